From an optimization exercise on the open Yosys and OpenROAD flow, aimed at small area, a short achievable clock period and few clock cycles; shortcuts taken in it are not production practice.
Where RTL was checked, it was by simulation tests only, not by an equivalence proof against the original.
Runs are listed by start time; runs that overlapped did not see each other's results, and the first one shown may already differ from the original design.
Some runs may be left out. An edit can pass the tests and still lose a function that they never use.
For runs 3 to 10, 13 to 16 and 30, only the layout was checked, not whether the RTL still works.

$ cat design.v
module MyDesign (
  input   wire dut_run                    , 
  output  reg dut_busy                   ,
  input   wire reset_b                    ,  
  input   wire clk                        ,
  output wire        input_sram_write_enable    ,
  output wire [11:0] input_sram_write_addresss  ,
  output wire [15:0] input_sram_write_data      ,
  output reg [11:0] input_sram_read_address    ,
  input wire [15:0] input_sram_read_data       ,
  output reg        output_sram_write_enable    ,
  output reg [11:0] output_sram_write_addresss  ,
  output reg [15:0] output_sram_write_data      ,
  output wire [11:0] output_sram_read_address    ,
  input wire [15:0] output_sram_read_data       ,
  output wire        scratchpad_sram_write_enable    ,
  output wire [11:0] scratchpad_sram_write_addresss  ,
  output wire [15:0] scratchpad_sram_write_data      ,
  output wire [11:0] scratchpad_sram_read_address    ,
  input wire [15:0] scratchpad_sram_read_data       ,
  output wire        weights_sram_write_enable    ,
  output wire [11:0] weights_sram_write_addresss  ,
  output wire [15:0] weights_sram_write_data      ,
  output reg [11:0] weights_sram_read_address    ,
  input wire [15:0] weights_sram_read_data       
);
  reg enable_reading_N, kernel_matrix_read, alternate_reg_storage, enable_reading_input_matrix, enable_accumulating, enable_relu, max_pooling_output_flag, enable_maxpooling, write_to_sram_flag, accumulate_to_write_to_sram, write_to_higher_bits_flag, new_matrix_flag, append_zero_flag, output_sram_write_enable_flag, increment_address_flag, reset_flag_set;
  reg signed [7:0] kernel_matrix_0, kernel_matrix_1, kernel_matrix_2, kernel_matrix_3, kernel_matrix_4, kernel_matrix_5, kernel_matrix_6, kernel_matrix_7, kernel_matrix_8;
  reg signed [7:0] input_temp_reg_1, input_temp_reg_2, input_temp_reg_3, input_temp_reg_4, input_temp_reg_5, input_temp_reg_6;
  reg [5:0] current_state, next_state;
  reg [6:0] N_value, row_number, col_number_tracker;
  reg [1:0] traversal_row_number, row_number_tracker;
  reg signed [7:0] kernel_reg_1, kernel_reg_2, kernel_reg_3;
  reg signed [8:0] relu_output_2, relu_output_1, max_pooling_reg_1, max_pooling_reg_2;
  reg signed [19:0] relu_input_1, relu_input_2;
  reg signed [19:0] accum1, accum2;
  reg [15:0] max_pooling_output, address_reference_for_right_shifting;
  reg [1:0] current_state_1, next_state_1;
  reg [19:0] write_to_higher_bits_counter;
  reg last_pass;
  assign input_sram_write_enable = 0;
  assign input_sram_write_addresss = 0;
  assign input_sram_write_data = 0;
  assign output_sram_read_address = 0;
  assign scratchpad_sram_write_enable = 0;
  assign scratchpad_sram_write_addresss = 0;
  assign scratchpad_sram_write_data = 0;
  assign scratchpad_sram_read_address = 0;
  assign weights_sram_write_enable = 0;
  assign weights_sram_write_addresss = 0;
  assign weights_sram_write_data = 0;
  parameter [3:0]
    Idle = 4'b0000,
    read_N_state = 4'b0001,
    delay_state = 4'b0010,
    read_inputs_1 = 4'b0011,
    read_inputs_2 = 4'b0100,
    delay_state_1 = 4'b0101,
    delay_state_2 = 4'b0110,
    delay_state_3 = 4'b0111,
    delay_state_4 = 4'b1000,
    delay_state_5 = 4'b1001;
  parameter [1:0]
    start_relu = 2'b00,
    stop_relu = 2'b01,
    generate_output = 2'b10,
    write_to_sram = 2'b11;
  always @(*) begin
    alternate_reg_storage = 1;
    enable_accumulating = 0;  
    write_to_sram_flag = 0;
    enable_reading_N = 0;
    enable_reading_input_matrix = 0;
    dut_busy = 1;
    casex(current_state) 
      Idle: begin  
              dut_busy = 0;
              if(dut_run)
              begin     
                next_state = read_N_state;
              end
              else
                next_state = Idle;
            end
      read_N_state: begin  
                      enable_reading_N = 1;
                      if(new_matrix_flag) 
                        next_state = read_inputs_1;
                      else
                        next_state = delay_state;
                    end
      delay_state:  begin  
                      enable_reading_N = 1;
                      next_state = read_inputs_1;
                    end
      read_inputs_1:  begin  
                        if(N_value == 7'h7f)
                          begin
                            next_state = delay_state_1;
                          end
                        else
                          begin
                            enable_reading_input_matrix = 1;
                            enable_accumulating = 1;
                            next_state = read_inputs_2;
                          end
                      end
      read_inputs_2:  begin  
                        alternate_reg_storage = 0;
                        if(new_matrix_flag)
                          next_state = last_pass ? delay_state_1 : read_N_state;
                        else
                          next_state = read_inputs_1;
                          enable_reading_input_matrix = 1;
                      end
      delay_state_1: begin  
                        next_state = delay_state_2;
                      end
      delay_state_2: begin
                        next_state = delay_state_3;
                      end
      delay_state_3: begin
                        next_state = delay_state_4;
                      end
      delay_state_4: begin
                      next_state = delay_state_5;
                    end
      delay_state_5: begin
                      next_state = Idle;
                    end
      default:  begin
                  next_state = Idle;
                end
    endcase
  end
  always @(posedge clk or negedge reset_b) begin
    if (!reset_b)
      current_state <= Idle;
    else
      current_state <= next_state;
  end
  always @(*) begin
    enable_relu = 0;    
    enable_maxpooling = 0; 
    casex(current_state_1) 
      start_relu:   
        begin
          if(traversal_row_number == 3 || reset_flag_set)
            begin
              next_state_1 = stop_relu;
              enable_relu = 1;
            end
          else if(traversal_row_number == 1)   
          begin
            next_state_1 = start_relu;
          end
          else 
            begin
              next_state_1 = start_relu;
            end
        end
      stop_relu: begin  
        enable_maxpooling = 1;
        next_state_1 = generate_output;
      end
      generate_output: begin  
        next_state_1 = write_to_sram;
        write_to_sram_flag = 1;
      end
      write_to_sram: begin  
        next_state_1 = start_relu;
      end
    endcase
  end
  always @(posedge clk) begin
    if (!reset_b || current_state == Idle)
      current_state_1 <= start_relu;
    else
      current_state_1 <= next_state_1;
  end
  always @(posedge clk) begin
    if(current_state == Idle || current_state == delay_state_5)
      reset_flag_set <= 0;
    if(current_state == Idle)
      last_pass <= 0;
    if(current_state == 0)
      begin
        input_sram_read_address <= 0;
        col_number_tracker <= 1;
        traversal_row_number <= 1;
        row_number_tracker <= 1;
        new_matrix_flag <= 0; 
        address_reference_for_right_shifting <= 1;
        row_number <= 1;
      end
    else if(enable_reading_N)
      begin
        input_sram_read_address <= input_sram_read_address + 1;
        if(input_sram_read_data[15:0] == 16'hffff)
          begin
            N_value <= 4;
            last_pass <= 1;
          end
        else
          begin
            N_value <= input_sram_read_data[7:0];
            last_pass <= 0;
          end
        if(input_sram_read_data[7:0] != 7'h7f)
          new_matrix_flag <= 0;
      end
    else if(enable_reading_input_matrix)
      begin
        if (alternate_reg_storage) begin
          input_temp_reg_1 <= input_sram_read_data[15:8];
          input_temp_reg_2 <= input_sram_read_data[7:0];
          input_temp_reg_4 <= input_sram_read_data[7:0];
          traversal_row_number <= traversal_row_number + 1;
          if(traversal_row_number != 3)
            input_sram_read_address <= input_sram_read_address + (N_value/2 - 1);
          else 
            begin
              traversal_row_number <= 1;
               if(col_number_tracker == (N_value/2 - 1) && row_number_tracker % 2 == 0)  
                begin
                  if(row_number + 1 == N_value/2)  
                    begin
                      input_sram_read_address <= input_sram_read_address + 1;
                      new_matrix_flag <= 1;
                      col_number_tracker <= 1;
                      address_reference_for_right_shifting <= input_sram_read_address + 2;
                      row_number <= 1;
                      row_number_tracker <= 1;
                    end
                  else  
                    begin
                      address_reference_for_right_shifting <= input_sram_read_address - (N_value - 1);
                      col_number_tracker <= 1;
                      row_number <= row_number + 1;
                      input_sram_read_address <= input_sram_read_address - (N_value - 1);
                      row_number_tracker <= 1;
                    end
                end
              else if(row_number_tracker % 2 == 0)  
                begin
                  col_number_tracker <= col_number_tracker + 1;
                  address_reference_for_right_shifting <= address_reference_for_right_shifting + 1;
                  input_sram_read_address <= address_reference_for_right_shifting + 1;
                  row_number_tracker <= 1;
                end
              else  
                begin
                  row_number_tracker <= row_number_tracker + 1;
                  input_sram_read_address <= input_sram_read_address - (N_value/2 + 1); 
                end
            end
        end
        else begin
          input_temp_reg_3 <= input_sram_read_data[15:8];
          input_temp_reg_5 <= input_sram_read_data[15:8];
          input_temp_reg_6 <= input_sram_read_data[7:0];
          input_sram_read_address <= input_sram_read_address + 1;
        end
      end
  end
  always @(posedge clk) begin
    if(current_state == Idle)
      begin
        accum1 <= 0;
        accum2 <= 0;
      end
    else if(enable_accumulating)
      begin
        accum1 <= accum1 + (input_temp_reg_1 * kernel_reg_1) + (input_temp_reg_2 * kernel_reg_2) + (input_temp_reg_3 * kernel_reg_3);  
        accum2 <= accum2 + (input_temp_reg_4 * kernel_reg_1) + (input_temp_reg_5 * kernel_reg_2) + (input_temp_reg_6 * kernel_reg_3);  
      end
    else
      begin
        if(traversal_row_number == 2)
          begin
            accum1 <= 0;
            accum2 <= 0;
            relu_input_1 <= accum1;
            relu_input_2 <= accum2;
            kernel_reg_1 <= kernel_matrix_0;
            kernel_reg_2 <= kernel_matrix_1;
            kernel_reg_3 <= kernel_matrix_2;
          end
        else if(traversal_row_number == 3)
          begin
            kernel_reg_1 <= kernel_matrix_3;
            kernel_reg_2 <= kernel_matrix_4;
            kernel_reg_3 <= kernel_matrix_5;
          end
        else
          begin
            kernel_reg_1 <= kernel_matrix_6;
            kernel_reg_2 <= kernel_matrix_7;
            kernel_reg_3 <= kernel_matrix_8;
          end
      end
  end
  always @(posedge clk) begin
    begin
      if(enable_relu)  
        begin
          if(relu_input_1 < 0)
            relu_output_1 <= 0;
          else if(relu_input_1 > 127)
            relu_output_1 <= 127;
          else
            relu_output_1 <= relu_input_1;
        end
      else
        relu_output_1 <= relu_output_1;
    end
  end
  always @(posedge clk)
    begin
      if(enable_relu)
        begin
          if(relu_input_2 < 0)
            relu_output_2 <= 0;
          else if(relu_input_2 > 127)
            relu_output_2 <= 127;
          else
            relu_output_2 <= relu_input_2;
        end
      else  
        relu_output_2 <= relu_output_2;
    end
  always @(posedge clk) 
    begin
      if(current_state == Idle)
        begin
          max_pooling_output_flag <= 0;
          write_to_higher_bits_flag <= 1;
          max_pooling_output <= 0;
          accumulate_to_write_to_sram <= 0;
          append_zero_flag <= 0;
          max_pooling_reg_1 <= 0;
          max_pooling_reg_2 <= 0;
          write_to_higher_bits_counter <= 0;
        end
      else if(enable_maxpooling)
        begin
        if(max_pooling_output_flag)
          begin
            max_pooling_reg_1 <= (relu_output_1 > relu_output_2)? relu_output_1: relu_output_2;  
            if(row_number == (N_value/2-1) && col_number_tracker == (N_value/2-1))
            begin
              append_zero_flag <= 1;
              if(reset_flag_set)
                begin
                  max_pooling_reg_2 <= 0;
                  accumulate_to_write_to_sram <= 1;
                  max_pooling_output_flag <= 1;
                end
            end
          end
        else
          begin
            max_pooling_reg_2 <= (relu_output_1 > relu_output_2)? relu_output_1: relu_output_2;
            accumulate_to_write_to_sram <= 1;
          end
      end
      if(current_state_1 == generate_output)
        max_pooling_output_flag <= ~max_pooling_output_flag;
      if(accumulate_to_write_to_sram)
        begin
          accumulate_to_write_to_sram <= 0;
          if(write_to_higher_bits_flag)
            begin
              max_pooling_output[7:0] <= (max_pooling_reg_1 > max_pooling_reg_2)? max_pooling_reg_1: max_pooling_reg_2;  
              write_to_higher_bits_flag <= 0;
              if(write_to_higher_bits_counter > 1)
                output_sram_write_enable_flag <= 1;
            end
          else 
            begin
              write_to_higher_bits_flag <= 1;
              max_pooling_output[15:8] <= (max_pooling_reg_1 > max_pooling_reg_2)? max_pooling_reg_1: max_pooling_reg_2;  
              if(append_zero_flag)
                begin
                  max_pooling_output[7:0] <= 0;
                  append_zero_flag <= 0;
                  output_sram_write_enable_flag <= 1;
                  write_to_higher_bits_flag <= 0;
                end
            end
        end
      if(current_state_1 == write_to_sram)
        write_to_higher_bits_counter <= write_to_higher_bits_counter + 1; 
      if(current_state_1 == start_relu)
        output_sram_write_enable_flag <= 0;
  end
  always @(posedge clk)
    begin
      if(current_state_1 == start_relu && traversal_row_number == 1)
        output_sram_write_enable <= 0;
      if(output_sram_write_enable_flag)  
        begin
          output_sram_write_enable <= 1;
          output_sram_write_data <= max_pooling_output;
          increment_address_flag <= 1;
        end
      if(current_state == Idle && dut_run)
        output_sram_write_addresss <= 0;
      else if(increment_address_flag)
        begin
          increment_address_flag <= 0;
          output_sram_write_addresss <= output_sram_write_addresss + 1;
        end
    end
  always @(posedge clk) begin
    if(current_state == Idle)
      begin
        kernel_matrix_read <= 0;
        weights_sram_read_address <= 0;
      end
    else if(reset_b && kernel_matrix_read)  
      begin
        if(weights_sram_read_address == 1)
          begin
            kernel_matrix_0 <= weights_sram_read_data[15:8];
            kernel_matrix_1 <= weights_sram_read_data[7:0];
          end
        else if(weights_sram_read_address == 2)
          begin
            kernel_matrix_2 <= weights_sram_read_data[15:8];
            kernel_matrix_3 <= weights_sram_read_data[7:0];
          end
        else if(weights_sram_read_address == 3)
          begin
            kernel_matrix_4 <= weights_sram_read_data[15:8];
            kernel_matrix_5 <= weights_sram_read_data[7:0];
          end
        else if(weights_sram_read_address == 4)
          begin
            kernel_matrix_6 <= weights_sram_read_data[15:8];
            kernel_matrix_7 <= weights_sram_read_data[7:0];
          end
        else if(weights_sram_read_address == 5)
          begin
            kernel_matrix_8 <= weights_sram_read_data[15:8];
            kernel_matrix_read <= 0;
          end
        weights_sram_read_address <= weights_sram_read_address + 1;
      end  
    if(!new_matrix_flag || current_state == Idle)
      kernel_matrix_read <= 1;
    else
      kernel_matrix_read <= 0;
  end
endmodule
$ cat run.sh
#!/bin/bash
# synth_recipe.tcl (not shown) runs the flow's synth.tcl, then flattens the netlist and writes it again
# the make line also repeats each setting of config.mk as NAME=value (left out here)
make -C /OpenROAD-flow-scripts/flow DESIGN_CONFIG=/design/flow/config.mk WORK_HOME=/design/flow/orfs CLKGATE_MAP_FILE= SYNTH_SCRIPT=/design/flow/synth_recipe.tcl finish
$ cat constraint.sdc
create_clock -name core_clock -period 8.5 [get_ports {clk}]
set_input_delay 1.7000 -clock core_clock [delete_from_list [all_inputs] [get_ports {clk}]]
set_output_delay 1.7000 -clock core_clock [all_outputs]
set_load 0.01 [all_outputs]
$ cat config.mk
export PLATFORM = sky130hd
export DESIGN_NAME = MyDesign
export DESIGN_NICKNAME = MyDesign
export VERILOG_FILES = /design/flow/design.v
export SDC_FILE = /design/flow/constraint.sdc
export NUM_CORES = 4
export LEC_CHECK = 0
export CAP_MARGIN = 20
export CORE_MARGIN = 2
export CORE_UTILIZATION = 40
export PLACE_DENSITY = 0.6
export SLEW_MARGIN = 20
==> flow_summary.yaml, run 1 <==
global_routing:
  grt-ovfl-total: 0
  grtUsageTotal_pct: 18.7
  grt_pass1_wl_microns: 143000
  first_global_vias: 25600
  grt_max_degree: 63
  antenna_found_initial: 0
placed_design:
  port_buffers: 88
  dpl.hpwl_microns: 67900
  place_congestion: 0.827
  place_inst: 5022
floorplanning:
  core_area_sq_um: 93300
  die_x_microns: 311
  initial_core_util_pct: 40.3
  num_rows: 112
  ios: 232
  die-area_sq_um: 96600
  die_h_microns: 311
timing:
  final-hold-violation-count: 0
  skew_ps: 53.5
  tns_ps: 0
  finalSetupViolCount: 0
  min_period_ps: 7750
  max_freq_ghz: 0.129
  worst_pin_slew_ps: 1000
  slew_viol_final: 0
  maxSlewHeadroom_pct: 33.3
  rsz0062_at_grt: "false"
  post-route-period-util_pct: 91.2
hold_path:
  min_path_cells: 0
  hold_path.startpoint: "max_pooling_output[10]$_DFF_P_"
  min_path_type: "register to register"
routing:
  routed_wl_microns: 88800
  via_per_inst: 4.97
  routedWlPerCell_microns: 17.4
  first_pass_iters: 5
  drt_iter0_drc: 1553
  detail-route-antenna-nets: 0
  drc: 0
  num_vias: 25400
synthesis:
  yosysSeqAreaShare_pct: 26.6
  synth_area_per_cell_sq_um: 9.96
  synth-main-ff-cell: "edfxtp_1"
  synth.largest_area_cell: "fa_1"
  yosysWarnings: 1
  ys_top_cells_by_area: "fa_1 (28%), edfxtp_1 (18%), ha_1 (8.7%), dfxtp_1 (7.9%), inv_1 (7.0%)"
  yosysTopAreaCellShare_pct: 27.8
  ys_ff_latch: 384
  synth_area_sq_um: 37700
  synth_edf_count: 231
  synthTopCellsByCount: "inv_1 (706), fa_1 (522), nand2_1 (306)"
  synthArstFlopShare_pct: 1.04
  postSynthCellCount: 3781
  yosysMostFrequentCell: "inv_1"
  synth_cell_type_count: 82
status:
  status: "no timing/DRC/antenna violations"
cts:
  cts-root-buf: "clkbuf_16"
  htree_levels: 2
  numCtsBuffers: 44
  post_cts_resized: 0
  holdBufCountCts: 0
  cts_sinks: 384
  clock_latency_ps: 610
  cts_setup_buffers: 0
  cts.clk_slew.worst_paths_ps: 60
  cts_tree: "built"
  clk_path_buf_depth: 3
setup_path:
  crit_type: "register to register"
  slowest_stage: "edfxtp_1"
  slowest_delay_ps: 900
  path_cells: "nand2_1 > fa_1 > inv_1 > fa_1 > inv_1 > fa_1 > fa_1 > inv_1 > fa_1 > fa_1 > inv_1 > fa_1 > inv_1 > ha_1 > a21o_1 > o41ai_1 > o21ai_0 > a311oi_1 > nor2_1 > and3_1 > nor4_1"
  endpoint_kind: "register"
  worstSetupPathDepth: 21
  r2r-end: "accum2[16]$_SDFFE_PP0P_"
  cp.required_ps: 9020
  crit_path_end: "accum2[16]$_SDFFE_PP0P_"
  cpMostUsedCell: "fa_1"
  cp_max_fo: 16
  crit_buf_inv: 5
  cp-start-kind: "register"
  reg2regPathDepth: 21
  crit_family: "adder cells"
  worstPathArrival_ps: 8270
  crit_start: "kernel_reg_2[0]$_DFFE_PP_"
  ff2ff_setup_slack_ps: 750
  r2r_start: "kernel_reg_2[0]$_DFFE_PP_"
final_layout:
  nets: 4666
  final_util_pct: 44.0
  area_delta_synth_final_pct: 9.05
  stdcell_count: 5105
  drive_gt1_share_pct: 3.69
job:
  max_cap_viol_count: 0
## flip-flops by register name, summed over array words and instances, names as in the netlist, 16 cells and up
name and flops:
relu_input_1 20, relu_input_2 20, accum1 20, output_sram_write_data 16
accum2 20, write_to_higher_bits_counter 20, max_pooling_output 16
## worst min-delay path by stage
stage,end,slack [ps]
5_1_grt,output_sram_write_data[9]$_DFFE_PP_,440
2_1_floorplan,kernel_matrix_read$_DFF_P_,390
6_report,output_sram_write_data[10]$_DFFE_PP_,430
3_3_place_gp,output_sram_write_data[11]$_DFFE_PP_,420
4_1_cts,output_sram_write_data[10]$_DFFE_PP_,440
3_5_place_dp,output_sram_write_data[15]$_DFFE_PP_,420
## layer usage
metal / track usage (%) / up-vias / wire, microns
met5: 0 / - / 0
met4: 5.37 / 0 / 2610
met3: 2.81 / 112 / 5230
met2: 30.0 / 662 / 41200
met1: 26.1 / 12700 / 39700
li1: - / 11900 / -
## cell families after synthesis
family	after synthesis	synth area share, %
buf+inv	952	10.7
compound gates	424	6.96
xor+xnor	168	3.96
mux	72	1.93
other cells	1	0.00996
simple gates	995	13.4
flops	384	26.6
fa+ha+maj	785	36.5
## layout by cell type (no fill, tap or decap), types with 16 or more instances in the layout
master | synthesis | layout
o21a_1 | 19 | 19
nor4_1 | 19 | 16
nor2b_1 | 16 | 16
dfxtp_1 | 149 | 149
a21oi_1 | 129 | 129
edfxtp_1 | 231 | 231
nand2b_1 | 35 | 35
or3_1 | 16 | 16
a21o_1 | 17 | 17
and3_1 | 24 | 24
xor2_1 | 58 | 58
and2_1 | 207 | 207
a211oi_1 | 29 | 29
inv_1 | 706 | 706
buf_4 | 112 | 27
ha_1 | 263 | 261
mux2i_1 | 69 | 69
nand4_1 | 20 | 20
nor3_1 | 54 | 51
clkdlybuf4s50_1 | 0 | 88
clkbuf_16 | 0 | 45
nor2_1 | 154 | 153
nand3_1 | 85 | 85
xnor2_1 | 108 | 108
o21ai_0 | 125 | 124
fa_1 | 522 | 522
nand2_1 | 306 | 306
conb_1 | 1 | 115
## worst register-to-register path: stages, from the launching register on
cell and delay, ps:
edfxtp_1 900, nand2_1 510, fa_1 630, inv_1 50, fa_1 490, inv_1 50
fa_1 490, fa_1 510, inv_1 50, fa_1 470, fa_1 540, inv_1 50
fa_1 550, inv_1 50, ha_1 340, a21o_1 210, o41ai_1 420, o21ai_0 310
a311oi_1 560, nor2_1 100, and3_1 200, nor4_1 230
## cell type report
cell class | instances | area, sq um
Antenna cell | 1 | 2.50
Clock buffer | 49 | 1140
Clock inverter | 33 | 472
Fill cell | 9095 | 52300
Inverter | 710 | 2670
Multi-Input combinational cell | 2559 | 24100
Sequential cell | 384 | 10000
Tap cell | 1254 | 1570
Timing Repair Buffer | 115 | 1080
## stage by stage
step | instance area (sq um) | hold slack [ps] | worst slack (ps)
after floorplan | 38100 | 393 | 2020
after global placement | 39400 | 417 | 895
after detailed placement | 39400 | 421 | 856
after CTS | 41100 | 437 | 887
after global routing | 41100 | 444 | 505
final | 41100 | 433 | 747
Testbench counts, summed over its fixed seeds: cycles 283,585.
Power of run 1 is not shown: default switching activity piles up to over one toggle a cycle in this logic, so the estimate is an artifact.
## Run 2: large edit since run 1, in outline
design.v: 455 -> 2088 lines; modules unchanged: 0
  MyDesign: edited, 455 -> 2088 lines, shown in part
==> module MyDesign, changes in run 2, first 38 of 2517 lines <==
@@ -1,455 +1,2088 @@
 module MyDesign (
-  input   wire dut_run                    , 
-  output  reg dut_busy                   ,
-  input   wire reset_b                    ,  
-  input   wire clk                        ,
-  output wire        input_sram_write_enable    ,
-  output wire [11:0] input_sram_write_addresss  ,
-  output wire [15:0] input_sram_write_data      ,
-  output reg [11:0] input_sram_read_address    ,
-  input wire [15:0] input_sram_read_data       ,
-  output reg        output_sram_write_enable    ,
-  output reg [11:0] output_sram_write_addresss  ,
-  output reg [15:0] output_sram_write_data      ,
-  output wire [11:0] output_sram_read_address    ,
-  input wire [15:0] output_sram_read_data       ,
-  output wire        scratchpad_sram_write_enable    ,
-  output wire [11:0] scratchpad_sram_write_addresss  ,
-  output wire [15:0] scratchpad_sram_write_data      ,
-  output wire [11:0] scratchpad_sram_read_address    ,
-  input wire [15:0] scratchpad_sram_read_data       ,
-  output wire        weights_sram_write_enable    ,
-  output wire [11:0] weights_sram_write_addresss  ,
-  output wire [15:0] weights_sram_write_data      ,
-  output reg [11:0] weights_sram_read_address    ,
-  input wire [15:0] weights_sram_read_data       
+  input  wire        dut_run,
+  output reg         dut_busy,
+  input  wire        reset_b,
+  input  wire        clk,
+  output wire        input_sram_write_enable,
+  output wire [11:0] input_sram_write_addresss,
+  output wire [15:0] input_sram_write_data,
+  output reg  [11:0] input_sram_read_address,
+  input  wire [15:0] input_sram_read_data,
+  output reg         output_sram_write_enable,
+  output reg  [11:0] output_sram_write_addresss,
+  output reg  [15:0] output_sram_write_data,
==> run 2 against run 1 <==
Count of clock-buffer cells in the layout increased by 18. Critical endpoint is now cs1_0[8]$_DFF_P_. Synthesized cell count decreased by 16%. Global-route usage increased by 1.5 points. Hold slack got worse by 110 ps.
==> flow_summary.yaml, run 2 <==
status:
  status: "no timing/DRC/antenna violations"
synthesis:
  yosysTopAreaCellShare_pct: 32.8
  synth_cell_type_count: 69
  synth_edf_count: 254
  synthArstFlopShare_pct: 6.07
  synth-main-ff-cell: "edfxtp_1"
  synth.largest_area_cell: "fa_1"
  postSynthCellCount: 3166
  yosysWarnings: 1
  synthTopCellsByCount: "inv_1 (638), fa_1 (551), nand2_1 (388)"
  synth_area_sq_um: 33700
  ys_ff_latch: 412
  synth_area_per_cell_sq_um: 10.6
  yosysMostFrequentCell: "inv_1"
  ys_top_cells_by_area: "fa_1 (33%), edfxtp_1 (23%), dfxtp_1 (7.9%), inv_1 (7.1%), and2_1 (6.6%)"
  yosysSeqAreaShare_pct: 32.4
timing:
  finalSetupViolCount: 0
  final-hold-violation-count: 0
  min_period_ps: 6290
  post-route-period-util_pct: 74.0
  maxSlewHeadroom_pct: 24.8
  layout_setup_ws_ps: 2210
  skew_ps: 72.3
  max_freq_ghz: 0.159
  rsz0062_at_grt: "false"
  tns_ps: 0
  worst_pin_slew_ps: 1130
  slew_viol_final: 0
routing:
  first_pass_iters: 5
  num_vias: 21700
  routedWlPerCell_microns: 19.4
  routed_wl_microns: 84900
  via_per_inst: 4.97
  drt_iter0_drc: 1741
  detail-route-antenna-nets: 0
  drc: 0
global_routing:
  first_global_vias: 22700
  grt_max_degree: 46
  grt_pass1_wl_microns: 134000
  grt-ovfl-total: 0
  grtUsageTotal_pct: 20.2
  antenna_found_initial: 3
placed_design:
  pre_cts_ws_ps: 2250
  port_buffers: 77
  place_congestion: 0.880
  place_inst: 4279
  dpl.hpwl_microns: 68400
floorplanning:
  num_rows: 106
  die_h_microns: 294
  die-area_sq_um: 86500
  initial_core_util_pct: 40.4
  die_x_microns: 294
  ios: 232
  core_area_sq_um: 83400
final_layout:
  largest_reg_flops: 19
  final_util_pct: 44.3
  nets: 3923
  top_register: "cs2_0"
  multiInputGateArea_sq_um: 19700
  reg_top3: "cs2_0 x19, cs1_0 x18, cs0_0 x17"
  area_delta_synth_final_pct: 9.82
  final_cell_mix: "inv_1 (638), fa_1 (551), nand2_1 (388), and2_1 (356), edfxtp_1 (254)"
  drive_gt1_share_pct: 3.62
  final_common_cell: "inv_1"
  nFillCells: 7905
  stdcell_count: 4369
  seq_area_sq_um: 10900
setup_path:
  worstPathArrival_ps: 6730
  crit_start: "p1$_DFF_PN0_"
  cp_max_fo: 33
  crit_type: "register to register"
  path_cells: "buf_4 > a22oi_1 > nand3_1 > and2_1 > fa_1 > inv_1 > fa_1 > inv_1 > fa_1 > fa_1 > fa_1 > fa_1 > inv_1 > fa_1 > inv_1 > fa_1 > fa_1"
  endpoint_kind: "register"
  r2r_start: "p1$_DFF_PN0_"
  cp-start-kind: "register"
  slowest_stage: "dfrtp_1"
  cp.required_ps: 8940
  slowest_delay_ps: 580
  cpMostUsedCell: "fa_1"
cts:
  cts.clk_slew.worst_paths_ps: 60
  cts-root-buf: "clkbuf_16"
  clock_latency_ps: 630
  cts_sinks: 412
  clk_path_buf_depth: 3
  cts_setup_buffers: 0
  cts_tree: "built"
  numCtsBuffers: 47
  post_cts_resized: 0
  htree_levels: 2
  holdBufCountCts: 0
hold_path:
  hold_path.startpoint: "l0$_DFF_P_"
  min_path_type: "register to register"
job:
  max_cap_viol_count: 0
-- run 2: cell types whose count changed after synthesis, moves of 57 or more --
cell	change
xnor2_1	-79
nor2_1	-81
o21ai_0	-67
mux2i_1	-63
ha_1	-206
a21oi_1	-96
clkbuf_1	-57
a22oi_1	+96
nand2_1	+82
and2_1	+149
inv_1	-68
-- run 2: cell families after synthesis --
kind of cell    count (synthesis)  synth area share [%]
simple gates                  994                  15.0
buf+inv                       820                  10.5
fa+ha+maj                     608                  34.9
flops                         412                  32.4
compound gates                279                  5.75
xor+xnor                       45                  1.17
mux                             7                 0.212
other cells                     1                0.0111
-- run 2: final timing paths --
check	endpoint	slack, ps	depth (start not counted)
max reg2reg	cs1_0[8]$_DFF_P_	2210	17
max	cs1_0[8]$_DFF_P_	2210	17
min reg2reg	l1$_DFF_P_	320	0
min in group asynchronous	sl[0]$_DFFE_PN0P_	1440	2
min	l1$_DFF_P_	320	0
max in group asynchronous	p3$_DFF_PN0_	6720	2
-- run 2: worst max-delay path, delay by kind of cell, from the launching register on --
family / cells / cell delay [ps]
adder cells (fa/ha/maj): 9 / 4010
AND/OR/NAND/NOR: 2 / 660
buffers and inverters: 5 / 630
flip-flops: 1 / 580
AO/OA/AOI/OAI: 1 / 200
-- run 2: final cells by class --
class	instances	share of cell area, %
well taps	1080	3.66
multi-input cells	2055	53.2
clock buffers	67	3.77
flip-flops and latches	412	29.5
clock inverters	21	0.880
diodes	2	0.0135
repair buffers	93	2.41
inverters	639	6.49
-- run 2: per-layer routing --
layer	vias up	wire length, microns	global-route usage [%]	share of wire [%]
li1	9773	-	-	-
met1	11200	37800	28.4	45
met2	671	40600	33.3	48
met3	85	5080	2.54	6.0
met4	0	1360	4.55	1.6
met5	-	0	0	0
-- run 2: metrics by stage --
step                      hold slack, ps  area, sq um
after floorplan                      310        34100
after global placement               311        35200
after global routing                 333        37000
after detailed placement             312        35200
final                                323        37000
after CTS                            326        37000
Testbench counts for the RTL of run 2, summed over its fixed seeds: cycles 100,565.
Power of run 2 is not shown: the default activity estimate is doubtful for this run.
## Run 3: large edit since run 2, in outline
design.v: 2088 -> 2663 lines; modules unchanged: 0
  MyDesign: edited, 2088 -> 2663 lines, shown in part
==> module MyDesign, changes in run 3, first 47 of 3000 lines <==
@@ -37,7 +37,7 @@
   assign weights_sram_write_data = 16'd0;
   localparam [3:0] S_IDLE = 4'd0, S_R0S = 4'd1, S_BUB = 4'd2, S_MS = 4'd3,
                    S_P0 = 4'd4, S_P1 = 4'd5, S_P2 = 4'd6, S_P3 = 4'd7,
-                   S_R0M = 4'd8, S_END = 4'd9;
+                   S_END = 4'd9;
   reg [3:0]  sl;           
   reg [11:0] colptr;       
   reg [11:0] sb;           
@@ -46,8 +46,8 @@
   reg [6:0]  w3m1;         
   reg [4:0]  wd;           
   reg [4:0]  prd;          
-  reg i_r0, i_r1, i_r2, i_r3, i_n, i_c, i_l;
-  reg a_r0, a_r1, a_r2, a_r3, a_n;
+  reg i_n, i_c, i_l;
+  reg a_n;
   reg p0, p1, p2, p3, p4, p5, p6;
   reg l0, l1, l2, l3, l4, l5, l6;
   reg [2:0]  wcnt;
@@ -76,7 +76,7 @@
   always @(*) begin
     xsel = 2'd0; ysel = 2'd0; cin = 1'b0;
     case (sl)
-      S_BUB, S_R0M: begin xsel = 2'd1; ysel = 2'd1; end            
+      S_BUB: begin xsel = 2'd1; ysel = 2'd1; end            
       S_MS, S_P3:   begin xsel = 2'd0; ysel = 2'd2; end            
       S_P0: begin
         if (!lastcol)        begin xsel = 2'd0; ysel = 2'd0; cin = 1'b1; end   
@@ -96,39 +96,36 @@
     if (!reset_b) begin
       sl <= S_IDLE;
       dut_busy <= 1'b0;
-      i_r0 <= 1'b0; i_r1 <= 1'b0; i_r2 <= 1'b0; i_r3 <= 1'b0; i_n <= 1'b0; i_c <= 1'b0; i_l <= 1'b0;
-      a_r0 <= 1'b0; a_r1 <= 1'b0; a_r2 <= 1'b0; a_r3 <= 1'b0; a_n <= 1'b0;
+      i_n <= 1'b0; i_c <= 1'b0; i_l <= 1'b0;
+      a_n <= 1'b0;
       p0 <= 1'b0;
     end else begin
-      a_r0 <= i_r0; a_r1 <= i_r1; a_r2 <= i_r2; a_r3 <= i_r3; a_n <= i_n;
+      a_n <= i_n;
       p0 <= i_c;
-      i_r0 <= 1'b0; i_r1 <= 1'b0; i_r2 <= 1'b0; i_r3 <= 1'b0; i_n <= 1'b0; i_c <= 1'b0; i_l <= 1'b0;
+      i_n <= 1'b0; i_c <= 1'b0; i_l <= 1'b0;
       case (sl)
         S_IDLE: begin
           if (dut_run) begin
==> run 3 against run 2 <==
Still clean. Global-route usage increased by 0.16 points. Wire length decreased by 6.0%. Setup slack got worse by 210 ps. Clock skew decreased by 38 ps. First-iteration DRC count decreased by 28%. Core utilization increased by 0.32 points. Critical endpoint unchanged. Largest cell class unchanged.
==> flow_summary.yaml, run 3 <==
synthesis:
  ys_ff_latch: 400
  ys_top_cells_by_area: "fa_1 (35%), dfxtp_1 (16%), edfxtp_1 (12%), inv_1 (5.3%), nor2b_1 (5.2%)"
  synth_edf_count: 126
  postSynthCellCount: 2750
  yosysTopAreaCellShare_pct: 35.3
  synth-main-ff-cell: "dfxtp_1"
  synth_area_per_cell_sq_um: 11.4
  synthTopCellsByCount: "fa_1 (551), inv_1 (440), nor2b_1 (260)"
  synthArstFlopShare_pct: 4.25
  yosysMostFrequentCell: "fa_1"
  synth_area_sq_um: 31200
  yosysSeqAreaShare_pct: 29.9
  synth_cell_type_count: 79
  synth.largest_area_cell: "fa_1"
  yosysWarnings: 1
setup_path:
  path_cells: "buf_4 > mux4_2 > and2_1 > fa_1 > inv_1 > fa_1 > fa_1 > fa_1 > fa_1 > inv_1 > fa_1 > fa_1 > fa_1"
  crit_type: "register to register"
  crit_family: "adder cells"
  cp-start-kind: "register"
  cp_max_fo: 14
  slowest_delay_ps: 830
  cp.required_ps: 8940
  worstPathArrival_ps: 6940
  cpMostUsedCell: "fa_1"
  crit_buf_inv: 3
  endpoint_kind: "register"
  slowest_stage: "dfxtp_1"
floorplanning:
  ios: 232
  core_area_sq_um: 77300
  die_h_microns: 283
  num_rows: 102
  initial_core_util_pct: 40.4
  die_x_microns: 283
  die-area_sq_um: 80300
global_routing:
  first_global_vias: 21800
  grt-ovfl-total: 0
  grtUsageTotal_pct: 20.3
  grt_pass1_wl_microns: 126000
  antenna_found_initial: 7
  grt_max_degree: 25
final_layout:
  largest_reg_flops: 19
  nFillCells: 7228
  top_register: "cs2_0"
  nets: 3541
  final_cell_mix: "fa_1 (551), inv_1 (440), nor2b_1 (260), dfxtp_1 (257), nand2_1 (199)"
  area_delta_synth_final_pct: 10.5
  reg_top3: "cs2_0 x19, cs1_0 x18, cs0_0 x17"
  final_common_cell: "fa_1"
  drive_gt1_share_pct: 6.03
timing:
  tns_ps: 0
  maxSlewHeadroom_pct: 23.1
  worst_pin_slew_ps: 1120
  final-hold-violation-count: 0
  skew_ps: 34.3
  post-route-period-util_pct: 76.5
  rsz0062_at_grt: "false"
  finalSetupViolCount: 0
  slew_viol_final: 0
  max_freq_ghz: 0.154
  min_period_ps: 6500
routing:
  first_pass_iters: 5
  num_vias: 19600
  drt_iter0_drc: 1246
  drc: 0
  detail-route-antenna-nets: 0
  routedWlPerCell_microns: 20.2
  routed_wl_microns: 79800
  via_per_inst: 4.96
placed_design:
  dpl.hpwl_microns: 64400
  port_buffers: 77
  place_congestion: 0.899
cts:
  htree_levels: 2
  post_cts_resized: 0
  cts_sinks: 400
  clk_path_buf_depth: 3
  holdBufCountCts: 0
  cts-root-buf: "clkbuf_16"
  numCtsBuffers: 45
  clock_latency_ps: 590
  cts_setup_buffers: 0
  cts.clk_slew.worst_paths_ps: 70
  cts_tree: "built"
job:
  max_cap_viol_count: 0
hold_path:
  min_path_type: "register to register"
status:
  status: "no timing/DRC/antenna violations"
-- run 3: layout make-up --
cell class	instances	area, sq um	area share [%]
Antenna cell	3	7.51	0.0217
Clock buffer	61	1370	3.98
Clock inverter	22	206	0.598
Inverter	441	1660	4.80
Multi-Input combinational cell	1873	19600	56.9
Sequential cell	400	9350	27.1
Tap cell	1040	1300	3.77
Timing Repair Buffer	105	981	2.84
-- run 3: metal layers --
layer	global-route usage, %	part of all wire [%]
met1	26.5	41
met2	34.2	50
met3	3.25	5.5
met4	7.49	3.5
met5	0	0
-- run 3: final timing paths --
check                                 from           endpoint  slack, ps  cells past startpoint
min                        sr4[13]$_DFF_P_    sr5[13]$_DFF_P_        320                      0
max                         s1i[0]$_DFF_P_   cs1_0[8]$_DFF_P_       2000                     13
max reg2reg                 s1i[0]$_DFF_P_   cs1_0[8]$_DFF_P_       2000                     13
min reg2reg                sr4[13]$_DFF_P_    sr5[13]$_DFF_P_        320                      0
max in group asynchronous          reset_b       p6$_DFF_PN0_       6340                      1
min in group asynchronous          reset_b  sl[1]$_DFFE_PN0P_       1610                      1
-- run 3: kinds of logic (layout without fill, tap and decap cells) --
group / count (synthesis) / in the layout / share of synthesized area, %
and+or+nand+nor: 848 / 848 / 15.1
adders and majority gates: 608 / 608 / 37.6
buffers and inverters: 598 / 629 / 8.70
DFF: 400 / 400 / 29.9
AOI/OAI and AO/OA: 172 / 172 / 3.87
muxes: 79 / 79 / 3.54
xor gates and xnor gates: 44 / 44 / 1.23
other: 1 / 125 / 0.0120
-- run 3: per-stage QoR --
stage | util, % | worst slack (ps) | instance area, sq um | instances | hold slack (ps)
floorplan | - | 2210 | 31700 | 2871 | 310
global placement | 42.6 | 1980 | 32900 | 3859 | 310
detailed placement | 42.6 | 1970 | 32900 | 3859 | 312
CTS | 44.6 | 1930 | 34500 | 3942 | 325
global route | 44.6 | 1710 | 34500 | 3942 | 331
finish | 44.6 | 2000 | 34500 | 3945 | 323
Power of run 3 is not shown: the default activity estimate is doubtful for this run.
--- run 4: outline of the changes from run 3 ---
design.v: 2663 -> 2718 lines; modules unchanged: 0
  MyDesign: edited, 2663 -> 2718 lines, shown in part
==> module MyDesign as of run 4, first 41 of 2718 lines <==
module MyDesign (
  input  wire        dut_run,
  output reg         dut_busy,
  input  wire        reset_b,
  input  wire        clk,
  output wire        input_sram_write_enable,
  output wire [11:0] input_sram_write_addresss,
  output wire [15:0] input_sram_write_data,
  output reg  [11:0] input_sram_read_address,
  input  wire [15:0] input_sram_read_data,
  output reg         output_sram_write_enable,
  output reg  [11:0] output_sram_write_addresss,
  output reg  [15:0] output_sram_write_data,
  output wire [11:0] output_sram_read_address,
  input  wire [15:0] output_sram_read_data,
  output wire        scratchpad_sram_write_enable,
  output wire [11:0] scratchpad_sram_write_addresss,
  output wire [15:0] scratchpad_sram_write_data,
  output wire [11:0] scratchpad_sram_read_address,
  input  wire [15:0] scratchpad_sram_read_data,
  output wire        weights_sram_write_enable,
  output wire [11:0] weights_sram_write_addresss,
  output wire [15:0] weights_sram_write_data,
  output wire [11:0] weights_sram_read_address,
  input  wire [15:0] weights_sram_read_data
);
  assign input_sram_write_enable = 1'b0;
  assign input_sram_write_addresss = 12'd0;
  assign input_sram_write_data = 16'd0;
  assign output_sram_read_address = 12'd0;
  assign scratchpad_sram_write_enable = 1'b0;
  assign scratchpad_sram_write_addresss = 12'd0;
  assign scratchpad_sram_write_data = 16'd0;
  assign scratchpad_sram_read_address = 12'd0;
  assign weights_sram_write_enable = 1'b0;
  assign weights_sram_write_addresss = 12'd0;
  assign weights_sram_write_data = 16'd0;
  localparam [3:0] S_IDLE = 4'd0, S_R0S = 4'd1, S_BUB = 4'd2, S_MS = 4'd3,
                   S_P0 = 4'd4, S_P1 = 4'd5, S_P2 = 4'd6, S_P3 = 4'd7,
                   S_END = 4'd9;
  reg [3:0]  sl;           
==> run 4 against run 3 <==
Area after synthesis up 4.2%. Wire length down 3.4%. Cell area up 3.9%. Register-to-register slack better by 580 ps. Synthesized cell count up 5.6%. Global-route usage down 1.3 points. Non-clock buffer count down 4. Clock skew down 4.3 ps. Critical path type unchanged. Critical path depth down 2. Core utilization down 0.089 points. Sequential share of layout area up 0.48 points.
==> flow_summary.yaml, run 4 <==
placed_design:
  place_congestion: 0.874
  place_inst: 4024
  port_buffers: 77
  pre_cts_ws_ps: 2580
  dpl.hpwl_microns: 63100
setup_path:
  reg2regPathDepth: 11
  crit_family: "adder cells"
  worstSetupPathDepth: 11
  crit_buf_inv: 2
  cp.required_ps: 8990
  slowest_stage: "dfxtp_1"
  ff2ff_setup_slack_ps: 2580
  slowest_delay_ps: 880
  cp-start-kind: "register"
  path_cells: "buf_4 > mux4_2 > and2_1 > fa_1 > fa_1 > fa_1 > fa_1 > fa_1 > fa_1 > fa_1 > inv_1"
  endpoint_kind: "register"
  r2r_start: "s1i[1]$_DFF_P_"
  crit_type: "register to register"
  crit_start: "s1i[1]$_DFF_P_"
  r2r-end: "cs1_1[11]$_DFF_P_"
  cpMostUsedCell: "fa_1"
  crit_path_end: "cs1_1[11]$_DFF_P_"
  cp_max_fo: 13
  worstPathArrival_ps: 6410
floorplanning:
  die_x_microns: 289
  die-area_sq_um: 83700
  ios: 232
  initial_core_util_pct: 40.4
  core_area_sq_um: 80500
  die_h_microns: 289
  num_rows: 104
cts:
  cts_tree: "built"
  cts_sinks: 427
  post_cts_resized: 0
  cts-root-buf: "clkbuf_16"
  cts.clk_slew.worst_paths_ps: 60
  clock_latency_ps: 610
  holdBufCountCts: 0
  cts_setup_buffers: 0
  clk_path_buf_depth: 3
  htree_levels: 2
  numCtsBuffers: 47
routing:
  first_pass_iters: 7
  routedWlPerCell_microns: 18.7
  num_vias: 19900
  routed_wl_microns: 77100
  detail-route-antenna-nets: 0
  drt_iter0_drc: 1095
  drc: 0
  via_per_inst: 4.84
timing:
  tns_ps: 0
  slew_viol_final: 0
  final-hold-violation-count: 0
  max_freq_ghz: 0.169
  skew_ps: 30.1
  worst_pin_slew_ps: 1120
  maxSlewHeadroom_pct: 23.4
  min_period_ps: 5920
  finalSetupViolCount: 0
  layout_setup_ws_ps: 2580
  post-route-period-util_pct: 69.7
  rsz0062_at_grt: "false"
synthesis:
  synthTopCellsByCount: "fa_1 (544), inv_1 (469), dfxtp_1 (284)"
  yosysSeqAreaShare_pct: 30.4
  ys_top_cells_by_area: "fa_1 (33%), dfxtp_1 (17%), edfxtp_1 (12%), inv_1 (5.4%), and2_1 (4.3%)"
  yosysTopAreaCellShare_pct: 33.4
  synth_area_per_cell_sq_um: 11.2
  synth.largest_area_cell: "fa_1"
  synthArstFlopShare_pct: 3.98
  synth_cell_type_count: 73
  synth_edf_count: 126
  yosysMostFrequentCell: "fa_1"
  postSynthCellCount: 2904
  synth_area_sq_um: 32600
  ys_ff_latch: 427
  synth-main-ff-cell: "dfxtp_1"
  yosysWarnings: 1
global_routing:
  use_met3_pct: 2.83
  grt_pass1_wl_microns: 121000
  grt-ovfl-total: 0
  grtUsageTotal_pct: 19.0
  use_met2_pct: 31.4
  grt_max_degree: 26
  use_met1_pct: 26.0
  gr-max-usage-layer: "met2"
  first_global_vias: 20900
  antenna_found_initial: 0
hold_path:
  min_path_type: "register to register"
final_layout:
  nets: 3728
  reg_top3: "cs2_0 x19, cs2_1 x19"
  stdcell_count: 4112
  area_delta_synth_final_pct: 10.2
  num_antenna_cells: 0
  drive_gt1_share_pct: 6.09
  final_common_cell: "fa_1"
  nFillCells: 7513
  final_cell_mix: "fa_1 (544), inv_1 (469), dfxtp_1 (284), nand2_1 (227), and2_1 (226)"
status:
  status: "no timing/DRC/antenna violations"
job:
  max_cap_viol_count: 0
[run 4: worst min path at each step]
stage	depth (start not counted)	start	slack (ps)	end
6_report	0	sr4[15]$_DFF_P_	310	sr5[15]$_DFF_P_
5_1_grt	0	sr4[1]$_DFF_P_	320	sr5[1]$_DFF_P_
4_1_cts	0	sr4[1]$_DFF_P_	310	sr5[1]$_DFF_P_
3_5_place_dp	0	sr1[6]$_DFF_P_	310	sr2[6]$_DFF_P_
3_3_place_gp	0	sr4[12]$_DFF_P_	310	sr5[12]$_DFF_P_
2_1_floorplan	0	l0$_DFF_P_	310	l1$_DFF_P_
[run 4: cells by family after synthesis]
group	after synthesis	share of synthesized area (%)
buffers and inverters	631	8.73
other	1	0.0115
xor gates and xnor gates	43	1.16
and+or+nand+nor	870	14.6
adders and majority gates	648	37.4
muxes	89	3.77
AOI/OAI and AO/OA	195	3.97
DFF	427	30.4
[run 4: metrics by stage]
step / instance area (sq um) / hold WS [ps] / util [%]
after floorplan: 33000 / 310 / -
after global placement: 34200 / 310 / 42.5
after detailed placement: 34200 / 312 / 42.5
after CTS: 35900 / 313 / 44.5
after global routing: 35900 / 322 / 44.5
final: 35900 / 315 / 44.5
[run 4: per-layer routing]
layer  up-vias  wire length (microns)
li1       9008                      -
met1     10300                  33100
met2       470                  37700
met3       122                   3820
met4         0                   2440
met5         -                      0
[run 4: final cells by class]
cell class,instances,area (sq um),share of cell area (%)
Clock buffer,63,1400,3.91
Clock inverter,25,258,0.718
Inverter,469,1760,4.91
Multi-Input combinational cell,1967,20300,56.5
Sequential cell,427,9890,27.6
Tap cell,1060,1330,3.70
Timing Repair Buffer,101,951,2.65
Power of run 4 is not shown: the default activity estimate is doubtful for this run.
==> run 5: changes to the inputs <==
--- a/design.v
+++ b/design.v
@@ -192,31 +192,32 @@
       endcase
     end
   end
-  reg [15:0] sr0, sr1, sr2, sr3, sr4, sr5, sr6, sr7;
+  reg [15:0] sr0, sr1, sr2, sr3, sr4, sr5;
+  reg [7:0]  sr6;
   always @(posedge clk) begin
     sr0 <= din; sr1 <= sr0; sr2 <= sr1; sr3 <= sr2;
-    sr4 <= sr3; sr5 <= sr4; sr6 <= sr5; sr7 <= sr6;
+    sr4 <= sr3; sr5 <= sr4; sr6 <= sr5[7:0];
   end
   reg s0o, s2o;
   reg [1:0] s1i;
   always @(posedge clk) begin
-    s0o <= p0 | p2;
-    s2o <= p2 | p4;
-    s1i <= {p2 | p3, p1 | p3};
+    s0o <= i_c | p1;
+    s2o <= p1 | p3;
+    s1i <= {p1 | p2, p0 | p2};
   end
-  wire [23:0] opA = {sr6[15:8], sr6[7:0], sr2[15:8]};   
-  wire [23:0] opB = {sr7[7:0],  sr3[15:8], sr3[7:0]};   
-  wire [23:0] opC = {sr5[15:8], sr5[7:0], sr1[15:8]};   
-  wire [23:0] opD = {sr6[7:0],  sr2[15:8], sr2[7:0]};   
-  wire [23:0] xs0 = s0o ? opB : opA;
-  wire [23:0] xs2 = s2o ? opD : opC;
-  reg  [23:0] xs1;
-  always @(*) begin
+  wire [23:0] opA = {sr5[15:8], sr5[7:0], sr1[15:8]};   
+  wire [23:0] opB = {sr6[7:0],  sr2[15:8], sr2[7:0]};   
+  wire [23:0] opC = {sr4[15:8], sr4[7:0], sr0[15:8]};   
+  wire [23:0] opD = {sr5[7:0],  sr1[15:8], sr1[7:0]};   
+  reg  [23:0] xs0, xs1, xs2;
+  always @(posedge clk) begin
+    xs0 <= s0o ? opB : opA;
+    xs2 <= s2o ? opD : opC;
     case (s1i)
-      2'd0: xs1 = opC;
-      2'd1: xs1 = opD;
-      2'd2: xs1 = opA;
-      default: xs1 = opB;
+      2'd0: xs1 <= opC;
+      2'd1: xs1 <= opD;
+      2'd2: xs1 <= opA;
+      default: xs1 <= opB;
     endcase
   end
   always @(posedge clk or negedge reset_b) begin
==> run 5 against run 4 <==
Sequential share of layout area up 2.2 points. Clock skew about the same. Die area increased by 3.3%. Highest routed layer unchanged.
==> flow_summary.yaml, run 5 <==
timing:
  rsz0062_at_grt: "false"
  final-hold-violation-count: 0
  skew_ps: 29.6
  maxSlewHeadroom_pct: 35.1
  max_freq_ghz: 0.186
  worst_pin_slew_ps: 966
  layout_setup_ws_ps: 3120
  post-route-period-util_pct: 63.3
  finalSetupViolCount: 0
  min_period_ps: 5380
  slew_viol_final: 0
  tns_ps: 0
setup_path:
  path_cells: "ha_1 > fa_1 > a211oi_1 > o211ai_1 > nand2b_1 > o22ai_1 > nor4_4 > nand4_4 > nor3_2 > nor2_1 > ha_1 > nor2b_1 > o21ai_0 > a21oi_1 > nor3_1 > nor2_2 > nor2_1 > or2_2 > o21ai_0"
  crit_family: "simple AND/OR/NAND/NOR gates"
  endpoint_kind: "register"
  cp_max_fo: 21
  crit_buf_inv: 0
  cp-start-kind: "register"
  slowest_stage: "nor2_2"
  cp.required_ps: 8960
  crit_type: "register to register"
  worstPathArrival_ps: 5830
  slowest_delay_ps: 610
synthesis:
  synth-main-ff-cell: "dfxtp_1"
  synth_area_sq_um: 33700
  yosysTopAreaCellShare_pct: 32.3
  synth.largest_area_cell: "fa_1"
  synthTopCellsByCount: "fa_1 (544), inv_1 (489), and2_1 (426)"
  synthArstFlopShare_pct: 3.52
  yosysWarnings: 1
  yosysMostFrequentCell: "fa_1"
  synth_cell_type_count: 83
  postSynthCellCount: 2963
  ys_top_cells_by_area: "fa_1 (32%), dfxtp_1 (20%), edfxtp_1 (11%), and2_1 (7.9%), inv_1 (5.5%)"
  yosysSeqAreaShare_pct: 32.7
  synth_area_per_cell_sq_um: 11.4
  ys_ff_latch: 483
  synth_edf_count: 126
routing:
  detail-route-antenna-nets: 0
  drc: 0
  num_vias: 20300
  via_per_inst: 4.84
  routedWlPerCell_microns: 18.8
  first_pass_iters: 5
  routed_wl_microns: 79000
  drt_iter0_drc: 1302
floorplanning:
  die_x_microns: 294
  initial_core_util_pct: 40.3
  die_h_microns: 294
  num_rows: 106
  ios: 232
  core_area_sq_um: 83600
  die-area_sq_um: 86500
final_layout:
  final_util_pct: 44.3
  drive_gt1_share_pct: 6.69
  nFillCells: 7893
  final_cell_mix: "fa_1 (544), inv_1 (489), and2_1 (425), dfxtp_1 (339), nand2_1 (234)"
  area_delta_synth_final_pct: 9.83
  final_common_cell: "fa_1"
  nets: 3781
  reg_top3: "xs0 x24, xs1 x24, xs2 x24"
cts:
  holdBufCountCts: 0
  cts_setup_buffers: 0
  cts.clk_slew.worst_paths_ps: 60
  clk_path_buf_depth: 3
  htree_levels: 2
  cts_tree: "built"
  clock_latency_ps: 620
  cts_sinks: 483
  numCtsBuffers: 53
  cts-root-buf: "clkbuf_16"
  post_cts_resized: 0
global_routing:
  grt_max_degree: 25
  first_global_vias: 21200
  grt_pass1_wl_microns: 124000
  antenna_found_initial: 1
  grtUsageTotal_pct: 18.8
  grt-ovfl-total: 0
placed_design:
  place_congestion: 0.877
  dpl.hpwl_microns: 64400
  pre_cts_ws_ps: 2890
  port_buffers: 77
status:
  status: "no timing/DRC/antenna violations"
job:
  max_cap_viol_count: 0
hold_path:
  min_path_type: "register to register"
## run 5: changes by cell type in the layout (fill, tap and decap cells not counted), sizes merged, moves of 20 or more
cell / previous run / this run
nand2b: 43 / 7
mux2i: 37 / 6
inv: 475 / 495
and2: 227 / 426
nor2b: 193 / 7
dfxtp: 284 / 340
mux2: 28 / 51
## run 5: cell type report
type / count / area (sq um) / area share, %
well taps: 1080 / 1350 / 3.65
clock buffers: 80 / 1570 / 4.25
flip-flops and latches: 483 / 11000 / 29.8
inverters: 490 / 1840 / 4.97
clock inverters: 20 / 156 / 0.423
repair buffers: 87 / 846 / 2.29
multi-input cells: 1951 / 20200 / 54.6
diodes: 1 / 2.50 / 0.00677
## run 5: logic make-up (layout without fill, tap and decap cells)
kind of cell | Yosys count | after routing | synth area share, %
AOI/OAI and AO/OA | 202 | 202 | 3.95
xor gates and xnor gates | 45 | 45 | 1.17
adders and majority gates | 648 | 648 | 36.2
buffers and inverters | 650 | 677 | 8.70
DFF | 483 | 483 | 32.7
muxes | 81 | 81 | 3.49
other | 1 | 123 | 0.0111
and+or+nand+nor | 853 | 853 | 13.7
## run 5: worst paths after layout
path	start	endpoint	slack [ps]	cells after the start
max in group asynchronous	reset_b	p0$_DFF_PN0_	6300	1
hold / removal	sr3[12]$_DFF_P_	sr4[12]$_DFF_P_	320	0
setup reg to reg	cs2_0[0]$_DFF_P_	mx[5]$_DFFE_PP_	3120	19
min in group asynchronous	reset_b	dut_busy$_DFFE_PN0P_	1620	1
hold reg to reg	sr3[12]$_DFF_P_	sr4[12]$_DFF_P_	320	0
setup / recovery	cs2_0[0]$_DFF_P_	mx[5]$_DFFE_PP_	3120	19
## run 5: per-stage QoR
| step | area [sq um] | instances | hold slack (ps) |
|---|---|---|---|
| after floorplan | 34100 | 3084 | 310 |
| after global placement | 35200 | 4090 | 310 |
| after detailed placement | 35200 | 4090 | 312 |
| after CTS | 37000 | 4190 | 308 |
| after global routing | 37000 | 4192 | 326 |
| final | 37000 | 4192 | 316 |
## run 5: routing by layer
metal,track usage (%),wire length [microns],vias up
li1,-,-,9189
met1,25.5,34000,10500
met2,31.2,38700,495
met3,2.52,3820,120
met4,5.90,2430,0
met5,0,0,-
Power of run 5 is not shown: the default activity estimate is doubtful for this run.
==> run 6: changes to the inputs <==
--- a/config.mk
+++ b/config.mk
@@ -9,4 +9,5 @@
 export CORE_MARGIN = 2
 export CORE_UTILIZATION = 40
 export PLACE_DENSITY = 0.6
+export SETUP_SLACK_MARGIN = 4.5
 export SLEW_MARGIN = 20
==> run 6 against run 5 <==
Core utilization rose by 2.5 points. Clock skew rose by 39 ps. Wire length rose by 5.5%. Sequential share of layout area fell by 1.5 points. Highest routed layer unchanged. Register-to-register slack improved by 1100 ps. Count of clock-buffer cells in the layout fell by 21. Cell count rose by 2.8%.
==> flow_summary.yaml, run 6 <==
status:
  status: "no timing/DRC/antenna violations"
timing:
  max_freq_ghz: 0.234
  slew_viol_final: 0
  skew_ps: 68.7
  layout_setup_ws_ps: 4230
  final-hold-violation-count: 0
  finalSetupViolCount: 0
  post-route-period-util_pct: 50.2
  worst_pin_slew_ps: 1060
  hold-worst-slack_ps: 287
  tns_ps: 0
  min_period_ps: 4270
  rsz0062_at_grt: "true"
  maxSlewHeadroom_pct: 29.4
setup_path:
  crit_type: "register to register"
  cp.required_ps: 9030
  cp_max_fo: 3
  slowest_stage: "fa_2"
  crit_family: "adder cells"
  worstPathArrival_ps: 4800
  cpMostUsedCell: "fa_2"
  path_cells: "and2_4 > fa_1 > inv_2 > fa_1 > inv_1 > fa_2 > fa_1 > fa_2 > fa_2 > fa_2 > inv_1"
  r2r_start: "k6[7]$_DFFE_PP_"
  crit_start: "k6[7]$_DFFE_PP_"
  endpoint_kind: "register"
  cp-start-kind: "register"
  slowest_delay_ps: 550
  crit_buf_inv: 3
routing:
  first_pass_iters: 6
  drc: 0
  routed-wl-met2_microns: 40700
  dr_wl_met3_microns: 4600
  routed_wl_microns: 83300
  num_vias: 21000
  drt_iter0_drc: 1360
  routedWlPerCell_microns: 19.3
  via_per_inst: 4.86
  detail-route-antenna-nets: 0
  met1_length_microns: 34900
  maxUsedRoutingLayer: "met4"
synthesis:
  synth_edf_count: 126
  yosysSeqAreaShare_pct: 32.7
  ys_ff_latch: 483
  synth_cell_type_count: 83
  synth-main-ff-cell: "dfxtp_1"
  yosysWarnings: 1
  postSynthCellCount: 2963
  synth.largest_area_cell: "fa_1"
  synthArstFlopShare_pct: 3.52
  synthTopCellsByCount: "fa_1 (544), inv_1 (489), and2_1 (426)"
  synth_area_sq_um: 33700
  ys_top_cells_by_area: "fa_1 (32%), dfxtp_1 (20%), edfxtp_1 (11%), and2_1 (7.9%), inv_1 (5.5%)"
  yosysMostFrequentCell: "fa_1"
  synth_area_per_cell_sq_um: 11.4
  yosysTopAreaCellShare_pct: 32.3
cts:
  holdBufCountCts: 0
  htree_levels: 2
  clk_path_buf_depth: 3
  cts.clk_slew.worst_paths_ps: 60
  cts_sinks: 483
  clock_latency_ps: 660
  cts-root-buf: "clkbuf_16"
  cts_tree: "built"
  numCtsBuffers: 52
global_routing:
  antenna_found_initial: 2
  grt-ovfl-total: 0
  first_global_vias: 21900
  grt_pass1_wl_microns: 128000
  grtUsageTotal_pct: 19.5
  grt_max_degree: 25
floorplanning:
  die-area_sq_um: 86500
  ios: 232
  num_rows: 106
  initial_core_util_pct: 40.3
  die_x_microns: 294
  core_area_sq_um: 83600
  die_h_microns: 294
final_layout:
  num_antenna_cells: 0
  seq_area_sq_um: 11000
  area_delta_synth_final_pct: 15.9
  drive_gt1_share_pct: 17.6
  final_common_cell: "inv_1"
  final_cell_mix: "inv_1 (471), fa_1 (447), and2_1 (399), dfxtp_1 (323), nand2_1 (232)"
  final_util_pct: 46.7
  nets: 3900
  nFillCells: 7594
  reg_top3: "xs0 x24, xs1 x24, xs2 x24"
  multiInputGateArea_sq_um: 21100
job:
  max_cap_viol_count: 0
placed_design:
  port_buffers: 77
  place_congestion: 0.868
  dpl.hpwl_microns: 64800
  pre_cts_ws_ps: 3350
hold_path:
  hold_path.startpoint: "sr3[10]$_DFF_P_"
  min_path_type: "register to register"
run 6: final cells by class:
| type | instances | share of cell area (%) |
|---|---|---|
| clock buffer | 59 | 3.51 |
| clock inverter | 39 | 1.26 |
| inverter | 490 | 4.72 |
| multi-input combinational | 1951 | 54.0 |
| sequential | 483 | 28.3 |
| tap | 1080 | 3.46 |
| timing repair buffer | 207 | 4.72 |
run 6: cells by family after synthesis:
kind of cell             synth area share, %
AND/OR/NAND/NOR                         13.7
buffers and inverters                   8.70
adder cells (fa/ha/maj)                 36.2
flip-flops                              32.7
AO/OA/AOI/OAI                           3.95
multiplexers                            3.49
XOR/XNOR                                1.17
other                                 0.0111
run 6: timing repair:
item                       in CTS  in global routing
pin swaps                      93                 96
setup endpoints to repair      81                 72
setup buffers                  60                 59
gates cloned                    2                  0
gates resized for setup       158                131
run 6: final timing paths:
kind,cells after the start,slack [ps],end
max,11,4230,cs2_1[8]$_DFF_P_
min in group asynchronous,1,1530,sl[3]$_DFFE_PN0P_
max in group asynchronous,1,6390,sl[2]$_DFFE_PN0P_
min reg2reg,0,290,sr4[10]$_DFF_P_
max reg2reg,11,4230,cs2_1[8]$_DFF_P_
min,0,290,sr4[10]$_DFF_P_
run 6: layer usage:
layer / up-vias / GRT usage [%]
met2: 569 / 32.1
li1: 9441 / -
met5: - / 0
met1: 10800 / 26.3
met3: 136 / 3.01
met4: 0 / 6.94
run 6: through the flow:
stage          area (sq um)  instances
4_1_cts               38200       4250
3_3_place_gp          35300       4090
5_1_grt               39000       4309
2_1_floorplan         34200       3084
3_5_place_dp          35300       4090
6_report              39000       4309
Power of run 6 is not shown: the default activity estimate is doubtful for this run.
==> run 7: changes to the inputs <==
--- a/config.mk
+++ b/config.mk
@@ -5,9 +5,10 @@
 export SDC_FILE = /design/flow/constraint.sdc
 export NUM_CORES = 4
 export LEC_CHECK = 0
+export ABC_CLOCK_PERIOD_IN_PS = 3500
 export CAP_MARGIN = 20
 export CORE_MARGIN = 2
 export CORE_UTILIZATION = 40
 export PLACE_DENSITY = 0.6
-export SETUP_SLACK_MARGIN = 4.5
+export SETUP_SLACK_MARGIN = 5.0
 export SLEW_MARGIN = 20
==> run 7 against run 6 <==
Register-to-register slack improved by 40 ps. Die area did not move. Core utilization rose by 0.89 points. Hold slack improved by 33 ps. Via count rose by 1.7%. Sequential share of layout area fell by 0.47 points. Critical endpoint is now cs1_1[8]$_DFF_P_. Highest routed layer unchanged.
==> flow_summary.yaml, run 7 <==
status:
  status: "no timing/DRC/antenna violations"
setup_path:
  slowest_stage: "fa_1"
  crit_path_end: "cs1_1[8]$_DFF_P_"
  ff2ff_setup_slack_ps: 4270
  worstSetupPathDepth: 11
  cp.required_ps: 9010
  path_cells: "buf_6 > and2_4 > fa_2 > fa_1 > inv_2 > fa_2 > fa_1 > fa_2 > fa_2 > fa_2 > inv_1"
  crit_start: "k3[4]$_DFFE_PP_"
  crit_buf_inv: 3
  worstPathArrival_ps: 4740
  r2r-end: "cs1_1[8]$_DFF_P_"
  r2r_start: "k3[4]$_DFFE_PP_"
  cp-start-kind: "register"
  cpMostUsedCell: "fa_2"
  crit_family: "adder cells"
  slowest_delay_ps: 550
  cp_max_fo: 4
  reg2regPathDepth: 11
  endpoint_kind: "register"
  crit_type: "register to register"
global_routing:
  grt_pass1_wl_microns: 134000
  grt_max_degree: 25
  antenna_found_initial: 5
  first_global_vias: 22600
  grt-ovfl-total: 0
  grtUsageTotal_pct: 20.5
routing:
  num_vias: 21300
  drt_iter0_drc: 1310
  routedWlPerCell_microns: 20.0
  routed_wl_microns: 87000
  via_per_inst: 4.90
  first_pass_iters: 5
  drc: 0
  detail-route-antenna-nets: 0
timing:
  rsz0062_at_grt: "true"
  max_freq_ghz: 0.236
  worst_pin_slew_ps: 1070
  skew_ps: 40.2
  slew_viol_final: 0
  min_period_ps: 4230
  tns_ps: 0
  maxSlewHeadroom_pct: 28.1
  final-hold-violation-count: 0
  post-route-period-util_pct: 49.8
  finalSetupViolCount: 0
synthesis:
  yosysWarnings: 1
  synth-adder-area-share_pct: 36.2
  synth_mux_area_share_pct: 3.49
  synth_area_sq_um: 33700
  synth_xor_area_share_pct: 1.17
  synth.largest_area_cell: "fa_1"
  synth-main-ff-cell: "dfxtp_1"
  synth_top_family_by_area: "adder cells"
  postSynthCellCount: 2963
  synth_area_per_cell_sq_um: 11.4
  synth_cell_type_count: 83
  yosysTopAreaCellShare_pct: 32.3
  synth_compound_area_share_pct: 3.95
  yosysSeqAreaShare_pct: 32.7
  yosysMostFrequentCell: "fa_1"
  synthArstFlopShare_pct: 3.52
  synth_edf_count: 126
  synth-simple-area-share_pct: 13.7
  ys_top_cells_by_area: "fa_1 (32%), dfxtp_1 (20%), edfxtp_1 (11%), and2_1 (7.9%), inv_1 (5.5%)"
  synthTopCellsByCount: "fa_1 (544), inv_1 (489), and2_1 (426)"
  ys_ff_latch: 483
placed_design:
  port_buffers: 77
  place_congestion: 0.851
  dpl.hpwl_microns: 66300
cts:
  clk_path_buf_depth: 3
  numCtsBuffers: 53
  cts-root-buf: "clkbuf_16"
  cts_tree: "built"
  holdBufCountCts: 0
  htree_levels: 2
  clock_latency_ps: 630
  cts_sinks: 483
  cts.clk_slew.worst_paths_ps: 70
floorplanning:
  die-area_sq_um: 86500
  core_area_sq_um: 83600
  die_h_microns: 294
  initial_core_util_pct: 40.3
  num_rows: 106
  die_x_microns: 294
  ios: 232
final_layout:
  reg_top3: "xs0 x24, xs1 x24, xs2 x24"
  drive_gt1_share_pct: 23.9
  final_cell_mix: "inv_1 (448), fa_1 (380), and2_1 (353), dfxtp_1 (307), nand2_1 (230)"
  final_common_cell: "inv_1"
  nets: 3944
  area_delta_synth_final_pct: 18.1
job:
  max_cap_viol_count: 0
hold_path:
  min_path_type: "register to register"
## run 7: per-layer routing
| metal | track usage [%] | share of wire [%] | vias to the layer above |
|---|---|---|---|
| met1 | 27.3 | 42 | 11100 |
| met3 | 3.04 | 5.3 | 142 |
| li1 | - | - | 9526 |
| met2 | 34.9 | 50 | 549 |
| met5 | 0 | 0 | - |
| met4 | 5.56 | 2.9 | 0 |
## run 7: worst register-to-register path: stages (launching register included)
cell and delay, ps:
edfxtp_1 520, buf_6 180, and2_4 130, fa_2 370, fa_1 550, inv_2 40, fa_2 530, fa_1 440
fa_2 360, fa_2 430, fa_2 540, inv_1 40
## run 7: cell families after synthesis
| family | after synthesis |
|---|---|
| other cells | 1 |
| compound gates | 202 |
| fa+ha+maj | 648 |
| xor+xnor | 45 |
| mux | 81 |
| simple gates | 853 |
| flops | 483 |
| buf+inv | 650 |
## run 7: how the worst min path moves through the flow
stage / startpoint / endpoint / cells after the start
6_report: sr0[1]$_DFF_P_ / sr1[1]$_DFF_P_ / 0
5_1_grt: sr3[2]$_DFF_P_ / sr4[2]$_DFF_P_ / 0
4_1_cts: sr3[2]$_DFF_P_ / sr4[2]$_DFF_P_ / 0
3_5_place_dp: sr3[13]$_DFF_P_ / sr4[13]$_DFF_P_ / 0
3_3_place_gp: sr3[10]$_DFF_P_ / sr4[10]$_DFF_P_ / 0
2_1_floorplan: l0$_DFF_P_ / l1$_DFF_P_ / 0
## run 7: final cells by class
cell class                 instances  area [sq um]
inverter                         490          1840
timing repair buffer             250          2250
tap                             1080          1350
sequential                       483         11100
clock buffer                      73          1550
antenna                            1          2.50
fill                            7695         43800
clock inverter                    27           277
multi-input combinational       1951         21400
## run 7: repair_timing
item / 4_1_cts / 5_1_grt
gates resized for setup: 174 / 147
setup buffers: 107 / 57
cloned: 1 / 1
pin swaps: 103 / 71
endpoints found under the setup margin: 106 / 101
## run 7: metrics by stage
| step | setup slack, ps | area, sq um | hold slack (ps) | utilization [%] | cells |
|---|---|---|---|---|---|
| 2_1_floorplan | 4550 | 34700 | 310 | - | 3084 |
| 3_3_place_gp | 3900 | 35700 | 310 | 42.8 | 4088 |
| 3_5_place_dp | 3840 | 35700 | 312 | 42.8 | 4088 |
| 4_1_cts | 4290 | 38900 | 316 | 46.6 | 4296 |
| 5_1_grt | 4130 | 39800 | 319 | 47.6 | 4354 |
| 6_report | 4270 | 39800 | 319 | 47.6 | 4355 |
Power of run 7 is not shown: the default activity estimate is doubtful for this run.
==> run 8: changes to the inputs <==
--- a/design.v
+++ b/design.v
@@ -48,13 +48,13 @@
   reg [4:0]  prd;          
   reg i_n, i_c, i_l;
   reg a_n;
-  reg p0, p1, p2, p3, p4, p5, p6;
-  reg l0, l1, l2, l3, l4, l5, l6;
+  reg p0, p1, p2, p3, p4, p5, p6, p7;
+  reg l0, l1, l2, l3, l4, l5, l6, l7;
   reg [2:0]  wcnt;
   reg        half, wlast;
   wire [5:0] wv = nreg[6:1];
-  wire lastcol = (wd == 5'd0);
-  wire laststrip = (prd == 5'd0);
+  reg  lastcol;            
+  reg  laststrip;          
   wire [15:0] din = input_sram_read_data;
   reg  [1:0] xsel, ysel;
   reg        cin;
@@ -153,7 +153,10 @@
       default: input_sram_read_address <= anext;
     endcase
     case (sl)
-      S_BUB: begin colptr <= sb; wd <= wv - 6'd1; prd <= wv - 6'd2; end
+      S_BUB: begin
+        colptr <= sb; wd <= wv - 6'd1; prd <= wv - 6'd2;
+        lastcol <= 1'b0; laststrip <= (wv == 6'd2);
+      end
       S_P0: begin
         colptr <= colptr + 12'd1;
         if (lastcol && !laststrip) sb <= anext;
@@ -164,8 +167,13 @@
         if (lastcol && laststrip) sb <= anext;
       end
       S_P3: begin
-        if (lastcol) begin wd <= wv - 6'd1; prd <= prd - 5'd1; end
-        else begin wd <= wd - 5'd1; end
+        if (lastcol) begin
+          wd <= wv - 6'd1; prd <= prd - 5'd1;
+          lastcol <= 1'b0; laststrip <= (prd == 5'd1);
+        end else begin
+          wd <= wd - 5'd1;
+          lastcol <= (wd == 5'd1);
+        end
       end
       default: ;
     endcase
@@ -222,13 +230,13 @@
   end
   always @(posedge clk or negedge reset_b) begin
     if (!reset_b) begin
-      p1 <= 1'b0; p2 <= 1'b0; p3 <= 1'b0; p4 <= 1'b0; p5 <= 1'b0; p6 <= 1'b0;
+      p1 <= 1'b0; p2 <= 1'b0; p3 <= 1'b0; p4 <= 1'b0; p5 <= 1'b0; p6 <= 1'b0; p7 <= 1'b0;
     end else begin
-      p1 <= p0; p2 <= p1; p3 <= p2; p4 <= p3; p5 <= p4; p6 <= p5;
+      p1 <= p0; p2 <= p1; p3 <= p2; p4 <= p3; p5 <= p4; p6 <= p5; p7 <= p6;
     end
   end
   always @(posedge clk) begin
-    l1 <= l0; l2 <= l1; l3 <= l2; l4 <= l3; l5 <= l4; l6 <= l5;
+    l1 <= l0; l2 <= l1; l3 <= l2; l4 <= l3; l5 <= l4; l6 <= l5; l7 <= l6;
   end
   reg [18:0] cs0_0, cs0_1;
   reg [18:0] cs1_0, cs1_1;
@@ -2686,27 +2694,29 @@
   assign cs2_1_d[18] = t2_423;
   always @(posedge clk) begin cs2_0 <= cs2_0_d; cs2_1 <= cs2_1_d; end
   wire [18:0] csum = cs2_0 + cs2_1;
-  wire [6:0] v = csum[18] ? 7'd0 : ((|csum[17:7]) ? 7'd127 : csum[6:0]);
+  reg  [6:0] vr;    
+  always @(posedge clk)
+    vr <= csum[18] ? 7'd0 : ((|csum[17:7]) ? 7'd127 : csum[6:0]);
   reg  [6:0] mx;
-  wire [6:0] mxv = (v > mx) ? v : mx;
+  wire [6:0] mxv = (vr > mx) ? vr : mx;
   always @(posedge clk) begin
-    if (p3) mx <= v;
-    else if (p4 || p5) mx <= mxv;
+    if (p4) mx <= vr;
+    else if (p5 || p6) mx <= mxv;
   end
   always @(posedge clk or negedge reset_b) begin
     if (!reset_b) output_sram_write_enable <= 1'b0;
-    else output_sram_write_enable <= p6 && (half || l6);
+    else output_sram_write_enable <= p7 && (half || l7);
   end
   always @(posedge clk) begin
     if (!dut_busy) begin
       half <= 1'b0;
       wlast <= 1'b0;
-    end else if (p6) begin
+    end else if (p7) begin
       if (!half) begin
         output_sram_write_data[15:8] <= {1'b0, mxv};
-        if (l6) output_sram_write_data[7:0] <= 8'd0;
+        if (l7) output_sram_write_data[7:0] <= 8'd0;
         else half <= 1'b1;
-        wlast <= l6;
+        wlast <= l7;
       end else begin
         output_sram_write_data[7:0] <= {1'b0, mxv};
         half <= 1'b0;
--- a/config.mk
+++ b/config.mk
@@ -5,10 +5,9 @@
 export SDC_FILE = /design/flow/constraint.sdc
 export NUM_CORES = 4
 export LEC_CHECK = 0
-export ABC_CLOCK_PERIOD_IN_PS = 3500
 export CAP_MARGIN = 20
 export CORE_MARGIN = 2
 export CORE_UTILIZATION = 40
 export PLACE_DENSITY = 0.6
-export SETUP_SLACK_MARGIN = 5.0
+export SETUP_SLACK_MARGIN = 4.5
 export SLEW_MARGIN = 20
==> run 8 against run 7 <==
Area after synthesis increased by 0.84%. Fmax about the same. Sequential share of layout area increased by 1.5 points. Global-route usage decreased by 1.1 points. Critical path type unchanged. Highest routed layer unchanged.
==> flow_summary.yaml, run 8 <==
final_layout:
  nFillCells: 7848
  stdcell_count: 4324
  nets: 3860
  area_delta_synth_final_pct: 13.5
  seq_area_sq_um: 11300
  final_util_pct: 46.0
  drive_gt1_share_pct: 14.5
  multiInputGateArea_sq_um: 20600
  reg_top3: "xs0 x24, xs1 x24, xs2 x24"
  num_antenna_cells: 0
  final_common_cell: "inv_1"
  final_cell_mix: "inv_1 (478), fa_1 (442), and2_1 (406), dfxtp_1 (334), nand2_1 (213)"
routing:
  num_vias: 20700
  routedWlPerCell_microns: 18.8
  detail-route-antenna-nets: 0
  routed_wl_microns: 81500
  drc: 0
  via_per_inst: 4.79
  first_pass_iters: 5
  drt_iter0_drc: 1137
timing:
  skew_ps: 36.3
  min_period_ps: 4240
  tns_ps: 0
  layout_setup_ws_ps: 4260
  max_freq_ghz: 0.236
  slew_viol_final: 0
  rsz0062_at_grt: "true"
  maxSlewHeadroom_pct: 28.7
  post-route-period-util_pct: 49.8
  worst_pin_slew_ps: 1070
  finalSetupViolCount: 0
  final-hold-violation-count: 0
cts:
  cts_sinks: 494
  clock_latency_ps: 630
  htree_levels: 2
  holdBufCountCts: 0
  clk_path_buf_depth: 3
  cts-root-buf: "clkbuf_16"
  cts.clk_slew.worst_paths_ps: 70
  numCtsBuffers: 54
  cts_tree: "built"
placed_design:
  place_congestion: 0.865
  dpl.hpwl_microns: 64800
  port_buffers: 77
  place_inst: 4141
  pre_cts_ws_ps: 4080
synthesis:
  yosysMostFrequentCell: "fa_1"
  synth-main-ff-cell: "dfxtp_1"
  ys_top_cells_by_area: "fa_1 (32%), dfxtp_1 (21%), edfxtp_1 (11%), and2_1 (8.0%), inv_1 (5.4%)"
  synthArstFlopShare_pct: 3.64
  synth_cell_type_count: 77
  synthTopCellsByCount: "fa_1 (544), inv_1 (492), and2_1 (434)"
  postSynthCellCount: 2961
  synth_edf_count: 128
  yosysWarnings: 1
  yosysSeqAreaShare_pct: 33.2
  synth.largest_area_cell: "fa_1"
  synth_area_per_cell_sq_um: 11.5
  yosysTopAreaCellShare_pct: 32.1
  ys_ff_latch: 494
  synth_area_sq_um: 34000
setup_path:
  ff2ff_setup_slack_ps: 4260
  slowest_stage: "edfxtp_1"
  cp_max_fo: 8
  worstPathArrival_ps: 4740
  cp.required_ps: 9010
  crit_buf_inv: 2
  slowest_delay_ps: 550
  endpoint_kind: "register"
  path_cells: "buf_4 > and2_4 > fa_1 > fa_2 > fa_2 > fa_2 > fa_2 > fa_2 > fa_2 > inv_1"
  cpMostUsedCell: "fa_2"
  reg2regPathDepth: 10
  crit_family: "adder cells"
  cp-start-kind: "register"
  r2r-end: "cs1_1[11]$_DFF_P_"
  r2r_start: "k3[2]$_DFFE_PP_"
  crit_type: "register to register"
hold_path:
  min_path_type: "register to register"
  min_to: "sr1[3]$_DFF_P_"
  min_path_cells: 0
  hold_path.startpoint: "sr0[3]$_DFF_P_"
global_routing:
  antenna_found_initial: 0
  first_global_vias: 22100
  grt-ovfl-total: 0
  grt_max_degree: 26
  grt_pass1_wl_microns: 128000
  grtUsageTotal_pct: 19.4
floorplanning:
  ios: 232
  die-area_sq_um: 87200
  num_rows: 106
  die_h_microns: 295
  die_x_microns: 295
  initial_core_util_pct: 40.5
  core_area_sq_um: 83800
status:
  status: "no timing/DRC/antenna violations"
job:
  max_cap_viol_count: 0
[run 8: how the worst max path moves through the flow]
| stage | startpoint | cells past startpoint | end | slack [ps] |
|---|---|---|---|---|
| after global routing | k3[7]$_DFFE_PP_ | 11 | cs1_1[8]$_DFF_P_ | 4200 |
| final | k3[2]$_DFFE_PP_ | 10 | cs1_1[11]$_DFF_P_ | 4260 |
| after CTS | k3[7]$_DFFE_PP_ | 11 | cs1_1[8]$_DFF_P_ | 4310 |
| after floorplan | k4[6]$_DFFE_PP_ | 10 | cs1_1[10]$_DFF_P_ | 4470 |
| after global placement | sl[2]$_DFFE_PN0P_ | 15 | input_sram_read_address[10]$_DFFE_PN_ | 4060 |
| after detailed placement | sl[2]$_DFFE_PN0P_ | 15 | input_sram_read_address[10]$_DFFE_PN_ | 4080 |
[run 8: layout make-up]
| class | instances | area share [%] |
|---|---|---|
| clock buffer | 69 | 4.01 |
| tap | 1134 | 3.68 |
| multi-input combinational | 1935 | 53.4 |
| clock inverter | 33 | 0.958 |
| sequential | 494 | 29.3 |
| inverter | 494 | 4.82 |
| timing repair buffer | 165 | 3.88 |
[run 8: logic make-up (layout without fill, tap and decap cells)]
| logic type | Yosys count | in the layout | synth area share [%] |
|---|---|---|---|
| simple gates | 841 | 841 | 13.4 |
| buf+inv | 653 | 761 | 8.64 |
| fa+ha+maj | 649 | 649 | 35.9 |
| flops | 494 | 494 | 33.2 |
| compound gates | 185 | 185 | 3.79 |
| mux | 93 | 93 | 3.86 |
| xor+xnor | 45 | 45 | 1.16 |
| other cells | 1 | 122 | 0.0110 |
[run 8: per-layer routing]
metal  track usage [%]  part of all wire (%)  vias up  wire length, microns
met5                 0                     0        -                     0
met4              6.22                   3.0        0                  2420
met3              2.68                   5.2      116                  4250
met2              31.8                    49      533                 39900
met1              26.5                    43    10700                 34900
li1                  -                     -     9354                     -
[run 8: what timing repair did]
action                     4_1_cts  5_1_grt
buffers inserted                54       27
gates resized for setup         87       90
setup endpoints to repair       49       41
pin swaps                       65       62
cloned                           0        0
[run 8: metrics by stage]
step | area (sq um) | hold WS, ps
2_1_floorplan | 34400 | 310
3_3_place_gp | 35600 | 310
3_5_place_dp | 35600 | 312
4_1_cts | 38100 | 318
5_1_grt | 38500 | 318
6_report | 38500 | 322
Power of run 8 is not shown: default switching activity piles up to over one toggle a cycle in this logic, so the estimate is an artifact.
==> run 9: too many edits to list; what changed since run 8 <==
design.v: 2729 -> 1947 lines; modules unchanged: 0
  MyDesign: edited, 2729 -> 1947 lines, shown in part
==> module MyDesign, changes in run 9, first 37 of 4133 lines <==
@@ -183,7 +183,23 @@
     end
     w3m1 <= {1'b0, nreg[6:1]} + nreg - 7'd1;
   end
-  reg signed [7:0] k0, k1, k2, k3, k4, k5, k6, k7, k8;
+  reg [11:0] k0, k1, k2, k3, k4, k5, k6, k7, k8;
+  wire [7:0] wh = weights_sram_read_data[15:8];
+  wire [7:0] wl = weights_sram_read_data[7:0];
+  wire [11:0] rh, rl;
+  genvar gi;
+  generate
+    for (gi = 0; gi < 4; gi = gi + 1) begin : g_rec
+      wire h0 = (gi == 0) ? 1'b0 : wh[(gi == 0) ? 0 : 2 * gi - 1];
+      wire l0 = (gi == 0) ? 1'b0 : wl[(gi == 0) ? 0 : 2 * gi - 1];
+      assign rh[3 * gi]     = wh[2 * gi] ^ h0;
+      assign rh[3 * gi + 1] = (wh[2 * gi + 1] & ~wh[2 * gi] & ~h0) | (~wh[2 * gi + 1] & wh[2 * gi] & h0);
+      assign rh[3 * gi + 2] = wh[2 * gi + 1];
+      assign rl[3 * gi]     = wl[2 * gi] ^ l0;
+      assign rl[3 * gi + 1] = (wl[2 * gi + 1] & ~wl[2 * gi] & ~l0) | (~wl[2 * gi + 1] & wl[2 * gi] & l0);
+      assign rl[3 * gi + 2] = wl[2 * gi + 1];
+    end
+  endgenerate
   assign weights_sram_read_address = {9'd0, wcnt};
   always @(posedge clk) begin
     if (sl == S_IDLE) wcnt <= dut_run ? 3'd1 : 3'd0;
@@ -191,11 +207,11 @@
     else if (wcnt != 3'd7) wcnt <= wcnt + 3'd1;
     if (sl != S_IDLE) begin
       case (wcnt)
-        3'd1: begin k0 <= weights_sram_read_data[15:8]; k1 <= weights_sram_read_data[7:0]; end
-        3'd2: begin k2 <= weights_sram_read_data[15:8]; k3 <= weights_sram_read_data[7:0]; end
-        3'd3: begin k4 <= weights_sram_read_data[15:8]; k5 <= weights_sram_read_data[7:0]; end
-        3'd4: begin k6 <= weights_sram_read_data[15:8]; k7 <= weights_sram_read_data[7:0]; end
-        3'd5: begin k8 <= weights_sram_read_data[15:8]; end
+        3'd1: begin k0 <= rh; k1 <= rl; end
+        3'd2: begin k2 <= rh; k3 <= rl; end
+        3'd3: begin k4 <= rh; k5 <= rl; end
==> run 9 against run 8 <==
Still clean on timing, DRC and antenna. Flip-flop and latch count rose by 36. Cell area fell by 4.9%. Sequential share of layout area rose by 4.4 points. Die area fell by 1.7%. Largest cell class unchanged.
==> flow_summary.yaml, run 9 <==
synthesis:
  yosysSeqAreaShare_pct: 37.0
  yosysMostFrequentCell: "inv_1"
  yosysWarnings: 1
  synthTopCellsByCount: "inv_1 (367), fa_1 (362), dfxtp_1 (348)"
  synth_compound_area_share_pct: 10.0
  synth_mux_area_share_pct: 3.96
  synth-simple-area-share_pct: 4.77
  synth.largest_area_cell: "fa_1"
  yosysTopAreaCellShare_pct: 21.7
  synth_xor_area_share_pct: 9.87
  ys_ff_latch: 530
  synth-adder-area-share_pct: 25.1
  ys_top_cells_by_area: "fa_1 (22%), dfxtp_1 (21%), edfxtp_1 (15%), xor2_1 (6.3%), a22oi_1 (5.9%)"
  synth_area_per_cell_sq_um: 11.4
  synth_cell_type_count: 79
  postSynthCellCount: 2930
  synth_area_sq_um: 33400
  synthArstFlopShare_pct: 3.40
  synth_edf_count: 164
  synth_top_family_by_area: "adder cells"
  synth-main-ff-cell: "dfxtp_1"
hold_path:
  hold_path.startpoint: "sr3[14]$_DFF_P_"
  min_to: "sr4[14]$_DFF_P_"
  min_path_cells: 0
  min_path_type: "register to register"
setup_path:
  slowest_delay_ps: 640
  crit_type: "register to register"
  reg2regPathDepth: 10
  ff2ff_setup_slack_ps: 4460
  cp.required_ps: 8990
  r2r_start: "k3[1]$_DFFE_PP_"
  r2r-end: "cs1_1[8]$_DFF_P_"
  cp_max_fo: 3
  path_cells: "buf_4 > a22oi_2 > xor2_1 > fa_1 > fa_2 > fa_1 > fa_2 > fa_2 > fa_1 > inv_1"
  slowest_stage: "fa_2"
  worstPathArrival_ps: 4530
  endpoint_kind: "register"
  cp-start-kind: "register"
routing:
  routed_wl_microns: 81700
  via_per_inst: 5.01
  detail-route-antenna-nets: 0
  routedWlPerCell_microns: 20.3
  num_vias: 20200
  first_pass_iters: 6
  drc: 0
  drt_iter0_drc: 1405
floorplanning:
  core_area_sq_um: 82400
  die_x_microns: 293
  num_rows: 105
  initial_core_util_pct: 40.5
  die-area_sq_um: 85700
  die_h_microns: 293
  ios: 232
global_routing:
  grt-ovfl-total: 0
  gr-max-usage-layer: "met2"
  grt_max_degree: 26
  grt_pass1_wl_microns: 125000
  antenna_found_initial: 3
  use_met2_pct: 32.1
  grtUsageTotal_pct: 19.1
  use_met1_pct: 26.0
  first_global_vias: 20600
  use_met3_pct: 2.72
timing:
  min_period_ps: 4040
  skew_ps: 59.0
  finalSetupViolCount: 0
  final-hold-violation-count: 0
  max_freq_ghz: 0.248
  slew_viol_final: 0
  worst_pin_slew_ps: 1240
  maxSlewHeadroom_pct: 16.4
  rsz0062_at_grt: "true"
  tns_ps: 0
  post-route-period-util_pct: 47.5
status:
  status: "no timing/DRC/antenna violations"
placed_design:
  port_buffers: 77
  place_congestion: 0.889
  dpl.hpwl_microns: 64200
cts:
  clk_path_buf_depth: 3
  cts_tree: "built"
  holdBufCountCts: 0
  cts-root-buf: "clkbuf_16"
  cts.clk_slew.worst_paths_ps: 70
  numCtsBuffers: 52
  htree_levels: 2
  clock_latency_ps: 650
  cts_sinks: 530
final_layout:
  final_common_cell: "inv_1"
  area_delta_synth_final_pct: 9.93
  final_cell_mix: "inv_1 (364), fa_1 (349), dfxtp_1 (344), a22oi_1 (258), xor2_1 (235)"
  final_util_pct: 44.5
  nets: 3433
  reg_top3: "xs0 x24, xs1 x24, xs2 x24"
  drive_gt1_share_pct: 10.2
job:
  max_cap_viol_count: 0
run 9: changes by cell type after synthesis, moves of 16 or more:
| cell | previous run | this run |
|---|---|---|
| nand2_1 | 215 | 90 |
| clkbuf_1 | 27 | 203 |
| and2_1 | 434 | 25 |
| xnor2_1 | 31 | 138 |
| edfxtp_1 | 128 | 164 |
| fa_1 | 544 | 362 |
| inv_1 | 492 | 367 |
| ha_1 | 105 | 89 |
| a22oi_1 | 7 | 260 |
| o21ai_0 | 47 | 84 |
| xor2_1 | 14 | 238 |
run 9: final cells by class:
cell class | count | area [sq um]
Multi-Input combinational cell | 1821 | 18500
Clock inverter | 29 | 297
Inverter | 367 | 1380
Timing Repair Buffer | 143 | 1270
Tap cell | 1070 | 1340
Sequential cell | 530 | 12400
Fill cell | 7648 | 45700
Antenna cell | 1 | 2.50
Clock buffer | 69 | 1530
run 9: stage by stage:
step                      cells  instance area [sq um]  setup WS (ps)  hold slack [ps]
after detailed placement   3879                  34300           3830              312
final                      4030                  36700           4460              303
after global placement     3879                  34300           3790              310
after CTS                  3992                  36300           4480              304
after global routing       4029                  36700           4380              308
after floorplan            3051                  33800           4530              310
run 9: worst max-delay path by stage:
| stage | cells past startpoint | from | to | slack, ps |
|---|---|---|---|---|
| 4_1_cts | 15 | sl[2]$_DFFE_PN0P_ | input_sram_read_address[10]$_DFFE_PN_ | 4480 |
| 6_report | 10 | k3[1]$_DFFE_PP_ | cs1_1[8]$_DFF_P_ | 4460 |
| 2_1_floorplan | 11 | k3[2]$_DFFE_PP_ | cs1_1[9]$_DFF_P_ | 4530 |
| 3_5_place_dp | 15 | sl[2]$_DFFE_PN0P_ | input_sram_read_address[10]$_DFFE_PN_ | 3830 |
| 5_1_grt | 10 | k3[1]$_DFFE_PP_ | cs1_1[8]$_DFF_P_ | 4380 |
| 3_3_place_gp | 15 | sl[2]$_DFFE_PN0P_ | input_sram_read_address[10]$_DFFE_PN_ | 3790 |
run 9: repair_timing:
action | in CTS | in global routing
setup buffers | 15 | 37
gates resized for setup | 9 | 33
pin swaps | 14 | 21
setup endpoints to repair | 23 | 22
gates cloned | 0 | 0
endpoints found under the hold margin | 0 | 0
run 9: cells by family after synthesis:
family | after synthesis
AO/OA/AOI/OAI | 464
XOR/XNOR | 376
adder cells (fa/ha/maj) | 451
buffers and inverters | 700
flip-flops | 530
multiplexers | 94
other | 1
AND/OR/NAND/NOR | 314
run 9: metal layers:
metal / part of all wire, % / up-vias
li1: - / 9353
met1: 44 / 10100
met2: 48 / 581
met3: 5.7 / 124
met4: 2.6 / 0
met5: 0 / -
run 9: worst max-delay path: cells and delay by family, from the launching register on:
| kind | cells | cell delay, ps |
|---|---|---|
| DFF | 1 | 450 |
| xor gates and xnor gates | 1 | 230 |
| buffers and inverters | 2 | 210 |
| adders and majority gates | 6 | 2900 |
| AOI/OAI and AO/OA | 1 | 150 |
Power of run 9 is left out for the same reason.
==> run 10: changes to the inputs <==
--- a/config.mk
+++ b/config.mk
@@ -9,5 +9,5 @@
 export CORE_MARGIN = 2
 export CORE_UTILIZATION = 40
 export PLACE_DENSITY = 0.6
-export SETUP_SLACK_MARGIN = 4.5
+export SETUP_SLACK_MARGIN = 5.0
 export SLEW_MARGIN = 20
==> run 10 against run 9 <==
Still clean. Wire length up 10%. Sequential share of layout area down 1.9 points. Count of clock-buffer cells in the layout up 3. Setup slack better by 150 ps. Clock skew down 16 ps. Register-to-register slack better by 150 ps. Critical path type unchanged. Highest routed layer unchanged.
==> flow_summary.yaml, run 10 <==
floorplanning:
  die-area_sq_um: 85700
  num_rows: 105
  core_area_sq_um: 82400
  initial_core_util_pct: 40.5
  die_h_microns: 293
  die_x_microns: 293
  ios: 232
routing:
  first_pass_iters: 5
  num_vias: 21700
  drc: 0
  detail-route-antenna-nets: 0
  via_per_inst: 5.15
  drt_iter0_drc: 1526
  routed_wl_microns: 89900
  routedWlPerCell_microns: 21.3
final_layout:
  area_delta_synth_final_pct: 16.9
  nFillCells: 7289
  final_area_sq_um: 39000
  drive_gt1_share_pct: 22.5
  final_cell_mix: "inv_1 (347), dfxtp_1 (310), fa_1 (262), a22oi_1 (223), buf_4 (220)"
  nets: 3615
  reg_top3: "xs0 x24, xs1 x24, xs2 x24"
  final_common_cell: "inv_1"
global_routing:
  use_met3_pct: 2.83
  grtUsageTotal_pct: 20.7
  use_met2_pct: 35.5
  antenna_found_initial: 3
  grt-ovfl-total: 0
  use_met1_pct: 27.0
  grt_pass1_wl_microns: 136000
  gr-max-usage-layer: "met2"
  first_global_vias: 22700
  grt_max_degree: 26
synthesis:
  synth-main-ff-cell: "dfxtp_1"
  yosysSeqAreaShare_pct: 37.0
  synth_cell_type_count: 79
  synth_area_per_cell_sq_um: 11.4
  yosysMostFrequentCell: "inv_1"
  yosysWarnings: 1
  yosysTopAreaCellShare_pct: 21.7
  synth_edf_count: 164
  synth_area_sq_um: 33400
  synthArstFlopShare_pct: 3.40
  postSynthCellCount: 2930
  ys_top_cells_by_area: "fa_1 (22%), dfxtp_1 (21%), edfxtp_1 (15%), xor2_1 (6.3%), a22oi_1 (5.9%)"
  synth.largest_area_cell: "fa_1"
  synthTopCellsByCount: "inv_1 (367), fa_1 (362), dfxtp_1 (348)"
  ys_ff_latch: 530
cts:
  clock_latency_ps: 640
  cts_sinks: 530
  clk_path_buf_depth: 3
  holdBufCountCts: 0
  htree_levels: 2
  cts.clk_slew.worst_paths_ps: 60
  cts_tree: "built"
  numCtsBuffers: 54
  cts-root-buf: "clkbuf_16"
setup_path:
  cp-start-kind: "register"
  cp.required_ps: 9050
  crit_start: "k3[0]$_DFFE_PP_"
  crit_type: "register to register"
  cp_max_fo: 4
  worstPathArrival_ps: 4440
  endpoint_kind: "register"
  r2r_start: "k3[0]$_DFFE_PP_"
placed_design:
  dpl_cell_area_sq_um: 34400
  place_congestion: 0.942
  dpl.hpwl_microns: 67100
  port_buffers: 77
  pre_cts_ws_ps: 3780
hold_path:
  min_path_type: "register to register"
  hold_path.startpoint: "sr3[14]$_DFF_P_"
timing:
  min_period_ps: 3890
  final-hold-violation-count: 0
  layout_setup_ws_ps: 4610
  tns_ps: 0
  post-route-period-util_pct: 45.8
  hold-worst-slack_ps: 314
  finalSetupViolCount: 0
  rsz0062_at_grt: "true"
  maxSlewHeadroom_pct: 18.9
  max_freq_ghz: 0.257
  skew_ps: 43.3
  slew_viol_final: 0
  worst_pin_slew_ps: 1200
job:
  max_cap_viol_count: 0
status:
  status: "no timing/DRC/antenna violations"
run 10: layout make-up:
type	instances	area, sq um	area share, %
multi-input combinational	1821	19200	49.3
sequential	530	12400	31.8
timing repair buffer	323	2750	7.04
clock buffer	72	1590	4.06
inverter	367	1380	3.53
tap	1070	1340	3.43
clock inverter	30	310	0.796
antenna	1	2.50	0.00642
run 10: metrics by stage:
step                      cells  util, %
after CTS                  4145     46.2
after global placement     3878     41.8
after floorplan            3051        -
final                      4214     47.3
after detailed placement   3878     41.8
after global routing       4213     47.3
run 10: what timing repair did:
item / CTS / global route
endpoints found under the setup margin: 82 / 67
setup buffers: 165 / 66
pin swaps: 107 / 101
resized for setup: 163 / 123
run 10: worst max-delay path: stages, from the launching register on:
cell      delay [ps]
edfxtp_1         510
o21ai_4          240
xor2_4           200
fa_2             460
inv_2             70
fa_1             410
inv_1             80
fa_2             480
fa_2             360
fa_2             540
fa_1             410
inv_1             60
run 10: cells by family after synthesis:
family          synth area share [%]
compound gates                  10.0
simple gates                    4.77
mux                             3.96
xor+xnor                        9.87
fa+ha+maj                       25.1
other cells                   0.0112
flops                           37.0
buf+inv                         9.30
run 10: final timing paths:
check / slack (ps) / cells after the start / end
min reg2reg: 310 / 0 / sr4[14]$_DFF_P_
min in group asynchronous: 1310 / 1 / sl[2]$_DFFE_PN0P_
max reg2reg: 4610 / 11 / cs1_1[9]$_DFF_P_
max: 4610 / 11 / cs1_1[9]$_DFF_P_
min: 310 / 0 / sr4[14]$_DFF_P_
max in group asynchronous: 6770 / 2 / a_n$_DFF_PN0_
run 10: metal layers:
layer,share of wire (%),up-vias
met4,3.3,0
li1,-,9718
met1,42,11000
met5,0,-
met3,5.4,175
met2,50,813
Power of run 10 is left out for the same reason.
==> run 11: changes to the inputs <==
--- a/design.v
+++ b/design.v
@@ -699,44 +699,44 @@
   wire t0_215 = t0_215_x ^ t0_182;
   wire t0_216 = (t0_183 & t0_152) | (t0_215_x & t0_182);
   wire [18:0] cs0_0_d, cs0_1_d;
-  assign cs0_0_d[0] = t0_185;
-  assign cs0_1_d[0] = t0_153;
-  assign cs0_0_d[1] = t0_186;
-  assign cs0_1_d[1] = t0_187;
-  assign cs0_0_d[2] = t0_188;
-  assign cs0_1_d[2] = t0_189;
-  assign cs0_0_d[3] = t0_190;
-  assign cs0_1_d[3] = t0_191;
-  assign cs0_0_d[4] = t0_192;
-  assign cs0_1_d[4] = t0_193;
-  assign cs0_0_d[5] = t0_194;
-  assign cs0_1_d[5] = t0_195;
-  assign cs0_0_d[6] = t0_196;
-  assign cs0_1_d[6] = t0_197;
-  assign cs0_0_d[7] = t0_198;
-  assign cs0_1_d[7] = t0_199;
-  assign cs0_0_d[8] = t0_200;
-  assign cs0_1_d[8] = t0_201;
-  assign cs0_0_d[9] = t0_202;
-  assign cs0_1_d[9] = t0_203;
-  assign cs0_0_d[10] = t0_204;
-  assign cs0_1_d[10] = t0_205;
-  assign cs0_0_d[11] = t0_206;
-  assign cs0_1_d[11] = t0_207;
-  assign cs0_0_d[12] = t0_208;
-  assign cs0_1_d[12] = t0_209;
-  assign cs0_0_d[13] = t0_210;
-  assign cs0_1_d[13] = t0_211;
-  assign cs0_0_d[14] = t0_212;
-  assign cs0_1_d[14] = t0_213;
-  assign cs0_0_d[15] = t0_214;
-  assign cs0_1_d[15] = t0_215;
-  assign cs0_0_d[16] = t0_216;
-  assign cs0_1_d[16] = t0_184;
-  assign cs0_0_d[17] = 1'b1;
-  assign cs0_0_d[18] = 1'b1;
-  assign cs0_1_d[17] = 1'b0;
-  assign cs0_1_d[18] = 1'b0;
+  assign cs0_0_d[0] = ~t0_185;
+  assign cs0_1_d[0] = ~t0_153;
+  assign cs0_0_d[1] = ~t0_186;
+  assign cs0_1_d[1] = ~t0_187;
+  assign cs0_0_d[2] = ~t0_188;
+  assign cs0_1_d[2] = ~t0_189;
+  assign cs0_0_d[3] = ~t0_190;
+  assign cs0_1_d[3] = ~t0_191;
+  assign cs0_0_d[4] = ~t0_192;
+  assign cs0_1_d[4] = ~t0_193;
+  assign cs0_0_d[5] = ~t0_194;
+  assign cs0_1_d[5] = ~t0_195;
+  assign cs0_0_d[6] = ~t0_196;
+  assign cs0_1_d[6] = ~t0_197;
+  assign cs0_0_d[7] = ~t0_198;
+  assign cs0_1_d[7] = ~t0_199;
+  assign cs0_0_d[8] = ~t0_200;
+  assign cs0_1_d[8] = ~t0_201;
+  assign cs0_0_d[9] = ~t0_202;
+  assign cs0_1_d[9] = ~t0_203;
+  assign cs0_0_d[10] = ~t0_204;
+  assign cs0_1_d[10] = ~t0_205;
+  assign cs0_0_d[11] = ~t0_206;
+  assign cs0_1_d[11] = ~t0_207;
+  assign cs0_0_d[12] = ~t0_208;
+  assign cs0_1_d[12] = ~t0_209;
+  assign cs0_0_d[13] = ~t0_210;
+  assign cs0_1_d[13] = ~t0_211;
+  assign cs0_0_d[14] = ~t0_212;
+  assign cs0_1_d[14] = ~t0_213;
+  assign cs0_0_d[15] = ~t0_214;
+  assign cs0_1_d[15] = ~t0_215;
+  assign cs0_0_d[16] = ~t0_216;
+  assign cs0_1_d[16] = ~t0_184;
+  assign cs0_0_d[17] = ~1'b1;
+  assign cs0_0_d[18] = ~1'b1;
+  assign cs0_1_d[17] = 1'b1;
+  assign cs0_1_d[18] = 1'b1;
   always @(posedge clk) begin cs0_0 <= cs0_0_d; cs0_1 <= cs0_1_d; end
   wire [7:0] x1_0 = xs1[23:16];
   wire [11:0] kr1_0 = k3;
@@ -869,37 +869,37 @@
   wire t1_3_x = kr1_0[11] ^ kr1_1[11];
   wire t1_3 = t1_3_x ^ kr1_2[11];
   wire t1_4 = (kr1_0[11] & kr1_1[11]) | (t1_3_x & kr1_2[11]);
-  wire t1_5_x = cs0_0[6] ^ cs0_1[6];
+  wire t1_5_x = ~cs0_0[6] ^ ~cs0_1[6];
   wire t1_5 = t1_5_x ^ pp1_0_0_6;
-  wire t1_6 = (cs0_0[6] & cs0_1[6]) | (t1_5_x & pp1_0_0_6);
-  wire t1_7_x = cs0_0[7] ^ cs0_1[7];
+  wire t1_6 = (~cs0_0[6] & ~cs0_1[6]) | (t1_5_x & pp1_0_0_6);
+  wire t1_7_x = ~cs0_0[7] ^ ~cs0_1[7];
   wire t1_7 = t1_7_x ^ pp1_0_0_7;
-  wire t1_8 = (cs0_0[7] & cs0_1[7]) | (t1_7_x & pp1_0_0_7);
+  wire t1_8 = (~cs0_0[7] & ~cs0_1[7]) | (t1_7_x & pp1_0_0_7);
   wire t1_9 = pp1_0_1_5 ^ pp1_0_2_3;
   wire t1_10 = pp1_0_1_5 & pp1_0_2_3;
-  wire t1_11_x = cs0_0[8] ^ cs0_1[8];
+  wire t1_11_x = ~cs0_0[8] ^ ~cs0_1[8];
   wire t1_11 = t1_11_x ^ pp1_0_0_8;
-  wire t1_12 = (cs0_0[8] & cs0_1[8]) | (t1_11_x & pp1_0_0_8);
+  wire t1_12 = (~cs0_0[8] & ~cs0_1[8]) | (t1_11_x & pp1_0_0_8);
   wire t1_13 = pp1_0_1_6 ^ pp1_0_2_4;
   wire t1_14 = pp1_0_1_6 & pp1_0_2_4;
-  wire t1_15_x = 1'b1 ^ cs0_0[9];
-  wire t1_15 = t1_15_x ^ cs0_1[9];
-  wire t1_16 = (1'b1 & cs0_0[9]) | (t1_15_x & cs0_1[9]);
+  wire t1_15_x = 1'b1 ^ ~cs0_0[9];
+  wire t1_15 = t1_15_x ^ ~cs0_1[9];
+  wire t1_16 = (1'b1 & ~cs0_0[9]) | (t1_15_x & ~cs0_1[9]);
   wire t1_17_x = pp1_0_0_9 ^ pp1_0_1_7;
   wire t1_17 = t1_17_x ^ pp1_0_2_5;
   wire t1_18 = (pp1_0_0_9 & pp1_0_1_7) | (t1_17_x & pp1_0_2_5);
   wire t1_19_x = kr1_0[5] ^ kr1_1[5];
   wire t1_19 = t1_19_x ^ kr1_2[5];
   wire t1_20 = (kr1_0[5] & kr1_1[5]) | (t1_19_x & kr1_2[5]);
-  wire t1_21_x = kr1_2[8] ^ cs0_0[4];
-  wire t1_21 = t1_21_x ^ cs0_1[4];
-  wire t1_22 = (kr1_2[8] & cs0_0[4]) | (t1_21_x & cs0_1[4]);
+  wire t1_21_x = kr1_2[8] ^ ~cs0_0[4];
+  wire t1_21 = t1_21_x ^ ~cs0_1[4];
+  wire t1_22 = (kr1_2[8] & ~cs0_0[4]) | (t1_21_x & ~cs0_1[4]);
   wire t1_23_x = t1_1 ^ pp1_0_0_4;
   wire t1_23 = t1_23_x ^ pp1_0_1_2;
   wire t1_24 = (t1_1 & pp1_0_0_4) | (t1_23_x & pp1_0_1_2);
-  wire t1_25_x = cs0_0[5] ^ cs0_1[5];
+  wire t1_25_x = ~cs0_0[5] ^ ~cs0_1[5];
   wire t1_25 = t1_25_x ^ t1_2;
-  wire t1_26 = (cs0_0[5] & cs0_1[5]) | (t1_25_x & t1_2);
+  wire t1_26 = (~cs0_0[5] & ~cs0_1[5]) | (t1_25_x & t1_2);
   wire t1_27_x = pp1_0_0_5 ^ pp1_0_1_3;
   wire t1_27 = t1_27_x ^ pp1_0_2_1;
   wire t1_28 = (pp1_0_0_5 & pp1_0_1_3) | (t1_27_x & pp1_0_2_1);
@@ -952,9 +952,9 @@
   wire t1_61_x = pp1_2_3_3 ^ t1_12;
   wire t1_61 = t1_61_x ^ t1_14;
   wire t1_62 = (pp1_2_3_3 & t1_12) | (t1_61_x & t1_14);
-  wire t1_63_x = cs0_0[10] ^ cs0_1[10];
+  wire t1_63_x = ~cs0_0[10] ^ ~cs0_1[10];
   wire t1_63 = t1_63_x ^ t1_16;
-  wire t1_64 = (cs0_0[10] & cs0_1[10]) | (t1_63_x & t1_16);
+  wire t1_64 = (~cs0_0[10] & ~cs0_1[10]) | (t1_63_x & t1_16);
   wire t1_65_x = pp1_0_1_8 ^ pp1_0_2_6;
   wire t1_65 = t1_65_x ^ pp1_0_3_4;
   wire t1_66 = (pp1_0_1_8 & pp1_0_2_6) | (t1_65_x & pp1_0_3_4);
@@ -964,29 +964,29 @@
   wire t1_69_x = pp1_2_1_8 ^ pp1_2_2_6;
   wire t1_69 = t1_69_x ^ pp1_2_3_4;
   wire t1_70 = (pp1_2_1_8 & pp1_2_2_6) | (t1_69_x & pp1_2_3_4);
-  wire t1_71_x = cs0_0[11] ^ cs0_1[11];
+  wire t1_71_x = ~cs0_0[11] ^ ~cs0_1[11];
   wire t1_71 = t1_71_x ^ pp1_0_1_9;
-  wire t1_72 = (cs0_0[11] & cs0_1[11]) | (t1_71_x & pp1_0_1_9);
+  wire t1_72 = (~cs0_0[11] & ~cs0_1[11]) | (t1_71_x & pp1_0_1_9);
   wire t1_73_x = pp1_0_2_7 ^ pp1_0_3_5;
   wire t1_73 = t1_73_x ^ pp1_1_1_9;
   wire t1_74 = (pp1_0_2_7 & pp1_0_3_5) | (t1_73_x & pp1_1_1_9);
   wire t1_75_x = pp1_1_2_7 ^ pp1_1_3_5;
   wire t1_75 = t1_75_x ^ pp1_2_1_9;
   wire t1_76 = (pp1_1_2_7 & pp1_1_3_5) | (t1_75_x & pp1_2_1_9);
-  wire t1_77_x = cs0_0[12] ^ cs0_1[12];
+  wire t1_77_x = ~cs0_0[12] ^ ~cs0_1[12];
   wire t1_77 = t1_77_x ^ pp1_0_2_8;
-  wire t1_78 = (cs0_0[12] & cs0_1[12]) | (t1_77_x & pp1_0_2_8);
+  wire t1_78 = (~cs0_0[12] & ~cs0_1[12]) | (t1_77_x & pp1_0_2_8);
   wire t1_79_x = kr1_0[2] ^ kr1_1[2];
   wire t1_79 = t1_79_x ^ kr1_2[2];
   wire t1_80 = (kr1_0[2] & kr1_1[2]) | (t1_79_x & kr1_2[2]);
-  wire t1_81_x = cs0_0[2] ^ cs0_1[2];
+  wire t1_81_x = ~cs0_0[2] ^ ~cs0_1[2];
   wire t1_81 = t1_81_x ^ t1_19;
-  wire t1_82 = (cs0_0[2] & cs0_1[2]) | (t1_81_x & t1_19);
+  wire t1_82 = (~cs0_0[2] & ~cs0_1[2]) | (t1_81_x & t1_19);
   wire t1_83 = pp1_0_0_2 ^ pp1_0_1_0;
   wire t1_84 = pp1_0_0_2 & pp1_0_1_0;
-  wire t1_85_x = cs0_0[3] ^ cs0_1[3];
+  wire t1_85_x = ~cs0_0[3] ^ ~cs0_1[3];
   wire t1_85 = t1_85_x ^ t1_20;
-  wire t1_86 = (cs0_0[3] & cs0_1[3]) | (t1_85_x & t1_20);
+  wire t1_86 = (~cs0_0[3] & ~cs0_1[3]) | (t1_85_x & t1_20);
   wire t1_87_x = pp1_0_0_3 ^ pp1_0_1_1;
   wire t1_87 = t1_87_x ^ pp1_1_0_3;
   wire t1_88 = (pp1_0_0_3 & pp1_0_1_1) | (t1_87_x & pp1_1_0_3);
@@ -1073,24 +1073,24 @@
   wire t1_143_x = t1_74 ^ t1_76;
   wire t1_143 = t1_143_x ^ t1_77;
   wire t1_144 = (t1_74 & t1_76) | (t1_143_x & t1_77);
-  wire t1_145_x = cs0_0[13] ^ cs0_1[13];
+  wire t1_145_x = ~cs0_0[13] ^ ~cs0_1[13];
   wire t1_145 = t1_145_x ^ pp1_0_2_9;
-  wire t1_146 = (cs0_0[13] & cs0_1[13]) | (t1_145_x & pp1_0_2_9);
+  wire t1_146 = (~cs0_0[13] & ~cs0_1[13]) | (t1_145_x & pp1_0_2_9);
   wire t1_147_x = pp1_0_3_7 ^ pp1_1_2_9;
   wire t1_147 = t1_147_x ^ pp1_1_3_7;
   wire t1_148 = (pp1_0_3_7 & pp1_1_2_9) | (t1_147_x & pp1_1_3_7);
   wire t1_149_x = pp1_2_2_9 ^ pp1_2_3_7;
   wire t1_149 = t1_149_x ^ t1_78;
   wire t1_150 = (pp1_2_2_9 & pp1_2_3_7) | (t1_149_x & t1_78);
-  wire t1_151_x = cs0_0[14] ^ cs0_1[14];
+  wire t1_151_x = ~cs0_0[14] ^ ~cs0_1[14];
   wire t1_151 = t1_151_x ^ pp1_0_3_8;
-  wire t1_152 = (cs0_0[14] & cs0_1[14]) | (t1_151_x & pp1_0_3_8);
-  wire t1_153_x = cs0_0[0] ^ cs0_1[0];
+  wire t1_152 = (~cs0_0[14] & ~cs0_1[14]) | (t1_151_x & pp1_0_3_8);
+  wire t1_153_x = ~cs0_0[0] ^ ~cs0_1[0];
   wire t1_153 = t1_153_x ^ t1_79;
-  wire t1_154 = (cs0_0[0] & cs0_1[0]) | (t1_153_x & t1_79);
-  wire t1_155_x = cs0_0[1] ^ cs0_1[1];
+  wire t1_154 = (~cs0_0[0] & ~cs0_1[0]) | (t1_153_x & t1_79);
+  wire t1_155_x = ~cs0_0[1] ^ ~cs0_1[1];
   wire t1_155 = t1_155_x ^ t1_80;
-  wire t1_156 = (cs0_0[1] & cs0_1[1]) | (t1_155_x & t1_80);
+  wire t1_156 = (~cs0_0[1] & ~cs0_1[1]) | (t1_155_x & t1_80);
   wire t1_157 = pp1_0_0_1 ^ pp1_1_0_1;
   wire t1_158 = pp1_0_0_1 & pp1_1_0_1;
   wire t1_159_x = t1_81 ^ pp1_1_0_2;
@@ -1171,9 +1171,9 @@
   wire t1_209_x = t1_148 ^ t1_151;
   wire t1_209 = t1_209_x ^ t1_150;
   wire t1_210 = (t1_148 & t1_151) | (t1_209_x & t1_150);
-  wire t1_211_x = cs0_0[15] ^ cs0_1[15];
+  wire t1_211_x = ~cs0_0[15] ^ ~cs0_1[15];
   wire t1_211 = t1_211_x ^ pp1_0_3_9;
-  wire t1_212 = (cs0_0[15] & cs0_1[15]) | (t1_211_x & pp1_0_3_9);
+  wire t1_212 = (~cs0_0[15] & ~cs0_1[15]) | (t1_211_x & pp1_0_3_9);
   wire t1_213_x = pp1_1_3_9 ^ pp1_2_3_9;
   wire t1_213 = t1_213_x ^ t1_152;
   wire t1_214 = (pp1_1_3_9 & pp1_2_3_9) | (t1_213_x & t1_152);
@@ -1224,9 +1224,9 @@
   wire t1_245_x = t1_211 ^ t1_208;
   wire t1_245 = t1_245_x ^ t1_213;
   wire t1_246 = (t1_211 & t1_208) | (t1_245_x & t1_213);
-  wire t1_247_x = cs0_0[16] ^ cs0_1[16];
+  wire t1_247_x = ~cs0_0[16] ^ ~cs0_1[16];
   wire t1_247 = t1_247_x ^ t1_212;
-  wire t1_248 = (cs0_0[16] & cs0_1[16]) | (t1_247_x & t1_212);
+  wire t1_248 = (~cs0_0[16] & ~cs0_1[16]) | (t1_247_x & t1_212);
   wire t1_249 = pp1_1_0_0 ^ pp1_2_0_0;
   wire t1_250 = pp1_1_0_0 & pp1_2_0_0;
   wire t1_251_x = t1_216 ^ t1_217;
@@ -1277,50 +1277,50 @@
   wire t1_281_x = t1_247 ^ t1_214;
   wire t1_281 = t1_281_x ^ t1_246;
   wire t1_282 = (t1_247 & t1_214) | (t1_281_x & t1_246);
-  wire t1_283_x = 1'b1 ^ cs0_0[17];
+  wire t1_283_x = 1'b1 ^ ~cs0_0[17];
   wire t1_283 = t1_283_x ^ t1_248;
-  wire t1_284 = (1'b1 & cs0_0[17]) | (t1_283_x & t1_248);
-  wire t1_285 = 1'b1 ^ cs0_0[18];
-  wire t1_286 = 1'b1 & cs0_0[18];
+  wire t1_284 = (1'b1 & ~cs0_0[17]) | (t1_283_x & t1_248);
+  wire t1_285 = 1'b1 ^ ~cs0_0[18];
+  wire t1_286 = 1'b1 & ~cs0_0[18];
   wire [18:0] cs1_0_d, cs1_1_d;
-  assign cs1_0_d[0] = t1_249;
-  assign cs1_1_d[0] = t1_215;
-  assign cs1_0_d[1] = t1_250;
-  assign cs1_1_d[1] = t1_251;
-  assign cs1_0_d[2] = t1_252;
-  assign cs1_1_d[2] = t1_253;
-  assign cs1_0_d[3] = t1_254;
-  assign cs1_1_d[3] = t1_255;
-  assign cs1_0_d[4] = t1_256;
-  assign cs1_1_d[4] = t1_257;
-  assign cs1_0_d[5] = t1_258;
-  assign cs1_1_d[5] = t1_259;
-  assign cs1_0_d[6] = t1_260;
-  assign cs1_1_d[6] = t1_261;
-  assign cs1_0_d[7] = t1_262;
-  assign cs1_1_d[7] = t1_263;
-  assign cs1_0_d[8] = t1_264;
-  assign cs1_1_d[8] = t1_265;
-  assign cs1_0_d[9] = t1_266;
-  assign cs1_1_d[9] = t1_267;
-  assign cs1_0_d[10] = t1_268;
-  assign cs1_1_d[10] = t1_269;
-  assign cs1_0_d[11] = t1_270;
-  assign cs1_1_d[11] = t1_271;
-  assign cs1_0_d[12] = t1_272;
-  assign cs1_1_d[12] = t1_273;
-  assign cs1_0_d[13] = t1_274;
-  assign cs1_1_d[13] = t1_275;
-  assign cs1_0_d[14] = t1_276;
-  assign cs1_1_d[14] = t1_277;
-  assign cs1_0_d[15] = t1_278;
-  assign cs1_1_d[15] = t1_279;
-  assign cs1_0_d[16] = t1_280;
-  assign cs1_1_d[16] = t1_281;
-  assign cs1_0_d[17] = t1_282;
-  assign cs1_1_d[17] = t1_283;
-  assign cs1_0_d[18] = t1_284;
-  assign cs1_1_d[18] = t1_285;
+  assign cs1_0_d[0] = ~t1_249;
+  assign cs1_1_d[0] = ~t1_215;
+  assign cs1_0_d[1] = ~t1_250;
+  assign cs1_1_d[1] = ~t1_251;
+  assign cs1_0_d[2] = ~t1_252;
+  assign cs1_1_d[2] = ~t1_253;
+  assign cs1_0_d[3] = ~t1_254;
+  assign cs1_1_d[3] = ~t1_255;
+  assign cs1_0_d[4] = ~t1_256;
+  assign cs1_1_d[4] = ~t1_257;
+  assign cs1_0_d[5] = ~t1_258;
+  assign cs1_1_d[5] = ~t1_259;
+  assign cs1_0_d[6] = ~t1_260;
+  assign cs1_1_d[6] = ~t1_261;
+  assign cs1_0_d[7] = ~t1_262;
+  assign cs1_1_d[7] = ~t1_263;
+  assign cs1_0_d[8] = ~t1_264;
+  assign cs1_1_d[8] = ~t1_265;
+  assign cs1_0_d[9] = ~t1_266;
+  assign cs1_1_d[9] = ~t1_267;
+  assign cs1_0_d[10] = ~t1_268;
+  assign cs1_1_d[10] = ~t1_269;
+  assign cs1_0_d[11] = ~t1_270;
+  assign cs1_1_d[11] = ~t1_271;
+  assign cs1_0_d[12] = ~t1_272;
+  assign cs1_1_d[12] = ~t1_273;
+  assign cs1_0_d[13] = ~t1_274;
+  assign cs1_1_d[13] = ~t1_275;
+  assign cs1_0_d[14] = ~t1_276;
+  assign cs1_1_d[14] = ~t1_277;
+  assign cs1_0_d[15] = ~t1_278;
+  assign cs1_1_d[15] = ~t1_279;
+  assign cs1_0_d[16] = ~t1_280;
+  assign cs1_1_d[16] = ~t1_281;
+  assign cs1_0_d[17] = ~t1_282;
+  assign cs1_1_d[17] = ~t1_283;
+  assign cs1_0_d[18] = ~t1_284;
+  assign cs1_1_d[18] = ~t1_285;
   always @(posedge clk) begin cs1_0 <= cs1_0_d; cs1_1 <= cs1_1_d; end
   wire [7:0] x2_0 = xs2[23:16];
   wire [11:0] kr2_0 = k6;
@@ -1453,37 +1453,37 @@
   wire t2_3_x = kr2_0[11] ^ kr2_1[11];
   wire t2_3 = t2_3_x ^ kr2_2[11];
   wire t2_4 = (kr2_0[11] & kr2_1[11]) | (t2_3_x & kr2_2[11]);
-  wire t2_5_x = cs1_0[6] ^ cs1_1[6];
+  wire t2_5_x = ~cs1_0[6] ^ ~cs1_1[6];
   wire t2_5 = t2_5_x ^ pp2_0_0_6;
-  wire t2_6 = (cs1_0[6] & cs1_1[6]) | (t2_5_x & pp2_0_0_6);
-  wire t2_7_x = cs1_0[7] ^ cs1_1[7];
+  wire t2_6 = (~cs1_0[6] & ~cs1_1[6]) | (t2_5_x & pp2_0_0_6);
+  wire t2_7_x = ~cs1_0[7] ^ ~cs1_1[7];
   wire t2_7 = t2_7_x ^ pp2_0_0_7;
-  wire t2_8 = (cs1_0[7] & cs1_1[7]) | (t2_7_x & pp2_0_0_7);
+  wire t2_8 = (~cs1_0[7] & ~cs1_1[7]) | (t2_7_x & pp2_0_0_7);
   wire t2_9 = pp2_0_1_5 ^ pp2_0_2_3;
   wire t2_10 = pp2_0_1_5 & pp2_0_2_3;
-  wire t2_11_x = cs1_0[8] ^ cs1_1[8];
+  wire t2_11_x = ~cs1_0[8] ^ ~cs1_1[8];
   wire t2_11 = t2_11_x ^ pp2_0_0_8;
-  wire t2_12 = (cs1_0[8] & cs1_1[8]) | (t2_11_x & pp2_0_0_8);
+  wire t2_12 = (~cs1_0[8] & ~cs1_1[8]) | (t2_11_x & pp2_0_0_8);
   wire t2_13 = pp2_0_1_6 ^ pp2_0_2_4;
   wire t2_14 = pp2_0_1_6 & pp2_0_2_4;
-  wire t2_15_x = 1'b1 ^ cs1_0[9];
-  wire t2_15 = t2_15_x ^ cs1_1[9];
-  wire t2_16 = (1'b1 & cs1_0[9]) | (t2_15_x & cs1_1[9]);
+  wire t2_15_x = 1'b1 ^ ~cs1_0[9];
+  wire t2_15 = t2_15_x ^ ~cs1_1[9];
+  wire t2_16 = (1'b1 & ~cs1_0[9]) | (t2_15_x & ~cs1_1[9]);
   wire t2_17_x = pp2_0_0_9 ^ pp2_0_1_7;
   wire t2_17 = t2_17_x ^ pp2_0_2_5;
   wire t2_18 = (pp2_0_0_9 & pp2_0_1_7) | (t2_17_x & pp2_0_2_5);
   wire t2_19_x = kr2_0[5] ^ kr2_1[5];
   wire t2_19 = t2_19_x ^ kr2_2[5];
   wire t2_20 = (kr2_0[5] & kr2_1[5]) | (t2_19_x & kr2_2[5]);
-  wire t2_21_x = kr2_2[8] ^ cs1_0[4];
-  wire t2_21 = t2_21_x ^ cs1_1[4];
-  wire t2_22 = (kr2_2[8] & cs1_0[4]) | (t2_21_x & cs1_1[4]);
+  wire t2_21_x = kr2_2[8] ^ ~cs1_0[4];
+  wire t2_21 = t2_21_x ^ ~cs1_1[4];
+  wire t2_22 = (kr2_2[8] & ~cs1_0[4]) | (t2_21_x & ~cs1_1[4]);
   wire t2_23_x = t2_1 ^ pp2_0_0_4;
   wire t2_23 = t2_23_x ^ pp2_0_1_2;
   wire t2_24 = (t2_1 & pp2_0_0_4) | (t2_23_x & pp2_0_1_2);
-  wire t2_25_x = cs1_0[5] ^ cs1_1[5];
+  wire t2_25_x = ~cs1_0[5] ^ ~cs1_1[5];
   wire t2_25 = t2_25_x ^ t2_2;
-  wire t2_26 = (cs1_0[5] & cs1_1[5]) | (t2_25_x & t2_2);
+  wire t2_26 = (~cs1_0[5] & ~cs1_1[5]) | (t2_25_x & t2_2);
   wire t2_27_x = pp2_0_0_5 ^ pp2_0_1_3;
   wire t2_27 = t2_27_x ^ pp2_0_2_1;
   wire t2_28 = (pp2_0_0_5 & pp2_0_1_3) | (t2_27_x & pp2_0_2_1);
@@ -1536,9 +1536,9 @@
   wire t2_61_x = pp2_2_3_3 ^ t2_12;
   wire t2_61 = t2_61_x ^ t2_14;
   wire t2_62 = (pp2_2_3_3 & t2_12) | (t2_61_x & t2_14);
-  wire t2_63_x = cs1_0[10] ^ cs1_1[10];
+  wire t2_63_x = ~cs1_0[10] ^ ~cs1_1[10];
   wire t2_63 = t2_63_x ^ t2_16;
-  wire t2_64 = (cs1_0[10] & cs1_1[10]) | (t2_63_x & t2_16);
+  wire t2_64 = (~cs1_0[10] & ~cs1_1[10]) | (t2_63_x & t2_16);
   wire t2_65_x = pp2_0_1_8 ^ pp2_0_2_6;
   wire t2_65 = t2_65_x ^ pp2_0_3_4;
   wire t2_66 = (pp2_0_1_8 & pp2_0_2_6) | (t2_65_x & pp2_0_3_4);
@@ -1548,29 +1548,29 @@
   wire t2_69_x = pp2_2_1_8 ^ pp2_2_2_6;
   wire t2_69 = t2_69_x ^ pp2_2_3_4;
   wire t2_70 = (pp2_2_1_8 & pp2_2_2_6) | (t2_69_x & pp2_2_3_4);
-  wire t2_71_x = cs1_0[11] ^ cs1_1[11];
+  wire t2_71_x = ~cs1_0[11] ^ ~cs1_1[11];
   wire t2_71 = t2_71_x ^ pp2_0_1_9;
-  wire t2_72 = (cs1_0[11] & cs1_1[11]) | (t2_71_x & pp2_0_1_9);
+  wire t2_72 = (~cs1_0[11] & ~cs1_1[11]) | (t2_71_x & pp2_0_1_9);
   wire t2_73_x = pp2_0_2_7 ^ pp2_0_3_5;
   wire t2_73 = t2_73_x ^ pp2_1_1_9;
   wire t2_74 = (pp2_0_2_7 & pp2_0_3_5) | (t2_73_x & pp2_1_1_9);
   wire t2_75_x = pp2_1_2_7 ^ pp2_1_3_5;
   wire t2_75 = t2_75_x ^ pp2_2_1_9;
   wire t2_76 = (pp2_1_2_7 & pp2_1_3_5) | (t2_75_x & pp2_2_1_9);
-  wire t2_77_x = cs1_0[12] ^ cs1_1[12];
+  wire t2_77_x = ~cs1_0[12] ^ ~cs1_1[12];
   wire t2_77 = t2_77_x ^ pp2_0_2_8;
-  wire t2_78 = (cs1_0[12] & cs1_1[12]) | (t2_77_x & pp2_0_2_8);
+  wire t2_78 = (~cs1_0[12] & ~cs1_1[12]) | (t2_77_x & pp2_0_2_8);
   wire t2_79_x = kr2_0[2] ^ kr2_1[2];
   wire t2_79 = t2_79_x ^ kr2_2[2];
   wire t2_80 = (kr2_0[2] & kr2_1[2]) | (t2_79_x & kr2_2[2]);
-  wire t2_81_x = cs1_0[2] ^ cs1_1[2];
+  wire t2_81_x = ~cs1_0[2] ^ ~cs1_1[2];
   wire t2_81 = t2_81_x ^ t2_19;
-  wire t2_82 = (cs1_0[2] & cs1_1[2]) | (t2_81_x & t2_19);
+  wire t2_82 = (~cs1_0[2] & ~cs1_1[2]) | (t2_81_x & t2_19);
   wire t2_83 = pp2_0_0_2 ^ pp2_0_1_0;
   wire t2_84 = pp2_0_0_2 & pp2_0_1_0;
-  wire t2_85_x = cs1_0[3] ^ cs1_1[3];
+  wire t2_85_x = ~cs1_0[3] ^ ~cs1_1[3];
   wire t2_85 = t2_85_x ^ t2_20;
-  wire t2_86 = (cs1_0[3] & cs1_1[3]) | (t2_85_x & t2_20);
+  wire t2_86 = (~cs1_0[3] & ~cs1_1[3]) | (t2_85_x & t2_20);
   wire t2_87_x = pp2_0_0_3 ^ pp2_0_1_1;
   wire t2_87 = t2_87_x ^ pp2_1_0_3;
   wire t2_88 = (pp2_0_0_3 & pp2_0_1_1) | (t2_87_x & pp2_1_0_3);
@@ -1657,24 +1657,24 @@
   wire t2_143_x = t2_74 ^ t2_76;
   wire t2_143 = t2_143_x ^ t2_77;
   wire t2_144 = (t2_74 & t2_76) | (t2_143_x & t2_77);
-  wire t2_145_x = cs1_0[13] ^ cs1_1[13];
+  wire t2_145_x = ~cs1_0[13] ^ ~cs1_1[13];
   wire t2_145 = t2_145_x ^ pp2_0_2_9;
-  wire t2_146 = (cs1_0[13] & cs1_1[13]) | (t2_145_x & pp2_0_2_9);
+  wire t2_146 = (~cs1_0[13] & ~cs1_1[13]) | (t2_145_x & pp2_0_2_9);
   wire t2_147_x = pp2_0_3_7 ^ pp2_1_2_9;
   wire t2_147 = t2_147_x ^ pp2_1_3_7;
   wire t2_148 = (pp2_0_3_7 & pp2_1_2_9) | (t2_147_x & pp2_1_3_7);
   wire t2_149_x = pp2_2_2_9 ^ pp2_2_3_7;
   wire t2_149 = t2_149_x ^ t2_78;
   wire t2_150 = (pp2_2_2_9 & pp2_2_3_7) | (t2_149_x & t2_78);
-  wire t2_151_x = cs1_0[14] ^ cs1_1[14];
+  wire t2_151_x = ~cs1_0[14] ^ ~cs1_1[14];
   wire t2_151 = t2_151_x ^ pp2_0_3_8;
-  wire t2_152 = (cs1_0[14] & cs1_1[14]) | (t2_151_x & pp2_0_3_8);
-  wire t2_153_x = cs1_0[0] ^ cs1_1[0];
+  wire t2_152 = (~cs1_0[14] & ~cs1_1[14]) | (t2_151_x & pp2_0_3_8);
+  wire t2_153_x = ~cs1_0[0] ^ ~cs1_1[0];
   wire t2_153 = t2_153_x ^ t2_79;
-  wire t2_154 = (cs1_0[0] & cs1_1[0]) | (t2_153_x & t2_79);
-  wire t2_155_x = cs1_0[1] ^ cs1_1[1];
+  wire t2_154 = (~cs1_0[0] & ~cs1_1[0]) | (t2_153_x & t2_79);
+  wire t2_155_x = ~cs1_0[1] ^ ~cs1_1[1];
   wire t2_155 = t2_155_x ^ t2_80;
-  wire t2_156 = (cs1_0[1] & cs1_1[1]) | (t2_155_x & t2_80);
+  wire t2_156 = (~cs1_0[1] & ~cs1_1[1]) | (t2_155_x & t2_80);
   wire t2_157 = pp2_0_0_1 ^ pp2_1_0_1;
   wire t2_158 = pp2_0_0_1 & pp2_1_0_1;
   wire t2_159_x = t2_81 ^ pp2_1_0_2;
@@ -1755,9 +1755,9 @@
   wire t2_209_x = t2_148 ^ t2_151;
   wire t2_209 = t2_209_x ^ t2_150;
   wire t2_210 = (t2_148 & t2_151) | (t2_209_x & t2_150);
-  wire t2_211_x = cs1_0[15] ^ cs1_1[15];
+  wire t2_211_x = ~cs1_0[15] ^ ~cs1_1[15];
   wire t2_211 = t2_211_x ^ pp2_0_3_9;
-  wire t2_212 = (cs1_0[15] & cs1_1[15]) | (t2_211_x & pp2_0_3_9);
+  wire t2_212 = (~cs1_0[15] & ~cs1_1[15]) | (t2_211_x & pp2_0_3_9);
   wire t2_213_x = pp2_1_3_9 ^ pp2_2_3_9;
   wire t2_213 = t2_213_x ^ t2_152;
   wire t2_214 = (pp2_1_3_9 & pp2_2_3_9) | (t2_213_x & t2_152);
@@ -1808,13 +1808,13 @@
   wire t2_245_x = t2_211 ^ t2_208;
   wire t2_245 = t2_245_x ^ t2_213;
   wire t2_246 = (t2_211 & t2_208) | (t2_245_x & t2_213);
-  wire t2_247_x = cs1_0[16] ^ cs1_1[16];
+  wire t2_247_x = ~cs1_0[16] ^ ~cs1_1[16];
   wire t2_247 = t2_247_x ^ t2_212;
-  wire t2_248 = (cs1_0[16] & cs1_1[16]) | (t2_247_x & t2_212);
-  wire t2_249 = 1'b1 ^ cs1_0[17];
-  wire t2_250 = 1'b1 & cs1_0[17];
-  wire t2_251 = 1'b1 ^ cs1_0[18];
-  wire t2_252 = 1'b1 & cs1_0[18];
+  wire t2_248 = (~cs1_0[16] & ~cs1_1[16]) | (t2_247_x & t2_212);
+  wire t2_249 = 1'b1 ^ ~cs1_0[17];
+  wire t2_250 = 1'b1 & ~cs1_0[17];
+  wire t2_251 = 1'b1 ^ ~cs1_0[18];
+  wire t2_252 = 1'b1 & ~cs1_0[18];
   wire t2_253 = pp2_1_0_0 ^ pp2_2_0_0;
   wire t2_254 = pp2_1_0_0 & pp2_2_0_0;
   wire t2_255_x = t2_216 ^ t2_217;
@@ -1865,53 +1865,53 @@
   wire t2_285_x = t2_247 ^ t2_214;
   wire t2_285 = t2_285_x ^ t2_246;
   wire t2_286 = (t2_247 & t2_214) | (t2_285_x & t2_246);
-  wire t2_287_x = cs1_1[17] ^ t2_249;
+  wire t2_287_x = ~cs1_1[17] ^ t2_249;
   wire t2_287 = t2_287_x ^ t2_248;
-  wire t2_288 = (cs1_1[17] & t2_249) | (t2_287_x & t2_248);
-  wire t2_289_x = cs1_1[18] ^ t2_250;
+  wire t2_288 = (~cs1_1[17] & t2_249) | (t2_287_x & t2_248);
+  wire t2_289_x = ~cs1_1[18] ^ t2_250;
   wire t2_289 = t2_289_x ^ t2_251;
-  wire t2_290 = (cs1_1[18] & t2_250) | (t2_289_x & t2_251);
+  wire t2_290 = (~cs1_1[18] & t2_250) | (t2_289_x & t2_251);
   wire [18:0] cs2_0_d, cs2_1_d;
-  assign cs2_0_d[0] = t2_253;
-  assign cs2_1_d[0] = t2_215;
-  assign cs2_0_d[1] = t2_254;
-  assign cs2_1_d[1] = t2_255;
-  assign cs2_0_d[2] = t2_256;
-  assign cs2_1_d[2] = t2_257;
-  assign cs2_0_d[3] = t2_258;
-  assign cs2_1_d[3] = t2_259;
-  assign cs2_0_d[4] = t2_260;
-  assign cs2_1_d[4] = t2_261;
-  assign cs2_0_d[5] = t2_262;
-  assign cs2_1_d[5] = t2_263;
-  assign cs2_0_d[6] = t2_264;
-  assign cs2_1_d[6] = t2_265;
-  assign cs2_0_d[7] = t2_266;
-  assign cs2_1_d[7] = t2_267;
-  assign cs2_0_d[8] = t2_268;
-  assign cs2_1_d[8] = t2_269;
-  assign cs2_0_d[9] = t2_270;
-  assign cs2_1_d[9] = t2_271;
-  assign cs2_0_d[10] = t2_272;
-  assign cs2_1_d[10] = t2_273;
-  assign cs2_0_d[11] = t2_274;
-  assign cs2_1_d[11] = t2_275;
-  assign cs2_0_d[12] = t2_276;
-  assign cs2_1_d[12] = t2_277;
-  assign cs2_0_d[13] = t2_278;
-  assign cs2_1_d[13] = t2_279;
-  assign cs2_0_d[14] = t2_280;
-  assign cs2_1_d[14] = t2_281;
-  assign cs2_0_d[15] = t2_282;
-  assign cs2_1_d[15] = t2_283;
-  assign cs2_0_d[16] = t2_284;
-  assign cs2_1_d[16] = t2_285;
-  assign cs2_0_d[17] = t2_286;
-  assign cs2_1_d[17] = t2_287;
-  assign cs2_0_d[18] = t2_288;
-  assign cs2_1_d[18] = t2_289;
+  assign cs2_0_d[0] = ~t2_253;
+  assign cs2_1_d[0] = ~t2_215;
+  assign cs2_0_d[1] = ~t2_254;
+  assign cs2_1_d[1] = ~t2_255;
+  assign cs2_0_d[2] = ~t2_256;
+  assign cs2_1_d[2] = ~t2_257;
+  assign cs2_0_d[3] = ~t2_258;
+  assign cs2_1_d[3] = ~t2_259;
+  assign cs2_0_d[4] = ~t2_260;
+  assign cs2_1_d[4] = ~t2_261;
+  assign cs2_0_d[5] = ~t2_262;
+  assign cs2_1_d[5] = ~t2_263;
+  assign cs2_0_d[6] = ~t2_264;
+  assign cs2_1_d[6] = ~t2_265;
+  assign cs2_0_d[7] = ~t2_266;
+  assign cs2_1_d[7] = ~t2_267;
+  assign cs2_0_d[8] = ~t2_268;
+  assign cs2_1_d[8] = ~t2_269;
+  assign cs2_0_d[9] = ~t2_270;
+  assign cs2_1_d[9] = ~t2_271;
+  assign cs2_0_d[10] = ~t2_272;
+  assign cs2_1_d[10] = ~t2_273;
+  assign cs2_0_d[11] = ~t2_274;
+  assign cs2_1_d[11] = ~t2_275;
+  assign cs2_0_d[12] = ~t2_276;
+  assign cs2_1_d[12] = ~t2_277;
+  assign cs2_0_d[13] = ~t2_278;
+  assign cs2_1_d[13] = ~t2_279;
+  assign cs2_0_d[14] = ~t2_280;
+  assign cs2_1_d[14] = ~t2_281;
+  assign cs2_0_d[15] = ~t2_282;
+  assign cs2_1_d[15] = ~t2_283;
+  assign cs2_0_d[16] = ~t2_284;
+  assign cs2_1_d[16] = ~t2_285;
+  assign cs2_0_d[17] = ~t2_286;
+  assign cs2_1_d[17] = ~t2_287;
+  assign cs2_0_d[18] = ~t2_288;
+  assign cs2_1_d[18] = ~t2_289;
   always @(posedge clk) begin cs2_0 <= cs2_0_d; cs2_1 <= cs2_1_d; end
-  wire [18:0] csum = cs2_0 + cs2_1;
+  wire [18:0] csum = ~cs2_0 + ~cs2_1;
   reg  [6:0] vr;    
   always @(posedge clk)
     vr <= csum[18] ? 7'd0 : ((|csum[17:7]) ? 7'd127 : csum[6:0]);
--- a/config.mk
+++ b/config.mk
@@ -9,5 +9,5 @@
 export CORE_MARGIN = 2
 export CORE_UTILIZATION = 40
 export PLACE_DENSITY = 0.6
-export SETUP_SLACK_MARGIN = 5.0
+export SETUP_SLACK_MARGIN = 4.5
 export SLEW_MARGIN = 20
==> run 11 against run 10 <==
Cell count fell by 6.2%. Critical path depth fell by 3. Cell area fell by 7.1%. Register-to-register slack got worse by 60 ps. First-iteration DRC count fell by 0.33%. Fmax fell by 1.5%. Setup slack got worse by 60 ps.
==> flow_summary.yaml, run 11 <==
setup_path:
  endpoint_kind: "register"
  crit_start: "xs1[22]$_DFF_P_"
  crit_path_end: "cs1_1[8]$_DFF_P_"
  reg2regPathDepth: 8
  r2r_start: "xs1[22]$_DFF_P_"
  cp_max_fo: 8
  r2r-end: "cs1_1[8]$_DFF_P_"
  crit_type: "register to register"
  cp-start-kind: "register"
  worstPathArrival_ps: 4410
  ff2ff_setup_slack_ps: 4550
  cp.required_ps: 8960
final_layout:
  nFillCells: 7570
  final_area_sq_um: 36200
  final_common_cell: "fa_1"
  drive_gt1_share_pct: 9.16
  area_delta_synth_final_pct: 9.43
  nets: 3355
  reg_top3: "xs0 x24, xs1 x24, xs2 x24"
  final_cell_mix: "fa_1 (355), dfxtp_1 (346), inv_1 (292), a22oi_1 (253), xor2_1 (240)"
  final_util_pct: 44.2
routing:
  num_vias: 20500
  routed_wl_microns: 84100
  routedWlPerCell_microns: 21.3
  drc: 0
  first_pass_iters: 6
  detail-route-antenna-nets: 0
  drt_iter0_drc: 1521
  via_per_inst: 5.19
synthesis:
  synth_area_sq_um: 33100
  synth_cell_type_count: 77
  yosysWarnings: 1
  yosysSeqAreaShare_pct: 37.3
  ys_ff_latch: 530
  ys_top_cells_by_area: "fa_1 (22%), dfxtp_1 (21%), edfxtp_1 (15%), xor2_1 (6.4%), a22oi_1 (5.8%)"
  synth_area_per_cell_sq_um: 11.5
  synth_edf_count: 164
  synthArstFlopShare_pct: 3.40
  yosysTopAreaCellShare_pct: 21.9
  postSynthCellCount: 2875
  yosysMostFrequentCell: "fa_1"
  synth-main-ff-cell: "dfxtp_1"
  synthTopCellsByCount: "fa_1 (362), dfxtp_1 (348), inv_1 (293)"
  synth.largest_area_cell: "fa_1"
timing:
  post-route-period-util_pct: 46.5
  tns_ps: 0
  finalSetupViolCount: 0
  worst_pin_slew_ps: 1130
  max_freq_ghz: 0.253
  layout_setup_ws_ps: 4550
  min_period_ps: 3950
  final-hold-violation-count: 0
  slew_viol_final: 0
  skew_ps: 53.6
  rsz0062_at_grt: "true"
  maxSlewHeadroom_pct: 23.6
floorplanning:
  num_rows: 105
  die_x_microns: 292
  core_area_sq_um: 82000
  initial_core_util_pct: 40.4
  die_h_microns: 292
  ios: 232
  die-area_sq_um: 85100
global_routing:
  grt_max_degree: 25
  grt-ovfl-total: 0
  grt_pass1_wl_microns: 129000
  use_met2_pct: 33.6
  gr-max-usage-layer: "met2"
  antenna_found_initial: 4
  use_met3_pct: 2.18
  grtUsageTotal_pct: 19.6
  first_global_vias: 21500
  use_met1_pct: 26.1
cts:
  cts_sinks: 530
  numCtsBuffers: 54
  htree_levels: 2
  cts_tree: "built"
  cts-root-buf: "clkbuf_16"
  cts.clk_slew.worst_paths_ps: 70
  clock_latency_ps: 630
  clk_path_buf_depth: 3
hold_path:
  min_path_cells: 0
  min_path_type: "register to register"
placed_design:
  dpl_cell_area_sq_um: 34100
  dpl.hpwl_microns: 67000
  place_congestion: 0.909
  port_buffers: 77
  pre_cts_ws_ps: 4090
status:
  status: "no timing/DRC/antenna violations"
job:
  max_cap_viol_count: 0
run 11: changes by cell type after synthesis, moves of 4 or more:
cell / previous run / this run
inv_1: 367 / 293
a21oi_1: 28 / 38
o21ai_0: 84 / 93
xnor2_1: 138 / 131
a22oi_1: 260 / 254
nand4_1: 15 / 9
nand3_1: 26 / 31
nor4_1: 2 / 7
and2_1: 25 / 21
o21a_1: 5 / 9
or3_1: 1 / 5
run 11: final cells by class:
type                       count  area [sq um]  area share [%]
sequential                   530         12400            34.1
multi-input combinational   1840         18500            51.0
inverter                     295          1110            3.06
clock inverter                34           392            1.08
clock buffer                  67          1490            4.12
tap                         1070          1340            3.70
timing repair buffer         116          1060            2.94
antenna                        1          2.50         0.00691
run 11: critical path, stage by stage (launching register included):
cell and delay (ps):
dfxtp_1 530, a22oi_2 140, xor2_1 230, fa_1 490, fa_1 600, fa_2 480, fa_2 370, fa_1 540
fa_1 410
run 11: kinds of logic after synthesis:
group	share of synthesized area, %
mux	3.92
simple gates	4.94
buf+inv	8.52
fa+ha+maj	25.3
compound gates	10.2
xor+xnor	9.84
other cells	0.0113
flops	37.3
run 11: metrics by stage:
step	hold slack, ps	instances
after floorplan	310	2996
after global placement	311	3827
after detailed placement	312	3827
after CTS	324	3940
after global routing	324	3952
final	322	3953
run 11: how the worst min path moves through the flow:
stage	end	slack, ps	startpoint
floorplan	l1$_DFF_P_	310	l0$_DFF_P_
global placement	sr4[3]$_DFF_P_	310	sr3[3]$_DFF_P_
detailed placement	sr4[0]$_DFF_P_	310	sr3[0]$_DFF_P_
CTS	l5$_DFF_P_	320	l4$_DFF_P_
global route	sr4[10]$_DFF_P_	320	sr3[10]$_DFF_P_
finish	l5$_DFF_P_	320	l4$_DFF_P_
run 11: per-layer routing:
layer | routed length [microns] | vias to the layer above
li1 | - | 9258
met1 | 36400 | 10400
met2 | 41500 | 664
met3 | 3780 | 157
met4 | 2450 | 0
met5 | 0 | -
run 11: what timing repair did:
action                     in CTS  in global routing
hold buffers                    0                  0
pin swaps                       8                 14
gates resized for setup        17                 10
setup buffers                  12                 11
setup endpoints to repair      23                 19
Testbench counts for the RTL of run 11, summed over its fixed seeds: cycles 100,730.
Power of run 11 is left out for the same reason.
==> run 12: changes to the inputs <==
--- a/config.mk
+++ b/config.mk
@@ -7,7 +7,7 @@
 export LEC_CHECK = 0
 export CAP_MARGIN = 20
 export CORE_MARGIN = 2
-export CORE_UTILIZATION = 40
-export PLACE_DENSITY = 0.6
+export CORE_UTILIZATION = 55
+export PLACE_DENSITY = 0.75
 export SETUP_SLACK_MARGIN = 4.5
 export SLEW_MARGIN = 20
==> run 12 against run 11 <==
Area after synthesis did not move. First-iteration DRC count rose by 37%. Fmax rose by 0.50%. Sequential share of layout area rose by 0.19 points. Register-to-register slack improved by 20 ps. Wire length fell by 1.3%. Hold slack got worse by 2.8 ps. Clock skew fell by 3.3 ps. Global-route usage rose by 7.1 points. Cell count fell by 7.1%. Non-clock buffer count rose by 17. Synthesized cell count did not move.
==> flow_summary.yaml, run 12 <==
synthesis:
  synth.largest_area_cell: "fa_1"
  ys_ff_latch: 530
  yosysSeqAreaShare_pct: 37.3
  yosysMostFrequentCell: "fa_1"
  synthTopCellsByCount: "fa_1 (362), dfxtp_1 (348), inv_1 (293)"
  synth_area_per_cell_sq_um: 11.5
  synth-main-ff-cell: "dfxtp_1"
  ys_top_cells_by_area: "fa_1 (22%), dfxtp_1 (21%), edfxtp_1 (15%), xor2_1 (6.4%), a22oi_1 (5.8%)"
  synth_cell_type_count: 77
  postSynthCellCount: 2875
  yosysWarnings: 1
  yosysTopAreaCellShare_pct: 21.9
  synth_edf_count: 164
  synthArstFlopShare_pct: 3.40
  synth_area_sq_um: 33100
cts:
  holdBufCountCts: 0
  cts_tree: "built"
  numCtsBuffers: 54
  cts_sinks: 530
  cts-root-buf: "clkbuf_16"
  clk_path_buf_depth: 3
  clock_latency_ps: 640
  htree_levels: 2
  cts.clk_slew.worst_paths_ps: 70
final_layout:
  area_delta_synth_final_pct: 8.82
  nets: 3372
  reg_top3: "xs0 x24, xs1 x24, xs2 x24"
  num_antenna_cells: 0
  final_cell_mix: "fa_1 (351), dfxtp_1 (345), inv_1 (293), a22oi_1 (251), xor2_1 (238)"
  final_common_cell: "fa_1"
  drive_gt1_share_pct: 10.1
timing:
  finalSetupViolCount: 0
  min_period_ps: 3930
  rsz0062_at_grt: "true"
  final-hold-violation-count: 0
  slew_viol_final: 0
  worst_pin_slew_ps: 1030
  maxSlewHeadroom_pct: 30.9
  skew_ps: 50.4
  tns_ps: 0
  max_freq_ghz: 0.254
  post-route-period-util_pct: 46.3
floorplanning:
  die-area_sq_um: 62200
  num_rows: 89
  ios: 232
  die_h_microns: 249
  die_x_microns: 249
  initial_core_util_pct: 55.9
  core_area_sq_um: 59200
setup_path:
  ff2ff_setup_slack_ps: 4570
  cp.required_ps: 9000
  endpoint_kind: "register"
  cp-start-kind: "register"
  worstPathArrival_ps: 4430
  crit_type: "register to register"
  cp_max_fo: 7
global_routing:
  antenna_found_initial: 4
  grt_pass1_wl_microns: 128000
  grt-ovfl-total: 0
  first_global_vias: 21800
  grt_max_degree: 25
  grtUsageTotal_pct: 26.6
routing:
  routed_wl_microns: 83000
  drc: 0
  via_per_inst: 5.68
  num_vias: 20900
  drt_iter0_drc: 2091
  routedWlPerCell_microns: 22.6
  detail-route-antenna-nets: 0
  first_pass_iters: 7
job:
  max_cap_viol_count: 0
placed_design:
  dpl.hpwl_microns: 64500
  place_congestion: 0.990
  port_buffers: 77
status:
  status: "no timing/DRC/antenna violations"
hold_path:
  min_path_type: "register to register"
==> run 12: cell counts after synthesis <==
No cell type changed its count.
==> run 12: final cells by class <==
| cell class | instances | area (sq um) |
|---|---|---|
| fill | 4689 | 23200 |
| multi-input combinational | 1840 | 18500 |
| sequential | 530 | 12400 |
| clock buffer | 71 | 1530 |
| timing repair buffer | 133 | 1200 |
| inverter | 295 | 1110 |
| tap | 773 | 967 |
| clock inverter | 31 | 349 |
==> run 12: critical path: stages, from the launching register on <==
cell and delay, ps:
edfxtp_1 530, a22oi_2 250, xor2_1 210, fa_1 490
fa_1 540, fa_2 480, fa_2 370, fa_2 540
fa_1 400
==> run 12: worst paths after layout <==
path | start | endpoint | cells after the start
worst min-delay path | sr3[15]$_DFF_P_ | sr4[15]$_DFF_P_ | 0
worst max-delay path | k6[1]$_DFFE_PP_ | cs2_1[8]$_DFF_P_ | 8
worst max register to register | k6[1]$_DFFE_PP_ | cs2_1[8]$_DFF_P_ | 8
worst min register to register | sr3[15]$_DFF_P_ | sr4[15]$_DFF_P_ | 0
max in group asynchronous | reset_b | sl[1]$_DFFE_PN0P_ | 1
min in group asynchronous | reset_b | dut_busy$_DFFE_PN0P_ | 1
==> run 12: stage by stage <==
step                      worst slack, ps  instances  hold WS [ps]  util [%]  instance area (sq um)
after floorplan                      4500       2996           310         -                  33600
after global placement               4240       3526           310      56.8                  33700
after detailed placement             4150       3527           312      56.9                  33700
after CTS                            4510       3640           321      60.2                  35700
after global routing                 4460       3673           324      60.8                  36000
final                                4570       3673           319      60.8                  36000
==> run 12: cell families (layout without fill, tap and decap cells) <==
group | Yosys count | count (layout) | share of synthesized area, %
buffers and inverters | 626 | 530 | 8.52
DFF | 530 | 530 | 37.3
AOI/OAI and AO/OA | 484 | 484 | 10.2
adders and majority gates | 451 | 451 | 25.3
xor gates and xnor gates | 372 | 372 | 9.84
and+or+nand+nor | 319 | 319 | 4.94
muxes | 92 | 92 | 3.92
other | 1 | 122 | 0.0113
==> run 12: per-layer routing <==
metal,global-route usage [%],routed length (microns),up-vias
li1,-,-,9294
met1,35.5,34500,10500
met2,44.3,39900,930
met3,4.43,5820,193
met4,9.23,2770,0
met5,0,0,-
==> run 12: what timing repair did <==
action                                 CTS  global route
endpoints found under the hold margin    0             0
setup buffers                           11            32
pin swaps                               10            16
resized for setup                       12            25
setup endpoints to repair               25            28
Power of run 12 is left out for the same reason.
==> run 13: too many edits to list; what changed since run 12 <==
design.v: 1947 -> 1930 lines; modules unchanged: 0
  MyDesign: edited, 1947 -> 1930 lines, shown in part
==> module MyDesign, changes in run 13, first 42 of 1772 lines <==
@@ -389,8 +389,9 @@
   wire t0_3_x = kr0_0[8] ^ kr0_1[8];
   wire t0_3 = t0_3_x ^ kr0_2[8];
   wire t0_4 = (kr0_0[8] & kr0_1[8]) | (t0_3_x & kr0_2[8]);
-  wire t0_5 = pp0_0_0_4 ^ pp0_0_1_2;
-  wire t0_6 = pp0_0_0_4 & pp0_0_1_2;
+  wire t0_5_x = pp0_0_0_4 ^ pp0_0_1_2;
+  wire t0_5 = t0_5_x ^ pp0_0_2_0;
+  wire t0_6 = (pp0_0_0_4 & pp0_0_1_2) | (t0_5_x & pp0_0_2_0);
   wire t0_7_x = pp0_0_0_5 ^ pp0_0_1_3;
   wire t0_7 = t0_7_x ^ pp0_0_2_1;
   wire t0_8 = (pp0_0_0_5 & pp0_0_1_3) | (t0_7_x & pp0_0_2_1);
@@ -400,8 +401,9 @@
   wire t0_11_x = pp0_0_2_2 ^ pp0_0_3_0;
   wire t0_11 = t0_11_x ^ pp0_1_0_6;
   wire t0_12 = (pp0_0_2_2 & pp0_0_3_0) | (t0_11_x & pp0_1_0_6);
-  wire t0_13 = pp0_1_1_4 ^ pp0_1_2_2;
-  wire t0_14 = pp0_1_1_4 & pp0_1_2_2;
+  wire t0_13_x = pp0_1_1_4 ^ pp0_1_2_2;
+  wire t0_13 = t0_13_x ^ pp0_1_3_0;
+  wire t0_14 = (pp0_1_1_4 & pp0_1_2_2) | (t0_13_x & pp0_1_3_0);
   wire t0_15_x = t0_2 ^ pp0_0_0_7;
   wire t0_15 = t0_15_x ^ pp0_0_1_5;
   wire t0_16 = (t0_2 & pp0_0_0_7) | (t0_15_x & pp0_0_1_5);
@@ -411,8 +413,9 @@
   wire t0_19_x = pp0_1_1_5 ^ pp0_1_2_3;
   wire t0_19 = t0_19_x ^ pp0_1_3_1;
   wire t0_20 = (pp0_1_1_5 & pp0_1_2_3) | (t0_19_x & pp0_1_3_1);
-  wire t0_21 = pp0_2_0_7 ^ pp0_2_1_5;
-  wire t0_22 = pp0_2_0_7 & pp0_2_1_5;
+  wire t0_21_x = pp0_2_0_7 ^ pp0_2_1_5;
+  wire t0_21 = t0_21_x ^ pp0_2_2_3;
+  wire t0_22 = (pp0_2_0_7 & pp0_2_1_5) | (t0_21_x & pp0_2_2_3);
   wire t0_23_x = pp0_0_0_8 ^ pp0_0_1_6;
   wire t0_23 = t0_23_x ^ pp0_0_2_4;
   wire t0_24 = (pp0_0_0_8 & pp0_0_1_6) | (t0_23_x & pp0_0_2_4);
@@ -422,8 +425,9 @@
   wire t0_27_x = pp0_1_2_4 ^ pp0_1_3_2;
   wire t0_27 = t0_27_x ^ pp0_2_0_8;
   wire t0_28 = (pp0_1_2_4 & pp0_1_3_2) | (t0_27_x & pp0_2_0_8);
-  wire t0_29 = pp0_2_1_6 ^ pp0_2_2_4;
-  wire t0_30 = pp0_2_1_6 & pp0_2_2_4;
--- a/config.mk
+++ b/config.mk
@@ -7,7 +7,8 @@
 export LEC_CHECK = 0
 export CAP_MARGIN = 20
 export CORE_MARGIN = 2
-export CORE_UTILIZATION = 55
-export PLACE_DENSITY = 0.75
+export CORE_UTILIZATION = 40
+export CTS_BUF_LIST = sky130_fd_sc_hd__clkbuf_4
+export PLACE_DENSITY = 0.6
 export SETUP_SLACK_MARGIN = 4.5
 export SLEW_MARGIN = 20
==> run 13 against run 12 <==
Count of clock-buffer cells in the layout up 123. Largest cell class unchanged. Highest routed layer unchanged. Die area up 35%. Area after synthesis down 1.1%.
==> flow_summary.yaml, run 13 <==
final_layout:
  area_delta_synth_final_pct: 10.9
  reg_top3: "xs0 x24, xs1 x24, xs2 x24"
  seq_area_sq_um: 12300
  nets: 3443
  multiInputGateArea_sq_um: 18300
  nFillCells: 7463
  final_area_sq_um: 36300
  final_common_cell: "fa_1"
  final_cell_mix: "fa_1 (352), dfxtp_1 (339), xor2_1 (297), inv_1 (293), a22oi_1 (248)"
  drive_gt1_share_pct: 15.1
global_routing:
  grtUsageTotal_pct: 20.1
  grt_max_degree: 25
  grt_pass1_wl_microns: 130000
  grt-ovfl-total: 0
  antenna_found_initial: 5
  first_global_vias: 22200
timing:
  min_period_ps: 3960
  rsz0062_at_grt: "true"
  finalSetupViolCount: 0
  maxSlewHeadroom_pct: 27.7
  skew_ps: 80.0
  worst_pin_slew_ps: 1080
  layout_setup_ws_ps: 4540
  final-hold-violation-count: 0
  post-route-period-util_pct: 46.5
  slew_viol_final: 0
  max_freq_ghz: 0.253
  tns_ps: 0
synthesis:
  synth_edf_count: 164
  postSynthCellCount: 2837
  yosysSeqAreaShare_pct: 37.5
  synth-main-ff-cell: "dfxtp_1"
  synth_area_sq_um: 32700
  synth_cell_type_count: 66
  yosysWarnings: 1
  synth.largest_area_cell: "fa_1"
  synthArstFlopShare_pct: 3.42
  ys_top_cells_by_area: "fa_1 (22%), dfxtp_1 (21%), edfxtp_1 (15%), xor2_1 (8.1%), a22oi_1 (5.9%)"
  synth_area_per_cell_sq_um: 11.5
  ys_ff_latch: 527
  synthTopCellsByCount: "fa_1 (361), dfxtp_1 (345), xor2_1 (302)"
  yosysTopAreaCellShare_pct: 22.1
  yosysMostFrequentCell: "fa_1"
cts:
  cts-root-buf: "clkbuf_4"
  htree_levels: 4
  clk_path_buf_depth: 3
  clock_latency_ps: 1000
  cts_tree: "built"
  numCtsBuffers: 138
  cts_sinks: 527
  cts.clk_slew.worst_paths_ps: 80
placed_design:
  pre_cts_ws_ps: 3960
  place_congestion: 0.939
  dpl_cell_area_sq_um: 33700
  port_buffers: 77
  dpl.hpwl_microns: 65500
setup_path:
  endpoint_kind: "register"
  cp_max_fo: 2
  worstPathArrival_ps: 4750
  cp-start-kind: "register"
  cp.required_ps: 9290
  crit_type: "register to register"
routing:
  routed_wl_microns: 85000
  detail-route-antenna-nets: 0
  first_pass_iters: 6
  drt_iter0_drc: 1627
  routedWlPerCell_microns: 20.7
  drc: 0
  via_per_inst: 5.09
  num_vias: 20900
floorplanning:
  initial_core_util_pct: 40.5
  die-area_sq_um: 84200
  num_rows: 104
  die_h_microns: 290
  ios: 232
  core_area_sq_um: 80800
  die_x_microns: 290
hold_path:
  min_path_type: "register to register"
job:
  max_cap_viol_count: 0
status:
  status: "no timing/DRC/antenna violations"
[run 13: path summary, 6_finish.rpt]
check / start / to / slack, ps / cells after the start
setup / recovery: k3[9]$_DFFE_PP_ / cs1_1[10]$_DFF_P_ / 4540 / 10
setup reg to reg: k3[9]$_DFFE_PP_ / cs1_1[10]$_DFF_P_ / 4540 / 10
min in group asynchronous: reset_b / i_n$_DFF_PN0_ / 1200 / 1
max in group asynchronous: reset_b / sl[1]$_DFFE_PN0P_ / 6650 / 1
hold reg to reg: sr3[9]$_DFF_P_ / sr4[9]$_DFF_P_ / 320 / 0
hold / removal: sr3[9]$_DFF_P_ / sr4[9]$_DFF_P_ / 320 / 0
[run 13: kinds of logic (layout without fill, tap and decap cells)]
kind of cell | count (synthesis) | after routing | synth area share (%)
flops | 527 | 527 | 37.5
fa+ha+maj | 442 | 442 | 25.2
buf+inv | 628 | 717 | 8.61
compound gates | 472 | 472 | 10.0
mux | 92 | 92 | 3.97
xor+xnor | 377 | 377 | 10.1
simple gates | 298 | 298 | 4.65
other cells | 1 | 125 | 0.0115
[run 13: critical path: stages (launching register included)]
cell	delay (ps)
edfxtp_1	450
a22oi_2	230
xor2_1	260
fa_2	490
fa_2	390
fa_1	610
inv_2	50
fa_2	330
inv_2	60
fa_1	440
fa_1	480
[run 13: metrics by stage]
step | utilization (%) | hold WS, ps | cells
floorplan | - | 310 | 2958
global placement | 41.7 | 311 | 3777
detailed placement | 41.7 | 312 | 3778
CTS | 44.3 | 319 | 4057
global route | 44.9 | 329 | 4108
finish | 44.9 | 318 | 4110
[run 13: repair_timing]
| action | in CTS | in global routing |
|---|---|---|
| buffers inserted | 26 | 50 |
| endpoints found under the setup margin | 21 | 22 |
| gates resized for setup | 21 | 36 |
| hold buffers | 0 | 0 |
| pin swaps | 12 | 21 |
[run 13: cell type report]
type / count / share of cell area, %
Antenna cell: 3 / 0.0207
Clock buffer: 194 / 4.01
Clock inverter: 59 / 1.04
Inverter: 297 / 3.07
Multi-Input combinational cell: 1803 / 50.4
Sequential cell: 527 / 33.9
Tap cell: 1060 / 3.65
Timing Repair Buffer: 167 / 3.99
[run 13: layer usage]
layer  vias to the layer above  GRT usage (%)  wire, microns
met5                         -              0              0
met4                         0           7.57           2630
met3                       183           4.07           4920
met2                       758           34.0          41800
met1                     10500           25.3          35600
li1                       9470              -              -
Power of run 13 is left out for the same reason.
==> run 14: changes to the inputs <==
--- a/config.mk
+++ b/config.mk
@@ -8,7 +8,7 @@
 export CAP_MARGIN = 20
 export CORE_MARGIN = 2
 export CORE_UTILIZATION = 40
-export CTS_BUF_LIST = sky130_fd_sc_hd__clkbuf_4
+export CTS_BUF_LIST = sky130_fd_sc_hd__clkbuf_8
 export PLACE_DENSITY = 0.6
 export SETUP_SLACK_MARGIN = 4.5
 export SLEW_MARGIN = 20
==> run 14 against run 13 <==
First-iteration DRC count decreased by 8.4%. Highest routed layer unchanged. Area after synthesis unchanged. Largest cell class unchanged. Wire length decreased by 0.87%. Critical path type unchanged. Still clean on timing, DRC and antenna.
==> flow_summary.yaml, run 14 <==
routing:
  num_vias: 20600
  drt_iter0_drc: 1490
  drc: 0
  detail-route-antenna-nets: 0
  first_pass_iters: 5
  via_per_inst: 5.12
  routedWlPerCell_microns: 20.9
  routed_wl_microns: 84200
global_routing:
  grt_max_degree: 25
  grt_pass1_wl_microns: 129000
  first_global_vias: 21700
  grtUsageTotal_pct: 19.8
  antenna_found_initial: 4
  grt-ovfl-total: 0
setup_path:
  r2r_start: "k6[0]$_DFFE_PP_"
  crit_type: "register to register"
  ff2ff_setup_slack_ps: 4550
  cp.required_ps: 9050
  worstPathArrival_ps: 4500
  endpoint_kind: "register"
  reg2regPathDepth: 9
  cp-start-kind: "register"
  r2r-end: "cs2_1[9]$_DFF_P_"
  cp_max_fo: 3
placed_design:
  dpl.hpwl_microns: 65500
  place_congestion: 0.939
  port_buffers: 77
floorplanning:
  ios: 232
  die-area_sq_um: 84200
  initial_core_util_pct: 40.5
  num_rows: 104
  die_x_microns: 290
  core_area_sq_um: 80800
  die_h_microns: 290
timing:
  finalSetupViolCount: 0
  max_freq_ghz: 0.253
  min_period_ps: 3950
  rsz0062_at_grt: "false"
  post-route-period-util_pct: 46.5
  skew_ps: 62.0
  slew_viol_final: 0
  maxSlewHeadroom_pct: 26.8
  final-hold-violation-count: 0
  tns_ps: 0
  worst_pin_slew_ps: 1090
final_layout:
  nets: 3398
  multiInputGateArea_sq_um: 18300
  drive_gt1_share_pct: 12.8
  reg_top3: "xs0 x24, xs1 x24, xs2 x24"
  area_delta_synth_final_pct: 11.2
  final_cell_mix: "fa_1 (352), dfxtp_1 (338), inv_1 (316), xor2_1 (299), a22oi_1 (251)"
  seq_area_sq_um: 12300
  nFillCells: 7420
  final_common_cell: "fa_1"
cts:
  holdBufCountCts: 0
  numCtsBuffers: 85
  cts.clk_slew.worst_paths_ps: 60
  clock_latency_ps: 700
  cts-root-buf: "clkbuf_8"
  cts_tree: "built"
  clk_path_buf_depth: 3
  cts_sinks: 527
  htree_levels: 3
synthesis:
  synth.largest_area_cell: "fa_1"
  ys_top_cells_by_area: "fa_1 (22%), dfxtp_1 (21%), edfxtp_1 (15%), xor2_1 (8.1%), a22oi_1 (5.9%)"
  yosysTopAreaCellShare_pct: 22.1
  postSynthCellCount: 2837
  synth-main-ff-cell: "dfxtp_1"
  yosysMostFrequentCell: "fa_1"
  synthArstFlopShare_pct: 3.42
  synth_area_sq_um: 32700
  synth_area_per_cell_sq_um: 11.5
  yosysSeqAreaShare_pct: 37.5
  ys_ff_latch: 527
  yosysWarnings: 1
  synthTopCellsByCount: "fa_1 (361), dfxtp_1 (345), xor2_1 (302)"
  synth_cell_type_count: 66
  synth_edf_count: 164
hold_path:
  min_path_cells: 0
  min_to: "sr1[6]$_DFF_P_"
  min_path_type: "register to register"
  hold_path.startpoint: "sr0[6]$_DFF_P_"
job:
  max_cap_viol_count: 0
status:
  status: "no timing/DRC/antenna violations"
[run 14: worst max-delay path by stage]
stage,startpoint,end,cells after the start
after detailed placement,sl[2]$_DFFE_PN0P_,input_sram_read_address[10]$_DFFE_PN_,14
after floorplan,sl[1]$_DFFE_PN0P_,input_sram_read_address[10]$_DFFE_PN_,15
after global routing,k6[0]$_DFFE_PP_,cs2_1[10]$_DFF_P_,12
final,k6[0]$_DFFE_PP_,cs2_1[9]$_DFF_P_,9
after global placement,sl[2]$_DFFE_PN0P_,input_sram_read_address[10]$_DFFE_PN_,14
after CTS,sl[3]$_DFFE_PN0P_,input_sram_read_address[10]$_DFFE_PN_,14
[run 14: cells by family after synthesis]
family,after synthesis,share of synthesized area (%)
DFF,527,37.5
adders and majority gates,442,25.2
other,1,0.0115
buffers and inverters,628,8.61
muxes,92,3.97
and+or+nand+nor,298,4.65
AOI/OAI and AO/OA,472,10.0
xor gates and xnor gates,377,10.1
[run 14: per-layer routing]
metal | GRT usage, % | wire (microns) | up-vias
met2 | 33.7 | 41500 | 704
met4 | 7.71 | 2720 | 0
met3 | 2.83 | 4610 | 166
li1 | - | - | 9291
met1 | 25.4 | 35400 | 10400
met5 | 0 | 0 | -
[run 14: cell type report]
| type | count | area share (%) |
|---|---|---|
| clock buffers | 102 | 3.86 |
| well taps | 1060 | 3.64 |
| clock inverters | 57 | 1.34 |
| multi-input cells | 1803 | 50.2 |
| inverters | 297 | 3.06 |
| repair buffers | 175 | 4.15 |
| flip-flops and latches | 527 | 33.8 |
| diodes | 3 | 0.0206 |
[run 14: what timing repair did]
item / CTS / global route
setup endpoints to repair: 19 / 21
setup buffers: 28 / 56
resized for setup: 25 / 28
pin swaps: 9 / 24
cloned: 0 / 0
[run 14: stage by stage]
step | util, % | cells | worst slack, ps | area, sq um | hold WS (ps)
after global routing | 45.1 | 4023 | 4480 | 36400 | 324
after detailed placement | 41.7 | 3778 | 3960 | 33700 | 312
after floorplan | - | 2958 | 4540 | 33200 | 310
final | 45.1 | 4024 | 4550 | 36400 | 303
after global placement | 41.7 | 3777 | 4070 | 33700 | 311
after CTS | 44.4 | 3965 | 4480 | 35900 | 309
[run 14: critical path: stages (launching register included)]
cell and delay [ps]:
edfxtp_1 440, buf_4 170, a22oi_1 200, xor2_1 250, fa_1 480, fa_1 470
fa_1 480, fa_1 420, fa_1 520, fa_1 410
Power of run 14 is left out for the same reason.
==> run 15: too many edits to list; what changed since run 14 <==
design.v: 1930 -> 1922 lines; modules unchanged: 0
  MyDesign: edited, 1930 -> 1922 lines, shown in part
==> module MyDesign, changes in run 15, first 51 of 3358 lines <==
@@ -56,7 +56,7 @@
   reg  lastcol;            
   reg  laststrip;          
   wire [15:0] din = input_sram_read_data;
-  reg  [1:0] xsel, ysel;
+  reg  [1:0] xsel, ysel;    
   reg        cin;
   reg [11:0] xop, yop;
   always @(*) begin
@@ -73,25 +73,8 @@
     endcase
   end
   wire [11:0] anext = xop + yop + {11'd0, cin};
-  always @(*) begin
-    xsel = 2'd0; ysel = 2'd0; cin = 1'b0;
-    case (sl)
-      S_BUB: begin xsel = 2'd1; ysel = 2'd1; end            
-      S_MS, S_P3:   begin xsel = 2'd0; ysel = 2'd2; end            
-      S_P0: begin
-        if (!lastcol)        begin xsel = 2'd0; ysel = 2'd0; cin = 1'b1; end   
-        else if (!laststrip) begin xsel = 2'd1; ysel = 2'd2; end               
-        else                 begin xsel = 2'd2; ysel = 2'd1; cin = 1'b1; end   
-      end
-      S_P1: begin xsel = 2'd0; ysel = 2'd3; end                    
-      S_P2: begin
-        if (!lastcol)        begin xsel = 2'd0; ysel = 2'd1; end               
-        else if (!laststrip) begin xsel = 2'd1; ysel = 2'd1; end               
-        else                 begin xsel = 2'd1; ysel = 2'd0; cin = 1'b1; end   
-      end
-      default: ;
-    endcase
-  end
+  wire lc_p3 = lastcol ? 1'b0 : (wd == 5'd1);
+  wire ls_p3 = lastcol ? (prd == 5'd1) : laststrip;
   always @(posedge clk or negedge reset_b) begin
     if (!reset_b) begin
       sl <= S_IDLE;
@@ -111,24 +94,41 @@
             dut_busy <= 1'b1;
           end
         end
-        S_R0S: sl <= S_BUB;
+        S_R0S: begin
+          sl <= S_BUB;
+          xsel <= 2'd1; ysel <= 2'd1; cin <= 1'b0;              
+        end
         S_BUB: begin
           if (endflag) sl <= S_END;
           else sl <= S_MS;
+          xsel <= 2'd0; ysel <= 2'd2; cin <= 1'b0;              
+        end
--- a/config.mk
+++ b/config.mk
@@ -8,7 +8,6 @@
 export CAP_MARGIN = 20
 export CORE_MARGIN = 2
 export CORE_UTILIZATION = 40
-export CTS_BUF_LIST = sky130_fd_sc_hd__clkbuf_8
 export PLACE_DENSITY = 0.6
 export SETUP_SLACK_MARGIN = 4.5
 export SLEW_MARGIN = 20
==> run 15 against run 14 <==
Fmax fell by 0.65%. Global-route usage fell by 0.43 points. Hold slack improved by 18 ps. Register-to-register slack got worse by 30 ps. Wire length fell by 1.2%. Core utilization fell by 0.63 points. Area after synthesis rose by 2.7%. Cell area rose by 1.8%. Non-clock buffer count fell by 68.
==> flow_summary.yaml, run 15 <==
cts:
  cts.clk_slew.worst_paths_ps: 70
  cts_tree: "built"
  numCtsBuffers: 56
  clk_path_buf_depth: 3
  holdBufCountCts: 0
  cts-root-buf: "clkbuf_16"
  clock_latency_ps: 640
  htree_levels: 2
  cts_sinks: 562
timing:
  worst_pin_slew_ps: 1090
  post-route-period-util_pct: 46.8
  maxSlewHeadroom_pct: 27.3
  min_period_ps: 3970
  max_freq_ghz: 0.252
  tns_ps: 0
  slew_viol_final: 0
  finalSetupViolCount: 0
  skew_ps: 54.3
  rsz0062_at_grt: "true"
  final-hold-violation-count: 0
floorplanning:
  die-area_sq_um: 86400
  core_area_sq_um: 83400
  initial_core_util_pct: 40.3
  die_h_microns: 294
  num_rows: 106
  ios: 232
  die_x_microns: 294
synthesis:
  synth.largest_area_cell: "dfxtp_1"
  yosysTopAreaCellShare_pct: 22.3
  synth_area_sq_um: 33600
  synthTopCellsByCount: "dfxtp_1 (375), fa_1 (342), inv_1 (301)"
  yosysMostFrequentCell: "dfxtp_1"
  yosysWarnings: 1
  yosysSeqAreaShare_pct: 38.8
  postSynthCellCount: 2917
  ys_ff_latch: 562
  synth_cell_type_count: 72
  ys_top_cells_by_area: "dfxtp_1 (22%), fa_1 (20%), edfxtp_1 (15%), xor2_1 (7.7%), a22oi_1 (5.8%)"
  synth_area_per_cell_sq_um: 11.5
  synth-main-ff-cell: "dfxtp_1"
  synthArstFlopShare_pct: 3.20
  synth_edf_count: 169
setup_path:
  endpoint_kind: "register"
  cp_max_fo: 8
  slowest_delay_ps: 530
  worstPathArrival_ps: 4460
  slowest_stage: "fa_1"
  cpMostUsedCell: "inv_1"
  crit_family: "adder cells"
  crit_buf_inv: 4
  path_cells: "buf_4 > o21ai_2 > xor2_2 > inv_1 > fa_1 > inv_1 > fa_1 > inv_1 > ha_4 > a211oi_4 > o211ai_1 > a41oi_1 > o31ai_1 > xnor2_1 > and4_4 > a41oi_2"
  cp-start-kind: "register"
  crit_type: "register to register"
  cp.required_ps: 8990
global_routing:
  grtUsageTotal_pct: 19.3
  first_global_vias: 21800
  antenna_found_initial: 2
  grt-ovfl-total: 0
  grt_pass1_wl_microns: 129000
  grt_max_degree: 25
final_layout:
  num_antenna_cells: 0
  reg_top3: "xs0 x24, xs1 x24, xs2 x24"
  final_common_cell: "dfxtp_1"
  final_cell_mix: "dfxtp_1 (374), fa_1 (341), inv_1 (301), xor2_1 (288), a22oi_1 (255)"
  area_delta_synth_final_pct: 10.2
  nets: 3381
  drive_gt1_share_pct: 9.59
status:
  status: "no timing/DRC/antenna violations"
routing:
  via_per_inst: 5.16
  routed_wl_microns: 83200
  num_vias: 20700
  routedWlPerCell_microns: 20.8
  drc: 0
  detail-route-antenna-nets: 0
  first_pass_iters: 5
  drt_iter0_drc: 1351
placed_design:
  port_buffers: 77
  dpl.hpwl_microns: 66000
  place_congestion: 0.905
job:
  max_cap_viol_count: 0
hold_path:
  min_path_type: "register to register"
==> run 15: changes by cell type after synthesis, moves of 9 or more <==
cell,change
ha_1,+9
clkbuf_1,-11
dfxtp_1,+30
nand2_1,+9
o21ai_0,+20
fa_1,-19
xnor2_1,+24
mux2i_1,+17
o21ai_1,-22
nand3_1,+9
==> run 15: layout make-up <==
type / count / area (sq um)
fillers: 7550 / 46400
multi-input cells: 1854 / 18600
flip-flops and latches: 562 / 13000
clock buffers: 79 / 1710
well taps: 1080 / 1350
inverters: 301 / 1130
repair buffers: 107 / 1010
clock inverters: 27 / 263
==> run 15: repair_timing <==
| action | in CTS | in global routing |
|---|---|---|
| resized for setup | 33 | 30 |
| setup endpoints to repair | 10 | 9 |
| pin swaps | 12 | 22 |
| buffers inserted | 8 | 6 |
==> run 15: path summary, 6_finish.rpt <==
check / from / end / slack [ps] / depth (start not counted)
worst min-delay path: sr0[7]$_DFF_P_ / sr1[7]$_DFF_P_ / 320 / 0
worst max-delay path: k8[7]$_DFFE_PP_ / vr[1]$_SDFF_PP0_ / 4530 / 16
max in group asynchronous: reset_b / p4$_DFF_PN0_ / 7100 / 1
min in group asynchronous: reset_b / sl[2]$_DFFE_PN0P_ / 1030 / 1
worst max register to register: k8[7]$_DFFE_PP_ / vr[1]$_SDFF_PP0_ / 4530 / 16
worst min register to register: sr0[7]$_DFF_P_ / sr1[7]$_DFF_P_ / 320 / 0
==> run 15: per-layer routing <==
| metal | wire length (microns) | vias to the layer above | share of wire (%) | GRT usage, % |
|---|---|---|---|---|
| met2 | 41700 | 603 | 50 | 33.7 |
| met4 | 2720 | 0 | 3.3 | 6.58 |
| met5 | 0 | - | 0 | 0 |
| met1 | 34900 | 10600 | 42 | 24.6 |
| li1 | - | 9368 | - | - |
| met3 | 3900 | 161 | 4.7 | 2.62 |
==> run 15: cell families (layout without fill, tap and decap cells) <==
kind of cell	after synthesis	count (layout)	share of synthesized area (%)
buffers and inverters	622	514	8.36
flip-flops	562	562	38.8
AO/OA/AOI/OAI	469	469	9.66
adder cells (fa/ha/maj)	432	432	23.7
XOR/XNOR	393	393	10.2
AND/OR/NAND/NOR	329	329	4.89
multiplexers	109	109	4.37
other	1	122	0.0112
==> run 15: per-stage QoR <==
stage | area (sq um) | hold WS [ps] | cells | utilization, % | setup WS, ps
final | 37100 | 321 | 4010 | 44.4 | 4530
after global routing | 37100 | 327 | 4010 | 44.4 | 4380
after CTS | 36900 | 326 | 4004 | 44.2 | 4500
after detailed placement | 34700 | 312 | 3890 | 41.6 | 3680
after global placement | 34700 | 310 | 3890 | 41.6 | 3770
after floorplan | 34100 | 310 | 3038 | - | 4550
Power of run 15 is left out for the same reason.
==> run 16: changes to the inputs <==
--- a/config.mk
+++ b/config.mk
@@ -9,5 +9,5 @@
 export CORE_MARGIN = 2
 export CORE_UTILIZATION = 40
 export PLACE_DENSITY = 0.6
-export SETUP_SLACK_MARGIN = 4.5
+export SETUP_SLACK_MARGIN = 5.0
 export SLEW_MARGIN = 20
==> run 16 against run 15 <==
Still clean on timing, DRC and antenna. Via count grew 3.7%. Hold slack barely moved. Die area unchanged. Cell count increased by 4.2%. Area after synthesis is the same. Core utilization is 2.8 points higher. Critical endpoint is now vr[6]$_SDFF_PP0_. Largest cell class unchanged.
==> flow_summary.yaml, run 16 <==
status:
  status: "no timing/DRC/antenna violations"
placed_design:
  place_congestion: 0.909
  pre_cts_ws_ps: 3740
  port_buffers: 77
  dpl.hpwl_microns: 66000
synthesis:
  synth_area_per_cell_sq_um: 11.5
  synthTopCellsByCount: "dfxtp_1 (375), fa_1 (342), inv_1 (301)"
  yosysWarnings: 1
  synth.largest_area_cell: "dfxtp_1"
  ys_top_cells_by_area: "dfxtp_1 (22%), fa_1 (20%), edfxtp_1 (15%), xor2_1 (7.7%), a22oi_1 (5.8%)"
  yosysSeqAreaShare_pct: 38.8
  yosysTopAreaCellShare_pct: 22.3
  synth_area_sq_um: 33600
  synth_edf_count: 169
  synthArstFlopShare_pct: 3.20
  postSynthCellCount: 2917
  synth-main-ff-cell: "dfxtp_1"
  yosysMostFrequentCell: "dfxtp_1"
  ys_ff_latch: 562
  synth_cell_type_count: 72
final_layout:
  nFillCells: 7417
  reg_top3: "xs0 x24, xs1 x24, xs2 x24"
  final_cell_mix: "dfxtp_1 (329), inv_1 (291), xor2_1 (271), fa_1 (256), a22oi_1 (200)"
  drive_gt1_share_pct: 22.3
  num_antenna_cells: 0
  multiInputGateArea_sq_um: 19300
  final_common_cell: "dfxtp_1"
  area_delta_synth_final_pct: 17.1
  seq_area_sq_um: 13100
  nets: 3553
timing:
  layout_setup_ws_ps: 4570
  rsz0062_at_grt: "true"
  tns_ps: 0
  post-route-period-util_pct: 46.2
  final-hold-violation-count: 0
  hold-worst-slack_ps: 321
  max_freq_ghz: 0.255
  min_period_ps: 3930
  skew_ps: 18.6
  slew_viol_final: 0
  finalSetupViolCount: 0
  maxSlewHeadroom_pct: 32.0
  worst_pin_slew_ps: 1020
setup_path:
  crit_family: "adder cells"
  crit_type: "register to register"
  endpoint_kind: "register"
  slowest_stage: "fa_1"
  ff2ff_setup_slack_ps: 4570
  worstPathArrival_ps: 4410
  cp-start-kind: "register"
  slowest_delay_ps: 530
  path_cells: "buf_6 > a22oi_2 > xor2_1 > fa_1 > fa_1 > inv_2 > ha_4 > a21o_4 > a31oi_4 > nand2_2 > o41a_2 > nand4_1 > and4_4 > a41oi_2"
  crit_buf_inv: 2
  cp_max_fo: 7
  cpMostUsedCell: "fa_1"
  cp.required_ps: 8980
cts:
  numCtsBuffers: 55
  holdBufCountCts: 0
  htree_levels: 2
  cts_tree: "built"
  clock_latency_ps: 630
  cts_sinks: 562
  clk_path_buf_depth: 3
  cts.clk_slew.worst_paths_ps: 70
  cts-root-buf: "clkbuf_16"
global_routing:
  antenna_found_initial: 3
  first_global_vias: 22400
  grt-ovfl-total: 0
  grtUsageTotal_pct: 19.7
  grt_pass1_wl_microns: 131000
  grt_max_degree: 25
floorplanning:
  num_rows: 106
  core_area_sq_um: 83400
  die_x_microns: 294
  die_h_microns: 294
  initial_core_util_pct: 40.3
  die-area_sq_um: 86400
  ios: 232
routing:
  detail-route-antenna-nets: 0
  drc: 0
  first_pass_iters: 5
  routed_wl_microns: 86300
  drt_iter0_drc: 1408
  num_vias: 21500
  via_per_inst: 5.13
  routedWlPerCell_microns: 20.7
job:
  max_cap_viol_count: 0
hold_path:
  min_path_type: "register to register"
run 16: cell families (layout without fill, tap and decap cells):
family          after synthesis  after routing  share of synthesized area (%)
compound gates              469            469                           9.66
xor+xnor                    393            393                           10.2
fa+ha+maj                   432            432                           23.7
buf+inv                     622            684                           8.36
flops                       562            562                           38.8
mux                         109            109                           4.37
other cells                   1            122                         0.0112
simple gates                329            329                           4.89
run 16: path summary, 6_finish.rpt:
path,to,from,cells after the start
min in group asynchronous,sl[0]$_DFFE_PN0P_,reset_b,1
worst min register to register,l4$_DFF_P_,l3$_DFF_P_,0
max in group asynchronous,output_sram_write_enable$_DFF_PN0_,reset_b,2
worst max register to register,vr[6]$_SDFF_PP0_,k8[7]$_DFFE_PP_,14
worst max-delay path,vr[6]$_SDFF_PP0_,k8[7]$_DFFE_PP_,14
worst min-delay path,l4$_DFF_P_,l3$_DFF_P_,0
run 16: timing repair:
item / 4_1_cts / 5_1_grt
buffers inserted: 127 / 58
pin swaps: 54 / 119
cloned: 0 / 0
setup endpoints to repair: 64 / 59
gates resized for setup: 141 / 200
run 16: routing by layer:
metal,wire length [microns],GRT usage [%],vias to the layer above
met5,0,0,-
met4,2930,6.55,0
met3,4170,2.45,196
met2,43900,35.0,691
met1,35300,24.7,10900
li1,-,-,9707
run 16: cell type report:
class	instances	share of cell area (%)
clock inverter	26	0.973
timing repair buffer	280	6.05
tap	1080	3.43
multi-input combinational	1854	49.0
inverter	301	2.87
sequential	562	33.3
clock buffer	77	4.39
run 16: stage by stage:
stage	area [sq um]	instances	util, %
floorplan	34200	3038	-
global placement	34700	3891	41.7
detailed placement	34700	3891	41.7
CTS	38200	4121	45.8
global route	39400	4180	47.2
finish	39400	4180	47.2
Power of run 16 is left out for the same reason.
==> run 17: changes to the inputs <==
--- a/design.v
+++ b/design.v
@@ -184,6 +184,8 @@
   end
   reg [11:0] k0, k1, k2, k3, k4, k5, k6, k7, k8;
   reg [11:0] negc;
+  reg [3:0]  nsh, nsl;
+  reg        nsv;
   wire [7:0] wh = weights_sram_read_data[15:8];
   wire [7:0] wl = weights_sram_read_data[7:0];
   wire [11:0] rh, rl;
@@ -215,10 +217,13 @@
         default: ;
       endcase
     end
+    nsh <= {wh[7], wh[5], wh[3], wh[1]};
+    nsl <= (wcnt == 3'd5) ? 4'd0 : {wl[7], wl[5], wl[3], wl[1]};
+    nsv <= (sl != S_IDLE) && (wcnt >= 3'd1) && (wcnt <= 3'd5);
     if (sl == S_IDLE) negc <= 12'd1536;
-    else if (wcnt >= 3'd1 && wcnt <= 3'd5)
-      negc <= negc + {5'd0, wh[7], 1'b0, wh[5], 1'b0, wh[3], 1'b0, wh[1]}
-                   + ((wcnt == 3'd5) ? 12'd0 : {5'd0, wl[7], 1'b0, wl[5], 1'b0, wl[3], 1'b0, wl[1]});
+    else if (nsv)
+      negc <= negc + {5'd0, nsh[3], 1'b0, nsh[2], 1'b0, nsh[1], 1'b0, nsh[0]}
+                   + {5'd0, nsl[3], 1'b0, nsl[2], 1'b0, nsl[1], 1'b0, nsl[0]};
   end
   reg [15:0] sr0, sr1, sr2, sr3, sr4, sr5;
   reg [7:0]  sr6;
@@ -261,8 +266,72 @@
   reg [18:0] cs0_0, cs0_1;
   reg [18:0] cs1_0, cs1_1;
   reg [18:0] cs2_0, cs2_1;
-  reg [7:0] xd1, xd2;    
-  always @(posedge clk) begin xd1 <= xs1[7:0]; xd2 <= xs2[7:0]; end
+  reg [7:0] xd1;    
+  always @(posedge clk) xd1 <= xs1[7:0];
+  wire [7:0] op3_0 = xs2[7:0];
+  wire pp3_0_2_0 = (k8[6] & op3_0[0]) ^ k8[8];
+  wire pp3_0_2_1 = ((k8[6] & op3_0[1]) | (k8[7] & op3_0[0])) ^ k8[8];
+  wire pp3_0_2_2 = ((k8[6] & op3_0[2]) | (k8[7] & op3_0[1])) ^ k8[8];
+  wire pp3_0_2_3 = ((k8[6] & op3_0[3]) | (k8[7] & op3_0[2])) ^ k8[8];
+  wire pp3_0_2_4 = ((k8[6] & op3_0[4]) | (k8[7] & op3_0[3])) ^ k8[8];
+  wire pp3_0_2_5 = ((k8[6] & op3_0[5]) | (k8[7] & op3_0[4])) ^ k8[8];
+  wire pp3_0_2_6 = ((k8[6] & op3_0[6]) | (k8[7] & op3_0[5])) ^ k8[8];
+  wire pp3_0_2_7 = ((k8[6] & op3_0[7]) | (k8[7] & op3_0[6])) ^ k8[8];
+  wire pp3_0_2_8 = ((k8[6] & op3_0[7]) | (k8[7] & op3_0[7])) ^ k8[8];
+  wire pp3_0_2_9 = ~(((k8[6] & op3_0[7]) | (k8[7] & op3_0[7])) ^ k8[8]);
+  wire [7:0] op3_1 = xs2[7:0];
+  wire pp3_1_3_0 = (k8[9] & op3_1[0]) ^ k8[11];
+  wire pp3_1_3_1 = ((k8[9] & op3_1[1]) | (k8[10] & op3_1[0])) ^ k8[11];
+  wire pp3_1_3_2 = ((k8[9] & op3_1[2]) | (k8[10] & op3_1[1])) ^ k8[11];
+  wire pp3_1_3_3 = ((k8[9] & op3_1[3]) | (k8[10] & op3_1[2])) ^ k8[11];
+  wire pp3_1_3_4 = ((k8[9] & op3_1[4]) | (k8[10] & op3_1[3])) ^ k8[11];
+  wire pp3_1_3_5 = ((k8[9] & op3_1[5]) | (k8[10] & op3_1[4])) ^ k8[11];
+  wire pp3_1_3_6 = ((k8[9] & op3_1[6]) | (k8[10] & op3_1[5])) ^ k8[11];
+  wire pp3_1_3_7 = ((k8[9] & op3_1[7]) | (k8[10] & op3_1[6])) ^ k8[11];
+  wire pp3_1_3_8 = ((k8[9] & op3_1[7]) | (k8[10] & op3_1[7])) ^ k8[11];
+  wire pp3_1_3_9 = ~(((k8[9] & op3_1[7]) | (k8[10] & op3_1[7])) ^ k8[11]);
+  reg r_pp3_0_2_0;
+  reg r_pp3_0_2_1;
+  reg r_pp3_0_2_2;
+  reg r_pp3_0_2_3;
+  reg r_pp3_0_2_4;
+  reg r_pp3_0_2_5;
+  reg r_pp3_0_2_6;
+  reg r_pp3_0_2_7;
+  reg r_pp3_0_2_8;
+  reg r_pp3_0_2_9;
+  reg r_pp3_1_3_0;
+  reg r_pp3_1_3_1;
+  reg r_pp3_1_3_2;
+  reg r_pp3_1_3_3;
+  reg r_pp3_1_3_4;
+  reg r_pp3_1_3_5;
+  reg r_pp3_1_3_6;
+  reg r_pp3_1_3_7;
+  reg r_pp3_1_3_8;
+  reg r_pp3_1_3_9;
+  always @(posedge clk) begin
+    r_pp3_0_2_0 <= pp3_0_2_0;
+    r_pp3_0_2_1 <= pp3_0_2_1;
+    r_pp3_0_2_2 <= pp3_0_2_2;
+    r_pp3_0_2_3 <= pp3_0_2_3;
+    r_pp3_0_2_4 <= pp3_0_2_4;
+    r_pp3_0_2_5 <= pp3_0_2_5;
+    r_pp3_0_2_6 <= pp3_0_2_6;
+    r_pp3_0_2_7 <= pp3_0_2_7;
+    r_pp3_0_2_8 <= pp3_0_2_8;
+    r_pp3_0_2_9 <= pp3_0_2_9;
+    r_pp3_1_3_0 <= pp3_1_3_0;
+    r_pp3_1_3_1 <= pp3_1_3_1;
+    r_pp3_1_3_2 <= pp3_1_3_2;
+    r_pp3_1_3_3 <= pp3_1_3_3;
+    r_pp3_1_3_4 <= pp3_1_3_4;
+    r_pp3_1_3_5 <= pp3_1_3_5;
+    r_pp3_1_3_6 <= pp3_1_3_6;
+    r_pp3_1_3_7 <= pp3_1_3_7;
+    r_pp3_1_3_8 <= pp3_1_3_8;
+    r_pp3_1_3_9 <= pp3_1_3_9;
+  end
   wire [7:0] op0_0 = xs0[23:16];
   wire pp0_0_0_0 = (k0[0] & op0_0[0]) ^ k0[2];
   wire pp0_0_0_1 = ((k0[0] & op0_0[1]) | (k0[1] & op0_0[0])) ^ k0[2];
@@ -1755,87 +1824,65 @@
   assign cs2_1_d[18] = ~(~cs1_0[18]);
   assign cs2_1_d[3] = 1'b1;
   always @(posedge clk) begin cs2_0 <= cs2_0_d; cs2_1 <= cs2_1_d; end
-  wire [7:0] op3_0 = xd2;
-  wire pp3_0_2_0 = (k8[6] & op3_0[0]) ^ k8[8];
-  wire pp3_0_2_1 = ((k8[6] & op3_0[1]) | (k8[7] & op3_0[0])) ^ k8[8];
-  wire pp3_0_2_2 = ((k8[6] & op3_0[2]) | (k8[7] & op3_0[1])) ^ k8[8];
-  wire pp3_0_2_3 = ((k8[6] & op3_0[3]) | (k8[7] & op3_0[2])) ^ k8[8];
-  wire pp3_0_2_4 = ((k8[6] & op3_0[4]) | (k8[7] & op3_0[3])) ^ k8[8];
-  wire pp3_0_2_5 = ((k8[6] & op3_0[5]) | (k8[7] & op3_0[4])) ^ k8[8];
-  wire pp3_0_2_6 = ((k8[6] & op3_0[6]) | (k8[7] & op3_0[5])) ^ k8[8];
-  wire pp3_0_2_7 = ((k8[6] & op3_0[7]) | (k8[7] & op3_0[6])) ^ k8[8];
-  wire pp3_0_2_8 = ((k8[6] & op3_0[7]) | (k8[7] & op3_0[7])) ^ k8[8];
-  wire pp3_0_2_9 = ~(((k8[6] & op3_0[7]) | (k8[7] & op3_0[7])) ^ k8[8]);
-  wire [7:0] op3_1 = xd2;
-  wire pp3_1_3_0 = (k8[9] & op3_1[0]) ^ k8[11];
-  wire pp3_1_3_1 = ((k8[9] & op3_1[1]) | (k8[10] & op3_1[0])) ^ k8[11];
-  wire pp3_1_3_2 = ((k8[9] & op3_1[2]) | (k8[10] & op3_1[1])) ^ k8[11];
-  wire pp3_1_3_3 = ((k8[9] & op3_1[3]) | (k8[10] & op3_1[2])) ^ k8[11];
-  wire pp3_1_3_4 = ((k8[9] & op3_1[4]) | (k8[10] & op3_1[3])) ^ k8[11];
-  wire pp3_1_3_5 = ((k8[9] & op3_1[5]) | (k8[10] & op3_1[4])) ^ k8[11];
-  wire pp3_1_3_6 = ((k8[9] & op3_1[6]) | (k8[10] & op3_1[5])) ^ k8[11];
-  wire pp3_1_3_7 = ((k8[9] & op3_1[7]) | (k8[10] & op3_1[6])) ^ k8[11];
-  wire pp3_1_3_8 = ((k8[9] & op3_1[7]) | (k8[10] & op3_1[7])) ^ k8[11];
-  wire pp3_1_3_9 = ~(((k8[9] & op3_1[7]) | (k8[10] & op3_1[7])) ^ k8[11]);
-  wire t3_1_x = ~cs2_0[6] ^ ~cs2_1[6];
-  wire t3_1 = t3_1_x ^ pp3_0_2_2;
-  wire t3_2 = (~cs2_0[6] & ~cs2_1[6]) | (t3_1_x & pp3_0_2_2);
-  wire t3_3_x = ~cs2_0[7] ^ ~cs2_1[7];
-  wire t3_3 = t3_3_x ^ pp3_0_2_3;
-  wire t3_4 = (~cs2_0[7] & ~cs2_1[7]) | (t3_3_x & pp3_0_2_3);
-  wire t3_5_x = ~cs2_0[8] ^ ~cs2_1[8];
-  wire t3_5 = t3_5_x ^ pp3_0_2_4;
-  wire t3_6 = (~cs2_0[8] & ~cs2_1[8]) | (t3_5_x & pp3_0_2_4);
-  wire t3_7_x = ~cs2_0[9] ^ ~cs2_1[9];
-  wire t3_7 = t3_7_x ^ pp3_0_2_5;
-  wire t3_8 = (~cs2_0[9] & ~cs2_1[9]) | (t3_7_x & pp3_0_2_5);
-  wire t3_9_x = ~cs2_0[10] ^ ~cs2_1[10];
-  wire t3_9 = t3_9_x ^ pp3_0_2_6;
-  wire t3_10 = (~cs2_0[10] & ~cs2_1[10]) | (t3_9_x & pp3_0_2_6);
-  wire t3_11_x = ~cs2_0[11] ^ ~cs2_1[11];
-  wire t3_11 = t3_11_x ^ pp3_0_2_7;
-  wire t3_12 = (~cs2_0[11] & ~cs2_1[11]) | (t3_11_x & pp3_0_2_7);
-  wire t3_13_x = ~cs2_0[12] ^ ~cs2_1[12];
-  wire t3_13 = t3_13_x ^ pp3_0_2_8;
-  wire t3_14 = (~cs2_0[12] & ~cs2_1[12]) | (t3_13_x & pp3_0_2_8);
-  wire t3_15_x = ~cs2_0[13] ^ ~cs2_1[13];
-  wire t3_15 = t3_15_x ^ pp3_0_2_9;
-  wire t3_16 = (~cs2_0[13] & ~cs2_1[13]) | (t3_15_x & pp3_0_2_9);
-  wire t3_17_x = ~cs2_0[14] ^ ~cs2_1[14];
-  wire t3_17 = t3_17_x ^ pp3_1_3_8;
-  wire t3_18 = (~cs2_0[14] & ~cs2_1[14]) | (t3_17_x & pp3_1_3_8);
-  wire t3_19_x = ~cs2_0[15] ^ ~cs2_1[15];
-  wire t3_19 = t3_19_x ^ pp3_1_3_9;
-  wire t3_20 = (~cs2_0[15] & ~cs2_1[15]) | (t3_19_x & pp3_1_3_9);
-  wire t3_21_x = ~cs2_0[4] ^ ~cs2_1[4];
-  wire t3_21 = t3_21_x ^ pp3_0_2_0;
-  wire t3_22 = (~cs2_0[4] & ~cs2_1[4]) | (t3_21_x & pp3_0_2_0);
-  wire t3_23_x = ~cs2_0[5] ^ ~cs2_1[5];
-  wire t3_23 = t3_23_x ^ pp3_0_2_1;
-  wire t3_24 = (~cs2_0[5] & ~cs2_1[5]) | (t3_23_x & pp3_0_2_1);
-  wire t3_25 = pp3_1_3_0 ^ t3_1;
-  wire t3_26 = pp3_1_3_0 & t3_1;
-  wire t3_27_x = pp3_1_3_1 ^ t3_2;
+  wire t3_1_x = r_pp3_0_2_2 ^ r_pp3_1_3_0;
+  wire t3_1 = t3_1_x ^ ~cs2_0[6];
+  wire t3_2 = (r_pp3_0_2_2 & r_pp3_1_3_0) | (t3_1_x & ~cs2_0[6]);
+  wire t3_3_x = r_pp3_0_2_3 ^ r_pp3_1_3_1;
+  wire t3_3 = t3_3_x ^ ~cs2_0[7];
+  wire t3_4 = (r_pp3_0_2_3 & r_pp3_1_3_1) | (t3_3_x & ~cs2_0[7]);
+  wire t3_5_x = r_pp3_0_2_4 ^ r_pp3_1_3_2;
+  wire t3_5 = t3_5_x ^ ~cs2_0[8];
+  wire t3_6 = (r_pp3_0_2_4 & r_pp3_1_3_2) | (t3_5_x & ~cs2_0[8]);
+  wire t3_7_x = r_pp3_0_2_5 ^ r_pp3_1_3_3;
+  wire t3_7 = t3_7_x ^ ~cs2_0[9];
+  wire t3_8 = (r_pp3_0_2_5 & r_pp3_1_3_3) | (t3_7_x & ~cs2_0[9]);
+  wire t3_9_x = r_pp3_0_2_6 ^ r_pp3_1_3_4;
+  wire t3_9 = t3_9_x ^ ~cs2_0[10];
+  wire t3_10 = (r_pp3_0_2_6 & r_pp3_1_3_4) | (t3_9_x & ~cs2_0[10]);
+  wire t3_11_x = r_pp3_0_2_7 ^ r_pp3_1_3_5;
+  wire t3_11 = t3_11_x ^ ~cs2_0[11];
+  wire t3_12 = (r_pp3_0_2_7 & r_pp3_1_3_5) | (t3_11_x & ~cs2_0[11]);
+  wire t3_13_x = r_pp3_0_2_8 ^ r_pp3_1_3_6;
+  wire t3_13 = t3_13_x ^ ~cs2_0[12];
+  wire t3_14 = (r_pp3_0_2_8 & r_pp3_1_3_6) | (t3_13_x & ~cs2_0[12]);
+  wire t3_15_x = r_pp3_0_2_9 ^ r_pp3_1_3_7;
+  wire t3_15 = t3_15_x ^ ~cs2_0[13];
+  wire t3_16 = (r_pp3_0_2_9 & r_pp3_1_3_7) | (t3_15_x & ~cs2_0[13]);
+  wire t3_17_x = r_pp3_1_3_8 ^ ~cs2_0[14];
+  wire t3_17 = t3_17_x ^ ~cs2_1[14];
+  wire t3_18 = (r_pp3_1_3_8 & ~cs2_0[14]) | (t3_17_x & ~cs2_1[14]);
+  wire t3_19_x = r_pp3_1_3_9 ^ ~cs2_0[15];
+  wire t3_19 = t3_19_x ^ ~cs2_1[15];
+  wire t3_20 = (r_pp3_1_3_9 & ~cs2_0[15]) | (t3_19_x & ~cs2_1[15]);
+  wire t3_21_x = r_pp3_0_2_0 ^ ~cs2_0[4];
+  wire t3_21 = t3_21_x ^ ~cs2_1[4];
+  wire t3_22 = (r_pp3_0_2_0 & ~cs2_0[4]) | (t3_21_x & ~cs2_1[4]);
+  wire t3_23_x = r_pp3_0_2_1 ^ ~cs2_0[5];
+  wire t3_23 = t3_23_x ^ ~cs2_1[5];
+  wire t3_24 = (r_pp3_0_2_1 & ~cs2_0[5]) | (t3_23_x & ~cs2_1[5]);
+  wire t3_25 = ~cs2_1[6] ^ t3_1;
+  wire t3_26 = ~cs2_1[6] & t3_1;
+  wire t3_27_x = ~cs2_1[7] ^ t3_2;
   wire t3_27 = t3_27_x ^ t3_3;
-  wire t3_28 = (pp3_1_3_1 & t3_2) | (t3_27_x & t3_3);
-  wire t3_29_x = pp3_1_3_2 ^ t3_4;
+  wire t3_28 = (~cs2_1[7] & t3_2) | (t3_27_x & t3_3);
+  wire t3_29_x = ~cs2_1[8] ^ t3_4;
   wire t3_29 = t3_29_x ^ t3_5;
-  wire t3_30 = (pp3_1_3_2 & t3_4) | (t3_29_x & t3_5);
-  wire t3_31_x = pp3_1_3_3 ^ t3_6;
+  wire t3_30 = (~cs2_1[8] & t3_4) | (t3_29_x & t3_5);
+  wire t3_31_x = ~cs2_1[9] ^ t3_6;
   wire t3_31 = t3_31_x ^ t3_7;
-  wire t3_32 = (pp3_1_3_3 & t3_6) | (t3_31_x & t3_7);
-  wire t3_33_x = pp3_1_3_4 ^ t3_8;
+  wire t3_32 = (~cs2_1[9] & t3_6) | (t3_31_x & t3_7);
+  wire t3_33_x = ~cs2_1[10] ^ t3_8;
   wire t3_33 = t3_33_x ^ t3_9;
-  wire t3_34 = (pp3_1_3_4 & t3_8) | (t3_33_x & t3_9);
-  wire t3_35_x = pp3_1_3_5 ^ t3_10;
+  wire t3_34 = (~cs2_1[10] & t3_8) | (t3_33_x & t3_9);
+  wire t3_35_x = ~cs2_1[11] ^ t3_10;
   wire t3_35 = t3_35_x ^ t3_11;
-  wire t3_36 = (pp3_1_3_5 & t3_10) | (t3_35_x & t3_11);
-  wire t3_37_x = pp3_1_3_6 ^ t3_12;
+  wire t3_36 = (~cs2_1[11] & t3_10) | (t3_35_x & t3_11);
+  wire t3_37_x = ~cs2_1[12] ^ t3_12;
   wire t3_37 = t3_37_x ^ t3_13;
-  wire t3_38 = (pp3_1_3_6 & t3_12) | (t3_37_x & t3_13);
-  wire t3_39_x = pp3_1_3_7 ^ t3_14;
+  wire t3_38 = (~cs2_1[12] & t3_12) | (t3_37_x & t3_13);
+  wire t3_39_x = ~cs2_1[13] ^ t3_14;
   wire t3_39 = t3_39_x ^ t3_15;
-  wire t3_40 = (pp3_1_3_7 & t3_14) | (t3_39_x & t3_15);
+  wire t3_40 = (~cs2_1[13] & t3_14) | (t3_39_x & t3_15);
   wire t3_41 = t3_16 ^ t3_17;
   wire t3_42 = t3_16 & t3_17;
   wire t3_43 = t3_18 ^ t3_19;
==> run 17 against run 16 <==
Still clean. Non-clock buffer count grew 1. Count of clock-buffer cells in the layout increased by 3. Core utilization fell by 0.19 points. Setup slack better by 340 ps. Via count about the same. Critical path depth fell by 6. Clock skew rose by 48 ps. Register-to-register slack gained 340 ps. Area after synthesis grew 1.6%. First-iteration DRC count grew 11%. Synthesized cell count grew 2.1%.
==> flow_summary.yaml, run 17 <==
cts:
  holdBufCountCts: 0
  htree_levels: 2
  cts.clk_slew.worst_paths_ps: 60
  clk_path_buf_depth: 3
  cts-root-buf: "clkbuf_16"
  cts_sinks: 583
  cts_tree: "built"
  numCtsBuffers: 60
  clock_latency_ps: 680
final_layout:
  nets: 3608
  final_cell_mix: "dfxtp_1 (339), inv_1 (307), fa_1 (280), xor2_1 (257), a22oi_1 (197)"
  reg_top3: "xs0 x24, xs1 x24, xs2 x24"
  area_delta_synth_final_pct: 16.7
  num_antenna_cells: 0
  final_common_cell: "dfxtp_1"
  drive_gt1_share_pct: 21.1
floorplanning:
  die_h_microns: 296
  die-area_sq_um: 87800
  initial_core_util_pct: 40.3
  ios: 232
  die_x_microns: 296
  num_rows: 107
  core_area_sq_um: 84900
placed_design:
  dpl.hpwl_microns: 63300
  place_congestion: 0.893
  port_buffers: 77
global_routing:
  first_global_vias: 21500
  grt-ovfl-total: 0
  grt_max_degree: 25
  antenna_found_initial: 5
  grtUsageTotal_pct: 19.1
  grt_pass1_wl_microns: 127000
synthesis:
  yosysSeqAreaShare_pct: 39.4
  ys_ff_latch: 583
  synthTopCellsByCount: "dfxtp_1 (396), fa_1 (342), inv_1 (317)"
  synthArstFlopShare_pct: 3.09
  postSynthCellCount: 2978
  ys_top_cells_by_area: "dfxtp_1 (23%), fa_1 (20%), edfxtp_1 (15%), xor2_1 (7.0%), a22oi_1 (5.7%)"
  yosysWarnings: 1
  synth_area_per_cell_sq_um: 11.5
  yosysTopAreaCellShare_pct: 23.2
  synth_edf_count: 169
  yosysMostFrequentCell: "dfxtp_1"
  synth_area_sq_um: 34200
  synth-main-ff-cell: "dfxtp_1"
  synth.largest_area_cell: "dfxtp_1"
  synth_cell_type_count: 61
setup_path:
  cp-start-kind: "register"
  path_cells: "buf_4 > a22oi_2 > xor2_1 > fa_1 > fa_2 > fa_2 > fa_2 > fa_2"
  cp.required_ps: 9000
  crit_family: "adder cells"
  reg2regPathDepth: 8
  cp_max_fo: 6
  worstSetupPathDepth: 8
  cpMostUsedCell: "fa_2"
  worstPathArrival_ps: 4080
  crit_buf_inv: 1
  crit_type: "register to register"
  slowest_delay_ps: 590
  slowest_stage: "fa_2"
  endpoint_kind: "register"
routing:
  first_pass_iters: 7
  drt_iter0_drc: 1560
  detail-route-antenna-nets: 0
  via_per_inst: 4.98
  num_vias: 21400
  routedWlPerCell_microns: 19.7
  drc: 0
  routed_wl_microns: 84800
timing:
  min_period_ps: 3590
  finalSetupViolCount: 0
  tns_ps: 0
  worst_pin_slew_ps: 1020
  final-hold-violation-count: 0
  rsz0062_at_grt: "true"
  skew_ps: 66.3
  maxSlewHeadroom_pct: 31.7
  post-route-period-util_pct: 42.2
  max_freq_ghz: 0.279
  slew_viol_final: 0
hold_path:
  min_path_type: "register to register"
  min_path_cells: 0
job:
  max_cap_viol_count: 0
status:
  status: "no timing/DRC/antenna violations"
[run 17: cell count changes in the layout (fill, tap and decap cells not counted), sizes merged, moves of 12 or more]
| cell | before | now |
|---|---|---|
| inv | 307 | 324 |
| a21oi | 35 | 48 |
| dfxtp | 375 | 396 |
| xnor2 | 99 | 117 |
| xor2 | 294 | 275 |
| o21ai | 99 | 111 |
[run 17: cell families (layout without fill, tap and decap cells)]
logic type               after synthesis  after routing  synth area share [%]
AO/OA/AOI/OAI                        478            478                  9.50
flip-flops                           583            583                  39.4
AND/OR/NAND/NOR                      334            334                  4.95
multiplexers                         108            108                  4.27
buffers and inverters                650            712                  8.52
other                                  1            122                0.0110
adder cells (fa/ha/maj)              432            432                  23.3
XOR/XNOR                             392            392                  10.0
[run 17: area by class of cell]
type                            count  area (sq um)
Fill cell                        7649         45000
Multi-Input combinational cell   1866         19200
Sequential cell                   583         13500
Timing Repair Buffer              281          2370
Clock buffer                       80          1710
Tap cell                         1144          1430
Inverter                          317          1190
Clock inverter                     34           472
[run 17: path summary, 6_finish.rpt]
kind	start	end	slack [ps]
worst min register to register	l3$_DFF_P_	l4$_DFF_P_	330
max in group asynchronous	reset_b	output_sram_write_enable$_DFF_PN0_	6250
worst max-delay path	k3[3]$_DFFE_PP_	cs1_1[10]$_DFF_P_	4910
min in group asynchronous	reset_b	sl[3]$_DFFE_PN0P_	1560
worst max register to register	k3[3]$_DFFE_PP_	cs1_1[10]$_DFF_P_	4910
worst min-delay path	l3$_DFF_P_	l4$_DFF_P_	330
[run 17: metrics by stage]
stage	area (sq um)	instances	hold slack [ps]	utilization (%)	setup WS (ps)
final	39900	4305	325	47.0	4910
after global routing	39900	4305	331	47.0	4830
after CTS	38700	4230	323	45.6	4920
after detailed placement	35200	4004	312	41.5	4450
after global placement	35200	4004	310	41.5	4450
after floorplan	34600	3099	310	-	5000
[run 17: metal layers]
layer	GRT usage (%)	part of all wire (%)	up-vias
met5	0	0	-
met4	6.10	3.2	0
met3	2.13	5.2	157
met2	31.9	48	656
met1	26.0	43	10800
li1	-	-	9838
[run 17: repair_timing]
action | CTS | global route
setup buffers | 112 | 75
resized for setup | 135 | 172
endpoints found under the setup margin | 53 | 58
pin swaps | 37 | 97
Testbench counts for the RTL of run 17, summed over its fixed seeds: cycles 100,730.
Power of run 17 is left out for the same reason.
==> run 18: changes to the inputs <==
--- a/config.mk
+++ b/config.mk
@@ -9,5 +9,5 @@
 export CORE_MARGIN = 2
 export CORE_UTILIZATION = 40
 export PLACE_DENSITY = 0.6
-export SETUP_SLACK_MARGIN = 5.0
+export SETUP_SLACK_MARGIN = 4.75
 export SLEW_MARGIN = 20
==> run 18 against run 17 <==
Non-clock buffer count decreased by 137. Via count down 4.7%. Critical path type unchanged. Die area unchanged. Flip-flop and latch count unchanged. Synthesized cell count stayed put. Setup slack got worse by 85 ps. Sequential share of layout area increased by 1.6 points. Wire length is 5.0% lower. Global-route usage decreased by 0.58 points. First-iteration DRC count up 0.45%.
==> flow_summary.yaml, run 18 <==
routing:
  routed_wl_microns: 80500
  via_per_inst: 4.90
  detail-route-antenna-nets: 0
  drt_iter0_drc: 1567
  num_vias: 20400
  first_pass_iters: 5
  routedWlPerCell_microns: 19.3
  drc: 0
synthesis:
  synth_cell_type_count: 61
  synth_area_sq_um: 34200
  synthTopCellsByCount: "dfxtp_1 (396), fa_1 (342), inv_1 (317)"
  synth_area_per_cell_sq_um: 11.5
  ys_ff_latch: 583
  synth-main-ff-cell: "dfxtp_1"
  yosysWarnings: 1
  synthArstFlopShare_pct: 3.09
  yosysMostFrequentCell: "dfxtp_1"
  synth.largest_area_cell: "dfxtp_1"
  yosysSeqAreaShare_pct: 39.4
  ys_top_cells_by_area: "dfxtp_1 (23%), fa_1 (20%), edfxtp_1 (15%), xor2_1 (7.0%), a22oi_1 (5.7%)"
  yosysTopAreaCellShare_pct: 23.2
  postSynthCellCount: 2978
  synth_edf_count: 169
floorplanning:
  die_h_microns: 296
  core_area_sq_um: 84900
  die_x_microns: 296
  initial_core_util_pct: 40.3
  die-area_sq_um: 87800
  ios: 232
  num_rows: 107
setup_path:
  cpMostUsedCell: "fa_1"
  cp-start-kind: "register"
  slowest_delay_ps: 550
  cp_max_fo: 7
  worstPathArrival_ps: 4150
  cp.required_ps: 8980
  slowest_stage: "fa_1"
  crit_type: "register to register"
  endpoint_kind: "register"
  path_cells: "buf_4 > a22oi_1 > xor2_1 > fa_1 > fa_1 > fa_1 > fa_1 > fa_1"
timing:
  maxSlewHeadroom_pct: 27.3
  max_freq_ghz: 0.272
  min_period_ps: 3670
  final-hold-violation-count: 0
  finalSetupViolCount: 0
  worst_pin_slew_ps: 1090
  slew_viol_final: 0
  rsz0062_at_grt: "false"
  skew_ps: 65.0
  tns_ps: 0
  post-route-period-util_pct: 43.2
final_layout:
  nFillCells: 7848
  final_util_pct: 44.6
  reg_top3: "xs0 x24, xs1 x24, xs2 x24"
  nets: 3472
  area_delta_synth_final_pct: 10.8
  final_cell_mix: "dfxtp_1 (384), fa_1 (341), inv_1 (317), xor2_1 (272), a22oi_1 (261)"
  drive_gt1_share_pct: 10.1
  final_common_cell: "dfxtp_1"
hold_path:
  min_path_type: "register to register"
status:
  status: "no timing/DRC/antenna violations"
cts:
  numCtsBuffers: 61
  clock_latency_ps: 670
  holdBufCountCts: 0
  clk_path_buf_depth: 3
  cts_tree: "built"
  cts_sinks: 583
  cts.clk_slew.worst_paths_ps: 60
  cts-root-buf: "clkbuf_16"
  htree_levels: 2
global_routing:
  antenna_found_initial: 6
  first_global_vias: 20700
  grt_max_degree: 25
  grtUsageTotal_pct: 18.5
  grt_pass1_wl_microns: 123000
  grt-ovfl-total: 0
job:
  max_cap_viol_count: 0
placed_design:
  dpl.hpwl_microns: 63100
  place_congestion: 0.881
  port_buffers: 77
run 18: cell counts after synthesis:
Identical to the previous run, type by type.
run 18: path summary, 6_finish.rpt:
kind / from / to / slack, ps / cells past startpoint
setup / recovery: k3[1]$_DFFE_PP_ / cs1_0[8]$_DFF_P_ / 4830 / 8
hold / removal: sr0[4]$_DFF_P_ / sr1[4]$_DFF_P_ / 320 / 0
setup reg to reg: k3[1]$_DFFE_PP_ / cs1_0[8]$_DFF_P_ / 4830 / 8
hold reg to reg: sr0[4]$_DFF_P_ / sr1[4]$_DFF_P_ / 320 / 0
max in group asynchronous: reset_b / dut_busy$_DFFE_PN0P_ / 6310 / 1
min in group asynchronous: reset_b / sl[1]$_DFFE_PN0P_ / 1560 / 1
run 18: layout make-up:
type                       count  area (sq um)  share of cell area [%]
antenna                        2          5.00                  0.0132
clock buffer                  84          1750                    4.62
clock inverter                32           345                   0.912
inverter                     317          1190                    3.14
multi-input combinational   1866         18400                    48.6
sequential                   583         13500                    35.6
tap                         1144          1430                    3.78
timing repair buffer         144          1280                    3.39
run 18: critical path, delay by kind of cell (launching register included):
kind	cells	cell delay (ps)
flops	1	500
xor+xnor	1	190
compound gates	1	190
buf+inv	1	190
fa+ha+maj	5	2430
run 18: logic make-up (layout without fill, tap and decap cells):
kind of cell               Yosys count  in the layout  synth area share (%)
and+or+nand+nor                    334            334                  4.95
other                                1            124                0.0110
DFF                                583            583                  39.4
AOI/OAI and AO/OA                  478            478                  9.50
buffers and inverters              650            577                  8.52
muxes                              108            108                  4.27
xor gates and xnor gates           392            392                  10.0
adders and majority gates          432            432                  23.3
run 18: repair_timing:
action | 4_1_cts | 5_1_grt
buffers inserted | 5 | 42
pin swaps | 0 | 1
resized for setup | 10 | 34
endpoints found under the setup margin | 19 | 38
run 18: through the flow:
stage / setup slack [ps] / hold WS [ps] / instance area, sq um / std cells
6_report: 4830 / 323 / 37800 / 4172
5_1_grt: 4720 / 330 / 37800 / 4170
4_1_cts: 4770 / 325 / 37400 / 4128
3_5_place_dp: 4430 / 312 / 35300 / 4007
3_3_place_gp: 4420 / 310 / 35200 / 4004
2_1_floorplan: 4970 / 310 / 34600 / 3099
run 18: per-layer routing:
metal / GRT usage, % / wire length [microns] / up-vias
met4: 6.32 / 2510 / 0
met2: 30.2 / 38200 / 596
met3: 2.17 / 4010 / 125
met5: 0 / 0 / -
li1: - / - / 9581
met1: 25.6 / 35800 / 10100
Power of run 18 is left out for the same reason.
==> run 19: changes to the inputs <==
--- a/config.mk
+++ b/config.mk
@@ -8,6 +8,8 @@
 export CAP_MARGIN = 20
 export CORE_MARGIN = 2
 export CORE_UTILIZATION = 40
+export CTS_CLUSTER_DIAMETER = 60
+export CTS_CLUSTER_SIZE = 30
 export PLACE_DENSITY = 0.6
 export SETUP_SLACK_MARGIN = 4.75
 export SLEW_MARGIN = 20
==> run 19 against run 18 <==
Via count is 0.57% lower. Still clean. Clock skew increased by 0.75 ps. Register-to-register slack about the same. Core utilization fell by 0.75 points. Global-route usage fell by 0.063 points. Sequential share of layout area is 0.61 points higher. Synthesized cell count did not move. Non-clock buffer count shrank 7. Wire length decreased by 0.44%. Cell count shrank 1.1%. Cell area shrank 1.7%. Flip-flop and latch count stayed put.
==> flow_summary.yaml, run 19 <==
setup_path:
  r2r-end: "cs1_0[8]$_DFF_P_"
  cp_max_fo: 8
  cp-start-kind: "register"
  crit_buf_inv: 1
  r2r_start: "k3[1]$_DFFE_PP_"
  crit_family: "adder cells"
  crit_path_end: "cs1_0[8]$_DFF_P_"
  worstSetupPathDepth: 8
  crit_start: "k3[1]$_DFFE_PP_"
  path_cells: "buf_4 > a22oi_1 > xor2_1 > fa_1 > fa_1 > fa_1 > fa_1 > fa_1"
  slowest_delay_ps: 520
  cp.required_ps: 8960
  slowest_stage: "edfxtp_1"
  reg2regPathDepth: 8
  worstPathArrival_ps: 4140
  endpoint_kind: "register"
  crit_type: "register to register"
  cpMostUsedCell: "fa_1"
  ff2ff_setup_slack_ps: 4820
timing:
  finalSetupViolCount: 0
  skew_ps: 65.8
  worst_pin_slew_ps: 1040
  final-hold-violation-count: 0
  slew_viol_final: 0
  min_period_ps: 3680
  rsz0062_at_grt: "true"
  tns_ps: 0
  post-route-period-util_pct: 43.3
  maxSlewHeadroom_pct: 30.6
  max_freq_ghz: 0.272
synthesis:
  synth_edf_count: 169
  yosysWarnings: 1
  synth_xor_area_share_pct: 10.0
  ys_ff_latch: 583
  synthTopCellsByCount: "dfxtp_1 (396), fa_1 (342), inv_1 (317)"
  synth-main-ff-cell: "dfxtp_1"
  synth_mux_area_share_pct: 4.27
  synth_cell_type_count: 61
  yosysMostFrequentCell: "dfxtp_1"
  postSynthCellCount: 2978
  ys_top_cells_by_area: "dfxtp_1 (23%), fa_1 (20%), edfxtp_1 (15%), xor2_1 (7.0%), a22oi_1 (5.7%)"
  synth_area_per_cell_sq_um: 11.5
  yosysSeqAreaShare_pct: 39.4
  synth_compound_area_share_pct: 9.50
  synth-adder-area-share_pct: 23.3
  synth.largest_area_cell: "dfxtp_1"
  synth-simple-area-share_pct: 4.95
  synth_top_family_by_area: "adder cells"
  synth_area_sq_um: 34200
  synthArstFlopShare_pct: 3.09
  yosysTopAreaCellShare_pct: 23.2
global_routing:
  first_global_vias: 20500
  antenna_found_initial: 5
  grt_max_degree: 32
  grt_pass1_wl_microns: 123000
  grtUsageTotal_pct: 18.5
  grt-ovfl-total: 0
cts:
  numCtsBuffers: 42
  cts_sinks: 583
  cts_tree: "built"
  clock_latency_ps: 650
  clk_path_buf_depth: 3
  holdBufCountCts: 0
  htree_levels: 2
  cts-root-buf: "clkbuf_16"
  cts.clk_slew.worst_paths_ps: 100
routing:
  detail-route-antenna-nets: 0
  maxUsedRoutingLayer: "met4"
  routed-wl-met2_microns: 38900
  dr_wl_met3_microns: 3560
  routed_wl_microns: 80200
  routedWlPerCell_microns: 19.4
  met1_length_microns: 35900
  via_per_inst: 4.92
  first_pass_iters: 5
  drt_iter0_drc: 1367
  num_vias: 20300
  drc: 0
floorplanning:
  die_x_microns: 296
  ios: 232
  initial_core_util_pct: 40.3
  core_area_sq_um: 84900
  die-area_sq_um: 87800
  die_h_microns: 296
  num_rows: 107
status:
  status: "no timing/DRC/antenna violations"
final_layout:
  final_common_cell: "dfxtp_1"
  reg_top3: "xs0 x24, xs1 x24, xs2 x24"
  final_cell_mix: "dfxtp_1 (384), fa_1 (342), inv_1 (317), xor2_1 (272), a22oi_1 (261)"
  area_delta_synth_final_pct: 8.91
  nets: 3446
  drive_gt1_share_pct: 9.06
hold_path:
  min_path_type: "register to register"
placed_design:
  place_congestion: 0.881
  dpl.hpwl_microns: 63100
  port_buffers: 77
job:
  max_cap_viol_count: 0
run 19: cell counts after synthesis:
Identical to the previous run, type by type.
run 19: per-layer routing:
metal	vias up	global-route usage [%]
met5	-	0
met4	0	4.41
met3	95	2.02
met2	531	31.0
met1	10200	25.6
li1	9516	-
run 19: cell type report:
cell class	count	area, sq um
clock buffers	50	1100
multi-input cells	1866	18400
flip-flops and latches	583	13500
diodes	1	2.50
fillers	7892	47700
inverters	317	1190
repair buffers	137	1230
clock inverters	28	402
well taps	1144	1430
run 19: cells by family (layout without fill, tap and decap cells):
logic type,Yosys count,after routing
buffers and inverters,650,532
flip-flops,583,583
AO/OA/AOI/OAI,478,478
adder cells (fa/ha/maj),432,432
XOR/XNOR,392,392
AND/OR/NAND/NOR,334,334
multiplexers,108,108
other,1,123
run 19: through the flow:
stage	hold WS, ps	utilization, %	instances	area (sq um)	setup WS, ps
2_1_floorplan	310	-	3099	34600	4970
3_3_place_gp	310	41.5	4004	35200	4420
3_5_place_dp	312	41.6	4007	35300	4430
4_1_cts	335	43.4	4090	36800	4770
5_1_grt	339	43.8	4125	37200	4710
6_report	330	43.8	4126	37200	4820
run 19: how the worst min path moves through the flow:
stage / startpoint / to / slack, ps / depth (start not counted)
floorplan: cs1_0[18]$_DFF_P_ / cs2_1[18]$_DFF_P_ / 310 / 0
global placement: l6$_DFF_P_ / l7$_DFF_P_ / 310 / 0
detailed placement: l0$_DFF_P_ / l1$_DFF_P_ / 310 / 0
CTS: l6$_DFF_P_ / l7$_DFF_P_ / 330 / 0
global route: cs1_0[18]$_DFF_P_ / cs2_1[18]$_DFF_P_ / 340 / 0
finish: cs1_0[18]$_DFF_P_ / cs2_1[18]$_DFF_P_ / 330 / 0
run 19: timing repair:
action | CTS | global route
pin swaps | 0 | 3
endpoints found under the setup margin | 21 | 40
buffers inserted | 5 | 35
resized for setup | 10 | 37
Power of run 19 is left out for the same reason.
==> run 20: changes to the inputs <==
--- a/config.mk
+++ b/config.mk
@@ -8,8 +8,8 @@
 export CAP_MARGIN = 20
 export CORE_MARGIN = 2
 export CORE_UTILIZATION = 40
-export CTS_CLUSTER_DIAMETER = 60
-export CTS_CLUSTER_SIZE = 30
+export CTS_CLUSTER_DIAMETER = 50
+export CTS_CLUSTER_SIZE = 40
 export PLACE_DENSITY = 0.6
 export SETUP_SLACK_MARGIN = 4.75
 export SLEW_MARGIN = 20
==> run 20 against run 19 <==
Area after synthesis is the same. Register-to-register slack gained 30 ps. Wire length grew 0.26%. Fmax grew 0.81%. Sequential share of layout area shrank 0.91 points. Hold slack lost 5.8 ps. Core utilization grew 1.1 points. Clock skew grew 22 ps. Cell area grew 2.6%. Synthesized cell count is the same. Critical path depth shrank 1. Global-route usage is essentially flat. Highest routed layer unchanged.
==> flow_summary.yaml, run 20 <==
cts:
  cts_tree: "built"
  cts.clk_slew.worst_paths_ps: 90
  htree_levels: 2
  clk_path_buf_depth: 3
  clock_latency_ps: 680
  cts-root-buf: "clkbuf_16"
  holdBufCountCts: 0
  cts_sinks: 583
  numCtsBuffers: 57
placed_design:
  dpl.hpwl_microns: 63100
  port_buffers: 77
  place_inst: 4007
  place_congestion: 0.881
  dpl_cell_area_sq_um: 35300
global_routing:
  grt_pass1_wl_microns: 123000
  antenna_found_initial: 7
  grtUsageTotal_pct: 18.5
  first_global_vias: 20600
  grt_max_degree: 26
  grt-ovfl-total: 0
routing:
  met1_length_microns: 35300
  drt_iter0_drc: 1426
  num_vias: 20500
  dr_wl_met3_microns: 4370
  detail-route-antenna-nets: 0
  routed_wl_microns: 80400
  via_per_inst: 4.91
  routed-wl-met2_microns: 38400
  maxUsedRoutingLayer: "met4"
  first_pass_iters: 5
  drc: 0
  routedWlPerCell_microns: 19.2
timing:
  min_period_ps: 3650
  post-route-period-util_pct: 43.0
  finalSetupViolCount: 0
  slew_viol_final: 0
  max_freq_ghz: 0.274
  skew_ps: 87.6
  final-hold-violation-count: 0
  tns_ps: 0
  rsz0062_at_grt: "true"
  maxSlewHeadroom_pct: 32.2
  worst_pin_slew_ps: 1010
final_layout:
  final_area_sq_um: 38200
  nets: 3488
  final_common_cell: "dfxtp_1"
  final_cell_mix: "dfxtp_1 (383), fa_1 (337), inv_1 (317), xor2_1 (271), a22oi_1 (257)"
  reg_top3: "xs0 x24, xs1 x24, xs2 x24"
  drive_gt1_share_pct: 11.4
  num_antenna_cells: 0
  area_delta_synth_final_pct: 11.7
  stdcell_count: 4182
  final_util_pct: 45.0
  nFillCells: 7820
floorplanning:
  die-area_sq_um: 87800
  die_x_microns: 296
  num_rows: 107
  ios: 232
  die_h_microns: 296
  initial_core_util_pct: 40.3
  core_area_sq_um: 84900
synthesis:
  synth_area_per_cell_sq_um: 11.5
  ys_ff_latch: 583
  yosysWarnings: 1
  yosysSeqAreaShare_pct: 39.4
  yosysMostFrequentCell: "dfxtp_1"
  synth_area_sq_um: 34200
  postSynthCellCount: 2978
  synthTopCellsByCount: "dfxtp_1 (396), fa_1 (342), inv_1 (317)"
  synth-main-ff-cell: "dfxtp_1"
  synth_edf_count: 169
  synthArstFlopShare_pct: 3.09
  ys_top_cells_by_area: "dfxtp_1 (23%), fa_1 (20%), edfxtp_1 (15%), xor2_1 (7.0%), a22oi_1 (5.7%)"
  synth_cell_type_count: 61
  yosysTopAreaCellShare_pct: 23.2
  synth.largest_area_cell: "dfxtp_1"
setup_path:
  slowest_delay_ps: 620
  path_cells: "a22oi_1 > xor2_1 > fa_1 > fa_2 > fa_1 > fa_1 > fa_1"
  worstPathArrival_ps: 4130
  cp_max_fo: 8
  crit_buf_inv: 0
  endpoint_kind: "register"
  slowest_stage: "fa_1"
  reg2regPathDepth: 7
  r2r_start: "xs1[18]$_DFF_P_"
  cpMostUsedCell: "fa_1"
  cp-start-kind: "register"
  crit_family: "adder cells"
  ff2ff_setup_slack_ps: 4850
  r2r-end: "cs1_1[9]$_DFF_P_"
  cp.required_ps: 8980
  crit_type: "register to register"
job:
  max_cap_viol_count: 0
hold_path:
  hold_path.startpoint: "l5$_DFF_P_"
  min_path_cells: 0
  min_path_type: "register to register"
  min_to: "l6$_DFF_P_"
status:
  status: "no timing/DRC/antenna violations"
-- run 20: what timing repair did --
action                                  4_1_cts  5_1_grt
pin swaps                                     0        8
buffers inserted                              5       62
gates resized for setup                      13       48
endpoints found under the setup margin       20       39
-- run 20: how the worst max path moves through the flow --
| stage | end | slack (ps) | cells past startpoint | start |
|---|---|---|---|---|
| floorplan | cs1_1[9]$_DFF_P_ | 4970 | 8 | k5[0]$_DFFE_PP_ |
| global placement | k0[7]$_DFFE_PP_ | 4420 | 4 | weights_sram_read_data[13] |
| detailed placement | k0[7]$_DFFE_PP_ | 4430 | 4 | weights_sram_read_data[13] |
| CTS | cs1_1[10]$_DFF_P_ | 4750 | 9 | k3[0]$_DFFE_PP_ |
| global route | vr[4]$_SDFF_PP0_ | 4740 | 13 | r_pp3_0_2_8$_DFF_P_ |
| finish | cs1_1[9]$_DFF_P_ | 4850 | 7 | xs1[18]$_DFF_P_ |
-- run 20: logic make-up (layout without fill, tap and decap cells) --
| logic type | count (synthesis) | count (layout) | synth area share [%] |
|---|---|---|---|
| buf+inv | 650 | 589 | 8.52 |
| flops | 583 | 583 | 39.4 |
| compound gates | 478 | 478 | 9.50 |
| fa+ha+maj | 432 | 432 | 23.3 |
| xor+xnor | 392 | 392 | 10.0 |
| simple gates | 334 | 334 | 4.95 |
| mux | 108 | 108 | 4.27 |
| other cells | 1 | 122 | 0.0110 |
-- run 20: cell type report --
| type | instances | area, sq um | share of cell area [%] |
|---|---|---|---|
| Multi-Input combinational cell | 1866 | 18400 | 48.3 |
| Sequential cell | 583 | 13500 | 35.3 |
| Timing Repair Buffer | 164 | 1450 | 3.79 |
| Tap cell | 1144 | 1430 | 3.75 |
| Clock buffer | 57 | 1430 | 3.74 |
| Inverter | 317 | 1190 | 3.12 |
| Clock inverter | 51 | 790 | 2.07 |
-- run 20: per-stage QoR --
stage | setup slack [ps] | hold WS (ps)
after floorplan | 4970 | 310
after global placement | 4420 | 310
after detailed placement | 4430 | 312
after CTS | 4750 | 326
after global routing | 4740 | 333
final | 4850 | 324
-- run 20: worst register-to-register path: cells and delay by family, from the launching register on --
family	cells	cell delay, ps
flip-flops	1	580
adder cells (fa/ha/maj)	5	2510
XOR/XNOR	1	190
AO/OA/AOI/OAI	1	180
-- run 20: routing by layer --
layer  vias up  GRT usage (%)
li1       9617              -
met3       136           2.45
met4         0           5.49
met5         -              0
met2       604           30.5
met1     10200           25.3
Power of run 20 is left out for the same reason.
==> run 21: changes to the inputs <==
--- a/config.mk
+++ b/config.mk
@@ -8,8 +8,8 @@
 export CAP_MARGIN = 20
 export CORE_MARGIN = 2
 export CORE_UTILIZATION = 40
-export CTS_CLUSTER_DIAMETER = 50
-export CTS_CLUSTER_SIZE = 40
+export CTS_CLUSTER_DIAMETER = 45
+export CTS_CLUSTER_SIZE = 50
 export PLACE_DENSITY = 0.6
 export SETUP_SLACK_MARGIN = 4.75
 export SLEW_MARGIN = 20
==> run 21 against run 20 <==
Core utilization up 0.20 points. Hold slack worse by 3.7 ps. Critical path depth up 1. Die area unchanged. Area after synthesis unchanged. Wire length up 0.44%. Via count up 0.34%. Highest routed layer unchanged.
==> flow_summary.yaml, run 21 <==
hold_path:
  min_path_type: "register to register"
  min_path_cells: 0
setup_path:
  endpoint_kind: "register"
  cp_max_fo: 7
  worstPathArrival_ps: 4160
  cp-start-kind: "register"
  cp.required_ps: 8980
  crit_type: "register to register"
  reg2regPathDepth: 8
routing:
  drt_iter0_drc: 1390
  routed_wl_microns: 80700
  num_vias: 20600
  detail-route-antenna-nets: 0
  via_per_inst: 4.92
  drc: 0
  routedWlPerCell_microns: 19.3
  first_pass_iters: 6
placed_design:
  port_buffers: 77
  dpl.hpwl_microns: 63100
  place_inst: 4007
  place_congestion: 0.881
global_routing:
  first_global_vias: 20800
  antenna_found_initial: 8
  grt_max_degree: 25
  grt_pass1_wl_microns: 124000
  grtUsageTotal_pct: 18.6
  grt-ovfl-total: 0
timing:
  maxSlewHeadroom_pct: 29.3
  skew_ps: 41.0
  post-route-period-util_pct: 43.3
  rsz0062_at_grt: "true"
  slew_viol_final: 0
  tns_ps: 0
  min_period_ps: 3680
  worst_pin_slew_ps: 1060
  final-hold-violation-count: 0
  finalSetupViolCount: 0
  max_freq_ghz: 0.272
synthesis:
  yosysTopAreaCellShare_pct: 23.2
  synth_edf_count: 169
  yosysMostFrequentCell: "dfxtp_1"
  ys_ff_latch: 583
  synth-main-ff-cell: "dfxtp_1"
  yosysSeqAreaShare_pct: 39.4
  synthArstFlopShare_pct: 3.09
  yosysWarnings: 1
  synth_area_sq_um: 34200
  postSynthCellCount: 2978
  synth_area_per_cell_sq_um: 11.5
  synth.largest_area_cell: "dfxtp_1"
  synth_cell_type_count: 61
  ys_top_cells_by_area: "dfxtp_1 (23%), fa_1 (20%), edfxtp_1 (15%), xor2_1 (7.0%), a22oi_1 (5.7%)"
  synthTopCellsByCount: "dfxtp_1 (396), fa_1 (342), inv_1 (317)"
final_layout:
  stdcell_count: 4191
  reg_top3: "xs0 x24, xs1 x24, xs2 x24"
  nets: 3485
  final_cell_mix: "dfxtp_1 (386), fa_1 (342), inv_1 (317), xor2_1 (272), a22oi_1 (261)"
  area_delta_synth_final_pct: 12.2
  final_common_cell: "dfxtp_1"
  num_antenna_cells: 0
  drive_gt1_share_pct: 11.1
cts:
  cts_sinks: 583
  cts.clk_slew.worst_paths_ps: 70
  clk_path_buf_depth: 3
  cts_tree: "built"
  numCtsBuffers: 73
  cts-root-buf: "clkbuf_16"
  clock_latency_ps: 640
  htree_levels: 3
floorplanning:
  die_h_microns: 296
  die_x_microns: 296
  die-area_sq_um: 87800
  initial_core_util_pct: 40.3
  ios: 232
  num_rows: 107
  core_area_sq_um: 84900
job:
  max_cap_viol_count: 0
status:
  status: "no timing/DRC/antenna violations"
[run 21: cell counts after synthesis]
No cell type changed its count.
[run 21: critical path, cell delays in order, from the launching register on]
cell and delay, ps:
edfxtp_1 510, buf_4 190, a22oi_1 190, xor2_1 200, fa_1 470, fa_1 470, fa_1 500, fa_1 520
fa_1 480
[run 21: path summary, 6_finish.rpt]
check | start | endpoint | slack (ps)
worst min-delay path | sr3[15]$_DFF_P_ | sr4[15]$_DFF_P_ | 320
worst min register to register | sr3[15]$_DFF_P_ | sr4[15]$_DFF_P_ | 320
worst max register to register | k3[1]$_DFFE_PP_ | cs1_1[8]$_DFF_P_ | 4820
worst max-delay path | k3[1]$_DFFE_PP_ | cs1_1[8]$_DFF_P_ | 4820
max in group asynchronous | reset_b | dut_busy$_DFFE_PN0P_ | 6240
min in group asynchronous | reset_b | i_n$_DFF_PN0_ | 1610
[run 21: metrics by stage]
stage	area [sq um]	setup slack [ps]	util (%)	hold slack [ps]
final	38300	4820	45.2	320
after global routing	38300	4690	45.2	324
after CTS	37900	4770	44.7	322
after detailed placement	35300	4430	41.6	312
after global placement	35200	4420	41.5	310
after floorplan	34600	4970	-	310
[run 21: cell type report]
| type | count | area [sq um] |
|---|---|---|
| Tap cell | 1144 | 1430 |
| Multi-Input combinational cell | 1866 | 18400 |
| Fill cell | 7799 | 46500 |
| Inverter | 317 | 1190 |
| Timing Repair Buffer | 145 | 1290 |
| Sequential cell | 583 | 13500 |
| Clock inverter | 55 | 617 |
| Clock buffer | 81 | 1970 |
[run 21: cell families (layout without fill, tap and decap cells)]
| group | Yosys count | after routing | share of synthesized area (%) |
|---|---|---|---|
| simple gates | 334 | 334 | 4.95 |
| buf+inv | 650 | 598 | 8.52 |
| other cells | 1 | 122 | 0.0110 |
| mux | 108 | 108 | 4.27 |
| flops | 583 | 583 | 39.4 |
| compound gates | 478 | 478 | 9.50 |
| fa+ha+maj | 432 | 432 | 23.3 |
| xor+xnor | 392 | 392 | 10.0 |
[run 21: repair_timing]
action,4_1_cts,5_1_grt
pin swaps,0,2
hold buffers,0,0
setup buffers,5,43
endpoints found under the setup margin,17,37
gates resized for setup,9,36
[run 21: routing by layer]
metal / vias to the layer above / GRT usage (%) / wire length, microns
met3: 142 / 2.62 / 4670
met4: 0 / 6.59 / 2480
met2: 627 / 30.3 / 38300
li1: 9629 / - / -
met1: 10200 / 25.4 / 35300
met5: - / 0 / 0
Power of run 21 is left out for the same reason.
==> run 22: changes to the inputs <==
--- a/config.mk
+++ b/config.mk
@@ -8,8 +8,8 @@
 export CAP_MARGIN = 20
 export CORE_MARGIN = 2
 export CORE_UTILIZATION = 40
-export CTS_CLUSTER_DIAMETER = 45
-export CTS_CLUSTER_SIZE = 50
+export CTS_CLUSTER_DIAMETER = 80
+export CTS_CLUSTER_SIZE = 30
 export PLACE_DENSITY = 0.6
 export SETUP_SLACK_MARGIN = 4.75
 export SLEW_MARGIN = 20
==> run 22 against run 21 <==
Still clean on timing, DRC and antenna. Cell count down 1.4%. Clock skew up 13 ps. First-iteration DRC count up 5.6%. Cell area down 3.3%. Fmax down 0.21%. Via count down 1.6%. Wire length down 1.2%. Register-to-register slack about the same. Critical path depth unchanged. Flip-flop and latch count unchanged. Area after synthesis unchanged. Critical endpoint unchanged.
==> flow_summary.yaml, run 22 <==
final_layout:
  area_delta_synth_final_pct: 8.57
  seq_area_sq_um: 13500
  reg_top3: "xs0 x24, xs1 x24, xs2 x24"
  nets: 3460
  nFillCells: 7936
  final_cell_mix: "dfxtp_1 (385), fa_1 (342), inv_1 (317), xor2_1 (272), a22oi_1 (261)"
  multiInputGateArea_sq_um: 18400
  drive_gt1_share_pct: 9.14
  final_common_cell: "dfxtp_1"
routing:
  routedWlPerCell_microns: 19.3
  first_pass_iters: 6
  routed_wl_microns: 79800
  drc: 0
  detail-route-antenna-nets: 0
  via_per_inst: 4.91
  num_vias: 20300
  drt_iter0_drc: 1468
setup_path:
  cp.required_ps: 8950
  endpoint_kind: "register"
  worstPathArrival_ps: 4140
  cp-start-kind: "register"
  cp_max_fo: 7
  crit_type: "register to register"
synthesis:
  postSynthCellCount: 2978
  synth_top_family_by_area: "adder cells"
  yosysTopAreaCellShare_pct: 23.2
  synth_edf_count: 169
  ys_ff_latch: 583
  synth_compound_area_share_pct: 9.50
  synth-adder-area-share_pct: 23.3
  yosysMostFrequentCell: "dfxtp_1"
  synth_mux_area_share_pct: 4.27
  synth-simple-area-share_pct: 4.95
  synth_area_sq_um: 34200
  synth-main-ff-cell: "dfxtp_1"
  synth_cell_type_count: 61
  yosysSeqAreaShare_pct: 39.4
  synth_area_per_cell_sq_um: 11.5
  synth.largest_area_cell: "dfxtp_1"
  ys_top_cells_by_area: "dfxtp_1 (23%), fa_1 (20%), edfxtp_1 (15%), xor2_1 (7.0%), a22oi_1 (5.7%)"
  synthArstFlopShare_pct: 3.09
  yosysWarnings: 1
  synthTopCellsByCount: "dfxtp_1 (396), fa_1 (342), inv_1 (317)"
  synth_xor_area_share_pct: 10.0
cts:
  clk_path_buf_depth: 3
  cts_sinks: 583
  clock_latency_ps: 610
  holdBufCountCts: 0
  cts_tree: "built"
  htree_levels: 2
  cts-root-buf: "clkbuf_16"
  numCtsBuffers: 34
  cts.clk_slew.worst_paths_ps: 100
timing:
  rsz0062_at_grt: "true"
  max_freq_ghz: 0.271
  worst_pin_slew_ps: 1070
  tns_ps: 0
  final-hold-violation-count: 0
  finalSetupViolCount: 0
  layout_setup_ws_ps: 4810
  min_period_ps: 3690
  skew_ps: 54.3
  post-route-period-util_pct: 43.4
  maxSlewHeadroom_pct: 28.9
  slew_viol_final: 0
floorplanning:
  die_x_microns: 296
  core_area_sq_um: 84900
  die_h_microns: 296
  initial_core_util_pct: 40.3
  num_rows: 107
  die-area_sq_um: 87800
  ios: 232
global_routing:
  grt-ovfl-total: 0
  first_global_vias: 20300
  grtUsageTotal_pct: 18.3
  grt_max_degree: 32
  antenna_found_initial: 6
  grt_pass1_wl_microns: 122000
placed_design:
  port_buffers: 77
  dpl.hpwl_microns: 63100
  pre_cts_ws_ps: 4430
  place_congestion: 0.881
hold_path:
  min_path_type: "register to register"
job:
  max_cap_viol_count: 0
status:
  status: "no timing/DRC/antenna violations"
## run 22: cell types whose count changed in the layout (fill, tap and decap cells not counted), moves of 2 or more
cell,before,now
buf_4,65,79
clkbuf_1,1,6
clkbuf_16,77,34
clkbuf_8,3,1
clkinv_1,3,0
clkinv_2,4,1
clkinv_4,5,0
clkinv_8,8,4
clkinvlp_4,4,2
inv_12,1,4
inv_16,0,3
inv_4,3,1
inv_6,13,2
inv_8,10,0
## run 22: final timing paths
check                                  startpoint                    to  slack, ps  cells past startpoint
worst max-delay path              k3[1]$_DFFE_PP_      cs1_1[8]$_DFF_P_       4810                      8
worst min-delay path            cs1_0[18]$_DFF_P_     cs2_1[18]$_DFF_P_        330                      0
worst max register to register    k3[1]$_DFFE_PP_      cs1_1[8]$_DFF_P_       4810                      8
worst min register to register  cs1_0[18]$_DFF_P_     cs2_1[18]$_DFF_P_        330                      0
max in group asynchronous                 reset_b  dut_busy$_DFFE_PN0P_       6230                      1
min in group asynchronous                 reset_b     sl[3]$_DFFE_PN0P_       1610                      1
## run 22: repair_timing
action                     4_1_cts  5_1_grt
setup endpoints to repair       19       39
resized for setup                8       35
setup buffers                    5       57
pin swaps                        0        3
## run 22: final cells by class
cell class,instances,area share (%)
multi-input combinational,1866,49.5
sequential,583,36.3
tap,1144,3.86
timing repair buffer,159,3.76
inverter,317,3.21
clock buffer,41,2.39
clock inverter,21,0.955
antenna,1,0.00675
## run 22: kinds of logic after synthesis
logic type / after synthesis
simple gates: 334
mux: 108
flops: 583
xor+xnor: 392
other cells: 1
fa+ha+maj: 432
compound gates: 478
buf+inv: 650
## run 22: worst max-delay path: stages, from the launching register on
cell,delay (ps)
edfxtp_1,510
buf_4,190
a22oi_1,190
xor2_1,190
fa_1,470
fa_1,470
fa_1,500
fa_1,520
fa_1,490
## run 22: through the flow
step	util, %	hold WS [ps]	instances	instance area [sq um]
3_3_place_gp	41.5	310	4004	35200
4_1_cts	43.1	335	4074	36600
6_report	43.7	329	4132	37100
3_5_place_dp	41.6	312	4007	35300
5_1_grt	43.7	342	4131	37100
2_1_floorplan	-	310	3099	34600
## run 22: metal layers
layer	global-route usage [%]	up-vias	part of all wire, %	wire length [microns]
li1	-	9530	-	-
met1	25.6	10100	45	35500
met2	30.6	564	48	38600
met3	1.97	97	4.9	3890
met4	4.40	0	2.2	1750
met5	0	-	0	0
Power of run 22 is left out for the same reason.
==> run 23: changes to the inputs <==
--- a/config.mk
+++ b/config.mk
@@ -8,8 +8,8 @@
 export CAP_MARGIN = 20
 export CORE_MARGIN = 2
 export CORE_UTILIZATION = 40
-export CTS_CLUSTER_DIAMETER = 80
-export CTS_CLUSTER_SIZE = 30
+export CTS_CLUSTER_DIAMETER = 70
+export CTS_CLUSTER_SIZE = 35
 export PLACE_DENSITY = 0.6
 export SETUP_SLACK_MARGIN = 4.75
 export SLEW_MARGIN = 20
==> run 23 against run 22 <==
Still clean on timing, DRC and antenna. Critical path depth unchanged. Cell count is 0.19% higher. Hold slack worse by 1.9 ps. Fmax grew 0.47%. Clock skew up 15 ps. Register-to-register slack improved by 20 ps. Synthesized cell count did not move. Flip-flop and latch count did not move. Setup slack better by 17 ps. Via count is 0.37% higher. Die area unchanged. Highest routed layer unchanged.
==> flow_summary.yaml, run 23 <==
status:
  status: "no timing/DRC/antenna violations"
global_routing:
  grt_max_degree: 37
  grtUsageTotal_pct: 18.3
  grt-ovfl-total: 0
  antenna_found_initial: 6
  grt_pass1_wl_microns: 122000
  first_global_vias: 20300
timing:
  skew_ps: 69.0
  tns_ps: 0
  final-hold-violation-count: 0
  finalSetupViolCount: 0
  worst_pin_slew_ps: 1040
  maxSlewHeadroom_pct: 30.7
  post-route-period-util_pct: 43.2
  min_period_ps: 3670
  slew_viol_final: 0
  max_freq_ghz: 0.272
  rsz0062_at_grt: "true"
synthesis:
  synth.largest_area_cell: "dfxtp_1"
  synth_xor_area_share_pct: 10.0
  ys_ff_latch: 583
  synth-adder-area-share_pct: 23.3
  synth-main-ff-cell: "dfxtp_1"
  synth-simple-area-share_pct: 4.95
  synth_compound_area_share_pct: 9.50
  synthArstFlopShare_pct: 3.09
  postSynthCellCount: 2978
  synthTopCellsByCount: "dfxtp_1 (396), fa_1 (342), inv_1 (317)"
  synth_area_sq_um: 34200
  synth_edf_count: 169
  yosysSeqAreaShare_pct: 39.4
  synth_mux_area_share_pct: 4.27
  ys_top_cells_by_area: "dfxtp_1 (23%), fa_1 (20%), edfxtp_1 (15%), xor2_1 (7.0%), a22oi_1 (5.7%)"
  synth_cell_type_count: 61
  yosysMostFrequentCell: "dfxtp_1"
  synth_top_family_by_area: "adder cells"
  yosysWarnings: 1
  synth_area_per_cell_sq_um: 11.5
  yosysTopAreaCellShare_pct: 23.2
setup_path:
  cp.required_ps: 8950
  cp_max_fo: 5
  crit_type: "register to register"
  r2r-end: "cs1_1[8]$_DFF_P_"
  endpoint_kind: "register"
  cp-start-kind: "register"
  worstPathArrival_ps: 4120
  reg2regPathDepth: 8
  r2r_start: "k3[0]$_DFFE_PP_"
  ff2ff_setup_slack_ps: 4830
  crit_start: "k3[0]$_DFFE_PP_"
final_layout:
  area_delta_synth_final_pct: 9.56
  final_cell_mix: "dfxtp_1 (383), fa_1 (340), inv_1 (317), xor2_1 (272), a22oi_1 (260)"
  final_common_cell: "dfxtp_1"
  drive_gt1_share_pct: 9.75
  reg_top3: "xs0 x24, xs1 x24, xs2 x24"
  nets: 3464
routing:
  routed_wl_microns: 79900
  first_pass_iters: 5
  via_per_inst: 4.91
  routedWlPerCell_microns: 19.3
  detail-route-antenna-nets: 0
  drc: 0
  num_vias: 20300
  drt_iter0_drc: 1399
floorplanning:
  die_h_microns: 296
  num_rows: 107
  ios: 232
  die_x_microns: 296
  die-area_sq_um: 87800
  core_area_sq_um: 84900
  initial_core_util_pct: 40.3
hold_path:
  min_path_type: "register to register"
  min_path_cells: 0
  min_to: "l1$_DFF_P_"
  hold_path.startpoint: "l0$_DFF_P_"
job:
  max_cap_viol_count: 0
cts:
  cts_sinks: 583
  cts-root-buf: "clkbuf_16"
  clk_path_buf_depth: 3
  cts_tree: "built"
  clock_latency_ps: 630
  holdBufCountCts: 0
  cts.clk_slew.worst_paths_ps: 120
  htree_levels: 2
  numCtsBuffers: 38
placed_design:
  place_congestion: 0.881
  dpl.hpwl_microns: 63100
  port_buffers: 77
## run 23: cell types whose count changed in the layout (fill, tap and decap cells not counted), moves of 2 or more
cell        delta
clkbuf_1       -4
clkbuf_16      +4
clkinv_16      +7
clkinv_4       +2
clkinv_8       -3
clkinvlp_4     -2
dfxtp_1        -2
dfxtp_2        +2
fa_1           -2
fa_2           +2
inv_6          +2
inv_8          +4
o21ai_0        -2
o21ai_2        +2
## run 23: metrics by stage
step           util [%]  hold WS [ps]  cell area (sq um)  cells  setup slack [ps]
3_3_place_gp       41.5           310              35200   4004              4420
3_5_place_dp       41.6           312              35300   4007              4430
2_1_floorplan         -           310              34600   3099              4970
4_1_cts            43.5           327              36900   4084              4760
5_1_grt            44.1           328              37400   4139              4700
6_report           44.1           327              37400   4140              4830
## run 23: worst max-delay path by stage
stage                             end  slack [ps]
floorplan            cs1_1[9]$_DFF_P_        4970
global placement      k0[7]$_DFFE_PP_        4420
detailed placement    k0[7]$_DFFE_PP_        4430
CTS                 cs0_1[10]$_DFF_P_        4760
global route        cs1_1[10]$_DFF_P_        4700
finish               cs1_1[8]$_DFF_P_        4830
## run 23: area by class of cell
| type | instances | area (sq um) |
|---|---|---|
| fillers | 7876 | 47400 |
| multi-input cells | 1866 | 18400 |
| flip-flops and latches | 583 | 13500 |
| well taps | 1144 | 1430 |
| repair buffers | 159 | 1410 |
| inverters | 317 | 1190 |
| clock buffers | 41 | 972 |
| clock inverters | 29 | 573 |
| diodes | 1 | 2.50 |
## run 23: worst max-delay path, cell delays in order, from the launching register on
cell	delay, ps
edfxtp_1	470
buf_4	190
a22oi_1	180
xor2_1	200
fa_1	470
fa_1	470
fa_1	500
fa_1	520
fa_1	480
## run 23: timing repair
item	CTS	global route
setup endpoints to repair	20	40
gates resized for setup	9	43
pin swaps	0	6
setup buffers	7	55
hold endpoints to repair	0	0
## run 23: layer usage
layer,part of all wire (%),track usage (%),vias to the layer above
met5,0,0,-
met4,2.6,4.74,0
met3,4.9,2.39,113
met2,48,30.4,569
met1,45,25.4,10100
li1,-,-,9536
## run 23: cells by family (layout without fill, tap and decap cells)
kind of cell / after synthesis / in the layout
xor+xnor: 392 / 392
compound gates: 478 / 478
mux: 108 / 108
buf+inv: 650 / 546
flops: 583 / 583
simple gates: 334 / 334
other cells: 1 / 123
fa+ha+maj: 432 / 432
Power of run 23 is left out for the same reason.
==> run 24: changes to the inputs <==
--- a/config.mk
+++ b/config.mk
@@ -8,8 +8,8 @@
 export CAP_MARGIN = 20
 export CORE_MARGIN = 2
 export CORE_UTILIZATION = 40
-export CTS_CLUSTER_DIAMETER = 70
-export CTS_CLUSTER_SIZE = 35
+export CTS_CLUSTER_DIAMETER = 60
+export CTS_CLUSTER_SIZE = 30
 export PLACE_DENSITY = 0.6
-export SETUP_SLACK_MARGIN = 4.75
+export SETUP_SLACK_MARGIN = 4.6
 export SLEW_MARGIN = 20
==> run 24 against run 23 <==
Critical path depth up 1. Via count down 1.1%. Count of clock-buffer cells in the layout up 9. Hold slack better by 2.6 ps. Non-clock buffer count down 57. Clock skew down 1.8 ps. Sequential share of layout area up 0.49 points. Core utilization down 0.65 points. Critical path type unchanged. Critical endpoint is now cs0_1[10]$_DFF_P_. Setup slack worse by 89 ps.
==> flow_summary.yaml, run 24 <==
timing:
  max_freq_ghz: 0.266
  tns_ps: 0
  skew_ps: 67.2
  worst_pin_slew_ps: 1030
  post-route-period-util_pct: 44.2
  slew_viol_final: 0
  final-hold-violation-count: 0
  min_period_ps: 3760
  finalSetupViolCount: 0
  maxSlewHeadroom_pct: 31.1
  rsz0062_at_grt: "true"
cts:
  htree_levels: 2
  clock_latency_ps: 650
  holdBufCountCts: 0
  cts_tree: "built"
  numCtsBuffers: 42
  cts_sinks: 583
  cts-root-buf: "clkbuf_16"
  cts.clk_slew.worst_paths_ps: 100
  clk_path_buf_depth: 3
hold_path:
  min_path_cells: 0
  min_path_type: "register to register"
  min_to: "cs2_1[18]$_DFF_P_"
  hold_path.startpoint: "cs1_0[18]$_DFF_P_"
global_routing:
  grt-ovfl-total: 0
  grt_max_degree: 32
  grt_pass1_wl_microns: 123000
  antenna_found_initial: 5
  grtUsageTotal_pct: 18.5
  first_global_vias: 20500
synthesis:
  synth_area_per_cell_sq_um: 11.5
  synth_area_sq_um: 34200
  ys_ff_latch: 583
  yosysMostFrequentCell: "dfxtp_1"
  synth_edf_count: 169
  yosysTopAreaCellShare_pct: 23.2
  synth-main-ff-cell: "dfxtp_1"
  ys_top_cells_by_area: "dfxtp_1 (23%), fa_1 (20%), edfxtp_1 (15%), xor2_1 (7.0%), a22oi_1 (5.7%)"
  yosysSeqAreaShare_pct: 39.4
  synthTopCellsByCount: "dfxtp_1 (396), fa_1 (342), inv_1 (317)"
  postSynthCellCount: 2978
  synth_cell_type_count: 61
  yosysWarnings: 1
  synthArstFlopShare_pct: 3.09
  synth.largest_area_cell: "dfxtp_1"
routing:
  drc: 0
  routedWlPerCell_microns: 19.5
  first_pass_iters: 5
  routed_wl_microns: 79900
  detail-route-antenna-nets: 0
  num_vias: 20100
  drt_iter0_drc: 1486
  via_per_inst: 4.92
floorplanning:
  core_area_sq_um: 84900
  die_x_microns: 296
  initial_core_util_pct: 40.3
  die_h_microns: 296
  die-area_sq_um: 87800
  num_rows: 107
  ios: 232
final_layout:
  reg_top3: "xs0 x24, xs1 x24, xs2 x24"
  final_common_cell: "dfxtp_1"
  area_delta_synth_final_pct: 7.95
  nets: 3411
  final_area_sq_um: 36900
  final_cell_mix: "dfxtp_1 (394), fa_1 (342), inv_1 (317), xor2_1 (271), a22oi_1 (261)"
  drive_gt1_share_pct: 7.23
setup_path:
  r2r_start: "k1[1]$_DFFE_PP_"
  crit_type: "register to register"
  cp_max_fo: 8
  ff2ff_setup_slack_ps: 4740
  endpoint_kind: "register"
  r2r-end: "cs0_1[10]$_DFF_P_"
  reg2regPathDepth: 9
  cp.required_ps: 8990
  cp-start-kind: "register"
  worstPathArrival_ps: 4250
placed_design:
  dpl.hpwl_microns: 63100
  port_buffers: 77
  dpl_cell_area_sq_um: 35300
  place_congestion: 0.881
status:
  status: "no timing/DRC/antenna violations"
job:
  max_cap_viol_count: 0
-- run 24: how the worst max path moves through the flow --
| stage | from | to |
|---|---|---|
| 6_report | k1[1]$_DFFE_PP_ | cs0_1[10]$_DFF_P_ |
| 5_1_grt | k1[1]$_DFFE_PP_ | cs0_1[10]$_DFF_P_ |
| 4_1_cts | r_pp3_0_2_5$_DFF_P_ | vr[0]$_SDFF_PP0_ |
| 3_5_place_dp | weights_sram_read_data[13] | k0[7]$_DFFE_PP_ |
| 3_3_place_gp | weights_sram_read_data[13] | k0[7]$_DFFE_PP_ |
| 2_1_floorplan | k5[0]$_DFFE_PP_ | cs1_1[9]$_DFF_P_ |
-- run 24: area by class of cell --
| cell class | count | area (sq um) |
|---|---|---|
| Multi-Input combinational cell | 1866 | 18300 |
| Inverter | 317 | 1190 |
| Clock inverter | 28 | 402 |
| Antenna cell | 1 | 2.50 |
| Sequential cell | 583 | 13500 |
| Tap cell | 1144 | 1430 |
| Fill cell | 7940 | 48000 |
| Clock buffer | 50 | 1100 |
| Timing Repair Buffer | 102 | 970 |
-- run 24: logic make-up (layout without fill, tap and decap cells) --
kind of cell / after synthesis / in the layout / share of synthesized area, %
AOI/OAI and AO/OA: 478 / 478 / 9.50
xor gates and xnor gates: 392 / 392 / 10.0
adders and majority gates: 432 / 432 / 23.3
buffers and inverters: 650 / 497 / 8.52
DFF: 583 / 583 / 39.4
muxes: 108 / 108 / 4.27
other: 1 / 123 / 0.0110
and+or+nand+nor: 334 / 334 / 4.95
-- run 24: repair_timing --
action / in CTS / in global routing
buffers inserted: 0 / 5
resized for setup: 1 / 14
setup endpoints to repair: 5 / 21
-- run 24: routing by layer --
layer / vias up / wire length, microns / GRT usage (%)
li1: 9444 / - / -
met1: 10100 / 35800 / 25.6
met2: 515 / 38700 / 31.0
met3: 91 / 3670 / 2.02
met4: 0 / 1730 / 4.29
met5: - / 0 / 0
-- run 24: through the flow --
step	utilization, %	setup WS, ps	instances	hold WS (ps)
3_3_place_gp	41.5	4420	4004	310
2_1_floorplan	-	4970	3099	310
5_1_grt	43.5	4580	4090	339
6_report	43.5	4740	4091	330
3_5_place_dp	41.6	4430	4007	312
4_1_cts	43.3	4630	4085	335
-- run 24: critical path, cell delays in order (launching register included) --
cell and delay [ps]:
edfxtp_1 520, o21ai_0 310, xor2_1 120, buf_4 180, fa_1 530, inv_1 60
fa_1 490, fa_1 410, fa_1 560, fa_1 420
Power of run 24 is left out for the same reason.
==> run 25: changes to the inputs <==
--- a/config.mk
+++ b/config.mk
@@ -11,5 +11,5 @@
 export CTS_CLUSTER_DIAMETER = 60
 export CTS_CLUSTER_SIZE = 30
 export PLACE_DENSITY = 0.6
-export SETUP_SLACK_MARGIN = 4.6
+export SETUP_SLACK_MARGIN = 4.9
 export SLEW_MARGIN = 20
==> run 25 against run 24 <==
Global-route usage grew 0.25 points. First-iteration DRC count decreased by 6.1%. Critical endpoint is now cs1_1[9]$_DFF_P_. Setup slack better by 200 ps. Area after synthesis unchanged. Wire length rose by 3.1%. Non-clock buffer count up 127. Highest routed layer unchanged. Sequential share of layout area shrank 1.3 points.
==> flow_summary.yaml, run 25 <==
global_routing:
  grtUsageTotal_pct: 18.7
  grt_pass1_wl_microns: 125000
  grt-ovfl-total: 0
  first_global_vias: 20700
  antenna_found_initial: 5
  grt_max_degree: 32
timing:
  max_freq_ghz: 0.281
  skew_ps: 66.1
  finalSetupViolCount: 0
  worst_pin_slew_ps: 1060
  min_period_ps: 3560
  maxSlewHeadroom_pct: 28.6
  slew_viol_final: 0
  post-route-period-util_pct: 41.9
  final-hold-violation-count: 0
  rsz0062_at_grt: "true"
  tns_ps: 0
floorplanning:
  die_x_microns: 296
  initial_core_util_pct: 40.3
  ios: 232
  die-area_sq_um: 87800
  num_rows: 107
  die_h_microns: 296
  core_area_sq_um: 84900
final_layout:
  final_cell_mix: "dfxtp_1 (351), inv_1 (317), fa_1 (313), xor2_1 (267), a22oi_1 (232)"
  area_delta_synth_final_pct: 12.3
  nFillCells: 7790
  num_antenna_cells: 0
  nets: 3538
  drive_gt1_share_pct: 15.4
  reg_top3: "xs0 x24, xs1 x24, xs2 x24"
  final_common_cell: "dfxtp_1"
synthesis:
  yosysTopAreaCellShare_pct: 23.2
  synth-main-ff-cell: "dfxtp_1"
  ys_ff_latch: 583
  synth_area_sq_um: 34200
  synth.largest_area_cell: "dfxtp_1"
  yosysWarnings: 1
  synthArstFlopShare_pct: 3.09
  synthTopCellsByCount: "dfxtp_1 (396), fa_1 (342), inv_1 (317)"
  synth_cell_type_count: 61
  yosysSeqAreaShare_pct: 39.4
  ys_top_cells_by_area: "dfxtp_1 (23%), fa_1 (20%), edfxtp_1 (15%), xor2_1 (7.0%), a22oi_1 (5.7%)"
  postSynthCellCount: 2978
  yosysMostFrequentCell: "dfxtp_1"
  synth_area_per_cell_sq_um: 11.5
  synth_edf_count: 169
setup_path:
  worstPathArrival_ps: 4040
  r2r-end: "cs1_1[9]$_DFF_P_"
  crit_path_end: "cs1_1[9]$_DFF_P_"
  cp-start-kind: "register"
  crit_type: "register to register"
  slowest_delay_ps: 520
  ff2ff_setup_slack_ps: 4940
  worstSetupPathDepth: 8
  cp_max_fo: 7
  crit_start: "k4[1]$_DFFE_PP_"
  slowest_stage: "edfxtp_1"
  cp.required_ps: 8970
  endpoint_kind: "register"
  crit_family: "adder cells"
  r2r_start: "k4[1]$_DFFE_PP_"
  cpMostUsedCell: "fa_1"
  reg2regPathDepth: 8
  crit_buf_inv: 1
  path_cells: "o21ai_2 > xor2_1 > buf_4 > fa_1 > fa_2 > fa_1 > fa_1 > fa_1"
cts:
  cts_tree: "built"
  cts-root-buf: "clkbuf_16"
  cts_sinks: 583
  cts.clk_slew.worst_paths_ps: 70
  holdBufCountCts: 0
  htree_levels: 2
  numCtsBuffers: 42
  clock_latency_ps: 650
  clk_path_buf_depth: 3
placed_design:
  port_buffers: 77
  place_congestion: 0.881
  dpl.hpwl_microns: 63100
job:
  max_cap_viol_count: 0
routing:
  num_vias: 20900
  drt_iter0_drc: 1396
  routed_wl_microns: 82300
  routedWlPerCell_microns: 19.5
  detail-route-antenna-nets: 0
  via_per_inst: 4.95
  drc: 0
  first_pass_iters: 5
status:
  status: "no timing/DRC/antenna violations"
hold_path:
  min_path_type: "register to register"
## run 25: changes by cell type in the layout (fill, tap and decap cells not counted), sizes merged
| cell | previous run | this run |
|---|---|---|
| diode | 1 | 0 |
| clkbuf | 50 | 51 |
| buf | 25 | 151 |
## run 25: through the flow
step	instances	instance area [sq um]	hold WS [ps]	setup WS, ps	utilization, %
6_report	4217	38400	330	4940	45.2
3_5_place_dp	4007	35300	312	4430	41.6
4_1_cts	4135	37200	335	4900	43.9
5_1_grt	4217	38400	339	4800	45.2
3_3_place_gp	4004	35200	310	4420	41.5
2_1_floorplan	3099	34600	310	4970	-
## run 25: timing repair
action                                  CTS  global route
pin swaps                                 2            53
resized for setup                        39           145
endpoints found under the setup margin   42            55
setup buffers                            50            82
## run 25: per-layer routing
metal  up-vias  GRT usage, %  share of wire, %
met1     10500          25.8                44
met4         0          4.57               2.5
met5         -             0                 0
met3       117          2.14               4.8
met2       592          31.5                49
li1       9692             -                 -
## run 25: worst min-delay path by stage
| stage | startpoint | slack (ps) | end | depth (start not counted) |
|---|---|---|---|---|
| 6_report | cs1_0[18]$_DFF_P_ | 330 | cs2_1[18]$_DFF_P_ | 0 |
| 5_1_grt | cs1_0[18]$_DFF_P_ | 340 | cs2_1[18]$_DFF_P_ | 0 |
| 4_1_cts | l6$_DFF_P_ | 330 | l7$_DFF_P_ | 0 |
| 3_5_place_dp | l0$_DFF_P_ | 310 | l1$_DFF_P_ | 0 |
| 3_3_place_gp | l6$_DFF_P_ | 310 | l7$_DFF_P_ | 0 |
| 2_1_floorplan | cs1_0[18]$_DFF_P_ | 310 | cs2_1[18]$_DFF_P_ | 0 |
## run 25: cell families (layout without fill, tap and decap cells)
family / count (synthesis) / in the layout / synth area share [%]
muxes: 108 / 108 / 4.27
other: 1 / 122 / 0.0110
DFF: 583 / 583 / 39.4
AOI/OAI and AO/OA: 478 / 478 / 9.50
buffers and inverters: 650 / 624 / 8.52
and+or+nand+nor: 334 / 334 / 4.95
adders and majority gates: 432 / 432 / 23.3
xor gates and xnor gates: 392 / 392 / 10.0
## run 25: layout make-up
cell class	instances	area, sq um	share of cell area, %
well taps	1144	1430	3.73
inverters	317	1190	3.10
multi-input cells	1866	18800	49.0
clock inverters	28	402	1.05
clock buffers	50	1100	2.87
repair buffers	229	1940	5.05
flip-flops and latches	583	13500	35.2
Power of run 25 is left out for the same reason.
==> run 26: changes to the inputs <==
--- a/config.mk
+++ b/config.mk
@@ -5,6 +5,7 @@
 export SDC_FILE = /design/flow/constraint.sdc
 export NUM_CORES = 4
 export LEC_CHECK = 0
+export ABC_AREA = 1
 export CAP_MARGIN = 20
 export CORE_MARGIN = 2
 export CORE_UTILIZATION = 40
==> run 26 against run 25 <==
Die area decreased by 0.30%. Non-clock buffer count decreased by 90. Core utilization about the same. Wire length increased by 6.8%. Area after synthesis decreased by 0.31%. Fmax decreased by 0.58%. Count of clock-buffer cells in the layout decreased by 5.
==> flow_summary.yaml, run 26 <==
status:
  status: "no timing/DRC/antenna violations"
routing:
  routedWlPerCell_microns: 18.8
  drt_iter0_drc: 1716
  detail-route-antenna-nets: 0
  drc: 0
  routed_wl_microns: 87900
  first_pass_iters: 6
  via_per_inst: 4.85
  num_vias: 22700
final_layout:
  final_common_cell: "inv_1"
  reg_top3: "xs0 x24, xs1 x24, xs2 x24"
  area_delta_synth_final_pct: 12.5
  nets: 4006
  drive_gt1_share_pct: 10.3
  final_cell_mix: "inv_1 (591), dfxtp_1 (372), xor2_1 (323), fa_1 (321), nand2_1 (305)"
  num_antenna_cells: 0
  nFillCells: 7982
setup_path:
  worstSetupPathDepth: 8
  slowest_stage: "fa_1"
  cp.required_ps: 8980
  path_cells: "clkinvlp_4 > o22ai_2 > xor2_1 > fa_1 > fa_2 > fa_1 > fa_1 > fa_1"
  crit_type: "register to register"
  worstPathArrival_ps: 4070
  slowest_delay_ps: 530
  crit_start: "xs1[20]$_DFF_P_"
  ff2ff_setup_slack_ps: 4920
  cp_max_fo: 8
  cpMostUsedCell: "fa_1"
  cp-start-kind: "register"
  reg2regPathDepth: 8
  crit_path_end: "cs1_1[7]$_DFF_P_"
  r2r_start: "xs1[20]$_DFF_P_"
  crit_buf_inv: 1
  r2r-end: "cs1_1[7]$_DFF_P_"
  endpoint_kind: "register"
  crit_family: "adder cells"
cts:
  cts.clk_slew.worst_paths_ps: 100
  clk_path_buf_depth: 3
  cts_tree: "built"
  cts_sinks: 583
  cts-root-buf: "clkbuf_16"
  clock_latency_ps: 650
  numCtsBuffers: 41
  holdBufCountCts: 0
  htree_levels: 2
placed_design:
  dpl.hpwl_microns: 69700
  place_congestion: 0.915
  port_buffers: 77
timing:
  slew_viol_final: 0
  maxSlewHeadroom_pct: 36.4
  skew_ps: 58.4
  tns_ps: 0
  post-route-period-util_pct: 42.2
  worst_pin_slew_ps: 951
  min_period_ps: 3580
  final-hold-violation-count: 0
  rsz0062_at_grt: "true"
  finalSetupViolCount: 0
  max_freq_ghz: 0.279
synthesis:
  synth_area_sq_um: 34100
  postSynthCellCount: 3367
  yosysMostFrequentCell: "inv_1"
  ys_ff_latch: 583
  synthTopCellsByCount: "inv_1 (641), dfxtp_1 (396), fa_1 (342)"
  synth_cell_type_count: 57
  ys_top_cells_by_area: "dfxtp_1 (23%), fa_1 (20%), edfxtp_1 (15%), xor2_1 (8.8%), inv_1 (7.1%)"
  synth_area_per_cell_sq_um: 10.1
  synth-main-ff-cell: "dfxtp_1"
  yosysWarnings: 1
  synthArstFlopShare_pct: 3.09
  synth_edf_count: 169
  yosysTopAreaCellShare_pct: 23.3
  synth.largest_area_cell: "dfxtp_1"
  yosysSeqAreaShare_pct: 39.5
floorplanning:
  die_h_microns: 296
  die-area_sq_um: 87500
  ios: 232
  core_area_sq_um: 84700
  num_rows: 107
  initial_core_util_pct: 40.2
  die_x_microns: 296
global_routing:
  grt_max_degree: 49
  antenna_found_initial: 5
  grtUsageTotal_pct: 20.0
  grt-ovfl-total: 0
  grt_pass1_wl_microns: 132000
  first_global_vias: 22000
job:
  max_cap_viol_count: 0
hold_path:
  min_path_type: "register to register"
run 26: changes by cell type in the layout (fill, tap and decap cells not counted), moves of 87 or more:
cell,before,now
nor2_1,63,150
nand2_1,98,305
xnor2_1,113,10
inv_1,317,591
a22oi_1,232,2
o22ai_1,3,255
run 26: stage by stage:
| step | hold WS (ps) | setup WS, ps | instance area [sq um] | utilization [%] | instances |
|---|---|---|---|---|---|
| floorplan | 310 | 4940 | 34500 | - | 3488 |
| global placement | 311 | 4600 | 35800 | 42.2 | 4562 |
| detailed placement | 312 | 4630 | 35800 | 42.2 | 4562 |
| CTS | 326 | 4870 | 37500 | 44.3 | 4642 |
| global route | 328 | 4810 | 38300 | 45.2 | 4684 |
| finish | 320 | 4920 | 38300 | 45.2 | 4684 |
run 26: layout make-up:
| cell class | count | area [sq um] | area share, % |
|---|---|---|---|
| clock buffer | 45 | 1080 | 2.82 |
| inverter | 681 | 2640 | 6.88 |
| sequential | 583 | 13500 | 35.2 |
| timing repair buffer | 139 | 1250 | 3.26 |
| clock inverter | 31 | 554 | 1.45 |
| tap | 1144 | 1430 | 3.73 |
| multi-input combinational | 2061 | 17900 | 46.6 |
run 26: logic make-up after synthesis:
| family | Yosys count | share of synthesized area (%) |
|---|---|---|
| AO/OA/AOI/OAI | 569 | 9.97 |
| AND/OR/NAND/NOR | 578 | 7.09 |
| flip-flops | 583 | 39.5 |
| XOR/XNOR | 353 | 9.13 |
| buffers and inverters | 844 | 10.7 |
| multiplexers | 7 | 0.231 |
| other | 1 | 0.0110 |
| adder cells (fa/ha/maj) | 432 | 23.4 |
run 26: worst min-delay path by stage:
stage                                 start                end  slack [ps]  depth (start not counted)
after global placement       sr3[1]$_DFF_P_     sr4[1]$_DFF_P_         310                          0
final                        sr0[4]$_DFF_P_     sr1[4]$_DFF_P_         320                          0
after floorplan           cs1_0[18]$_DFF_P_  cs2_1[18]$_DFF_P_         310                          0
after detailed placement     sr3[0]$_DFF_P_     sr4[0]$_DFF_P_         310                          0
after global routing         sr0[4]$_DFF_P_     sr1[4]$_DFF_P_         330                          0
after CTS                    sr0[4]$_DFF_P_     sr1[4]$_DFF_P_         330                          0
run 26: timing repair:
| item | 4_1_cts | 5_1_grt |
|---|---|---|
| buffers inserted | 4 | 42 |
| resized for setup | 49 | 149 |
| pin swaps | 6 | 55 |
| setup endpoints to repair | 30 | 50 |
run 26: layer usage:
layer	vias up	part of all wire, %	GRT usage [%]
met5	-	0	0
met4	0	3.6	6.61
met3	147	6.3	3.04
met2	749	47	32.8
met1	11000	43	27.0
li1	10800	-	-
run 26: worst reg2reg max path, cell delays in order (launching register included):
cell	delay, ps
dfxtp_2	380
clkinvlp_4	230
o22ai_2	260
xor2_1	210
fa_1	480
fa_2	440
fa_1	490
fa_1	530
fa_1	400
Power of run 26 is left out for the same reason.
==> run 27: changes to the inputs <==
--- a/design.v
+++ b/design.v
@@ -43,6 +43,7 @@
   reg [11:0] sb;           
   reg [6:0]  nreg;         
   reg        endflag;      
+  reg        fm;           
   reg [6:0]  w3m1;         
   reg [4:0]  wd;           
   reg [4:0]  prd;          
@@ -56,6 +57,7 @@
   reg  lastcol;            
   reg  laststrip;          
   wire [15:0] din = input_sram_read_data;
+  wire empty = (sl == S_BUB) && endflag && fm;    
   reg  [1:0] xsel, ysel;    
   reg        cin;
   reg [11:0] xop, yop;
@@ -99,7 +101,8 @@
           xsel <= 2'd1; ysel <= 2'd1; cin <= 1'b0;              
         end
         S_BUB: begin
-          if (endflag) sl <= S_END;
+          if (empty) begin sl <= S_IDLE; dut_busy <= 1'b0; end   
+          else if (endflag) sl <= S_END;
           else sl <= S_MS;
           xsel <= 2'd0; ysel <= 2'd2; cin <= 1'b0;              
         end
@@ -147,8 +150,13 @@
         input_sram_read_address <= dut_run ? 12'd1 : 12'd0;
         colptr <= 12'd1;
         sb <= 12'd1;
+        fm <= 1'b1;
       end
       S_R0S: ;
+      S_BUB: begin
+        input_sram_read_address <= empty ? 12'd0 : anext;
+        fm <= 1'b0;
+      end
       S_END: input_sram_read_address <= 12'd0;
       default: input_sram_read_address <= anext;
     endcase
@@ -205,7 +213,7 @@
   assign weights_sram_read_address = {9'd0, wcnt};
   always @(posedge clk) begin
     if (sl == S_IDLE) wcnt <= dut_run ? 3'd1 : 3'd0;
-    else if (sl == S_END) wcnt <= 3'd0;
+    else if (sl == S_END || empty) wcnt <= 3'd0;
     else if (wcnt != 3'd7) wcnt <= wcnt + 3'd1;
     if (sl != S_IDLE) begin
       case (wcnt)
--- a/config.mk
+++ b/config.mk
@@ -5,12 +5,11 @@
 export SDC_FILE = /design/flow/constraint.sdc
 export NUM_CORES = 4
 export LEC_CHECK = 0
-export ABC_AREA = 1
 export CAP_MARGIN = 20
 export CORE_MARGIN = 2
 export CORE_UTILIZATION = 40
 export CTS_CLUSTER_DIAMETER = 60
 export CTS_CLUSTER_SIZE = 30
 export PLACE_DENSITY = 0.6
-export SETUP_SLACK_MARGIN = 4.9
+export SETUP_SLACK_MARGIN = 5.0
 export SLEW_MARGIN = 20
==> run 27 against run 26 <==
Still clean on timing, DRC and antenna. Fmax grew 0.23%. Core utilization is essentially flat. Count of clock-buffer cells in the layout up 1. Critical endpoint is now cs1_1[11]$_DFF_P_.
==> flow_summary.yaml, run 27 <==
timing:
  worst_pin_slew_ps: 1090
  max_freq_ghz: 0.280
  tns_ps: 0
  min_period_ps: 3580
  skew_ps: 57.3
  rsz0062_at_grt: "true"
  post-route-period-util_pct: 42.1
  final-hold-violation-count: 0
  finalSetupViolCount: 0
  maxSlewHeadroom_pct: 27.0
  slew_viol_final: 0
global_routing:
  grt_max_degree: 32
  grtUsageTotal_pct: 18.9
  grt-ovfl-total: 0
  antenna_found_initial: 3
  first_global_vias: 21300
  grt_pass1_wl_microns: 126000
cts:
  cts-root-buf: "clkbuf_16"
  cts_tree: "built"
  numCtsBuffers: 41
  htree_levels: 2
  cts_sinks: 584
  clk_path_buf_depth: 3
  clock_latency_ps: 640
  cts.clk_slew.worst_paths_ps: 110
routing:
  drt_iter0_drc: 1450
  detail-route-antenna-nets: 0
  routedWlPerCell_microns: 19.8
  via_per_inst: 4.95
  num_vias: 20600
  first_pass_iters: 5
  routed_wl_microns: 82600
  drc: 0
final_layout:
  nFillCells: 7861
  final_common_cell: "dfxtp_1"
  nets: 3490
  reg_top3: "xs0 x24, xs1 x24, xs2 x24"
  drive_gt1_share_pct: 16.4
  final_cell_mix: "dfxtp_1 (357), inv_1 (311), fa_1 (280), xor2_1 (257), a22oi_1 (234)"
  area_delta_synth_final_pct: 12.4
synthesis:
  synth_compound_area_share_pct: 9.72
  yosysTopAreaCellShare_pct: 23.2
  synth_top_family_by_area: "adder cells"
  synth-main-ff-cell: "dfxtp_1"
  synthArstFlopShare_pct: 3.08
  ys_ff_latch: 584
  synth_cell_type_count: 68
  ys_top_cells_by_area: "dfxtp_1 (23%), fa_1 (20%), edfxtp_1 (15%), xor2_1 (7.0%), a22oi_1 (5.8%)"
  yosysWarnings: 1
  synth.largest_area_cell: "dfxtp_1"
  synth_xor_area_share_pct: 9.97
  synth_area_per_cell_sq_um: 11.6
  synth_edf_count: 170
  synth-adder-area-share_pct: 23.3
  postSynthCellCount: 2956
  yosysMostFrequentCell: "dfxtp_1"
  synth_mux_area_share_pct: 4.43
  synthTopCellsByCount: "dfxtp_1 (396), fa_1 (342), inv_1 (318)"
  synth-simple-area-share_pct: 4.62
  synth_area_sq_um: 34200
  yosysSeqAreaShare_pct: 39.5
status:
  status: "no timing/DRC/antenna violations"
floorplanning:
  die_x_microns: 296
  die_h_microns: 296
  ios: 232
  initial_core_util_pct: 40.2
  core_area_sq_um: 84900
  die-area_sq_um: 87800
  num_rows: 107
placed_design:
  place_congestion: 0.881
  port_buffers: 77
  dpl.hpwl_microns: 63700
setup_path:
  cp.required_ps: 8970
  crit_type: "register to register"
  worstPathArrival_ps: 4050
  endpoint_kind: "register"
  cp-start-kind: "register"
  cp_max_fo: 4
job:
  max_cap_viol_count: 0
hold_path:
  min_path_type: "register to register"
[run 27: worst max-delay path: stages, from the launching register on]
cell,delay [ps]
edfxtp_1,530
buf_6,170
o21ai_2,110
xor2_1,70
buf_4,170
fa_2,560
fa_2,460
fa_2,360
fa_1,550
fa_1,410
[run 27: final cells by class]
type,count,area (sq um),area share [%]
Multi-Input combinational cell,1849,19000,49.5
Sequential cell,584,13500,35.2
Timing Repair Buffer,197,1720,4.47
Tap cell,1144,1430,3.73
Inverter,318,1190,3.11
Clock buffer,46,1040,2.72
Clock inverter,30,485,1.26
Antenna cell,1,2.50,0.00652
[run 27: through the flow]
step / setup slack (ps) / cell area, sq um / utilization (%) / std cells / hold slack, ps
6_report: 4920 / 38400 / 45.2 / 4169 / 322
5_1_grt: 4840 / 38400 / 45.2 / 4168 / 328
4_1_cts: 4940 / 37600 / 44.3 / 4132 / 326
3_5_place_dp: 4540 / 35300 / 41.5 / 3986 / 312
3_3_place_gp: 4570 / 35300 / 41.5 / 3986 / 310
2_1_floorplan: 5000 / 34600 / - / 3077 / 310
[run 27: final timing paths]
kind	start	slack, ps	endpoint	cells after the start
worst max-delay path	k3[3]$_DFFE_PP_	4920	cs1_1[11]$_DFF_P_	9
worst min-delay path	sr0[2]$_DFF_P_	320	sr1[2]$_DFF_P_	0
worst max register to register	k3[3]$_DFFE_PP_	4920	cs1_1[11]$_DFF_P_	9
worst min register to register	sr0[2]$_DFF_P_	320	sr1[2]$_DFF_P_	0
max in group asynchronous	reset_b	7110	p1$_DFF_PN0_	1
min in group asynchronous	reset_b	1020	i_l$_DFF_PN0_	1
[run 27: per-layer routing]
| layer | GRT usage (%) | vias to the layer above | share of wire, % |
|---|---|---|---|
| met5 | 0 | - | 0 |
| met1 | 25.0 | 10300 | 43 |
| met2 | 32.1 | 579 | 49 |
| met3 | 2.86 | 154 | 5.4 |
| li1 | - | 9587 | - |
| met4 | 5.67 | 0 | 3.1 |
[run 27: kinds of logic after synthesis]
family,Yosys count
AOI/OAI and AO/OA,474
DFF,584
other,1
muxes,113
buffers and inverters,644
adders and majority gates,432
xor gates and xnor gates,389
and+or+nand+nor,319
[run 27: repair_timing]
item | 4_1_cts | 5_1_grt
gates resized for setup | 99 | 130
setup buffers | 70 | 36
pin swaps | 55 | 74
hold buffers | 0 | 0
endpoints found under the setup margin | 55 | 59
Testbench counts for the RTL of run 27, summed over its fixed seeds: cycles 100,730.
Power of run 27 is left out for the same reason.
==> run 28: changes to the inputs <==
--- a/config.mk
+++ b/config.mk
@@ -7,9 +7,9 @@
 export LEC_CHECK = 0
 export CAP_MARGIN = 20
 export CORE_MARGIN = 2
-export CORE_UTILIZATION = 40
+export CORE_UTILIZATION = 50
 export CTS_CLUSTER_DIAMETER = 60
 export CTS_CLUSTER_SIZE = 30
-export PLACE_DENSITY = 0.6
-export SETUP_SLACK_MARGIN = 5.0
+export PLACE_DENSITY = 0.7
+export SETUP_SLACK_MARGIN = 4.9
 export SLEW_MARGIN = 20
==> run 28 against run 27 <==
Non-clock buffer count up 34. Largest cell class unchanged. First-iteration DRC count up 20%. Synthesized cell count unchanged. Sequential share of layout area up 0.32 points. Via count up 3.8%. Critical path depth down 1. Die area down 20%. Core utilization up 11 points. Fmax down 2.9%. Cell count down 5.8%.
==> flow_summary.yaml, run 28 <==
synthesis:
  synth_area_per_cell_sq_um: 11.6
  ys_top_cells_by_area: "dfxtp_1 (23%), fa_1 (20%), edfxtp_1 (15%), xor2_1 (7.0%), a22oi_1 (5.8%)"
  yosysSeqAreaShare_pct: 39.5
  ys_ff_latch: 584
  synth_edf_count: 170
  yosysWarnings: 1
  postSynthCellCount: 2956
  synth_area_sq_um: 34200
  yosysMostFrequentCell: "dfxtp_1"
  synthTopCellsByCount: "dfxtp_1 (396), fa_1 (342), inv_1 (318)"
  synth-main-ff-cell: "dfxtp_1"
  synth.largest_area_cell: "dfxtp_1"
  synthArstFlopShare_pct: 3.08
  synth_cell_type_count: 68
  yosysTopAreaCellShare_pct: 23.2
setup_path:
  slowest_stage: "fa_2"
  worstPathArrival_ps: 4210
  crit_buf_inv: 1
  cpMostUsedCell: "fa_2"
  cp_max_fo: 5
  cp-start-kind: "register"
  path_cells: "buf_6 > a22oi_1 > xor2_1 > fa_2 > fa_2 > fa_2 > fa_2 > fa_1"
  slowest_delay_ps: 560
  crit_family: "adder cells"
  endpoint_kind: "register"
  cp.required_ps: 9030
  crit_type: "register to register"
final_layout:
  drive_gt1_share_pct: 15.8
  nets: 3522
  final_cell_mix: "dfxtp_1 (357), inv_1 (314), fa_1 (302), xor2_1 (266), a22oi_1 (233)"
  num_antenna_cells: 0
  reg_top3: "xs0 x24, xs1 x24, xs2 x24"
  final_common_cell: "dfxtp_1"
  final_area_sq_um: 38100
  area_delta_synth_final_pct: 11.4
routing:
  routedWlPerCell_microns: 21.2
  routed-wl-met2_microns: 41800
  via_per_inst: 5.46
  first_pass_iters: 5
  num_vias: 21400
  drc: 0
  drt_iter0_drc: 1741
  met1_length_microns: 34400
  maxUsedRoutingLayer: "met4"
  detail-route-antenna-nets: 0
  routed_wl_microns: 83400
  dr_wl_met3_microns: 4390
cts:
  numCtsBuffers: 39
  cts_tree: "built"
  cts.clk_slew.worst_paths_ps: 110
  cts-root-buf: "clkbuf_16"
  clock_latency_ps: 630
  holdBufCountCts: 0
  cts_sinks: 584
  clk_path_buf_depth: 3
  htree_levels: 2
timing:
  slew_viol_final: 0
  skew_ps: 63.5
  post-route-period-util_pct: 43.3
  worst_pin_slew_ps: 1040
  maxSlewHeadroom_pct: 30.7
  finalSetupViolCount: 0
  min_period_ps: 3680
  rsz0062_at_grt: "true"
  max_freq_ghz: 0.271
  final-hold-violation-count: 0
  tns_ps: 0
global_routing:
  grt-ovfl-total: 0
  antenna_found_initial: 1
  grtUsageTotal_pct: 23.4
  grt_max_degree: 32
  first_global_vias: 22200
  grt_pass1_wl_microns: 127000
floorplanning:
  initial_core_util_pct: 50.7
  die_h_microns: 265
  die_x_microns: 265
  num_rows: 95
  core_area_sq_um: 67400
  ios: 232
  die-area_sq_um: 70400
placed_design:
  dpl_cell_area_sq_um: 34900
  dpl.hpwl_microns: 64200
  place_congestion: 0.916
  port_buffers: 77
job:
  max_cap_viol_count: 0
status:
  status: "no timing/DRC/antenna violations"
hold_path:
  min_path_type: "register to register"
## run 28: cell families after synthesis
kind of cell             synth area share, %
other                                 0.0110
buffers and inverters                   8.45
adder cells (fa/ha/maj)                 23.3
AND/OR/NAND/NOR                         4.62
multiplexers                            4.43
AO/OA/AOI/OAI                           9.72
flip-flops                              39.5
XOR/XNOR                                9.97
## run 28: per-stage QoR
stage / util (%) / hold WS (ps) / setup WS [ps] / cells
after global routing: 56.5 / 332 / 4750 / 3927
final: 56.5 / 330 / 4820 / 3927
after global placement: 51.8 / 311 / 4690 / 3714
after CTS: 55.0 / 330 / 4880 / 3858
after floorplan: - / 310 / 4970 / 3077
after detailed placement: 51.8 / 312 / 4630 / 3714
## run 28: routing by layer
| metal | global-route usage [%] | up-vias |
|---|---|---|
| met5 | 0 | - |
| met2 | 41.1 | 802 |
| met3 | 2.61 | 179 |
| met4 | 8.28 | 0 |
| li1 | - | 9654 |
| met1 | 30.1 | 10800 |
## run 28: worst register-to-register path: cells and delay by family, from the launching register on
kind                       cells  cell delay, ps
buffers and inverters          1             180
DFF                            1             520
adders and majority gates      5            2410
AOI/OAI and AO/OA              1             250
xor gates and xnor gates       1             230
## run 28: repair_timing
item | CTS | global route
pin swaps | 15 | 61
resized for setup | 51 | 133
gates cloned | 0 | 0
setup endpoints to repair | 47 | 55
setup buffers | 72 | 69
hold endpoints to repair | 0 | 0
## run 28: final cells by class
class | count | area, sq um
clock inverter | 30 | 493
timing repair buffer | 231 | 1970
clock buffer | 42 | 1010
fill | 5439 | 29300
inverter | 318 | 1190
sequential | 584 | 13500
tap | 873 | 1090
multi-input combinational | 1849 | 18800
## run 28: path summary, 6_finish.rpt
| check | slack, ps | end | from | depth (start not counted) |
|---|---|---|---|---|
| worst max-delay path | 4820 | cs1_1[8]$_DFF_P_ | k3[4]$_DFFE_PP_ | 8 |
| worst min-delay path | 330 | sr4[6]$_DFF_P_ | sr3[6]$_DFF_P_ | 0 |
| worst max register to register | 4820 | cs1_1[8]$_DFF_P_ | k3[4]$_DFFE_PP_ | 8 |
| worst min register to register | 330 | sr4[6]$_DFF_P_ | sr3[6]$_DFF_P_ | 0 |
| max in group asynchronous | 7100 | output_sram_write_enable$_DFF_PN0_ | reset_b | 1 |
| min in group asynchronous | 1020 | sl[0]$_DFFE_PN0P_ | reset_b | 1 |
Power of run 28 is left out for the same reason.
==> run 29: changes to the inputs <==
--- a/config.mk
+++ b/config.mk
@@ -7,9 +7,9 @@
 export LEC_CHECK = 0
 export CAP_MARGIN = 20
 export CORE_MARGIN = 2
-export CORE_UTILIZATION = 50
+export CORE_UTILIZATION = 40
 export CTS_CLUSTER_DIAMETER = 60
 export CTS_CLUSTER_SIZE = 30
-export PLACE_DENSITY = 0.7
+export PLACE_DENSITY = 0.6
 export SETUP_SLACK_MARGIN = 4.9
 export SLEW_MARGIN = 20
==> run 29 against run 28 <==
Still clean. Fmax rose by 1.9%. Flip-flop and latch count did not move. First-iteration DRC count fell by 15%. Register-to-register slack improved by 70 ps. Wire length fell by 1.2%. Cell area rose by 0.49%. Global-route usage fell by 4.7 points. Sequential share of layout area fell by 0.18 points. Core utilization fell by 11 points. Setup slack improved by 68 ps. Count of clock-buffer cells in the layout rose by 3. Hold slack got worse by 2.9 ps. Critical path type unchanged. Highest routed layer unchanged.
==> flow_summary.yaml, run 29 <==
setup_path:
  crit_buf_inv: 0
  crit_family: "adder cells"
  cp-start-kind: "register"
  slowest_delay_ps: 580
  path_cells: "o21ai_2 > xor2_2 > fa_1 > fa_1 > fa_1 > fa_1 > fa_2"
  reg2regPathDepth: 7
  worstSetupPathDepth: 7
  cp.required_ps: 9020
  worstPathArrival_ps: 4130
  cpMostUsedCell: "fa_1"
  slowest_stage: "fa_2"
  crit_type: "register to register"
  endpoint_kind: "register"
  cp_max_fo: 3
timing:
  max_freq_ghz: 0.277
  skew_ps: 57.5
  slew_viol_final: 0
  maxSlewHeadroom_pct: 30.9
  min_period_ps: 3620
  final-hold-violation-count: 0
  rsz0062_at_grt: "true"
  worst_pin_slew_ps: 1030
  finalSetupViolCount: 0
  post-route-period-util_pct: 42.5
  tns_ps: 0
floorplanning:
  initial_core_util_pct: 40.2
  ios: 232
  die-area_sq_um: 87800
  num_rows: 107
  die_x_microns: 296
  die_h_microns: 296
  core_area_sq_um: 84900
synthesis:
  yosysWarnings: 1
  synth-main-ff-cell: "dfxtp_1"
  ys_ff_latch: 584
  synthTopCellsByCount: "dfxtp_1 (396), fa_1 (342), inv_1 (318)"
  synthArstFlopShare_pct: 3.08
  yosysTopAreaCellShare_pct: 23.2
  postSynthCellCount: 2956
  synth.largest_area_cell: "dfxtp_1"
  synth_area_sq_um: 34200
  synth_area_per_cell_sq_um: 11.6
  yosysSeqAreaShare_pct: 39.5
  yosysMostFrequentCell: "dfxtp_1"
  synth_edf_count: 170
  ys_top_cells_by_area: "dfxtp_1 (23%), fa_1 (20%), edfxtp_1 (15%), xor2_1 (7.0%), a22oi_1 (5.8%)"
  synth_cell_type_count: 68
final_layout:
  final_cell_mix: "dfxtp_1 (356), inv_1 (314), fa_1 (306), xor2_1 (263), a22oi_1 (236)"
  nets: 3503
  reg_top3: "xs0 x24, xs1 x24, xs2 x24"
  area_delta_synth_final_pct: 12.0
  num_antenna_cells: 0
  nFillCells: 7897
  final_common_cell: "dfxtp_1"
  drive_gt1_share_pct: 15.1
placed_design:
  dpl.hpwl_microns: 63400
  place_congestion: 0.858
  port_buffers: 77
routing:
  via_per_inst: 4.97
  drt_iter0_drc: 1486
  drc: 0
  routed_wl_microns: 82400
  dr_wl_met3_microns: 3960
  routedWlPerCell_microns: 19.7
  maxUsedRoutingLayer: "met4"
  routed-wl-met2_microns: 40300
  detail-route-antenna-nets: 0
  num_vias: 20800
  met1_length_microns: 35900
  first_pass_iters: 5
cts:
  clock_latency_ps: 630
  clk_path_buf_depth: 3
  cts_sinks: 584
  cts-root-buf: "clkbuf_16"
  cts_tree: "built"
  cts.clk_slew.worst_paths_ps: 110
  numCtsBuffers: 42
  htree_levels: 2
hold_path:
  min_path_type: "register to register"
  min_path_cells: 0
global_routing:
  grtUsageTotal_pct: 18.8
  grt_pass1_wl_microns: 125000
  antenna_found_initial: 2
  grt-ovfl-total: 0
  first_global_vias: 21100
  grt_max_degree: 32
job:
  max_cap_viol_count: 0
status:
  status: "no timing/DRC/antenna violations"
## run 29: final cells by class
cell class,count,area [sq um],area share (%)
Multi-Input combinational cell,1849,18700,48.9
Tap cell,1144,1430,3.74
Clock buffer,45,1060,2.78
Sequential cell,584,13500,35.4
Timing Repair Buffer,209,1810,4.74
Clock inverter,33,494,1.29
Inverter,318,1190,3.12
## run 29: final timing paths
kind,to,startpoint,slack [ps]
hold reg to reg,sr4[10]$_DFF_P_,sr3[10]$_DFF_P_,330
setup reg to reg,cs1_1[9]$_DFF_P_,k3[1]$_DFFE_PP_,4880
setup / recovery,cs1_1[9]$_DFF_P_,k3[1]$_DFFE_PP_,4880
max in group asynchronous,p3$_DFF_PN0_,reset_b,6830
min in group asynchronous,sl[2]$_DFFE_PN0P_,reset_b,1410
hold / removal,sr4[10]$_DFF_P_,sr3[10]$_DFF_P_,330
## run 29: stage by stage
stage,hold WS [ps],utilization [%],cell area (sq um),setup WS (ps),std cells
finish,327,45.1,38300,4880,4182
floorplan,310,-,34600,4970,3077
global placement,310,41.5,35300,4580,3987
detailed placement,312,41.5,35300,4550,3987
global route,340,45.1,38300,4810,4182
CTS,327,43.9,37300,4850,4112
## run 29: routing by layer
layer / track usage [%] / vias to the layer above
li1: - / 9617
met1: 25.3 / 10500
met2: 32.0 / 577
met3: 2.00 / 127
met4: 5.22 / 0
met5: 0 / -
## run 29: what timing repair did
| action | CTS | global route |
|---|---|---|
| resized for setup | 37 | 133 |
| endpoints found under the setup margin | 43 | 56 |
| hold buffers | 0 | 0 |
| hold endpoints to repair | 0 | 0 |
| setup buffers | 47 | 70 |
| pin swaps | 14 | 69 |
## run 29: kinds of logic after synthesis
family	synth area share, %
buffers and inverters	8.45
flip-flops	39.5
other	0.0110
multiplexers	4.43
adder cells (fa/ha/maj)	23.3
AO/OA/AOI/OAI	9.72
XOR/XNOR	9.97
AND/OR/NAND/NOR	4.62
Power of run 29 is left out for the same reason.
==> run 30: changes to the inputs <==
--- a/design.v
+++ b/design.v
@@ -204,10 +204,10 @@
       wire l0 = (gi == 0) ? 1'b0 : wl[(gi == 0) ? 0 : 2 * gi - 1];
       assign rh[3 * gi]     = wh[2 * gi] ^ h0;
       assign rh[3 * gi + 1] = (wh[2 * gi + 1] & ~wh[2 * gi] & ~h0) | (~wh[2 * gi + 1] & wh[2 * gi] & h0);
-      assign rh[3 * gi + 2] = wh[2 * gi + 1];
+      assign rh[3 * gi + 2] = wh[2 * gi + 1] & ~(wh[2 * gi] & h0);
       assign rl[3 * gi]     = wl[2 * gi] ^ l0;
       assign rl[3 * gi + 1] = (wl[2 * gi + 1] & ~wl[2 * gi] & ~l0) | (~wl[2 * gi + 1] & wl[2 * gi] & l0);
-      assign rl[3 * gi + 2] = wl[2 * gi + 1];
+      assign rl[3 * gi + 2] = wl[2 * gi + 1] & ~(wl[2 * gi] & l0);
     end
   endgenerate
   assign weights_sram_read_address = {9'd0, wcnt};
@@ -225,8 +225,8 @@
         default: ;
       endcase
     end
-    nsh <= {wh[7], wh[5], wh[3], wh[1]};
-    nsl <= (wcnt == 3'd5) ? 4'd0 : {wl[7], wl[5], wl[3], wl[1]};
+    nsh <= {rh[11], rh[8], rh[5], rh[2]};
+    nsl <= (wcnt == 3'd5) ? 4'd0 : {rl[11], rl[8], rl[5], rl[2]};
     nsv <= (sl != S_IDLE) && (wcnt >= 3'd1) && (wcnt <= 3'd5);
     if (sl == S_IDLE) negc <= 12'd1536;
     else if (nsv)
@@ -277,27 +277,29 @@
   reg [7:0] xd1;    
   always @(posedge clk) xd1 <= xs1[7:0];
   wire [7:0] op3_0 = xs2[7:0];
-  wire pp3_0_2_0 = (k8[6] & op3_0[0]) ^ k8[8];
-  wire pp3_0_2_1 = ((k8[6] & op3_0[1]) | (k8[7] & op3_0[0])) ^ k8[8];
-  wire pp3_0_2_2 = ((k8[6] & op3_0[2]) | (k8[7] & op3_0[1])) ^ k8[8];
-  wire pp3_0_2_3 = ((k8[6] & op3_0[3]) | (k8[7] & op3_0[2])) ^ k8[8];
-  wire pp3_0_2_4 = ((k8[6] & op3_0[4]) | (k8[7] & op3_0[3])) ^ k8[8];
-  wire pp3_0_2_5 = ((k8[6] & op3_0[5]) | (k8[7] & op3_0[4])) ^ k8[8];
-  wire pp3_0_2_6 = ((k8[6] & op3_0[6]) | (k8[7] & op3_0[5])) ^ k8[8];
-  wire pp3_0_2_7 = ((k8[6] & op3_0[7]) | (k8[7] & op3_0[6])) ^ k8[8];
-  wire pp3_0_2_8 = ((k8[6] & op3_0[7]) | (k8[7] & op3_0[7])) ^ k8[8];
-  wire pp3_0_2_9 = ~(((k8[6] & op3_0[7]) | (k8[7] & op3_0[7])) ^ k8[8]);
+  wire [7:0] tx3_0_2 = op3_0 ^ {8{k8[8]}};
+  wire pp3_0_2_0 = (k8[6] & tx3_0_2[0]) | (k8[7] & k8[8]);
+  wire pp3_0_2_1 = (k8[6] & tx3_0_2[1]) | (k8[7] & tx3_0_2[0]);
+  wire pp3_0_2_2 = (k8[6] & tx3_0_2[2]) | (k8[7] & tx3_0_2[1]);
+  wire pp3_0_2_3 = (k8[6] & tx3_0_2[3]) | (k8[7] & tx3_0_2[2]);
+  wire pp3_0_2_4 = (k8[6] & tx3_0_2[4]) | (k8[7] & tx3_0_2[3]);
+  wire pp3_0_2_5 = (k8[6] & tx3_0_2[5]) | (k8[7] & tx3_0_2[4]);
+  wire pp3_0_2_6 = (k8[6] & tx3_0_2[6]) | (k8[7] & tx3_0_2[5]);
+  wire pp3_0_2_7 = (k8[6] & tx3_0_2[7]) | (k8[7] & tx3_0_2[6]);
+  wire pp3_0_2_8 = (k8[6] & tx3_0_2[7]) | (k8[7] & tx3_0_2[7]);
+  wire pp3_0_2_9 = ~((k8[6] & tx3_0_2[7]) | (k8[7] & tx3_0_2[7]));
   wire [7:0] op3_1 = xs2[7:0];
-  wire pp3_1_3_0 = (k8[9] & op3_1[0]) ^ k8[11];
-  wire pp3_1_3_1 = ((k8[9] & op3_1[1]) | (k8[10] & op3_1[0])) ^ k8[11];
-  wire pp3_1_3_2 = ((k8[9] & op3_1[2]) | (k8[10] & op3_1[1])) ^ k8[11];
-  wire pp3_1_3_3 = ((k8[9] & op3_1[3]) | (k8[10] & op3_1[2])) ^ k8[11];
-  wire pp3_1_3_4 = ((k8[9] & op3_1[4]) | (k8[10] & op3_1[3])) ^ k8[11];
-  wire pp3_1_3_5 = ((k8[9] & op3_1[5]) | (k8[10] & op3_1[4])) ^ k8[11];
-  wire pp3_1_3_6 = ((k8[9] & op3_1[6]) | (k8[10] & op3_1[5])) ^ k8[11];
-  wire pp3_1_3_7 = ((k8[9] & op3_1[7]) | (k8[10] & op3_1[6])) ^ k8[11];
-  wire pp3_1_3_8 = ((k8[9] & op3_1[7]) | (k8[10] & op3_1[7])) ^ k8[11];
-  wire pp3_1_3_9 = ~(((k8[9] & op3_1[7]) | (k8[10] & op3_1[7])) ^ k8[11]);
+  wire [7:0] tx3_1_3 = op3_1 ^ {8{k8[11]}};
+  wire pp3_1_3_0 = (k8[9] & tx3_1_3[0]) | (k8[10] & k8[11]);
+  wire pp3_1_3_1 = (k8[9] & tx3_1_3[1]) | (k8[10] & tx3_1_3[0]);
+  wire pp3_1_3_2 = (k8[9] & tx3_1_3[2]) | (k8[10] & tx3_1_3[1]);
+  wire pp3_1_3_3 = (k8[9] & tx3_1_3[3]) | (k8[10] & tx3_1_3[2]);
+  wire pp3_1_3_4 = (k8[9] & tx3_1_3[4]) | (k8[10] & tx3_1_3[3]);
+  wire pp3_1_3_5 = (k8[9] & tx3_1_3[5]) | (k8[10] & tx3_1_3[4]);
+  wire pp3_1_3_6 = (k8[9] & tx3_1_3[6]) | (k8[10] & tx3_1_3[5]);
+  wire pp3_1_3_7 = (k8[9] & tx3_1_3[7]) | (k8[10] & tx3_1_3[6]);
+  wire pp3_1_3_8 = (k8[9] & tx3_1_3[7]) | (k8[10] & tx3_1_3[7]);
+  wire pp3_1_3_9 = ~((k8[9] & tx3_1_3[7]) | (k8[10] & tx3_1_3[7]));
   reg r_pp3_0_2_0;
   reg r_pp3_0_2_1;
   reg r_pp3_0_2_2;
@@ -341,137 +343,149 @@
     r_pp3_1_3_9 <= pp3_1_3_9;
   end
   wire [7:0] op0_0 = xs0[23:16];
-  wire pp0_0_0_0 = (k0[0] & op0_0[0]) ^ k0[2];
-  wire pp0_0_0_1 = ((k0[0] & op0_0[1]) | (k0[1] & op0_0[0])) ^ k0[2];
-  wire pp0_0_0_2 = ((k0[0] & op0_0[2]) | (k0[1] & op0_0[1])) ^ k0[2];
-  wire pp0_0_0_3 = ((k0[0] & op0_0[3]) | (k0[1] & op0_0[2])) ^ k0[2];
-  wire pp0_0_0_4 = ((k0[0] & op0_0[4]) | (k0[1] & op0_0[3])) ^ k0[2];
-  wire pp0_0_0_5 = ((k0[0] & op0_0[5]) | (k0[1] & op0_0[4])) ^ k0[2];
-  wire pp0_0_0_6 = ((k0[0] & op0_0[6]) | (k0[1] & op0_0[5])) ^ k0[2];
-  wire pp0_0_0_7 = ((k0[0] & op0_0[7]) | (k0[1] & op0_0[6])) ^ k0[2];
-  wire pp0_0_0_8 = ((k0[0] & op0_0[7]) | (k0[1] & op0_0[7])) ^ k0[2];
-  wire pp0_0_0_9 = ~(((k0[0] & op0_0[7]) | (k0[1] & op0_0[7])) ^ k0[2]);
+  wire [7:0] tx0_0_0 = op0_0 ^ {8{k0[2]}};
+  wire pp0_0_0_0 = (k0[0] & tx0_0_0[0]) | (k0[1] & k0[2]);
+  wire pp0_0_0_1 = (k0[0] & tx0_0_0[1]) | (k0[1] & tx0_0_0[0]);
+  wire pp0_0_0_2 = (k0[0] & tx0_0_0[2]) | (k0[1] & tx0_0_0[1]);
+  wire pp0_0_0_3 = (k0[0] & tx0_0_0[3]) | (k0[1] & tx0_0_0[2]);
+  wire pp0_0_0_4 = (k0[0] & tx0_0_0[4]) | (k0[1] & tx0_0_0[3]);
+  wire pp0_0_0_5 = (k0[0] & tx0_0_0[5]) | (k0[1] & tx0_0_0[4]);
+  wire pp0_0_0_6 = (k0[0] & tx0_0_0[6]) | (k0[1] & tx0_0_0[5]);
+  wire pp0_0_0_7 = (k0[0] & tx0_0_0[7]) | (k0[1] & tx0_0_0[6]);
+  wire pp0_0_0_8 = (k0[0] & tx0_0_0[7]) | (k0[1] & tx0_0_0[7]);
+  wire pp0_0_0_9 = ~((k0[0] & tx0_0_0[7]) | (k0[1] & tx0_0_0[7]));
   wire [7:0] op0_1 = xs0[23:16];
-  wire pp0_1_1_0 = (k0[3] & op0_1[0]) ^ k0[5];
-  wire pp0_1_1_1 = ((k0[3] & op0_1[1]) | (k0[4] & op0_1[0])) ^ k0[5];
-  wire pp0_1_1_2 = ((k0[3] & op0_1[2]) | (k0[4] & op0_1[1])) ^ k0[5];
-  wire pp0_1_1_3 = ((k0[3] & op0_1[3]) | (k0[4] & op0_1[2])) ^ k0[5];
-  wire pp0_1_1_4 = ((k0[3] & op0_1[4]) | (k0[4] & op0_1[3])) ^ k0[5];
-  wire pp0_1_1_5 = ((k0[3] & op0_1[5]) | (k0[4] & op0_1[4])) ^ k0[5];
-  wire pp0_1_1_6 = ((k0[3] & op0_1[6]) | (k0[4] & op0_1[5])) ^ k0[5];
-  wire pp0_1_1_7 = ((k0[3] & op0_1[7]) | (k0[4] & op0_1[6])) ^ k0[5];
-  wire pp0_1_1_8 = ((k0[3] & op0_1[7]) | (k0[4] & op0_1[7])) ^ k0[5];
-  wire pp0_1_1_9 = ~(((k0[3] & op0_1[7]) | (k0[4] & op0_1[7])) ^ k0[5]);
+  wire [7:0] tx0_1_1 = op0_1 ^ {8{k0[5]}};
+  wire pp0_1_1_0 = (k0[3] & tx0_1_1[0]) | (k0[4] & k0[5]);
+  wire pp0_1_1_1 = (k0[3] & tx0_1_1[1]) | (k0[4] & tx0_1_1[0]);
+  wire pp0_1_1_2 = (k0[3] & tx0_1_1[2]) | (k0[4] & tx0_1_1[1]);
+  wire pp0_1_1_3 = (k0[3] & tx0_1_1[3]) | (k0[4] & tx0_1_1[2]);
+  wire pp0_1_1_4 = (k0[3] & tx0_1_1[4]) | (k0[4] & tx0_1_1[3]);
+  wire pp0_1_1_5 = (k0[3] & tx0_1_1[5]) | (k0[4] & tx0_1_1[4]);
+  wire pp0_1_1_6 = (k0[3] & tx0_1_1[6]) | (k0[4] & tx0_1_1[5]);
+  wire pp0_1_1_7 = (k0[3] & tx0_1_1[7]) | (k0[4] & tx0_1_1[6]);
+  wire pp0_1_1_8 = (k0[3] & tx0_1_1[7]) | (k0[4] & tx0_1_1[7]);
+  wire pp0_1_1_9 = ~((k0[3] & tx0_1_1[7]) | (k0[4] & tx0_1_1[7]));
   wire [7:0] op0_2 = xs0[23:16];
-  wire pp0_2_2_0 = (k0[6] & op0_2[0]) ^ k0[8];
-  wire pp0_2_2_1 = ((k0[6] & op0_2[1]) | (k0[7] & op0_2[0])) ^ k0[8];
-  wire pp0_2_2_2 = ((k0[6] & op0_2[2]) | (k0[7] & op0_2[1])) ^ k0[8];
-  wire pp0_2_2_3 = ((k0[6] & op0_2[3]) | (k0[7] & op0_2[2])) ^ k0[8];
-  wire pp0_2_2_4 = ((k0[6] & op0_2[4]) | (k0[7] & op0_2[3])) ^ k0[8];
-  wire pp0_2_2_5 = ((k0[6] & op0_2[5]) | (k0[7] & op0_2[4])) ^ k0[8];
-  wire pp0_2_2_6 = ((k0[6] & op0_2[6]) | (k0[7] & op0_2[5])) ^ k0[8];
-  wire pp0_2_2_7 = ((k0[6] & op0_2[7]) | (k0[7] & op0_2[6])) ^ k0[8];
-  wire pp0_2_2_8 = ((k0[6] & op0_2[7]) | (k0[7] & op0_2[7])) ^ k0[8];
-  wire pp0_2_2_9 = ~(((k0[6] & op0_2[7]) | (k0[7] & op0_2[7])) ^ k0[8]);
+  wire [7:0] tx0_2_2 = op0_2 ^ {8{k0[8]}};
+  wire pp0_2_2_0 = (k0[6] & tx0_2_2[0]) | (k0[7] & k0[8]);
+  wire pp0_2_2_1 = (k0[6] & tx0_2_2[1]) | (k0[7] & tx0_2_2[0]);
+  wire pp0_2_2_2 = (k0[6] & tx0_2_2[2]) | (k0[7] & tx0_2_2[1]);
+  wire pp0_2_2_3 = (k0[6] & tx0_2_2[3]) | (k0[7] & tx0_2_2[2]);
+  wire pp0_2_2_4 = (k0[6] & tx0_2_2[4]) | (k0[7] & tx0_2_2[3]);
+  wire pp0_2_2_5 = (k0[6] & tx0_2_2[5]) | (k0[7] & tx0_2_2[4]);
+  wire pp0_2_2_6 = (k0[6] & tx0_2_2[6]) | (k0[7] & tx0_2_2[5]);
+  wire pp0_2_2_7 = (k0[6] & tx0_2_2[7]) | (k0[7] & tx0_2_2[6]);
+  wire pp0_2_2_8 = (k0[6] & tx0_2_2[7]) | (k0[7] & tx0_2_2[7]);
+  wire pp0_2_2_9 = ~((k0[6] & tx0_2_2[7]) | (k0[7] & tx0_2_2[7]));
   wire [7:0] op0_3 = xs0[23:16];
-  wire pp0_3_3_0 = (k0[9] & op0_3[0]) ^ k0[11];
-  wire pp0_3_3_1 = ((k0[9] & op0_3[1]) | (k0[10] & op0_3[0])) ^ k0[11];
-  wire pp0_3_3_2 = ((k0[9] & op0_3[2]) | (k0[10] & op0_3[1])) ^ k0[11];
-  wire pp0_3_3_3 = ((k0[9] & op0_3[3]) | (k0[10] & op0_3[2])) ^ k0[11];
-  wire pp0_3_3_4 = ((k0[9] & op0_3[4]) | (k0[10] & op0_3[3])) ^ k0[11];
-  wire pp0_3_3_5 = ((k0[9] & op0_3[5]) | (k0[10] & op0_3[4])) ^ k0[11];
-  wire pp0_3_3_6 = ((k0[9] & op0_3[6]) | (k0[10] & op0_3[5])) ^ k0[11];
-  wire pp0_3_3_7 = ((k0[9] & op0_3[7]) | (k0[10] & op0_3[6])) ^ k0[11];
-  wire pp0_3_3_8 = ((k0[9] & op0_3[7]) | (k0[10] & op0_3[7])) ^ k0[11];
-  wire pp0_3_3_9 = ~(((k0[9] & op0_3[7]) | (k0[10] & op0_3[7])) ^ k0[11]);
+  wire [7:0] tx0_3_3 = op0_3 ^ {8{k0[11]}};
+  wire pp0_3_3_0 = (k0[9] & tx0_3_3[0]) | (k0[10] & k0[11]);
+  wire pp0_3_3_1 = (k0[9] & tx0_3_3[1]) | (k0[10] & tx0_3_3[0]);
+  wire pp0_3_3_2 = (k0[9] & tx0_3_3[2]) | (k0[10] & tx0_3_3[1]);
+  wire pp0_3_3_3 = (k0[9] & tx0_3_3[3]) | (k0[10] & tx0_3_3[2]);
+  wire pp0_3_3_4 = (k0[9] & tx0_3_3[4]) | (k0[10] & tx0_3_3[3]);
+  wire pp0_3_3_5 = (k0[9] & tx0_3_3[5]) | (k0[10] & tx0_3_3[4]);
+  wire pp0_3_3_6 = (k0[9] & tx0_3_3[6]) | (k0[10] & tx0_3_3[5]);
+  wire pp0_3_3_7 = (k0[9] & tx0_3_3[7]) | (k0[10] & tx0_3_3[6]);
+  wire pp0_3_3_8 = (k0[9] & tx0_3_3[7]) | (k0[10] & tx0_3_3[7]);
+  wire pp0_3_3_9 = ~((k0[9] & tx0_3_3[7]) | (k0[10] & tx0_3_3[7]));
   wire [7:0] op0_4 = xs0[15:8];
-  wire pp0_4_0_0 = (k1[0] & op0_4[0]) ^ k1[2];
-  wire pp0_4_0_1 = ((k1[0] & op0_4[1]) | (k1[1] & op0_4[0])) ^ k1[2];
-  wire pp0_4_0_2 = ((k1[0] & op0_4[2]) | (k1[1] & op0_4[1])) ^ k1[2];
-  wire pp0_4_0_3 = ((k1[0] & op0_4[3]) | (k1[1] & op0_4[2])) ^ k1[2];
-  wire pp0_4_0_4 = ((k1[0] & op0_4[4]) | (k1[1] & op0_4[3])) ^ k1[2];
-  wire pp0_4_0_5 = ((k1[0] & op0_4[5]) | (k1[1] & op0_4[4])) ^ k1[2];
-  wire pp0_4_0_6 = ((k1[0] & op0_4[6]) | (k1[1] & op0_4[5])) ^ k1[2];
-  wire pp0_4_0_7 = ((k1[0] & op0_4[7]) | (k1[1] & op0_4[6])) ^ k1[2];
-  wire pp0_4_0_8 = ((k1[0] & op0_4[7]) | (k1[1] & op0_4[7])) ^ k1[2];
-  wire pp0_4_0_9 = ~(((k1[0] & op0_4[7]) | (k1[1] & op0_4[7])) ^ k1[2]);
+  wire [7:0] tx0_4_0 = op0_4 ^ {8{k1[2]}};
+  wire pp0_4_0_0 = (k1[0] & tx0_4_0[0]) | (k1[1] & k1[2]);
+  wire pp0_4_0_1 = (k1[0] & tx0_4_0[1]) | (k1[1] & tx0_4_0[0]);
+  wire pp0_4_0_2 = (k1[0] & tx0_4_0[2]) | (k1[1] & tx0_4_0[1]);
+  wire pp0_4_0_3 = (k1[0] & tx0_4_0[3]) | (k1[1] & tx0_4_0[2]);
+  wire pp0_4_0_4 = (k1[0] & tx0_4_0[4]) | (k1[1] & tx0_4_0[3]);
+  wire pp0_4_0_5 = (k1[0] & tx0_4_0[5]) | (k1[1] & tx0_4_0[4]);
+  wire pp0_4_0_6 = (k1[0] & tx0_4_0[6]) | (k1[1] & tx0_4_0[5]);
+  wire pp0_4_0_7 = (k1[0] & tx0_4_0[7]) | (k1[1] & tx0_4_0[6]);
+  wire pp0_4_0_8 = (k1[0] & tx0_4_0[7]) | (k1[1] & tx0_4_0[7]);
+  wire pp0_4_0_9 = ~((k1[0] & tx0_4_0[7]) | (k1[1] & tx0_4_0[7]));
   wire [7:0] op0_5 = xs0[15:8];
-  wire pp0_5_1_0 = (k1[3] & op0_5[0]) ^ k1[5];
-  wire pp0_5_1_1 = ((k1[3] & op0_5[1]) | (k1[4] & op0_5[0])) ^ k1[5];
-  wire pp0_5_1_2 = ((k1[3] & op0_5[2]) | (k1[4] & op0_5[1])) ^ k1[5];
-  wire pp0_5_1_3 = ((k1[3] & op0_5[3]) | (k1[4] & op0_5[2])) ^ k1[5];
-  wire pp0_5_1_4 = ((k1[3] & op0_5[4]) | (k1[4] & op0_5[3])) ^ k1[5];
-  wire pp0_5_1_5 = ((k1[3] & op0_5[5]) | (k1[4] & op0_5[4])) ^ k1[5];
-  wire pp0_5_1_6 = ((k1[3] & op0_5[6]) | (k1[4] & op0_5[5])) ^ k1[5];
-  wire pp0_5_1_7 = ((k1[3] & op0_5[7]) | (k1[4] & op0_5[6])) ^ k1[5];
-  wire pp0_5_1_8 = ((k1[3] & op0_5[7]) | (k1[4] & op0_5[7])) ^ k1[5];
-  wire pp0_5_1_9 = ~(((k1[3] & op0_5[7]) | (k1[4] & op0_5[7])) ^ k1[5]);
+  wire [7:0] tx0_5_1 = op0_5 ^ {8{k1[5]}};
+  wire pp0_5_1_0 = (k1[3] & tx0_5_1[0]) | (k1[4] & k1[5]);
+  wire pp0_5_1_1 = (k1[3] & tx0_5_1[1]) | (k1[4] & tx0_5_1[0]);
+  wire pp0_5_1_2 = (k1[3] & tx0_5_1[2]) | (k1[4] & tx0_5_1[1]);
+  wire pp0_5_1_3 = (k1[3] & tx0_5_1[3]) | (k1[4] & tx0_5_1[2]);
+  wire pp0_5_1_4 = (k1[3] & tx0_5_1[4]) | (k1[4] & tx0_5_1[3]);
+  wire pp0_5_1_5 = (k1[3] & tx0_5_1[5]) | (k1[4] & tx0_5_1[4]);
+  wire pp0_5_1_6 = (k1[3] & tx0_5_1[6]) | (k1[4] & tx0_5_1[5]);
+  wire pp0_5_1_7 = (k1[3] & tx0_5_1[7]) | (k1[4] & tx0_5_1[6]);
+  wire pp0_5_1_8 = (k1[3] & tx0_5_1[7]) | (k1[4] & tx0_5_1[7]);
+  wire pp0_5_1_9 = ~((k1[3] & tx0_5_1[7]) | (k1[4] & tx0_5_1[7]));
   wire [7:0] op0_6 = xs0[15:8];
-  wire pp0_6_2_0 = (k1[6] & op0_6[0]) ^ k1[8];
-  wire pp0_6_2_1 = ((k1[6] & op0_6[1]) | (k1[7] & op0_6[0])) ^ k1[8];
-  wire pp0_6_2_2 = ((k1[6] & op0_6[2]) | (k1[7] & op0_6[1])) ^ k1[8];
-  wire pp0_6_2_3 = ((k1[6] & op0_6[3]) | (k1[7] & op0_6[2])) ^ k1[8];
-  wire pp0_6_2_4 = ((k1[6] & op0_6[4]) | (k1[7] & op0_6[3])) ^ k1[8];
-  wire pp0_6_2_5 = ((k1[6] & op0_6[5]) | (k1[7] & op0_6[4])) ^ k1[8];
-  wire pp0_6_2_6 = ((k1[6] & op0_6[6]) | (k1[7] & op0_6[5])) ^ k1[8];
-  wire pp0_6_2_7 = ((k1[6] & op0_6[7]) | (k1[7] & op0_6[6])) ^ k1[8];
-  wire pp0_6_2_8 = ((k1[6] & op0_6[7]) | (k1[7] & op0_6[7])) ^ k1[8];
-  wire pp0_6_2_9 = ~(((k1[6] & op0_6[7]) | (k1[7] & op0_6[7])) ^ k1[8]);
+  wire [7:0] tx0_6_2 = op0_6 ^ {8{k1[8]}};
+  wire pp0_6_2_0 = (k1[6] & tx0_6_2[0]) | (k1[7] & k1[8]);
+  wire pp0_6_2_1 = (k1[6] & tx0_6_2[1]) | (k1[7] & tx0_6_2[0]);
+  wire pp0_6_2_2 = (k1[6] & tx0_6_2[2]) | (k1[7] & tx0_6_2[1]);
+  wire pp0_6_2_3 = (k1[6] & tx0_6_2[3]) | (k1[7] & tx0_6_2[2]);
+  wire pp0_6_2_4 = (k1[6] & tx0_6_2[4]) | (k1[7] & tx0_6_2[3]);
+  wire pp0_6_2_5 = (k1[6] & tx0_6_2[5]) | (k1[7] & tx0_6_2[4]);
+  wire pp0_6_2_6 = (k1[6] & tx0_6_2[6]) | (k1[7] & tx0_6_2[5]);
+  wire pp0_6_2_7 = (k1[6] & tx0_6_2[7]) | (k1[7] & tx0_6_2[6]);
+  wire pp0_6_2_8 = (k1[6] & tx0_6_2[7]) | (k1[7] & tx0_6_2[7]);
+  wire pp0_6_2_9 = ~((k1[6] & tx0_6_2[7]) | (k1[7] & tx0_6_2[7]));
   wire [7:0] op0_7 = xs0[15:8];
-  wire pp0_7_3_0 = (k1[9] & op0_7[0]) ^ k1[11];
-  wire pp0_7_3_1 = ((k1[9] & op0_7[1]) | (k1[10] & op0_7[0])) ^ k1[11];
-  wire pp0_7_3_2 = ((k1[9] & op0_7[2]) | (k1[10] & op0_7[1])) ^ k1[11];
-  wire pp0_7_3_3 = ((k1[9] & op0_7[3]) | (k1[10] & op0_7[2])) ^ k1[11];
-  wire pp0_7_3_4 = ((k1[9] & op0_7[4]) | (k1[10] & op0_7[3])) ^ k1[11];
-  wire pp0_7_3_5 = ((k1[9] & op0_7[5]) | (k1[10] & op0_7[4])) ^ k1[11];
-  wire pp0_7_3_6 = ((k1[9] & op0_7[6]) | (k1[10] & op0_7[5])) ^ k1[11];
-  wire pp0_7_3_7 = ((k1[9] & op0_7[7]) | (k1[10] & op0_7[6])) ^ k1[11];
-  wire pp0_7_3_8 = ((k1[9] & op0_7[7]) | (k1[10] & op0_7[7])) ^ k1[11];
-  wire pp0_7_3_9 = ~(((k1[9] & op0_7[7]) | (k1[10] & op0_7[7])) ^ k1[11]);
+  wire [7:0] tx0_7_3 = op0_7 ^ {8{k1[11]}};
+  wire pp0_7_3_0 = (k1[9] & tx0_7_3[0]) | (k1[10] & k1[11]);
+  wire pp0_7_3_1 = (k1[9] & tx0_7_3[1]) | (k1[10] & tx0_7_3[0]);
+  wire pp0_7_3_2 = (k1[9] & tx0_7_3[2]) | (k1[10] & tx0_7_3[1]);
+  wire pp0_7_3_3 = (k1[9] & tx0_7_3[3]) | (k1[10] & tx0_7_3[2]);
+  wire pp0_7_3_4 = (k1[9] & tx0_7_3[4]) | (k1[10] & tx0_7_3[3]);
+  wire pp0_7_3_5 = (k1[9] & tx0_7_3[5]) | (k1[10] & tx0_7_3[4]);
+  wire pp0_7_3_6 = (k1[9] & tx0_7_3[6]) | (k1[10] & tx0_7_3[5]);
+  wire pp0_7_3_7 = (k1[9] & tx0_7_3[7]) | (k1[10] & tx0_7_3[6]);
+  wire pp0_7_3_8 = (k1[9] & tx0_7_3[7]) | (k1[10] & tx0_7_3[7]);
+  wire pp0_7_3_9 = ~((k1[9] & tx0_7_3[7]) | (k1[10] & tx0_7_3[7]));
   wire [7:0] op0_8 = xs0[7:0];
-  wire pp0_8_0_0 = (k2[0] & op0_8[0]) ^ k2[2];
-  wire pp0_8_0_1 = ((k2[0] & op0_8[1]) | (k2[1] & op0_8[0])) ^ k2[2];
-  wire pp0_8_0_2 = ((k2[0] & op0_8[2]) | (k2[1] & op0_8[1])) ^ k2[2];
-  wire pp0_8_0_3 = ((k2[0] & op0_8[3]) | (k2[1] & op0_8[2])) ^ k2[2];
-  wire pp0_8_0_4 = ((k2[0] & op0_8[4]) | (k2[1] & op0_8[3])) ^ k2[2];
-  wire pp0_8_0_5 = ((k2[0] & op0_8[5]) | (k2[1] & op0_8[4])) ^ k2[2];
-  wire pp0_8_0_6 = ((k2[0] & op0_8[6]) | (k2[1] & op0_8[5])) ^ k2[2];
-  wire pp0_8_0_7 = ((k2[0] & op0_8[7]) | (k2[1] & op0_8[6])) ^ k2[2];
-  wire pp0_8_0_8 = ((k2[0] & op0_8[7]) | (k2[1] & op0_8[7])) ^ k2[2];
-  wire pp0_8_0_9 = ~(((k2[0] & op0_8[7]) | (k2[1] & op0_8[7])) ^ k2[2]);
+  wire [7:0] tx0_8_0 = op0_8 ^ {8{k2[2]}};
+  wire pp0_8_0_0 = (k2[0] & tx0_8_0[0]) | (k2[1] & k2[2]);
+  wire pp0_8_0_1 = (k2[0] & tx0_8_0[1]) | (k2[1] & tx0_8_0[0]);
+  wire pp0_8_0_2 = (k2[0] & tx0_8_0[2]) | (k2[1] & tx0_8_0[1]);
+  wire pp0_8_0_3 = (k2[0] & tx0_8_0[3]) | (k2[1] & tx0_8_0[2]);
+  wire pp0_8_0_4 = (k2[0] & tx0_8_0[4]) | (k2[1] & tx0_8_0[3]);
+  wire pp0_8_0_5 = (k2[0] & tx0_8_0[5]) | (k2[1] & tx0_8_0[4]);
+  wire pp0_8_0_6 = (k2[0] & tx0_8_0[6]) | (k2[1] & tx0_8_0[5]);
+  wire pp0_8_0_7 = (k2[0] & tx0_8_0[7]) | (k2[1] & tx0_8_0[6]);
+  wire pp0_8_0_8 = (k2[0] & tx0_8_0[7]) | (k2[1] & tx0_8_0[7]);
+  wire pp0_8_0_9 = ~((k2[0] & tx0_8_0[7]) | (k2[1] & tx0_8_0[7]));
   wire [7:0] op0_9 = xs0[7:0];
-  wire pp0_9_1_0 = (k2[3] & op0_9[0]) ^ k2[5];
-  wire pp0_9_1_1 = ((k2[3] & op0_9[1]) | (k2[4] & op0_9[0])) ^ k2[5];
-  wire pp0_9_1_2 = ((k2[3] & op0_9[2]) | (k2[4] & op0_9[1])) ^ k2[5];
-  wire pp0_9_1_3 = ((k2[3] & op0_9[3]) | (k2[4] & op0_9[2])) ^ k2[5];
-  wire pp0_9_1_4 = ((k2[3] & op0_9[4]) | (k2[4] & op0_9[3])) ^ k2[5];
-  wire pp0_9_1_5 = ((k2[3] & op0_9[5]) | (k2[4] & op0_9[4])) ^ k2[5];
-  wire pp0_9_1_6 = ((k2[3] & op0_9[6]) | (k2[4] & op0_9[5])) ^ k2[5];
-  wire pp0_9_1_7 = ((k2[3] & op0_9[7]) | (k2[4] & op0_9[6])) ^ k2[5];
-  wire pp0_9_1_8 = ((k2[3] & op0_9[7]) | (k2[4] & op0_9[7])) ^ k2[5];
-  wire pp0_9_1_9 = ~(((k2[3] & op0_9[7]) | (k2[4] & op0_9[7])) ^ k2[5]);
+  wire [7:0] tx0_9_1 = op0_9 ^ {8{k2[5]}};
+  wire pp0_9_1_0 = (k2[3] & tx0_9_1[0]) | (k2[4] & k2[5]);
+  wire pp0_9_1_1 = (k2[3] & tx0_9_1[1]) | (k2[4] & tx0_9_1[0]);
+  wire pp0_9_1_2 = (k2[3] & tx0_9_1[2]) | (k2[4] & tx0_9_1[1]);
+  wire pp0_9_1_3 = (k2[3] & tx0_9_1[3]) | (k2[4] & tx0_9_1[2]);
+  wire pp0_9_1_4 = (k2[3] & tx0_9_1[4]) | (k2[4] & tx0_9_1[3]);
+  wire pp0_9_1_5 = (k2[3] & tx0_9_1[5]) | (k2[4] & tx0_9_1[4]);
+  wire pp0_9_1_6 = (k2[3] & tx0_9_1[6]) | (k2[4] & tx0_9_1[5]);
+  wire pp0_9_1_7 = (k2[3] & tx0_9_1[7]) | (k2[4] & tx0_9_1[6]);
+  wire pp0_9_1_8 = (k2[3] & tx0_9_1[7]) | (k2[4] & tx0_9_1[7]);
+  wire pp0_9_1_9 = ~((k2[3] & tx0_9_1[7]) | (k2[4] & tx0_9_1[7]));
   wire [7:0] op0_10 = xs0[7:0];
-  wire pp0_10_2_0 = (k2[6] & op0_10[0]) ^ k2[8];
-  wire pp0_10_2_1 = ((k2[6] & op0_10[1]) | (k2[7] & op0_10[0])) ^ k2[8];
-  wire pp0_10_2_2 = ((k2[6] & op0_10[2]) | (k2[7] & op0_10[1])) ^ k2[8];
-  wire pp0_10_2_3 = ((k2[6] & op0_10[3]) | (k2[7] & op0_10[2])) ^ k2[8];
-  wire pp0_10_2_4 = ((k2[6] & op0_10[4]) | (k2[7] & op0_10[3])) ^ k2[8];
-  wire pp0_10_2_5 = ((k2[6] & op0_10[5]) | (k2[7] & op0_10[4])) ^ k2[8];
-  wire pp0_10_2_6 = ((k2[6] & op0_10[6]) | (k2[7] & op0_10[5])) ^ k2[8];
-  wire pp0_10_2_7 = ((k2[6] & op0_10[7]) | (k2[7] & op0_10[6])) ^ k2[8];
-  wire pp0_10_2_8 = ((k2[6] & op0_10[7]) | (k2[7] & op0_10[7])) ^ k2[8];
-  wire pp0_10_2_9 = ~(((k2[6] & op0_10[7]) | (k2[7] & op0_10[7])) ^ k2[8]);
+  wire [7:0] tx0_10_2 = op0_10 ^ {8{k2[8]}};
+  wire pp0_10_2_0 = (k2[6] & tx0_10_2[0]) | (k2[7] & k2[8]);
+  wire pp0_10_2_1 = (k2[6] & tx0_10_2[1]) | (k2[7] & tx0_10_2[0]);
+  wire pp0_10_2_2 = (k2[6] & tx0_10_2[2]) | (k2[7] & tx0_10_2[1]);
+  wire pp0_10_2_3 = (k2[6] & tx0_10_2[3]) | (k2[7] & tx0_10_2[2]);
+  wire pp0_10_2_4 = (k2[6] & tx0_10_2[4]) | (k2[7] & tx0_10_2[3]);
+  wire pp0_10_2_5 = (k2[6] & tx0_10_2[5]) | (k2[7] & tx0_10_2[4]);
+  wire pp0_10_2_6 = (k2[6] & tx0_10_2[6]) | (k2[7] & tx0_10_2[5]);
+  wire pp0_10_2_7 = (k2[6] & tx0_10_2[7]) | (k2[7] & tx0_10_2[6]);
+  wire pp0_10_2_8 = (k2[6] & tx0_10_2[7]) | (k2[7] & tx0_10_2[7]);
+  wire pp0_10_2_9 = ~((k2[6] & tx0_10_2[7]) | (k2[7] & tx0_10_2[7]));
   wire [7:0] op0_11 = xs0[7:0];
-  wire pp0_11_3_0 = (k2[9] & op0_11[0]) ^ k2[11];
-  wire pp0_11_3_1 = ((k2[9] & op0_11[1]) | (k2[10] & op0_11[0])) ^ k2[11];
-  wire pp0_11_3_2 = ((k2[9] & op0_11[2]) | (k2[10] & op0_11[1])) ^ k2[11];
-  wire pp0_11_3_3 = ((k2[9] & op0_11[3]) | (k2[10] & op0_11[2])) ^ k2[11];
-  wire pp0_11_3_4 = ((k2[9] & op0_11[4]) | (k2[10] & op0_11[3])) ^ k2[11];
-  wire pp0_11_3_5 = ((k2[9] & op0_11[5]) | (k2[10] & op0_11[4])) ^ k2[11];
-  wire pp0_11_3_6 = ((k2[9] & op0_11[6]) | (k2[10] & op0_11[5])) ^ k2[11];
-  wire pp0_11_3_7 = ((k2[9] & op0_11[7]) | (k2[10] & op0_11[6])) ^ k2[11];
-  wire pp0_11_3_8 = ((k2[9] & op0_11[7]) | (k2[10] & op0_11[7])) ^ k2[11];
-  wire pp0_11_3_9 = ~(((k2[9] & op0_11[7]) | (k2[10] & op0_11[7])) ^ k2[11]);
+  wire [7:0] tx0_11_3 = op0_11 ^ {8{k2[11]}};
+  wire pp0_11_3_0 = (k2[9] & tx0_11_3[0]) | (k2[10] & k2[11]);
+  wire pp0_11_3_1 = (k2[9] & tx0_11_3[1]) | (k2[10] & tx0_11_3[0]);
+  wire pp0_11_3_2 = (k2[9] & tx0_11_3[2]) | (k2[10] & tx0_11_3[1]);
+  wire pp0_11_3_3 = (k2[9] & tx0_11_3[3]) | (k2[10] & tx0_11_3[2]);
+  wire pp0_11_3_4 = (k2[9] & tx0_11_3[4]) | (k2[10] & tx0_11_3[3]);
+  wire pp0_11_3_5 = (k2[9] & tx0_11_3[5]) | (k2[10] & tx0_11_3[4]);
+  wire pp0_11_3_6 = (k2[9] & tx0_11_3[6]) | (k2[10] & tx0_11_3[5]);
+  wire pp0_11_3_7 = (k2[9] & tx0_11_3[7]) | (k2[10] & tx0_11_3[6]);
+  wire pp0_11_3_8 = (k2[9] & tx0_11_3[7]) | (k2[10] & tx0_11_3[7]);
+  wire pp0_11_3_9 = ~((k2[9] & tx0_11_3[7]) | (k2[10] & tx0_11_3[7]));
   wire t0_1_x = negc[4] ^ pp0_0_0_4;
   wire t0_1 = t0_1_x ^ pp0_1_1_2;
   wire t0_2 = (negc[4] & pp0_0_0_4) | (t0_1_x & pp0_1_1_2);
@@ -831,126 +845,137 @@
   assign cs0_1_d[18] = 1'b1;
   always @(posedge clk) begin cs0_0 <= cs0_0_d; cs0_1 <= cs0_1_d; end
   wire [7:0] op1_0 = xs1[23:16];
-  wire pp1_0_0_0 = (k3[0] & op1_0[0]) ^ k3[2];
-  wire pp1_0_0_1 = ((k3[0] & op1_0[1]) | (k3[1] & op1_0[0])) ^ k3[2];
-  wire pp1_0_0_2 = ((k3[0] & op1_0[2]) | (k3[1] & op1_0[1])) ^ k3[2];
-  wire pp1_0_0_3 = ((k3[0] & op1_0[3]) | (k3[1] & op1_0[2])) ^ k3[2];
-  wire pp1_0_0_4 = ((k3[0] & op1_0[4]) | (k3[1] & op1_0[3])) ^ k3[2];
-  wire pp1_0_0_5 = ((k3[0] & op1_0[5]) | (k3[1] & op1_0[4])) ^ k3[2];
-  wire pp1_0_0_6 = ((k3[0] & op1_0[6]) | (k3[1] & op1_0[5])) ^ k3[2];
-  wire pp1_0_0_7 = ((k3[0] & op1_0[7]) | (k3[1] & op1_0[6])) ^ k3[2];
-  wire pp1_0_0_8 = ((k3[0] & op1_0[7]) | (k3[1] & op1_0[7])) ^ k3[2];
-  wire pp1_0_0_9 = ~(((k3[0] & op1_0[7]) | (k3[1] & op1_0[7])) ^ k3[2]);
+  wire [7:0] tx1_0_0 = op1_0 ^ {8{k3[2]}};
+  wire pp1_0_0_0 = (k3[0] & tx1_0_0[0]) | (k3[1] & k3[2]);
+  wire pp1_0_0_1 = (k3[0] & tx1_0_0[1]) | (k3[1] & tx1_0_0[0]);
+  wire pp1_0_0_2 = (k3[0] & tx1_0_0[2]) | (k3[1] & tx1_0_0[1]);
+  wire pp1_0_0_3 = (k3[0] & tx1_0_0[3]) | (k3[1] & tx1_0_0[2]);
+  wire pp1_0_0_4 = (k3[0] & tx1_0_0[4]) | (k3[1] & tx1_0_0[3]);
+  wire pp1_0_0_5 = (k3[0] & tx1_0_0[5]) | (k3[1] & tx1_0_0[4]);
+  wire pp1_0_0_6 = (k3[0] & tx1_0_0[6]) | (k3[1] & tx1_0_0[5]);
+  wire pp1_0_0_7 = (k3[0] & tx1_0_0[7]) | (k3[1] & tx1_0_0[6]);
+  wire pp1_0_0_8 = (k3[0] & tx1_0_0[7]) | (k3[1] & tx1_0_0[7]);
+  wire pp1_0_0_9 = ~((k3[0] & tx1_0_0[7]) | (k3[1] & tx1_0_0[7]));
   wire [7:0] op1_1 = xs1[23:16];
-  wire pp1_1_1_0 = (k3[3] & op1_1[0]) ^ k3[5];
-  wire pp1_1_1_1 = ((k3[3] & op1_1[1]) | (k3[4] & op1_1[0])) ^ k3[5];
-  wire pp1_1_1_2 = ((k3[3] & op1_1[2]) | (k3[4] & op1_1[1])) ^ k3[5];
-  wire pp1_1_1_3 = ((k3[3] & op1_1[3]) | (k3[4] & op1_1[2])) ^ k3[5];
-  wire pp1_1_1_4 = ((k3[3] & op1_1[4]) | (k3[4] & op1_1[3])) ^ k3[5];
-  wire pp1_1_1_5 = ((k3[3] & op1_1[5]) | (k3[4] & op1_1[4])) ^ k3[5];
-  wire pp1_1_1_6 = ((k3[3] & op1_1[6]) | (k3[4] & op1_1[5])) ^ k3[5];
-  wire pp1_1_1_7 = ((k3[3] & op1_1[7]) | (k3[4] & op1_1[6])) ^ k3[5];
-  wire pp1_1_1_8 = ((k3[3] & op1_1[7]) | (k3[4] & op1_1[7])) ^ k3[5];
-  wire pp1_1_1_9 = ~(((k3[3] & op1_1[7]) | (k3[4] & op1_1[7])) ^ k3[5]);
+  wire [7:0] tx1_1_1 = op1_1 ^ {8{k3[5]}};
+  wire pp1_1_1_0 = (k3[3] & tx1_1_1[0]) | (k3[4] & k3[5]);
+  wire pp1_1_1_1 = (k3[3] & tx1_1_1[1]) | (k3[4] & tx1_1_1[0]);
+  wire pp1_1_1_2 = (k3[3] & tx1_1_1[2]) | (k3[4] & tx1_1_1[1]);
+  wire pp1_1_1_3 = (k3[3] & tx1_1_1[3]) | (k3[4] & tx1_1_1[2]);
+  wire pp1_1_1_4 = (k3[3] & tx1_1_1[4]) | (k3[4] & tx1_1_1[3]);
+  wire pp1_1_1_5 = (k3[3] & tx1_1_1[5]) | (k3[4] & tx1_1_1[4]);
+  wire pp1_1_1_6 = (k3[3] & tx1_1_1[6]) | (k3[4] & tx1_1_1[5]);
+  wire pp1_1_1_7 = (k3[3] & tx1_1_1[7]) | (k3[4] & tx1_1_1[6]);
+  wire pp1_1_1_8 = (k3[3] & tx1_1_1[7]) | (k3[4] & tx1_1_1[7]);
+  wire pp1_1_1_9 = ~((k3[3] & tx1_1_1[7]) | (k3[4] & tx1_1_1[7]));
   wire [7:0] op1_2 = xs1[23:16];
-  wire pp1_2_2_0 = (k3[6] & op1_2[0]) ^ k3[8];
-  wire pp1_2_2_1 = ((k3[6] & op1_2[1]) | (k3[7] & op1_2[0])) ^ k3[8];
-  wire pp1_2_2_2 = ((k3[6] & op1_2[2]) | (k3[7] & op1_2[1])) ^ k3[8];
-  wire pp1_2_2_3 = ((k3[6] & op1_2[3]) | (k3[7] & op1_2[2])) ^ k3[8];
-  wire pp1_2_2_4 = ((k3[6] & op1_2[4]) | (k3[7] & op1_2[3])) ^ k3[8];
-  wire pp1_2_2_5 = ((k3[6] & op1_2[5]) | (k3[7] & op1_2[4])) ^ k3[8];
-  wire pp1_2_2_6 = ((k3[6] & op1_2[6]) | (k3[7] & op1_2[5])) ^ k3[8];
-  wire pp1_2_2_7 = ((k3[6] & op1_2[7]) | (k3[7] & op1_2[6])) ^ k3[8];
-  wire pp1_2_2_8 = ((k3[6] & op1_2[7]) | (k3[7] & op1_2[7])) ^ k3[8];
-  wire pp1_2_2_9 = ~(((k3[6] & op1_2[7]) | (k3[7] & op1_2[7])) ^ k3[8]);
+  wire [7:0] tx1_2_2 = op1_2 ^ {8{k3[8]}};
+  wire pp1_2_2_0 = (k3[6] & tx1_2_2[0]) | (k3[7] & k3[8]);
+  wire pp1_2_2_1 = (k3[6] & tx1_2_2[1]) | (k3[7] & tx1_2_2[0]);
+  wire pp1_2_2_2 = (k3[6] & tx1_2_2[2]) | (k3[7] & tx1_2_2[1]);
+  wire pp1_2_2_3 = (k3[6] & tx1_2_2[3]) | (k3[7] & tx1_2_2[2]);
+  wire pp1_2_2_4 = (k3[6] & tx1_2_2[4]) | (k3[7] & tx1_2_2[3]);
+  wire pp1_2_2_5 = (k3[6] & tx1_2_2[5]) | (k3[7] & tx1_2_2[4]);
+  wire pp1_2_2_6 = (k3[6] & tx1_2_2[6]) | (k3[7] & tx1_2_2[5]);
+  wire pp1_2_2_7 = (k3[6] & tx1_2_2[7]) | (k3[7] & tx1_2_2[6]);
+  wire pp1_2_2_8 = (k3[6] & tx1_2_2[7]) | (k3[7] & tx1_2_2[7]);
+  wire pp1_2_2_9 = ~((k3[6] & tx1_2_2[7]) | (k3[7] & tx1_2_2[7]));
   wire [7:0] op1_3 = xs1[23:16];
-  wire pp1_3_3_0 = (k3[9] & op1_3[0]) ^ k3[11];
-  wire pp1_3_3_1 = ((k3[9] & op1_3[1]) | (k3[10] & op1_3[0])) ^ k3[11];
-  wire pp1_3_3_2 = ((k3[9] & op1_3[2]) | (k3[10] & op1_3[1])) ^ k3[11];
-  wire pp1_3_3_3 = ((k3[9] & op1_3[3]) | (k3[10] & op1_3[2])) ^ k3[11];
-  wire pp1_3_3_4 = ((k3[9] & op1_3[4]) | (k3[10] & op1_3[3])) ^ k3[11];
-  wire pp1_3_3_5 = ((k3[9] & op1_3[5]) | (k3[10] & op1_3[4])) ^ k3[11];
-  wire pp1_3_3_6 = ((k3[9] & op1_3[6]) | (k3[10] & op1_3[5])) ^ k3[11];
-  wire pp1_3_3_7 = ((k3[9] & op1_3[7]) | (k3[10] & op1_3[6])) ^ k3[11];
-  wire pp1_3_3_8 = ((k3[9] & op1_3[7]) | (k3[10] & op1_3[7])) ^ k3[11];
-  wire pp1_3_3_9 = ~(((k3[9] & op1_3[7]) | (k3[10] & op1_3[7])) ^ k3[11]);
+  wire [7:0] tx1_3_3 = op1_3 ^ {8{k3[11]}};
+  wire pp1_3_3_0 = (k3[9] & tx1_3_3[0]) | (k3[10] & k3[11]);
+  wire pp1_3_3_1 = (k3[9] & tx1_3_3[1]) | (k3[10] & tx1_3_3[0]);
+  wire pp1_3_3_2 = (k3[9] & tx1_3_3[2]) | (k3[10] & tx1_3_3[1]);
+  wire pp1_3_3_3 = (k3[9] & tx1_3_3[3]) | (k3[10] & tx1_3_3[2]);
+  wire pp1_3_3_4 = (k3[9] & tx1_3_3[4]) | (k3[10] & tx1_3_3[3]);
+  wire pp1_3_3_5 = (k3[9] & tx1_3_3[5]) | (k3[10] & tx1_3_3[4]);
+  wire pp1_3_3_6 = (k3[9] & tx1_3_3[6]) | (k3[10] & tx1_3_3[5]);
+  wire pp1_3_3_7 = (k3[9] & tx1_3_3[7]) | (k3[10] & tx1_3_3[6]);
+  wire pp1_3_3_8 = (k3[9] & tx1_3_3[7]) | (k3[10] & tx1_3_3[7]);
+  wire pp1_3_3_9 = ~((k3[9] & tx1_3_3[7]) | (k3[10] & tx1_3_3[7]));
   wire [7:0] op1_4 = xs1[15:8];
-  wire pp1_4_0_0 = (k4[0] & op1_4[0]) ^ k4[2];
-  wire pp1_4_0_1 = ((k4[0] & op1_4[1]) | (k4[1] & op1_4[0])) ^ k4[2];
-  wire pp1_4_0_2 = ((k4[0] & op1_4[2]) | (k4[1] & op1_4[1])) ^ k4[2];
-  wire pp1_4_0_3 = ((k4[0] & op1_4[3]) | (k4[1] & op1_4[2])) ^ k4[2];
-  wire pp1_4_0_4 = ((k4[0] & op1_4[4]) | (k4[1] & op1_4[3])) ^ k4[2];
-  wire pp1_4_0_5 = ((k4[0] & op1_4[5]) | (k4[1] & op1_4[4])) ^ k4[2];
-  wire pp1_4_0_6 = ((k4[0] & op1_4[6]) | (k4[1] & op1_4[5])) ^ k4[2];
-  wire pp1_4_0_7 = ((k4[0] & op1_4[7]) | (k4[1] & op1_4[6])) ^ k4[2];
-  wire pp1_4_0_8 = ((k4[0] & op1_4[7]) | (k4[1] & op1_4[7])) ^ k4[2];
-  wire pp1_4_0_9 = ~(((k4[0] & op1_4[7]) | (k4[1] & op1_4[7])) ^ k4[2]);
+  wire [7:0] tx1_4_0 = op1_4 ^ {8{k4[2]}};
+  wire pp1_4_0_0 = (k4[0] & tx1_4_0[0]) | (k4[1] & k4[2]);
+  wire pp1_4_0_1 = (k4[0] & tx1_4_0[1]) | (k4[1] & tx1_4_0[0]);
+  wire pp1_4_0_2 = (k4[0] & tx1_4_0[2]) | (k4[1] & tx1_4_0[1]);
+  wire pp1_4_0_3 = (k4[0] & tx1_4_0[3]) | (k4[1] & tx1_4_0[2]);
+  wire pp1_4_0_4 = (k4[0] & tx1_4_0[4]) | (k4[1] & tx1_4_0[3]);
+  wire pp1_4_0_5 = (k4[0] & tx1_4_0[5]) | (k4[1] & tx1_4_0[4]);
+  wire pp1_4_0_6 = (k4[0] & tx1_4_0[6]) | (k4[1] & tx1_4_0[5]);
+  wire pp1_4_0_7 = (k4[0] & tx1_4_0[7]) | (k4[1] & tx1_4_0[6]);
+  wire pp1_4_0_8 = (k4[0] & tx1_4_0[7]) | (k4[1] & tx1_4_0[7]);
+  wire pp1_4_0_9 = ~((k4[0] & tx1_4_0[7]) | (k4[1] & tx1_4_0[7]));
   wire [7:0] op1_5 = xs1[15:8];
-  wire pp1_5_1_0 = (k4[3] & op1_5[0]) ^ k4[5];
-  wire pp1_5_1_1 = ((k4[3] & op1_5[1]) | (k4[4] & op1_5[0])) ^ k4[5];
-  wire pp1_5_1_2 = ((k4[3] & op1_5[2]) | (k4[4] & op1_5[1])) ^ k4[5];
-  wire pp1_5_1_3 = ((k4[3] & op1_5[3]) | (k4[4] & op1_5[2])) ^ k4[5];
-  wire pp1_5_1_4 = ((k4[3] & op1_5[4]) | (k4[4] & op1_5[3])) ^ k4[5];
-  wire pp1_5_1_5 = ((k4[3] & op1_5[5]) | (k4[4] & op1_5[4])) ^ k4[5];
-  wire pp1_5_1_6 = ((k4[3] & op1_5[6]) | (k4[4] & op1_5[5])) ^ k4[5];
-  wire pp1_5_1_7 = ((k4[3] & op1_5[7]) | (k4[4] & op1_5[6])) ^ k4[5];
-  wire pp1_5_1_8 = ((k4[3] & op1_5[7]) | (k4[4] & op1_5[7])) ^ k4[5];
-  wire pp1_5_1_9 = ~(((k4[3] & op1_5[7]) | (k4[4] & op1_5[7])) ^ k4[5]);
+  wire [7:0] tx1_5_1 = op1_5 ^ {8{k4[5]}};
+  wire pp1_5_1_0 = (k4[3] & tx1_5_1[0]) | (k4[4] & k4[5]);
+  wire pp1_5_1_1 = (k4[3] & tx1_5_1[1]) | (k4[4] & tx1_5_1[0]);
+  wire pp1_5_1_2 = (k4[3] & tx1_5_1[2]) | (k4[4] & tx1_5_1[1]);
+  wire pp1_5_1_3 = (k4[3] & tx1_5_1[3]) | (k4[4] & tx1_5_1[2]);
+  wire pp1_5_1_4 = (k4[3] & tx1_5_1[4]) | (k4[4] & tx1_5_1[3]);
+  wire pp1_5_1_5 = (k4[3] & tx1_5_1[5]) | (k4[4] & tx1_5_1[4]);
+  wire pp1_5_1_6 = (k4[3] & tx1_5_1[6]) | (k4[4] & tx1_5_1[5]);
+  wire pp1_5_1_7 = (k4[3] & tx1_5_1[7]) | (k4[4] & tx1_5_1[6]);
+  wire pp1_5_1_8 = (k4[3] & tx1_5_1[7]) | (k4[4] & tx1_5_1[7]);
+  wire pp1_5_1_9 = ~((k4[3] & tx1_5_1[7]) | (k4[4] & tx1_5_1[7]));
   wire [7:0] op1_6 = xs1[15:8];
-  wire pp1_6_2_0 = (k4[6] & op1_6[0]) ^ k4[8];
-  wire pp1_6_2_1 = ((k4[6] & op1_6[1]) | (k4[7] & op1_6[0])) ^ k4[8];
-  wire pp1_6_2_2 = ((k4[6] & op1_6[2]) | (k4[7] & op1_6[1])) ^ k4[8];
-  wire pp1_6_2_3 = ((k4[6] & op1_6[3]) | (k4[7] & op1_6[2])) ^ k4[8];
-  wire pp1_6_2_4 = ((k4[6] & op1_6[4]) | (k4[7] & op1_6[3])) ^ k4[8];
-  wire pp1_6_2_5 = ((k4[6] & op1_6[5]) | (k4[7] & op1_6[4])) ^ k4[8];
-  wire pp1_6_2_6 = ((k4[6] & op1_6[6]) | (k4[7] & op1_6[5])) ^ k4[8];
-  wire pp1_6_2_7 = ((k4[6] & op1_6[7]) | (k4[7] & op1_6[6])) ^ k4[8];
-  wire pp1_6_2_8 = ((k4[6] & op1_6[7]) | (k4[7] & op1_6[7])) ^ k4[8];
-  wire pp1_6_2_9 = ~(((k4[6] & op1_6[7]) | (k4[7] & op1_6[7])) ^ k4[8]);
+  wire [7:0] tx1_6_2 = op1_6 ^ {8{k4[8]}};
+  wire pp1_6_2_0 = (k4[6] & tx1_6_2[0]) | (k4[7] & k4[8]);
+  wire pp1_6_2_1 = (k4[6] & tx1_6_2[1]) | (k4[7] & tx1_6_2[0]);
+  wire pp1_6_2_2 = (k4[6] & tx1_6_2[2]) | (k4[7] & tx1_6_2[1]);
+  wire pp1_6_2_3 = (k4[6] & tx1_6_2[3]) | (k4[7] & tx1_6_2[2]);
+  wire pp1_6_2_4 = (k4[6] & tx1_6_2[4]) | (k4[7] & tx1_6_2[3]);
+  wire pp1_6_2_5 = (k4[6] & tx1_6_2[5]) | (k4[7] & tx1_6_2[4]);
+  wire pp1_6_2_6 = (k4[6] & tx1_6_2[6]) | (k4[7] & tx1_6_2[5]);
+  wire pp1_6_2_7 = (k4[6] & tx1_6_2[7]) | (k4[7] & tx1_6_2[6]);
+  wire pp1_6_2_8 = (k4[6] & tx1_6_2[7]) | (k4[7] & tx1_6_2[7]);
+  wire pp1_6_2_9 = ~((k4[6] & tx1_6_2[7]) | (k4[7] & tx1_6_2[7]));
   wire [7:0] op1_7 = xs1[15:8];
-  wire pp1_7_3_0 = (k4[9] & op1_7[0]) ^ k4[11];
-  wire pp1_7_3_1 = ((k4[9] & op1_7[1]) | (k4[10] & op1_7[0])) ^ k4[11];
-  wire pp1_7_3_2 = ((k4[9] & op1_7[2]) | (k4[10] & op1_7[1])) ^ k4[11];
-  wire pp1_7_3_3 = ((k4[9] & op1_7[3]) | (k4[10] & op1_7[2])) ^ k4[11];
-  wire pp1_7_3_4 = ((k4[9] & op1_7[4]) | (k4[10] & op1_7[3])) ^ k4[11];
-  wire pp1_7_3_5 = ((k4[9] & op1_7[5]) | (k4[10] & op1_7[4])) ^ k4[11];
-  wire pp1_7_3_6 = ((k4[9] & op1_7[6]) | (k4[10] & op1_7[5])) ^ k4[11];
-  wire pp1_7_3_7 = ((k4[9] & op1_7[7]) | (k4[10] & op1_7[6])) ^ k4[11];
-  wire pp1_7_3_8 = ((k4[9] & op1_7[7]) | (k4[10] & op1_7[7])) ^ k4[11];
-  wire pp1_7_3_9 = ~(((k4[9] & op1_7[7]) | (k4[10] & op1_7[7])) ^ k4[11]);
+  wire [7:0] tx1_7_3 = op1_7 ^ {8{k4[11]}};
+  wire pp1_7_3_0 = (k4[9] & tx1_7_3[0]) | (k4[10] & k4[11]);
+  wire pp1_7_3_1 = (k4[9] & tx1_7_3[1]) | (k4[10] & tx1_7_3[0]);
+  wire pp1_7_3_2 = (k4[9] & tx1_7_3[2]) | (k4[10] & tx1_7_3[1]);
+  wire pp1_7_3_3 = (k4[9] & tx1_7_3[3]) | (k4[10] & tx1_7_3[2]);
+  wire pp1_7_3_4 = (k4[9] & tx1_7_3[4]) | (k4[10] & tx1_7_3[3]);
+  wire pp1_7_3_5 = (k4[9] & tx1_7_3[5]) | (k4[10] & tx1_7_3[4]);
+  wire pp1_7_3_6 = (k4[9] & tx1_7_3[6]) | (k4[10] & tx1_7_3[5]);
+  wire pp1_7_3_7 = (k4[9] & tx1_7_3[7]) | (k4[10] & tx1_7_3[6]);
+  wire pp1_7_3_8 = (k4[9] & tx1_7_3[7]) | (k4[10] & tx1_7_3[7]);
+  wire pp1_7_3_9 = ~((k4[9] & tx1_7_3[7]) | (k4[10] & tx1_7_3[7]));
   wire [7:0] op1_8 = xs1[7:0];
-  wire pp1_8_0_0 = (k5[0] & op1_8[0]) ^ k5[2];
-  wire pp1_8_0_1 = ((k5[0] & op1_8[1]) | (k5[1] & op1_8[0])) ^ k5[2];
-  wire pp1_8_0_2 = ((k5[0] & op1_8[2]) | (k5[1] & op1_8[1])) ^ k5[2];
-  wire pp1_8_0_3 = ((k5[0] & op1_8[3]) | (k5[1] & op1_8[2])) ^ k5[2];
-  wire pp1_8_0_4 = ((k5[0] & op1_8[4]) | (k5[1] & op1_8[3])) ^ k5[2];
-  wire pp1_8_0_5 = ((k5[0] & op1_8[5]) | (k5[1] & op1_8[4])) ^ k5[2];
-  wire pp1_8_0_6 = ((k5[0] & op1_8[6]) | (k5[1] & op1_8[5])) ^ k5[2];
-  wire pp1_8_0_7 = ((k5[0] & op1_8[7]) | (k5[1] & op1_8[6])) ^ k5[2];
-  wire pp1_8_0_8 = ((k5[0] & op1_8[7]) | (k5[1] & op1_8[7])) ^ k5[2];
-  wire pp1_8_0_9 = ~(((k5[0] & op1_8[7]) | (k5[1] & op1_8[7])) ^ k5[2]);
+  wire [7:0] tx1_8_0 = op1_8 ^ {8{k5[2]}};
+  wire pp1_8_0_0 = (k5[0] & tx1_8_0[0]) | (k5[1] & k5[2]);
+  wire pp1_8_0_1 = (k5[0] & tx1_8_0[1]) | (k5[1] & tx1_8_0[0]);
+  wire pp1_8_0_2 = (k5[0] & tx1_8_0[2]) | (k5[1] & tx1_8_0[1]);
+  wire pp1_8_0_3 = (k5[0] & tx1_8_0[3]) | (k5[1] & tx1_8_0[2]);
+  wire pp1_8_0_4 = (k5[0] & tx1_8_0[4]) | (k5[1] & tx1_8_0[3]);
+  wire pp1_8_0_5 = (k5[0] & tx1_8_0[5]) | (k5[1] & tx1_8_0[4]);
+  wire pp1_8_0_6 = (k5[0] & tx1_8_0[6]) | (k5[1] & tx1_8_0[5]);
+  wire pp1_8_0_7 = (k5[0] & tx1_8_0[7]) | (k5[1] & tx1_8_0[6]);
+  wire pp1_8_0_8 = (k5[0] & tx1_8_0[7]) | (k5[1] & tx1_8_0[7]);
+  wire pp1_8_0_9 = ~((k5[0] & tx1_8_0[7]) | (k5[1] & tx1_8_0[7]));
   wire [7:0] op1_9 = xs1[7:0];
-  wire pp1_9_1_0 = (k5[3] & op1_9[0]) ^ k5[5];
-  wire pp1_9_1_1 = ((k5[3] & op1_9[1]) | (k5[4] & op1_9[0])) ^ k5[5];
-  wire pp1_9_1_2 = ((k5[3] & op1_9[2]) | (k5[4] & op1_9[1])) ^ k5[5];
-  wire pp1_9_1_3 = ((k5[3] & op1_9[3]) | (k5[4] & op1_9[2])) ^ k5[5];
-  wire pp1_9_1_4 = ((k5[3] & op1_9[4]) | (k5[4] & op1_9[3])) ^ k5[5];
-  wire pp1_9_1_5 = ((k5[3] & op1_9[5]) | (k5[4] & op1_9[4])) ^ k5[5];
-  wire pp1_9_1_6 = ((k5[3] & op1_9[6]) | (k5[4] & op1_9[5])) ^ k5[5];
-  wire pp1_9_1_7 = ((k5[3] & op1_9[7]) | (k5[4] & op1_9[6])) ^ k5[5];
-  wire pp1_9_1_8 = ((k5[3] & op1_9[7]) | (k5[4] & op1_9[7])) ^ k5[5];
-  wire pp1_9_1_9 = ~(((k5[3] & op1_9[7]) | (k5[4] & op1_9[7])) ^ k5[5]);
+  wire [7:0] tx1_9_1 = op1_9 ^ {8{k5[5]}};
+  wire pp1_9_1_0 = (k5[3] & tx1_9_1[0]) | (k5[4] & k5[5]);
+  wire pp1_9_1_1 = (k5[3] & tx1_9_1[1]) | (k5[4] & tx1_9_1[0]);
+  wire pp1_9_1_2 = (k5[3] & tx1_9_1[2]) | (k5[4] & tx1_9_1[1]);
+  wire pp1_9_1_3 = (k5[3] & tx1_9_1[3]) | (k5[4] & tx1_9_1[2]);
+  wire pp1_9_1_4 = (k5[3] & tx1_9_1[4]) | (k5[4] & tx1_9_1[3]);
+  wire pp1_9_1_5 = (k5[3] & tx1_9_1[5]) | (k5[4] & tx1_9_1[4]);
+  wire pp1_9_1_6 = (k5[3] & tx1_9_1[6]) | (k5[4] & tx1_9_1[5]);
+  wire pp1_9_1_7 = (k5[3] & tx1_9_1[7]) | (k5[4] & tx1_9_1[6]);
+  wire pp1_9_1_8 = (k5[3] & tx1_9_1[7]) | (k5[4] & tx1_9_1[7]);
+  wire pp1_9_1_9 = ~((k5[3] & tx1_9_1[7]) | (k5[4] & tx1_9_1[7]));
   wire [7:0] op1_10 = xs1[7:0];
-  wire pp1_10_2_0 = (k5[6] & op1_10[0]) ^ k5[8];
-  wire pp1_10_2_1 = ((k5[6] & op1_10[1]) | (k5[7] & op1_10[0])) ^ k5[8];
-  wire pp1_10_2_2 = ((k5[6] & op1_10[2]) | (k5[7] & op1_10[1])) ^ k5[8];
-  wire pp1_10_2_3 = ((k5[6] & op1_10[3]) | (k5[7] & op1_10[2])) ^ k5[8];
-  wire pp1_10_2_4 = ((k5[6] & op1_10[4]) | (k5[7] & op1_10[3])) ^ k5[8];
-  wire pp1_10_2_5 = ((k5[6] & op1_10[5]) | (k5[7] & op1_10[4])) ^ k5[8];
-  wire pp1_10_2_6 = ((k5[6] & op1_10[6]) | (k5[7] & op1_10[5])) ^ k5[8];
-  wire pp1_10_2_7 = ((k5[6] & op1_10[7]) | (k5[7] & op1_10[6])) ^ k5[8];
-  wire pp1_10_2_8 = ((k5[6] & op1_10[7]) | (k5[7] & op1_10[7])) ^ k5[8];
-  wire pp1_10_2_9 = ~(((k5[6] & op1_10[7]) | (k5[7] & op1_10[7])) ^ k5[8]);
+  wire [7:0] tx1_10_2 = op1_10 ^ {8{k5[8]}};
+  wire pp1_10_2_0 = (k5[6] & tx1_10_2[0]) | (k5[7] & k5[8]);
+  wire pp1_10_2_1 = (k5[6] & tx1_10_2[1]) | (k5[7] & tx1_10_2[0]);
+  wire pp1_10_2_2 = (k5[6] & tx1_10_2[2]) | (k5[7] & tx1_10_2[1]);
+  wire pp1_10_2_3 = (k5[6] & tx1_10_2[3]) | (k5[7] & tx1_10_2[2]);
+  wire pp1_10_2_4 = (k5[6] & tx1_10_2[4]) | (k5[7] & tx1_10_2[3]);
+  wire pp1_10_2_5 = (k5[6] & tx1_10_2[5]) | (k5[7] & tx1_10_2[4]);
+  wire pp1_10_2_6 = (k5[6] & tx1_10_2[6]) | (k5[7] & tx1_10_2[5]);
+  wire pp1_10_2_7 = (k5[6] & tx1_10_2[7]) | (k5[7] & tx1_10_2[6]);
+  wire pp1_10_2_8 = (k5[6] & tx1_10_2[7]) | (k5[7] & tx1_10_2[7]);
+  wire pp1_10_2_9 = ~((k5[6] & tx1_10_2[7]) | (k5[7] & tx1_10_2[7]));
   wire t1_1_x = ~cs0_0[4] ^ ~cs0_1[4];
   wire t1_1 = t1_1_x ^ pp1_0_0_4;
   wire t1_2 = (~cs0_0[4] & ~cs0_1[4]) | (t1_1_x & pp1_0_0_4);
@@ -1333,126 +1358,137 @@
   assign cs1_1_d[18] = 1'b1;
   always @(posedge clk) begin cs1_0 <= cs1_0_d; cs1_1 <= cs1_1_d; end
   wire [7:0] op2_0 = xs2[23:16];
-  wire pp2_0_0_0 = (k6[0] & op2_0[0]) ^ k6[2];
-  wire pp2_0_0_1 = ((k6[0] & op2_0[1]) | (k6[1] & op2_0[0])) ^ k6[2];
-  wire pp2_0_0_2 = ((k6[0] & op2_0[2]) | (k6[1] & op2_0[1])) ^ k6[2];
-  wire pp2_0_0_3 = ((k6[0] & op2_0[3]) | (k6[1] & op2_0[2])) ^ k6[2];
-  wire pp2_0_0_4 = ((k6[0] & op2_0[4]) | (k6[1] & op2_0[3])) ^ k6[2];
-  wire pp2_0_0_5 = ((k6[0] & op2_0[5]) | (k6[1] & op2_0[4])) ^ k6[2];
-  wire pp2_0_0_6 = ((k6[0] & op2_0[6]) | (k6[1] & op2_0[5])) ^ k6[2];
-  wire pp2_0_0_7 = ((k6[0] & op2_0[7]) | (k6[1] & op2_0[6])) ^ k6[2];
-  wire pp2_0_0_8 = ((k6[0] & op2_0[7]) | (k6[1] & op2_0[7])) ^ k6[2];
-  wire pp2_0_0_9 = ~(((k6[0] & op2_0[7]) | (k6[1] & op2_0[7])) ^ k6[2]);
+  wire [7:0] tx2_0_0 = op2_0 ^ {8{k6[2]}};
+  wire pp2_0_0_0 = (k6[0] & tx2_0_0[0]) | (k6[1] & k6[2]);
+  wire pp2_0_0_1 = (k6[0] & tx2_0_0[1]) | (k6[1] & tx2_0_0[0]);
+  wire pp2_0_0_2 = (k6[0] & tx2_0_0[2]) | (k6[1] & tx2_0_0[1]);
+  wire pp2_0_0_3 = (k6[0] & tx2_0_0[3]) | (k6[1] & tx2_0_0[2]);
+  wire pp2_0_0_4 = (k6[0] & tx2_0_0[4]) | (k6[1] & tx2_0_0[3]);
+  wire pp2_0_0_5 = (k6[0] & tx2_0_0[5]) | (k6[1] & tx2_0_0[4]);
+  wire pp2_0_0_6 = (k6[0] & tx2_0_0[6]) | (k6[1] & tx2_0_0[5]);
+  wire pp2_0_0_7 = (k6[0] & tx2_0_0[7]) | (k6[1] & tx2_0_0[6]);
+  wire pp2_0_0_8 = (k6[0] & tx2_0_0[7]) | (k6[1] & tx2_0_0[7]);
+  wire pp2_0_0_9 = ~((k6[0] & tx2_0_0[7]) | (k6[1] & tx2_0_0[7]));
   wire [7:0] op2_1 = xs2[23:16];
-  wire pp2_1_1_0 = (k6[3] & op2_1[0]) ^ k6[5];
-  wire pp2_1_1_1 = ((k6[3] & op2_1[1]) | (k6[4] & op2_1[0])) ^ k6[5];
-  wire pp2_1_1_2 = ((k6[3] & op2_1[2]) | (k6[4] & op2_1[1])) ^ k6[5];
-  wire pp2_1_1_3 = ((k6[3] & op2_1[3]) | (k6[4] & op2_1[2])) ^ k6[5];
-  wire pp2_1_1_4 = ((k6[3] & op2_1[4]) | (k6[4] & op2_1[3])) ^ k6[5];
-  wire pp2_1_1_5 = ((k6[3] & op2_1[5]) | (k6[4] & op2_1[4])) ^ k6[5];
-  wire pp2_1_1_6 = ((k6[3] & op2_1[6]) | (k6[4] & op2_1[5])) ^ k6[5];
-  wire pp2_1_1_7 = ((k6[3] & op2_1[7]) | (k6[4] & op2_1[6])) ^ k6[5];
-  wire pp2_1_1_8 = ((k6[3] & op2_1[7]) | (k6[4] & op2_1[7])) ^ k6[5];
-  wire pp2_1_1_9 = ~(((k6[3] & op2_1[7]) | (k6[4] & op2_1[7])) ^ k6[5]);
+  wire [7:0] tx2_1_1 = op2_1 ^ {8{k6[5]}};
+  wire pp2_1_1_0 = (k6[3] & tx2_1_1[0]) | (k6[4] & k6[5]);
+  wire pp2_1_1_1 = (k6[3] & tx2_1_1[1]) | (k6[4] & tx2_1_1[0]);
+  wire pp2_1_1_2 = (k6[3] & tx2_1_1[2]) | (k6[4] & tx2_1_1[1]);
+  wire pp2_1_1_3 = (k6[3] & tx2_1_1[3]) | (k6[4] & tx2_1_1[2]);
+  wire pp2_1_1_4 = (k6[3] & tx2_1_1[4]) | (k6[4] & tx2_1_1[3]);
+  wire pp2_1_1_5 = (k6[3] & tx2_1_1[5]) | (k6[4] & tx2_1_1[4]);
+  wire pp2_1_1_6 = (k6[3] & tx2_1_1[6]) | (k6[4] & tx2_1_1[5]);
+  wire pp2_1_1_7 = (k6[3] & tx2_1_1[7]) | (k6[4] & tx2_1_1[6]);
+  wire pp2_1_1_8 = (k6[3] & tx2_1_1[7]) | (k6[4] & tx2_1_1[7]);
+  wire pp2_1_1_9 = ~((k6[3] & tx2_1_1[7]) | (k6[4] & tx2_1_1[7]));
   wire [7:0] op2_2 = xs2[23:16];
-  wire pp2_2_2_0 = (k6[6] & op2_2[0]) ^ k6[8];
-  wire pp2_2_2_1 = ((k6[6] & op2_2[1]) | (k6[7] & op2_2[0])) ^ k6[8];
-  wire pp2_2_2_2 = ((k6[6] & op2_2[2]) | (k6[7] & op2_2[1])) ^ k6[8];
-  wire pp2_2_2_3 = ((k6[6] & op2_2[3]) | (k6[7] & op2_2[2])) ^ k6[8];
-  wire pp2_2_2_4 = ((k6[6] & op2_2[4]) | (k6[7] & op2_2[3])) ^ k6[8];
-  wire pp2_2_2_5 = ((k6[6] & op2_2[5]) | (k6[7] & op2_2[4])) ^ k6[8];
-  wire pp2_2_2_6 = ((k6[6] & op2_2[6]) | (k6[7] & op2_2[5])) ^ k6[8];
-  wire pp2_2_2_7 = ((k6[6] & op2_2[7]) | (k6[7] & op2_2[6])) ^ k6[8];
-  wire pp2_2_2_8 = ((k6[6] & op2_2[7]) | (k6[7] & op2_2[7])) ^ k6[8];
-  wire pp2_2_2_9 = ~(((k6[6] & op2_2[7]) | (k6[7] & op2_2[7])) ^ k6[8]);
+  wire [7:0] tx2_2_2 = op2_2 ^ {8{k6[8]}};
+  wire pp2_2_2_0 = (k6[6] & tx2_2_2[0]) | (k6[7] & k6[8]);
+  wire pp2_2_2_1 = (k6[6] & tx2_2_2[1]) | (k6[7] & tx2_2_2[0]);
+  wire pp2_2_2_2 = (k6[6] & tx2_2_2[2]) | (k6[7] & tx2_2_2[1]);
+  wire pp2_2_2_3 = (k6[6] & tx2_2_2[3]) | (k6[7] & tx2_2_2[2]);
+  wire pp2_2_2_4 = (k6[6] & tx2_2_2[4]) | (k6[7] & tx2_2_2[3]);
+  wire pp2_2_2_5 = (k6[6] & tx2_2_2[5]) | (k6[7] & tx2_2_2[4]);
+  wire pp2_2_2_6 = (k6[6] & tx2_2_2[6]) | (k6[7] & tx2_2_2[5]);
+  wire pp2_2_2_7 = (k6[6] & tx2_2_2[7]) | (k6[7] & tx2_2_2[6]);
+  wire pp2_2_2_8 = (k6[6] & tx2_2_2[7]) | (k6[7] & tx2_2_2[7]);
+  wire pp2_2_2_9 = ~((k6[6] & tx2_2_2[7]) | (k6[7] & tx2_2_2[7]));
   wire [7:0] op2_3 = xs2[23:16];
-  wire pp2_3_3_0 = (k6[9] & op2_3[0]) ^ k6[11];
-  wire pp2_3_3_1 = ((k6[9] & op2_3[1]) | (k6[10] & op2_3[0])) ^ k6[11];
-  wire pp2_3_3_2 = ((k6[9] & op2_3[2]) | (k6[10] & op2_3[1])) ^ k6[11];
-  wire pp2_3_3_3 = ((k6[9] & op2_3[3]) | (k6[10] & op2_3[2])) ^ k6[11];
-  wire pp2_3_3_4 = ((k6[9] & op2_3[4]) | (k6[10] & op2_3[3])) ^ k6[11];
-  wire pp2_3_3_5 = ((k6[9] & op2_3[5]) | (k6[10] & op2_3[4])) ^ k6[11];
-  wire pp2_3_3_6 = ((k6[9] & op2_3[6]) | (k6[10] & op2_3[5])) ^ k6[11];
-  wire pp2_3_3_7 = ((k6[9] & op2_3[7]) | (k6[10] & op2_3[6])) ^ k6[11];
-  wire pp2_3_3_8 = ((k6[9] & op2_3[7]) | (k6[10] & op2_3[7])) ^ k6[11];
-  wire pp2_3_3_9 = ~(((k6[9] & op2_3[7]) | (k6[10] & op2_3[7])) ^ k6[11]);
+  wire [7:0] tx2_3_3 = op2_3 ^ {8{k6[11]}};
+  wire pp2_3_3_0 = (k6[9] & tx2_3_3[0]) | (k6[10] & k6[11]);
+  wire pp2_3_3_1 = (k6[9] & tx2_3_3[1]) | (k6[10] & tx2_3_3[0]);
+  wire pp2_3_3_2 = (k6[9] & tx2_3_3[2]) | (k6[10] & tx2_3_3[1]);
+  wire pp2_3_3_3 = (k6[9] & tx2_3_3[3]) | (k6[10] & tx2_3_3[2]);
+  wire pp2_3_3_4 = (k6[9] & tx2_3_3[4]) | (k6[10] & tx2_3_3[3]);
+  wire pp2_3_3_5 = (k6[9] & tx2_3_3[5]) | (k6[10] & tx2_3_3[4]);
+  wire pp2_3_3_6 = (k6[9] & tx2_3_3[6]) | (k6[10] & tx2_3_3[5]);
+  wire pp2_3_3_7 = (k6[9] & tx2_3_3[7]) | (k6[10] & tx2_3_3[6]);
+  wire pp2_3_3_8 = (k6[9] & tx2_3_3[7]) | (k6[10] & tx2_3_3[7]);
+  wire pp2_3_3_9 = ~((k6[9] & tx2_3_3[7]) | (k6[10] & tx2_3_3[7]));
   wire [7:0] op2_4 = xs2[15:8];
-  wire pp2_4_0_0 = (k7[0] & op2_4[0]) ^ k7[2];
-  wire pp2_4_0_1 = ((k7[0] & op2_4[1]) | (k7[1] & op2_4[0])) ^ k7[2];
-  wire pp2_4_0_2 = ((k7[0] & op2_4[2]) | (k7[1] & op2_4[1])) ^ k7[2];
-  wire pp2_4_0_3 = ((k7[0] & op2_4[3]) | (k7[1] & op2_4[2])) ^ k7[2];
-  wire pp2_4_0_4 = ((k7[0] & op2_4[4]) | (k7[1] & op2_4[3])) ^ k7[2];
-  wire pp2_4_0_5 = ((k7[0] & op2_4[5]) | (k7[1] & op2_4[4])) ^ k7[2];
-  wire pp2_4_0_6 = ((k7[0] & op2_4[6]) | (k7[1] & op2_4[5])) ^ k7[2];
-  wire pp2_4_0_7 = ((k7[0] & op2_4[7]) | (k7[1] & op2_4[6])) ^ k7[2];
-  wire pp2_4_0_8 = ((k7[0] & op2_4[7]) | (k7[1] & op2_4[7])) ^ k7[2];
-  wire pp2_4_0_9 = ~(((k7[0] & op2_4[7]) | (k7[1] & op2_4[7])) ^ k7[2]);
+  wire [7:0] tx2_4_0 = op2_4 ^ {8{k7[2]}};
+  wire pp2_4_0_0 = (k7[0] & tx2_4_0[0]) | (k7[1] & k7[2]);
+  wire pp2_4_0_1 = (k7[0] & tx2_4_0[1]) | (k7[1] & tx2_4_0[0]);
+  wire pp2_4_0_2 = (k7[0] & tx2_4_0[2]) | (k7[1] & tx2_4_0[1]);
+  wire pp2_4_0_3 = (k7[0] & tx2_4_0[3]) | (k7[1] & tx2_4_0[2]);
+  wire pp2_4_0_4 = (k7[0] & tx2_4_0[4]) | (k7[1] & tx2_4_0[3]);
+  wire pp2_4_0_5 = (k7[0] & tx2_4_0[5]) | (k7[1] & tx2_4_0[4]);
+  wire pp2_4_0_6 = (k7[0] & tx2_4_0[6]) | (k7[1] & tx2_4_0[5]);
+  wire pp2_4_0_7 = (k7[0] & tx2_4_0[7]) | (k7[1] & tx2_4_0[6]);
+  wire pp2_4_0_8 = (k7[0] & tx2_4_0[7]) | (k7[1] & tx2_4_0[7]);
+  wire pp2_4_0_9 = ~((k7[0] & tx2_4_0[7]) | (k7[1] & tx2_4_0[7]));
   wire [7:0] op2_5 = xs2[15:8];
-  wire pp2_5_1_0 = (k7[3] & op2_5[0]) ^ k7[5];
-  wire pp2_5_1_1 = ((k7[3] & op2_5[1]) | (k7[4] & op2_5[0])) ^ k7[5];
-  wire pp2_5_1_2 = ((k7[3] & op2_5[2]) | (k7[4] & op2_5[1])) ^ k7[5];
-  wire pp2_5_1_3 = ((k7[3] & op2_5[3]) | (k7[4] & op2_5[2])) ^ k7[5];
-  wire pp2_5_1_4 = ((k7[3] & op2_5[4]) | (k7[4] & op2_5[3])) ^ k7[5];
-  wire pp2_5_1_5 = ((k7[3] & op2_5[5]) | (k7[4] & op2_5[4])) ^ k7[5];
-  wire pp2_5_1_6 = ((k7[3] & op2_5[6]) | (k7[4] & op2_5[5])) ^ k7[5];
-  wire pp2_5_1_7 = ((k7[3] & op2_5[7]) | (k7[4] & op2_5[6])) ^ k7[5];
-  wire pp2_5_1_8 = ((k7[3] & op2_5[7]) | (k7[4] & op2_5[7])) ^ k7[5];
-  wire pp2_5_1_9 = ~(((k7[3] & op2_5[7]) | (k7[4] & op2_5[7])) ^ k7[5]);
+  wire [7:0] tx2_5_1 = op2_5 ^ {8{k7[5]}};
+  wire pp2_5_1_0 = (k7[3] & tx2_5_1[0]) | (k7[4] & k7[5]);
+  wire pp2_5_1_1 = (k7[3] & tx2_5_1[1]) | (k7[4] & tx2_5_1[0]);
+  wire pp2_5_1_2 = (k7[3] & tx2_5_1[2]) | (k7[4] & tx2_5_1[1]);
+  wire pp2_5_1_3 = (k7[3] & tx2_5_1[3]) | (k7[4] & tx2_5_1[2]);
+  wire pp2_5_1_4 = (k7[3] & tx2_5_1[4]) | (k7[4] & tx2_5_1[3]);
+  wire pp2_5_1_5 = (k7[3] & tx2_5_1[5]) | (k7[4] & tx2_5_1[4]);
+  wire pp2_5_1_6 = (k7[3] & tx2_5_1[6]) | (k7[4] & tx2_5_1[5]);
+  wire pp2_5_1_7 = (k7[3] & tx2_5_1[7]) | (k7[4] & tx2_5_1[6]);
+  wire pp2_5_1_8 = (k7[3] & tx2_5_1[7]) | (k7[4] & tx2_5_1[7]);
+  wire pp2_5_1_9 = ~((k7[3] & tx2_5_1[7]) | (k7[4] & tx2_5_1[7]));
   wire [7:0] op2_6 = xs2[15:8];
-  wire pp2_6_2_0 = (k7[6] & op2_6[0]) ^ k7[8];
-  wire pp2_6_2_1 = ((k7[6] & op2_6[1]) | (k7[7] & op2_6[0])) ^ k7[8];
-  wire pp2_6_2_2 = ((k7[6] & op2_6[2]) | (k7[7] & op2_6[1])) ^ k7[8];
-  wire pp2_6_2_3 = ((k7[6] & op2_6[3]) | (k7[7] & op2_6[2])) ^ k7[8];
-  wire pp2_6_2_4 = ((k7[6] & op2_6[4]) | (k7[7] & op2_6[3])) ^ k7[8];
-  wire pp2_6_2_5 = ((k7[6] & op2_6[5]) | (k7[7] & op2_6[4])) ^ k7[8];
-  wire pp2_6_2_6 = ((k7[6] & op2_6[6]) | (k7[7] & op2_6[5])) ^ k7[8];
-  wire pp2_6_2_7 = ((k7[6] & op2_6[7]) | (k7[7] & op2_6[6])) ^ k7[8];
-  wire pp2_6_2_8 = ((k7[6] & op2_6[7]) | (k7[7] & op2_6[7])) ^ k7[8];
-  wire pp2_6_2_9 = ~(((k7[6] & op2_6[7]) | (k7[7] & op2_6[7])) ^ k7[8]);
+  wire [7:0] tx2_6_2 = op2_6 ^ {8{k7[8]}};
+  wire pp2_6_2_0 = (k7[6] & tx2_6_2[0]) | (k7[7] & k7[8]);
+  wire pp2_6_2_1 = (k7[6] & tx2_6_2[1]) | (k7[7] & tx2_6_2[0]);
+  wire pp2_6_2_2 = (k7[6] & tx2_6_2[2]) | (k7[7] & tx2_6_2[1]);
+  wire pp2_6_2_3 = (k7[6] & tx2_6_2[3]) | (k7[7] & tx2_6_2[2]);
+  wire pp2_6_2_4 = (k7[6] & tx2_6_2[4]) | (k7[7] & tx2_6_2[3]);
+  wire pp2_6_2_5 = (k7[6] & tx2_6_2[5]) | (k7[7] & tx2_6_2[4]);
+  wire pp2_6_2_6 = (k7[6] & tx2_6_2[6]) | (k7[7] & tx2_6_2[5]);
+  wire pp2_6_2_7 = (k7[6] & tx2_6_2[7]) | (k7[7] & tx2_6_2[6]);
+  wire pp2_6_2_8 = (k7[6] & tx2_6_2[7]) | (k7[7] & tx2_6_2[7]);
+  wire pp2_6_2_9 = ~((k7[6] & tx2_6_2[7]) | (k7[7] & tx2_6_2[7]));
   wire [7:0] op2_7 = xs2[15:8];
-  wire pp2_7_3_0 = (k7[9] & op2_7[0]) ^ k7[11];
-  wire pp2_7_3_1 = ((k7[9] & op2_7[1]) | (k7[10] & op2_7[0])) ^ k7[11];
-  wire pp2_7_3_2 = ((k7[9] & op2_7[2]) | (k7[10] & op2_7[1])) ^ k7[11];
-  wire pp2_7_3_3 = ((k7[9] & op2_7[3]) | (k7[10] & op2_7[2])) ^ k7[11];
-  wire pp2_7_3_4 = ((k7[9] & op2_7[4]) | (k7[10] & op2_7[3])) ^ k7[11];
-  wire pp2_7_3_5 = ((k7[9] & op2_7[5]) | (k7[10] & op2_7[4])) ^ k7[11];
-  wire pp2_7_3_6 = ((k7[9] & op2_7[6]) | (k7[10] & op2_7[5])) ^ k7[11];
-  wire pp2_7_3_7 = ((k7[9] & op2_7[7]) | (k7[10] & op2_7[6])) ^ k7[11];
-  wire pp2_7_3_8 = ((k7[9] & op2_7[7]) | (k7[10] & op2_7[7])) ^ k7[11];
-  wire pp2_7_3_9 = ~(((k7[9] & op2_7[7]) | (k7[10] & op2_7[7])) ^ k7[11]);
+  wire [7:0] tx2_7_3 = op2_7 ^ {8{k7[11]}};
+  wire pp2_7_3_0 = (k7[9] & tx2_7_3[0]) | (k7[10] & k7[11]);
+  wire pp2_7_3_1 = (k7[9] & tx2_7_3[1]) | (k7[10] & tx2_7_3[0]);
+  wire pp2_7_3_2 = (k7[9] & tx2_7_3[2]) | (k7[10] & tx2_7_3[1]);
+  wire pp2_7_3_3 = (k7[9] & tx2_7_3[3]) | (k7[10] & tx2_7_3[2]);
+  wire pp2_7_3_4 = (k7[9] & tx2_7_3[4]) | (k7[10] & tx2_7_3[3]);
+  wire pp2_7_3_5 = (k7[9] & tx2_7_3[5]) | (k7[10] & tx2_7_3[4]);
+  wire pp2_7_3_6 = (k7[9] & tx2_7_3[6]) | (k7[10] & tx2_7_3[5]);
+  wire pp2_7_3_7 = (k7[9] & tx2_7_3[7]) | (k7[10] & tx2_7_3[6]);
+  wire pp2_7_3_8 = (k7[9] & tx2_7_3[7]) | (k7[10] & tx2_7_3[7]);
+  wire pp2_7_3_9 = ~((k7[9] & tx2_7_3[7]) | (k7[10] & tx2_7_3[7]));
   wire [7:0] op2_8 = xs2[7:0];
-  wire pp2_8_0_0 = (k8[0] & op2_8[0]) ^ k8[2];
-  wire pp2_8_0_1 = ((k8[0] & op2_8[1]) | (k8[1] & op2_8[0])) ^ k8[2];
-  wire pp2_8_0_2 = ((k8[0] & op2_8[2]) | (k8[1] & op2_8[1])) ^ k8[2];
-  wire pp2_8_0_3 = ((k8[0] & op2_8[3]) | (k8[1] & op2_8[2])) ^ k8[2];
-  wire pp2_8_0_4 = ((k8[0] & op2_8[4]) | (k8[1] & op2_8[3])) ^ k8[2];
-  wire pp2_8_0_5 = ((k8[0] & op2_8[5]) | (k8[1] & op2_8[4])) ^ k8[2];
-  wire pp2_8_0_6 = ((k8[0] & op2_8[6]) | (k8[1] & op2_8[5])) ^ k8[2];
-  wire pp2_8_0_7 = ((k8[0] & op2_8[7]) | (k8[1] & op2_8[6])) ^ k8[2];
-  wire pp2_8_0_8 = ((k8[0] & op2_8[7]) | (k8[1] & op2_8[7])) ^ k8[2];
-  wire pp2_8_0_9 = ~(((k8[0] & op2_8[7]) | (k8[1] & op2_8[7])) ^ k8[2]);
+  wire [7:0] tx2_8_0 = op2_8 ^ {8{k8[2]}};
+  wire pp2_8_0_0 = (k8[0] & tx2_8_0[0]) | (k8[1] & k8[2]);
+  wire pp2_8_0_1 = (k8[0] & tx2_8_0[1]) | (k8[1] & tx2_8_0[0]);
+  wire pp2_8_0_2 = (k8[0] & tx2_8_0[2]) | (k8[1] & tx2_8_0[1]);
+  wire pp2_8_0_3 = (k8[0] & tx2_8_0[3]) | (k8[1] & tx2_8_0[2]);
+  wire pp2_8_0_4 = (k8[0] & tx2_8_0[4]) | (k8[1] & tx2_8_0[3]);
+  wire pp2_8_0_5 = (k8[0] & tx2_8_0[5]) | (k8[1] & tx2_8_0[4]);
+  wire pp2_8_0_6 = (k8[0] & tx2_8_0[6]) | (k8[1] & tx2_8_0[5]);
+  wire pp2_8_0_7 = (k8[0] & tx2_8_0[7]) | (k8[1] & tx2_8_0[6]);
+  wire pp2_8_0_8 = (k8[0] & tx2_8_0[7]) | (k8[1] & tx2_8_0[7]);
+  wire pp2_8_0_9 = ~((k8[0] & tx2_8_0[7]) | (k8[1] & tx2_8_0[7]));
   wire [7:0] op2_9 = xs2[7:0];
-  wire pp2_9_1_0 = (k8[3] & op2_9[0]) ^ k8[5];
-  wire pp2_9_1_1 = ((k8[3] & op2_9[1]) | (k8[4] & op2_9[0])) ^ k8[5];
-  wire pp2_9_1_2 = ((k8[3] & op2_9[2]) | (k8[4] & op2_9[1])) ^ k8[5];
-  wire pp2_9_1_3 = ((k8[3] & op2_9[3]) | (k8[4] & op2_9[2])) ^ k8[5];
-  wire pp2_9_1_4 = ((k8[3] & op2_9[4]) | (k8[4] & op2_9[3])) ^ k8[5];
-  wire pp2_9_1_5 = ((k8[3] & op2_9[5]) | (k8[4] & op2_9[4])) ^ k8[5];
-  wire pp2_9_1_6 = ((k8[3] & op2_9[6]) | (k8[4] & op2_9[5])) ^ k8[5];
-  wire pp2_9_1_7 = ((k8[3] & op2_9[7]) | (k8[4] & op2_9[6])) ^ k8[5];
-  wire pp2_9_1_8 = ((k8[3] & op2_9[7]) | (k8[4] & op2_9[7])) ^ k8[5];
-  wire pp2_9_1_9 = ~(((k8[3] & op2_9[7]) | (k8[4] & op2_9[7])) ^ k8[5]);
+  wire [7:0] tx2_9_1 = op2_9 ^ {8{k8[5]}};
+  wire pp2_9_1_0 = (k8[3] & tx2_9_1[0]) | (k8[4] & k8[5]);
+  wire pp2_9_1_1 = (k8[3] & tx2_9_1[1]) | (k8[4] & tx2_9_1[0]);
+  wire pp2_9_1_2 = (k8[3] & tx2_9_1[2]) | (k8[4] & tx2_9_1[1]);
+  wire pp2_9_1_3 = (k8[3] & tx2_9_1[3]) | (k8[4] & tx2_9_1[2]);
+  wire pp2_9_1_4 = (k8[3] & tx2_9_1[4]) | (k8[4] & tx2_9_1[3]);
+  wire pp2_9_1_5 = (k8[3] & tx2_9_1[5]) | (k8[4] & tx2_9_1[4]);
+  wire pp2_9_1_6 = (k8[3] & tx2_9_1[6]) | (k8[4] & tx2_9_1[5]);
+  wire pp2_9_1_7 = (k8[3] & tx2_9_1[7]) | (k8[4] & tx2_9_1[6]);
+  wire pp2_9_1_8 = (k8[3] & tx2_9_1[7]) | (k8[4] & tx2_9_1[7]);
+  wire pp2_9_1_9 = ~((k8[3] & tx2_9_1[7]) | (k8[4] & tx2_9_1[7]));
   wire [7:0] op2_10 = xd1;
-  wire pp2_10_3_0 = (k5[9] & op2_10[0]) ^ k5[11];
-  wire pp2_10_3_1 = ((k5[9] & op2_10[1]) | (k5[10] & op2_10[0])) ^ k5[11];
-  wire pp2_10_3_2 = ((k5[9] & op2_10[2]) | (k5[10] & op2_10[1])) ^ k5[11];
-  wire pp2_10_3_3 = ((k5[9] & op2_10[3]) | (k5[10] & op2_10[2])) ^ k5[11];
-  wire pp2_10_3_4 = ((k5[9] & op2_10[4]) | (k5[10] & op2_10[3])) ^ k5[11];
-  wire pp2_10_3_5 = ((k5[9] & op2_10[5]) | (k5[10] & op2_10[4])) ^ k5[11];
-  wire pp2_10_3_6 = ((k5[9] & op2_10[6]) | (k5[10] & op2_10[5])) ^ k5[11];
-  wire pp2_10_3_7 = ((k5[9] & op2_10[7]) | (k5[10] & op2_10[6])) ^ k5[11];
-  wire pp2_10_3_8 = ((k5[9] & op2_10[7]) | (k5[10] & op2_10[7])) ^ k5[11];
-  wire pp2_10_3_9 = ~(((k5[9] & op2_10[7]) | (k5[10] & op2_10[7])) ^ k5[11]);
+  wire [7:0] tx2_10_3 = op2_10 ^ {8{k5[11]}};
+  wire pp2_10_3_0 = (k5[9] & tx2_10_3[0]) | (k5[10] & k5[11]);
+  wire pp2_10_3_1 = (k5[9] & tx2_10_3[1]) | (k5[10] & tx2_10_3[0]);
+  wire pp2_10_3_2 = (k5[9] & tx2_10_3[2]) | (k5[10] & tx2_10_3[1]);
+  wire pp2_10_3_3 = (k5[9] & tx2_10_3[3]) | (k5[10] & tx2_10_3[2]);
+  wire pp2_10_3_4 = (k5[9] & tx2_10_3[4]) | (k5[10] & tx2_10_3[3]);
+  wire pp2_10_3_5 = (k5[9] & tx2_10_3[5]) | (k5[10] & tx2_10_3[4]);
+  wire pp2_10_3_6 = (k5[9] & tx2_10_3[6]) | (k5[10] & tx2_10_3[5]);
+  wire pp2_10_3_7 = (k5[9] & tx2_10_3[7]) | (k5[10] & tx2_10_3[6]);
+  wire pp2_10_3_8 = (k5[9] & tx2_10_3[7]) | (k5[10] & tx2_10_3[7]);
+  wire pp2_10_3_9 = ~((k5[9] & tx2_10_3[7]) | (k5[10] & tx2_10_3[7]));
   wire t2_1_x = ~cs1_0[4] ^ ~cs1_1[4];
   wire t2_1 = t2_1_x ^ pp2_0_0_4;
   wire t2_2 = (~cs1_0[4] & ~cs1_1[4]) | (t2_1_x & pp2_0_0_4);
==> run 30 against run 29 <==
Cell area is 1.1% higher. Register-to-register slack better by 20 ps. Sequential share of layout area is 0.39 points lower. Count of clock-buffer cells in the layout is 4 higher. Global-route usage hardly changed. Setup slack better by 24 ps. Critical path type unchanged. Largest cell class unchanged. Hold slack better by 3.0 ps.
==> flow_summary.yaml, run 30 <==
status:
  status: "no timing/DRC/antenna violations"
routing:
  drc: 0
  first_pass_iters: 8
  drt_iter0_drc: 1446
  via_per_inst: 5.05
  num_vias: 21200
  detail-route-antenna-nets: 0
  routedWlPerCell_microns: 20.1
  routed_wl_microns: 84400
setup_path:
  crit_type: "register to register"
  cp_max_fo: 7
  cp-start-kind: "register"
  crit_start: "k0[8]$_DFFE_PP_"
  r2r_start: "k0[8]$_DFFE_PP_"
  worstPathArrival_ps: 4070
  cp.required_ps: 8980
  ff2ff_setup_slack_ps: 4910
  endpoint_kind: "register"
synthesis:
  ys_ff_latch: 584
  synth_area_sq_um: 34300
  synth_cell_type_count: 65
  postSynthCellCount: 2963
  yosysWarnings: 1
  synth.largest_area_cell: "dfxtp_1"
  yosysTopAreaCellShare_pct: 23.1
  synthArstFlopShare_pct: 3.08
  ys_top_cells_by_area: "dfxtp_1 (23%), fa_1 (20%), edfxtp_1 (15%), xor2_1 (7.3%), a22oi_1 (4.7%)"
  synth-main-ff-cell: "dfxtp_1"
  yosysSeqAreaShare_pct: 39.3
  yosysMostFrequentCell: "dfxtp_1"
  synthTopCellsByCount: "dfxtp_1 (396), fa_1 (342), inv_1 (314)"
  synth_edf_count: 170
  synth_area_per_cell_sq_um: 11.6
hold_path:
  min_path_type: "register to register"
  hold_path.startpoint: "sr3[2]$_DFF_P_"
global_routing:
  grt_max_degree: 32
  grt_pass1_wl_microns: 127000
  antenna_found_initial: 3
  grt-ovfl-total: 0
  first_global_vias: 21200
  grtUsageTotal_pct: 18.7
timing:
  skew_ps: 51.2
  slew_viol_final: 0
  final-hold-violation-count: 0
  rsz0062_at_grt: "true"
  min_period_ps: 3590
  tns_ps: 0
  finalSetupViolCount: 0
  worst_pin_slew_ps: 1180
  post-route-period-util_pct: 42.3
  maxSlewHeadroom_pct: 21.0
  max_freq_ghz: 0.278
cts:
  numCtsBuffers: 42
  cts-root-buf: "clkbuf_16"
  cts_tree: "built"
  clk_path_buf_depth: 3
  clock_latency_ps: 640
  holdBufCountCts: 0
  cts_sinks: 584
  cts.clk_slew.worst_paths_ps: 110
  htree_levels: 2
floorplanning:
  ios: 232
  die-area_sq_um: 88100
  initial_core_util_pct: 40.3
  core_area_sq_um: 85000
  num_rows: 107
  die_x_microns: 297
  die_h_microns: 297
final_layout:
  area_delta_synth_final_pct: 12.7
  drive_gt1_share_pct: 14.6
  nets: 3530
  final_cell_mix: "dfxtp_1 (365), inv_1 (310), fa_1 (300), xor2_1 (256), a22oi_1 (191)"
  reg_top3: "xs0 x24, xs1 x24, xs2 x24"
  final_common_cell: "dfxtp_1"
job:
  max_cap_viol_count: 0
placed_design:
  port_buffers: 77
  dpl.hpwl_microns: 67100
  place_congestion: 0.906
run 30: what timing repair did:
action | 4_1_cts | 5_1_grt
pin swaps | 22 | 69
buffers inserted | 60 | 31
gates resized for setup | 48 | 144
setup endpoints to repair | 51 | 56
run 30: metal layers:
metal  track usage, %  up-vias  wire length [microns]
li1                 -     9868                      -
met5                0        -                      0
met3             2.21      108                   3450
met1             24.5    10800                  36500
met2             33.0      442                  42700
met4             4.48        0                   1750
run 30: critical path: stages, from the launching register on:
cell and delay, ps:
edfxtp_1 540, xor2_1 230, a22o_1 250, fa_1 500
inv_1 50, fa_1 430, fa_1 430, fa_2 590
fa_2 440
run 30: stage by stage:
stage                     instances  worst slack (ps)  hold WS (ps)  cell area, sq um  utilization [%]
after detailed placement       4034              4680           312             35600             41.8
after floorplan                3084              4900           310             34800                -
after CTS                      4172              4840           331             37800             44.5
final                          4204              4910           330             38700             45.5
after global routing           4203              4810           334             38700             45.5
after global placement         4034              4700           311             35600             41.8
run 30: cell families (layout without fill, tap and decap cells):
| kind of cell | count (synthesis) | in the layout | synth area share (%) |
|---|---|---|---|
| buf+inv | 605 | 580 | 7.96 |
| flops | 584 | 584 | 39.3 |
| compound gates | 551 | 551 | 11.5 |
| fa+ha+maj | 438 | 438 | 23.5 |
| simple gates | 358 | 358 | 5.31 |
| xor+xnor | 317 | 317 | 8.10 |
| mux | 109 | 109 | 4.29 |
| other cells | 1 | 123 | 0.0109 |
run 30: area by class of cell:
type	instances	area [sq um]
Timing Repair Buffer	188	1640
Clock inverter	29	533
Sequential cell	584	13500
Tap cell	1144	1430
Antenna cell	1	2.50
Clock buffer	49	1180
Inverter	314	1180
Multi-Input combinational cell	1895	19200
Fill cell	7758	46400
run 30: path summary, 6_finish.rpt:
kind / to / cells past startpoint
worst max-delay path: cs0_1[11]$_DFF_P_ / 8
worst min-delay path: sr4[2]$_DFF_P_ / 0
worst max register to register: cs0_1[11]$_DFF_P_ / 8
worst min register to register: sr4[2]$_DFF_P_ / 0
max in group asynchronous: output_sram_write_enable$_DFF_PN0_ / 1
min in group asynchronous: sl[1]$_DFFE_PN0P_ / 1
Power of run 30 is left out for the same reason.

[separate check: timing with driven ports]
Ports are ideal in the flow. The routed layouts listed here were re-timed in OpenROAD.
Step 1, drivers: a clkbuf_16 drives clk and a buf_2 each remaining input, both assumed.
Step 2 adds t to the input delays and takes it off the output delays; t is the mean of the earliest and latest rising clock arrival at the registers after step 1. Input paths then give back, and output paths get back, about the clock's delay inside the block.
a / b / c = ideal ports / drivers / drivers and shift; a / b = the first two.
run | shift t [ns] | setup slack, ns | worst hold slack (ns) | worst slew at a driven data input, ns
run 1 | 0.651 | 0.747 / 0.747 / 0.747 | 0.433 / 0.433 / 0.433 | 0.09
run 2 | 0.653 | 2.211 / 2.211 / 2.211 | 0.323 / 0.323 / 0.323 | 0.07
run 3 | 0.641 | 2.001 / 2.001 / 2.001 | 0.323 / 0.323 / 0.323 | 0.03
run 4 | 0.659 | 2.578 / 2.578 / 2.578 | 0.315 / 0.315 / 0.315 | 0.06
run 5 | 0.663 | 3.121 / 3.121 / 3.121 | 0.316 / 0.316 / 0.316 | 0.06
run 6 | 0.686 | 4.229 / 4.229 / 4.229 | 0.287 / 0.287 / 0.287 | 0.05
run 7 | 0.679 | 4.269 / 4.269 / 4.269 | 0.319 / 0.319 / 0.319 | 0.07
run 8 | 0.668 | 4.265 / 4.265 / 4.265 | 0.322 / 0.322 / 0.322 | 0.07
run 9 | 0.685 | 4.463 / 4.463 / 4.433 | 0.303 / 0.303 / 0.303 | 0.07
run 10 | 0.686 | 4.609 / 4.609 / 4.525 | 0.314 / 0.314 / 0.314 | 0.07
run 11 | 0.655 | 4.549 / 4.549 / 4.549 | 0.322 / 0.322 / 0.322 | 0.05
run 12 | 0.669 | 4.568 / 4.568 / 4.547 | 0.319 / 0.319 / 0.319 | 0.05
run 13 | 1.014 | 4.544 / 4.544 / 4.544 | 0.318 / 0.318 / 0.318 | 0.08
run 14 | 0.732 | 4.551 / 4.551 / 4.551 | 0.303 / 0.303 / 0.303 | 0.08
run 15 | 0.672 | 4.525 / 4.525 / 4.034 | 0.321 / 0.321 / 0.321 | 0.04
run 16 | 0.684 | 4.572 / 4.572 / 4.416 | 0.321 / 0.321 / 0.321 | 0.03
run 17 | 0.716 | 4.913 / 4.913 / 4.564 | 0.325 / 0.325 / 0.325 | 0.05
run 18 | 0.707 | 4.828 / 4.828 / 4.318 | 0.323 / 0.323 / 0.323 | 0.05
run 19 | 0.679 | 4.818 / 4.818 / 4.361 | 0.330 / 0.330 / 0.330 | 0.05
run 20 | 0.703 | 4.848 / 4.848 / 4.387 | 0.324 / 0.324 / 0.324 | 0.05
run 21 | 0.684 | 4.819 / 4.819 / 4.321 | 0.320 / 0.320 / 0.320 | 0.05
run 22 | 0.654 | 4.811 / 4.811 / 4.331 | 0.329 / 0.329 / 0.329 | 0.05
run 23 | 0.662 | 4.829 / 4.829 / 4.304 | 0.327 / 0.327 / 0.327 | 0.05
run 24 | 0.680 | 4.740 / 4.740 / 4.370 | 0.330 / 0.330 / 0.330 | 0.05
run 25 | 0.681 | 4.937 / 4.899 / 4.358 | 0.330 / 0.330 / 0.330 | 0.05
run 26 | 0.680 | 4.917 / 4.917 / 4.544 | 0.320 / 0.320 / 0.320 | 0.07
run 27 | 0.676 | 4.925 / 4.925 / 4.423 | 0.322 / 0.322 / 0.322 | 0.04
run 28 | 0.656 | 4.817 / 4.817 / 4.597 | 0.330 / 0.330 / 0.330 | 0.04
run 29 | 0.661 | 4.884 / 4.884 / 4.529 | 0.327 / 0.327 / 0.327 | 0.04
run 30 | 0.674 | 4.908 / 4.908 / 4.722 | 0.330 / 0.330 / 0.330 | 0.05
After both steps setup and hold are still met in every run listed. The setup slack of run 25, which loses most, moves by -0.038 ns with the drivers and by -0.579 ns with both steps.
